Background: an optimization exercise with open tools, aiming at small area, a short achievable clock period and few clock cycles. Do not read the settings as production practice.
At most, simulation tests tie the RTL to the original design; equivalence was not proved.
Runs are listed by start time; runs that overlapped did not see each other's results, and the first one shown may already differ from the original design.
Some runs may be left out. An edit can pass the tests and still lose a function that they never use.
Function not checked in runs 3 to 8, 13 to 15, 21, 23 to 27, 30, 32 and 36: the RTL went through the layout flow alone.

`flow/run.sh`:
```
#!/bin/bash
# synth_recipe.tcl (not shown) runs the flow's synth.tcl, then flattens the netlist and writes it again
# the make line also repeats each setting of config.mk as NAME=value (left out here)
make -C /OpenROAD-flow-scripts/flow DESIGN_CONFIG=/design/flow/config.mk WORK_HOME=/design/flow/orfs CLKGATE_MAP_FILE= SYNTH_SCRIPT=/design/flow/synth_recipe.tcl finish
```
`flow/config.mk`:
```
export PLATFORM = sky130hd
export DESIGN_NAME = kcpsmx
export DESIGN_NICKNAME = kcpsmx
export VERILOG_FILES = /design/flow/design.v
export SDC_FILE = /design/flow/constraint.sdc
export NUM_CORES = 4
export LEC_CHECK = 0
export CAP_MARGIN = 20
export CORE_MARGIN = 2
export CORE_UTILIZATION = 40
export SLEW_MARGIN = 20
```
`flow/constraint.sdc`:
```
create_clock -name core_clock -period 6.0 [get_ports {clk}]
set_input_delay 1.2000 -clock core_clock [delete_from_list [all_inputs] [get_ports {clk}]]
set_output_delay 1.2000 -clock core_clock [all_outputs]
set_load 0.01 [all_outputs]
```
`flow/design.v`:
```
package kcpsmx3_inc;
localparam OPERAND_WIDTH    = 8;                     
localparam CODE_WIDTH       = 18;
localparam CODE_DEPTH       = 10;                    
localparam CODE_SIZE        = (1 << CODE_DEPTH);     
localparam PORT_WIDTH       = OPERAND_WIDTH;         
localparam PORT_DEPTH       = OPERAND_WIDTH;         
localparam PORT_SIZE        = (1 << PORT_DEPTH);     
localparam STACK_WIDTH      = CODE_DEPTH;            
localparam STACK_DEPTH      = 5;                     
localparam STACK_SIZE       = (1 << STACK_DEPTH);    
localparam REGISTER_WIDTH   = OPERAND_WIDTH;         
localparam REGISTER_DEPTH   = 4;                     
localparam REGISTER_SIZE    = (1 << REGISTER_DEPTH); 
localparam SCRATCH_WIDTH    = OPERAND_WIDTH;         
localparam SCRATCH_DEPTH    = 6;                     
localparam SCRATCH_SIZE     = (1 << SCRATCH_DEPTH);  
localparam OPERATION_WIDTH  = 5;
localparam RESET_VECTOR     = 0;                     
localparam INTERRUPT_VECTOR = (CODE_SIZE - 1);        
typedef enum logic [1:0] {
    Z           = 2'b00,  
    NZ          = 2'b01,  
    C           = 2'b10,  
    NC          = 2'b11   
} cond_flag_t;
typedef enum logic [1:0] {
    SA          = 2'b00,  
    RL_SRX      = 2'b01,  
    RR_SLX      = 2'b10,  
    SC          = 2'b11  
} shift_op_t;
typedef enum logic [4:0] {
    LOAD        = 5'h00,
    INPUT       = 5'h02,
    FETCH       = 5'h03,
    AND         = 5'h05,
    OR          = 5'h06,
    XOR         = 5'h07,
    TEST        = 5'h09,
    COMPARE     = 5'h0a,
    ADD         = 5'h0c,
    ADDCY       = 5'h0d,
    SUB         = 5'h0e,
    SUBCY       = 5'h0f,
    RS          = 5'h10,
    RETURN      = 5'h15,
    OUTPUT      = 5'h16,
    STORE       = 5'h17,
    CALL        = 5'h18,
    JUMP        = 5'h1a,
    RETURNI     = 5'h1c,
    INTERRUPT   = 5'h1e
} opcode_t;
typedef struct packed {
    logic [11:8] x_addr;                 
    logic [7:4] y_addr;                  
    logic [3:0] padding;                 
} reg_reg_instr_t;
typedef struct packed {
    logic [11:8] x_addr;                 
    logic [7:0] constant;                
} reg_const_instr_t;
typedef struct packed {
    logic [11:8] x_addr;                 
    logic [7:6] padding;                 
    logic [5:0] scratch_addr;            
} scratch_instr_t;
typedef struct packed {
    logic [11:8] x_addr;                 
    logic [7:0] port_addr;               
} port_instr_t;
typedef struct packed {
    logic [11:8] x_addr;                 
    logic [7:4] padding;                 
    logic [3:3] dir;                     
    shift_op_t  op;                      
    logic [0:0] constant;                
} shift_instr_t;
typedef struct packed {
    cond_flag_t flags;                   
    logic [9:0] code_addr;               
} jump_instr_t;
typedef struct packed {
    logic [11:1] padding;
    logic [0:0] en;
} int_instr_t;
typedef struct packed {
    opcode_t    operation;           
    logic       op_cond_sel;         
    union packed {                   
        reg_reg_instr_t reg_reg;
        reg_const_instr_t reg_const;
        scratch_instr_t scratch;
        port_instr_t port;
        shift_instr_t shift;
        jump_instr_t jump;
        int_instr_t interrupt;
    } instr_type;
} instr_t;
endpackage
import kcpsmx3_inc::*;
module kcpsmx_idu(
	instruction_bits,
	operation,
	shift_operation, shift_direction, shift_constant,
	operand_selection,
	x_address, y_address,
	implied_value, port_address,
	scratch_address,
	code_address,
	conditional, condition_flags,
	interrupt_enable
);
input  [CODE_WIDTH-1:0] instruction_bits;                    
output logic [4:0] operation;                                
output logic [1:0] shift_operation;                          
output logic shift_direction;                                
output logic shift_constant;                                 
output logic operand_selection;                              
output logic [REGISTER_DEPTH-1:0] x_address, y_address;      
output logic [OPERAND_WIDTH-1:0] implied_value;              
output logic [PORT_DEPTH-1:0] port_address;                  
output logic [SCRATCH_DEPTH-1:0] scratch_address;            
output logic [CODE_DEPTH-1:0] code_address;                  
output logic conditional;                                    
output logic [1:0] condition_flags;                          
output logic interrupt_enable;                               
assign operation = instruction_bits[17:13];
assign x_address = instruction_bits[11:8];
assign y_address = instruction_bits[7:4];
assign operand_selection = instruction_bits[12];
assign interrupt_enable = instruction_bits[0];
assign scratch_address = instruction_bits[5:0];
assign shift_direction = instruction_bits[3];
assign shift_operation = instruction_bits[2:1];
assign shift_constant = instruction_bits[0];
assign conditional = instruction_bits[12];
assign condition_flags = instruction_bits[11:10];
assign implied_value = instruction_bits[7:0];
assign port_address = instruction_bits[7:0];
assign code_address = instruction_bits[9:0];
endmodule
import kcpsmx3_inc::*;
module kcpsmx_register(
    input clk, reset, w_write_enable,
    input  [REGISTER_DEPTH-1:0] w_address, x_address, y_address,
    input  [REGISTER_WIDTH-1:0] w_data_in,
    output [REGISTER_WIDTH-1:0] x_data_out, y_data_out
);
logic [REGISTER_WIDTH-1:0] dpr[0:REGISTER_SIZE-1];
assign x_data_out = dpr[x_address];
assign y_data_out = dpr[y_address];
always_ff @(negedge clk)
    if (w_write_enable) dpr[w_address] <= w_data_in;
endmodule
import kcpsmx3_inc::*;
module kcpsmx_alu(
    operation,
    shift_operation, shift_direction, shift_constant,
    result, operand_a, operand_b, carry_in,
    zero_out, carry_out
);
input [4:0]                     operation;				 
input [1:0]                     shift_operation;		 
input                           shift_direction;		 
input                           shift_constant;			 
output logic [OPERAND_WIDTH-1:0] result;				 
input [OPERAND_WIDTH-1:0]       operand_a, operand_b;	 
input                            carry_in;				 
output logic                     zero_out;				 
output logic                     carry_out;				 
wire [OPERAND_WIDTH-1:0] addsub_b =
    (operation == SUB
    || operation == SUBCY
    || operation == COMPARE
    ) ? (~operand_b) :
    operand_b;
wire addsub_carry =
    (operation == ADDCY) ? carry_in :
    (operation == SUB
    || operation == COMPARE
    ) ? 1 :                                          
    (operation == SUBCY) ? ~carry_in : 0;   
wire [OPERAND_WIDTH:0] addsub_result = operand_a + addsub_b + addsub_carry;
logic shift_bit;
always_comb
begin: shift_bit_mux
    case (shift_operation)
        RR_SLX: shift_bit = operand_a[0];
        RL_SRX: shift_bit = operand_a[7];
        SA:     shift_bit = carry_in;
        default:shift_bit = shift_constant;
    endcase
end
always_comb
begin: on_alu
    carry_out = 0;
    case (operation)
        ADD,
        ADDCY:
            {carry_out, result} = addsub_result;
        COMPARE,
        SUB,
        SUBCY:
            {carry_out, result} = {~addsub_result[8], addsub_result[7:0]};
        AND:
            result = operand_a & operand_b;
        OR:
            result = operand_a | operand_b;
        TEST:
            begin
                result = operand_a & operand_b; carry_out = ^result;
            end
        XOR:
            result = operand_a ^ operand_b;
        RS:
            if (shift_direction)                                 
                {result, carry_out} = {shift_bit, operand_a};
            else                                                 
                {carry_out, result} = {operand_a, shift_bit};
        default:
            result = operand_b;
    endcase
    zero_out = ~|result;
end
endmodule
import kcpsmx3_inc::*;
module kcpsmx_scratch(
	address, write_enable, data_in, data_out,
	reset, clk
);
input logic 	clk, reset, write_enable;
input logic  [SCRATCH_DEPTH-1:0] address;
input logic  [SCRATCH_WIDTH-1:0] data_in;
output logic [SCRATCH_WIDTH-1:0] data_out;
logic [SCRATCH_WIDTH-1:0] spr[0:SCRATCH_SIZE-1];
assign data_out = spr[address];
always_ff @ (posedge clk)
begin
    if (write_enable)
        spr[address] <= data_in;
end
endmodule
import kcpsmx3_inc::*;
module kcpsmx_stack(
	address, write_enable, data_in, data_out,
	reset, clk
);
input logic  clk, reset, write_enable;
input logic  [STACK_DEPTH-1:0] address;
input logic  [STACK_WIDTH-1:0] data_in;
output logic [STACK_WIDTH-1:0] data_out;
logic [STACK_WIDTH-1:0] spr[0: STACK_SIZE-1];
assign data_out = spr[address];
always_ff @(posedge clk)
begin
     if (write_enable) 
        spr[address] <= data_in;
end
endmodule
import kcpsmx3_inc::*;
module kcpsmx(
    output logic [PORT_DEPTH-1:0]   port_id,         
    output logic                    write_strobe,    
    output logic [PORT_WIDTH-1:0]   out_port,        
    output logic                    read_strobe,     
    input        [PORT_WIDTH-1:0]   in_port,         
    input                           interrupt,       
    output logic                    interrupt_ack,   
    input                           reset,           
    input                           clk,             
    output logic [CODE_DEPTH-1:0]   address,         
    input        [CODE_WIDTH-1:0]   instruction      
);
logic [CODE_DEPTH-1:0]      program_counter;
logic [CODE_DEPTH-1:0]      ifid_pcplus2;            
logic [STACK_DEPTH-1:0]     stack_pointer;           
logic                       stack_write_enable;
logic [CODE_DEPTH-1:0]      idex_pcplus2;            
logic [REGISTER_WIDTH-1:0]  idex_reg_x_out,          
                            idex_reg_y_out;          
logic [REGISTER_DEPTH-1:0]  idex_dst;                
logic                       register_write_enable;   
logic [1:0]                 idex_reg_source;         
logic                       scratch_write_enable;
logic [4:0]                 idex_operation;
logic [1:0]                 idex_shift_operation;
logic                       idex_shift_direction;
logic                       idex_shift_constant;
logic [REGISTER_DEPTH-1:0]  idex_x_address;
logic [REGISTER_DEPTH-1:0]  idex_y_address;
logic                       idex_operand_selection;
logic [REGISTER_WIDTH-1:0]  exwb_alu_result;
logic [PORT_WIDTH-1:0]      exwb_in_port;
logic [REGISTER_WIDTH-1:0]  exwb_scratch_out;
logic [REGISTER_DEPTH-1:0]  exwb_dst;
logic [1:0]                 exwb_reg_source;         
logic                       exwb_register_write;     
logic                       zero;                    
logic                       carry;                   
logic                       zero_carry_write_enable; 
logic interrupt_enable;                              
logic interrupt_latch;                               
wire zero_saved = 1'b0;                              
wire carry_saved = 1'b0;                             
logic [1:0] reset_latch;                             
wire internal_reset;                                 
wire conditional_match;                              
wire enable_PC, enable_IF, enable_EX, enable_WB;     
logic [CODE_WIDTH-1:0]           instruction_reg;         
wire [4:0]                  idu_operation;
wire [1:0]                  idu_shift_operation;
wire                        idu_shift_direction;
wire                        idu_shift_constant;
wire                        idu_operand_selection;
wire [REGISTER_DEPTH-1:0]   idu_x_address, idu_y_address;
wire [OPERAND_WIDTH-1:0]    idu_implied_value;
wire [PORT_DEPTH-1:0]       idu_port_address;
wire [SCRATCH_DEPTH-1:0]    idu_scratch_address;
wire [CODE_DEPTH-1:0]       idu_code_address;
wire                        idu_conditional;
wire [1:0]                 idu_condition_flags;
wire                        idu_interrupt_enable;
wire [OPERAND_WIDTH-1:0] alu_operand_a_in, alu_operand_b_in, alu_result;
wire alu_zero_out, alu_carry_out;
wire [STACK_WIDTH-1:0] stack_data_out;
wire [SCRATCH_DEPTH-1:0] scratch_address;
wire [SCRATCH_WIDTH-1:0] scratch_data_in, scratch_data_out;
wire [REGISTER_WIDTH-1:0] register_w_data_in, register_x_data_out, register_y_data_out;
assign address = program_counter;
always_ff @(posedge clk)
    if (internal_reset) instruction_reg <= 18'h02000;
    else if (enable_IF) instruction_reg <= instruction;
kcpsmx_idu idu(
    .instruction_bits(instruction_reg),
    .operation(idu_operation),
    .shift_operation(idu_shift_operation),
    .shift_direction(idu_shift_direction),
    .shift_constant(idu_shift_constant),
    .operand_selection(idu_operand_selection),
    .x_address(idu_x_address),
    .y_address(idu_y_address),
    .implied_value(idu_implied_value),
    .port_address(idu_port_address),
    .scratch_address(idu_scratch_address),
    .code_address(idu_code_address),
    .conditional(idu_conditional),
    .condition_flags(idu_condition_flags),
    .interrupt_enable(idu_interrupt_enable)
);
assign register_w_data_in =
    exwb_reg_source[1] ? exwb_scratch_out :
    exwb_reg_source[0] ? exwb_in_port : exwb_alu_result;
kcpsmx_register register(
    .w_address(exwb_dst),
    .w_write_enable(exwb_register_write),
    .w_data_in(register_w_data_in),
    .x_address(idu_x_address),
    .x_data_out(register_x_data_out),
    .y_address(idu_y_address),
    .y_data_out(register_y_data_out),
    .reset(reset),
    .clk(clk)
);
wire forward_alu_a_in = ((exwb_register_write == 1) && (exwb_dst == idex_x_address));
wire forward_alu_b_in = ((exwb_register_write == 1) && (exwb_dst == idex_y_address) && (idex_operand_selection == 1));
assign alu_operand_a_in = forward_alu_a_in ? register_w_data_in : idex_reg_x_out;
assign alu_operand_b_in = forward_alu_b_in ? register_w_data_in : idex_reg_y_out;
kcpsmx_alu alu(
    .operation(idex_operation),
    .shift_operation(idex_shift_operation),
    .shift_direction(idex_shift_direction),
    .shift_constant(idex_shift_constant),
    .result(alu_result),
    .operand_a(alu_operand_a_in),
    .operand_b(alu_operand_b_in),
    .carry_in(carry),
    .zero_out(alu_zero_out),
    .carry_out(alu_carry_out)
);
kcpsmx_stack stack(
    .address(stack_pointer),
    .write_enable(stack_write_enable),
    .data_in(idex_pcplus2),
    .data_out(stack_data_out),
    .reset(reset),
    .clk(clk)
);
assign scratch_address = alu_operand_b_in[SCRATCH_DEPTH-1:0];
assign scratch_data_in = alu_operand_a_in;
kcpsmx_scratch scratch(
    .address(scratch_address),
    .write_enable(scratch_write_enable),
    .data_in(scratch_data_in),
    .data_out(scratch_data_out),
    .reset(reset),
    .clk(clk)
);
assign conditional_match =
    (!idu_conditional
    || (idu_condition_flags == C && carry)
    || (idu_condition_flags == NC && ~carry)
    || (idu_condition_flags == Z && zero)
    || (idu_condition_flags == NZ && ~zero)
    ) ? 1 : 0;
assign port_id = (read_strobe || write_strobe) ? alu_operand_b_in : 0;
assign out_port = write_strobe ? alu_operand_a_in : 0;
always_ff @(posedge clk) begin: on_reset
    if (reset) reset_latch <= 'b11;
    else begin
        reset_latch[1] <= reset_latch[0];
        reset_latch[0] <= 0;
    end
end
assign internal_reset = reset_latch[1];
logic [0:3] enable_stage;
always_ff @(posedge clk) begin
    if (internal_reset) enable_stage <= 4'b1111;  
    else enable_stage <= {enable_stage[3],enable_stage[0:2]};  
end
assign {enable_PC, enable_IF, enable_EX, enable_WB} = enable_stage;
always_ff @(posedge clk) begin
    if (internal_reset) begin: on_internal_reset
        program_counter         <= RESET_VECTOR;
        stack_pointer           <= -1;  
        idex_operation          <= LOAD;
        idex_reg_x_out          <= 0;
        idex_reg_y_out          <= 0;
        idex_dst                <= 0;
        zero                    <= 0;
        carry                   <= 0;
        interrupt_ack           <= 0;
        interrupt_enable        <= 0;
        interrupt_latch         <= 0;
        write_strobe            <= 0;
        read_strobe             <= 0;
        register_write_enable   <= 0;
        exwb_register_write     <= 0;
        scratch_write_enable    <= 0;
        stack_write_enable      <= 0;
        zero_carry_write_enable <= 0;
    end
    else begin: on_run
        read_strobe             <= 0;
        write_strobe            <= 0;
        register_write_enable   <= 0;
        exwb_register_write     <= 0;
        scratch_write_enable    <= 0;
        stack_write_enable      <= 0;
        interrupt_ack           <= 0;
        zero_carry_write_enable <= 0;
        if (enable_PC) begin
            if (((idu_operation == JUMP) || (idu_operation == CALL)) && conditional_match)
                program_counter <= idu_code_address;
            else if (((idu_operation == RETURN) || (idu_operation == RETURNI)) && conditional_match)
                program_counter <= stack_data_out;
            else
                program_counter <= program_counter + 1;
        end
        if (enable_IF) begin  
            ifid_pcplus2 <= program_counter + 2;  
        end
        if (enable_EX) begin  
            idex_reg_x_out  <= register_x_data_out;
            idex_reg_y_out  <= (idu_operand_selection == 0) ? idu_implied_value : register_y_data_out;
            idex_pcplus2    <= ifid_pcplus2;
            idex_dst        <= idu_x_address;
            idex_reg_source <= {(idu_operation == FETCH),(idu_operation == INPUT)};
            idex_operation       <= idu_operation;
            idex_shift_operation <= idu_shift_operation;
            idex_shift_direction <= idu_shift_direction;
            idex_shift_constant  <= idu_shift_constant;
            execute(idu_operation);
                idex_x_address         <= idu_x_address;
                idex_y_address         <= idu_y_address;
                idex_operand_selection <= idu_operand_selection;
        end
        if (enable_WB) begin  
            exwb_alu_result     <= alu_result;
            exwb_scratch_out    <= scratch_data_out;
            exwb_dst            <= idex_dst;
            exwb_register_write <= register_write_enable;
            exwb_reg_source     <= idex_reg_source;
            exwb_in_port        <= in_port;
            if (zero_carry_write_enable) begin
                zero            <= alu_zero_out;
                carry           <= alu_carry_out;
            end
        end
    end  
end  
task execute;
input [4:0] operation;
begin
    case (operation)
        LOAD: register_write_enable <= 1;
        AND,
        OR,
        XOR,
        ADD,
        ADDCY,
        SUB,
        SUBCY,
        RS: begin
                register_write_enable   <= 1;  
                zero_carry_write_enable <= 1;  
            end
        CALL:
            if (conditional_match) begin
                stack_write_enable <= 1;
                stack_pointer      <= stack_pointer + 1;
            end
        RETURN:
            if (conditional_match) stack_pointer <= stack_pointer - 1;  
        RETURNI: begin
                stack_pointer    <= stack_pointer - 1;  
                zero             <= zero_saved;
                carry            <= carry_saved;
                interrupt_enable <= idu_interrupt_enable;
            end
        INTERRUPT: interrupt_enable <= idu_interrupt_enable;
        INPUT: begin
                read_strobe <= 1;
                register_write_enable <= 1;
            end
        OUTPUT: begin
                write_strobe <= 1;
            end
        COMPARE:
            zero_carry_write_enable <= 1;
        TEST:
            zero_carry_write_enable <= 1;
        FETCH:
            register_write_enable <= 1;  
        STORE:
            scratch_write_enable <= 1;   
        default: ;
    endcase
end
endtask
endmodule
```
==> out/results.ini, run 1 <==
[worst_setup_path]
rr_worst_depth = 16
crit_type = flip-flop to flip-flop
r2r_slack_ps = 520
worst_ep_required_time_ps = 6620
cp.arrival_ps = 6100
r2r_start = exwb_reg_source[0]
startpoint_type = flip-flop
regToRegEndpoint = zero
cp-end-kind = flip-flop
critPathMaxFanout = 23

[layout]
nFillCells = 9281
num_antenna_cells = 0
largest_reg_flops = 512
stdcell_area_mm2 = 0.0512
area_growth_syn_to_layout_pct = 15.5
nets = 2839
fin_cells = 4358
drive_gt1_share_pct = 16.8

[sta]
final.min_clock_period_ps = 5480
setup_viol = 0
rsz0062_at_grt = no
tightestPinTransition_ps = 1170
timing.fmax_mhz = 182
finClkSkew_ps = 49.2
slew-limit-headroom_pct = 21.3
fin_crit_sh_pct = 91.4
hold_slack_ps = 402
hold_viol_final = 0
slew_viol_final = 0
fin_tns_setup_ps = 0

[yosys]
synth_top_family_by_area = multiplexers
synth-adder-area-share_pct = 0.926
synth-main-ff-cell = edfxtp_1
synth-edff-count = 1025
netlist_instances = 2553
synthSimpleGateAreaFrac_pct = 4.74
synth_xor_area_share_pct = 0.948
ys_types = 68
syn_avg_cell_area_um2 = 17.4
netlist_area_mm2 = 0.0443
synth_mux_area_share_pct = 10.8
synth-compound-area-share_pct = 8.01
yosysTopAreaCellShare_pct = 69.4
seq_area_frac_synth_pct = 72.9
yosys-top-cells-area = edfxtp_1 (69%), mux4_2 (9.0%), dfxtp_1 (3.5%)
yosys_warnings = 5
synthArstFlopShare_pct = 0
synth_fp_nets = 2613
ys_seq_elements = 1103
synth_top_area_cell = edfxtp_1

[clock_network]
cts-buffers-inserted = 110
clk_latency_ps = 730
holdBufCountCts = 0
cts_setup_buffers = 0
cts_tree = built
cts_resized = 0
htreeDepth = 3
ctsLongestPathBuffers = 3
cts_root_buf = clkbuf_16
cts.reportedPaths.clkPinSlew_ps = 70
numClockSinks = 1103

[routing]
drt_wl_total_um = 112000
ant_nets = 0
vias = 25100
drc = 0
drt-initial-drc-count = 2736
wl_per_cell_um = 25.7
via_per_inst = 5.76
dr.pass1.iters = 6

[place]
dp_hpwl_um = 68700
dp.cells = 4018
placed_cell_area_mm2 = 0.0468
port-buffer-count = 55
place.gp.congestion = 0.889

[grt]
antenna_found_initial = 0
grt_pass1_vias = 25200
grt-ovfl-total = 0
grt_max_degree = 69
use_met3_pct = 3.35
grt_pass1_wl_um = 166000
track_usage_pct = 19.7
grt-busiest-layer = met2
met1_usage_pct = 26.9
grtUsageMet2_pct = 32.0

[hold_path]
holdPathEnd = idex_pcplus2[0]
hp-start = ifid_pcplus2[0]
holdPathStages = 0
hp-class = flip-flop to flip-flop

[floorplan]
coreArea_mm2 = 0.110
die-area_mm2 = 0.114
start_util_pct = 40.2
die_x_um = 337
die_h_um = 337
ios = 58
core.rowCount = 122

[flow_run]
cap_violations = 0

[status]
outcome = complete, no violations

## layer usage
metal	up-vias	wire length (µm)
met1	12900	47000
li1	10900	-
met5	-	0
met4	0	3220
met2	1076	53700
met3	210	8140
## cell families after synthesis
| group | count (synthesis) |
|---|---|
| AO/OA/AOI/OAI | 476 |
| XOR/XNOR | 48 |
| adder cells (fa/ha/maj) | 31 |
| buffers and inverters | 181 |
| flip-flops | 1103 |
| multiplexers | 255 |
| other | 1 |
| AND/OR/NAND/NOR | 458 |
## cell usage after synthesis, types with 35 or more instances
master    count
mux4_2      177
a221oi_1     60
nand2_1      92
nand3_1      35
dfxtp_1      78
a31oi_1      61
mux2i_1      65
a22oi_1     131
nor2_1      208
clkbuf_1    104
a22o_1       55
edfxtp_1   1025
a21oi_1      39
## worst max-delay path by stage
| stage | endpoint | cells after the start | slack, ps | from |
|---|---|---|---|---|
| 4_1_cts | zero | 16 | 550 | exwb_reg_source[0] |
| 5_1_grt | carry | 17 | 250 | exwb_reg_source[0] |
| 3_5_place_dp | zero | 16 | 580 | exwb_reg_source[0] |
| 3_3_place_gp | zero | 16 | 710 | exwb_reg_source[0] |
| 6_report | zero | 16 | 520 | exwb_reg_source[0] |
| 2_1_floorplan | register.dpr[0][3] | 3 | 1070 | exwb_reg_source[1] |
## through the flow
| stage | worst slack, ps | utilization, % |
|---|---|---|
| finish | 516 | 46.4 |
| global route | 254 | 46.4 |
| detailed placement | 580 | 42.4 |
| global placement | 710 | 42.4 |
| CTS | 552 | 46.2 |
| floorplan | 1070 | - |
## critical path: stages (launching register included)
cell and delay [ps]:
edfxtp_1 650, mux2i_1 300, o21a_1 270, clkinv_1 600
nand2_1 370, nand2_1 150, inv_1 230, xnor2_1 150
fa_1 460, fa_1 510, xor2_1 180, a22oi_1 130
o21ai_0 110, a221o_1 310, nor4b_2 260, or4b_1 520
o31ai_2 190
## final cells by class
type	instances	area (µm²)	share of cell area, %
clock buffer	127	2890	5.64
clock inverter	204	1310	2.55
inverter	31	116	0.227
multi-input combinational	1269	11400	22.2
sequential	1103	32400	63.2
tap	1488	1860	3.64
timing repair buffer	136	1320	2.58
## cell usage in the layout, fill, tap and decap left out, drive strengths merged, types with 23 or more instances in the layout
master and instances:
nor2 208, xnor2 31, buf 81, mux4 177, nand2 92, o21ai 33, a211oi 29, a21oi 39
edfxtp 1025, a221oi 60, clkdlybuf4s50 55, ha 28, a22oi 131, dfxtp 78, clkbuf 127, a22o 55
nand3 36, clkinv 58, nor4 23, mux2i 70, a31oi 61, inv 163
Testbench counts, summed over its fixed seeds: cycles 295,275.
Power of run 1 is not shown: the default activity estimate is doubtful for this run.
==> run 2, diff against run 1 <==
--- a/flow/config.mk
+++ b/flow/config.mk
@@ -5,7 +5,9 @@
 export SDC_FILE = /design/flow/constraint.sdc
 export NUM_CORES = 4
 export LEC_CHECK = 0
+export ABC_CLOCK_PERIOD_IN_PS = 3000
 export CAP_MARGIN = 20
 export CORE_MARGIN = 2
-export CORE_UTILIZATION = 40
+export CORE_UTILIZATION = 50
+export SETUP_SLACK_MARGIN = 2.5
 export SLEW_MARGIN = 20
==> run 2 against run 1 <==
Against the previous run:
- via count rose by 8.3%
- critical path type unchanged
- still clean on timing, DRC and antenna
- synthesized cell count unchanged
- count of clock-buffer cells in the layout is 11 higher
==> out/results.ini, run 2 <==
[sta]
rsz0062_at_grt = yes
fin_tns_setup_ps = 0
slew-limit-headroom_pct = 27.0
slew_viol_final = 0
hold_viol_final = 0
finClkSkew_ps = 24.9
hold_slack_ps = 418
tightestPinTransition_ps = 1090
setup_viol = 0

[yosys]
synthArstFlopShare_pct = 0
ys_seq_elements = 1103
synth_fp_nets = 2613
yosysTopAreaCellShare_pct = 69.4
synth_mux_area_share_pct = 10.8
synth-main-ff-cell = edfxtp_1
synth_most_common_cell = edfxtp_1
yosys-top-cells-area = edfxtp_1 (69%), mux4_2 (9.0%), dfxtp_1 (3.5%)
synthSimpleGateAreaFrac_pct = 4.74
syn_avg_cell_area_um2 = 17.4
netlist_instances = 2553
synth-edff-count = 1025
yosys_warnings = 5
synth-adder-area-share_pct = 0.926
seq_area_frac_synth_pct = 72.9
synth_xor_area_share_pct = 0.948
synth_commonest_cells = edfxtp_1 (1,025), nor2_1 (208), mux4_2 (177), a22oi_1 (131), clkbuf_1 (104)
synth-compound-area-share_pct = 8.01
synth_top_family_by_area = multiplexers
synth_top_area_cell = edfxtp_1
ys_types = 68
netlist_area_mm2 = 0.0443

[worst_setup_path]
r2r_slack_ps = 1140
critPathSlowestCell = mux4_2
cp-end-kind = flip-flop
worstPathCellList = mux4_2, mux4_2, mux2i_1, a211oi_1
cp.arrival_ps = 5410
cp-startpoint = register.dpr[4][1]
cp_common_cell = mux4_2
r2r_start = register.dpr[4][1]
worst_ep_required_time_ps = 6550
crit_type = flip-flop to flip-flop
startpoint_type = flip-flop
crit_end = idex_reg_y_out[1]
max_stage_delay_ps = 530
rr_worst_depth = 4
regToRegEndpoint = idex_reg_y_out[1]
critPathMaxFanout = 2

[grt]
grt_pass1_wl_um = 175000
grt_pass1_vias = 25900
track_usage_pct = 26.3
grt-ovfl-total = 0
antenna_found_initial = 0
grt_max_degree = 69

[floorplan]
die_h_um = 302
start_util_pct = 50.3
die-area_mm2 = 0.0911
ios = 58
coreArea_mm2 = 0.0881
core.rowCount = 109
die_x_um = 302

[hold_path]
holdPathStages = 0
hp-class = flip-flop to flip-flop

[layout]
layout_common_cells = edfxtp_1 (1,025), mux4_2 (177), inv_1 (144)
utilization_pct = 63.4
area_growth_syn_to_layout_pct = 25.9
largest_reg_flops = 512
nets = 3063
num_antenna_cells = 0
layout_commonest_cell = edfxtp_1
fin_cells = 4258
drive_gt1_share_pct = 33.4

[routing]
drt_wl_total_um = 124000
drt-initial-drc-count = 3439
ant_nets = 0
vias = 27200
via_per_inst = 6.38
wl_per_cell_um = 29.2
dr.pass1.iters = 8
drc = 0

[clock_network]
clk_latency_ps = 720
cts_tree = built
ctsLongestPathBuffers = 3
numClockSinks = 1103
cts.reportedPaths.clkPinSlew_ps = 60
cts-buffers-inserted = 113
cts_root_buf = clkbuf_16
htreeDepth = 3

[flow_run]
cap_violations = 0

[status]
outcome = complete, no violations

[place]
place.gp.congestion = 0.918
port-buffer-count = 55
dp_hpwl_um = 68900
dp.cells = 3676

## run 2: critical path: cells and delay by family (launching register included)
family	cells	cell delay [ps]
DFF	1	390
muxes	3	1210
AOI/OAI and AO/OA	1	90
## run 2: how the worst min path moves through the flow
stage | startpoint | slack [ps] | to
CTS | idex_reg_source[1] | 420 | exwb_reg_source[1]
global placement | ifid_pcplus2[8] | 410 | idex_pcplus2[8]
finish | idex_reg_source[1] | 420 | exwb_reg_source[1]
global route | idex_reg_source[1] | 430 | exwb_reg_source[1]
detailed placement | idex_reg_source[1] | 400 | exwb_reg_source[1]
floorplan | reset_latch[0] | 390 | reset_latch[1]
## run 2: cell type report
cell class | count | area [µm²]
Fill cell | 6097 | 32300
Timing Repair inverter | 5 | 61.3
Timing Repair Buffer | 348 | 3780
Multi-Input combinational cell | 1273 | 13900
Sequential cell | 1103 | 32400
Tap cell | 1165 | 1460
Clock buffer | 138 | 3000
Clock inverter | 195 | 1040
Inverter | 31 | 231
## run 2: routing by layer
metal	up-vias	track usage (%)	wire [µm]
li1	11400	-	-
met1	14100	39.5	51200
met2	1444	39.3	57200
met3	264	4.73	11300
met4	0	8.90	4350
met5	-	0	0
## run 2: kinds of logic (layout without fill, tap and decap cells)
group	count (synthesis)	after routing
fa+ha+maj	31	31
mux	255	256
compound gates	476	477
buf+inv	181	717
simple gates	458	460
xor+xnor	48	48
other cells	1	1
flops	1103	1103
## run 2: metrics by stage
step	setup slack, ps	area [µm²]
6_report	1140	55800
3_5_place_dp	946	46600
5_1_grt	1100	55800
2_1_floorplan	1400	44700
3_3_place_gp	1020	46500
4_1_cts	1190	53900
## run 2: timing repair
item / in CTS / in global routing
setup endpoints to repair: 822 / 680
pin swaps: 75 / 84
setup buffers: 144 / 77
cloned: 9 / 8
resized for setup: 442 / 217
hold buffers: 0 / 0
Power of run 2 is not shown: the default activity estimate is doubtful for this run.
==> run 3, diff against run 2 <==
==> flow/design.v (replaced) <==
package kcpsmx3_inc;
localparam OPERAND_WIDTH    = 8;                     
localparam CODE_WIDTH       = 18;
localparam CODE_DEPTH       = 10;                    
localparam CODE_SIZE        = (1 << CODE_DEPTH);     
localparam PORT_WIDTH       = OPERAND_WIDTH;         
localparam PORT_DEPTH       = OPERAND_WIDTH;         
localparam PORT_SIZE        = (1 << PORT_DEPTH);     
localparam STACK_WIDTH      = CODE_DEPTH;            
localparam STACK_DEPTH      = 5;                     
localparam STACK_SIZE       = (1 << STACK_DEPTH);    
localparam REGISTER_WIDTH   = OPERAND_WIDTH;         
localparam REGISTER_DEPTH   = 4;                     
localparam REGISTER_SIZE    = (1 << REGISTER_DEPTH); 
localparam SCRATCH_WIDTH    = OPERAND_WIDTH;         
localparam SCRATCH_DEPTH    = 6;                     
localparam SCRATCH_SIZE     = (1 << SCRATCH_DEPTH);  
localparam OPERATION_WIDTH  = 5;
localparam RESET_VECTOR     = 0;                     
localparam INTERRUPT_VECTOR = (CODE_SIZE - 1);        
typedef enum logic [1:0] {
    Z           = 2'b00,  
    NZ          = 2'b01,  
    C           = 2'b10,  
    NC          = 2'b11   
} cond_flag_t;
typedef enum logic [1:0] {
    SA          = 2'b00,  
    RL_SRX      = 2'b01,  
    RR_SLX      = 2'b10,  
    SC          = 2'b11  
} shift_op_t;
typedef enum logic [4:0] {
    LOAD        = 5'h00,
    INPUT       = 5'h02,
    FETCH       = 5'h03,
    AND         = 5'h05,
    OR          = 5'h06,
    XOR         = 5'h07,
    TEST        = 5'h09,
    COMPARE     = 5'h0a,
    ADD         = 5'h0c,
    ADDCY       = 5'h0d,
    SUB         = 5'h0e,
    SUBCY       = 5'h0f,
    RS          = 5'h10,
    RETURN      = 5'h15,
    OUTPUT      = 5'h16,
    STORE       = 5'h17,
    CALL        = 5'h18,
    JUMP        = 5'h1a,
    RETURNI     = 5'h1c,
    INTERRUPT   = 5'h1e
} opcode_t;
typedef struct packed {
    logic [11:8] x_addr;                 
    logic [7:4] y_addr;                  
    logic [3:0] padding;                 
} reg_reg_instr_t;
typedef struct packed {
    logic [11:8] x_addr;                 
    logic [7:0] constant;                
} reg_const_instr_t;
typedef struct packed {
    logic [11:8] x_addr;                 
    logic [7:6] padding;                 
    logic [5:0] scratch_addr;            
} scratch_instr_t;
typedef struct packed {
    logic [11:8] x_addr;                 
    logic [7:0] port_addr;               
} port_instr_t;
typedef struct packed {
    logic [11:8] x_addr;                 
    logic [7:4] padding;                 
    logic [3:3] dir;                     
    shift_op_t  op;                      
    logic [0:0] constant;                
} shift_instr_t;
typedef struct packed {
    cond_flag_t flags;                   
    logic [9:0] code_addr;               
} jump_instr_t;
typedef struct packed {
    logic [11:1] padding;
    logic [0:0] en;
} int_instr_t;
typedef struct packed {
    opcode_t    operation;           
    logic       op_cond_sel;         
    union packed {                   
        reg_reg_instr_t reg_reg;
        reg_const_instr_t reg_const;
        scratch_instr_t scratch;
        port_instr_t port;
        shift_instr_t shift;
        jump_instr_t jump;
        int_instr_t interrupt;
    } instr_type;
} instr_t;
endpackage
import kcpsmx3_inc::*;
module kcpsmx(
    output logic [PORT_DEPTH-1:0]   port_id,         
    output logic                    write_strobe,    
    output logic [PORT_WIDTH-1:0]   out_port,        
    output logic                    read_strobe,     
    input        [PORT_WIDTH-1:0]   in_port,         
    input                           interrupt,       
    output logic                    interrupt_ack,   
    input                           reset,           
    input                           clk,             
    output logic [CODE_DEPTH-1:0]   address,         
    input        [CODE_WIDTH-1:0]   instruction      
);
assign interrupt_ack = 1'b0;
logic [9:0]  pc;
logic [17:0] ir;
logic [7:0]  rf  [0:15];         
logic [7:0]  spr [0:63];         
logic [9:0]  stk [0:31];         
logic [4:0]  sp;                 
logic [9:0]  tos;                
logic        carry, zero;
logic [7:0]  e_a, e_b;
logic        e_fa, e_fb;         
logic [3:0]  e_dst;
logic        e_regwrite, e_flagwrite;
logic        e_input, e_output, e_store, e_reti, e_push;
logic        e_sub;
logic [1:0]  e_cin;              
logic        e_sel_add, e_sel_and, e_sel_or, e_sel_xor, e_sel_sh, e_sel_b, e_sel_scr;
logic        e_test;
logic        e_sdir;
logic [1:0]  e_sop;
logic        e_sconst;
logic [9:0]  e_pushdata;
logic [7:0]  res;
logic [3:0]  w_dst;
logic        w_regwrite, w_input, w_flagwrite, w_zclr;
assign address = pc;
wire [4:0] op = ir[17:13];
wire d_load    = (op == LOAD);
wire d_input   = (op == INPUT);
wire d_fetch   = (op == FETCH);
wire d_and     = (op == AND);
wire d_or      = (op == OR);
wire d_xor     = (op == XOR);
wire d_test    = (op == TEST);
wire d_cmp     = (op == COMPARE);
wire d_add     = (op == ADD);
wire d_addcy   = (op == ADDCY);
wire d_sub     = (op == SUB);
wire d_subcy   = (op == SUBCY);
wire d_rs      = (op == RS);
wire d_ret     = (op == RETURN);
wire d_output  = (op == OUTPUT);
wire d_store   = (op == STORE);
wire d_call    = (op == CALL);
wire d_jump    = (op == JUMP);
wire d_reti    = (op == RETURNI);
wire d_arith     = d_add | d_addcy | d_sub | d_subcy | d_cmp;
wire d_regwrite  = d_load | d_input | d_fetch | d_and | d_or | d_xor |
                   d_add | d_addcy | d_sub | d_subcy | d_rs;
wire d_flagwrite = d_and | d_or | d_xor | d_test | d_arith | d_rs;
wire d_usex      = d_and | d_or | d_xor | d_test | d_arith | d_rs | d_output | d_store;
wire d_usey      = ir[12] & (d_load | d_input | d_fetch | d_and | d_or | d_xor | d_test |
                             d_arith | d_output | d_store);
wire [7:0] wb_data = w_input ? in_port : res;
wire z_eff = w_flagwrite ? ~|res : (w_zclr ? 1'b0 : zero);
wire cond_ok = ~ir[12] | (ir[11] ? (carry ^ ir[10]) : (z_eff ^ ir[10]));
wire d_jmp  = (d_jump | d_call) & cond_ok;
wire d_retk = (d_ret & cond_ok) | d_reti;
wire d_push = d_call & cond_ok;
wire stall = e_input & ((d_usex & (ir[11:8] == e_dst)) | (d_usey & (ir[7:4] == e_dst)));
wire [9:0] pc_inc = pc + 10'd1;
wire [3:0] xa = ir[11:8];
wire [3:0] ya = ir[7:4];
wire [7:0] xv = (w_regwrite && w_dst == xa) ? wb_data : rf[xa];
wire [7:0] yv = (w_regwrite && w_dst == ya) ? wb_data : rf[ya];
always_ff @(posedge clk) begin
    if (reset) begin
        pc <= 10'd0;
        ir <= 18'h02000;         
        sp <= 5'd31;
    end else if (!stall) begin
        ir <= instruction;
        if (d_jmp)       pc <= ir[9:0];
        else if (d_retk) pc <= tos;
        else             pc <= pc_inc;
        if (d_push)      sp <= sp + 5'd1;
        else if (d_retk) sp <= sp - 5'd1;
    end
end
always_ff @(posedge clk) begin
    e_a   <= xv;
    e_b   <= ir[12] ? yv : ir[7:0];
    e_dst <= xa;
    e_fa  <= e_regwrite & (e_dst == xa);
    e_fb  <= ir[12] & e_regwrite & (e_dst == ya);
    e_sub <= d_sub | d_subcy | d_cmp;
    e_cin <= d_addcy ? 2'd2 : d_subcy ? 2'd3 : (d_sub | d_cmp) ? 2'd1 : 2'd0;
    e_sel_add <= d_arith;
    e_sel_and <= d_and | d_test;
    e_sel_or  <= d_or;
    e_sel_xor <= d_xor;
    e_sel_sh  <= d_rs;
    e_sel_b   <= d_load;
    e_sel_scr <= d_fetch;
    e_test    <= d_test;
    e_sdir    <= ir[3];
    e_sop     <= ir[2:1];
    e_sconst  <= ir[0];
    e_pushdata <= pc_inc;        
    if (reset || stall) begin
        e_regwrite  <= 1'b0;
        e_flagwrite <= 1'b0;
        e_input     <= 1'b0;
        e_output    <= 1'b0;
        e_store     <= 1'b0;
        e_reti      <= 1'b0;
        e_push      <= 1'b0;
    end else begin
        e_regwrite  <= d_regwrite;
        e_flagwrite <= d_flagwrite;
        e_input     <= d_input;
        e_output    <= d_output;
        e_store     <= d_store;
        e_reti      <= d_reti;
        e_push      <= d_push;
    end
end
wire [7:0] a = e_fa ? res : e_a;
wire [7:0] b = e_fb ? res : e_b;
wire [7:0] bx  = b ^ {8{e_sub}};
wire       cin = e_cin[1] ? (carry ^ e_cin[0]) : e_cin[0];
wire [8:0] sum = {1'b0, a} + {1'b0, bx} + {8'd0, cin};
wire sbit = (e_sop == 2'b10) ? a[0] :
            (e_sop == 2'b01) ? a[7] :
            (e_sop == 2'b00) ? carry : e_sconst;
wire [7:0] shres = e_sdir ? {sbit, a[7:1]} : {a[6:0], sbit};
wire       shout = e_sdir ? a[0] : a[7];
wire [7:0] andv = a & b;
wire [7:0] scr  = spr[b[5:0]];
wire [7:0] result = ({8{e_sel_add}} & sum[7:0]) |
                    ({8{e_sel_and}} & andv)     |
                    ({8{e_sel_or }} & (a | b))  |
                    ({8{e_sel_xor}} & (a ^ b))  |
                    ({8{e_sel_sh }} & shres)    |
                    ({8{e_sel_b  }} & b)        |
                    ({8{e_sel_scr}} & scr);
wire c_new = (e_sel_add & (sum[8] ^ e_sub)) |
             (e_test    & (^andv))           |
             (e_sel_sh  & shout);
always_ff @(posedge clk) begin
    if (e_store) spr[b[5:0]] <= a;
    if (e_push)  stk[sp] <= e_pushdata;
    tos <= e_push ? e_pushdata : stk[sp];
end
always_ff @(posedge clk) begin
    res      <= result;
    w_dst    <= e_dst;
    port_id  <= b;
    out_port <= a;
    if (reset) begin
        carry        <= 1'b0;
        w_regwrite   <= 1'b0;
        w_input      <= 1'b0;
        w_flagwrite  <= 1'b0;
        w_zclr       <= 1'b0;
        read_strobe  <= 1'b0;
        write_strobe <= 1'b0;
    end else begin
        if (e_flagwrite)                carry <= c_new;
        else if (e_reti && !w_flagwrite) carry <= 1'b0;
        w_regwrite   <= e_regwrite;
        w_input      <= e_input;
        w_flagwrite  <= e_flagwrite;
        w_zclr       <= e_reti & ~w_flagwrite;
        read_strobe  <= e_input;
        write_strobe <= e_output;
    end
end
always_ff @(posedge clk) begin
    if (w_regwrite) rf[w_dst] <= wb_data;
end
always_ff @(posedge clk) begin
    if (reset) zero <= 1'b0;
    else       zero <= z_eff;
end
endmodule
==> flow/config.mk (replaced) <==
export PLATFORM = sky130hd
export DESIGN_NAME = kcpsmx
export DESIGN_NICKNAME = kcpsmx
export VERILOG_FILES = /design/flow/design.v
export SDC_FILE = /design/flow/constraint.sdc
export NUM_CORES = 4
export LEC_CHECK = 0
export ABC_CLOCK_PERIOD_IN_PS = 2000
export CAP_MARGIN = 20
export CORE_MARGIN = 2
export CORE_UTILIZATION = 40
export SETUP_SLACK_MARGIN = 4.0
export SLEW_MARGIN = 20
==> run 3 against run 2 <==
Against the previous run:
- synthesized cell count up 10%
- critical path depth up 11
- first-iteration DRC count increased by 33%
- non-clock buffer count grew 182
- flip-flop and latch count fell by 20
- core utilization down 9.7 points
==> out/results.ini, run 3 <==
[yosys]
netlist_instances = 2817
synth-main-ff-cell = edfxtp_1
synth_commonest_cells = edfxtp_1 (960), nand2_1 (312), nor2_1 (183), mux4_2 (173), dfxtp_1 (123)
seq_area_frac_synth_pct = 70.8
yosys-top-cells-area = edfxtp_1 (65%), mux4_2 (8.8%), dfxtp_1 (5.6%)
netlist_area_mm2 = 0.0442
synth_fp_nets = 2876
synth-edff-count = 960
synth_top_area_cell = edfxtp_1
ys_seq_elements = 1083
syn_avg_cell_area_um2 = 15.7
yosys_warnings = 1
yosysTopAreaCellShare_pct = 65.2
synth_most_common_cell = edfxtp_1
ys_types = 81
synthArstFlopShare_pct = 0

[clock_network]
numClockSinks = 1083
cts.reportedPaths.clkPinSlew_ps = 60
clk_latency_ps = 730
ctsLongestPathBuffers = 3
htreeDepth = 3
cts_root_buf = clkbuf_16
cts-buffers-inserted = 108
cts_tree = built

[sta]
timing.fmax_mhz = 284
slew_viol_final = 0
tightestPinTransition_ps = 1050
slew-limit-headroom_pct = 29.8
rsz0062_at_grt = yes
finClkSkew_ps = 47.9
fin_crit_sh_pct = 58.6
setup_viol = 0
hold_viol_final = 0
final.min_clock_period_ps = 3520
fin_tns_setup_ps = 0

[place]
dp_hpwl_um = 70200
port-buffer-count = 55
place.gp.congestion = 0.894
placed_cell_area_mm2 = 0.0464

[status]
outcome = complete, no violations

[worst_setup_path]
worst_ep_required_time_ps = 6580
cp.arrival_ps = 4100
critPathMaxFanout = 7
cp-end-kind = flip-flop
crit_type = flip-flop to flip-flop
startpoint_type = flip-flop

[grt]
antenna_found_initial = 9
grt-ovfl-total = 0
track_usage_pct = 24.4
grt_pass1_vias = 28500
grt_pass1_wl_um = 201000
grt_max_degree = 53

[routing]
dr.pass1.iters = 9
via_per_inst = 6.18
wl_per_cell_um = 30.6
vias = 30000
ant_nets = 0
drc = 0
drt-initial-drc-count = 4572
drt_wl_total_um = 148000

[floorplan]
die_x_um = 336
die-area_mm2 = 0.113
coreArea_mm2 = 0.109
core.rowCount = 121
die_h_um = 336
start_util_pct = 40.5
ios = 58

[layout]
layout_commonest_cell = edfxtp_1
nFillCells = 8187
largest_reg_flops = 512
stdcell_area_mm2 = 0.0585
area_growth_syn_to_layout_pct = 32.5
multi_input_area_mm2 = 0.0140
nets = 3350
seqCellArea_mm2 = 0.0314
drive_gt1_share_pct = 37.2
layout_common_cells = edfxtp_1 (960), nand2_1 (288), buf_4 (179)

[flow_run]
cap_violations = 0

[hold_path]
hp-class = flip-flop to flip-flop

==> run 3: changes by cell type in the layout (fill, tap and decap cells not counted), sizes merged, moves of 43 or more <==
cell,delta
a21oi,+43
a221oi,-48
a22o,-54
a22oi,-114
buf,+182
dfxtp,+45
edfxtp,-65
inv,-131
nand2,+223
nand3,+44
o22ai,+65
==> run 3: critical path: stages, from the launching register on <==
cell,delay [ps]
dfxtp_4,460
buf_12,170
mux4_2,540
nor3_4,240
a2111oi_4,80
a21oi_2,180
inv_2,80
ha_4,210
nor2b_4,120
o21ai_2,180
a21oi_2,90
or4_1,450
o311ai_2,110
xnor2_1,120
a221oi_2,240
o211ai_1,110
==> run 3: path summary, 6_finish.rpt <==
| check | cells after the start | start | slack (ps) | endpoint |
|---|---|---|---|---|
| max reg2reg | 15 | e_dst[0] | 2480 | res[7] |
| max | 15 | e_dst[0] | 2480 | res[7] |
| min | 0 | ir[11] | 420 | e_dst[3] |
| min reg2reg | 0 | ir[11] | 420 | e_dst[3] |
==> run 3: kinds of logic (layout without fill, tap and decap cells) <==
family	count (synthesis)	in the layout	share of synthesized area, %
muxes	256	256	10.9
buffers and inverters	217	776	2.18
adders and majority gates	30	30	0.900
AOI/OAI and AO/OA	422	422	6.41
DFF	1083	1083	70.8
xor gates and xnor gates	49	49	0.971
other	1	3	0.00848
and+or+nand+nor	759	760	7.79
==> run 3: area by class of cell <==
class / count / share of cell area, %
timing repair buffer: 530 / 12.6
multi-input combinational: 1518 / 23.9
antenna: 2 / 0.00855
inverter: 41 / 0.509
clock inverter: 51 / 0.921
tap: 1476 / 3.15
timing repair inverter: 9 / 0.135
clock buffer: 145 / 5.06
sequential: 1083 / 53.7
==> run 3: stage by stage <==
step / worst slack [ps] / hold slack [ps] / utilization [%] / std cells
final: 2480 / 423 / 53.6 / 4855
after global routing: 2410 / 436 / 53.6 / 4854
after CTS: 2500 / 415 / 51.7 / 4745
after detailed placement: 1470 / 415 / 42.5 / 4224
after global placement: 1430 / 403 / 42.4 / 4223
after floorplan: 286 / 326 / - / 2817
==> run 3: layer usage <==
layer	up-vias	global-route usage (%)	routed length [µm]	part of all wire, %
met3	636	5.62	17900	12
li1	12000	-	-	-
met5	-	0	153	0.10
met2	2173	38.6	67500	45
met4	12	11.7	9630	6.5
met1	15100	32.0	53200	36
==> run 3: repair_timing <==
| item | 4_1_cts | 5_1_grt |
|---|---|---|
| hold endpoints to repair | 0 | 0 |
| hold buffers | 0 | 0 |
| gates cloned | 56 | 17 |
| setup buffers | 269 | 90 |
| setup endpoints to repair | 1443 | 1254 |
| resized for setup | 777 | 198 |
| pin swaps | 122 | 90 |
Power of run 3 is not shown: the default activity estimate is doubtful for this run.
==> run 4, diff against run 3 <==
==> flow/config.mk (replaced) <==
export PLATFORM = sky130hd
export DESIGN_NAME = kcpsmx
export DESIGN_NICKNAME = kcpsmx
export VERILOG_FILES = /design/flow/design.v
export SDC_FILE = /design/flow/constraint.sdc
export NUM_CORES = 4
export LEC_CHECK = 0
export ABC_CLOCK_PERIOD_IN_PS = 2500
export CAP_MARGIN = 20
export CORE_MARGIN = 2
export CORE_UTILIZATION = 40
export SETUP_SLACK_MARGIN = 3.5
export SLEW_MARGIN = 20
==> run 4 against run 3 <==
Against the previous run:
- clock skew is 5.9 ps lower
- setup slack better by 54 ps
- via count is 6.5% lower
- cell area shrank 5.5%
- non-clock buffer count is 148 lower
- global-route usage shrank 2.0 points
- register-to-register slack gained 50 ps
- wire length is 10% lower
- first-iteration DRC count fell by 18%
- highest routed layer unchanged
==> out/results.ini, run 4 <==
[layout]
nets = 3199
stdcell_area_mm2 = 0.0553
layout_common_cells = edfxtp_1 (960), nand2_1 (305), buf_4 (179)
largest_reg_flops = 512
area_growth_syn_to_layout_pct = 25.2
seqCellArea_mm2 = 0.0314
nFillCells = 8631
layout_commonest_cell = edfxtp_1
utilization_pct = 50.7
multi_input_area_mm2 = 0.0134
drive_gt1_share_pct = 31.5

[place]
port-buffer-count = 55
placed_cell_area_mm2 = 0.0464
place.gp.congestion = 0.894
dp_hpwl_um = 70200

[yosys]
synth_commonest_cells = edfxtp_1 (960), nand2_1 (312), nor2_1 (183), mux4_2 (173), dfxtp_1 (123)
synth_top_area_cell = edfxtp_1
syn_avg_cell_area_um2 = 15.7
ys_types = 81
synth_most_common_cell = edfxtp_1
seq_area_frac_synth_pct = 70.8
synthArstFlopShare_pct = 0
synth_xor_area_share_pct = 0.971
synth_fp_nets = 2876
synth_mux_area_share_pct = 10.9
netlist_area_mm2 = 0.0442
yosys-top-cells-area = edfxtp_1 (65%), mux4_2 (8.8%), dfxtp_1 (5.6%)
yosysTopAreaCellShare_pct = 65.2
synth-compound-area-share_pct = 6.41
netlist_instances = 2817
synth-main-ff-cell = edfxtp_1
synthSimpleGateAreaFrac_pct = 7.79
ys_seq_elements = 1083
synth-edff-count = 960
synth_top_family_by_area = multiplexers
synth-adder-area-share_pct = 0.900
yosys_warnings = 1

[hold_path]
hp-start = ir[11]
hp-class = flip-flop to flip-flop
holdPathStages = 0
holdPathEnd = e_dst[3]

[clock_network]
cts_tree = built
clk_latency_ps = 720
numClockSinks = 1083
cts-buffers-inserted = 108
cts_root_buf = clkbuf_16
ctsLongestPathBuffers = 3
htreeDepth = 3
cts.reportedPaths.clkPinSlew_ps = 60

[sta]
rsz0062_at_grt = yes
finClkSkew_ps = 42.0
setup_viol = 0
slew_viol_final = 0
final.min_clock_period_ps = 3460
timing.fmax_mhz = 289
hold_viol_final = 0
fin_tns_setup_ps = 0
fin_crit_sh_pct = 57.7
tightestPinTransition_ps = 1150
slew-limit-headroom_pct = 22.3

[routing]
drt_wl_total_um = 133000
wl_per_cell_um = 28.4
vias = 28000
drc = 0
drt-initial-drc-count = 3727
ant_nets = 0
via_per_inst = 5.96
dr.pass1.iters = 6

[floorplan]
coreArea_mm2 = 0.109
core.rowCount = 121
die_h_um = 336
ios = 58
die-area_mm2 = 0.113
die_x_um = 336
start_util_pct = 40.5

[grt]
grt_max_degree = 89
antenna_found_initial = 4
grt-ovfl-total = 0
grt_pass1_wl_um = 186000
grt_pass1_vias = 27200
track_usage_pct = 22.4

[worst_setup_path]
cp-end-kind = flip-flop
worstPathCellList = buf_12, mux4_2, a22oi_2, nand3_2, a21boi_4, fa_2, fa_2, nor2b_2, o21ai_2, a21boi_2, o21ai_2, a21oi_2, xor2_1, a221oi_2, nor3_1
r2r_slack_ps = 2540
rr_worst_depth = 15
crit_type = flip-flop to flip-flop
critPathMaxFanout = 6
regToRegEndpoint = carry
cp.arrival_ps = 4040
cp-startpoint = e_dst[0]
r2r_start = e_dst[0]
critPathSlowestCell = mux4_2
worst_ep_required_time_ps = 6570
max_stage_delay_ps = 500
startpoint_type = flip-flop

[flow_run]
cap_violations = 0

[status]
outcome = complete, no violations

## run 4: cell counts after synthesis
No cell type changed its count.
## run 4: cell families (layout without fill, tap and decap cells)
logic type	Yosys count	after routing
simple gates	759	759
other cells	1	3
buf+inv	217	626
compound gates	422	422
mux	256	256
fa+ha+maj	30	30
flops	1083	1083
xor+xnor	49	49
## run 4: final cells by class
type / count / share of cell area [%]
clock buffer: 145 / 5.35
timing repair inverter: 7 / 0.122
sequential: 1083 / 56.7
multi-input combinational: 1517 / 24.3
tap: 1476 / 3.34
clock inverter: 51 / 0.974
timing repair buffer: 382 / 8.66
antenna: 2 / 0.00904
inverter: 41 / 0.506
## run 4: worst max path at each step
stage	depth (start not counted)	endpoint	slack, ps
6_report	15	carry	2540
5_1_grt	16	carry	2450
3_5_place_dp	13	carry	1470
3_3_place_gp	13	carry	1430
2_1_floorplan	11	res[7]	290
4_1_cts	14	res[7]	2490
## run 4: routing by layer
layer,up-vias,global-route usage (%),wire length [µm]
met5,-,0,27
met4,4,10.2,6680
met3,401,4.15,12800
met2,1619,35.6,62200
met1,14300,30.1,51700
li1,11700,-,-
## run 4: metrics by stage
stage	hold slack, ps	setup slack [ps]	instances
5_1_grt	425	2450	4702
6_report	411	2540	4704
3_3_place_gp	403	1430	4223
4_1_cts	415	2490	4595
2_1_floorplan	326	286	2817
3_5_place_dp	415	1470	4224
## run 4: what timing repair did
action / in CTS / in global routing
endpoints found under the setup margin: 1117 / 852
resized for setup: 474 / 143
hold buffers: 0 / 0
pin swaps: 71 / 62
buffers inserted: 153 / 88
cloned: 22 / 17
## run 4: worst max-delay path: cells and delay by family, from the launching register on
kind                       cells  cell delay, ps
and+or+nand+nor                3             290
DFF                            1             460
muxes                          1             500
adders and majority gates      2             510
buffers and inverters          1             150
AOI/OAI and AO/OA              7            1260
xor gates and xnor gates       1             160
Power of run 4 is not shown: the default activity estimate is doubtful for this run.
==> run 5, diff against run 4 <==
--- a/flow/design.v
+++ b/flow/design.v
@@ -116,9 +116,9 @@
 assign interrupt_ack = 1'b0;
 logic [9:0]  pc;
 logic [17:0] ir;
-logic [7:0]  rf  [0:15];         
-logic [7:0]  spr [0:63];         
-logic [9:0]  stk [0:31];         
+logic [15:0][7:0] rf;            
+logic [63:0][7:0] spr;           
+logic [31:0][9:0] stk;           
 logic [4:0]  sp;                 
 logic [9:0]  tos;                
 logic        carry, zero;
@@ -253,8 +253,10 @@
              (e_test    & (^andv))           |
              (e_sel_sh  & shout);
 always_ff @(posedge clk) begin
-    if (e_store) spr[b[5:0]] <= a;
-    if (e_push)  stk[sp] <= e_pushdata;
+    for (int k = 0; k < 64; k++)
+        if (e_store && b[5:0] == k) spr[k] <= a;
+    for (int k = 0; k < 32; k++)
+        if (e_push && sp == k) stk[k] <= e_pushdata;
     tos <= e_push ? e_pushdata : stk[sp];
 end
 always_ff @(posedge clk) begin
@@ -282,7 +284,8 @@
     end
 end
 always_ff @(posedge clk) begin
-    if (w_regwrite) rf[w_dst] <= wb_data;
+    for (int k = 0; k < 16; k++)
+        if (w_regwrite && w_dst == k) rf[k] <= wb_data;
 end
 always_ff @(posedge clk) begin
     if (reset) zero <= 1'b0;
==> flow/config.mk (replaced) <==
export PLATFORM = sky130hd
export DESIGN_NAME = kcpsmx
export DESIGN_NICKNAME = kcpsmx
export VERILOG_FILES = /design/flow/design.v
export SDC_FILE = /design/flow/constraint.sdc
export NUM_CORES = 4
export LEC_CHECK = 0
export ABC_CLOCK_PERIOD_IN_PS = 2200
export CAP_MARGIN = 20
export CORE_MARGIN = 2
export CORE_UTILIZATION = 60
export SETUP_SLACK_MARGIN = 3.8
export SLEW_MARGIN = 20
export TNS_END_PERCENT = 20
==> run 5 against run 4 <==
Against the previous run:
- maximum frequency grew 17%
- count of clock-buffer cells in the layout grew 5
- critical path depth shrank 5
- cell area shrank 2.9%
- register-to-register slack gained 490 ps
- final cell count shrank 15%
- hold slack lost 25 ps
- flip-flop and latch count grew 9
- wire length shrank 11%
- clock skew shrank 24 ps
- first-iteration DRC count shrank 19%
==> out/results.ini, run 5 <==
[routing]
wl_per_cell_um = 29.6
drt-initial-drc-count = 3034
drt_wl_total_um = 118000
drc = 0
ant_nets = 0
via_per_inst = 6.59
vias = 26300
dr.pass1.iters = 8

[floorplan]
ios = 58
die_h_um = 277
die-area_mm2 = 0.0766
coreArea_mm2 = 0.0733
core.rowCount = 99
start_util_pct = 60.9
die_x_um = 277

[yosys]
synth_fp_nets = 2758
seq_area_frac_synth_pct = 70.5
synthArstFlopShare_pct = 0
synth_most_common_cell = edfxtp_1
synth_top_area_cell = edfxtp_1
yosysTopAreaCellShare_pct = 64.6
synth_commonest_cells = edfxtp_1 (960), nand2_1 (291), mux4_2 (239), dfxtp_1 (132), nor2_1 (132)
yosys-top-cells-area = edfxtp_1 (65%), mux4_2 (12%), dfxtp_1 (5.9%)
yosys_warnings = 1
synth-edff-count = 960
netlist_area_mm2 = 0.0446
netlist_instances = 2696
ys_seq_elements = 1092
synth-main-ff-cell = edfxtp_1
ys_types = 76
syn_avg_cell_area_um2 = 16.6

[hold_path]
hp-start = e_dst[1]
holdPathEnd = w_dst[1]
holdPathStages = 0
hp-class = flip-flop to flip-flop

[worst_setup_path]
r2r_start = res[1]
cp.arrival_ps = 3540
crit_family = compound AO/OA/AOI/OAI gates
critPathBufInv = 2
rr_worst_depth = 10
worstPathCellList = mux2i_4, clkinvlp_4, buf_6, fa_2, a21o_1, a21oi_2, o21bai_2, a2111oi_4, or4b_2, a311oi_1
regToRegEndpoint = carry
worst_ep_required_time_ps = 6570
crit_type = flip-flop to flip-flop
startpoint_type = flip-flop
r2r_slack_ps = 3030
critPathSlowestCell = or4b_2
max_stage_delay_ps = 640
critPathMaxFanout = 48
cp-end-kind = flip-flop

[sta]
final.min_clock_period_ps = 2970
timing.fmax_mhz = 336
hold_viol_final = 0
rsz0062_at_grt = yes
finClkSkew_ps = 18.3
fin_crit_sh_pct = 49.5
finalWorstSetupSlack_ps = 3030
tightestPinTransition_ps = 1120
slew_viol_final = 0
fin_tns_setup_ps = 0
slew-limit-headroom_pct = 25.3
hold_slack_ps = 386
setup_viol = 0

[status]
outcome = complete, no violations

[clock_network]
holdBufCountCts = 0
numClockSinks = 1092
cts_tree = built
htreeDepth = 3
ctsLongestPathBuffers = 3
cts-buffers-inserted = 109
cts.reportedPaths.clkPinSlew_ps = 60
clk_latency_ps = 670
cts_root_buf = clkbuf_16

[layout]
layout_common_cells = edfxtp_1 (960), nand2_1 (286), mux4_2 (239)
seqCellArea_mm2 = 0.0316
nets = 3001
multi_input_area_mm2 = 0.0137
nFillCells = 4454
layout_commonest_cell = edfxtp_1
drive_gt1_share_pct = 31.6
area_growth_syn_to_layout_pct = 20.4
largest_reg_flops = 512
num_antenna_cells = 0
stdcell_area_mm2 = 0.0537

[place]
dp_hpwl_um = 65700
port-buffer-count = 55
placed_cell_area_mm2 = 0.0465
place.gp.congestion = 0.851
dp_slack_ps = 1870

[grt]
antenna_found_initial = 4
grt_pass1_wl_um = 170000
grt-ovfl-total = 0
grt_max_degree = 70
track_usage_pct = 30.3
grt_pass1_vias = 25800

[flow_run]
cap_violations = 0

## run 5: cell count changes in the layout (fill, tap and decap cells not counted), moves of 31 or more
| cell | before | now |
|---|---|---|
| mux4_2 | 173 | 239 |
| o22ai_1 | 70 | 7 |
| nor2_4 | 63 | 17 |
| nand3_1 | 63 | 107 |
| o221ai_1 | 34 | 1 |
| nor3_4 | 0 | 32 |
| buf_12 | 71 | 40 |
## run 5: what timing repair did
action,CTS,global route
buffers inserted,85,68
endpoints found under the hold margin,0,0
pin swaps,47,28
cloned,17,6
endpoints found under the setup margin,961,930
gates resized for setup,238,262
## run 5: metal layers
layer | vias to the layer above | share of wire [%] | routed length, µm | global-route usage [%]
met5 | - | 0.011 | 13 | 0
met4 | 2 | 4.3 | 5080 | 12.2
met3 | 263 | 8.5 | 10100 | 5.10
met2 | 1368 | 49 | 57400 | 48.7
met1 | 13600 | 39 | 45600 | 42.1
li1 | 11100 | - | - | -
## run 5: kinds of logic (layout without fill, tap and decap cells)
family | after synthesis | count (layout) | synth area share (%)
AOI/OAI and AO/OA | 286 | 286 | 4.37
buffers and inverters | 213 | 550 | 2.17
other | 1 | 1 | 0.00840
DFF | 1092 | 1092 | 70.5
xor gates and xnor gates | 51 | 51 | 1.02
adders and majority gates | 33 | 33 | 0.959
muxes | 320 | 322 | 14.0
and+or+nand+nor | 700 | 700 | 6.97
## run 5: area by class of cell
class	instances	area share, %
Multi-Input combinational cell	1393	25.5
Sequential cell	1092	58.8
Inverter	42	0.377
Timing Repair Buffer	295	6.27
Clock buffer	150	5.72
Timing Repair inverter	6	0.133
Clock inverter	57	1.01
Tap cell	959	2.23
## run 5: worst reg2reg max path: stages, from the launching register on
cell and delay (ps):
dfxtp_2 480, mux2i_4 130, clkinvlp_4 170, buf_6 380, fa_2 340, a21o_1 130
a21oi_2 70, o21bai_2 180, a2111oi_4 110, or4b_2 640, a311oi_1 260
## run 5: how the worst max path moves through the flow
| stage | from | endpoint | slack, ps | cells after the start |
|---|---|---|---|---|
| 2_1_floorplan | e_fb | carry | 2800 | 13 |
| 3_3_place_gp | e_fb | spr[462] | 1870 | 4 |
| 3_5_place_dp | e_fb | spr[110] | 1870 | 4 |
| 4_1_cts | sp[0] | tos[4] | 2930 | 5 |
| 5_1_grt | e_fb | carry | 2950 | 11 |
| 6_report | res[1] | carry | 3030 | 10 |
## run 5: metrics by stage
step | std cells | util (%)
after floorplan | 2696 | -
after global placement | 3608 | 63.2
after detailed placement | 3610 | 63.4
after CTS | 3919 | 71.4
after global routing | 3994 | 73.3
final | 3994 | 73.3
Power of run 5 is not shown: the default activity estimate is doubtful for this run.
==> run 6, diff against run 5 <==
--- a/flow/config.mk
+++ b/flow/config.mk
@@ -9,6 +9,5 @@
 export CAP_MARGIN = 20
 export CORE_MARGIN = 2
 export CORE_UTILIZATION = 60
-export SETUP_SLACK_MARGIN = 3.8
+export SETUP_SLACK_MARGIN = 3.0
 export SLEW_MARGIN = 20
-export TNS_END_PERCENT = 20
==> run 6 against run 5 <==
Against the previous run:
- setup slack worse by 85 ps
- maximum frequency shrank 2.8%
- synthesized cell count unchanged
- area after synthesis unchanged
- cell area is 4.9% lower
- non-clock buffer count decreased by 123
- hold slack improved by 3.9 ps
- flip-flop and latch count stayed put
- final cell count fell by 3.3%
- clock skew up 2.0 ps
- critical endpoint unchanged
==> out/results.ini, run 6 <==
[clock_network]
clk_latency_ps = 680
cts.reportedPaths.clkPinSlew_ps = 60
ctsLongestPathBuffers = 3
cts-buffers-inserted = 107
numClockSinks = 1092
cts_root_buf = clkbuf_16
htreeDepth = 3
cts_tree = built
holdBufCountCts = 0

[layout]
layout_commonest_cell = edfxtp_1
num_antenna_cells = 0
layout_common_cells = edfxtp_1 (960), nand2_1 (289), mux4_2 (239)
nFillCells = 4791
drive_gt1_share_pct = 24.1
nets = 2873
largest_reg_flops = 512
area_growth_syn_to_layout_pct = 14.6

[floorplan]
core.rowCount = 99
die_h_um = 277
coreArea_mm2 = 0.0733
start_util_pct = 60.9
ios = 58
die-area_mm2 = 0.0766
die_x_um = 277

[place]
place.gp.congestion = 0.849
dp_hpwl_um = 65200
port-buffer-count = 55

[hold_path]
hp-class = flip-flop to flip-flop
holdPathStages = 0
hp-start = e_dst[1]
holdPathEnd = w_dst[1]

[worst_setup_path]
r2r_start = e_fb
startpoint_type = flip-flop
cp-end-kind = flip-flop
cp.arrival_ps = 3640
rr_worst_depth = 10
r2r_slack_ps = 2940
worst_ep_required_time_ps = 6580
critPathMaxFanout = 23
regToRegEndpoint = carry
crit_type = flip-flop to flip-flop

[yosys]
netlist_instances = 2696
yosys-top-cells-area = edfxtp_1 (65%), mux4_2 (12%), dfxtp_1 (5.9%)
seq_area_frac_synth_pct = 70.5
synthArstFlopShare_pct = 0
synth_commonest_cells = edfxtp_1 (960), nand2_1 (291), mux4_2 (239), dfxtp_1 (132), nor2_1 (132)
synth_fp_nets = 2758
synth_most_common_cell = edfxtp_1
synth-edff-count = 960
syn_avg_cell_area_um2 = 16.6
yosys_warnings = 1
yosysTopAreaCellShare_pct = 64.6
synth_top_area_cell = edfxtp_1
ys_types = 76
synth-main-ff-cell = edfxtp_1
ys_seq_elements = 1092
netlist_area_mm2 = 0.0446

[grt]
grt_pass1_vias = 25000
track_usage_pct = 29.2
grt_max_degree = 69
grt-ovfl-total = 0
grt_pass1_wl_um = 164000
antenna_found_initial = 0

[routing]
drt_wl_total_um = 112000
drt-initial-drc-count = 2706
wl_per_cell_um = 28.9
drc = 0
ant_nets = 0
dr.pass1.iters = 6
via_per_inst = 6.51
vias = 25200

[sta]
slew-limit-headroom_pct = 24.0
tightestPinTransition_ps = 1140
fin_crit_sh_pct = 51.0
setup_viol = 0
fin_tns_setup_ps = 0
timing.fmax_mhz = 327
finClkSkew_ps = 20.3
rsz0062_at_grt = yes
final.min_clock_period_ps = 3060
slew_viol_final = 0
hold_viol_final = 0

[flow_run]
cap_violations = 0

[status]
outcome = complete, no violations

run 6: critical path: stages (launching register included):
cell       delay [ps]
dfxtp_4           420
buf_4             190
mux2i_4           350
buf_12            250
xnor2_1            90
ha_1              370
a21oi_2            90
o21bai_2          200
a2111oi_4         100
or4b_2            640
a311oi_1          250
run 6: worst max path at each step:
stage          from  endpoint  slack [ps]  depth (start not counted)
2_1_floorplan  e_fb     carry        2800                         13
3_3_place_gp   e_fb  spr[240]        2030                          4
3_5_place_dp   e_fb   spr[16]        1950                          7
4_1_cts        e_fb     carry        2900                         11
5_1_grt        e_fb     carry        2810                         12
6_report       e_fb     carry        2940                         10
run 6: area by class of cell:
type                            count  area, µm²  share of cell area [%]
Clock buffer                      140       2990                    5.84
Clock inverter                     63        587                    1.15
Inverter                           42        210                   0.411
Multi-Input combinational cell   1393      12800                    25.1
Sequential cell                  1092      31500                    61.7
Tap cell                          959       1200                    2.35
Timing Repair Buffer              172       1740                    3.40
Timing Repair inverter              3       25.0                  0.0490
run 6: metal layers:
| layer | GRT usage, % | vias to the layer above | part of all wire [%] |
|---|---|---|---|
| met5 | 0 | - | 0 |
| met4 | 9.46 | 0 | 3.1 |
| met3 | 5.33 | 198 | 8.2 |
| met2 | 47.7 | 1169 | 49 |
| met1 | 40.3 | 12900 | 39 |
| li1 | - | 10800 | - |
run 6: cell families after synthesis:
family	count (synthesis)	synth area share [%]
flip-flops	1092	70.5
AND/OR/NAND/NOR	700	6.97
multiplexers	320	14.0
AO/OA/AOI/OAI	286	4.37
buffers and inverters	213	2.17
XOR/XNOR	51	1.02
adder cells (fa/ha/maj)	33	0.959
other	1	0.00840
run 6: stage by stage:
step / setup slack (ps) / instance area, µm² / instances / hold slack, ps / util (%)
3_5_place_dp: 1950 / 46400 / 3616 / 381 / 63.3
5_1_grt: 2810 / 51100 / 3864 / 402 / 69.7
4_1_cts: 2900 / 50800 / 3852 / 390 / 69.2
3_3_place_gp: 2030 / 46300 / 3616 / 381 / 63.1
2_1_floorplan: 2800 / 44700 / 2696 / 329 / -
6_report: 2940 / 51100 / 3864 / 390 / 69.7
run 6: timing repair:
item                       4_1_cts  5_1_grt
setup endpoints to repair      650      162
cloned                           7        3
hold endpoints to repair         0        0
gates resized for setup         91       50
buffers inserted                26        8
pin swaps                        4        4
Power of run 6 is not shown: the default activity estimate is doubtful for this run.
==> run 7, diff against run 6 <==
--- a/flow/design.v
+++ b/flow/design.v
@@ -123,6 +123,7 @@
 logic [9:0]  tos;                
 logic        carry, zero;
 logic [7:0]  e_a, e_b;
+logic [5:0]  e_saddr;            
 logic        e_fa, e_fb;         
 logic [3:0]  e_dst;
 logic        e_regwrite, e_flagwrite;
@@ -172,7 +173,10 @@
 wire d_jmp  = (d_jump | d_call) & cond_ok;
 wire d_retk = (d_ret & cond_ok) | d_reti;
 wire d_push = d_call & cond_ok;
-wire stall = e_input & ((d_usex & (ir[11:8] == e_dst)) | (d_usey & (ir[7:4] == e_dst)));
+wire d_memport = d_input | d_output | d_fetch | d_store;
+wire stall = (e_input & ((d_usex & (ir[11:8] == e_dst)) | (d_usey & (ir[7:4] == e_dst)))) |
+             (e_regwrite & ((d_memport & ir[12] & (ir[7:4] == e_dst)) |
+                            (d_store & (ir[11:8] == e_dst))));
 wire [9:0] pc_inc = pc + 10'd1;
 wire [3:0] xa = ir[11:8];
 wire [3:0] ya = ir[7:4];
@@ -195,6 +199,7 @@
 always_ff @(posedge clk) begin
     e_a   <= xv;
     e_b   <= ir[12] ? yv : ir[7:0];
+    e_saddr <= ir[12] ? yv[5:0] : ir[5:0];
     e_dst <= xa;
     e_fa  <= e_regwrite & (e_dst == xa);
     e_fb  <= ir[12] & e_regwrite & (e_dst == ya);
@@ -241,7 +246,7 @@
 wire [7:0] shres = e_sdir ? {sbit, a[7:1]} : {a[6:0], sbit};
 wire       shout = e_sdir ? a[0] : a[7];
 wire [7:0] andv = a & b;
-wire [7:0] scr  = spr[b[5:0]];
+wire [7:0] scr  = spr[e_saddr];
 wire [7:0] result = ({8{e_sel_add}} & sum[7:0]) |
                     ({8{e_sel_and}} & andv)     |
                     ({8{e_sel_or }} & (a | b))  |
@@ -254,7 +259,7 @@
              (e_sel_sh  & shout);
 always_ff @(posedge clk) begin
     for (int k = 0; k < 64; k++)
-        if (e_store && b[5:0] == k) spr[k] <= a;
+        if (e_store && e_saddr == k) spr[k] <= e_a;
     for (int k = 0; k < 32; k++)
         if (e_push && sp == k) stk[k] <= e_pushdata;
     tos <= e_push ? e_pushdata : stk[sp];
@@ -262,7 +267,7 @@
 always_ff @(posedge clk) begin
     res      <= result;
     w_dst    <= e_dst;
-    port_id  <= b;
+    port_id  <= e_b;
     out_port <= a;
     if (reset) begin
         carry        <= 1'b0;
--- a/flow/config.mk
+++ b/flow/config.mk
@@ -9,5 +9,6 @@
 export CAP_MARGIN = 20
 export CORE_MARGIN = 2
 export CORE_UTILIZATION = 60
-export SETUP_SLACK_MARGIN = 3.0
+export SETUP_SLACK_MARGIN = 3.5
 export SLEW_MARGIN = 20
+export TNS_END_PERCENT = 30
==> run 7 against run 6 <==
Against the previous run:
- critical path depth grew 3
- maximum frequency grew 3.1%
- register-to-register slack gained 90 ps
- first-iteration DRC count is essentially flat
- via count shrank 9.8%
- critical path type unchanged
==> out/results.ini, run 7 <==
[clock_network]
cts_root_buf = clkbuf_16
ctsLongestPathBuffers = 3
holdBufCountCts = 0
numClockSinks = 1092
clk_latency_ps = 680
cts_tree = built
cts.reportedPaths.clkPinSlew_ps = 60
cts-buffers-inserted = 108
htreeDepth = 3

[hold_path]
hp-class = flip-flop to flip-flop

[place]
dp.cells = 3222
port-buffer-count = 55
dp_hpwl_um = 61300
place.gp.congestion = 0.878
dp_slack_ps = 2500

[grt]
grt_pass1_vias = 22700
grt_max_degree = 68
antenna_found_initial = 1
track_usage_pct = 27.9
grt-ovfl-total = 0
grt_pass1_wl_um = 152000

[sta]
fin_crit_sh_pct = 49.4
hold_viol_final = 0
finClkSkew_ps = 25.5
setup_viol = 0
tightestPinTransition_ps = 1130
fin_tns_setup_ps = 0
slew-limit-headroom_pct = 24.2
final.min_clock_period_ps = 2960
slew_viol_final = 0
timing.fmax_mhz = 337
rsz0062_at_grt = yes
finalWorstSetupSlack_ps = 3040

[routing]
drt_wl_total_um = 104000
wl_per_cell_um = 29.7
dr.pass1.iters = 24
drt-initial-drc-count = 2704
via_per_inst = 6.49
ant_nets = 0
drc = 0
vias = 22700

[worst_setup_path]
cp.arrival_ps = 3490
startpoint_type = flip-flop
critPathMaxFanout = 3
worst_ep_required_time_ps = 6530
cp-end-kind = flip-flop
crit_type = flip-flop to flip-flop

[yosys]
yosys-top-cells-area = edfxtp_1 (65%), mux4_2 (17%), dfxtp_1 (6.0%)
yosysTopAreaCellShare_pct = 65.1
synth-edff-count = 960
synth_top_area_cell = edfxtp_1
yosys_warnings = 1
synth-main-ff-cell = edfxtp_1
netlist_area_mm2 = 0.0443
netlist_instances = 2308
synthArstFlopShare_pct = 0
synth_most_common_cell = edfxtp_1
synth_commonest_cells = edfxtp_1 (960), mux4_2 (329), nor2_1 (166), dfxtp_1 (132), mux2i_1 (87)
seq_area_frac_synth_pct = 71.0
synth_fp_nets = 2370
ys_seq_elements = 1092
ys_types = 69
syn_avg_cell_area_um2 = 19.2

[layout]
largest_reg_flops = 512
nets = 2505
layout_commonest_cell = edfxtp_1
area_growth_syn_to_layout_pct = 14.8
fin_cells = 3495
drive_gt1_share_pct = 29.3
utilization_pct = 69.6
layout_common_cells = edfxtp_1 (960), mux4_2 (329), nor2_1 (132)

[floorplan]
ios = 58
die-area_mm2 = 0.0760
coreArea_mm2 = 0.0731
die_x_um = 276
start_util_pct = 60.6
die_h_um = 276
core.rowCount = 99

[status]
outcome = complete, no violations

[flow_run]
cap_violations = 0

[run 7: changes by cell type after synthesis, moves of 23 or more]
cell      change
nand3_1      -82
mux4_2       +90
mux2i_1      +25
nor2_1       +34
clkbuf_1     -23
a21oi_1      -39
nor3_1       -68
nand2_1     -210
[run 7: kinds of logic (layout without fill, tap and decap cells)]
family	count (synthesis)	count (layout)	synth area share (%)
AOI/OAI and AO/OA	153	153	2.25
xor gates and xnor gates	50	50	0.988
adders and majority gates	33	33	0.966
buffers and inverters	163	390	1.62
DFF	1092	1092	71.0
muxes	435	435	19.2
other	1	2	0.00846
and+or+nand+nor	381	381	3.95
[run 7: what timing repair did]
item	in CTS	in global routing
resized for setup	133	55
endpoints found under the setup margin	922	799
endpoints found under the hold margin	0	0
buffers inserted	48	11
pin swaps	21	11
cloned	11	0
[run 7: critical path, cell delays in order (launching register included)]
cell      delay [ps]
dfxtp_4          350
buf_12           120
mux2i_4          180
inv_2             90
fa_2             430
fa_2             380
a21o_1           200
buf_4            150
buf_6            110
buf_6            110
a21oi_4          130
xnor2_2          100
a211oi_2         320
nand4_1          160
[run 7: per-stage QoR]
stage	hold WS [ps]	instance area, µm²
final	353	50900
after global routing	361	50900
after CTS	355	50600
after detailed placement	344	45800
after global placement	349	45800
after floorplan	326	44400
[run 7: worst paths after layout]
kind                             start    endpoint  slack (ps)  cells after the start
worst max-delay path            e_a[0]      res[4]        3040                     13
worst min-delay path            e_b[7]  port_id[7]         350                      0
worst max register to register  e_a[0]      res[4]        3040                     13
worst min register to register  e_b[7]  port_id[7]         350                      0
[run 7: area by class of cell]
cell class,instances,area (µm²)
flip-flops and latches,1092,31600
fillers,4656,22200
multi-input cells,1053,12500
clock buffers,131,2830
repair buffers,160,2050
well taps,959,1200
clock inverters,71,629
inverters,28,105
diodes,1,2.50
[run 7: metal layers]
metal / vias up / wire length (µm) / GRT usage [%]
met3: 174 / 8220 / 4.80
met4: 2 / 2750 / 7.51
met5: - / 12 / 0
met2: 944 / 48600 / 42.7
met1: 11900 / 44100 / 42.5
li1: 9648 / - / -
Power of run 7 is not shown: the default activity estimate is doubtful for this run.
==> run 8, diff against run 7 <==
--- a/flow/config.mk
+++ b/flow/config.mk
@@ -9,6 +9,5 @@
 export CAP_MARGIN = 20
 export CORE_MARGIN = 2
 export CORE_UTILIZATION = 60
-export SETUP_SLACK_MARGIN = 3.5
+export SETUP_SLACK_MARGIN = 3.8
 export SLEW_MARGIN = 20
-export TNS_END_PERCENT = 30
==> run 8 against run 7 <==
Against the previous run:
- non-clock buffer count grew 85
- clock skew grew 2.6 ps
- die area is the same
- first-iteration DRC count grew 6.5%
- count of clock-buffer cells in the layout grew 21
- global-route usage grew 0.69 points
- core utilization grew 3.4 points
- wire length grew 4.2%
- cell area grew 4.8%
- largest cell class unchanged
- still clean on timing, DRC and antenna
- maximum frequency shrank 0.88%
==> out/results.ini, run 8 <==
[status]
outcome = complete, no violations

[yosys]
synth_fp_nets = 2370
netlist_area_mm2 = 0.0443
synthArstFlopShare_pct = 0
synth_top_area_cell = edfxtp_1
synth_most_common_cell = edfxtp_1
netlist_instances = 2308
yosys-top-cells-area = edfxtp_1 (65%), mux4_2 (17%), dfxtp_1 (6.0%)
synth-main-ff-cell = edfxtp_1
synth_commonest_cells = edfxtp_1 (960), mux4_2 (329), nor2_1 (166), dfxtp_1 (132), mux2i_1 (87)
yosysTopAreaCellShare_pct = 65.1
ys_seq_elements = 1092
seq_area_frac_synth_pct = 71.0
syn_avg_cell_area_um2 = 19.2
ys_types = 69
synth-edff-count = 960
yosys_warnings = 1

[clock_network]
clk_latency_ps = 680
htreeDepth = 3
cts-buffers-inserted = 110
holdBufCountCts = 0
cts_root_buf = clkbuf_16
ctsLongestPathBuffers = 3
numClockSinks = 1092
cts.reportedPaths.clkPinSlew_ps = 60
cts_tree = built

[worst_setup_path]
rr_worst_depth = 12
r2r_start = e_fb
worst_ep_required_time_ps = 6520
max_stage_delay_ps = 390
critPathMaxFanout = 2
startpoint_type = flip-flop
cp-end-kind = flip-flop
r2r_slack_ps = 3010
critPathSlowestCell = fa_2
cp-startpoint = e_fb
crit_type = flip-flop to flip-flop
cp.arrival_ps = 3510
regToRegEndpoint = res[4]
worstPathCellList = mux2i_4, xnor2_2, fa_2, fa_2, a21o_1, buf_4, buf_4, buf_6, a21oi_4, xnor2_2, a211oi_2, nand4_1

[sta]
timing.fmax_mhz = 334
slew_viol_final = 0
fin_crit_sh_pct = 49.8
tightestPinTransition_ps = 1180
setup_viol = 0
finClkSkew_ps = 28.1
rsz0062_at_grt = yes
finalWorstSetupSlack_ps = 3010
hold_viol_final = 0
fin_tns_setup_ps = 0
slew-limit-headroom_pct = 21.4
final.min_clock_period_ps = 2990

[layout]
num_antenna_cells = 0
layout_common_cells = edfxtp_1 (960), mux4_2 (329), clkbuf_16 (116)
largest_reg_flops = 512
fin_cells = 3584
layout_commonest_cell = edfxtp_1
drive_gt1_share_pct = 38.4
area_growth_syn_to_layout_pct = 20.4
nets = 2592

[place]
dp.cells = 3223
dp_slack_ps = 2520
place.gp.congestion = 0.833
port-buffer-count = 55
dp_hpwl_um = 61000

[floorplan]
coreArea_mm2 = 0.0731
ios = 58
start_util_pct = 60.6
die_x_um = 276
die_h_um = 276
die-area_mm2 = 0.0760
core.rowCount = 99

[routing]
drc = 0
dr.pass1.iters = 23
vias = 23400
via_per_inst = 6.54
ant_nets = 0
drt-initial-drc-count = 2881
wl_per_cell_um = 30.1
drt_wl_total_um = 108000

[grt]
grt-ovfl-total = 0
antenna_found_initial = 1
grt_pass1_wl_um = 156000
grt_pass1_vias = 23100
grt_max_degree = 68
track_usage_pct = 28.6

[hold_path]
holdPathStages = 0
holdPathEnd = port_id[7]
hp-class = flip-flop to flip-flop
hp-start = e_b[7]

[flow_run]
cap_violations = 0

## run 8: cell families (layout without fill, tap and decap cells)
kind of cell             Yosys count  after routing  share of synthesized area (%)
other                              1              1                        0.00846
buffers and inverters            163            480                           1.62
adder cells (fa/ha/maj)           33             33                          0.966
multiplexers                     435            435                           19.2
AND/OR/NAND/NOR                  381            381                           3.95
XOR/XNOR                          50             50                          0.988
AO/OA/AOI/OAI                    153            153                           2.25
flip-flops                      1092           1092                           71.0
## run 8: repair_timing
| item | CTS | global route |
|---|---|---|
| resized for setup | 465 | 96 |
| hold endpoints to repair | 0 | 0 |
| cloned | 14 | 4 |
| pin swaps | 31 | 34 |
| endpoints found under the setup margin | 950 | 719 |
| buffers inserted | 87 | 49 |
## run 8: layout make-up
type	instances	area, µm²
clock buffer	152	3040
clock inverter	55	637
fill	4300	19800
inverter	28	109
multi-input combinational	1053	13500
sequential	1092	31600
tap	959	1200
timing repair buffer	245	3260
## run 8: worst max-delay path, delay by kind of cell, from the launching register on
kind | cells | cell delay [ps]
XOR/XNOR | 2 | 190
AO/OA/AOI/OAI | 3 | 690
adder cells (fa/ha/maj) | 2 | 770
multiplexers | 1 | 260
buffers and inverters | 3 | 370
AND/OR/NAND/NOR | 1 | 170
flip-flops | 1 | 370
## run 8: worst max-delay path by stage
| stage | endpoint | slack (ps) | cells after the start |
|---|---|---|---|
| global route | carry | 3010 | 11 |
| global placement | carry | 2490 | 11 |
| CTS | carry | 3170 | 11 |
| finish | res[4] | 3010 | 12 |
| detailed placement | carry | 2520 | 11 |
| floorplan | carry | 3000 | 15 |
## run 8: layer usage
| layer | GRT usage [%] | part of all wire [%] | up-vias |
|---|---|---|---|
| met1 | 44.3 | 43 | 12400 |
| met4 | 6.18 | 2.2 | 0 |
| li1 | - | - | 9833 |
| met2 | 43.9 | 47 | 1082 |
| met5 | 0 | 0 | - |
| met3 | 4.66 | 8.1 | 173 |
## run 8: through the flow
| stage | area (µm²) | utilization (%) | hold slack [ps] |
|---|---|---|---|
| 5_1_grt | 53300 | 73.0 | 374 |
| 6_report | 53300 | 73.0 | 371 |
| 3_3_place_gp | 45900 | 62.8 | 351 |
| 3_5_place_dp | 45900 | 62.8 | 352 |
| 4_1_cts | 52200 | 71.4 | 369 |
| 2_1_floorplan | 44500 | - | 326 |
Power of run 8 is not shown: the default activity estimate is doubtful for this run.
==> run 9, diff against run 8 <==
--- a/flow/design.v
+++ b/flow/design.v
@@ -122,8 +122,9 @@
 logic [4:0]  sp;                 
 logic [9:0]  tos;                
 logic        carry, zero;
-logic [7:0]  e_a, e_b;
+logic [7:0]  e_a, e_bx;          
 logic [5:0]  e_saddr;            
+logic [7:0]  e_sd;               
 logic        e_fa, e_fb;         
 logic [3:0]  e_dst;
 logic        e_regwrite, e_flagwrite;
@@ -198,8 +199,9 @@
 end
 always_ff @(posedge clk) begin
     e_a   <= xv;
-    e_b   <= ir[12] ? yv : ir[7:0];
+    e_bx  <= (ir[12] ? yv : ir[7:0]) ^ {8{d_sub | d_subcy | d_cmp}};
     e_saddr <= ir[12] ? yv[5:0] : ir[5:0];
+    if (d_store) e_sd <= xv;
     e_dst <= xa;
     e_fa  <= e_regwrite & (e_dst == xa);
     e_fb  <= ir[12] & e_regwrite & (e_dst == ya);
@@ -235,11 +237,12 @@
         e_push      <= d_push;
     end
 end
-wire [7:0] a = e_fa ? res : e_a;
-wire [7:0] b = e_fb ? res : e_b;
-wire [7:0] bx  = b ^ {8{e_sub}};
+wire [7:0] a  = e_fa ? res : e_a;
+wire [7:0] bx = e_fb ? (res ^ {8{e_sub}}) : e_bx;
+wire [7:0] b  = bx;              
 wire       cin = e_cin[1] ? (carry ^ e_cin[0]) : e_cin[0];
-wire [8:0] sum = {1'b0, a} + {1'b0, bx} + {8'd0, cin};
+wire [9:0] sum2 = {1'b0, a, 1'b1} + {1'b0, bx, cin};
+wire [8:0] sum  = sum2[9:1];
 wire sbit = (e_sop == 2'b10) ? a[0] :
             (e_sop == 2'b01) ? a[7] :
             (e_sop == 2'b00) ? carry : e_sconst;
@@ -259,7 +262,7 @@
              (e_sel_sh  & shout);
 always_ff @(posedge clk) begin
     for (int k = 0; k < 64; k++)
-        if (e_store && e_saddr == k) spr[k] <= e_a;
+        if (e_store && e_saddr == k) spr[k] <= e_sd;
     for (int k = 0; k < 32; k++)
         if (e_push && sp == k) stk[k] <= e_pushdata;
     tos <= e_push ? e_pushdata : stk[sp];
@@ -267,7 +270,7 @@
 always_ff @(posedge clk) begin
     res      <= result;
     w_dst    <= e_dst;
-    port_id  <= e_b;
+    port_id  <= e_bx;
     out_port <= a;
     if (reset) begin
         carry        <= 1'b0;
--- a/flow/config.mk
+++ b/flow/config.mk
@@ -9,5 +9,6 @@
 export CAP_MARGIN = 20
 export CORE_MARGIN = 2
 export CORE_UTILIZATION = 60
-export SETUP_SLACK_MARGIN = 3.8
+export SETUP_SLACK_MARGIN = 3.5
 export SLEW_MARGIN = 20
+export TNS_END_PERCENT = 30
==> run 9 against run 8 <==
Against the previous run:
- via count shrank 2.0%
- still clean on timing, DRC and antenna
- core utilization fell by 4.3 points
- setup slack improved by 240 ps
- synthesized cell count is 2.2% higher
- wire length decreased by 5.6%
- flip-flop and latch count increased by 14
- area after synthesis is 1.1% higher
- first-iteration DRC count fell by 18%
==> out/results.ini, run 9 <==
[grt]
grt_pass1_wl_um = 153000
grt-ovfl-total = 0
grt_max_degree = 65
antenna_found_initial = 1
grt_pass1_vias = 23000
track_usage_pct = 27.1

[floorplan]
start_util_pct = 60.3
ios = 58
die_h_um = 277
core.rowCount = 100
die-area_mm2 = 0.0768
die_x_um = 277
coreArea_mm2 = 0.0742

[yosys]
yosys_warnings = 1
syn_avg_cell_area_um2 = 19.0
netlist_area_mm2 = 0.0448
synth_fp_nets = 2412
yosysTopAreaCellShare_pct = 64.9
synth_top_area_cell = edfxtp_1
synth-edff-count = 968
ys_types = 70
ys_seq_elements = 1106
synth_most_common_cell = edfxtp_1
seq_area_frac_synth_pct = 71.1
yosys-top-cells-area = edfxtp_1 (65%), mux4_2 (17%), dfxtp_1 (6.2%)
synth-main-ff-cell = edfxtp_1
netlist_instances = 2358
synthArstFlopShare_pct = 0
synth_commonest_cells = edfxtp_1 (968), mux4_2 (328), nor2_1 (180), dfxtp_1 (138), clkbuf_1 (82)

[clock_network]
cts_root_buf = clkbuf_16
htreeDepth = 3
clk_latency_ps = 690
cts-buffers-inserted = 110
cts_tree = built
ctsLongestPathBuffers = 3
holdBufCountCts = 0
numClockSinks = 1106
cts.reportedPaths.clkPinSlew_ps = 70

[routing]
drt-initial-drc-count = 2355
ant_nets = 0
drt_wl_total_um = 102000
drc = 0
vias = 23000
wl_per_cell_um = 29.0
dr.pass1.iters = 5
via_per_inst = 6.52

[sta]
setup_viol = 0
fin_tns_setup_ps = 0
tightestPinTransition_ps = 1120
slew-limit-headroom_pct = 25.2
final.min_clock_period_ps = 2750
fin_crit_sh_pct = 45.8
hold_viol_final = 0
rsz0062_at_grt = yes
finClkSkew_ps = 27.1
slew_viol_final = 0
timing.fmax_mhz = 364

[layout]
area_growth_syn_to_layout_pct = 13.8
layout_common_cells = edfxtp_1 (968), mux4_2 (328), clkbuf_16 (110)
num_antenna_cells = 0
largest_reg_flops = 512
layout_commonest_cell = edfxtp_1
fin_cells = 3524
nets = 2515
drive_gt1_share_pct = 29.2
utilization_pct = 68.7

[hold_path]
hp-class = flip-flop to flip-flop

[worst_setup_path]
crit_type = flip-flop to flip-flop
cp.arrival_ps = 3040
cp-end-kind = flip-flop
startpoint_type = flip-flop
worst_ep_required_time_ps = 6290
critPathMaxFanout = 23

[flow_run]
cap_violations = 0

[place]
port-buffer-count = 55
place.gp.congestion = 0.877
dp_hpwl_um = 61600
dp.cells = 3271

[status]
outcome = complete, no violations

[run 9: cell types whose count changed after synthesis, sizes merged, moves of 9 or more]
cell	before	now
a22oi	9	25
a31oi	9	0
clkbuf	73	82
inv	28	37
mux2i	88	73
nor2	166	180
nor3	12	27
xnor2	28	38
[run 9: cells by family (layout without fill, tap and decap cells)]
group	count (synthesis)	count (layout)	share of synthesized area [%]
AO/OA/AOI/OAI	165	165	2.54
XOR/XNOR	55	55	1.08
multiplexers	418	418	18.6
adder cells (fa/ha/maj)	25	25	0.715
flip-flops	1106	1106	71.1
AND/OR/NAND/NOR	410	410	4.35
other	1	1	0.00838
buffers and inverters	178	375	1.65
[run 9: final cells by class]
type | instances | area (µm²)
inverters | 38 | 143
fillers | 4752 | 23300
flip-flops and latches | 1106 | 31900
repair buffers | 131 | 1410
multi-input cells | 1074 | 12700
well taps | 969 | 1210
clock inverters | 78 | 787
clock buffers | 128 | 2820
[run 9: routing by layer]
metal	vias up	track usage, %	routed length (µm)
li1	9771	-	-
met1	12100	42.0	44800
met2	952	40.9	47700
met3	185	4.56	7190
met4	0	6.80	2320
met5	-	0	0
[run 9: path summary, 6_finish.rpt]
| kind | start | to | slack, ps | cells after the start |
|---|---|---|---|---|
| hold / removal | e_bx[1] | port_id[1] | 360 | 0 |
| setup reg to reg | e_saddr[0] | spr[129] | 3250 | 5 |
| hold reg to reg | e_bx[1] | port_id[1] | 360 | 0 |
| setup / recovery | e_saddr[0] | spr[129] | 3250 | 5 |
[run 9: what timing repair did]
item | in CTS | in global routing
gates resized for setup | 127 | 58
endpoints found under the hold margin | 0 | 0
pin swaps | 11 | 2
setup endpoints to repair | 934 | 878
cloned | 3 | 0
setup buffers | 31 | 12
[run 9: worst max-delay path, stage by stage, from the launching register on]
cell and delay, ps:
dfxtp_4 400, buf_4 160, bufbuf_16 310, nor2_1 310, nand2_1 370, nor2_1 800
[run 9: per-stage QoR]
step	hold slack [ps]	cell area [µm²]	worst slack, ps
final	359	50900	3250
after global routing	368	50900	3160
after CTS	359	50600	3240
after detailed placement	348	46200	2440
after global placement	345	46200	2520
after floorplan	326	44800	3510
Testbench counts for the RTL of run 9, summed over its fixed seeds: cycles 296,784.
Power of run 9 is not shown: the default activity estimate is doubtful for this run.
==> run 10, diff against run 9 <==
--- a/flow/config.mk
+++ b/flow/config.mk
@@ -9,6 +9,7 @@
 export CAP_MARGIN = 20
 export CORE_MARGIN = 2
 export CORE_UTILIZATION = 60
+export CTS_BUF_LIST = sky130_fd_sc_hd__clkbuf_8
 export SETUP_SLACK_MARGIN = 3.5
 export SLEW_MARGIN = 20
 export TNS_END_PERCENT = 30
==> run 10 against run 9 <==
Against the previous run:
- wire length rose by 0.97%
- first-iteration DRC count up 1.3%
- non-clock buffer count down 4
- synthesized cell count stayed put
- sequential share of layout area up 0.35 points
- highest routed layer unchanged
- critical path depth decreased by 2
- hold slack better by 0.78 ps
- clock skew up 36 ps
- maximum frequency up 3.8%
- flip-flop and latch count unchanged
==> out/results.ini, run 10 <==
[place]
dp_hpwl_um = 61600
port-buffer-count = 55
dp_slack_ps = 2440
placed_cell_area_mm2 = 0.0462
place.gp.congestion = 0.877

[worst_setup_path]
worst_ep_required_time_ps = 6420
rr_worst_depth = 3
crit_end = spr[138]
r2r_slack_ps = 3350
startpoint_type = flip-flop
r2r_start = e_saddr[5]
regToRegEndpoint = spr[138]
cp.arrival_ps = 3070
critPathMaxFanout = 24
cp-startpoint = e_saddr[5]
crit_type = flip-flop to flip-flop
cp-end-kind = flip-flop

[clock_network]
cts.reportedPaths.clkPinSlew_ps = 60
ctsLongestPathBuffers = 3
cts_tree = built
htreeDepth = 4
cts-buffers-inserted = 174
numClockSinks = 1106
clk_latency_ps = 840
cts_root_buf = clkbuf_8
holdBufCountCts = 0

[sta]
slew_viol_final = 0
finClkSkew_ps = 63.4
tightestPinTransition_ps = 1170
hold_viol_final = 0
fin_crit_sh_pct = 44.2
slew-limit-headroom_pct = 21.3
setup_viol = 0
timing.fmax_mhz = 377
finalWorstSetupSlack_ps = 3350
fin_tns_setup_ps = 0
final.min_clock_period_ps = 2650
rsz0062_at_grt = yes
hold_slack_ps = 360

[yosys]
netlist_instances = 2358
synth_xor_area_share_pct = 1.08
yosys_warnings = 1
synthSimpleGateAreaFrac_pct = 4.35
synth_top_family_by_area = multiplexers
synth-main-ff-cell = edfxtp_1
synth-compound-area-share_pct = 2.54
netlist_area_mm2 = 0.0448
yosys-top-cells-area = edfxtp_1 (65%), mux4_2 (17%), dfxtp_1 (6.2%)
synth-adder-area-share_pct = 0.715
synth_most_common_cell = edfxtp_1
seq_area_frac_synth_pct = 71.1
synthArstFlopShare_pct = 0
ys_seq_elements = 1106
synth_top_area_cell = edfxtp_1
yosysTopAreaCellShare_pct = 64.9
syn_avg_cell_area_um2 = 19.0
ys_types = 70
synth-edff-count = 968
synth_mux_area_share_pct = 18.6
synth_fp_nets = 2412
synth_commonest_cells = edfxtp_1 (968), mux4_2 (328), nor2_1 (180), dfxtp_1 (138), clkbuf_1 (82)

[floorplan]
die-area_mm2 = 0.0768
coreArea_mm2 = 0.0742
start_util_pct = 60.3
die_h_um = 277
die_x_um = 277
ios = 58
core.rowCount = 100

[layout]
stdcell_area_mm2 = 0.0507
layout_commonest_cell = edfxtp_1
area_growth_syn_to_layout_pct = 13.2
largest_reg_flops = 512
layout_common_cells = edfxtp_1 (968), mux4_2 (328), clkbuf_8 (181)
nets = 2575
nFillCells = 4826
drive_gt1_share_pct = 31.2

[grt]
grt-ovfl-total = 0
grt_pass1_vias = 23500
grt_pass1_wl_um = 154000
antenna_found_initial = 1
grt_max_degree = 65
track_usage_pct = 27.5

[routing]
dr.pass1.iters = 5
via_per_inst = 6.40
vias = 23300
wl_per_cell_um = 28.3
ant_nets = 0
drc = 0
drt-initial-drc-count = 2385
drt_wl_total_um = 103000

[flow_run]
cap_violations = 0

[status]
outcome = complete, no violations

[hold_path]
hp-class = flip-flop to flip-flop
hp-start = e_bx[1]

run 10: kinds of logic (layout without fill, tap and decap cells):
kind of cell | Yosys count | after routing
compound gates | 165 | 165
xor+xnor | 55 | 55
fa+ha+maj | 25 | 25
buf+inv | 178 | 489
flops | 1106 | 1106
mux | 418 | 418
other cells | 1 | 2
simple gates | 410 | 410
run 10: what timing repair did:
| action | in CTS | in global routing |
|---|---|---|
| pin swaps | 9 | 1 |
| setup endpoints to repair | 943 | 896 |
| gates cloned | 4 | 0 |
| setup buffers | 36 | 3 |
| gates resized for setup | 192 | 59 |
run 10: through the flow:
step	utilization [%]	instances
2_1_floorplan	-	2358
6_report	68.3	3639
4_1_cts	68.0	3635
3_5_place_dp	62.3	3271
5_1_grt	68.3	3639
3_3_place_gp	62.3	3271
run 10: routing by layer:
metal	up-vias	part of all wire, %	track usage [%]
met5	-	0	0
met2	1019	47	40.9
met3	144	7.8	5.31
met4	0	2.0	8.42
li1	9935	-	-
met1	12200	43	42.1
run 10: layout make-up:
cell class                 instances  area [µm²]  share of cell area (%)
clock buffer                     181        2490                    4.91
timing repair buffer             127        1400                    2.75
multi-input combinational       1074       12700                    25.1
inverter                          38         143                   0.281
sequential                      1106       31900                    63.0
clock inverter                   143         815                    1.61
tap                              969        1210                    2.39
antenna                            1        2.50                 0.00494
run 10: critical path, cell delays in order (launching register included):
cell and delay (ps):
dfxtp_1 310, buf_4 240, nand3b_1 870, nor2_2 840
run 10: worst min path at each step:
stage,endpoint,slack (ps),depth (start not counted)
after global placement,port_id[6],350,0
after floorplan,e_dst[0],330,0
after detailed placement,port_id[7],350,0
final,port_id[1],360,0
after CTS,port_id[7],360,0
after global routing,port_id[7],370,0
Power of run 10 is not shown: the default activity estimate is doubtful for this run.
==> run 11, diff against run 10 <==
==> flow/flow/run.sh (new file) <==
#!/bin/bash
cp standard.sh out/standard.sh.copy 2>/dev/null
cp synth_recipe.tcl out/synth_recipe.tcl.copy 2>/dev/null
bash standard.sh > standard.log 2>&1
==> flow/standard.sh (new file) <==
#!/bin/bash
# synth_recipe.tcl (not shown) runs the flow's synth.tcl, then flattens the netlist and writes it again
# the make line also repeats each setting of config.mk as NAME=value (left out here)
make -C /OpenROAD-flow-scripts/flow DESIGN_CONFIG=/design/flow/config.mk WORK_HOME=/design/flow/orfs CLKGATE_MAP_FILE= SYNTH_SCRIPT=/design/flow/synth_recipe.tcl "${@:-finish}"
removed: flow/run.sh
==> run 11 against run 10 <==
Against the previous run:
- flip-flop and latch count unchanged
- non-clock buffer count unchanged
- clock skew stayed put
- area after synthesis stayed put
- maximum frequency unchanged
- hold slack stayed put
- synthesized cell count unchanged
- wire length stayed put
- via count unchanged
- setup slack unchanged
- largest cell class unchanged
==> out/results.ini, run 11 <==
[status]
outcome = complete, no violations

[yosys]
netlist_area_mm2 = 0.0448
yosys-top-cells-area = edfxtp_1 (65%), mux4_2 (17%), dfxtp_1 (6.2%)
ys_seq_elements = 1106
ys_types = 70
synth_most_common_cell = edfxtp_1
synth-main-ff-cell = edfxtp_1
syn_avg_cell_area_um2 = 19.0
synth_top_area_cell = edfxtp_1
yosysTopAreaCellShare_pct = 64.9
seq_area_frac_synth_pct = 71.1
synth_fp_nets = 2412
synthArstFlopShare_pct = 0
synth_commonest_cells = edfxtp_1 (968), mux4_2 (328), nor2_1 (180), dfxtp_1 (138), clkbuf_1 (82)
netlist_instances = 2358
yosys_warnings = 1
synth-edff-count = 968

[worst_setup_path]
cp.arrival_ps = 3070
crit_type = flip-flop to flip-flop
critPathSlowestCell = nand3b_1
cp-end-kind = flip-flop
startpoint_type = flip-flop
crit_family = simple AND/OR/NAND/NOR gates
worstPathCellList = buf_4, nand3b_1, nor2_2
critPathBufInv = 1
max_stage_delay_ps = 870
worst_ep_required_time_ps = 6420
critPathMaxFanout = 24

[hold_path]
hp-class = flip-flop to flip-flop

[sta]
timing.fmax_mhz = 377
final.min_clock_period_ps = 2650
tightestPinTransition_ps = 1170
setup_viol = 0
rsz0062_at_grt = yes
slew_viol_final = 0
fin_crit_sh_pct = 44.2
hold_viol_final = 0
finClkSkew_ps = 63.4
fin_tns_setup_ps = 0
slew-limit-headroom_pct = 21.3

[routing]
dr.pass1.iters = 5
drc = 0
drt_wl_total_um = 103000
via_per_inst = 6.40
ant_nets = 0
vias = 23300
wl_per_cell_um = 28.3
drt-initial-drc-count = 2385

[grt]
antenna_found_initial = 1
grt_max_degree = 65
track_usage_pct = 27.5
grt-ovfl-total = 0
grt_pass1_vias = 23500
grt_pass1_wl_um = 154000

[floorplan]
die_x_um = 277
core.rowCount = 100
die-area_mm2 = 0.0768
coreArea_mm2 = 0.0742
die_h_um = 277
start_util_pct = 60.3
ios = 58

[flow_run]
cap_violations = 0

[layout]
nFillCells = 4826
multi_input_area_mm2 = 0.0127
drive_gt1_share_pct = 31.2
stdcell_area_mm2 = 0.0507
nets = 2575
layout_common_cells = edfxtp_1 (968), mux4_2 (328), clkbuf_8 (181)
utilization_pct = 68.3
largest_reg_flops = 512
layout_commonest_cell = edfxtp_1
seqCellArea_mm2 = 0.0319
area_growth_syn_to_layout_pct = 13.2

[place]
port-buffer-count = 55
place.gp.congestion = 0.877
placed_cell_area_mm2 = 0.0462
dp_hpwl_um = 61600

[clock_network]
cts.reportedPaths.clkPinSlew_ps = 60
clk_latency_ps = 840
htreeDepth = 4
holdBufCountCts = 0
ctsLongestPathBuffers = 3
numClockSinks = 1106
cts_root_buf = clkbuf_8
cts-buffers-inserted = 174
cts_tree = built

run 11: cell counts after synthesis:
Identical to the previous run, type by type.
run 11: logic make-up after synthesis:
kind of cell / Yosys count / synth area share, %
other: 1 / 0.00838
DFF: 1106 / 71.1
xor gates and xnor gates: 55 / 1.08
and+or+nand+nor: 410 / 4.35
adders and majority gates: 25 / 0.715
buffers and inverters: 178 / 1.65
AOI/OAI and AO/OA: 165 / 2.54
muxes: 418 / 18.6
run 11: path summary, 6_finish.rpt:
path	startpoint	to	slack, ps	cells past startpoint
max	e_saddr[5]	spr[138]	3350	3
min	e_bx[1]	port_id[1]	360	0
max reg2reg	e_saddr[5]	spr[138]	3350	3
min reg2reg	e_bx[1]	port_id[1]	360	0
run 11: worst register-to-register path, cell delays in order (launching register included):
cell      delay (ps)
dfxtp_1          310
buf_4            240
nand3b_1         880
nor2_2           840
run 11: routing by layer:
metal | vias to the layer above | GRT usage [%] | routed length [µm]
met5 | - | 0 | 0
met4 | 0 | 8.42 | 2050
met3 | 144 | 5.31 | 8070
met2 | 1019 | 40.9 | 48400
met1 | 12200 | 42.1 | 44400
li1 | 9935 | - | -
run 11: layout make-up:
type,instances,area share (%)
Antenna cell,1,0.00494
Tap cell,969,2.39
Clock buffer,181,4.91
Clock inverter,143,1.61
Timing Repair Buffer,127,2.75
Sequential cell,1106,63.0
Inverter,38,0.281
Multi-Input combinational cell,1074,25.1
run 11: metrics by stage:
step / std cells / hold slack [ps] / setup slack, ps
5_1_grt: 3639 / 367 / 3240
2_1_floorplan: 2358 / 326 / 3510
6_report: 3639 / 360 / 3350
4_1_cts: 3635 / 356 / 3290
3_5_place_dp: 3271 / 348 / 2440
3_3_place_gp: 3271 / 345 / 2520
run 11: timing repair:
item,in CTS,in global routing
endpoints found under the setup margin,943,896
gates cloned,4,0
pin swaps,9,1
gates resized for setup,192,59
setup buffers,36,3
Power of run 11 is not shown: the default activity estimate is doubtful for this run.
==> run 12, diff against run 11 <==
==> flow/run.sh (new file) <==
#!/bin/bash
# synth_recipe.tcl (not shown) runs the flow's synth.tcl, then flattens the netlist and writes it again
# the make line also repeats each setting of config.mk as NAME=value (left out here)
make -C /OpenROAD-flow-scripts/flow DESIGN_CONFIG=/design/flow/config.mk WORK_HOME=/design/flow/orfs CLKGATE_MAP_FILE= SYNTH_SCRIPT=/design/flow/synth_recipe.tcl finish
--- a/flow/config.mk
+++ b/flow/config.mk
@@ -8,7 +8,7 @@
 export ABC_CLOCK_PERIOD_IN_PS = 2200
 export CAP_MARGIN = 20
 export CORE_MARGIN = 2
-export CORE_UTILIZATION = 60
+export CORE_UTILIZATION = 75
 export CTS_BUF_LIST = sky130_fd_sc_hd__clkbuf_8
 export SETUP_SLACK_MARGIN = 3.5
 export SLEW_MARGIN = 20
removed: flow/flow/run.sh
removed: flow/standard.sh
==> run 12 against run 11 <==
Against the previous run:
- register-to-register slack about the same
- sequential share of layout area increased by 0.77 points
- setup slack improved by 2.3 ps
- first-iteration DRC count increased by 51%
- largest cell class unchanged
- critical path type unchanged
- core utilization increased by 17 points
==> out/results.ini, run 12 <==
[status]
outcome = complete, no violations

[layout]
area_growth_syn_to_layout_pct = 11.9
seqCellArea_mm2 = 0.0319
largest_reg_flops = 512
layout_commonest_cell = edfxtp_1
multi_input_area_mm2 = 0.0127
nets = 2558
nFillCells = 2464
layout_common_cells = edfxtp_1 (968), mux4_2 (328), clkbuf_8 (175)
fin_cells = 3406
drive_gt1_share_pct = 30.4

[yosys]
netlist_area_mm2 = 0.0448
yosysTopAreaCellShare_pct = 64.9
synthArstFlopShare_pct = 0
synth_commonest_cells = edfxtp_1 (968), mux4_2 (328), nor2_1 (180), dfxtp_1 (138), clkbuf_1 (82)
synth_fp_nets = 2412
synth-edff-count = 968
netlist_instances = 2358
synth-main-ff-cell = edfxtp_1
syn_avg_cell_area_um2 = 19.0
ys_types = 70
synth_most_common_cell = edfxtp_1
yosys-top-cells-area = edfxtp_1 (65%), mux4_2 (17%), dfxtp_1 (6.2%)
ys_seq_elements = 1106
seq_area_frac_synth_pct = 71.1
yosys_warnings = 1
synth_top_area_cell = edfxtp_1

[clock_network]
numClockSinks = 1106
cts_tree = built
clk_latency_ps = 830
htreeDepth = 4
cts_root_buf = clkbuf_8
ctsLongestPathBuffers = 3
cts-buffers-inserted = 163
cts.reportedPaths.clkPinSlew_ps = 60

[place]
dp.cells = 3077
port-buffer-count = 55
place.gp.congestion = 0.918
dp_hpwl_um = 62500

[worst_setup_path]
worstPathCellList = buf_16, nor2b_1, nand2_1, nor2_1
crit_type = flip-flop to flip-flop
r2r_slack_ps = 3350
startpoint_type = flip-flop
cp-end-kind = flip-flop
worst_ep_required_time_ps = 6440
r2r_start = e_saddr[1]
cp.arrival_ps = 3080
rr_worst_depth = 4
regToRegEndpoint = spr[114]
critPathMaxFanout = 68
max_stage_delay_ps = 680
critPathSlowestCell = nor2_1

[hold_path]
hp-start = e_bx[4]
hp-class = flip-flop to flip-flop
holdPathEnd = port_id[4]
holdPathStages = 0

[floorplan]
die_h_um = 248
core.rowCount = 89
start_util_pct = 75.9
coreArea_mm2 = 0.0590
die-area_mm2 = 0.0617
ios = 58
die_x_um = 248

[routing]
via_per_inst = 7.18
vias = 24500
ant_nets = 0
wl_per_cell_um = 31.9
drt_wl_total_um = 109000
drc = 0
drt-initial-drc-count = 3600
dr.pass1.iters = 5

[sta]
tightestPinTransition_ps = 1180
finClkSkew_ps = 53.0
fin_tns_setup_ps = 0
setup_viol = 0
hold_viol_final = 0
final.min_clock_period_ps = 2650
rsz0062_at_grt = yes
slew_viol_final = 0
timing.fmax_mhz = 378
slew-limit-headroom_pct = 21.1
fin_crit_sh_pct = 44.1

[grt]
grt-ovfl-total = 0
grt_pass1_wl_um = 159000
antenna_found_initial = 4
track_usage_pct = 36.5
grt_max_degree = 69
grt_pass1_vias = 24400

[flow_run]
cap_violations = 0

## run 12: cell counts after synthesis
Identical to the previous run, type by type.
## run 12: cells by family after synthesis
family / after synthesis / share of synthesized area (%)
DFF: 1106 / 71.1
muxes: 418 / 18.6
and+or+nand+nor: 410 / 4.35
buffers and inverters: 178 / 1.65
AOI/OAI and AO/OA: 165 / 2.54
xor gates and xnor gates: 55 / 1.08
adders and majority gates: 25 / 0.715
other: 1 / 0.00838
## run 12: area by class of cell
type	instances	area share (%)
Clock inverter	118	1.25
Clock buffer	175	4.81
Sequential cell	1106	63.7
Tap cell	773	1.93
Timing Repair Buffer	121	2.66
Inverter	38	0.292
Multi-Input combinational cell	1074	25.3
Antenna cell	1	0.00500
## run 12: worst max-delay path by stage
| stage | from | end | slack [ps] |
|---|---|---|---|
| 5_1_grt | e_saddr[3] | spr[251] | 3240 |
| 2_1_floorplan | e_sub | carry | 3510 |
| 4_1_cts | e_saddr[2] | spr[161] | 3270 |
| 6_report | e_saddr[1] | spr[114] | 3350 |
| 3_3_place_gp | e_saddr[0] | res[4] | 2660 |
| 3_5_place_dp | e_saddr[0] | res[4] | 2700 |
## run 12: per-layer routing
metal	share of wire, %	track usage [%]	vias to the layer above
met5	0.031	0	-
met4	3.3	12.6	6
met3	12	9.30	297
met2	48	55.7	1893
met1	36	52.9	12400
li1	-	-	9870
## run 12: repair_timing
| action | 4_1_cts | 5_1_grt |
|---|---|---|
| setup buffers | 28 | 4 |
| pin swaps | 9 | 2 |
| cloned | 3 | 0 |
| resized for setup | 201 | 76 |
| hold endpoints to repair | 0 | 0 |
| hold buffers | 0 | 0 |
| endpoints found under the setup margin | 908 | 869 |
## run 12: per-stage QoR
step                      hold WS [ps]  setup slack (ps)  area [µm²]  utilization [%]
after floorplan                    326              3510       44800                -
after global placement             346              2660       46000             77.9
after detailed placement           345              2700       46000             77.9
after CTS                          359              3270       49800             84.3
after global routing               368              3240       50100             84.9
final                              361              3350       50100             84.9
## run 12: worst max-delay path, delay by kind of cell, from the launching register on
family,cells,cell delay [ps]
buffers and inverters,1,320
and+or+nand+nor,3,1430
DFF,1,410
Power of run 12 is not shown: the default activity estimate is doubtful for this run.
==> run 13, diff against run 12 <==
--- a/flow/design.v
+++ b/flow/design.v
@@ -116,6 +116,8 @@
 assign interrupt_ack = 1'b0;
 logic [9:0]  pc;
 logic [17:0] ir;
+logic        stall;              
+logic        byx, byy;           
 logic [15:0][7:0] rf;            
 logic [63:0][7:0] spr;           
 logic [31:0][9:0] stk;           
@@ -125,10 +127,11 @@
 logic [7:0]  e_a, e_bx;          
 logic [5:0]  e_saddr;            
 logic [7:0]  e_sd;               
+logic [7:0]  e_whi, e_wlo;       
 logic        e_fa, e_fb;         
 logic [3:0]  e_dst;
 logic        e_regwrite, e_flagwrite;
-logic        e_input, e_output, e_store, e_reti, e_push;
+logic        e_input, e_output, e_reti, e_push;
 logic        e_sub;
 logic [1:0]  e_cin;              
 logic        e_sel_add, e_sel_and, e_sel_or, e_sel_xor, e_sel_sh, e_sel_b, e_sel_scr;
@@ -139,7 +142,20 @@
 logic [9:0]  e_pushdata;
 logic [7:0]  res;
 logic [3:0]  w_dst;
-logic        w_regwrite, w_input, w_flagwrite, w_zclr;
+logic        w_regwrite, w_input, w_flagwrite;
+function automatic logic [4:0] uses(input logic [17:0] i);
+    logic [4:0] o;
+    logic alu, mem;
+    o   = i[17:13];
+    alu = (o == AND) | (o == OR) | (o == XOR) | (o == TEST) | (o == COMPARE) |
+          (o == ADD) | (o == ADDCY) | (o == SUB) | (o == SUBCY);
+    mem = (o == INPUT) | (o == OUTPUT) | (o == FETCH) | (o == STORE);
+    uses = {alu | (o == RS) | (o == OUTPUT) | (o == STORE),
+            i[12] & (alu | mem | (o == LOAD)),
+            i[12] & mem,
+            (o == STORE),
+            1'b0};
+endfunction
 assign address = pc;
 wire [4:0] op = ir[17:13];
 wire d_load    = (op == LOAD);
@@ -165,43 +181,52 @@
 wire d_regwrite  = d_load | d_input | d_fetch | d_and | d_or | d_xor |
                    d_add | d_addcy | d_sub | d_subcy | d_rs;
 wire d_flagwrite = d_and | d_or | d_xor | d_test | d_arith | d_rs;
-wire d_usex      = d_and | d_or | d_xor | d_test | d_arith | d_rs | d_output | d_store;
-wire d_usey      = ir[12] & (d_load | d_input | d_fetch | d_and | d_or | d_xor | d_test |
-                             d_arith | d_output | d_store);
-wire [7:0] wb_data = w_input ? in_port : res;
-wire z_eff = w_flagwrite ? ~|res : (w_zclr ? 1'b0 : zero);
-wire cond_ok = ~ir[12] | (ir[11] ? (carry ^ ir[10]) : (z_eff ^ ir[10]));
+wire cond_ok = ~ir[12] | (ir[11] ? (carry ^ ir[10]) : (zero ^ ir[10]));
 wire d_jmp  = (d_jump | d_call) & cond_ok;
 wire d_retk = (d_ret & cond_ok) | d_reti;
 wire d_push = d_call & cond_ok;
-wire d_memport = d_input | d_output | d_fetch | d_store;
-wire stall = (e_input & ((d_usex & (ir[11:8] == e_dst)) | (d_usey & (ir[7:4] == e_dst)))) |
-             (e_regwrite & ((d_memport & ir[12] & (ir[7:4] == e_dst)) |
-                            (d_store & (ir[11:8] == e_dst))));
 wire [9:0] pc_inc = pc + 10'd1;
+wire [7:0] wb_data = w_input ? in_port : res;
 wire [3:0] xa = ir[11:8];
 wire [3:0] ya = ir[7:4];
-wire [7:0] xv = (w_regwrite && w_dst == xa) ? wb_data : rf[xa];
-wire [7:0] yv = (w_regwrite && w_dst == ya) ? wb_data : rf[ya];
+wire [7:0] xv = byx ? wb_data : rf[xa];
+wire [7:0] yv = byy ? wb_data : rf[ya];
+wire [5:0] d_saddr = ir[12] ? yv[5:0] : ir[5:0];
+wire [17:0] nxt = stall ? ir : instruction;
+wire [4:0]  nxt_use = uses(instruction);
+wire stall_nxt = ~stall & (
+    (d_input & ((nxt_use[4] & (instruction[11:8] == xa)) |
+                (nxt_use[3] & (instruction[7:4]  == xa)))) |
+    (d_regwrite & ((nxt_use[2] & (instruction[7:4]  == xa)) |
+                   (nxt_use[1] & (instruction[11:8] == xa)))));
 always_ff @(posedge clk) begin
     if (reset) begin
-        pc <= 10'd0;
-        ir <= 18'h02000;         
-        sp <= 5'd31;
-    end else if (!stall) begin
-        ir <= instruction;
-        if (d_jmp)       pc <= ir[9:0];
-        else if (d_retk) pc <= tos;
-        else             pc <= pc_inc;
-        if (d_push)      sp <= sp + 5'd1;
-        else if (d_retk) sp <= sp - 5'd1;
+        pc    <= 10'd0;
+        ir    <= 18'h02000;      
+        sp    <= 5'd31;
+        stall <= 1'b0;
+        byx   <= 1'b0;
+        byy   <= 1'b0;
+    end else begin
+        stall <= stall_nxt;
+        byx   <= e_regwrite & (e_dst == nxt[11:8]);
+        byy   <= e_regwrite & (e_dst == nxt[7:4]);
+        if (!stall) begin
+            ir <= instruction;
+            if (d_jmp)       pc <= ir[9:0];
+            else if (d_retk) pc <= tos;
+            else             pc <= pc_inc;
+            if (d_push)      sp <= sp + 5'd1;
+            else if (d_retk) sp <= sp - 5'd1;
+        end
     end
 end
 always_ff @(posedge clk) begin
     e_a   <= xv;
     e_bx  <= (ir[12] ? yv : ir[7:0]) ^ {8{d_sub | d_subcy | d_cmp}};
-    e_saddr <= ir[12] ? yv[5:0] : ir[5:0];
+    e_saddr <= d_saddr;
     if (d_store) e_sd <= xv;
+    for (int k = 0; k < 8; k++) e_wlo[k] <= (d_saddr[2:0] == k);
     e_dst <= xa;
     e_fa  <= e_regwrite & (e_dst == xa);
     e_fb  <= ir[12] & e_regwrite & (e_dst == ya);
@@ -224,17 +249,17 @@
         e_flagwrite <= 1'b0;
         e_input     <= 1'b0;
         e_output    <= 1'b0;
-        e_store     <= 1'b0;
         e_reti      <= 1'b0;
         e_push      <= 1'b0;
+        e_whi       <= 8'd0;
     end else begin
         e_regwrite  <= d_regwrite;
         e_flagwrite <= d_flagwrite;
         e_input     <= d_input;
         e_output    <= d_output;
-        e_store     <= d_store;
         e_reti      <= d_reti;
         e_push      <= d_push;
+        for (int k = 0; k < 8; k++) e_whi[k] <= d_store & (d_saddr[5:3] == k);
     end
 end
 wire [7:0] a  = e_fa ? res : e_a;
@@ -249,20 +274,29 @@
 wire [7:0] shres = e_sdir ? {sbit, a[7:1]} : {a[6:0], sbit};
 wire       shout = e_sdir ? a[0] : a[7];
 wire [7:0] andv = a & b;
+wire [7:0] orv  = a | b;
+wire [7:0] xorv = a ^ b;
 wire [7:0] scr  = spr[e_saddr];
 wire [7:0] result = ({8{e_sel_add}} & sum[7:0]) |
                     ({8{e_sel_and}} & andv)     |
-                    ({8{e_sel_or }} & (a | b))  |
-                    ({8{e_sel_xor}} & (a ^ b))  |
+                    ({8{e_sel_or }} & orv)      |
+                    ({8{e_sel_xor}} & xorv)     |
                     ({8{e_sel_sh }} & shres)    |
                     ({8{e_sel_b  }} & b)        |
                     ({8{e_sel_scr}} & scr);
 wire c_new = (e_sel_add & (sum[8] ^ e_sub)) |
              (e_test    & (^andv))           |
              (e_sel_sh  & shout);
+wire [7:0] zk    = {orv[6:0], cin};
+wire       z_add = &(xorv ~^ zk);
+wire z_new = (e_sel_add & z_add)       |
+             (e_sel_and & ~|andv)      |
+             (e_sel_or  & ~|orv)       |
+             (e_sel_xor & ~|xorv)      |
+             (e_sel_sh  & ~|shres);
 always_ff @(posedge clk) begin
     for (int k = 0; k < 64; k++)
-        if (e_store && e_saddr == k) spr[k] <= e_sd;
+        if (e_whi[k / 8] && e_wlo[k % 8]) spr[k] <= e_sd;
     for (int k = 0; k < 32; k++)
         if (e_push && sp == k) stk[k] <= e_pushdata;
     tos <= e_push ? e_pushdata : stk[sp];
@@ -274,19 +308,23 @@
     out_port <= a;
     if (reset) begin
         carry        <= 1'b0;
+        zero         <= 1'b0;
         w_regwrite   <= 1'b0;
         w_input      <= 1'b0;
         w_flagwrite  <= 1'b0;
-        w_zclr       <= 1'b0;
         read_strobe  <= 1'b0;
         write_strobe <= 1'b0;
     end else begin
-        if (e_flagwrite)                carry <= c_new;
-        else if (e_reti && !w_flagwrite) carry <= 1'b0;
+        if (e_flagwrite) begin
+            carry <= c_new;
+            zero  <= z_new;
+        end else if (e_reti && !w_flagwrite) begin
+            carry <= 1'b0;
+            zero  <= 1'b0;
+        end
         w_regwrite   <= e_regwrite;
         w_input      <= e_input;
         w_flagwrite  <= e_flagwrite;
-        w_zclr       <= e_reti & ~w_flagwrite;
         read_strobe  <= e_input;
         write_strobe <= e_output;
     end
@@ -295,8 +333,4 @@
     for (int k = 0; k < 16; k++)
         if (w_regwrite && w_dst == k) rf[k] <= wb_data;
 end
-always_ff @(posedge clk) begin
-    if (reset) zero <= 1'b0;
-    else       zero <= z_eff;
-end
 endmodule
--- a/flow/config.mk
+++ b/flow/config.mk
@@ -8,7 +8,7 @@
 export ABC_CLOCK_PERIOD_IN_PS = 2200
 export CAP_MARGIN = 20
 export CORE_MARGIN = 2
-export CORE_UTILIZATION = 75
+export CORE_UTILIZATION = 60
 export CTS_BUF_LIST = sky130_fd_sc_hd__clkbuf_8
 export SETUP_SLACK_MARGIN = 3.5
 export SLEW_MARGIN = 20
==> run 13 against run 12 <==
Against the previous run:
- still clean on timing, DRC and antenna
- maximum frequency is 0.47% higher
- via count is 2.1% lower
- setup slack better by 12 ps
- global-route usage is 7.7 points lower
- hold slack worse by 35 ps
- final cell count is 11% higher
- area after synthesis is 1.8% higher
- wire length is 1.5% higher
- flip-flop and latch count is 17 higher
- count of clock-buffer cells in the layout is 12 higher
- non-clock buffer count is 42 higher
- largest cell class unchanged
- highest routed layer unchanged
==> out/results.ini, run 13 <==
[sta]
tightestPinTransition_ps = 1170
rsz0062_at_grt = yes
fin_tns_setup_ps = 0
final.min_clock_period_ps = 2640
setup_viol = 0
finClkSkew_ps = 58.0
hold_viol_final = 0
timing.fmax_mhz = 379
slew_viol_final = 0
fin_crit_sh_pct = 43.9
finalWorstSetupSlack_ps = 3360
slew-limit-headroom_pct = 21.8

[routing]
drt-initial-drc-count = 2293
ant_nets = 0
via_per_inst = 6.35
dr.pass1.iters = 7
drt_wl_total_um = 110000
vias = 24000
drc = 0
wl_per_cell_um = 29.2

[layout]
layout_common_cells = edfxtp_1 (968), mux4_2 (315), clkbuf_8 (187)
fin_cells = 3772
largest_reg_flops = 512
area_growth_syn_to_layout_pct = 13.5
nets = 2705
layout_commonest_cell = edfxtp_1
drive_gt1_share_pct = 29.4

[status]
outcome = complete, no violations

[worst_setup_path]
worst_ep_required_time_ps = 4800
cp-startpoint = write_strobe
critPathSlowestCell = dfxtp_2
critPathMaxFanout = 1
critPathBufInv = 1
startpoint_type = flip-flop
max_stage_delay_ps = 390
r2r_slack_ps = 3440
crit_type = flip-flop to output port
crit_family = flip-flops
cp.arrival_ps = 1440
worstPathCellList = clkdlybuf4s15_2
r2r_start = sp[1]
cp-end-kind = output port

[place]
dp.cells = 3375
dp_slack_ps = 2310
port-buffer-count = 55
dp_hpwl_um = 66400
place.gp.congestion = 0.872

[clock_network]
numClockSinks = 1123
cts_tree = built
cts_root_buf = clkbuf_8
cts.reportedPaths.clkPinSlew_ps = 70
cts-buffers-inserted = 176
htreeDepth = 4
ctsLongestPathBuffers = 3
holdBufCountCts = 0
clk_latency_ps = 830

[floorplan]
ios = 58
start_util_pct = 60.3
coreArea_mm2 = 0.0756
die_x_um = 280
die-area_mm2 = 0.0782
die_h_um = 280
core.rowCount = 101

[yosys]
yosys-top-cells-area = edfxtp_1 (64%), mux4_2 (16%), dfxtp_1 (6.8%)
ys_seq_elements = 1123
synth-edff-count = 968
netlist_area_mm2 = 0.0456
synth-main-ff-cell = edfxtp_1
ys_types = 68
synth_fp_nets = 2501
synthArstFlopShare_pct = 0
yosysTopAreaCellShare_pct = 63.8
synth_most_common_cell = edfxtp_1
syn_avg_cell_area_um2 = 18.7
seq_area_frac_synth_pct = 70.6
synth_top_area_cell = edfxtp_1
synth_commonest_cells = edfxtp_1 (968), mux4_2 (315), dfxtp_1 (155), nor2_1 (131), nand2_1 (81)
yosys_warnings = 1
netlist_instances = 2442

[flow_run]
cap_violations = 0

[grt]
met1_usage_pct = 39.0
grt_pass1_wl_um = 161000
use_met3_pct = 5.22
grt-ovfl-total = 0
antenna_found_initial = 2
grt-busiest-layer = met2
grt_pass1_vias = 24600
grtUsageMet2_pct = 47.5
track_usage_pct = 28.8
grt_max_degree = 65

[hold_path]
hp-class = flip-flop to flip-flop
hp-start = e_bx[5]

==> run 13: cell count changes after synthesis, moves of 10 or more <==
cell | before | now
and2_1 | 8 | 68
a31oi_1 | 0 | 10
a22oi_1 | 25 | 13
o21ai_0 | 26 | 39
mux4_2 | 328 | 315
buf_4 | 5 | 20
dfxtp_1 | 138 | 155
clkbuf_1 | 82 | 60
xor2_1 | 17 | 33
nor2_1 | 180 | 131
a211o_1 | 1 | 11
inv_1 | 37 | 50
==> run 13: cell type report <==
cell class                      count  area (µm²)
Inverter                           52         195
Multi-Input combinational cell   1130       13000
Clock inverter                    138         696
Clock buffer                      187        2570
Antenna cell                        1        2.50
Fill cell                        4981       23800
Timing Repair Buffer              163        1770
Sequential cell                  1123       32300
Tap cell                          978        1220
==> run 13: cell families after synthesis <==
group           synth area share [%]
fa+ha+maj                      0.857
mux                             17.8
compound gates                  2.77
other cells                  0.00823
buf+inv                         1.96
flops                           70.6
xor+xnor                        1.33
simple gates                    4.67
==> run 13: per-stage QoR <==
step / instance area [µm²] / hold WS (ps) / utilization, %
detailed placement: 47000 / 346 / 62.2
finish: 51700 / 325 / 68.5
global route: 51700 / 351 / 68.5
floorplan: 45600 / 326 / -
global placement: 47000 / 349 / 62.2
CTS: 51200 / 332 / 67.8
==> run 13: timing repair <==
item,4_1_cts,5_1_grt
cloned,2,1
setup endpoints to repair,418,355
pin swaps,4,6
setup buffers,44,22
gates resized for setup,166,70
==> run 13: path summary, 6_finish.rpt <==
check / cells after the start / end
worst max register to register: 5 / stk[254]
worst min register to register: 0 / port_id[5]
worst min-delay path: 0 / port_id[5]
worst max-delay path: 1 / write_strobe
==> run 13: metal layers <==
layer,wire (µm),share of wire [%]
met4,3610,3.3
met5,13,0.012
met3,7550,6.9
met2,55800,51
met1,43200,39
Power of run 13 is not shown: the default activity estimate is doubtful for this run.
==> run 14, diff against run 13 <==
--- a/flow/config.mk
+++ b/flow/config.mk
@@ -8,7 +8,7 @@
 export ABC_CLOCK_PERIOD_IN_PS = 2200
 export CAP_MARGIN = 20
 export CORE_MARGIN = 2
-export CORE_UTILIZATION = 60
+export CORE_UTILIZATION = 75
 export CTS_BUF_LIST = sky130_fd_sc_hd__clkbuf_8
 export SETUP_SLACK_MARGIN = 3.5
 export SLEW_MARGIN = 20
==> run 14 against run 13 <==
Against the previous run:
- still clean
- global-route usage rose by 7.7 points
- via count rose by 4.7%
- core utilization rose by 17 points
- area after synthesis did not move
- critical endpoint is now port_id[7]
==> out/results.ini, run 14 <==
[floorplan]
ios = 58
coreArea_mm2 = 0.0602
start_util_pct = 75.6
die_h_um = 251
die_x_um = 251
core.rowCount = 90
die-area_mm2 = 0.0628

[worst_setup_path]
cp.arrival_ps = 1410
r2r_start = e_saddr[1]
cp-startpoint = port_id[7]
critPathSlowestCell = dfxtp_1
max_stage_delay_ps = 330
crit_family = flip-flops
crit_end = port_id[7]
crit_type = flip-flop to output port
rr_worst_depth = 7
cp-end-kind = output port
regToRegEndpoint = res[4]
critPathMaxFanout = 1
path_depth = 1
r2r_slack_ps = 3420
worstPathCellList = dlygate4sd2_1
startpoint_type = flip-flop
critPathBufInv = 1
worst_ep_required_time_ps = 4800

[grt]
grt_max_degree = 65
track_usage_pct = 36.4
antenna_found_initial = 0
grt_pass1_wl_um = 163000
grt-ovfl-total = 0
grt_pass1_vias = 25200

[hold_path]
hp-class = flip-flop to flip-flop

[layout]
nets = 2684
largest_reg_flops = 512
area_growth_syn_to_layout_pct = 12.5
nFillCells = 2484
layout_commonest_cell = edfxtp_1
drive_gt1_share_pct = 29.3
layout_common_cells = edfxtp_1 (968), mux4_2 (315), clkbuf_8 (184)

[sta]
setup_viol = 0
fin_crit_sh_pct = 43.5
slew-limit-headroom_pct = 23.6
hold_viol_final = 0
fin_tns_setup_ps = 0
tightestPinTransition_ps = 1140
slew_viol_final = 0
timing.fmax_mhz = 383
final.min_clock_period_ps = 2610
rsz0062_at_grt = yes
finClkSkew_ps = 42.9

[place]
place.gp.congestion = 0.902
port-buffer-count = 55
dp_hpwl_um = 65700

[yosys]
yosys_warnings = 1
synth-edff-count = 968
yosysTopAreaCellShare_pct = 63.8
seq_area_frac_synth_pct = 70.6
ys_seq_elements = 1123
synth_top_area_cell = edfxtp_1
netlist_area_mm2 = 0.0456
syn_avg_cell_area_um2 = 18.7
synthArstFlopShare_pct = 0
synth_most_common_cell = edfxtp_1
synth_commonest_cells = edfxtp_1 (968), mux4_2 (315), dfxtp_1 (155), nor2_1 (131), nand2_1 (81)
ys_types = 68
synth-main-ff-cell = edfxtp_1
yosys-top-cells-area = edfxtp_1 (64%), mux4_2 (16%), dfxtp_1 (6.8%)
synth_fp_nets = 2501
netlist_instances = 2442

[routing]
drc = 0
vias = 25100
drt_wl_total_um = 112000
wl_per_cell_um = 31.8
dr.pass1.iters = 6
ant_nets = 0
drt-initial-drc-count = 3391
via_per_inst = 7.09

[clock_network]
clk_latency_ps = 820
ctsLongestPathBuffers = 3
cts.reportedPaths.clkPinSlew_ps = 60
numClockSinks = 1123
cts_root_buf = clkbuf_8
holdBufCountCts = 0
cts-buffers-inserted = 169
cts_tree = built
htreeDepth = 4

[flow_run]
cap_violations = 0

[status]
outcome = complete, no violations

run 14: layout make-up:
cell class,count,area [µm²],share of cell area (%)
Clock inverter,118,656,1.28
Tap cell,782,978,1.91
Multi-Input combinational cell,1130,12900,25.2
Sequential cell,1123,32300,63.0
Antenna cell,2,5.00,0.00976
Timing Repair Buffer,149,1710,3.34
Inverter,52,195,0.381
Clock buffer,184,2530,4.94
run 14: how the worst min path moves through the flow:
stage | from | to | slack [ps] | depth (start not counted)
after floorplan | ir[9] | e_dst[1] | 330 | 0
after detailed placement | e_bx[3] | port_id[3] | 340 | 0
final | e_bx[3] | port_id[3] | 350 | 0
after global placement | e_bx[3] | port_id[3] | 350 | 0
after global routing | e_bx[3] | port_id[3] | 360 | 0
after CTS | e_bx[3] | port_id[3] | 350 | 0
run 14: kinds of logic after synthesis:
| kind of cell | after synthesis | share of synthesized area [%] |
|---|---|---|
| XOR/XNOR | 69 | 1.33 |
| AO/OA/AOI/OAI | 184 | 2.77 |
| AND/OR/NAND/NOR | 431 | 4.67 |
| adder cells (fa/ha/maj) | 30 | 0.857 |
| multiplexers | 415 | 17.8 |
| buffers and inverters | 189 | 1.96 |
| flip-flops | 1123 | 70.6 |
| other | 1 | 0.00823 |
run 14: routing by layer:
| layer | vias to the layer above | track usage, % | routed length [µm] |
|---|---|---|---|
| met5 | - | 0 | 0 |
| met4 | 0 | 16.8 | 5220 |
| met3 | 302 | 7.13 | 10700 |
| met2 | 1791 | 59.0 | 56800 |
| met1 | 12800 | 49.0 | 39800 |
| li1 | 10200 | - | - |
run 14: stage by stage:
step | hold WS, ps | util (%) | setup slack (ps) | std cells | area, µm²
detailed placement | 338 | 77.5 | 2420 | 3171 | 46700
CTS | 350 | 84.4 | 3260 | 3516 | 50900
floorplan | 326 | - | 3530 | 2442 | 45600
global route | 360 | 85.1 | 3340 | 3538 | 51300
finish | 351 | 85.1 | 3390 | 3540 | 51300
global placement | 346 | 77.5 | 2410 | 3171 | 46700
run 14: what timing repair did:
item,CTS,global route
pin swaps,6,2
gates resized for setup,157,92
endpoints found under the setup margin,422,349
gates cloned,5,0
buffers inserted,38,22
Power of run 14 is not shown: the default activity estimate is doubtful for this run.
==> run 15, diff against run 14 <==
--- a/flow/design.v
+++ b/flow/design.v
@@ -118,6 +118,7 @@
 logic [17:0] ir;
 logic        stall;              
 logic        byx, byy;           
+logic [15:0] selx, sely;         
 logic [15:0][7:0] rf;            
 logic [63:0][7:0] spr;           
 logic [31:0][9:0] stk;           
@@ -125,9 +126,9 @@
 logic [9:0]  tos;                
 logic        carry, zero;
 logic [7:0]  e_a, e_bx;          
-logic [5:0]  e_saddr;            
 logic [7:0]  e_sd;               
 logic [7:0]  e_whi, e_wlo;       
+logic [7:0]  e_rhi;              
 logic        e_fa, e_fb;         
 logic [3:0]  e_dst;
 logic        e_regwrite, e_flagwrite;
@@ -189,8 +190,17 @@
 wire [7:0] wb_data = w_input ? in_port : res;
 wire [3:0] xa = ir[11:8];
 wire [3:0] ya = ir[7:4];
-wire [7:0] xv = byx ? wb_data : rf[xa];
-wire [7:0] yv = byy ? wb_data : rf[ya];
+logic [7:0] xr, yr;
+always_comb begin
+    xr = 8'd0;
+    yr = 8'd0;
+    for (int k = 0; k < 16; k++) begin
+        xr = xr | (rf[k] & {8{selx[k]}});
+        yr = yr | (rf[k] & {8{sely[k]}});
+    end
+end
+wire [7:0] xv = byx ? wb_data : xr;
+wire [7:0] yv = byy ? wb_data : yr;
 wire [5:0] d_saddr = ir[12] ? yv[5:0] : ir[5:0];
 wire [17:0] nxt = stall ? ir : instruction;
 wire [4:0]  nxt_use = uses(instruction);
@@ -207,12 +217,18 @@
         stall <= 1'b0;
         byx   <= 1'b0;
         byy   <= 1'b0;
+        selx  <= 16'd0;
+        sely  <= 16'd0;
     end else begin
         stall <= stall_nxt;
         byx   <= e_regwrite & (e_dst == nxt[11:8]);
         byy   <= e_regwrite & (e_dst == nxt[7:4]);
         if (!stall) begin
             ir <= instruction;
+            for (int k = 0; k < 16; k++) begin
+                selx[k] <= (instruction[11:8] == k);
+                sely[k] <= (instruction[7:4] == k);
+            end
             if (d_jmp)       pc <= ir[9:0];
             else if (d_retk) pc <= tos;
             else             pc <= pc_inc;
@@ -224,9 +240,11 @@
 always_ff @(posedge clk) begin
     e_a   <= xv;
     e_bx  <= (ir[12] ? yv : ir[7:0]) ^ {8{d_sub | d_subcy | d_cmp}};
-    e_saddr <= d_saddr;
     if (d_store) e_sd <= xv;
-    for (int k = 0; k < 8; k++) e_wlo[k] <= (d_saddr[2:0] == k);
+    for (int k = 0; k < 8; k++) begin
+        e_wlo[k] <= (d_saddr[2:0] == k);
+        e_rhi[k] <= (d_saddr[5:3] == k);
+    end
     e_dst <= xa;
     e_fa  <= e_regwrite & (e_dst == xa);
     e_fb  <= ir[12] & e_regwrite & (e_dst == ya);
@@ -276,7 +294,16 @@
 wire [7:0] andv = a & b;
 wire [7:0] orv  = a | b;
 wire [7:0] xorv = a ^ b;
-wire [7:0] scr  = spr[e_saddr];
+logic [7:0] scr;
+always_comb begin
+    logic [7:0] grp;
+    scr = 8'd0;
+    for (int g = 0; g < 8; g++) begin
+        grp = 8'd0;
+        for (int j = 0; j < 8; j++) grp = grp | (spr[8 * g + j] & {8{e_wlo[j]}});
+        scr = scr | (grp & {8{e_rhi[g]}});
+    end
+end
 wire [7:0] result = ({8{e_sel_add}} & sum[7:0]) |
                     ({8{e_sel_and}} & andv)     |
                     ({8{e_sel_or }} & orv)      |
==> run 15 against run 14 <==
Against the previous run:
- flip-flop and latch count up 34
- count of clock-buffer cells in the layout is 4 higher
- core utilization fell by 0.82 points
- maximum frequency decreased by 1.3%
- cell area down 2.8%
- via count up 12%
==> out/results.ini, run 15 <==
[status]
outcome = complete, no violations

[sta]
slew-limit-headroom_pct = 15.6
timing.fmax_mhz = 378
final.min_clock_period_ps = 2640
finClkSkew_ps = 45.8
fin_tns_setup_ps = 0
rsz0062_at_grt = yes
tightestPinTransition_ps = 1260
setup_viol = 0
fin_crit_sh_pct = 44.1
hold_viol_final = 0
slew_viol_final = 0

[routing]
wl_per_cell_um = 30.3
drt_wl_total_um = 117000
drc = 0
dr.pass1.iters = 18
ant_nets = 0
drt-initial-drc-count = 3772
vias = 28200
via_per_inst = 7.32

[yosys]
ys_types = 79
yosysTopAreaCellShare_pct = 64.8
synth-edff-count = 968
synth_mux_area_share_pct = 5.24
syn_avg_cell_area_um2 = 15.8
ys_seq_elements = 1157
synthSimpleGateAreaFrac_pct = 6.36
synth_top_family_by_area = compound AO/OA/AOI/OAI gates
netlist_instances = 2838
synth_most_common_cell = edfxtp_1
netlist_area_mm2 = 0.0449
synth_top_area_cell = edfxtp_1
synth_commonest_cells = edfxtp_1 (968), a22oi_1 (376), dfxtp_1 (189), clkbuf_1 (139), nand2_1 (104)
synth-main-ff-cell = edfxtp_1
synthArstFlopShare_pct = 0
yosys_warnings = 1
seq_area_frac_synth_pct = 73.2
synth_xor_area_share_pct = 1.33
synth-compound-area-share_pct = 10.6
synth-adder-area-share_pct = 0.870
synth_fp_nets = 2897
yosys-top-cells-area = edfxtp_1 (65%), dfxtp_1 (8.4%), a22oi_1 (6.3%)

[worst_setup_path]
cp.arrival_ps = 3320
cp-end-kind = flip-flop
r2r_slack_ps = 3360
regToRegEndpoint = e_bx[7]
startpoint_type = flip-flop
critPathSlowestCell = a2111oi_0
critPathBufInv = 0
rr_worst_depth = 6
crit_type = flip-flop to flip-flop
max_stage_delay_ps = 910
crit_family = compound AO/OA/AOI/OAI gates
r2r_start = sely[15]
worst_ep_required_time_ps = 6680
critPathMaxFanout = 9
worstPathCellList = a22o_1, a221oi_1, nand4_1, a2111oi_0, o22ai_1, xor2_1

[floorplan]
ios = 58
start_util_pct = 75.9
coreArea_mm2 = 0.0591
core.rowCount = 89
die_x_um = 249
die-area_mm2 = 0.0618
die_h_um = 249

[place]
place.gp.congestion = 0.935
port-buffer-count = 55
dp_hpwl_um = 69000

[layout]
nets = 2990
drive_gt1_share_pct = 16.1
area_growth_syn_to_layout_pct = 11.1
nFillCells = 2710
largest_reg_flops = 512
layout_commonest_cell = edfxtp_1
layout_common_cells = edfxtp_1 (968), a22oi_1 (372), clkbuf_8 (188)

[grt]
grt_pass1_vias = 27500
use_met3_pct = 8.60
grt_max_degree = 68
track_usage_pct = 37.8
grtUsageMet2_pct = 59.1
grt-ovfl-total = 0
grt-busiest-layer = met2
grt_pass1_wl_um = 172000
antenna_found_initial = 7
met1_usage_pct = 51.0

[clock_network]
htreeDepth = 4
cts_tree = built
cts_root_buf = clkbuf_8
cts.reportedPaths.clkPinSlew_ps = 70
holdBufCountCts = 0
ctsLongestPathBuffers = 3
cts-buffers-inserted = 171
numClockSinks = 1157
clk_latency_ps = 840

[flow_run]
cap_violations = 0

[hold_path]
holdPathEnd = port_id[2]
hp-class = flip-flop to flip-flop
hp-start = e_bx[2]
holdPathStages = 0

## run 15: cell types whose count changed in the layout (fill, tap and decap cells not counted), sizes merged, moves of 16 or more
| cell | change |
|---|---|
| mux4 | -230 |
| buf | -34 |
| dfxtp | +34 |
| nand2 | +23 |
| nor2 | -31 |
| nor3 | +16 |
| nand3 | +17 |
| mux2i | -43 |
| nand4 | +80 |
| o22ai | +68 |
| a22oi | +363 |
## run 15: kinds of logic after synthesis
family                   count (synthesis)
AO/OA/AOI/OAI                          647
flip-flops                            1157
other                                    1
adder cells (fa/ha/maj)                 30
AND/OR/NAND/NOR                        550
multiplexers                           127
buffers and inverters                  258
XOR/XNOR                                68
## run 15: worst max path at each step
| stage | startpoint | endpoint | slack (ps) | cells after the start |
|---|---|---|---|---|
| floorplan | e_fa | res[6] | 3500 | 12 |
| global placement | sp[0] | tos[5] | 2800 | 5 |
| detailed placement | sp[0] | tos[9] | 2820 | 5 |
| CTS | w_input | read_strobe | 3320 | 1 |
| global route | sp[1] | stk[204] | 3240 | 5 |
| finish | sely[15] | e_bx[7] | 3360 | 6 |
## run 15: area by class of cell
cell class / instances / area [µm²] / area share, %
Sequential cell: 1157 / 33000 / 66.1
Multi-Input combinational cell: 1423 / 11300 / 22.6
Clock buffer: 188 / 2590 / 5.19
Timing Repair Buffer: 115 / 1090 / 2.19
Tap cell: 773 / 967 / 1.94
Clock inverter: 127 / 706 / 1.42
Inverter: 63 / 236 / 0.475
Antenna cell: 6 / 15.0 / 0.0301
## run 15: per-layer routing
layer	part of all wire, %	vias to the layer above	wire length [µm]
li1	-	11600	-
met1	35	13700	40400
met2	48	2381	55600
met3	12	473	14300
met4	5.6	2	6560
met5	0.011	-	13
## run 15: what timing repair did
item / CTS / global route
endpoints found under the setup margin: 348 / 272
cloned: 0 / 0
pin swaps: 2 / 8
gates resized for setup: 137 / 42
setup buffers: 22 / 9
## run 15: metrics by stage
stage               util (%)  hold WS [ps]  instance area [µm²]  std cells  setup slack, ps
finish                  84.3           351                49800       3852             3360
global route            84.3           356                49800       3850             3240
CTS                     83.8           351                49500       3837             3320
detailed placement      77.5           336                45800       3500             2820
global placement        77.5           345                45800       3500             2800
floorplan                  -           329                44900       2838             3500
Power of run 15 is not shown: the default activity estimate is doubtful for this run.
==> run 16, diff against run 15 <==
--- a/flow/design.v
+++ b/flow/design.v
@@ -141,6 +141,8 @@
 logic [1:0]  e_sop;
 logic        e_sconst;
 logic [9:0]  e_pushdata;
+logic [3:0]  e_phi;              
+logic [7:0]  e_plo;
 logic [7:0]  res;
 logic [3:0]  w_dst;
 logic        w_regwrite, w_input, w_flagwrite;
@@ -187,6 +189,7 @@
 wire d_retk = (d_ret & cond_ok) | d_reti;
 wire d_push = d_call & cond_ok;
 wire [9:0] pc_inc = pc + 10'd1;
+wire [4:0] sp_inc = sp + 5'd1;
 wire [7:0] wb_data = w_input ? in_port : res;
 wire [3:0] xa = ir[11:8];
 wire [3:0] ya = ir[7:4];
@@ -232,7 +235,7 @@
             if (d_jmp)       pc <= ir[9:0];
             else if (d_retk) pc <= tos;
             else             pc <= pc_inc;
-            if (d_push)      sp <= sp + 5'd1;
+            if (d_push)      sp <= sp_inc;
             else if (d_retk) sp <= sp - 5'd1;
         end
     end
@@ -262,6 +265,7 @@
     e_sop     <= ir[2:1];
     e_sconst  <= ir[0];
     e_pushdata <= pc_inc;        
+    for (int k = 0; k < 8; k++) e_plo[k] <= (sp_inc[2:0] == k);
     if (reset || stall) begin
         e_regwrite  <= 1'b0;
         e_flagwrite <= 1'b0;
@@ -269,6 +273,7 @@
         e_output    <= 1'b0;
         e_reti      <= 1'b0;
         e_push      <= 1'b0;
+        e_phi       <= 4'd0;
         e_whi       <= 8'd0;
     end else begin
         e_regwrite  <= d_regwrite;
@@ -277,6 +282,7 @@
         e_output    <= d_output;
         e_reti      <= d_reti;
         e_push      <= d_push;
+        for (int k = 0; k < 4; k++) e_phi[k] <= d_push & (sp_inc[4:3] == k);
         for (int k = 0; k < 8; k++) e_whi[k] <= d_store & (d_saddr[5:3] == k);
     end
 end
@@ -325,7 +331,7 @@
     for (int k = 0; k < 64; k++)
         if (e_whi[k / 8] && e_wlo[k % 8]) spr[k] <= e_sd;
     for (int k = 0; k < 32; k++)
-        if (e_push && sp == k) stk[k] <= e_pushdata;
+        if (e_phi[k / 8] && e_plo[k % 8]) stk[k] <= e_pushdata;
     tos <= e_push ? e_pushdata : stk[sp];
 end
 always_ff @(posedge clk) begin
==> flow/config.mk (replaced) <==
export PLATFORM = sky130hd
export DESIGN_NAME = kcpsmx
export DESIGN_NICKNAME = kcpsmx
export VERILOG_FILES = /design/flow/design.v
export SDC_FILE = /design/flow/constraint.sdc
export NUM_CORES = 4
export LEC_CHECK = 0
export CAP_MARGIN = 20
export CORE_MARGIN = 2
export CORE_UTILIZATION = 75
export CTS_BUF_LIST = sky130_fd_sc_hd__clkbuf_16
export CTS_CLUSTER_DIAMETER = 60
export CTS_CLUSTER_SIZE = 30
export SETUP_SLACK_MARGIN = 3.5
export SLEW_MARGIN = 20
export TNS_END_PERCENT = 30
==> run 16 against run 15 <==
Against the previous run:
- still clean
- via count is 4.6% lower
- register-to-register slack worse by 30 ps
- core utilization fell by 2.3 points
- count of clock-buffer cells in the layout down 129
- setup slack lost 43 ps
- critical path depth shrank 5
- clock skew shrank 16 ps
- cell area down 2.5%
- first-iteration DRC count is 8.3% higher
- critical path type is now flip-flop to output port
- largest cell class unchanged
==> out/results.ini, run 16 <==
[place]
dp.cells = 3516
dp_hpwl_um = 68900
port-buffer-count = 55
place.gp.congestion = 0.925
placed_cell_area_mm2 = 0.0462

[sta]
tightestPinTransition_ps = 1290
setup_viol = 0
fin_crit_sh_pct = 44.8
slew_viol_final = 0
timing.fmax_mhz = 372
slew-limit-headroom_pct = 13.9
rsz0062_at_grt = yes
fin_tns_setup_ps = 0
final.min_clock_period_ps = 2690
finClkSkew_ps = 30.1
hold_viol_final = 0

[floorplan]
start_util_pct = 76.2
core.rowCount = 89
die_x_um = 249
ios = 58
die-area_mm2 = 0.0621
coreArea_mm2 = 0.0592
die_h_um = 249

[flow_run]
cap_violations = 0

[worst_setup_path]
r2r_start = sely[4]
path_depth = 1
rr_worst_depth = 6
critPathSlowestCell = clkdlybuf4s50_1
cp.arrival_ps = 1490
regToRegEndpoint = e_whi[5]
r2r_slack_ps = 3330
critPathBufInv = 1
max_stage_delay_ps = 530
startpoint_type = flip-flop
cp-startpoint = write_strobe
critPathMaxFanout = 1
cp-end-kind = output port
worst_ep_required_time_ps = 4800
crit_end = write_strobe
crit_type = flip-flop to output port
crit_family = buffers and inverters
worstPathCellList = clkdlybuf4s50_1

[yosys]
synth_commonest_cells = edfxtp_1 (968), a22oi_1 (409), dfxtp_1 (201), clkbuf_1 (155), nand2_1 (109)
synth-edff-count = 968
yosys-top-cells-area = edfxtp_1 (64%), dfxtp_1 (8.9%), a22oi_1 (6.8%)
netlist_instances = 2845
synthArstFlopShare_pct = 0
netlist_area_mm2 = 0.0451
synth_fp_nets = 2903
syn_avg_cell_area_um2 = 15.9
synth_top_area_cell = edfxtp_1
seq_area_frac_synth_pct = 73.3
synth-main-ff-cell = edfxtp_1
synth_most_common_cell = edfxtp_1
yosysTopAreaCellShare_pct = 64.4
yosys_warnings = 1
ys_types = 71
ys_seq_elements = 1169

[routing]
drt-initial-drc-count = 4086
drc = 0
vias = 26900
ant_nets = 0
wl_per_cell_um = 31.6
via_per_inst = 7.41
drt_wl_total_um = 115000
dr.pass1.iters = 7

[grt]
grt_max_degree = 79
antenna_found_initial = 5
grt_pass1_vias = 26100
grt-ovfl-total = 0
track_usage_pct = 36.9
grt_pass1_wl_um = 169000

[layout]
num_antenna_cells = 0
stdcell_area_mm2 = 0.0486
nets = 2875
fin_cells = 3633
largest_reg_flops = 512
layout_common_cells = edfxtp_1 (968), a22oi_1 (403), dfxtp_1 (161)
area_growth_syn_to_layout_pct = 7.66
layout_commonest_cell = edfxtp_1
drive_gt1_share_pct = 11.3
utilization_pct = 82.0

[hold_path]
hp-class = flip-flop to flip-flop

[clock_network]
cts_tree = built
htreeDepth = 2
clk_latency_ps = 670
cts-buffers-inserted = 53
cts_root_buf = clkbuf_16
numClockSinks = 1169
ctsLongestPathBuffers = 3
cts.reportedPaths.clkPinSlew_ps = 90

[status]
outcome = complete, no violations

==> run 16: changes by cell type after synthesis, moves of 9 or more <==
| cell | change |
|---|---|
| nand3_1 | -25 |
| dfxtp_1 | +12 |
| mux2i_1 | +9 |
| nor4_1 | -12 |
| o22ai_1 | -41 |
| buf_1 | -9 |
| and2_1 | +36 |
| clkbuf_1 | +16 |
| nor3_1 | -18 |
| a22oi_1 | +33 |
| a21oi_1 | +36 |
| inv_1 | -9 |
| a22o_1 | +11 |
| nor2_1 | -14 |
==> run 16: worst register-to-register path: stages (launching register included) <==
cell and delay, ps:
dfxtp_1 820, a22oi_1 210, and4_1 230, nand4_1 160
a22o_1 510, nand3_1 270, nor2_1 350
==> run 16: layer usage <==
| layer | share of wire (%) | global-route usage (%) | wire length, µm | vias up |
|---|---|---|---|---|
| met3 | 12 | 6.66 | 13400 | 330 |
| met2 | 48 | 58.9 | 54800 | 1986 |
| met4 | 4.5 | 14.4 | 5120 | 6 |
| met5 | 0.033 | 0 | 38 | - |
| li1 | - | - | - | 11200 |
| met1 | 36 | 51.7 | 41300 | 13300 |
==> run 16: metrics by stage <==
stage | hold slack, ps | worst slack [ps]
after CTS | 356 | 3240
final | 358 | 3310
after global routing | 372 | 3270
after global placement | 344 | 2790
after floorplan | 329 | 3500
after detailed placement | 342 | 2710
==> run 16: timing repair <==
action                                  in CTS  in global routing
buffers inserted                            16                  2
endpoints found under the setup margin      66                 54
resized for setup                           81                 32
pin swaps                                    1                  2
cloned                                       1                  0
hold buffers                                 0                  0
==> run 16: area by class of cell <==
type                       count  area, µm²
sequential                  1169      33200
multi-input combinational   1433      11300
fill                        2938      10700
clock buffer                  59       1480
timing repair buffer         108       1120
tap                          773        967
clock inverter                39        370
inverter                      52        195
==> run 16: cells by family after synthesis <==
kind of cell    share of synthesized area, %
flops                                   73.3
compound gates                          10.7
simple gates                            6.26
buf+inv                                 2.12
mux                                     5.32
xor+xnor                                1.42
fa+ha+maj                              0.837
other cells                          0.00831
==> run 16: worst min path at each step <==
stage	from	to	slack (ps)	cells past startpoint
finish	e_bx[0]	port_id[0]	360	0
global route	e_bx[0]	port_id[0]	370	0
CTS	e_bx[0]	port_id[0]	360	0
detailed placement	e_bx[0]	port_id[0]	340	0
global placement	e_bx[0]	port_id[0]	340	0
floorplan	ir[9]	e_dst[1]	330	0
Testbench counts for the RTL of run 16, summed over its fixed seeds: cycles 296,784.
Power of run 16 is not shown: the default activity estimate is doubtful for this run.
==> run 17, diff against run 16 <==
==> flow/config.mk (replaced) <==
export PLATFORM = sky130hd
export DESIGN_NAME = kcpsmx
export DESIGN_NICKNAME = kcpsmx
export VERILOG_FILES = /design/flow/design.v
export SDC_FILE = /design/flow/constraint.sdc
export NUM_CORES = 4
export LEC_CHECK = 0
export ABC_CLOCK_PERIOD_IN_PS = 2200
export CAP_MARGIN = 20
export CORE_MARGIN = 2
export CORE_UTILIZATION = 75
export CTS_BUF_LIST = sky130_fd_sc_hd__clkbuf_8
export SETUP_SLACK_MARGIN = 3.5
export SLEW_MARGIN = 20
export TNS_END_PERCENT = 30
==> run 17 against run 16 <==
Against the previous run:
- still clean on timing, DRC and antenna
- first-iteration DRC count increased by 7.1%
- wire length increased by 2.0%
- critical path type unchanged
- count of clock-buffer cells in the layout increased by 123
- register-to-register slack improved by 150 ps
- via count increased by 4.2%
==> out/results.ini, run 17 <==
[routing]
vias = 28000
wl_per_cell_um = 30.3
via_per_inst = 7.26
drt_wl_total_um = 117000
ant_nets = 0
dr.pass1.iters = 8
drc = 0
drt-initial-drc-count = 4377

[floorplan]
die-area_mm2 = 0.0621
die_h_um = 249
start_util_pct = 76.2
core.rowCount = 89
ios = 58
die_x_um = 249
coreArea_mm2 = 0.0592

[worst_setup_path]
regToRegEndpoint = e_whi[5]
cp-startpoint = port_id[1]
worstPathCellList = clkdlybuf4s15_2
r2r_slack_ps = 3480
startpoint_type = flip-flop
r2r_start = sely[8]
crit_type = flip-flop to output port
worst_ep_required_time_ps = 4800
critPathMaxFanout = 1
crit_family = flip-flops
critPathBufInv = 1
critPathSlowestCell = dfxtp_1
max_stage_delay_ps = 320
rr_worst_depth = 6
cp.arrival_ps = 1350
cp-end-kind = output port

[yosys]
netlist_instances = 2845
netlist_area_mm2 = 0.0451
synth_top_area_cell = edfxtp_1
synthArstFlopShare_pct = 0
yosys_warnings = 1
ys_seq_elements = 1169
synth_fp_nets = 2903
synth_commonest_cells = edfxtp_1 (968), a22oi_1 (409), dfxtp_1 (201), clkbuf_1 (155), nand2_1 (109)
yosysTopAreaCellShare_pct = 64.4
seq_area_frac_synth_pct = 73.3
ys_types = 71
synth_most_common_cell = edfxtp_1
synth-main-ff-cell = edfxtp_1
yosys-top-cells-area = edfxtp_1 (64%), dfxtp_1 (8.9%), a22oi_1 (6.8%)
syn_avg_cell_area_um2 = 15.9
synth-edff-count = 968

[hold_path]
hp-start = e_bx[0]
holdPathEnd = port_id[0]
holdPathStages = 0
hp-class = flip-flop to flip-flop

[layout]
multi_input_area_mm2 = 0.0114
largest_reg_flops = 512
area_growth_syn_to_layout_pct = 11.0
nFillCells = 2715
nets = 3013
seqCellArea_mm2 = 0.0332
drive_gt1_share_pct = 16.5
layout_common_cells = edfxtp_1 (968), a22oi_1 (404), clkbuf_8 (182)
layout_commonest_cell = edfxtp_1

[clock_network]
cts_root_buf = clkbuf_8
cts_tree = built
numClockSinks = 1169
htreeDepth = 4
cts.reportedPaths.clkPinSlew_ps = 60
ctsLongestPathBuffers = 3
cts-buffers-inserted = 171
clk_latency_ps = 830
holdBufCountCts = 0

[grt]
grt-ovfl-total = 0
grt_pass1_vias = 27300
grt_max_degree = 79
grt_pass1_wl_um = 171000
track_usage_pct = 37.4
antenna_found_initial = 6
grt-busiest-layer = met2
met1_usage_pct = 51.2
use_met3_pct = 8.36
grtUsageMet2_pct = 58.3

[place]
dp_hpwl_um = 68900
port-buffer-count = 55
place.gp.congestion = 0.925

[sta]
hold_viol_final = 0
setup_viol = 0
final.min_clock_period_ps = 2550
fin_tns_setup_ps = 0
slew_viol_final = 0
timing.fmax_mhz = 393
tightestPinTransition_ps = 1240
rsz0062_at_grt = yes
slew-limit-headroom_pct = 17.0
finClkSkew_ps = 25.9
fin_crit_sh_pct = 42.4

[status]
outcome = complete, no violations

[flow_run]
cap_violations = 0

==> run 17: how the worst max path moves through the flow <==
stage,endpoint,cells after the start,slack [ps]
finish,port_id[1],1,3450
global route,port_id[4],1,3400
CTS,port_id[3],1,3400
detailed placement,tos[8],6,2710
global placement,tos[8],6,2790
floorplan,carry,10,3500
==> run 17: routing by layer <==
metal,vias up,share of wire [%]
met2,2212,47
met3,410,12
li1,11600,-
met1,13800,35
met4,6,5.0
met5,-,0.030
==> run 17: cell type report <==
class / count / area share [%]
diodes: 3 / 0.0150
multi-input cells: 1433 / 22.8
flip-flops and latches: 1169 / 66.3
well taps: 773 / 1.93
repair buffers: 128 / 2.49
inverters: 52 / 0.390
clock buffers: 182 / 5.00
clock inverters: 122 / 1.15
==> run 17: worst reg2reg max path, cell delays in order, from the launching register on <==
cell and delay, ps:
dfxtp_1 790, a22oi_1 140, and4_1 240, nand4_1 180, a22o_2 360, nand3_1 220
nor2_1 450
==> run 17: metrics by stage <==
stage | worst slack, ps | instance area [µm²] | cells | hold slack [ps] | utilization, %
floorplan | 3500 | 45200 | 2845 | 329 | -
global placement | 2790 | 46200 | 3516 | 344 | 78.0
detailed placement | 2710 | 46200 | 3516 | 342 | 78.0
CTS | 3400 | 49700 | 3842 | 347 | 83.9
global route | 3400 | 50100 | 3860 | 356 | 84.6
finish | 3450 | 50100 | 3862 | 349 | 84.6
==> run 17: cell families (layout without fill, tap and decap cells) <==
kind of cell,count (synthesis),after routing,synth area share [%]
adders and majority gates,29,29,0.837
buffers and inverters,243,484,2.12
other,1,4,0.00831
muxes,133,133,5.32
and+or+nand+nor,528,528,6.26
xor gates and xnor gates,73,73,1.42
AOI/OAI and AO/OA,669,669,10.7
DFF,1169,1169,73.3
==> run 17: timing repair <==
item | in CTS | in global routing
resized for setup | 170 | 59
setup endpoints to repair | 64 | 49
pin swaps | 2 | 11
cloned | 1 | 1
setup buffers | 21 | 16
Power of run 17 is not shown: the default activity estimate is doubtful for this run.
==> run 18, diff against run 17 <==
==> flow/flow/run.sh (new file) <==
#!/bin/bash
# Standard layout, with the port buffers made from buf_4 cells instead of the
# default choice (a delay cell).
export BUFFER_PORTS_ARGS="-buffer_cell sky130_fd_sc_hd__buf_4"
bash standard.sh > standard.log 2>&1
==> flow/standard.sh (new file) <==
#!/bin/bash
# synth_recipe.tcl (not shown) runs the flow's synth.tcl, then flattens the netlist and writes it again
# the make line also repeats each setting of config.mk as NAME=value (left out here)
make -C /OpenROAD-flow-scripts/flow DESIGN_CONFIG=/design/flow/config.mk WORK_HOME=/design/flow/orfs CLKGATE_MAP_FILE= SYNTH_SCRIPT=/design/flow/synth_recipe.tcl "${@:-finish}"
removed: flow/run.sh
==> run 18 against run 17 <==
Against the previous run:
- core utilization shrank 0.070 points
- area after synthesis is the same
- hold slack better by 7.9 ps
- via count rose by 0.79%
- cell area about the same
- largest cell class unchanged
- highest routed layer unchanged
==> out/results.ini, run 18 <==
[clock_network]
cts-buffers-inserted = 171
ctsLongestPathBuffers = 3
cts_root_buf = clkbuf_8
holdBufCountCts = 0
cts_tree = built
clk_latency_ps = 840
numClockSinks = 1169
htreeDepth = 4
cts.reportedPaths.clkPinSlew_ps = 60

[sta]
fin_tns_setup_ps = 0
tightestPinTransition_ps = 1230
slew-limit-headroom_pct = 17.6
timing.fmax_mhz = 381
rsz0062_at_grt = yes
setup_viol = 0
hold_slack_ps = 357
fin_crit_sh_pct = 43.8
slew_viol_final = 0
hold_viol_final = 0
final.min_clock_period_ps = 2630
finClkSkew_ps = 37.9

[grt]
grt_max_degree = 79
grt-ovfl-total = 0
grt_pass1_wl_um = 173000
track_usage_pct = 38.0
grt_pass1_vias = 27400
antenna_found_initial = 5

[worst_setup_path]
path_depth = 1
cp-end-kind = output port
worst_ep_required_time_ps = 4800
r2r_start = res[2]
worstPathCellList = buf_4
regToRegEndpoint = carry
max_stage_delay_ps = 440
rr_worst_depth = 9
crit_family = flip-flops
startpoint_type = flip-flop
critPathMaxFanout = 5
critPathBufInv = 1
cp.arrival_ps = 1430
r2r_slack_ps = 3450
critPathSlowestCell = dfxtp_1
crit_type = flip-flop to output port

[yosys]
synth_top_area_cell = edfxtp_1
ys_types = 71
syn_avg_cell_area_um2 = 15.9
yosysTopAreaCellShare_pct = 64.4
synth_most_common_cell = edfxtp_1
synth_fp_nets = 2903
netlist_area_mm2 = 0.0451
netlist_instances = 2845
ys_seq_elements = 1169
synth-edff-count = 968
yosys-top-cells-area = edfxtp_1 (64%), dfxtp_1 (8.9%), a22oi_1 (6.8%)
synth_commonest_cells = edfxtp_1 (968), a22oi_1 (409), dfxtp_1 (201), clkbuf_1 (155), nand2_1 (109)
yosys_warnings = 1
synthArstFlopShare_pct = 0
synth-main-ff-cell = edfxtp_1
seq_area_frac_synth_pct = 73.3

[floorplan]
ios = 58
coreArea_mm2 = 0.0592
start_util_pct = 76.2
die-area_mm2 = 0.0621
die_x_um = 249
die_h_um = 249
core.rowCount = 89

[place]
dp.cells = 3514
port-buffer-count = 55
place.gp.congestion = 0.938
dp_hpwl_um = 69200

[routing]
drt-initial-drc-count = 3823
ant_nets = 0
drc = 0
vias = 28300
dr.pass1.iters = 8
via_per_inst = 7.29
wl_per_cell_um = 30.7
drt_wl_total_um = 119000

[layout]
largest_reg_flops = 512
drive_gt1_share_pct = 17.1
layout_common_cells = edfxtp_1 (968), a22oi_1 (404), clkbuf_8 (183)
fin_cells = 3873
layout_commonest_cell = edfxtp_1
nets = 3009
nFillCells = 2623
area_growth_syn_to_layout_pct = 10.9

[hold_path]
hp-start = e_bx[3]
hp-class = flip-flop to flip-flop
holdPathStages = 0
holdPathEnd = port_id[3]

[flow_run]
cap_violations = 0

[status]
outcome = complete, no violations

## run 18: changes by cell type in the layout (fill, tap and decap cells not counted), sizes merged
cell / change
buf: +34
inv: +27
clkdlybuf4s50: -26
clkinv: -15
clkdlybuf4s15: -10
bufinv: +6
clkinvlp: -3
bufbuf: -1
diode: -1
## run 18: how the worst max path moves through the flow
stage	startpoint	endpoint
3_5_place_dp	e_fa	carry
6_report	pc[4]	address[4]
5_1_grt	res[2]	carry
4_1_cts	pc[1]	address[1]
3_3_place_gp	e_fa	carry
2_1_floorplan	e_fa	carry
## run 18: logic make-up (layout without fill, tap and decap cells)
kind of cell,count (synthesis),in the layout,share of synthesized area [%]
AOI/OAI and AO/OA,669,669,10.7
xor gates and xnor gates,73,73,1.42
adders and majority gates,29,29,0.837
buffers and inverters,243,496,2.12
DFF,1169,1169,73.3
muxes,133,133,5.32
other,1,3,0.00831
and+or+nand+nor,528,528,6.26
## run 18: final cells by class
class	instances	area (µm²)	area share, %
clock buffer	183	2520	5.03
sequential	1169	33200	66.3
clock inverter	137	833	1.66
multi-input combinational	1433	11300	22.5
inverter	52	195	0.390
antenna	2	5.00	0.0100
timing repair buffer	124	1080	2.16
tap	773	967	1.93
## run 18: through the flow
stage	util [%]	setup slack [ps]	cell area (µm²)
global placement	77.7	2580	46100
CTS	83.8	3270	49700
global route	84.5	3350	50100
detailed placement	77.7	2610	46100
floorplan	-	3500	45200
finish	84.5	3370	50100
## run 18: routing by layer
metal	wire length, µm	GRT usage [%]	part of all wire, %
met5	74	0.541	0.062
met4	6440	19.0	5.4
met3	13800	8.27	12
met2	56600	59.5	48
met1	42000	51.4	35
## run 18: what timing repair did
action / CTS / global route
endpoints found under the setup margin: 53 / 54
resized for setup: 33 / 58
gates cloned: 0 / 0
pin swaps: 4 / 7
buffers inserted: 9 / 27
Power of run 18 is not shown: the default activity estimate is doubtful for this run.
==> run 19, diff against run 18 <==
==> flow/run.sh (new file) <==
#!/bin/bash
# synth_recipe.tcl (not shown) runs the flow's synth.tcl, then flattens the netlist and writes it again
# the make line also repeats each setting of config.mk as NAME=value (left out here)
make -C /OpenROAD-flow-scripts/flow DESIGN_CONFIG=/design/flow/config.mk WORK_HOME=/design/flow/orfs CLKGATE_MAP_FILE= SYNTH_SCRIPT=/design/flow/synth_recipe.tcl finish
==> flow/config.mk (replaced) <==
export PLATFORM = sky130hd
export DESIGN_NAME = kcpsmx
export DESIGN_NICKNAME = kcpsmx
export VERILOG_FILES = /design/flow/design.v
export SDC_FILE = /design/flow/constraint.sdc
export NUM_CORES = 4
export LEC_CHECK = 0
export CAP_MARGIN = 20
export CORE_MARGIN = 2
export CORE_UTILIZATION = 75
export CTS_BUF_LIST = sky130_fd_sc_hd__clkbuf_16
export CTS_CLUSTER_DIAMETER = 50
export CTS_CLUSTER_SIZE = 20
export SETUP_SLACK_MARGIN = 3.5
export SLEW_MARGIN = 20
export TNS_END_PERCENT = 30
removed: flow/flow/run.sh
removed: flow/standard.sh
==> run 19 against run 18 <==
Against the previous run:
- clock skew fell by 18 ps
- critical path depth rose by 5
- hold slack about the same
- wire length decreased by 1.1%
- global-route usage about the same
- flip-flop and latch count is the same
- non-clock buffer count down 28
- synthesized cell count did not move
- critical endpoint is now e_whi[5]
- final cell count down 5.0%
- still clean
- register-to-register slack got worse by 260 ps
- via count decreased by 2.7%
- first-iteration DRC count grew 12%
==> out/results.ini, run 19 <==
[worst_setup_path]
crit_end = e_whi[5]
critPathMaxFanout = 11
regToRegEndpoint = e_whi[5]
startpoint_type = flip-flop
cp.arrival_ps = 3300
crit_type = flip-flop to flip-flop
r2r_slack_ps = 3190
rr_worst_depth = 6
r2r_start = sely[4]
worst_ep_required_time_ps = 6490
cp-end-kind = flip-flop
cp-startpoint = sely[4]

[hold_path]
hp-class = flip-flop to flip-flop

[layout]
drive_gt1_share_pct = 12.0
nets = 2895
largest_reg_flops = 512
layout_commonest_cell = edfxtp_1
nFillCells = 2765
area_growth_syn_to_layout_pct = 9.49
utilization_pct = 83.4
layout_common_cells = edfxtp_1 (968), a22oi_1 (406), dfxtp_1 (165)

[yosys]
synth-edff-count = 968
synth_xor_area_share_pct = 1.42
synth-compound-area-share_pct = 10.7
ys_types = 71
synth_fp_nets = 2903
yosys-top-cells-area = edfxtp_1 (64%), dfxtp_1 (8.9%), a22oi_1 (6.8%)
synth-adder-area-share_pct = 0.837
synth_top_area_cell = edfxtp_1
synthSimpleGateAreaFrac_pct = 6.26
synth_top_family_by_area = compound AO/OA/AOI/OAI gates
ys_seq_elements = 1169
yosys_warnings = 1
seq_area_frac_synth_pct = 73.3
netlist_area_mm2 = 0.0451
synth-main-ff-cell = edfxtp_1
synth_most_common_cell = edfxtp_1
yosysTopAreaCellShare_pct = 64.4
netlist_instances = 2845
synth_commonest_cells = edfxtp_1 (968), a22oi_1 (409), dfxtp_1 (201), clkbuf_1 (155), nand2_1 (109)
syn_avg_cell_area_um2 = 15.9
synthArstFlopShare_pct = 0
synth_mux_area_share_pct = 5.32

[sta]
hold_viol_final = 0
finClkSkew_ps = 19.9
rsz0062_at_grt = yes
hold_slack_ps = 357
timing.fmax_mhz = 356
final.min_clock_period_ps = 2810
tightestPinTransition_ps = 1290
setup_viol = 0
slew-limit-headroom_pct = 13.9
finalWorstSetupSlack_ps = 3190
slew_viol_final = 0
fin_crit_sh_pct = 46.8
fin_tns_setup_ps = 0

[routing]
vias = 27500
dr.pass1.iters = 13
drt_wl_total_um = 118000
drt-initial-drc-count = 4271
via_per_inst = 7.47
ant_nets = 0
drc = 0
wl_per_cell_um = 32.0

[clock_network]
holdBufCountCts = 0
cts.reportedPaths.clkPinSlew_ps = 80
cts_tree = built
clk_latency_ps = 650
cts-buffers-inserted = 85
ctsLongestPathBuffers = 3
numClockSinks = 1169
cts_root_buf = clkbuf_16
htreeDepth = 3

[floorplan]
die-area_mm2 = 0.0621
die_h_um = 249
start_util_pct = 76.2
coreArea_mm2 = 0.0592
ios = 58
core.rowCount = 89
die_x_um = 249

[grt]
grt-ovfl-total = 0
antenna_found_initial = 4
track_usage_pct = 37.9
grt_max_degree = 79
grt_pass1_wl_um = 174000
grt_pass1_vias = 26900

[place]
dp_slack_ps = 2710
place.gp.congestion = 0.925
port-buffer-count = 55
dp_hpwl_um = 68900

[flow_run]
cap_violations = 0

[status]
outcome = complete, no violations

==> run 19: cell counts after synthesis <==
Identical to the previous run, type by type.
==> run 19: area by class of cell <==
type	instances	area (µm²)	area share (%)
clock buffer	90	2250	4.56
sequential	1169	33200	67.1
multi-input combinational	1433	11200	22.7
timing repair buffer	96	972	1.97
inverter	52	195	0.395
clock inverter	66	639	1.29
tap	773	967	1.96
antenna	1	2.50	0.00506
==> run 19: logic make-up (layout without fill, tap and decap cells) <==
logic type	after synthesis	count (layout)
xor gates and xnor gates	73	73
adders and majority gates	29	29
AOI/OAI and AO/OA	669	669
other	1	2
and+or+nand+nor	528	528
buffers and inverters	243	304
DFF	1169	1169
muxes	133	133
==> run 19: metal layers <==
layer	vias to the layer above	track usage, %	part of all wire, %
met3	401	6.60	12
li1	11300	-	-
met5	-	0	0.030
met4	6	16.3	5.0
met2	2233	60.8	48
met1	13500	52.5	35
==> run 19: how the worst min path moves through the flow <==
stage | start | endpoint | slack, ps | cells after the start
2_1_floorplan | ir[9] | e_dst[1] | 330 | 0
3_3_place_gp | e_bx[0] | port_id[0] | 340 | 0
3_5_place_dp | e_bx[0] | port_id[0] | 340 | 0
4_1_cts | e_bx[0] | port_id[0] | 360 | 0
5_1_grt | e_bx[0] | port_id[0] | 370 | 0
6_report | e_bx[0] | port_id[0] | 360 | 0
==> run 19: through the flow <==
stage | cell area, µm² | cells
finish | 49400 | 3680
global route | 49400 | 3679
CTS | 49300 | 3679
detailed placement | 46200 | 3516
global placement | 46200 | 3516
floorplan | 45200 | 2845
==> run 19: worst max-delay path: stages (launching register included) <==
cell     delay, ps
dfxtp_1        800
a22oi_1        200
and4_1         220
nand4_1        160
a22o_1         550
nand3_1        260
nor2_1         440
==> run 19: timing repair <==
item / 4_1_cts / 5_1_grt
endpoints found under the setup margin: 66 / 50
resized for setup: 55 / 32
setup buffers: 7 / 0
pin swaps: 0 / 0
Power of run 19 is not shown: the default activity estimate is doubtful for this run.
==> run 20, diff against run 19 <==
--- a/flow/config.mk
+++ b/flow/config.mk
@@ -8,9 +8,7 @@
 export CAP_MARGIN = 20
 export CORE_MARGIN = 2
 export CORE_UTILIZATION = 75
-export CTS_BUF_LIST = sky130_fd_sc_hd__clkbuf_16
-export CTS_CLUSTER_DIAMETER = 50
-export CTS_CLUSTER_SIZE = 20
+export CTS_BUF_LIST = sky130_fd_sc_hd__clkbuf_8 sky130_fd_sc_hd__clkbuf_16
 export SETUP_SLACK_MARGIN = 3.5
 export SLEW_MARGIN = 20
 export TNS_END_PERCENT = 30
==> run 20 against run 19 <==
Against the previous run:
- critical path type unchanged
- via count up 2.7%
- critical endpoint unchanged
- setup slack better by 49 ps
- critical path depth unchanged
- synthesized cell count unchanged
- wire length up 5.5%
==> out/results.ini, run 20 <==
[floorplan]
die_x_um = 249
start_util_pct = 76.2
coreArea_mm2 = 0.0592
core.rowCount = 89
ios = 58
die-area_mm2 = 0.0621
die_h_um = 249

[status]
outcome = complete, no violations

[worst_setup_path]
critPathMaxFanout = 11
regToRegEndpoint = e_whi[5]
r2r_start = sely[4]
cp-end-kind = flip-flop
rr_worst_depth = 6
worst_ep_required_time_ps = 6560
crit_type = flip-flop to flip-flop
cp.arrival_ps = 3320
r2r_slack_ps = 3240
startpoint_type = flip-flop

[grt]
grt_max_degree = 79
antenna_found_initial = 5
grt_pass1_wl_um = 183000
track_usage_pct = 40.1
grt_pass1_vias = 27900
grt-ovfl-total = 0

[clock_network]
cts.reportedPaths.clkPinSlew_ps = 70
cts-buffers-inserted = 106
cts_tree = built
holdBufCountCts = 0
numClockSinks = 1169
htreeDepth = 3
clk_latency_ps = 710
ctsLongestPathBuffers = 3
cts_root_buf = clkbuf_16

[yosys]
synth_top_area_cell = edfxtp_1
synth_commonest_cells = edfxtp_1 (968), a22oi_1 (409), dfxtp_1 (201), clkbuf_1 (155), nand2_1 (109)
synthArstFlopShare_pct = 0
seq_area_frac_synth_pct = 73.3
synth-main-ff-cell = edfxtp_1
yosys-top-cells-area = edfxtp_1 (64%), dfxtp_1 (8.9%), a22oi_1 (6.8%)
yosysTopAreaCellShare_pct = 64.4
netlist_instances = 2845
synth_fp_nets = 2903
ys_types = 71
synth-edff-count = 968
netlist_area_mm2 = 0.0451
syn_avg_cell_area_um2 = 15.9
ys_seq_elements = 1169
synth_most_common_cell = edfxtp_1
yosys_warnings = 1

[sta]
tightestPinTransition_ps = 1240
setup_viol = 0
hold_viol_final = 0
slew-limit-headroom_pct = 17.2
slew_viol_final = 0
rsz0062_at_grt = yes
final.min_clock_period_ps = 2760
timing.fmax_mhz = 362
hold_slack_ps = 354
finClkSkew_ps = 49.1
fin_tns_setup_ps = 0
fin_crit_sh_pct = 46.0

[hold_path]
holdPathStages = 0
holdPathEnd = port_id[0]
hp-class = flip-flop to flip-flop
hp-start = e_bx[0]

[flow_run]
cap_violations = 0

[layout]
layout_common_cells = edfxtp_1 (968), a22oi_1 (405), dfxtp_1 (164)
fin_cells = 3736
drive_gt1_share_pct = 13.4
largest_reg_flops = 512
nets = 2926
layout_commonest_cell = edfxtp_1
area_growth_syn_to_layout_pct = 11.3

[routing]
wl_per_cell_um = 33.2
via_per_inst = 7.55
dr.pass1.iters = 7
drt-initial-drc-count = 4442
vias = 28200
ant_nets = 0
drt_wl_total_um = 124000
drc = 0

[place]
port-buffer-count = 55
dp.cells = 3516
dp_hpwl_um = 68900
place.gp.congestion = 0.925

## run 20: routing by layer
layer,track usage (%),routed length (µm),vias to the layer above
li1,-,-,11400
met1,52.8,41400,13800
met2,64.5,59100,2497
met3,8.83,16000,543
met4,19.8,7550,6
met5,0,35,-
## run 20: kinds of logic (layout without fill, tap and decap cells)
family,Yosys count,count (layout),share of synthesized area [%]
adder cells (fa/ha/maj),29,29,0.837
AO/OA/AOI/OAI,669,669,10.7
multiplexers,133,133,5.32
flip-flops,1169,1169,73.3
AND/OR/NAND/NOR,528,528,6.26
other,1,3,0.00831
buffers and inverters,243,359,2.12
XOR/XNOR,73,73,1.42
## run 20: how the worst max path moves through the flow
stage / startpoint / end / cells past startpoint
5_1_grt: out_port[4] / out_port[4] / 1
3_5_place_dp: sp[0] / tos[8] / 6
4_1_cts: out_port[6] / out_port[6] / 1
3_3_place_gp: sp[0] / tos[8] / 6
2_1_floorplan: e_fa / carry / 10
6_report: sely[4] / e_whi[5] / 6
## run 20: critical path, cell delays in order, from the launching register on
cell     delay (ps)
dfxtp_1         840
a22oi_1         200
and4_1          230
nand4_1         170
a22o_1          540
nand3_1         290
nor2_1          370
## run 20: final cells by class
class,count,area [µm²]
Antenna cell,2,5.00
Tap cell,773,967
Clock buffer,116,2810
Clock inverter,85,751
Inverter,52,195
Multi-Input combinational cell,1433,11300
Timing Repair Buffer,106,1060
Sequential cell,1169,33200
Fill cell,2564,9020
## run 20: through the flow
step | area (µm²) | setup slack [ps] | utilization (%)
floorplan | 45200 | 3500 | -
global placement | 46200 | 2790 | 78.0
detailed placement | 46200 | 2710 | 78.0
CTS | 50200 | 3240 | 84.7
global route | 50200 | 3270 | 84.8
finish | 50200 | 3240 | 84.8
## run 20: repair_timing
| item | 4_1_cts | 5_1_grt |
|---|---|---|
| resized for setup | 75 | 22 |
| setup endpoints to repair | 66 | 55 |
| pin swaps | 1 | 0 |
| buffers inserted | 17 | 0 |
Power of run 20 is not shown: the default activity estimate is doubtful for this run.
==> run 21, diff against run 20 <==
--- a/flow/design.v
+++ b/flow/design.v
@@ -130,12 +130,14 @@
 logic [7:0]  e_whi, e_wlo;       
 logic [7:0]  e_rhi;              
 logic        e_fa, e_fb;         
+logic        e_far, e_faf;       
+logic        e_fetch;
 logic [3:0]  e_dst;
 logic        e_regwrite, e_flagwrite;
 logic        e_input, e_output, e_reti, e_push;
 logic        e_sub;
 logic [1:0]  e_cin;              
-logic        e_sel_add, e_sel_and, e_sel_or, e_sel_xor, e_sel_sh, e_sel_b, e_sel_scr;
+logic        e_sel_add, e_sel_and, e_sel_or, e_sel_xor, e_sel_sh, e_sel_b;
 logic        e_test;
 logic        e_sdir;
 logic [1:0]  e_sop;
@@ -145,7 +147,8 @@
 logic [7:0]  e_plo;
 logic [7:0]  res;
 logic [3:0]  w_dst;
-logic        w_regwrite, w_input, w_flagwrite;
+logic        w_regwrite, w_input, w_flagwrite, w_fetch;
+logic [7:0]  fres;               
 function automatic logic [4:0] uses(input logic [17:0] i);
     logic [4:0] o;
     logic alu, mem;
@@ -190,7 +193,7 @@
 wire d_push = d_call & cond_ok;
 wire [9:0] pc_inc = pc + 10'd1;
 wire [4:0] sp_inc = sp + 5'd1;
-wire [7:0] wb_data = w_input ? in_port : res;
+wire [7:0] wb_data = w_input ? in_port : (w_fetch ? fres : res);
 wire [3:0] xa = ir[11:8];
 wire [3:0] ya = ir[7:4];
 logic [7:0] xr, yr;
@@ -211,7 +214,8 @@
     (d_input & ((nxt_use[4] & (instruction[11:8] == xa)) |
                 (nxt_use[3] & (instruction[7:4]  == xa)))) |
     (d_regwrite & ((nxt_use[2] & (instruction[7:4]  == xa)) |
-                   (nxt_use[1] & (instruction[11:8] == xa)))));
+                   (nxt_use[1] & (instruction[11:8] == xa)))) |
+    (d_fetch & nxt_use[3] & (instruction[7:4] == xa)));
 always_ff @(posedge clk) begin
     if (reset) begin
         pc    <= 10'd0;
@@ -250,6 +254,8 @@
     end
     e_dst <= xa;
     e_fa  <= e_regwrite & (e_dst == xa);
+    e_far <= e_regwrite & ~e_fetch & (e_dst == xa);
+    e_faf <= e_regwrite &  e_fetch & (e_dst == xa);
     e_fb  <= ir[12] & e_regwrite & (e_dst == ya);
     e_sub <= d_sub | d_subcy | d_cmp;
     e_cin <= d_addcy ? 2'd2 : d_subcy ? 2'd3 : (d_sub | d_cmp) ? 2'd1 : 2'd0;
@@ -259,7 +265,7 @@
     e_sel_xor <= d_xor;
     e_sel_sh  <= d_rs;
     e_sel_b   <= d_load;
-    e_sel_scr <= d_fetch;
+    e_fetch   <= d_fetch;
     e_test    <= d_test;
     e_sdir    <= ir[3];
     e_sop     <= ir[2:1];
@@ -286,7 +292,7 @@
         for (int k = 0; k < 8; k++) e_whi[k] <= d_store & (d_saddr[5:3] == k);
     end
 end
-wire [7:0] a  = e_fa ? res : e_a;
+wire [7:0] a  = ({8{e_far}} & res) | ({8{e_faf}} & fres) | ({8{~e_fa}} & e_a);
 wire [7:0] bx = e_fb ? (res ^ {8{e_sub}}) : e_bx;
 wire [7:0] b  = bx;              
 wire       cin = e_cin[1] ? (carry ^ e_cin[0]) : e_cin[0];
@@ -315,8 +321,7 @@
                     ({8{e_sel_or }} & orv)      |
                     ({8{e_sel_xor}} & xorv)     |
                     ({8{e_sel_sh }} & shres)    |
-                    ({8{e_sel_b  }} & b)        |
-                    ({8{e_sel_scr}} & scr);
+                    ({8{e_sel_b  }} & b);
 wire c_new = (e_sel_add & (sum[8] ^ e_sub)) |
              (e_test    & (^andv))           |
              (e_sel_sh  & shout);
@@ -336,6 +341,7 @@
 end
 always_ff @(posedge clk) begin
     res      <= result;
+    fres     <= scr;
     w_dst    <= e_dst;
     port_id  <= e_bx;
     out_port <= a;
@@ -344,6 +350,7 @@
         zero         <= 1'b0;
         w_regwrite   <= 1'b0;
         w_input      <= 1'b0;
+        w_fetch      <= 1'b0;
         w_flagwrite  <= 1'b0;
         read_strobe  <= 1'b0;
         write_strobe <= 1'b0;
@@ -357,6 +364,7 @@
         end
         w_regwrite   <= e_regwrite;
         w_input      <= e_input;
+        w_fetch      <= e_fetch;
         w_flagwrite  <= e_flagwrite;
         read_strobe  <= e_input;
         write_strobe <= e_output;
==> flow/config.mk (replaced) <==
export PLATFORM = sky130hd
export DESIGN_NAME = kcpsmx
export DESIGN_NICKNAME = kcpsmx
export VERILOG_FILES = /design/flow/design.v
export SDC_FILE = /design/flow/constraint.sdc
export NUM_CORES = 4
export LEC_CHECK = 0
export ABC_CLOCK_PERIOD_IN_PS = 2200
export CAP_MARGIN = 20
export CORE_MARGIN = 2
export CORE_UTILIZATION = 75
export CTS_BUF_LIST = sky130_fd_sc_hd__clkbuf_8
export SETUP_SLACK_MARGIN = 3.5
export SLEW_MARGIN = 20
export TNS_END_PERCENT = 30
==> run 21 against run 20 <==
Against the previous run:
- first-iteration DRC count decreased by 7.0%
- wire length down 7.7%
- final cell count is 2.9% higher
- setup slack better by 190 ps
- core utilization decreased by 0.55 points
- hold slack better by 18 ps
==> out/results.ini, run 21 <==
[clock_network]
cts.reportedPaths.clkPinSlew_ps = 60
cts_tree = built
cts-buffers-inserted = 173
ctsLongestPathBuffers = 3
clk_latency_ps = 820
cts_root_buf = clkbuf_8
htreeDepth = 4
numClockSinks = 1180

[worst_setup_path]
startpoint_type = flip-flop
critPathMaxFanout = 1
max_stage_delay_ps = 300
worst_ep_required_time_ps = 4800
worstPathCellList = dlygate4sd2_1
cp-end-kind = output port
regToRegEndpoint = e_whi[3]
r2r_slack_ps = 3450
rr_worst_depth = 6
critPathSlowestCell = dfxtp_1
crit_type = flip-flop to output port
crit_family = flip-flops
critPathBufInv = 1
r2r_start = sely[9]
cp.arrival_ps = 1370

[yosys]
synth-main-ff-cell = edfxtp_1
synthArstFlopShare_pct = 0
yosys_warnings = 1
yosys-top-cells-area = edfxtp_1 (64%), dfxtp_1 (9.3%), mux4_2 (4.9%)
seq_area_frac_synth_pct = 73.0
synth_commonest_cells = edfxtp_1 (968), a22oi_1 (291), dfxtp_1 (212), clkbuf_1 (133), nand2_1 (114)
syn_avg_cell_area_um2 = 16.3
synth-edff-count = 968
synth_top_area_cell = edfxtp_1
netlist_instances = 2804
netlist_area_mm2 = 0.0456
yosysTopAreaCellShare_pct = 63.7
synth_fp_nets = 2862
ys_types = 72
ys_seq_elements = 1180
synth_most_common_cell = edfxtp_1

[grt]
grt-ovfl-total = 0
grt_pass1_wl_um = 168000
track_usage_pct = 36.7
grt_max_degree = 73
antenna_found_initial = 2
grt_pass1_vias = 26900

[routing]
dr.pass1.iters = 7
drc = 0
wl_per_cell_um = 29.8
ant_nets = 0
vias = 27500
drt-initial-drc-count = 4129
drt_wl_total_um = 115000
via_per_inst = 7.15

[floorplan]
core.rowCount = 90
die-area_mm2 = 0.0628
coreArea_mm2 = 0.0602
die_x_um = 251
ios = 58
die_h_um = 251
start_util_pct = 75.7

[sta]
hold_viol_final = 0
fin_tns_setup_ps = 0
finalWorstSetupSlack_ps = 3430
slew-limit-headroom_pct = 21.2
final.min_clock_period_ps = 2570
setup_viol = 0
slew_viol_final = 0
fin_crit_sh_pct = 42.9
finClkSkew_ps = 24.9
rsz0062_at_grt = yes
hold_slack_ps = 372
tightestPinTransition_ps = 1180
timing.fmax_mhz = 389

[status]
outcome = complete, no violations

[hold_path]
hp-class = flip-flop to flip-flop
holdPathEnd = port_id[7]
holdPathStages = 0
hp-start = e_bx[7]

[layout]
nets = 2973
area_growth_syn_to_layout_pct = 11.3
nFillCells = 2734
drive_gt1_share_pct = 18.0
layout_commonest_cell = edfxtp_1
layout_common_cells = edfxtp_1 (968), a22oi_1 (291), clkbuf_8 (190)
largest_reg_flops = 512

[flow_run]
cap_violations = 0

[place]
port-buffer-count = 55
dp_slack_ps = 2370
place.gp.congestion = 0.995
dp_hpwl_um = 67100

==> run 21: cell families after synthesis <==
| group | synth area share (%) |
|---|---|
| AO/OA/AOI/OAI | 9.77 |
| XOR/XNOR | 1.48 |
| adder cells (fa/ha/maj) | 0.829 |
| buffers and inverters | 2.09 |
| flip-flops | 73.0 |
| multiplexers | 6.47 |
| other | 0.00822 |
| AND/OR/NAND/NOR | 6.32 |
==> run 21: per-layer routing <==
layer / GRT usage [%] / wire length (µm) / vias to the layer above
met5: 0 / 0 / -
met4: 12.9 / 3890 / 0
met3: 9.21 / 15100 / 294
met2: 54.7 / 52800 / 2174
met1: 54.2 / 42800 / 13500
li1: - / - / 11500
==> run 21: how the worst max path moves through the flow <==
stage	start	end	cells past startpoint
detailed placement	in_port[3]	e_whi[3]	7
global placement	in_port[3]	e_whi[3]	7
global route	res[7]	zero	10
floorplan	e_sub	res[6]	12
finish	port_id[2]	port_id[2]	1
CTS	port_id[6]	port_id[6]	1
==> run 21: area by class of cell <==
class | count | area, µm² | share of cell area (%)
multi-input combinational | 1395 | 11700 | 23.0
sequential | 1180 | 33400 | 65.8
timing repair buffer | 123 | 1100 | 2.16
antenna | 2 | 5.00 | 0.00986
tap | 782 | 978 | 1.93
inverter | 42 | 158 | 0.311
clock buffer | 190 | 2620 | 5.15
clock inverter | 129 | 823 | 1.62
==> run 21: per-stage QoR <==
stage,instances,instance area [µm²],utilization (%)
2_1_floorplan,2804,45600,-
3_3_place_gp,3482,46600,77.3
3_5_place_dp,3483,46600,77.3
4_1_cts,3833,50500,83.8
5_1_grt,3842,50700,84.2
6_report,3843,50700,84.2
==> run 21: timing repair <==
| action | CTS | global route |
|---|---|---|
| buffers inserted | 31 | 8 |
| hold buffers | 0 | 0 |
| pin swaps | 8 | 17 |
| resized for setup | 143 | 61 |
| endpoints found under the setup margin | 74 | 68 |
Power of run 21 is not shown: the default activity estimate is doubtful for this run.
==> run 22, diff against run 21 <==
==> flow/design.v: back to that of run 16 <==
--- a/flow/config.mk
+++ b/flow/config.mk
@@ -12,4 +12,3 @@
 export CTS_BUF_LIST = sky130_fd_sc_hd__clkbuf_8
 export SETUP_SLACK_MARGIN = 3.5
 export SLEW_MARGIN = 20
-export TNS_END_PERCENT = 30
==> run 22 against run 21 <==
Against the previous run:
- count of clock-buffer cells in the layout fell by 8
- via count grew 2.2%
- critical path depth up 5
- largest cell class unchanged
- area after synthesis fell by 1.1%
- cell area is 1.3% lower
- critical endpoint is now res[3]
- clock skew is 3.1 ps higher
- still clean
- hold slack worse by 32 ps
- highest routed layer is now met5
- core utilization rose by 0.28 points
- final cell count is 0.49% higher
==> out/results.ini, run 22 <==
[worst_setup_path]
regToRegEndpoint = res[3]
worstPathCellList = buf_6, a22oi_1, nand4_1, a22oi_2, nand4_1, a221o_1
rr_worst_depth = 6
cp-end-kind = flip-flop
cp.arrival_ps = 3210
crit_type = flip-flop to flip-flop
r2r_start = e_wlo[0]
worst_ep_required_time_ps = 6690
max_stage_delay_ps = 490
r2r_slack_ps = 3480
critPathBufInv = 1
crit_family = compound AO/OA/AOI/OAI gates
critPathMaxFanout = 33
critPathSlowestCell = dfxtp_4
startpoint_type = flip-flop
cp_common_cell = nand4_1

[yosys]
synth_mux_area_share_pct = 5.32
synth_top_area_cell = edfxtp_1
synth_commonest_cells = edfxtp_1 (968), a22oi_1 (409), dfxtp_1 (201), clkbuf_1 (155), nand2_1 (109)
yosys-top-cells-area = edfxtp_1 (64%), dfxtp_1 (8.9%), a22oi_1 (6.8%)
synthArstFlopShare_pct = 0
seq_area_frac_synth_pct = 73.3
synth_top_family_by_area = compound AO/OA/AOI/OAI gates
synth-compound-area-share_pct = 10.7
yosys_warnings = 1
synth-main-ff-cell = edfxtp_1
synth-edff-count = 968
syn_avg_cell_area_um2 = 15.9
synth_fp_nets = 2903
synth_most_common_cell = edfxtp_1
synth_xor_area_share_pct = 1.42
synth-adder-area-share_pct = 0.837
netlist_instances = 2845
ys_seq_elements = 1169
netlist_area_mm2 = 0.0451
yosysTopAreaCellShare_pct = 64.4
ys_types = 71
synthSimpleGateAreaFrac_pct = 6.26

[hold_path]
hp-class = flip-flop to flip-flop
holdPathStages = 0
holdPathEnd = port_id[0]
hp-start = e_bx[0]

[sta]
fin_crit_sh_pct = 41.9
final.min_clock_period_ps = 2520
rsz0062_at_grt = yes
setup_viol = 0
slew-limit-headroom_pct = 17.4
timing.fmax_mhz = 398
finClkSkew_ps = 28.0
hold_viol_final = 0
fin_tns_setup_ps = 0
tightestPinTransition_ps = 1230
slew_viol_final = 0

[floorplan]
ios = 58
die-area_mm2 = 0.0621
core.rowCount = 89
start_util_pct = 76.2
die_h_um = 249
coreArea_mm2 = 0.0592
die_x_um = 249

[clock_network]
numClockSinks = 1169
holdBufCountCts = 0
htreeDepth = 4
cts_root_buf = clkbuf_8
ctsLongestPathBuffers = 3
cts.reportedPaths.clkPinSlew_ps = 60
clk_latency_ps = 840
cts_tree = built
cts-buffers-inserted = 171

[routing]
drt_wl_total_um = 116000
ant_nets = 0
drc = 0
drt-initial-drc-count = 4211
via_per_inst = 7.27
wl_per_cell_um = 30.2
dr.pass1.iters = 8
vias = 28100

[grt]
met1_usage_pct = 51.0
grt_max_degree = 79
grt_pass1_vias = 27400
antenna_found_initial = 6
track_usage_pct = 37.4
grt_pass1_wl_um = 171000
grt-busiest-layer = met2
use_met3_pct = 8.46
grtUsageMet2_pct = 58.5
grt-ovfl-total = 0

[status]
outcome = complete, no violations

[place]
dp.cells = 3516
port-buffer-count = 55
place.gp.congestion = 0.925
dp_hpwl_um = 68900

[layout]
nFillCells = 2727
seqCellArea_mm2 = 0.0332
largest_reg_flops = 512
drive_gt1_share_pct = 16.9
layout_commonest_cell = edfxtp_1
fin_cells = 3862
layout_common_cells = edfxtp_1 (968), a22oi_1 (403), clkbuf_8 (182)
multi_input_area_mm2 = 0.0114
nets = 3013
area_growth_syn_to_layout_pct = 10.9

[flow_run]
cap_violations = 0

[run 22: cell count changes in the layout (fill, tap and decap cells not counted), moves of 15 or more]
cell      change
mux4_2       -15
clkinv_1     +16
a21oi_1      +39
a221oi_1     -44
nor2_1       +16
a22o_1       -40
a22oi_1     +112
dfxtp_1      -20
[run 22: cell type report]
| type | instances | share of cell area (%) |
|---|---|---|
| Antenna cell | 3 | 0.0150 |
| Clock buffer | 182 | 5.00 |
| Clock inverter | 122 | 1.15 |
| Inverter | 52 | 0.390 |
| Multi-Input combinational cell | 1433 | 22.8 |
| Sequential cell | 1169 | 66.3 |
| Tap cell | 773 | 1.93 |
| Timing Repair Buffer | 128 | 2.38 |
[run 22: logic make-up after synthesis]
logic type               Yosys count
AO/OA/AOI/OAI                    669
XOR/XNOR                          73
adder cells (fa/ha/maj)           29
buffers and inverters            243
flip-flops                      1169
multiplexers                     133
other                              1
AND/OR/NAND/NOR                  528
[run 22: how the worst max path moves through the flow]
stage / startpoint / to / depth (start not counted)
6_report: e_wlo[0] / res[3] / 6
3_5_place_dp: sp[0] / tos[8] / 6
5_1_grt: e_sub / zero / 12
2_1_floorplan: e_fa / carry / 10
3_3_place_gp: sp[0] / tos[8] / 6
4_1_cts: pc[8] / address[8] / 1
[run 22: through the flow]
stage                     area [µm²]  utilization, %  hold slack (ps)  setup WS (ps)
after floorplan                45200               -              329           3500
after global placement         46200            78.0              344           2790
after detailed placement       46200            78.0              342           2710
after CTS                      49700            83.9              347           3450
after global routing           50100            84.5              349           3420
final                          50100            84.5              340           3480
[run 22: timing repair]
action | in CTS | in global routing
resized for setup | 200 | 57
pin swaps | 2 | 13
endpoints found under the setup margin | 64 | 37
gates cloned | 1 | 0
buffers inserted | 22 | 16
[run 22: metal layers]
metal	share of wire (%)	vias up
li1	-	11600
met1	35	13800
met2	47	2255
met3	12	430
met4	5.0	6
met5	0.030	-
Testbench counts for the RTL of run 22, summed over its fixed seeds: cycles 296,784.
Power of run 22 is not shown: the default activity estimate is doubtful for this run.
==> run 23, diff against run 22 <==
--- a/flow/design.v
+++ b/flow/design.v
@@ -123,12 +123,13 @@
 logic [63:0][7:0] spr;           
 logic [31:0][9:0] stk;           
 logic [4:0]  sp;                 
-logic [9:0]  tos;                
+logic [3:0]  sp_hi;              
+logic [7:0]  sp_lo;
 logic        carry, zero;
 logic [7:0]  e_a, e_bx;          
 logic [7:0]  e_sd;               
-logic [7:0]  e_whi, e_wlo;       
-logic [7:0]  e_rhi;              
+logic [7:0]  e_shi, e_slo;       
+logic        e_store;
 logic        e_fa, e_fb;         
 logic [3:0]  e_dst;
 logic        e_regwrite, e_flagwrite;
@@ -190,6 +191,17 @@
 wire d_push = d_call & cond_ok;
 wire [9:0] pc_inc = pc + 10'd1;
 wire [4:0] sp_inc = sp + 5'd1;
+wire [4:0] sp_nxt = stall ? sp : d_push ? sp_inc : d_retk ? sp - 5'd1 : sp;
+logic [9:0] tos;
+always_comb begin
+    logic [9:0] grp;
+    tos = 10'd0;
+    for (int g = 0; g < 4; g++) begin
+        grp = 10'd0;
+        for (int j = 0; j < 8; j++) grp = grp | (stk[8 * g + j] & {10{sp_lo[j]}});
+        tos = tos | (grp & {10{sp_hi[g]}});
+    end
+end
 wire [7:0] wb_data = w_input ? in_port : res;
 wire [3:0] xa = ir[11:8];
 wire [3:0] ya = ir[7:4];
@@ -217,6 +229,8 @@
         pc    <= 10'd0;
         ir    <= 18'h02000;      
         sp    <= 5'd31;
+        sp_hi <= 4'b1000;
+        sp_lo <= 8'b1000_0000;
         stall <= 1'b0;
         byx   <= 1'b0;
         byy   <= 1'b0;
@@ -224,6 +238,9 @@
         sely  <= 16'd0;
     end else begin
         stall <= stall_nxt;
+        sp    <= sp_nxt;
+        for (int k = 0; k < 4; k++) sp_hi[k] <= (sp_nxt[4:3] == k);
+        for (int k = 0; k < 8; k++) sp_lo[k] <= (sp_nxt[2:0] == k);
         byx   <= e_regwrite & (e_dst == nxt[11:8]);
         byy   <= e_regwrite & (e_dst == nxt[7:4]);
         if (!stall) begin
@@ -235,8 +252,6 @@
             if (d_jmp)       pc <= ir[9:0];
             else if (d_retk) pc <= tos;
             else             pc <= pc_inc;
-            if (d_push)      sp <= sp_inc;
-            else if (d_retk) sp <= sp - 5'd1;
         end
     end
 end
@@ -245,8 +260,8 @@
     e_bx  <= (ir[12] ? yv : ir[7:0]) ^ {8{d_sub | d_subcy | d_cmp}};
     if (d_store) e_sd <= xv;
     for (int k = 0; k < 8; k++) begin
-        e_wlo[k] <= (d_saddr[2:0] == k);
-        e_rhi[k] <= (d_saddr[5:3] == k);
+        e_slo[k] <= (d_saddr[2:0] == k);
+        e_shi[k] <= (d_saddr[5:3] == k);
     end
     e_dst <= xa;
     e_fa  <= e_regwrite & (e_dst == xa);
@@ -274,7 +289,7 @@
         e_reti      <= 1'b0;
         e_push      <= 1'b0;
         e_phi       <= 4'd0;
-        e_whi       <= 8'd0;
+        e_store     <= 1'b0;
     end else begin
         e_regwrite  <= d_regwrite;
         e_flagwrite <= d_flagwrite;
@@ -283,7 +298,7 @@
         e_reti      <= d_reti;
         e_push      <= d_push;
         for (int k = 0; k < 4; k++) e_phi[k] <= d_push & (sp_inc[4:3] == k);
-        for (int k = 0; k < 8; k++) e_whi[k] <= d_store & (d_saddr[5:3] == k);
+        e_store     <= d_store;
     end
 end
 wire [7:0] a  = e_fa ? res : e_a;
@@ -306,8 +321,8 @@
     scr = 8'd0;
     for (int g = 0; g < 8; g++) begin
         grp = 8'd0;
-        for (int j = 0; j < 8; j++) grp = grp | (spr[8 * g + j] & {8{e_wlo[j]}});
-        scr = scr | (grp & {8{e_rhi[g]}});
+        for (int j = 0; j < 8; j++) grp = grp | (spr[8 * g + j] & {8{e_slo[j]}});
+        scr = scr | (grp & {8{e_shi[g]}});
     end
 end
 wire [7:0] result = ({8{e_sel_add}} & sum[7:0]) |
@@ -329,10 +344,9 @@
              (e_sel_sh  & ~|shres);
 always_ff @(posedge clk) begin
     for (int k = 0; k < 64; k++)
-        if (e_whi[k / 8] && e_wlo[k % 8]) spr[k] <= e_sd;
+        if (e_store && e_shi[k / 8] && e_slo[k % 8]) spr[k] <= e_sd;
     for (int k = 0; k < 32; k++)
         if (e_phi[k / 8] && e_plo[k % 8]) stk[k] <= e_pushdata;
-    tos <= e_push ? e_pushdata : stk[sp];
 end
 always_ff @(posedge clk) begin
     res      <= result;
--- a/flow/config.mk
+++ b/flow/config.mk
@@ -12,3 +12,4 @@
 export CTS_BUF_LIST = sky130_fd_sc_hd__clkbuf_8
 export SETUP_SLACK_MARGIN = 3.5
 export SLEW_MARGIN = 20
+export TNS_END_PERCENT = 30
==> run 23 against run 22 <==
Against the previous run:
- still clean on timing, DRC and antenna
- non-clock buffer count up 32
- core utilization up 0.16 points
- setup slack worse by 35 ps
- critical endpoint is now port_id[0]
- highest routed layer is now met4
==> out/results.ini, run 23 <==
[sta]
rsz0062_at_grt = yes
timing.fmax_mhz = 392
setup_viol = 0
slew_viol_final = 0
hold_viol_final = 0
finalWorstSetupSlack_ps = 3450
fin_tns_setup_ps = 0
slew-limit-headroom_pct = 16.7
finClkSkew_ps = 46.7
final.min_clock_period_ps = 2550
fin_crit_sh_pct = 42.5
tightestPinTransition_ps = 1240

[worst_setup_path]
startpoint_type = flip-flop
cp-end-kind = output port
crit_family = flip-flops
critPathSlowestCell = dfxtp_1
worst_ep_required_time_ps = 4800
crit_type = flip-flop to output port
cp.arrival_ps = 1350
critPathBufInv = 1
max_stage_delay_ps = 320
worstPathCellList = clkdlybuf4s15_1
critPathMaxFanout = 1

[routing]
ant_nets = 0
drt_wl_total_um = 119000
drt-initial-drc-count = 4486
drc = 0
vias = 29000
wl_per_cell_um = 30.2
via_per_inst = 7.35
dr.pass1.iters = 6

[yosys]
synthArstFlopShare_pct = 0
netlist_instances = 2929
synth-main-ff-cell = edfxtp_1
yosys-top-cells-area = edfxtp_1 (65%), a22oi_1 (9.3%), dfxtp_1 (8.8%)
seq_area_frac_synth_pct = 74.0
synth_top_area_cell = edfxtp_1
synth-edff-count = 968
yosysTopAreaCellShare_pct = 65.3
syn_avg_cell_area_um2 = 15.2
ys_seq_elements = 1163
netlist_area_mm2 = 0.0445
synth_fp_nets = 2987
yosys_warnings = 1
synth_commonest_cells = edfxtp_1 (968), a22oi_1 (549), dfxtp_1 (195), clkbuf_1 (163), nand4_1 (125)
ys_types = 74
synth_most_common_cell = edfxtp_1

[floorplan]
core.rowCount = 89
ios = 58
die_x_um = 248
coreArea_mm2 = 0.0589
die_h_um = 248
die-area_mm2 = 0.0613
start_util_pct = 75.6

[grt]
grt_max_degree = 89
grt_pass1_vias = 27300
use_met3_pct = 9.87
grtUsageMet2_pct = 57.9
track_usage_pct = 37.9
grt-busiest-layer = met2
grt-ovfl-total = 0
met1_usage_pct = 52.5
grt_pass1_wl_um = 168000
antenna_found_initial = 1

[place]
dp_hpwl_um = 67500
port-buffer-count = 55
dp_slack_ps = 2960
place.gp.congestion = 0.989
placed_cell_area_mm2 = 0.0456

[clock_network]
cts.reportedPaths.clkPinSlew_ps = 70
cts_tree = built
cts_root_buf = clkbuf_8
htreeDepth = 4
cts-buffers-inserted = 169
clk_latency_ps = 810
ctsLongestPathBuffers = 3
holdBufCountCts = 0
numClockSinks = 1163

[layout]
layout_common_cells = edfxtp_1 (968), a22oi_1 (541), clkbuf_8 (184)
layout_commonest_cell = edfxtp_1
area_growth_syn_to_layout_pct = 12.0
multi_input_area_mm2 = 0.0109
nets = 3107
seqCellArea_mm2 = 0.0331
drive_gt1_share_pct = 14.6
stdcell_area_mm2 = 0.0499
largest_reg_flops = 512
nFillCells = 2740

[status]
outcome = complete, no violations

[flow_run]
cap_violations = 0

[hold_path]
hp-class = flip-flop to flip-flop

==> run 23: final timing paths <==
kind,from,endpoint,slack [ps],cells past startpoint
setup / recovery,port_id[0],port_id[0],3450,1
hold / removal,e_bx[4],port_id[4],350,0
setup reg to reg,sp_lo[1],pc[9],3470,7
hold reg to reg,e_bx[4],port_id[4],350,0
==> run 23: logic make-up after synthesis <==
logic type / share of synthesized area, %
buffers and inverters: 2.34
and+or+nand+nor: 6.87
other: 0.00842
xor gates and xnor gates: 1.42
DFF: 74.0
AOI/OAI and AO/OA: 13.1
muxes: 1.36
adders and majority gates: 0.848
==> run 23: area by class of cell <==
| class | instances | area share (%) |
|---|---|---|
| timing repair buffer | 160 | 3.22 |
| antenna | 1 | 0.00502 |
| tap | 773 | 1.94 |
| inverter | 56 | 0.429 |
| multi-input combinational | 1498 | 21.8 |
| timing repair inverter | 1 | 0.0100 |
| clock inverter | 115 | 1.13 |
| sequential | 1163 | 66.4 |
| clock buffer | 184 | 5.08 |
==> run 23: metrics by stage <==
step           hold slack [ps]  util, %  cells
2_1_floorplan              329        -   2929
3_3_place_gp               345     77.3   3580
3_5_place_dp               345     77.3   3582
4_1_cts                    347     83.3   3901
5_1_grt                    354     84.7   3951
6_report                   348     84.7   3951
==> run 23: metal layers <==
metal / part of all wire [%] / vias to the layer above
met5: 0 / -
met4: 4.5 / 0
met3: 14 / 425
met2: 47 / 2428
met1: 35 / 14200
li1: - / 12000
==> run 23: what timing repair did <==
| action | in CTS | in global routing |
|---|---|---|
| pin swaps | 5 | 19 |
| cloned | 1 | 4 |
| setup buffers | 19 | 45 |
| resized for setup | 175 | 106 |
| endpoints found under the setup margin | 69 | 44 |
| hold endpoints to repair | 0 | 0 |
Power of run 23 is not shown: the default activity estimate is doubtful for this run.
==> run 24, diff against run 23 <==
==> flow/config.mk (replaced) <==
export PLATFORM = sky130hd
export DESIGN_NAME = kcpsmx
export DESIGN_NICKNAME = kcpsmx
export VERILOG_FILES = /design/flow/design.v
export SDC_FILE = /design/flow/constraint.sdc
export NUM_CORES = 4
export LEC_CHECK = 0
export CAP_MARGIN = 20
export CORE_MARGIN = 2
export CORE_UTILIZATION = 75
export CTS_BUF_LIST = sky130_fd_sc_hd__clkbuf_4
export SETUP_SLACK_MARGIN = 3.5
export SLEW_MARGIN = 20
export TNS_END_PERCENT = 30
==> run 24 against run 23 <==
Against the previous run:
- count of clock-buffer cells in the layout is 236 higher
- global-route usage rose by 0.74 points
- core utilization decreased by 0.087 points
- sequential share of layout area up 0.056 points
- wire length up 1.6%
- setup slack worse by 230 ps
- clock skew increased by 60 ps
- register-to-register slack worse by 70 ps
- synthesized cell count is the same
- critical path type unchanged
- largest cell class unchanged
==> out/results.ini, run 24 <==
[worst_setup_path]
cp.arrival_ps = 1580
crit_type = flip-flop to output port
r2r_slack_ps = 3400
max_stage_delay_ps = 370
critPathBufInv = 1
startpoint_type = flip-flop
cp-startpoint = out_port[4]
rr_worst_depth = 9
r2r_start = res[3]
critPathMaxFanout = 1
regToRegEndpoint = carry
crit_end = out_port[4]
worstPathCellList = buf_6
critPathSlowestCell = dfxtp_4
worst_ep_required_time_ps = 4800
path_depth = 1
cp-end-kind = output port
crit_family = flip-flops

[yosys]
yosys_warnings = 1
seq_area_frac_synth_pct = 74.0
syn_avg_cell_area_um2 = 15.2
synth_most_common_cell = edfxtp_1
ys_seq_elements = 1163
ys_types = 74
synthArstFlopShare_pct = 0
netlist_area_mm2 = 0.0445
yosysTopAreaCellShare_pct = 65.3
synth-edff-count = 968
synth_fp_nets = 2987
synth-main-ff-cell = edfxtp_1
netlist_instances = 2929
synth_commonest_cells = edfxtp_1 (968), a22oi_1 (549), dfxtp_1 (195), clkbuf_1 (163), nand4_1 (125)
yosys-top-cells-area = edfxtp_1 (65%), a22oi_1 (9.3%), dfxtp_1 (8.8%)
synth_top_area_cell = edfxtp_1

[floorplan]
start_util_pct = 75.6
die-area_mm2 = 0.0613
die_h_um = 248
coreArea_mm2 = 0.0589
die_x_um = 248
ios = 58
core.rowCount = 89

[routing]
ant_nets = 0
wl_per_cell_um = 29.5
drc = 0
via_per_inst = 7.23
drt-initial-drc-count = 4313
drt_wl_total_um = 121000
vias = 29700
dr.pass1.iters = 7

[flow_run]
cap_violations = 0

[sta]
timing.fmax_mhz = 360
finClkSkew_ps = 107
fin_tns_setup_ps = 0
hold_viol_final = 0
slew-limit-headroom_pct = 18.1
fin_crit_sh_pct = 46.3
final.min_clock_period_ps = 2780
finalWorstSetupSlack_ps = 3220
slew_viol_final = 0
rsz0062_at_grt = yes
tightestPinTransition_ps = 1220
setup_viol = 0

[layout]
nFillCells = 2782
layout_common_cells = edfxtp_1 (968), a22oi_1 (542), clkbuf_4 (421)
nets = 3205
drive_gt1_share_pct = 19.8
fin_cells = 4109
area_growth_syn_to_layout_pct = 11.9
utilization_pct = 84.6
layout_commonest_cell = edfxtp_1
largest_reg_flops = 512

[hold_path]
hp-class = flip-flop to flip-flop

[place]
port-buffer-count = 55
place.gp.congestion = 0.989
dp.cells = 3582
dp_hpwl_um = 67500
dp_slack_ps = 2960

[grt]
grt_pass1_vias = 28500
grt_pass1_wl_um = 172000
grt-ovfl-total = 0
track_usage_pct = 38.6
antenna_found_initial = 2
grt_max_degree = 89

[clock_network]
cts-buffers-inserted = 291
ctsLongestPathBuffers = 4
cts_root_buf = clkbuf_4
holdBufCountCts = 0
cts_tree = built
cts.reportedPaths.clkPinSlew_ps = 70
numClockSinks = 1163
htreeDepth = 5
clk_latency_ps = 1140

[status]
outcome = complete, no violations

run 24: cell counts after synthesis:
Identical to the previous run, type by type.
run 24: cell families after synthesis:
family,share of synthesized area (%)
xor+xnor,1.42
simple gates,6.87
other cells,0.00842
buf+inv,2.34
fa+ha+maj,0.848
mux,1.36
flops,74.0
compound gates,13.1
run 24: worst min path at each step:
stage / endpoint / cells after the start / from / slack [ps]
after detailed placement: port_id[4] / 0 / e_bx[4] / 340
after global placement: port_id[3] / 0 / e_bx[3] / 340
after floorplan: e_dst[0] / 0 / ir[8] / 330
after global routing: port_id[5] / 0 / e_bx[5] / 350
after CTS: port_id[5] / 0 / e_bx[5] / 340
final: port_id[5] / 0 / e_bx[5] / 340
run 24: timing repair:
action                                  CTS  global route
buffers inserted                         11            31
hold endpoints to repair                  0             0
pin swaps                                 0            13
endpoints found under the setup margin   74            79
gates resized for setup                 178            90
cloned                                    0             3
run 24: layer usage:
metal | up-vias | wire length, µm | GRT usage (%)
met5 | - | 13 | 0
met4 | 2 | 5760 | 17.5
met3 | 479 | 17100 | 10.4
met2 | 2539 | 56700 | 59.6
met1 | 14300 | 41600 | 52.5
li1 | 12400 | - | -
run 24: per-stage QoR:
step | area [µm²] | hold slack [ps]
2_1_floorplan | 44600 | 329
3_3_place_gp | 45500 | 345
5_1_grt | 49800 | 353
3_5_place_dp | 45600 | 345
6_report | 49800 | 344
4_1_cts | 49100 | 344
run 24: layout make-up:
| type | instances | area [µm²] | area share [%] |
|---|---|---|---|
| Inverter | 56 | 214 | 0.429 |
| Timing Repair Buffer | 136 | 1370 | 2.75 |
| Timing Repair inverter | 1 | 5.00 | 0.0100 |
| Clock buffer | 420 | 3150 | 6.33 |
| Sequential cell | 1163 | 33100 | 66.4 |
| Multi-Input combinational cell | 1498 | 10700 | 21.6 |
| Clock inverter | 61 | 260 | 0.522 |
| Antenna cell | 1 | 2.50 | 0.00502 |
| Tap cell | 773 | 967 | 1.94 |
Power of run 24 is not shown: the default activity estimate is doubtful for this run.
==> run 25, diff against run 24 <==
--- a/flow/config.mk
+++ b/flow/config.mk
@@ -7,8 +7,8 @@
 export LEC_CHECK = 0
 export CAP_MARGIN = 20
 export CORE_MARGIN = 2
-export CORE_UTILIZATION = 75
-export CTS_BUF_LIST = sky130_fd_sc_hd__clkbuf_4
+export CORE_UTILIZATION = 85
+export CTS_BUF_LIST = sky130_fd_sc_hd__clkbuf_8
 export SETUP_SLACK_MARGIN = 3.5
 export SLEW_MARGIN = 20
 export TNS_END_PERCENT = 30
==> run 25 against run 24 <==
Against the previous run:
- the flow now stops in global routing
- area after synthesis unchanged
- synthesized cell count unchanged
==> out/results.ini, run 25 <==
[place]
place.gp.congestion = 0.967
dp_hpwl_um = 76000
port-buffer-count = 55

[status]
stop_error = [ERROR GRT-0232] Routing congestion too high. Check the congestion heatmap in the GUI.
outcome = aborted with a tool error
haltStage = global routing

[yosys]
synth_commonest_cells = edfxtp_1 (968), a22oi_1 (549), dfxtp_1 (195), clkbuf_1 (163), nand4_1 (125)
yosys_warnings = 1
synth_fp_nets = 2987
seq_area_frac_synth_pct = 74.0
ys_seq_elements = 1163
synth-main-ff-cell = edfxtp_1
ys_types = 74
synth-edff-count = 968
netlist_area_mm2 = 0.0445
synth_most_common_cell = edfxtp_1
synthArstFlopShare_pct = 0
yosys-top-cells-area = edfxtp_1 (65%), a22oi_1 (9.3%), dfxtp_1 (8.8%)
syn_avg_cell_area_um2 = 15.2
yosysTopAreaCellShare_pct = 65.3
netlist_instances = 2929
synth_top_area_cell = edfxtp_1

[floorplan]
core.rowCount = 83
die_x_um = 233
die_h_um = 233
start_util_pct = 86.5
ios = 58

[grt]
track_usage_pct = 98.6
grt_max_degree = 74
grt-ovfl-total = 2260

[clock_network]
holdBufCountCts = 0
cts_root_buf = clkbuf_8
htreeDepth = 4
ctsLongestPathBuffers = 3
numClockSinks = 1163
cts-buffers-inserted = 166

## run 25: logic make-up after synthesis
kind of cell	after synthesis	synth area share (%)
compound gates	782	13.1
xor+xnor	72	1.42
fa+ha+maj	29	0.848
buf+inv	268	2.34
flops	1163	74.0
mux	52	1.36
other cells	1	0.00842
simple gates	562	6.87
## run 25: per-stage QoR
step	utilization [%]	instances	area, µm²	worst slack, ps
after floorplan	-	2929	44600	3480
after global placement	88.1	3482	45400	2870
after detailed placement	88.1	3482	45400	2680
after CTS	95.8	3818	49300	3410
## run 25: timing repair
action	4_1_cts
buffers inserted	38
setup endpoints to repair	78
gates resized for setup	273
pin swaps	32
endpoints found under the hold margin	0
## run 25: worst max path at each step
| stage | end | slack, ps | cells after the start |
|---|---|---|---|
| 2_1_floorplan | res[7] | 3480 | 11 |
| 3_3_place_gp | stall | 2870 | 6 |
| 3_5_place_dp | carry | 2680 | 9 |
| 4_1_cts | carry | 3410 | 10 |
## run 25: metal layers
layer  track usage (%)  GRT overflow
met1              93.3           137
met2               109          1254
met3              90.8           172
met4               104           669
met5              79.2            28
==> run 26, diff against run 25 <==
--- a/flow/config.mk
+++ b/flow/config.mk
@@ -7,7 +7,7 @@
 export LEC_CHECK = 0
 export CAP_MARGIN = 20
 export CORE_MARGIN = 2
-export CORE_UTILIZATION = 85
+export CORE_UTILIZATION = 80
 export CTS_BUF_LIST = sky130_fd_sc_hd__clkbuf_8
 export SETUP_SLACK_MARGIN = 3.5
 export SLEW_MARGIN = 20
==> run 26 against run 25 <==
Against the previous run:
- now clean on timing, DRC and antenna
- synthesized cell count stayed put
- area after synthesis stayed put
==> out/results.ini, run 26 <==
[floorplan]
die_x_um = 240
start_util_pct = 80.8
core.rowCount = 86
ios = 58
die_h_um = 240
die-area_mm2 = 0.0576
coreArea_mm2 = 0.0551

[yosys]
ys_seq_elements = 1163
synth-main-ff-cell = edfxtp_1
yosys-top-cells-area = edfxtp_1 (65%), a22oi_1 (9.3%), dfxtp_1 (8.8%)
synth_commonest_cells = edfxtp_1 (968), a22oi_1 (549), dfxtp_1 (195), clkbuf_1 (163), nand4_1 (125)
netlist_instances = 2929
seq_area_frac_synth_pct = 74.0
yosys_warnings = 1
syn_avg_cell_area_um2 = 15.2
synth_most_common_cell = edfxtp_1
synth_top_area_cell = edfxtp_1
netlist_area_mm2 = 0.0445
yosysTopAreaCellShare_pct = 65.3
synth-edff-count = 968
synth_fp_nets = 2987
ys_types = 74
synthArstFlopShare_pct = 0

[clock_network]
ctsLongestPathBuffers = 3
clk_latency_ps = 850
numClockSinks = 1163
htreeDepth = 4
cts_tree = built
cts-buffers-inserted = 167
holdBufCountCts = 0
cts.reportedPaths.clkPinSlew_ps = 70
cts_root_buf = clkbuf_8

[worst_setup_path]
r2r_slack_ps = 3180
cp-end-kind = flip-flop
cp.arrival_ps = 3520
rr_worst_depth = 8
cp-startpoint = e_slo[6]
regToRegEndpoint = res[5]
critPathMaxFanout = 11
worst_ep_required_time_ps = 6710
r2r_start = e_slo[6]
crit_type = flip-flop to flip-flop
startpoint_type = flip-flop

[place]
place.gp.congestion = 0.962
dp.cells = 3557
dp_hpwl_um = 69200
port-buffer-count = 55

[grt]
antenna_found_initial = 5
track_usage_pct = 44.5
grt_pass1_wl_um = 184000
grt_max_degree = 74
grt_pass1_vias = 29300
grt-ovfl-total = 0

[sta]
finClkSkew_ps = 49.0
timing.fmax_mhz = 355
hold_viol_final = 0
fin_crit_sh_pct = 47.0
setup_viol = 0
tightestPinTransition_ps = 1240
hold_slack_ps = 330
final.min_clock_period_ps = 2820
slew-limit-headroom_pct = 17.0
slew_viol_final = 0
fin_tns_setup_ps = 0
rsz0062_at_grt = yes

[routing]
top_layer_used = met5
wl_met3_um = 22200
drt_wl_total_um = 134000
dr.pass1.iters = 7
wl_per_cell_um = 34.3
met2_length_um = 61200
drc = 0
ant_nets = 0
drt-initial-drc-count = 6159
met1_length_um = 40900
vias = 31000
via_per_inst = 7.93

[hold_path]
holdPathEnd = port_id[2]
hp-start = e_bx[2]
holdPathStages = 0
hp-class = flip-flop to flip-flop

[layout]
largest_reg_flops = 512
seqCellArea_mm2 = 0.0331
drive_gt1_share_pct = 14.6
area_growth_syn_to_layout_pct = 11.7
multi_input_area_mm2 = 0.0109
nFillCells = 1881
layout_common_cells = edfxtp_1 (968), a22oi_1 (537), clkbuf_8 (186)
nets = 3092
fin_cells = 3915
layout_commonest_cell = edfxtp_1

[flow_run]
cap_violations = 0

[status]
outcome = complete, no violations

-- run 26: cell counts after synthesis --
Identical to the previous run, type by type.
-- run 26: area by class of cell --
cell class                      instances  share of cell area (%)
Antenna cell                            2                  0.0101
Clock buffer                          186                    5.15
Clock inverter                        114                    1.08
Inverter                               56                   0.423
Multi-Input combinational cell       1498                    21.9
Sequential cell                      1163                    66.5
Tap cell                              748                    1.88
Timing Repair Buffer                  148                    3.01
-- run 26: worst max path at each step --
stage                  to  slack, ps  cells past startpoint
4_1_cts        port_id[4]       3410                      1
6_report           res[5]       3180                      8
3_3_place_gp       res[7]       2870                     10
2_1_floorplan      res[7]       3480                     11
5_1_grt            res[5]       3200                      8
3_5_place_dp       res[7]       2820                     10
-- run 26: routing by layer --
layer,track usage (%),vias up
li1,-,12000
met5,0,-
met3,12.6,834
met1,57.4,14600
met2,69.2,3609
met4,24.8,6
-- run 26: timing repair --
item	CTS	global route
cloned	1	6
gates resized for setup	197	83
endpoints found under the setup margin	47	46
pin swaps	5	26
setup buffers	16	33
-- run 26: cells by family (layout without fill, tap and decap cells) --
| logic type | after synthesis | in the layout | synth area share, % |
|---|---|---|---|
| AOI/OAI and AO/OA | 782 | 782 | 13.1 |
| xor gates and xnor gates | 72 | 72 | 1.42 |
| adders and majority gates | 29 | 29 | 0.848 |
| buffers and inverters | 268 | 504 | 2.34 |
| DFF | 1163 | 1163 | 74.0 |
| muxes | 52 | 52 | 1.36 |
| other | 1 | 3 | 0.00842 |
| and+or+nand+nor | 562 | 562 | 6.87 |
-- run 26: worst max-delay path, stage by stage (launching register included) --
cell and delay, ps:
dfxtp_4 350, buf_12 140, buf_4 140, clkbuf_16 180
a22oi_1 190, nand4_1 300, a22oi_1 370, nand4_1 480
a221o_1 510
-- run 26: per-stage QoR --
stage / utilization [%] / setup WS [ps] / cell area [µm²]
after detailed placement: 82.6 / 2820 / 45500
after floorplan: - / 3480 / 44600
after global placement: 82.6 / 2870 / 45500
final: 90.3 / 3180 / 49700
after CTS: 88.9 / 3410 / 49000
after global routing: 90.3 / 3200 / 49700
Power of run 26 is not shown: the default activity estimate is doubtful for this run.
==> run 27, diff against run 26 <==
--- a/flow/design.v
+++ b/flow/design.v
@@ -131,22 +131,22 @@
 logic [7:0]  e_shi, e_slo;       
 logic        e_store;
 logic        e_fa, e_fb;         
+logic        e_far, e_faf;       
+logic        e_fetch;
 logic [3:0]  e_dst;
 logic        e_regwrite, e_flagwrite;
-logic        e_input, e_output, e_reti, e_push;
+logic        e_input, e_output, e_reti;
 logic        e_sub;
 logic [1:0]  e_cin;              
-logic        e_sel_add, e_sel_and, e_sel_or, e_sel_xor, e_sel_sh, e_sel_b, e_sel_scr;
+logic        e_sel_add, e_sel_and, e_sel_or, e_sel_xor, e_sel_sh, e_sel_b;
 logic        e_test;
 logic        e_sdir;
 logic [1:0]  e_sop;
 logic        e_sconst;
-logic [9:0]  e_pushdata;
-logic [3:0]  e_phi;              
-logic [7:0]  e_plo;
 logic [7:0]  res;
 logic [3:0]  w_dst;
-logic        w_regwrite, w_input, w_flagwrite;
+logic        w_regwrite, w_input, w_flagwrite, w_fetch;
+logic [7:0]  fres;               
 function automatic logic [4:0] uses(input logic [17:0] i);
     logic [4:0] o;
     logic alu, mem;
@@ -192,6 +192,12 @@
 wire [9:0] pc_inc = pc + 10'd1;
 wire [4:0] sp_inc = sp + 5'd1;
 wire [4:0] sp_nxt = stall ? sp : d_push ? sp_inc : d_retk ? sp - 5'd1 : sp;
+wire [7:0] push_lo = {sp_lo[6:0], sp_lo[7]};
+wire [3:0] push_hi = sp_lo[7] ? {sp_hi[2:0], sp_hi[3]} : sp_hi;
+always_ff @(posedge clk) begin
+    for (int k = 0; k < 32; k++)
+        if (d_push && push_hi[k / 8] && push_lo[k % 8]) stk[k] <= pc_inc;
+end
 logic [9:0] tos;
 always_comb begin
     logic [9:0] grp;
@@ -202,7 +208,7 @@
         tos = tos | (grp & {10{sp_hi[g]}});
     end
 end
-wire [7:0] wb_data = w_input ? in_port : res;
+wire [7:0] wb_data = w_input ? in_port : (w_fetch ? fres : res);
 wire [3:0] xa = ir[11:8];
 wire [3:0] ya = ir[7:4];
 logic [7:0] xr, yr;
@@ -223,7 +229,8 @@
     (d_input & ((nxt_use[4] & (instruction[11:8] == xa)) |
                 (nxt_use[3] & (instruction[7:4]  == xa)))) |
     (d_regwrite & ((nxt_use[2] & (instruction[7:4]  == xa)) |
-                   (nxt_use[1] & (instruction[11:8] == xa)))));
+                   (nxt_use[1] & (instruction[11:8] == xa)))) |
+    (d_fetch & nxt_use[3] & (instruction[7:4] == xa)));
 always_ff @(posedge clk) begin
     if (reset) begin
         pc    <= 10'd0;
@@ -265,6 +272,8 @@
     end
     e_dst <= xa;
     e_fa  <= e_regwrite & (e_dst == xa);
+    e_far <= e_regwrite & ~e_fetch & (e_dst == xa);
+    e_faf <= e_regwrite &  e_fetch & (e_dst == xa);
     e_fb  <= ir[12] & e_regwrite & (e_dst == ya);
     e_sub <= d_sub | d_subcy | d_cmp;
     e_cin <= d_addcy ? 2'd2 : d_subcy ? 2'd3 : (d_sub | d_cmp) ? 2'd1 : 2'd0;
@@ -274,21 +283,17 @@
     e_sel_xor <= d_xor;
     e_sel_sh  <= d_rs;
     e_sel_b   <= d_load;
-    e_sel_scr <= d_fetch;
+    e_fetch   <= d_fetch;
     e_test    <= d_test;
     e_sdir    <= ir[3];
     e_sop     <= ir[2:1];
     e_sconst  <= ir[0];
-    e_pushdata <= pc_inc;        
-    for (int k = 0; k < 8; k++) e_plo[k] <= (sp_inc[2:0] == k);
     if (reset || stall) begin
         e_regwrite  <= 1'b0;
         e_flagwrite <= 1'b0;
         e_input     <= 1'b0;
         e_output    <= 1'b0;
         e_reti      <= 1'b0;
-        e_push      <= 1'b0;
-        e_phi       <= 4'd0;
         e_store     <= 1'b0;
     end else begin
         e_regwrite  <= d_regwrite;
@@ -296,12 +301,10 @@
         e_input     <= d_input;
         e_output    <= d_output;
         e_reti      <= d_reti;
-        e_push      <= d_push;
-        for (int k = 0; k < 4; k++) e_phi[k] <= d_push & (sp_inc[4:3] == k);
         e_store     <= d_store;
     end
 end
-wire [7:0] a  = e_fa ? res : e_a;
+wire [7:0] a  = ({8{e_far}} & res) | ({8{e_faf}} & fres) | ({8{~e_fa}} & e_a);
 wire [7:0] bx = e_fb ? (res ^ {8{e_sub}}) : e_bx;
 wire [7:0] b  = bx;              
 wire       cin = e_cin[1] ? (carry ^ e_cin[0]) : e_cin[0];
@@ -330,8 +333,7 @@
                     ({8{e_sel_or }} & orv)      |
                     ({8{e_sel_xor}} & xorv)     |
                     ({8{e_sel_sh }} & shres)    |
-                    ({8{e_sel_b  }} & b)        |
-                    ({8{e_sel_scr}} & scr);
+                    ({8{e_sel_b  }} & b);
 wire c_new = (e_sel_add & (sum[8] ^ e_sub)) |
              (e_test    & (^andv))           |
              (e_sel_sh  & shout);
@@ -345,11 +347,10 @@
 always_ff @(posedge clk) begin
     for (int k = 0; k < 64; k++)
         if (e_store && e_shi[k / 8] && e_slo[k % 8]) spr[k] <= e_sd;
-    for (int k = 0; k < 32; k++)
-        if (e_phi[k / 8] && e_plo[k % 8]) stk[k] <= e_pushdata;
 end
 always_ff @(posedge clk) begin
     res      <= result;
+    fres     <= scr;
     w_dst    <= e_dst;
     port_id  <= e_bx;
     out_port <= a;
@@ -358,6 +359,7 @@
         zero         <= 1'b0;
         w_regwrite   <= 1'b0;
         w_input      <= 1'b0;
+        w_fetch      <= 1'b0;
         w_flagwrite  <= 1'b0;
         read_strobe  <= 1'b0;
         write_strobe <= 1'b0;
@@ -371,6 +373,7 @@
         end
         w_regwrite   <= e_regwrite;
         w_input      <= e_input;
+        w_fetch      <= e_fetch;
         w_flagwrite  <= e_flagwrite;
         read_strobe  <= e_input;
         write_strobe <= e_output;
--- a/flow/config.mk
+++ b/flow/config.mk
@@ -5,9 +5,10 @@
 export SDC_FILE = /design/flow/constraint.sdc
 export NUM_CORES = 4
 export LEC_CHECK = 0
+export ABC_CLOCK_PERIOD_IN_PS = 2200
 export CAP_MARGIN = 20
 export CORE_MARGIN = 2
-export CORE_UTILIZATION = 80
+export CORE_UTILIZATION = 75
 export CTS_BUF_LIST = sky130_fd_sc_hd__clkbuf_8
 export SETUP_SLACK_MARGIN = 3.5
 export SLEW_MARGIN = 20
==> run 27 against run 26 <==
Against the previous run:
- critical path depth shrank 1
- still clean
- synthesized cell count grew 0.41%
- setup slack gained 240 ps
- critical path type unchanged
- sequential share of layout area grew 0.071 points
- hold slack gained 48 ps
- count of clock-buffer cells in the layout shrank 5
- area after synthesis shrank 0.40%
- die area grew 6.1%
==> out/results.ini, run 27 <==
[worst_setup_path]
cp-startpoint = pc[0]
r2r_slack_ps = 3420
cp_common_cell = buf_4
critPathSlowestCell = or4_1
cp-end-kind = flip-flop
max_stage_delay_ps = 660
rr_worst_depth = 7
regToRegEndpoint = pc[9]
r2r_start = pc[0]
worst_ep_required_time_ps = 6700
crit_end = pc[9]
worstPathCellList = buf_4, clkinvlp_4, or4_1, xnor2_2, buf_4, o211ai_1, a221oi_1
critPathMaxFanout = 33
cp.arrival_ps = 3280
path_depth = 7
crit_type = flip-flop to flip-flop
startpoint_type = flip-flop
critPathBufInv = 3
crit_family = buffers and inverters

[grt]
grt_max_degree = 104
track_usage_pct = 38.6
antenna_found_initial = 5
grt_pass1_wl_um = 171000
grt_pass1_vias = 27800
grt-ovfl-total = 0

[routing]
via_per_inst = 7.28
drc = 0
dr.pass1.iters = 7
wl_per_cell_um = 30.0
drt_wl_total_um = 118000
vias = 28600
drt-initial-drc-count = 3950
ant_nets = 0

[yosys]
yosys-top-cells-area = edfxtp_1 (66%), dfxtp_1 (8.3%), a22oi_1 (8.0%)
synth-main-ff-cell = edfxtp_1
yosys_warnings = 1
seq_area_frac_synth_pct = 73.8
synth_most_common_cell = edfxtp_1
synth_commonest_cells = edfxtp_1 (968), a22oi_1 (473), clkbuf_1 (205), dfxtp_1 (184), nand4_1 (126)
netlist_instances = 2941
ys_types = 66
syn_avg_cell_area_um2 = 15.1
ys_seq_elements = 1152
synth_fp_nets = 2994
synth_top_area_cell = edfxtp_1
yosysTopAreaCellShare_pct = 65.5
synth-edff-count = 968
netlist_area_mm2 = 0.0444
synthArstFlopShare_pct = 0

[layout]
layout_common_cells = edfxtp_1 (968), a22oi_1 (472), clkbuf_8 (181)
area_growth_syn_to_layout_pct = 11.2
nets = 3069
drive_gt1_share_pct = 14.7
layout_commonest_cell = edfxtp_1
largest_reg_flops = 512
nFillCells = 2781

[clock_network]
numClockSinks = 1152
ctsLongestPathBuffers = 3
htreeDepth = 4
cts-buffers-inserted = 170
cts_tree = built
cts.reportedPaths.clkPinSlew_ps = 60
clk_latency_ps = 860
holdBufCountCts = 0
cts_root_buf = clkbuf_8

[sta]
slew-limit-headroom_pct = 17.3
hold_viol_final = 0
final.min_clock_period_ps = 2580
fin_tns_setup_ps = 0
finClkSkew_ps = 65.2
slew_viol_final = 0
timing.fmax_mhz = 388
setup_viol = 0
fin_crit_sh_pct = 43.0
tightestPinTransition_ps = 1240
rsz0062_at_grt = yes

[hold_path]
hp-class = flip-flop to flip-flop

[status]
outcome = complete, no violations

[floorplan]
die_x_um = 247
die_h_um = 247
core.rowCount = 89
start_util_pct = 75.4
die-area_mm2 = 0.0611
coreArea_mm2 = 0.0588
ios = 58

[flow_run]
cap_violations = 0

[place]
port-buffer-count = 55
dp_hpwl_um = 65800
place.gp.congestion = 0.964

[run 27: metrics by stage]
step	utilization (%)	instance area [µm²]	setup slack (ps)	cells	hold slack, ps
2_1_floorplan	-	44400	3380	2941	326
3_3_place_gp	77.3	45500	2960	3591	388
3_5_place_dp	77.3	45500	2920	3591	384
4_1_cts	83.2	48900	3410	3918	382
5_1_grt	83.9	49300	3390	3931	391
6_report	83.9	49300	3420	3931	377
[run 27: how the worst min path moves through the flow]
stage | slack [ps] | start | cells past startpoint | to
floorplan | 330 | ir[11] | 0 | e_dst[3]
global placement | 390 | e_bx[7] | 0 | port_id[7]
detailed placement | 380 | e_bx[7] | 0 | port_id[7]
CTS | 380 | e_bx[6] | 0 | port_id[6]
global route | 390 | e_bx[7] | 0 | port_id[7]
finish | 380 | e_bx[6] | 0 | port_id[6]
[run 27: layout make-up]
class                      count  area [µm²]  area share (%)
timing repair inverter         1        5.00          0.0101
clock inverter               132         768            1.56
timing repair buffer         122        1040            2.12
clock buffer                 181        2490            5.05
multi-input combinational   1521       11000            22.3
sequential                  1152       32800            66.6
inverter                      48         184           0.373
tap                          773         967            1.96
antenna                        1        2.50         0.00507
[run 27: cell families (layout without fill, tap and decap cells)]
family          after synthesis  in the layout  share of synthesized area [%]
buf+inv                     269            484                           2.31
simple gates                593            593                           7.40
fa+ha+maj                    24             24                          0.694
mux                          53             53                           1.30
other cells                   1              2                        0.00845
compound gates              776            776                           13.0
xor+xnor                     73             74                           1.44
flops                      1152           1152                           73.8
[run 27: repair_timing]
| action | in CTS | in global routing |
|---|---|---|
| pin swaps | 0 | 13 |
| setup buffers | 13 | 10 |
| gates cloned | 1 | 1 |
| gates resized for setup | 177 | 80 |
| endpoints found under the setup margin | 370 | 403 |
[run 27: layer usage]
layer	vias to the layer above	routed length, µm	share of wire (%)	track usage [%]
met1	13800	40200	34	52.0
met3	429	15900	13	8.39
li1	12000	-	-	-
met5	-	49	0.042	0
met4	8	5970	5.1	18.7
met2	2417	55800	47	60.7
Power of run 27 is not shown: the default activity estimate is doubtful for this run.
==> run 28, diff against run 27 <==
--- a/flow/design.v
+++ b/flow/design.v
@@ -143,6 +143,9 @@
 logic        e_sdir;
 logic [1:0]  e_sop;
 logic        e_sconst;
+logic [9:0]  e_pushdata;
+logic [3:0]  e_phi;              
+logic [7:0]  e_plo;
 logic [7:0]  res;
 logic [3:0]  w_dst;
 logic        w_regwrite, w_input, w_flagwrite, w_fetch;
@@ -192,12 +195,6 @@
 wire [9:0] pc_inc = pc + 10'd1;
 wire [4:0] sp_inc = sp + 5'd1;
 wire [4:0] sp_nxt = stall ? sp : d_push ? sp_inc : d_retk ? sp - 5'd1 : sp;
-wire [7:0] push_lo = {sp_lo[6:0], sp_lo[7]};
-wire [3:0] push_hi = sp_lo[7] ? {sp_hi[2:0], sp_hi[3]} : sp_hi;
-always_ff @(posedge clk) begin
-    for (int k = 0; k < 32; k++)
-        if (d_push && push_hi[k / 8] && push_lo[k % 8]) stk[k] <= pc_inc;
-end
 logic [9:0] tos;
 always_comb begin
     logic [9:0] grp;
@@ -288,12 +285,15 @@
     e_sdir    <= ir[3];
     e_sop     <= ir[2:1];
     e_sconst  <= ir[0];
+    e_pushdata <= pc_inc;        
+    for (int k = 0; k < 8; k++) e_plo[k] <= (sp_inc[2:0] == k);
     if (reset || stall) begin
         e_regwrite  <= 1'b0;
         e_flagwrite <= 1'b0;
         e_input     <= 1'b0;
         e_output    <= 1'b0;
         e_reti      <= 1'b0;
+        e_phi       <= 4'd0;
         e_store     <= 1'b0;
     end else begin
         e_regwrite  <= d_regwrite;
@@ -301,6 +301,7 @@
         e_input     <= d_input;
         e_output    <= d_output;
         e_reti      <= d_reti;
+        for (int k = 0; k < 4; k++) e_phi[k] <= d_push & (sp_inc[4:3] == k);
         e_store     <= d_store;
     end
 end
@@ -347,6 +348,8 @@
 always_ff @(posedge clk) begin
     for (int k = 0; k < 64; k++)
         if (e_store && e_shi[k / 8] && e_slo[k % 8]) spr[k] <= e_sd;
+    for (int k = 0; k < 32; k++)
+        if (e_phi[k / 8] && e_plo[k % 8]) stk[k] <= e_pushdata;
 end
 always_ff @(posedge clk) begin
     res      <= result;
==> run 28 against run 27 <==
Against the previous run:
- still clean
- highest routed layer is now met4
- die area is 1.2% higher
- critical path depth is 1 lower
- hold slack better by 20 ps
- sequential share of layout area is 0.71 points higher
- first-iteration DRC count is 1.5% higher
- largest cell class unchanged
- area after synthesis is 1.2% higher
==> out/results.ini, run 28 <==
[status]
outcome = complete, no violations

[clock_network]
ctsLongestPathBuffers = 3
cts.reportedPaths.clkPinSlew_ps = 60
cts-buffers-inserted = 172
numClockSinks = 1174
clk_latency_ps = 830
htreeDepth = 4
cts_root_buf = clkbuf_8
cts_tree = built

[yosys]
netlist_instances = 2975
synthSimpleGateAreaFrac_pct = 7.48
synthArstFlopShare_pct = 0
synth_fp_nets = 3032
netlist_area_mm2 = 0.0449
synth_most_common_cell = edfxtp_1
synth_xor_area_share_pct = 1.48
seq_area_frac_synth_pct = 73.9
synth-compound-area-share_pct = 12.9
synth_mux_area_share_pct = 1.21
yosys-top-cells-area = edfxtp_1 (65%), dfxtp_1 (9.2%), a22oi_1 (7.9%)
yosysTopAreaCellShare_pct = 64.7
ys_seq_elements = 1174
yosys_warnings = 1
synth_top_area_cell = edfxtp_1
synth-edff-count = 968
synth_top_family_by_area = compound AO/OA/AOI/OAI gates
synth-main-ff-cell = edfxtp_1
synth_commonest_cells = edfxtp_1 (968), a22oi_1 (472), dfxtp_1 (206), clkbuf_1 (195), nand4_1 (125)
syn_avg_cell_area_um2 = 15.1
ys_types = 72
synth-adder-area-share_pct = 0.797

[flow_run]
cap_violations = 0

[worst_setup_path]
worst_ep_required_time_ps = 6640
max_stage_delay_ps = 540
critPathSlowestCell = a22oi_1
cp-end-kind = flip-flop
cp.arrival_ps = 3160
crit_type = flip-flop to flip-flop
startpoint_type = flip-flop
critPathMaxFanout = 33
worstPathCellList = buf_4, buf_4, a22oi_1, nand4_1, a22oi_1, nand4_1

[routing]
drc = 0
wl_per_cell_um = 29.0
drt_wl_total_um = 115000
ant_nets = 0
vias = 28700
via_per_inst = 7.24
drt-initial-drc-count = 4011
dr.pass1.iters = 27

[sta]
finClkSkew_ps = 44.3
hold_viol_final = 0
fin_tns_setup_ps = 0
tightestPinTransition_ps = 1170
slew_viol_final = 0
final.min_clock_period_ps = 2520
slew-limit-headroom_pct = 21.6
rsz0062_at_grt = yes
fin_crit_sh_pct = 42.1
setup_viol = 0
timing.fmax_mhz = 396

[grt]
track_usage_pct = 37.2
grt_pass1_wl_um = 171000
grt-ovfl-total = 0
antenna_found_initial = 4
grt_pass1_vias = 28000
grt_max_degree = 65

[layout]
fin_cells = 3962
drive_gt1_share_pct = 12.6
layout_commonest_cell = edfxtp_1
layout_common_cells = edfxtp_1 (968), a22oi_1 (472), clkbuf_8 (180)
nets = 3102
area_growth_syn_to_layout_pct = 10.1
nFillCells = 2831
largest_reg_flops = 512

[hold_path]
hp-class = flip-flop to flip-flop

[place]
dp_hpwl_um = 66200
place.gp.congestion = 0.968
port-buffer-count = 55
dp.cells = 3629

[floorplan]
core.rowCount = 89
die_h_um = 249
die_x_um = 249
coreArea_mm2 = 0.0591
die-area_mm2 = 0.0619
start_util_pct = 76.0
ios = 58

run 28: final timing paths:
check,endpoint,cells past startpoint,from,slack [ps]
worst max-delay path,fres[1],6,e_slo[4],3480
worst min-delay path,port_id[3],0,e_bx[3],400
worst min register to register,port_id[3],0,e_bx[3],400
worst max register to register,fres[1],6,e_slo[4],3480
run 28: cell families after synthesis:
group | after synthesis
compound gates | 782
xor+xnor | 76
fa+ha+maj | 28
buf+inv | 257
flops | 1174
mux | 49
other cells | 1
simple gates | 608
run 28: metrics by stage:
step	cell area (µm²)	hold WS [ps]	setup WS (ps)	util, %
floorplan	44900	326	3550	-
global placement	45900	364	2790	77.7
CTS	49300	391	3400	83.3
global route	49400	394	3430	83.6
finish	49400	397	3480	83.6
detailed placement	45900	383	2650	77.7
run 28: repair_timing:
action / 4_1_cts / 5_1_grt
pin swaps: 2 / 4
hold buffers: 0 / 0
gates cloned: 0 / 1
buffers inserted: 11 / 3
resized for setup: 151 / 34
endpoints found under the setup margin: 63 / 42
endpoints found under the hold margin: 0 / 0
run 28: cell type report:
class	count	area (µm²)	share of cell area [%]
Tap cell	773	967	1.96
Clock buffer	180	2480	5.01
Sequential cell	1174	33300	67.3
Clock inverter	135	774	1.57
Inverter	44	165	0.334
Timing Repair Buffer	108	847	1.71
Antenna cell	3	7.51	0.0152
Multi-Input combinational cell	1545	10900	22.1
run 28: routing by layer:
metal | track usage, % | vias up | share of wire [%]
met5 | 0 | - | 0
met3 | 9.13 | 347 | 13
met2 | 58.0 | 2217 | 48
li1 | - | 12100 | -
met1 | 51.1 | 14000 | 36
met4 | 16.2 | 0 | 3.8
run 28: worst max-delay path, delay by kind of cell, from the launching register on:
family | cells | cell delay [ps]
buffers and inverters | 2 | 660
AOI/OAI and AO/OA | 2 | 770
DFF | 1 | 410
and+or+nand+nor | 2 | 460
Testbench counts for the RTL of run 28, summed over its fixed seeds: cycles 296,972.
Power of run 28 is not shown: the default activity estimate is doubtful for this run.
==> run 29, diff against run 28 <==
--- a/flow/config.mk
+++ b/flow/config.mk
@@ -5,10 +5,9 @@
 export SDC_FILE = /design/flow/constraint.sdc
 export NUM_CORES = 4
 export LEC_CHECK = 0
-export ABC_CLOCK_PERIOD_IN_PS = 2200
 export CAP_MARGIN = 20
 export CORE_MARGIN = 2
-export CORE_UTILIZATION = 75
+export CORE_UTILIZATION = 70
 export CTS_BUF_LIST = sky130_fd_sc_hd__clkbuf_8
 export SETUP_SLACK_MARGIN = 3.5
 export SLEW_MARGIN = 20
==> run 29 against run 28 <==
Against the previous run:
- still clean on timing, DRC and antenna
- sequential share of layout area is 0.48 points lower
- wire length is 0.56% higher
- hold slack worse by 37 ps
- maximum frequency is 0.90% lower
- area after synthesis stayed put
- final cell count is 2.0% higher
- flip-flop and latch count stayed put
- clock skew is 25 ps higher
- critical endpoint is now spr[308]
- highest routed layer unchanged
==> out/results.ini, run 29 <==
[place]
port-buffer-count = 55
dp_slack_ps = 2660
dp_hpwl_um = 66700
place.gp.congestion = 0.927

[yosys]
yosys_warnings = 1
netlist_instances = 2975
synth-main-ff-cell = edfxtp_1
yosysTopAreaCellShare_pct = 64.7
synth_top_area_cell = edfxtp_1
syn_avg_cell_area_um2 = 15.1
yosys-top-cells-area = edfxtp_1 (65%), dfxtp_1 (9.2%), a22oi_1 (7.9%)
synth_most_common_cell = edfxtp_1
ys_types = 72
ys_seq_elements = 1174
synth_fp_nets = 3032
synthArstFlopShare_pct = 0
synth-edff-count = 968
seq_area_frac_synth_pct = 73.9
netlist_area_mm2 = 0.0449
synth_commonest_cells = edfxtp_1 (968), a22oi_1 (472), dfxtp_1 (206), clkbuf_1 (195), nand4_1 (125)

[layout]
seqCellArea_mm2 = 0.0333
layout_common_cells = edfxtp_1 (968), a22oi_1 (472), clkbuf_8 (185)
drive_gt1_share_pct = 13.5
nets = 3109
nFillCells = 3579
multi_input_area_mm2 = 0.0110
layout_commonest_cell = edfxtp_1
area_growth_syn_to_layout_pct = 10.8
largest_reg_flops = 512

[routing]
ant_nets = 0
wl_per_cell_um = 28.6
drc = 0
dr.pass1.iters = 8
vias = 28500
drt-initial-drc-count = 3866
drt_wl_total_um = 116000
via_per_inst = 7.05

[floorplan]
ios = 58
coreArea_mm2 = 0.0632
start_util_pct = 71.1
die_h_um = 257
die-area_mm2 = 0.0662
die_x_um = 257
core.rowCount = 92

[sta]
finClkSkew_ps = 69.5
tightestPinTransition_ps = 1260
finalWorstSetupSlack_ps = 3450
fin_crit_sh_pct = 42.4
setup_viol = 0
slew-limit-headroom_pct = 15.9
rsz0062_at_grt = yes
slew_viol_final = 0
hold_viol_final = 0
fin_tns_setup_ps = 0
timing.fmax_mhz = 393
final.min_clock_period_ps = 2550

[worst_setup_path]
critPathSlowestCell = dfxtp_2
r2r_slack_ps = 3450
regToRegEndpoint = spr[308]
worstPathCellList = buf_4, and3_1
worst_ep_required_time_ps = 6440
cp-end-kind = flip-flop
max_stage_delay_ps = 990
critPathMaxFanout = 39
r2r_start = e_slo[6]
crit_end = spr[308]
cp.arrival_ps = 2980
crit_type = flip-flop to flip-flop
cp-startpoint = e_slo[6]
startpoint_type = flip-flop
rr_worst_depth = 2

[clock_network]
clk_latency_ps = 860
htreeDepth = 4
ctsLongestPathBuffers = 3
cts-buffers-inserted = 173
cts_root_buf = clkbuf_8
holdBufCountCts = 0
cts.reportedPaths.clkPinSlew_ps = 60
cts_tree = built
numClockSinks = 1174

[status]
outcome = complete, no violations

[grt]
grt_max_degree = 65
grt-ovfl-total = 0
grt_pass1_vias = 27500
antenna_found_initial = 3
grt_pass1_wl_um = 170000
track_usage_pct = 34.7

[hold_path]
hp-class = flip-flop to flip-flop

[flow_run]
cap_violations = 0

[run 29: cell counts after synthesis]
No cell type changed its count.
[run 29: worst min path at each step]
| stage | from | endpoint | slack (ps) | depth (start not counted) |
|---|---|---|---|---|
| global placement | e_bx[3] | port_id[3] | 350 | 0 |
| CTS | e_bx[3] | port_id[3] | 360 | 0 |
| floorplan | e_bx[7] | port_id[7] | 330 | 0 |
| detailed placement | e_bx[3] | port_id[3] | 360 | 0 |
| global route | e_bx[3] | port_id[3] | 370 | 0 |
| finish | e_bx[3] | port_id[3] | 360 | 0 |
[run 29: cells by family (layout without fill, tap and decap cells)]
family / Yosys count / after routing / synth area share [%]
xor+xnor: 76 / 76 / 1.48
simple gates: 608 / 608 / 7.48
mux: 49 / 49 / 1.21
other cells: 1 / 2 / 0.00835
fa+ha+maj: 28 / 28 / 0.797
flops: 1174 / 1174 / 73.9
buf+inv: 257 / 477 / 2.21
compound gates: 782 / 783 / 12.9
[run 29: per-stage QoR]
stage	hold WS, ps	util, %	area (µm²)	instances
global placement	354	72.8	46000	3702
global route	366	78.8	49800	4043
finish	361	78.8	49800	4043
floorplan	326	-	44900	2975
CTS	357	78.4	49600	4033
detailed placement	355	72.8	46000	3702
[run 29: what timing repair did]
| action | 4_1_cts | 5_1_grt |
|---|---|---|
| resized for setup | 142 | 59 |
| gates cloned | 1 | 0 |
| buffers inserted | 11 | 9 |
| setup endpoints to repair | 73 | 90 |
[run 29: layout make-up]
class                   count  area share, %
repair buffers            114           1.89
well taps                 846           2.13
flip-flops and latches   1174           66.8
clock inverters           134           1.68
diodes                      1        0.00503
multi-input cells        1545           22.0
inverters                  44          0.339
clock buffers             185           5.11
[run 29: critical path: cells and delay by family, from the launching register on]
kind	cells	cell delay [ps]
DFF	1	990
buffers and inverters	1	570
and+or+nand+nor	1	570
[run 29: layer usage]
metal	routed length (µm)	vias up	global-route usage [%]
met1	43600	14000	49.2
met4	4990	0	15.3
met2	53300	1996	52.7
met3	13800	346	7.67
li1	-	12100	-
met5	0	-	0
Power of run 29 is not shown: the default activity estimate is doubtful for this run.
==> run 30, diff against run 29 <==
--- a/flow/design.v
+++ b/flow/design.v
@@ -127,7 +127,6 @@
 logic [7:0]  sp_lo;
 logic        carry, zero;
 logic [7:0]  e_a, e_bx;          
-logic [7:0]  e_sd;               
 logic [7:0]  e_shi, e_slo;       
 logic        e_store;
 logic        e_fa, e_fb;         
@@ -262,7 +261,6 @@
 always_ff @(posedge clk) begin
     e_a   <= xv;
     e_bx  <= (ir[12] ? yv : ir[7:0]) ^ {8{d_sub | d_subcy | d_cmp}};
-    if (d_store) e_sd <= xv;
     for (int k = 0; k < 8; k++) begin
         e_slo[k] <= (d_saddr[2:0] == k);
         e_shi[k] <= (d_saddr[5:3] == k);
@@ -347,7 +345,7 @@
              (e_sel_sh  & ~|shres);
 always_ff @(posedge clk) begin
     for (int k = 0; k < 64; k++)
-        if (e_store && e_shi[k / 8] && e_slo[k % 8]) spr[k] <= e_sd;
+        if (e_store && e_shi[k / 8] && e_slo[k % 8]) spr[k] <= e_a;      
     for (int k = 0; k < 32; k++)
         if (e_phi[k / 8] && e_plo[k % 8]) stk[k] <= e_pushdata;
 end
--- a/flow/config.mk
+++ b/flow/config.mk
@@ -5,9 +5,10 @@
 export SDC_FILE = /design/flow/constraint.sdc
 export NUM_CORES = 4
 export LEC_CHECK = 0
+export ABC_CLOCK_PERIOD_IN_PS = 2200
 export CAP_MARGIN = 20
 export CORE_MARGIN = 2
-export CORE_UTILIZATION = 70
+export CORE_UTILIZATION = 75
 export CTS_BUF_LIST = sky130_fd_sc_hd__clkbuf_8
 export SETUP_SLACK_MARGIN = 3.5
 export SLEW_MARGIN = 20
==> run 30 against run 29 <==
Against the previous run:
- core utilization increased by 5.9 points
- hold slack improved by 12 ps
- largest cell class unchanged
- maximum frequency increased by 0.42%
- area after synthesis decreased by 0.83%
- critical path depth increased by 4
- flip-flop and latch count decreased by 8
- register-to-register slack about the same
- critical endpoint is now e_slo[5]
- sequential share of layout area decreased by 0.53 points
- synthesized cell count decreased by 1.1%
- highest routed layer is now met5
- clock skew decreased by 32 ps
- die area decreased by 7.3%
- count of clock-buffer cells in the layout increased by 15
==> out/results.ini, run 30 <==
[worst_setup_path]
rr_worst_depth = 6
crit_type = flip-flop to flip-flop
cp-end-kind = flip-flop
max_stage_delay_ps = 760
worst_ep_required_time_ps = 6720
critPathMaxFanout = 9
cp-startpoint = sely[0]
r2r_start = sely[0]
regToRegEndpoint = e_slo[5]
startpoint_type = flip-flop
worstPathCellList = a22o_1, a221oi_1, and4_1, o21ai_0, mux2_2, and3b_1
cp.arrival_ps = 3250
critPathSlowestCell = dfxtp_1
r2r_slack_ps = 3460

[place]
dp_hpwl_um = 67200
dp.cells = 3597
port-buffer-count = 55
place.gp.congestion = 0.956

[yosys]
synth_commonest_cells = edfxtp_1 (960), a22oi_1 (476), dfxtp_1 (206), clkbuf_1 (186), nand4_1 (124)
yosys_warnings = 1
netlist_instances = 2941
synth_top_family_by_area = compound AO/OA/AOI/OAI gates
ys_seq_elements = 1166
yosysTopAreaCellShare_pct = 64.7
synth_mux_area_share_pct = 1.19
netlist_area_mm2 = 0.0445
synth_most_common_cell = edfxtp_1
syn_avg_cell_area_um2 = 15.1
synth-adder-area-share_pct = 0.803
ys_types = 71
yosys-top-cells-area = edfxtp_1 (65%), dfxtp_1 (9.3%), a22oi_1 (8.0%)
synthArstFlopShare_pct = 0
synth-edff-count = 960
synthSimpleGateAreaFrac_pct = 7.15
synth_top_area_cell = edfxtp_1
synth-main-ff-cell = edfxtp_1
synth-compound-area-share_pct = 13.1
seq_area_frac_synth_pct = 74.0
synth_fp_nets = 2998
synth_xor_area_share_pct = 1.47

[flow_run]
cap_violations = 0

[grt]
grt_pass1_wl_um = 179000
grt_max_degree = 71
track_usage_pct = 40.5
antenna_found_initial = 2
grt-ovfl-total = 0
grt_pass1_vias = 28300

[hold_path]
hp-class = flip-flop to flip-flop
holdPathStages = 0
holdPathEnd = port_id[7]
hp-start = e_bx[7]

[routing]
vias = 29300
drc = 0
via_per_inst = 7.40
dr.pass1.iters = 6
drt_wl_total_um = 124000
drt-initial-drc-count = 4160
wl_per_cell_um = 31.3
ant_nets = 0

[sta]
fin_tns_setup_ps = 0
tightestPinTransition_ps = 1190
final.min_clock_period_ps = 2540
fin_crit_sh_pct = 42.3
slew-limit-headroom_pct = 20.4
slew_viol_final = 0
timing.fmax_mhz = 394
rsz0062_at_grt = yes
finClkSkew_ps = 37.7
setup_viol = 0
hold_viol_final = 0

[clock_network]
holdBufCountCts = 0
cts.reportedPaths.clkPinSlew_ps = 70
cts_root_buf = clkbuf_8
cts-buffers-inserted = 172
clk_latency_ps = 850
ctsLongestPathBuffers = 3
htreeDepth = 4
numClockSinks = 1166
cts_tree = built

[layout]
fin_cells = 3957
utilization_pct = 84.7
layout_commonest_cell = edfxtp_1
layout_common_cells = edfxtp_1 (960), a22oi_1 (475), clkbuf_8 (200)
multi_input_area_mm2 = 0.0109
drive_gt1_share_pct = 14.7
area_growth_syn_to_layout_pct = 12.0
largest_reg_flops = 512
nets = 3099
nFillCells = 2721
seqCellArea_mm2 = 0.0331

[floorplan]
die-area_mm2 = 0.0614
die_x_um = 248
coreArea_mm2 = 0.0589
die_h_um = 248
start_util_pct = 75.6
ios = 58
core.rowCount = 89

[status]
outcome = complete, no violations

## run 30: how the worst max path moves through the flow
| stage | to | slack, ps | depth (start not counted) |
|---|---|---|---|
| 2_1_floorplan | res[5] | 3370 | 10 |
| 3_3_place_gp | sp_lo[7] | 2730 | 6 |
| 3_5_place_dp | sp_lo[7] | 2660 | 6 |
| 4_1_cts | out_port[3] | 3430 | 1 |
| 5_1_grt | res[5] | 3390 | 11 |
| 6_report | e_slo[5] | 3460 | 6 |
## run 30: through the flow
step	setup slack (ps)	area, µm²	hold slack (ps)
floorplan	3370	44500	326
finish	3460	49900	372
detailed placement	2660	45600	360
CTS	3430	49500	368
global placement	2730	45500	371
global route	3390	49900	389
## run 30: timing repair
item,4_1_cts,5_1_grt
gates cloned,6,3
buffers inserted,20,14
pin swaps,2,11
setup endpoints to repair,90,72
resized for setup,199,47
## run 30: cells by family (layout without fill, tap and decap cells)
| group | after synthesis | in the layout |
|---|---|---|
| flip-flops | 1166 | 1166 |
| AO/OA/AOI/OAI | 785 | 786 |
| AND/OR/NAND/NOR | 582 | 582 |
| buffers and inverters | 256 | 497 |
| XOR/XNOR | 75 | 75 |
| multiplexers | 48 | 48 |
| adder cells (fa/ha/maj) | 28 | 28 |
| other | 1 | 2 |
## run 30: metal layers
layer	up-vias	global-route usage, %	routed length, µm	part of all wire (%)
li1	12100	-	-	-
met1	14200	53.7	41700	34
met2	2533	62.7	58200	47
met3	492	9.79	16800	14
met4	2	22.1	7330	5.9
met5	-	0	8	0.0065
## run 30: critical path: cells and delay by family, from the launching register on
| family | cells | cell delay [ps] |
|---|---|---|
| compound gates | 3 | 760 |
| mux | 1 | 380 |
| simple gates | 2 | 500 |
| flops | 1 | 760 |
## run 30: area by class of cell
class | count | area share (%)
diodes | 1 | 0.00502
clock buffers | 200 | 5.52
well taps | 773 | 1.94
multi-input cells | 1520 | 21.9
clock inverters | 115 | 1.20
inverters | 48 | 0.361
repair buffers | 134 | 2.76
flip-flops and latches | 1166 | 66.3
Power of run 30 is not shown: the default activity estimate is doubtful for this run.
==> run 31, diff against run 30 <==
--- a/flow/design.v
+++ b/flow/design.v
@@ -127,6 +127,7 @@
 logic [7:0]  sp_lo;
 logic        carry, zero;
 logic [7:0]  e_a, e_bx;          
+logic [7:0]  e_sd;               
 logic [7:0]  e_shi, e_slo;       
 logic        e_store;
 logic        e_fa, e_fb;         
@@ -261,6 +262,7 @@
 always_ff @(posedge clk) begin
     e_a   <= xv;
     e_bx  <= (ir[12] ? yv : ir[7:0]) ^ {8{d_sub | d_subcy | d_cmp}};
+    if (d_store) e_sd <= xv;
     for (int k = 0; k < 8; k++) begin
         e_slo[k] <= (d_saddr[2:0] == k);
         e_shi[k] <= (d_saddr[5:3] == k);
@@ -345,7 +347,7 @@
              (e_sel_sh  & ~|shres);
 always_ff @(posedge clk) begin
     for (int k = 0; k < 64; k++)
-        if (e_store && e_shi[k / 8] && e_slo[k % 8]) spr[k] <= e_a;      
+        if (e_store && e_shi[k / 8] && e_slo[k % 8]) spr[k] <= e_sd;
     for (int k = 0; k < 32; k++)
         if (e_phi[k / 8] && e_plo[k % 8]) stk[k] <= e_pushdata;
 end
==> flow/config.mk (replaced) <==
export PLATFORM = sky130hd
export DESIGN_NAME = kcpsmx
export DESIGN_NICKNAME = kcpsmx
export VERILOG_FILES = /design/flow/design.v
export SDC_FILE = /design/flow/constraint.sdc
export NUM_CORES = 4
export LEC_CHECK = 0
export CAP_MARGIN = 20
export CORE_MARGIN = 2
export CORE_UTILIZATION = 75
export CTS_BUF_LIST = sky130_fd_sc_hd__clkbuf_8
export SETUP_SLACK_MARGIN = 3.6
export SLEW_MARGIN = 20
export TNS_END_PERCENT = 30
==> run 31 against run 30 <==
Against the previous run:
- final cell count up 0.33%
- wire length down 6.2%
- clock skew down 1.2 ps
- flip-flop and latch count up 8
- sequential share of layout area up 0.79 points
- global-route usage down 3.1 points
- non-clock buffer count down 12
- register-to-register slack better by 80 ps
- count of clock-buffer cells in the layout down 21
- synthesized cell count up 1.2%
- critical path type is now flip-flop to output port
- cell area down 0.47%
==> out/results.ini, run 31 <==
[status]
outcome = complete, no violations

[yosys]
netlist_area_mm2 = 0.0449
yosysTopAreaCellShare_pct = 64.7
seq_area_frac_synth_pct = 73.9
yosys-top-cells-area = edfxtp_1 (65%), dfxtp_1 (9.2%), a22oi_1 (7.9%)
synthArstFlopShare_pct = 0
ys_seq_elements = 1174
synth-main-ff-cell = edfxtp_1
synth_most_common_cell = edfxtp_1
ys_types = 72
synth_fp_nets = 3032
netlist_instances = 2975
synth-edff-count = 968
synth_commonest_cells = edfxtp_1 (968), a22oi_1 (472), dfxtp_1 (206), clkbuf_1 (195), nand4_1 (125)
synth_top_area_cell = edfxtp_1
yosys_warnings = 1
syn_avg_cell_area_um2 = 15.1

[routing]
drc = 0
vias = 28800
ant_nets = 0
wl_per_cell_um = 29.3
drt_wl_total_um = 116000
via_per_inst = 7.26
drt-initial-drc-count = 4175
dr.pass1.iters = 28

[worst_setup_path]
startpoint_type = flip-flop
cp-end-kind = output port
critPathMaxFanout = 2
critPathSlowestCell = dfxtp_4
worst_ep_required_time_ps = 4800
worstPathCellList = buf_6
cp.arrival_ps = 1290
crit_type = flip-flop to output port
critPathBufInv = 1
max_stage_delay_ps = 360
crit_family = flip-flops

[layout]
layout_common_cells = edfxtp_1 (968), a22oi_1 (470), clkbuf_8 (179)
utilization_pct = 83.9
drive_gt1_share_pct = 13.8
nets = 3117
fin_cells = 3970
layout_commonest_cell = edfxtp_1
largest_reg_flops = 512
area_growth_syn_to_layout_pct = 10.5

[place]
dp_hpwl_um = 66600
port-buffer-count = 55
place.gp.congestion = 0.954
dp.cells = 3625

[sta]
hold_slack_ps = 393
fin_crit_sh_pct = 41.5
final.min_clock_period_ps = 2490
setup_viol = 0
tightestPinTransition_ps = 1300
slew_viol_final = 0
finClkSkew_ps = 36.4
timing.fmax_mhz = 402
rsz0062_at_grt = yes
slew-limit-headroom_pct = 12.9
fin_tns_setup_ps = 0
hold_viol_final = 0

[floorplan]
die_x_um = 249
coreArea_mm2 = 0.0591
die_h_um = 249
start_util_pct = 76.0
die-area_mm2 = 0.0619
core.rowCount = 89
ios = 58

[grt]
track_usage_pct = 37.4
grt_pass1_wl_um = 172000
antenna_found_initial = 5
grt_pass1_vias = 27800
grt-ovfl-total = 0
grt_max_degree = 94

[clock_network]
cts_root_buf = clkbuf_8
numClockSinks = 1174
clk_latency_ps = 820
ctsLongestPathBuffers = 3
cts_tree = built
holdBufCountCts = 0
htreeDepth = 4
cts-buffers-inserted = 172
cts.reportedPaths.clkPinSlew_ps = 60

[hold_path]
hp-class = flip-flop to flip-flop

[flow_run]
cap_violations = 0

[run 31: cell types whose count changed after synthesis, moves of 7 or more]
cell and change:
a21oi_1 +32, clkbuf_1 +9, edfxtp_1 +8, nand2_1 -21, nand2b_1 +7, nand3_1 -10
nor2_1 +25, nor3_1 +15, nor4_1 +16, o22ai_1 -31, xnor2_1 +7
[run 31: what timing repair did]
item	4_1_cts	5_1_grt
pin swaps	1	13
endpoints found under the setup margin	118	210
setup buffers	12	19
gates resized for setup	184	64
cloned	1	1
[run 31: final timing paths]
check | from | to | slack, ps | depth (start not counted)
hold reg to reg | e_bx[4] | port_id[4] | 390 | 0
setup reg to reg | e_sub | carry | 3540 | 11
setup / recovery | pc[0] | address[0] | 3510 | 1
hold / removal | e_bx[4] | port_id[4] | 390 | 0
[run 31: layer usage]
metal	routed length (µm)	track usage, %	vias up
met5	23	0	-
met3	15000	9.08	377
li1	-	-	12100
met4	4720	16.1	4
met2	54800	57.3	2327
met1	41900	52.2	14000
[run 31: cell type report]
| cell class | instances | area, µm² |
|---|---|---|
| clock buffer | 179 | 2460 |
| clock inverter | 129 | 612 |
| fill | 2831 | 9500 |
| multi-input combinational | 1546 | 11100 |
| inverter | 44 | 169 |
| sequential | 1174 | 33300 |
| timing repair buffer | 122 | 1040 |
| tap | 773 | 967 |
| antenna | 3 | 7.51 |
[run 31: cell families after synthesis]
family | count (synthesis) | synth area share, %
DFF | 1174 | 73.9
AOI/OAI and AO/OA | 782 | 12.9
and+or+nand+nor | 608 | 7.48
buffers and inverters | 257 | 2.21
xor gates and xnor gates | 76 | 1.48
muxes | 49 | 1.21
adders and majority gates | 28 | 0.797
other | 1 | 0.00835
[run 31: per-stage QoR]
step	setup slack, ps	instance area (µm²)
2_1_floorplan	3570	44900
3_3_place_gp	2800	45900
3_5_place_dp	2730	45900
4_1_cts	3470	49200
5_1_grt	3450	49600
6_report	3510	49600
Testbench counts for the RTL of run 31, summed over its fixed seeds: cycles 296,972.
Power of run 31 is not shown: the default activity estimate is doubtful for this run.
==> run 32, diff against run 31 <==
--- a/flow/design.v
+++ b/flow/design.v
@@ -114,6 +114,7 @@
     input        [CODE_WIDTH-1:0]   instruction      
 );
 assign interrupt_ack = 1'b0;
+logic        rst;                
 logic [9:0]  pc;
 logic [17:0] ir;
 logic        stall;              
@@ -164,6 +165,7 @@
             1'b0};
 endfunction
 assign address = pc;
+always_ff @(posedge clk) rst <= reset;
 wire [4:0] op = ir[17:13];
 wire d_load    = (op == LOAD);
 wire d_input   = (op == INPUT);
@@ -229,7 +231,7 @@
                    (nxt_use[1] & (instruction[11:8] == xa)))) |
     (d_fetch & nxt_use[3] & (instruction[7:4] == xa)));
 always_ff @(posedge clk) begin
-    if (reset) begin
+    if (rst) begin
         pc    <= 10'd0;
         ir    <= 18'h02000;      
         sp    <= 5'd31;
@@ -287,7 +289,7 @@
     e_sconst  <= ir[0];
     e_pushdata <= pc_inc;        
     for (int k = 0; k < 8; k++) e_plo[k] <= (sp_inc[2:0] == k);
-    if (reset || stall) begin
+    if (rst || stall) begin
         e_regwrite  <= 1'b0;
         e_flagwrite <= 1'b0;
         e_input     <= 1'b0;
@@ -357,7 +359,7 @@
     w_dst    <= e_dst;
     port_id  <= e_bx;
     out_port <= a;
-    if (reset) begin
+    if (rst) begin
         carry        <= 1'b0;
         zero         <= 1'b0;
         w_regwrite   <= 1'b0;
--- a/flow/config.mk
+++ b/flow/config.mk
@@ -5,10 +5,11 @@
 export SDC_FILE = /design/flow/constraint.sdc
 export NUM_CORES = 4
 export LEC_CHECK = 0
+export ABC_CLOCK_PERIOD_IN_PS = 2200
 export CAP_MARGIN = 20
 export CORE_MARGIN = 2
 export CORE_UTILIZATION = 75
 export CTS_BUF_LIST = sky130_fd_sc_hd__clkbuf_8
-export SETUP_SLACK_MARGIN = 3.6
+export SETUP_SLACK_MARGIN = 3.5
 export SLEW_MARGIN = 20
 export TNS_END_PERCENT = 30
==> run 32 against run 31 <==
Against the previous run:
- area after synthesis decreased by 0.21%
- wire length shrank 0.65%
- critical endpoint is now port_id[2]
- sequential share of layout area rose by 0.38 points
- maximum frequency is 2.2% lower
- synthesized cell count is 0.97% lower
- still clean on timing, DRC and antenna
- flip-flop and latch count increased by 1
- core utilization shrank 0.35 points
- die area down 0.20%
- count of clock-buffer cells in the layout is 12 higher
- highest routed layer unchanged
- first-iteration DRC count is 5.5% higher
- via count down 0.84%
- clock skew increased by 2.6 ps
==> out/results.ini, run 32 <==
[routing]
wl_per_cell_um = 29.3
drc = 0
dr.pass1.iters = 8
via_per_inst = 7.26
ant_nets = 0
drt-initial-drc-count = 4404
vias = 28600
drt_wl_total_um = 116000

[clock_network]
htreeDepth = 4
cts-buffers-inserted = 172
cts.reportedPaths.clkPinSlew_ps = 60
numClockSinks = 1175
cts_tree = built
ctsLongestPathBuffers = 3
cts_root_buf = clkbuf_8
clk_latency_ps = 850

[worst_setup_path]
crit_family = flip-flops
critPathSlowestCell = dfxtp_1
critPathBufInv = 1
worst_ep_required_time_ps = 4800
max_stage_delay_ps = 320
critPathMaxFanout = 1
startpoint_type = flip-flop
path_depth = 1
cp.arrival_ps = 1350
cp-end-kind = output port
crit_type = flip-flop to output port
rr_worst_depth = 9
worstPathCellList = clkdlybuf4s15_2

[yosys]
ys_seq_elements = 1175
synth_top_area_cell = edfxtp_1
synth_xor_area_share_pct = 1.43
synth-main-ff-cell = edfxtp_1
synthArstFlopShare_pct = 0
synth-edff-count = 968
yosysTopAreaCellShare_pct = 64.9
seq_area_frac_synth_pct = 74.1
synth-compound-area-share_pct = 13.1
synth_mux_area_share_pct = 1.19
synth-adder-area-share_pct = 0.798
synthSimpleGateAreaFrac_pct = 7.20
synth_fp_nets = 3003
synth_most_common_cell = edfxtp_1
yosys-top-cells-area = edfxtp_1 (65%), dfxtp_1 (9.2%), a22oi_1 (7.9%)
netlist_instances = 2946
synth_top_family_by_area = compound AO/OA/AOI/OAI gates
netlist_area_mm2 = 0.0448
synth_commonest_cells = edfxtp_1 (968), a22oi_1 (472), dfxtp_1 (207), clkbuf_1 (180), nand4_1 (124)
ys_types = 75
syn_avg_cell_area_um2 = 15.2
yosys_warnings = 1

[sta]
hold_slack_ps = 372
setup_viol = 0
timing.fmax_mhz = 393
rsz0062_at_grt = yes
fin_crit_sh_pct = 42.4
hold_viol_final = 0
finClkSkew_ps = 39.0
fin_tns_setup_ps = 0
slew_viol_final = 0
tightestPinTransition_ps = 1220
final.min_clock_period_ps = 2550
slew-limit-headroom_pct = 18.4

[layout]
layout_common_cells = edfxtp_1 (968), a22oi_1 (472), clkbuf_8 (191)
nFillCells = 2933
layout_commonest_cell = edfxtp_1
nets = 3078
utilization_pct = 83.6
area_growth_syn_to_layout_pct = 10.1
largest_reg_flops = 512
seqCellArea_mm2 = 0.0333
multi_input_area_mm2 = 0.0107
drive_gt1_share_pct = 12.2

[floorplan]
start_util_pct = 75.9
coreArea_mm2 = 0.0590
core.rowCount = 89
ios = 58
die_x_um = 248
die-area_mm2 = 0.0617
die_h_um = 248

[hold_path]
hp-class = flip-flop to flip-flop
holdPathStages = 0

[status]
outcome = complete, no violations

[grt]
grt_max_degree = 73
grt_pass1_wl_um = 171000
track_usage_pct = 37.1
grt_pass1_vias = 27900
antenna_found_initial = 4
grt-ovfl-total = 0

[place]
place.gp.congestion = 1.01
dp_hpwl_um = 67000
port-buffer-count = 55

[flow_run]
cap_violations = 0

-- run 32: cell types whose count changed after synthesis, moves of 4 or more --
cell      delta
a21oi_1     -33
buf_1        +9
buf_2        -4
clkbuf_1    -15
inv_1        +7
nand2_1     +27
nand2b_1     -7
nor2_1      -32
nor3_1       -9
nor4_1      -17
o211ai_1     -4
o22ai_1     +32
or3_1       +10
xor2_1       -5
-- run 32: worst paths after layout --
check	slack [ps]	end	from
worst min register to register	370	port_id[7]	e_bx[7]
worst max register to register	3460	res[6]	e_fb
worst min-delay path	370	port_id[7]	e_bx[7]
worst max-delay path	3450	port_id[2]	port_id[2]
-- run 32: layout make-up --
type                            count  share of cell area (%)
Sequential cell                  1175                    67.5
Antenna cell                        2                  0.0101
Clock buffer                      191                    5.33
Timing Repair inverter              1                  0.0101
Tap cell                          773                    1.96
Clock inverter                    126                    1.21
Timing Repair Buffer              103                    1.83
Inverter                           51                   0.396
Multi-Input combinational cell   1517                    21.8
-- run 32: repair_timing --
item                       4_1_cts  5_1_grt
hold buffers                     0        0
pin swaps                        0        2
setup buffers                   12        0
hold endpoints to repair         0        0
setup endpoints to repair       44       55
gates resized for setup        130       34
gates cloned                     0        1
-- run 32: per-layer routing --
layer  share of wire (%)  GRT usage (%)  up-vias
met5               0.024              0        -
met4                 4.6           17.2        4
met3                  12           7.96      380
met2                  47           57.9     2332
met1                  36           51.0    13800
li1                    -              -    12000
-- run 32: worst reg2reg max path, delay by kind of cell, from the launching register on --
family	cells	cell delay, ps
simple gates	4	580
xor+xnor	1	180
compound gates	2	640
buf+inv	1	130
flops	1	470
fa+ha+maj	1	410
-- run 32: cell families (layout without fill, tap and decap cells) --
group,Yosys count,in the layout
simple gates,586,586
mux,48,48
buf+inv,254,472
fa+ha+maj,28,28
other cells,1,3
flops,1175,1175
xor+xnor,73,73
compound gates,781,781
-- run 32: metrics by stage --
stage | std cells | instance area, µm² | setup WS [ps]
floorplan | 2946 | 44800 | 3540
global placement | 3607 | 45900 | 2800
detailed placement | 3607 | 45900 | 2680
CTS | 3936 | 49200 | 3410
global route | 3939 | 49300 | 3350
finish | 3939 | 49300 | 3450
Power of run 32 is not shown: the default activity estimate is doubtful for this run.
==> run 33, diff against run 32 <==
--- a/flow/design.v
+++ b/flow/design.v
@@ -114,7 +114,6 @@
     input        [CODE_WIDTH-1:0]   instruction      
 );
 assign interrupt_ack = 1'b0;
-logic        rst;                
 logic [9:0]  pc;
 logic [17:0] ir;
 logic        stall;              
@@ -165,7 +164,6 @@
             1'b0};
 endfunction
 assign address = pc;
-always_ff @(posedge clk) rst <= reset;
 wire [4:0] op = ir[17:13];
 wire d_load    = (op == LOAD);
 wire d_input   = (op == INPUT);
@@ -231,7 +229,7 @@
                    (nxt_use[1] & (instruction[11:8] == xa)))) |
     (d_fetch & nxt_use[3] & (instruction[7:4] == xa)));
 always_ff @(posedge clk) begin
-    if (rst) begin
+    if (reset) begin
         pc    <= 10'd0;
         ir    <= 18'h02000;      
         sp    <= 5'd31;
@@ -289,7 +287,7 @@
     e_sconst  <= ir[0];
     e_pushdata <= pc_inc;        
     for (int k = 0; k < 8; k++) e_plo[k] <= (sp_inc[2:0] == k);
-    if (rst || stall) begin
+    if (reset || stall) begin
         e_regwrite  <= 1'b0;
         e_flagwrite <= 1'b0;
         e_input     <= 1'b0;
@@ -359,7 +357,7 @@
     w_dst    <= e_dst;
     port_id  <= e_bx;
     out_port <= a;
-    if (rst) begin
+    if (reset) begin
         carry        <= 1'b0;
         zero         <= 1'b0;
         w_regwrite   <= 1'b0;
==> flow/flow/run.sh (new file) <==
#!/bin/bash
# Standard layout, with the port buffers made from buf_4 cells instead of the
# default choice (a delay cell).
export BUFFER_PORTS_ARGS="-buffer_cell sky130_fd_sc_hd__buf_4"
bash standard.sh > standard.log 2>&1
==> flow/standard.sh (new file) <==
#!/bin/bash
# synth_recipe.tcl (not shown) runs the flow's synth.tcl, then flattens the netlist and writes it again
# the make line also repeats each setting of config.mk as NAME=value (left out here)
make -C /OpenROAD-flow-scripts/flow DESIGN_CONFIG=/design/flow/config.mk WORK_HOME=/design/flow/orfs CLKGATE_MAP_FILE= SYNTH_SCRIPT=/design/flow/synth_recipe.tcl "${@:-finish}"
removed: flow/run.sh
==> run 33 against run 32 <==
Against the previous run:
- cell area grew 0.18%
- still clean on timing, DRC and antenna
- setup slack improved by 33 ps
- critical path depth unchanged
- count of clock-buffer cells in the layout increased by 5
- final cell count grew 0.46%
- area after synthesis rose by 0.21%
==> out/results.ini, run 33 <==
[place]
place.gp.congestion = 0.950
port-buffer-count = 55
dp_hpwl_um = 66000

[routing]
vias = 28400
via_per_inst = 7.19
wl_per_cell_um = 28.9
wl_met3_um = 14500
top_layer_used = met5
drc = 0
drt_wl_total_um = 114000
met2_length_um = 53500
drt-initial-drc-count = 4034
met1_length_um = 42000
dr.pass1.iters = 27
ant_nets = 0

[sta]
hold_viol_final = 0
setup_viol = 0
timing.fmax_mhz = 398
rsz0062_at_grt = yes
slew-limit-headroom_pct = 19.0
fin_crit_sh_pct = 41.9
slew_viol_final = 0
tightestPinTransition_ps = 1210
fin_tns_setup_ps = 0
final.min_clock_period_ps = 2510
finClkSkew_ps = 32.1

[yosys]
ys_seq_elements = 1174
synth_top_area_cell = edfxtp_1
synthArstFlopShare_pct = 0
synth-main-ff-cell = edfxtp_1
synth-edff-count = 968
yosysTopAreaCellShare_pct = 64.7
synth_fp_nets = 3032
yosys-top-cells-area = edfxtp_1 (65%), dfxtp_1 (9.2%), a22oi_1 (7.9%)
syn_avg_cell_area_um2 = 15.1
synth_most_common_cell = edfxtp_1
netlist_area_mm2 = 0.0449
yosys_warnings = 1
seq_area_frac_synth_pct = 73.9
synth_commonest_cells = edfxtp_1 (968), a22oi_1 (472), dfxtp_1 (206), clkbuf_1 (195), nand4_1 (125)
netlist_instances = 2975
ys_types = 72

[clock_network]
cts.reportedPaths.clkPinSlew_ps = 60
htreeDepth = 4
holdBufCountCts = 0
cts-buffers-inserted = 174
cts_tree = built
clk_latency_ps = 830
numClockSinks = 1174
cts_root_buf = clkbuf_8
ctsLongestPathBuffers = 3

[layout]
utilization_pct = 83.6
multi_input_area_mm2 = 0.0109
area_growth_syn_to_layout_pct = 10.0
nFillCells = 2867
seqCellArea_mm2 = 0.0333
nets = 3097
layout_commonest_cell = edfxtp_1
drive_gt1_share_pct = 13.5
layout_common_cells = edfxtp_1 (968), a22oi_1 (472), clkbuf_8 (196)
largest_reg_flops = 512

[hold_path]
hp-class = flip-flop to flip-flop

[worst_setup_path]
worst_ep_required_time_ps = 4800
critPathSlowestCell = dfxtp_2
startpoint_type = flip-flop
cp.arrival_ps = 1310
crit_type = flip-flop to output port
critPathBufInv = 1
crit_family = flip-flops
max_stage_delay_ps = 370
critPathMaxFanout = 1
worstPathCellList = buf_4
cp-end-kind = output port

[flow_run]
cap_violations = 0

[floorplan]
die_h_um = 249
die-area_mm2 = 0.0619
start_util_pct = 76.0
core.rowCount = 89
coreArea_mm2 = 0.0591
die_x_um = 249
ios = 58

[grt]
grt_pass1_wl_um = 171000
antenna_found_initial = 3
track_usage_pct = 37.1
grt_max_degree = 65
grt-ovfl-total = 0
grt_pass1_vias = 28000

[status]
outcome = complete, no violations

==> run 33: metal layers <==
metal	track usage, %	vias up
met4	15.6	2
met5	0	-
li1	-	12100
met1	52.2	13800
met2	56.8	2224
met3	9.09	309
==> run 33: what timing repair did <==
item                       4_1_cts  5_1_grt
pin swaps                        2        3
buffers inserted                12        0
setup endpoints to repair       57       40
gates resized for setup         43       29
==> run 33: area by class of cell <==
cell class | instances | area share [%]
flip-flops and latches | 1174 | 67.3
multi-input cells | 1544 | 22.0
clock buffers | 196 | 5.46
well taps | 773 | 1.96
repair buffers | 102 | 1.60
clock inverters | 120 | 1.30
inverters | 44 | 0.334
diodes | 4 | 0.0203
==> run 33: final timing paths <==
| kind | from | endpoint | slack, ps | cells past startpoint |
|---|---|---|---|---|
| max | out_port[1] | out_port[1] | 3490 | 1 |
| min | e_bx[4] | port_id[4] | 410 | 0 |
| max reg2reg | e_slo[0] | fres[4] | 3510 | 5 |
| min reg2reg | e_bx[4] | port_id[4] | 410 | 0 |
==> run 33: logic make-up after synthesis <==
kind of cell / share of synthesized area, %
AOI/OAI and AO/OA: 12.9
other: 0.00835
buffers and inverters: 2.21
adders and majority gates: 0.797
xor gates and xnor gates: 1.48
muxes: 1.21
and+or+nand+nor: 7.48
DFF: 73.9
==> run 33: through the flow <==
step	cells	setup WS, ps	hold WS [ps]	area, µm²
after floorplan	2975	3550	326	44900
after global placement	3623	2790	399	45700
after detailed placement	3623	2710	403	45700
after CTS	3951	3440	397	49300
after global routing	3955	3420	400	49400
final	3957	3490	407	49400
Testbench counts for the RTL of run 33, summed over its fixed seeds: cycles 296,972.
Power of run 33 is not shown: the default activity estimate is doubtful for this run.
==> run 34, diff against run 33 <==
==> flow/run.sh (new file) <==
#!/bin/bash
# synth_recipe.tcl (not shown) runs the flow's synth.tcl, then flattens the netlist and writes it again
# the make line also repeats each setting of config.mk as NAME=value (left out here)
make -C /OpenROAD-flow-scripts/flow DESIGN_CONFIG=/design/flow/config.mk WORK_HOME=/design/flow/orfs CLKGATE_MAP_FILE= SYNTH_SCRIPT=/design/flow/synth_recipe.tcl finish
==> flow/config.mk (replaced) <==
export PLATFORM = sky130hd
export DESIGN_NAME = kcpsmx
export DESIGN_NICKNAME = kcpsmx
export VERILOG_FILES = /design/flow/design.v
export SDC_FILE = /design/flow/constraint.sdc
export NUM_CORES = 4
export LEC_CHECK = 0
export CAP_MARGIN = 20
export CORE_MARGIN = 2
export CORE_UTILIZATION = 75
export CTS_BUF_LIST = sky130_fd_sc_hd__clkbuf_8
export SETUP_SLACK_MARGIN = 3.7
export SLEW_MARGIN = 20
export TNS_END_PERCENT = 30
removed: flow/flow/run.sh
removed: flow/standard.sh
==> run 34 against run 33 <==
Against the previous run:
- first-iteration DRC count up 1.5%
- core utilization is 1.3 points higher
- synthesized cell count unchanged
- final cell count rose by 0.83%
- cell area up 1.5%
- wire length up 1.6%
- maximum frequency increased by 0.96%
- via count is 1.2% higher
- non-clock buffer count up 32
- register-to-register slack improved by 80 ps
- hold slack improved by 8.8 ps
- critical path type unchanged
- critical endpoint is now read_strobe
- largest cell class unchanged
==> out/results.ini, run 34 <==
[status]
outcome = complete, no violations

[place]
placed_cell_area_mm2 = 0.0459
place.gp.congestion = 0.941
dp_hpwl_um = 65800
port-buffer-count = 55

[yosys]
yosysTopAreaCellShare_pct = 64.7
synth-adder-area-share_pct = 0.797
ys_seq_elements = 1174
seq_area_frac_synth_pct = 73.9
yosys-top-cells-area = edfxtp_1 (65%), dfxtp_1 (9.2%), a22oi_1 (7.9%)
synth_mux_area_share_pct = 1.21
syn_avg_cell_area_um2 = 15.1
synthArstFlopShare_pct = 0
synthSimpleGateAreaFrac_pct = 7.48
ys_types = 72
synth_top_area_cell = edfxtp_1
synth_commonest_cells = edfxtp_1 (968), a22oi_1 (472), dfxtp_1 (206), clkbuf_1 (195), nand4_1 (125)
synth-compound-area-share_pct = 12.9
synth_top_family_by_area = compound AO/OA/AOI/OAI gates
synth_most_common_cell = edfxtp_1
synth_xor_area_share_pct = 1.48
synth_fp_nets = 3032
netlist_area_mm2 = 0.0449
yosys_warnings = 1
synth-edff-count = 968
netlist_instances = 2975
synth-main-ff-cell = edfxtp_1

[layout]
utilization_pct = 84.9
largest_reg_flops = 512
drive_gt1_share_pct = 15.9
nets = 3131
area_growth_syn_to_layout_pct = 11.7
layout_common_cells = edfxtp_1 (968), a22oi_1 (467), clkbuf_8 (185)
stdcell_area_mm2 = 0.0502
nFillCells = 2765
layout_commonest_cell = edfxtp_1

[clock_network]
ctsLongestPathBuffers = 3
htreeDepth = 4
cts_root_buf = clkbuf_8
clk_latency_ps = 820
cts_tree = built
cts-buffers-inserted = 174
cts.reportedPaths.clkPinSlew_ps = 60
holdBufCountCts = 0
numClockSinks = 1174

[hold_path]
holdPathStages = 0
hp-class = flip-flop to flip-flop

[worst_setup_path]
cp.arrival_ps = 1290
critPathMaxFanout = 5
max_stage_delay_ps = 360
worst_ep_required_time_ps = 4800
critPathBufInv = 1
startpoint_type = flip-flop
worstPathCellList = buf_6
crit_type = flip-flop to output port
path_depth = 1
crit_family = flip-flops
critPathSlowestCell = dfxtp_4
rr_worst_depth = 11
cp-end-kind = output port

[routing]
drt_wl_total_um = 116000
drc = 0
dr.pass1.iters = 23
wl_per_cell_um = 29.1
drt-initial-drc-count = 4095
vias = 28800
ant_nets = 0
via_per_inst = 7.21

[grt]
antenna_found_initial = 4
grt_pass1_vias = 27800
grt_pass1_wl_um = 172000
track_usage_pct = 37.5
grt-ovfl-total = 0
grt_max_degree = 65

[sta]
tightestPinTransition_ps = 1190
hold_viol_final = 0
setup_viol = 0
fin_crit_sh_pct = 41.5
slew-limit-headroom_pct = 20.3
slew_viol_final = 0
final.min_clock_period_ps = 2490
finClkSkew_ps = 36.5
timing.fmax_mhz = 402
fin_tns_setup_ps = 0
rsz0062_at_grt = yes

[floorplan]
core.rowCount = 89
start_util_pct = 76.0
die_h_um = 249
coreArea_mm2 = 0.0591
die_x_um = 249
die-area_mm2 = 0.0619
ios = 58

[flow_run]
cap_violations = 0

[run 34: cell count changes in the layout (fill, tap and decap cells not counted), moves of 8 or more]
cell             change
buf_4               -30
dfxtp_1             -28
buf_6               +27
clkdlybuf4s50_1     +26
dfxtp_2             +26
inv_1               -21
clkinv_1            +14
clkbuf_8            -11
clkinv_2            +11
ha_4                +11
ha_1                 -8
[run 34: timing repair]
action	4_1_cts	5_1_grt
pin swaps	14	17
setup buffers	31	13
cloned	1	1
resized for setup	231	75
endpoints found under the setup margin	203	390
[run 34: stage by stage]
stage	setup WS [ps]	cells	hold WS (ps)
floorplan	3580	2975	326
global placement	2800	3625	391
detailed placement	2670	3625	390
CTS	3470	3973	412
global route	3460	3989	409
finish	3510	3990	416
[run 34: layout make-up]
cell class | instances | area (µm²) | area share (%)
multi-input cells | 1545 | 11200 | 22.4
clock inverters | 131 | 739 | 1.47
repair inverters | 1 | 5.00 | 0.00997
repair buffers | 134 | 1200 | 2.39
clock buffers | 185 | 2550 | 5.07
diodes | 3 | 7.51 | 0.0150
well taps | 773 | 967 | 1.93
flip-flops and latches | 1174 | 33300 | 66.4
inverters | 44 | 173 | 0.344
[run 34: cells by family after synthesis]
| logic type | count (synthesis) |
|---|---|
| AOI/OAI and AO/OA | 782 |
| other | 1 |
| and+or+nand+nor | 608 |
| muxes | 49 |
| DFF | 1174 |
| adders and majority gates | 28 |
| xor gates and xnor gates | 76 |
| buffers and inverters | 257 |
[run 34: worst paths after layout]
| path | from | end | slack [ps] |
|---|---|---|---|
| max | w_input | read_strobe | 3510 |
| min | e_bx[4] | port_id[4] | 420 |
| max reg2reg | e_sub | res[5] | 3590 |
| min reg2reg | e_bx[4] | port_id[4] | 420 |
[run 34: routing by layer]
layer  wire, µm  global-route usage [%]  vias up
met5         23                       0        -
met4       4290                    15.0        4
met3      15400                    8.77      333
met2      54600                    57.4     2247
met1      41800                    53.1    14000
li1           -                       -    12100
Power of run 34 is not shown: the default activity estimate is doubtful for this run.
==> run 35, diff against run 34 <==
--- a/flow/config.mk
+++ b/flow/config.mk
@@ -9,6 +9,6 @@
 export CORE_MARGIN = 2
 export CORE_UTILIZATION = 75
 export CTS_BUF_LIST = sky130_fd_sc_hd__clkbuf_8
-export SETUP_SLACK_MARGIN = 3.7
+export SETUP_SLACK_MARGIN = 3.8
 export SLEW_MARGIN = 20
 export TNS_END_PERCENT = 30
==> run 35 against run 34 <==
Against the previous run:
- setup slack got worse by 20 ps
- die area did not move
- cell area fell by 0.13%
- global-route usage rose by 0.15 points
- flip-flop and latch count did not move
- clock skew rose by 14 ps
- area after synthesis did not move
- count of clock-buffer cells in the layout fell by 2
- maximum frequency fell by 0.80%
- final cell count fell by 0.23%
- register-to-register slack barely moved
- non-clock buffer count fell by 6
==> out/results.ini, run 35 <==
[status]
outcome = complete, no violations

[routing]
dr.pass1.iters = 25
vias = 28800
drt_wl_total_um = 117000
via_per_inst = 7.24
wl_per_cell_um = 29.3
drt-initial-drc-count = 4535
drc = 0
ant_nets = 0

[sta]
tightestPinTransition_ps = 1210
fin_crit_sh_pct = 41.8
rsz0062_at_grt = yes
timing.fmax_mhz = 398
hold_viol_final = 0
setup_viol = 0
slew_viol_final = 0
hold_slack_ps = 347
slew-limit-headroom_pct = 18.8
fin_tns_setup_ps = 0
finClkSkew_ps = 50.8
final.min_clock_period_ps = 2510

[yosys]
yosysTopAreaCellShare_pct = 64.7
synth_top_area_cell = edfxtp_1
synth-main-ff-cell = edfxtp_1
synth-edff-count = 968
syn_avg_cell_area_um2 = 15.1
synthArstFlopShare_pct = 0
seq_area_frac_synth_pct = 73.9
synth_most_common_cell = edfxtp_1
synth_commonest_cells = edfxtp_1 (968), a22oi_1 (472), dfxtp_1 (206), clkbuf_1 (195), nand4_1 (125)
ys_seq_elements = 1174
netlist_area_mm2 = 0.0449
netlist_instances = 2975
synth_fp_nets = 3032
yosys_warnings = 1
yosys-top-cells-area = edfxtp_1 (65%), dfxtp_1 (9.2%), a22oi_1 (7.9%)
ys_types = 72

[floorplan]
die_h_um = 249
coreArea_mm2 = 0.0591
start_util_pct = 76.0
die-area_mm2 = 0.0619
ios = 58
die_x_um = 249
core.rowCount = 89

[grt]
grt_pass1_wl_um = 172000
grt_max_degree = 73
grt_pass1_vias = 28100
track_usage_pct = 37.6
grt-ovfl-total = 0
antenna_found_initial = 3

[layout]
area_growth_syn_to_layout_pct = 11.6
fin_cells = 3981
stdcell_area_mm2 = 0.0501
layout_commonest_cell = edfxtp_1
drive_gt1_share_pct = 15.8
layout_common_cells = edfxtp_1 (968), a22oi_1 (467), clkbuf_8 (183)
nets = 3122
largest_reg_flops = 512

[worst_setup_path]
critPathSlowestCell = dfxtp_4
r2r_slack_ps = 3590
worstPathCellList = buf_6
cp.arrival_ps = 1310
cp-end-kind = output port
critPathBufInv = 1
crit_type = flip-flop to output port
worst_ep_required_time_ps = 4800
max_stage_delay_ps = 390
critPathMaxFanout = 2
startpoint_type = flip-flop
crit_family = flip-flops

[clock_network]
cts.reportedPaths.clkPinSlew_ps = 70
htreeDepth = 4
numClockSinks = 1174
cts-buffers-inserted = 170
clk_latency_ps = 840
holdBufCountCts = 0
cts_tree = built
cts_root_buf = clkbuf_8
ctsLongestPathBuffers = 3

[place]
dp.cells = 3622
dp_hpwl_um = 66600
place.gp.congestion = 0.976
placed_cell_area_mm2 = 0.0459
port-buffer-count = 55

[hold_path]
hp-class = flip-flop to flip-flop

[flow_run]
cap_violations = 0

==> run 35: cell counts after synthesis <==
Identical to the previous run, type by type.
==> run 35: per-layer routing <==
layer  vias up  part of all wire [%]  track usage (%)
li1      12100                     -                -
met1     14100                    36             52.9
met2      2290                    47             58.0
met3       305                    13             8.48
met4         0                   4.0             15.8
met5         -                     0                0
==> run 35: cells by family after synthesis <==
kind of cell | after synthesis | synth area share, %
fa+ha+maj | 28 | 0.797
xor+xnor | 76 | 1.48
buf+inv | 257 | 2.21
simple gates | 608 | 7.48
flops | 1174 | 73.9
compound gates | 782 | 12.9
other cells | 1 | 0.00835
mux | 49 | 1.21
==> run 35: through the flow <==
stage	utilization (%)	setup slack, ps
4_1_cts	84.1	3460
3_3_place_gp	77.6	2780
5_1_grt	84.7	3460
6_report	84.7	3490
3_5_place_dp	77.6	2680
2_1_floorplan	-	3710
==> run 35: final timing paths <==
check,startpoint,end,depth (start not counted)
setup / recovery,w_input,read_strobe,1
hold reg to reg,e_bx[4],port_id[4],0
setup reg to reg,e_sub,carry,10
hold / removal,e_bx[4],port_id[4],0
==> run 35: area by class of cell <==
| cell class | count | area [µm²] |
|---|---|---|
| timing repair inverter | 1 | 5.00 |
| timing repair buffer | 128 | 1130 |
| antenna | 1 | 2.50 |
| clock inverter | 131 | 689 |
| fill | 2718 | 9020 |
| tap | 773 | 967 |
| multi-input combinational | 1546 | 11300 |
| sequential | 1174 | 33300 |
| clock buffer | 183 | 2520 |
| inverter | 44 | 173 |
==> run 35: timing repair <==
action | 4_1_cts | 5_1_grt
setup endpoints to repair | 284 | 331
pin swaps | 25 | 13
buffers inserted | 38 | 3
resized for setup | 238 | 79
cloned | 3 | 0
Power of run 35 is not shown: the default activity estimate is doubtful for this run.
==> run 36, diff against run 35 <==
--- a/flow/design.v
+++ b/flow/design.v
@@ -355,13 +355,13 @@
     res      <= result;
     fres     <= scr;
     w_dst    <= e_dst;
+    w_input  <= e_input;         
     port_id  <= e_bx;
     out_port <= a;
     if (reset) begin
         carry        <= 1'b0;
         zero         <= 1'b0;
         w_regwrite   <= 1'b0;
-        w_input      <= 1'b0;
         w_fetch      <= 1'b0;
         w_flagwrite  <= 1'b0;
         read_strobe  <= 1'b0;
@@ -375,7 +375,6 @@
             zero  <= 1'b0;
         end
         w_regwrite   <= e_regwrite;
-        w_input      <= e_input;
         w_fetch      <= e_fetch;
         w_flagwrite  <= e_flagwrite;
         read_strobe  <= e_input;
--- a/flow/config.mk
+++ b/flow/config.mk
@@ -9,6 +9,6 @@
 export CORE_MARGIN = 2
 export CORE_UTILIZATION = 75
 export CTS_BUF_LIST = sky130_fd_sc_hd__clkbuf_8
-export SETUP_SLACK_MARGIN = 3.8
+export SETUP_SLACK_MARGIN = 3.7
 export SLEW_MARGIN = 20
 export TNS_END_PERCENT = 30
==> run 36 against run 35 <==
Against the previous run:
- register-to-register slack worse by 20 ps
- final cell count up 0.45%
- critical path type unchanged
- wire length up 3.6%
- core utilization about the same
- via count up 1.9%
- synthesized cell count hardly changed
- critical endpoint is now out_port[2]
- flip-flop and latch count rose by 1
- clock skew fell by 6.5 ps
==> out/results.ini, run 36 <==
[sta]
tightestPinTransition_ps = 1230
fin_crit_sh_pct = 41.6
setup_viol = 0
slew-limit-headroom_pct = 17.5
final.min_clock_period_ps = 2490
slew_viol_final = 0
finalWorstSetupSlack_ps = 3510
fin_tns_setup_ps = 0
timing.fmax_mhz = 401
hold_viol_final = 0
finClkSkew_ps = 44.3
rsz0062_at_grt = yes

[yosys]
synth_top_area_cell = edfxtp_1
synth_commonest_cells = edfxtp_1 (968), a22oi_1 (472), dfxtp_1 (207), clkbuf_1 (192), nand4_1 (125)
synth-main-ff-cell = edfxtp_1
syn_avg_cell_area_um2 = 15.1
ys_seq_elements = 1175
synth_fp_nets = 3033
synth-edff-count = 968
netlist_instances = 2976
yosys_warnings = 1
ys_types = 74
yosysTopAreaCellShare_pct = 64.7
netlist_area_mm2 = 0.0449
yosys-top-cells-area = edfxtp_1 (65%), dfxtp_1 (9.2%), a22oi_1 (7.9%)
synth_most_common_cell = edfxtp_1
synthArstFlopShare_pct = 0
seq_area_frac_synth_pct = 73.9

[layout]
layout_common_cells = edfxtp_1 (968), a22oi_1 (471), clkbuf_8 (185)
nFillCells = 2675
area_growth_syn_to_layout_pct = 11.5
seqCellArea_mm2 = 0.0333
largest_reg_flops = 512
multi_input_area_mm2 = 0.0111
nets = 3142
drive_gt1_share_pct = 15.5
fin_cells = 3999
layout_commonest_cell = edfxtp_1

[clock_network]
htreeDepth = 4
clk_latency_ps = 840
cts_tree = built
cts.reportedPaths.clkPinSlew_ps = 70
ctsLongestPathBuffers = 3
numClockSinks = 1175
cts-buffers-inserted = 172
cts_root_buf = clkbuf_8

[worst_setup_path]
path_depth = 1
max_stage_delay_ps = 370
cp.arrival_ps = 1290
critPathMaxFanout = 1
critPathSlowestCell = dfxtp_4
rr_worst_depth = 12
worst_ep_required_time_ps = 4800
critPathBufInv = 1
worstPathCellList = buf_6
crit_family = flip-flops
crit_type = flip-flop to output port
startpoint_type = flip-flop
cp-end-kind = output port

[routing]
drt_wl_total_um = 121000
via_per_inst = 7.35
drt-initial-drc-count = 4453
wl_per_cell_um = 30.2
vias = 29400
ant_nets = 0
dr.pass1.iters = 6
drc = 0

[place]
dp_slack_ps = 2580
dp.cells = 3629
dp_hpwl_um = 68000
port-buffer-count = 55
place.gp.congestion = 0.960

[status]
outcome = complete, no violations

[flow_run]
cap_violations = 0

[grt]
grt_pass1_wl_um = 176000
grt_max_degree = 65
antenna_found_initial = 4
grt_pass1_vias = 28200
track_usage_pct = 38.3
grt-ovfl-total = 0

[floorplan]
coreArea_mm2 = 0.0591
ios = 58
die-area_mm2 = 0.0619
die_h_um = 249
start_util_pct = 76.0
core.rowCount = 89
die_x_um = 249

[hold_path]
holdPathStages = 0
hp-class = flip-flop to flip-flop

run 36: per-stage QoR:
step / hold slack, ps / utilization, % / instance area (µm²)
floorplan: 324 / - / 45000
global placement: 342 / 77.7 / 46000
detailed placement: 341 / 77.7 / 46000
CTS: 348 / 84.1 / 49800
global route: 353 / 84.8 / 50100
finish: 349 / 84.8 / 50100
run 36: logic make-up after synthesis:
kind of cell             after synthesis  share of synthesized area [%]
XOR/XNOR                              76                           1.48
multiplexers                          49                           1.21
other                                  1                        0.00834
flip-flops                          1175                           73.9
AND/OR/NAND/NOR                      608                           7.49
AO/OA/AOI/OAI                        782                           12.9
adder cells (fa/ha/maj)               28                          0.796
buffers and inverters                257                           2.21
run 36: area by class of cell:
class / count / share of cell area, %
Sequential cell: 1175 / 66.5
Clock buffer: 185 / 5.08
Multi-Input combinational cell: 1546 / 22.2
Clock inverter: 128 / 1.36
Timing Repair inverter: 1 / 0.00998
Antenna cell: 2 / 0.00998
Inverter: 44 / 0.349
Tap cell: 773 / 1.93
Timing Repair Buffer: 145 / 2.55
run 36: what timing repair did:
action	in CTS	in global routing
gates cloned	0	3
hold buffers	0	0
buffers inserted	33	17
endpoints found under the hold margin	0	0
endpoints found under the setup margin	197	408
pin swaps	17	20
resized for setup	236	58
run 36: final timing paths:
kind                    start     endpoint  slack [ps]
setup / recovery  out_port[2]  out_port[2]        3510
setup reg to reg        e_sub       res[6]        3570
hold reg to reg       e_bx[4]   port_id[4]         350
hold / removal        e_bx[4]   port_id[4]         350
run 36: routing by layer:
metal / part of all wire, % / track usage [%]
met5: 0.011 / 0
met4: 3.7 / 14.0
met3: 14 / 8.73
met2: 47 / 60.0
met1: 36 / 53.8
Power of run 36 is not shown: the default activity estimate is doubtful for this run.
==> run 37, diff against run 36 <==
--- a/flow/design.v
+++ b/flow/design.v
@@ -355,13 +355,13 @@
     res      <= result;
     fres     <= scr;
     w_dst    <= e_dst;
-    w_input  <= e_input;         
     port_id  <= e_bx;
     out_port <= a;
     if (reset) begin
         carry        <= 1'b0;
         zero         <= 1'b0;
         w_regwrite   <= 1'b0;
+        w_input      <= 1'b0;
         w_fetch      <= 1'b0;
         w_flagwrite  <= 1'b0;
         read_strobe  <= 1'b0;
@@ -375,6 +375,7 @@
             zero  <= 1'b0;
         end
         w_regwrite   <= e_regwrite;
+        w_input      <= e_input;
         w_fetch      <= e_fetch;
         w_flagwrite  <= e_flagwrite;
         read_strobe  <= e_input;
--- a/flow/config.mk
+++ b/flow/config.mk
@@ -5,10 +5,10 @@
 export SDC_FILE = /design/flow/constraint.sdc
 export NUM_CORES = 4
 export LEC_CHECK = 0
-export CAP_MARGIN = 20
+export CAP_MARGIN = 0
 export CORE_MARGIN = 2
 export CORE_UTILIZATION = 75
 export CTS_BUF_LIST = sky130_fd_sc_hd__clkbuf_8
 export SETUP_SLACK_MARGIN = 3.7
-export SLEW_MARGIN = 20
+export SLEW_MARGIN = 0
 export TNS_END_PERCENT = 30
==> run 37 against run 36 <==
Against the previous run:
- register-to-register slack better by 40 ps
- maximum frequency is 0.53% lower
- area after synthesis hardly changed
- sequential share of layout area hardly changed
- wire length is 3.6% lower
- hold slack better by 41 ps
- via count is 1.6% lower
- count of clock-buffer cells in the layout is 3 higher
==> out/results.ini, run 37 <==
[yosys]
ys_types = 72
synth_fp_nets = 3032
synth_most_common_cell = edfxtp_1
netlist_instances = 2975
synth_top_area_cell = edfxtp_1
synth-edff-count = 968
synth-main-ff-cell = edfxtp_1
synthArstFlopShare_pct = 0
synth_commonest_cells = edfxtp_1 (968), a22oi_1 (472), dfxtp_1 (206), clkbuf_1 (195), nand4_1 (125)
yosys_warnings = 1
ys_seq_elements = 1174
syn_avg_cell_area_um2 = 15.1
yosys-top-cells-area = edfxtp_1 (65%), dfxtp_1 (9.2%), a22oi_1 (7.9%)
yosysTopAreaCellShare_pct = 64.7
netlist_area_mm2 = 0.0449
seq_area_frac_synth_pct = 73.9

[clock_network]
htreeDepth = 4
numClockSinks = 1174
ctsLongestPathBuffers = 3
cts-buffers-inserted = 172
cts_tree = built
cts.reportedPaths.clkPinSlew_ps = 60
cts_root_buf = clkbuf_8
clk_latency_ps = 830

[floorplan]
ios = 58
start_util_pct = 76.0
die-area_mm2 = 0.0619
die_x_um = 249
coreArea_mm2 = 0.0591
core.rowCount = 89
die_h_um = 249

[worst_setup_path]
startpoint_type = flip-flop
max_stage_delay_ps = 380
critPathSlowestCell = dfxtp_4
critPathBufInv = 1
cp.arrival_ps = 1310
cp-end-kind = output port
worst_ep_required_time_ps = 4800
critPathMaxFanout = 1
worstPathCellList = buf_6
rr_worst_depth = 2
crit_family = flip-flops
path_depth = 1
crit_type = flip-flop to output port

[sta]
rsz0062_at_grt = yes
hold_viol_final = 0
slew-limit-headroom_pct = 9.31
setup_viol = 0
slew_viol_final = 0
fin_crit_sh_pct = 41.8
finClkSkew_ps = 38.5
final.min_clock_period_ps = 2510
fin_tns_setup_ps = 0
tightestPinTransition_ps = 1360
timing.fmax_mhz = 399

[routing]
dr.pass1.iters = 26
drt_wl_total_um = 117000
vias = 28900
drc = 0
via_per_inst = 7.26
ant_nets = 0
wl_per_cell_um = 29.3
drt-initial-drc-count = 4194

[layout]
drive_gt1_share_pct = 15.8
num_antenna_cells = 0
layout_common_cells = edfxtp_1 (968), a22oi_1 (465), clkbuf_8 (188)
nFillCells = 2769
layout_commonest_cell = edfxtp_1
largest_reg_flops = 512
nets = 3131
area_growth_syn_to_layout_pct = 11.6

[grt]
grt_pass1_wl_um = 173000
grt_pass1_vias = 27900
antenna_found_initial = 3
grt-ovfl-total = 0
grt_max_degree = 65
track_usage_pct = 37.7

[hold_path]
holdPathStages = 0
hp-class = flip-flop to flip-flop

[status]
outcome = complete, no violations

[place]
port-buffer-count = 55
dp_hpwl_um = 65800
place.gp.congestion = 0.941

[flow_run]
cap_violations = 0

[run 37: logic make-up after synthesis]
logic type	share of synthesized area (%)
buf+inv	2.21
xor+xnor	1.48
fa+ha+maj	0.797
compound gates	12.9
simple gates	7.48
mux	1.21
flops	73.9
other cells	0.00835
[run 37: metrics by stage]
step                      hold slack, ps  worst slack, ps  instance area (µm²)  util (%)  cells
after floorplan                      326             3580                44900         -   2975
after global placement               391             2800                45900      77.6   3625
after detailed placement             381             2680                45900      77.6   3625
after CTS                            380             3460                49700      84.0   3970
after global routing                 385             3450                50100      84.7   3983
final                                390             3490                50100      84.7   3983
[run 37: timing repair]
action                                  CTS  global route
gates resized for setup                 232            81
setup buffers                            34            11
hold buffers                              0             0
endpoints found under the setup margin  216           390
gates cloned                              1             2
pin swaps                                19            26
[run 37: final timing paths]
check,startpoint,to,slack (ps)
setup / recovery,out_port[1],out_port[1],3490
hold / removal,e_bx[3],port_id[3],390
setup reg to reg,e_slo[3],spr[153],3610
hold reg to reg,e_bx[3],port_id[3],390
[run 37: worst reg2reg max path, delay by kind of cell (launching register included)]
family	cells	cell delay (ps)
buffers and inverters	1	690
flip-flops	1	650
AND/OR/NAND/NOR	1	680
[run 37: final cells by class]
class                   instances  area (µm²)  area share (%)
flip-flops and latches       1174       33300            66.5
clock buffers                 188        2590            5.16
repair buffers                135        1190            2.37
repair inverters                1        5.00         0.00999
multi-input cells            1546       11300            22.5
inverters                      44         175           0.350
well taps                     773         967            1.93
clock inverters               122         612            1.22
[run 37: layer usage]
metal	part of all wire, %	routed length (µm)	track usage, %
met1	36	41900	53.0
met2	47	55200	58.0
met3	13	15300	9.03
met4	3.5	4090	15.2
met5	0.023	27	0
Testbench counts for the RTL of run 37, summed over its fixed seeds: cycles 296,972.
Power of run 37 is not shown: the default activity estimate is doubtful for this run.
==> run 38, diff against run 37 <==
==> flow/config.mk (replaced) <==
export PLATFORM = sky130hd
export DESIGN_NAME = kcpsmx
export DESIGN_NICKNAME = kcpsmx
export VERILOG_FILES = /design/flow/design.v
export SDC_FILE = /design/flow/constraint.sdc
export NUM_CORES = 4
export LEC_CHECK = 0
export CAP_MARGIN = 20
export CORE_MARGIN = 2
export CORE_UTILIZATION = 75
export CTS_BUF_LIST = sky130_fd_sc_hd__clkbuf_8
export SETUP_SLACK_MARGIN = 3.7
export SLEW_MARGIN = 20
export TNS_END_PERCENT = 10
==> run 38 against run 37 <==
Against the previous run:
- cell area fell by 0.38%
- still clean on timing, DRC and antenna
- global-route usage fell by 0.45 points
- wire length fell by 0.73%
- critical path depth did not move
- largest cell class unchanged
- first-iteration DRC count fell by 0.76%
- synthesized cell count did not move
- sequential share of layout area rose by 0.25 points
- setup slack improved by 15 ps
- flip-flop and latch count did not move
- final cell count barely moved
- register-to-register slack got worse by 90 ps
- core utilization fell by 0.32 points
==> out/results.ini, run 38 <==
[status]
outcome = complete, no violations

[clock_network]
cts_root_buf = clkbuf_8
htreeDepth = 4
cts.reportedPaths.clkPinSlew_ps = 60
cts-buffers-inserted = 174
holdBufCountCts = 0
cts_tree = built
clk_latency_ps = 830
ctsLongestPathBuffers = 3
numClockSinks = 1174

[yosys]
synth-edff-count = 968
synth_xor_area_share_pct = 1.48
ys_types = 72
synth_most_common_cell = edfxtp_1
synth-compound-area-share_pct = 12.9
netlist_area_mm2 = 0.0449
synthSimpleGateAreaFrac_pct = 7.48
synth-main-ff-cell = edfxtp_1
syn_avg_cell_area_um2 = 15.1
yosysTopAreaCellShare_pct = 64.7
synth_commonest_cells = edfxtp_1 (968), a22oi_1 (472), dfxtp_1 (206), clkbuf_1 (195), nand4_1 (125)
synth_top_area_cell = edfxtp_1
synthArstFlopShare_pct = 0
synth-adder-area-share_pct = 0.797
synth_top_family_by_area = compound AO/OA/AOI/OAI gates
seq_area_frac_synth_pct = 73.9
yosys_warnings = 1
synth_fp_nets = 3032
netlist_instances = 2975
yosys-top-cells-area = edfxtp_1 (65%), dfxtp_1 (9.2%), a22oi_1 (7.9%)
ys_seq_elements = 1174
synth_mux_area_share_pct = 1.21

[worst_setup_path]
critPathSlowestCell = dfxtp_4
cp-startpoint = w_input
worstPathCellList = buf_6
r2r_slack_ps = 3520
max_stage_delay_ps = 360
cp-end-kind = output port
crit_end = read_strobe
regToRegEndpoint = carry
crit_family = flip-flops
path_depth = 1
startpoint_type = flip-flop
crit_type = flip-flop to output port
cp.arrival_ps = 1290
r2r_start = e_fa
worst_ep_required_time_ps = 4800
critPathMaxFanout = 5
critPathBufInv = 1
rr_worst_depth = 11

[routing]
drc = 0
via_per_inst = 7.24
drt-initial-drc-count = 4162
drt_wl_total_um = 116000
vias = 28800
dr.pass1.iters = 23
ant_nets = 0
wl_per_cell_um = 29.0

[grt]
grt_pass1_vias = 27700
grt-ovfl-total = 0
grt_pass1_wl_um = 171000
antenna_found_initial = 4
grtUsageMet2_pct = 57.1
track_usage_pct = 37.2
grt-busiest-layer = met2
grt_max_degree = 65
use_met3_pct = 8.55
met1_usage_pct = 52.9

[floorplan]
start_util_pct = 76.0
die_x_um = 249
die_h_um = 249
die-area_mm2 = 0.0619
coreArea_mm2 = 0.0591
core.rowCount = 89
ios = 58

[layout]
layout_common_cells = edfxtp_1 (968), a22oi_1 (471), clkbuf_8 (185)
largest_reg_flops = 512
nFillCells = 2826
drive_gt1_share_pct = 15.0
layout_commonest_cell = edfxtp_1
utilization_pct = 84.4
nets = 3123
area_growth_syn_to_layout_pct = 11.1

[sta]
fin_crit_sh_pct = 41.6
fin_tns_setup_ps = 0
finClkSkew_ps = 39.9
setup_viol = 0
hold_viol_final = 0
slew_viol_final = 0
timing.fmax_mhz = 401
rsz0062_at_grt = yes
tightestPinTransition_ps = 1200
slew-limit-headroom_pct = 19.2
final.min_clock_period_ps = 2490

[place]
place.gp.congestion = 0.941
dp_hpwl_um = 65800
port-buffer-count = 55

[flow_run]
cap_violations = 0

[hold_path]
hp-class = flip-flop to flip-flop

==> run 38: cell counts after synthesis <==
No cell type changed its count.
==> run 38: layout make-up <==
class	count	area, µm²	share of cell area, %
multi-input cells	1545	11100	22.3
clock inverters	131	739	1.48
well taps	773	967	1.94
repair inverters	1	5.00	0.0100
repair buffers	126	1060	2.13
inverters	44	173	0.346
flip-flops and latches	1174	33300	66.7
diodes	3	7.51	0.0150
clock buffers	185	2550	5.10
==> run 38: cell families after synthesis <==
logic type,after synthesis
multiplexers,49
AND/OR/NAND/NOR,608
buffers and inverters,257
XOR/XNOR,76
flip-flops,1174
AO/OA/AOI/OAI,782
adder cells (fa/ha/maj),28
other,1
==> run 38: stage by stage <==
stage | hold WS, ps | worst slack (ps) | area [µm²] | std cells
floorplan | 326 | 3580 | 44900 | 2975
global placement | 391 | 2800 | 45900 | 3625
detailed placement | 390 | 2670 | 45900 | 3625
CTS | 412 | 3470 | 49400 | 3957
global route | 409 | 3390 | 49900 | 3980
finish | 409 | 3510 | 49900 | 3982
==> run 38: how the worst min path moves through the flow <==
stage | startpoint | to | slack, ps | depth (start not counted)
after floorplan | e_bx[7] | port_id[7] | 330 | 0
after global placement | e_bx[3] | port_id[3] | 390 | 0
after detailed placement | e_bx[4] | port_id[4] | 390 | 0
after CTS | e_bx[3] | port_id[3] | 410 | 0
after global routing | e_bx[4] | port_id[4] | 410 | 0
final | e_bx[4] | port_id[4] | 410 | 0
==> run 38: what timing repair did <==
item	in CTS	in global routing
pin swaps	1	21
gates cloned	1	1
setup endpoints to repair	203	392
gates resized for setup	171	99
setup buffers	15	21
==> run 38: per-layer routing <==
metal	wire length (µm)	vias to the layer above
met5	25	-
met3	15200	352
met2	54200	2315
met4	4560	4
met1	41700	14000
li1	-	12100
Power of run 38 is not shown: the default activity estimate is doubtful for this run.
==> run 39, diff against run 38 <==
--- a/flow/config.mk
+++ b/flow/config.mk
@@ -9,6 +9,7 @@
 export CORE_MARGIN = 2
 export CORE_UTILIZATION = 75
 export CTS_BUF_LIST = sky130_fd_sc_hd__clkbuf_8
+export PLACE_DENSITY = 0.85
 export SETUP_SLACK_MARGIN = 3.7
 export SLEW_MARGIN = 20
-export TNS_END_PERCENT = 10
+export TNS_END_PERCENT = 30
==> run 39 against run 38 <==
Against the previous run:
- critical path depth unchanged
- setup slack got worse by 12 ps
- global-route usage increased by 1.3 points
- clock skew increased by 9.5 ps
- count of clock-buffer cells in the layout decreased by 2
- register-to-register slack improved by 70 ps
- critical path type unchanged
==> out/results.ini, run 39 <==
[status]
outcome = complete, no violations

[routing]
ant_nets = 0
vias = 29400
drt-initial-drc-count = 4926
via_per_inst = 7.41
dr.pass1.iters = 23
wl_per_cell_um = 30.2
drt_wl_total_um = 120000
drc = 0

[clock_network]
cts_tree = built
ctsLongestPathBuffers = 3
clk_latency_ps = 820
cts.reportedPaths.clkPinSlew_ps = 60
numClockSinks = 1174
htreeDepth = 4
holdBufCountCts = 0
cts_root_buf = clkbuf_8
cts-buffers-inserted = 170

[worst_setup_path]
crit_family = flip-flops
critPathBufInv = 1
startpoint_type = flip-flop
critPathMaxFanout = 1
critPathSlowestCell = dfxtp_4
worstPathCellList = buf_6
cp.arrival_ps = 1300
cp-end-kind = output port
max_stage_delay_ps = 360
worst_ep_required_time_ps = 4800
crit_type = flip-flop to output port

[floorplan]
coreArea_mm2 = 0.0591
die_x_um = 249
die_h_um = 249
core.rowCount = 89
ios = 58
die-area_mm2 = 0.0619
start_util_pct = 76.0

[layout]
seqCellArea_mm2 = 0.0333
area_growth_syn_to_layout_pct = 11.0
multi_input_area_mm2 = 0.0111
largest_reg_flops = 512
nets = 3118
layout_commonest_cell = edfxtp_1
drive_gt1_share_pct = 14.9
nFillCells = 2653
layout_common_cells = edfxtp_1 (968), a22oi_1 (471), clkbuf_8 (183)

[yosys]
yosys_warnings = 1
netlist_area_mm2 = 0.0449
ys_types = 72
yosysTopAreaCellShare_pct = 64.7
yosys-top-cells-area = edfxtp_1 (65%), dfxtp_1 (9.2%), a22oi_1 (7.9%)
ys_seq_elements = 1174
synth_commonest_cells = edfxtp_1 (968), a22oi_1 (472), dfxtp_1 (206), clkbuf_1 (195), nand4_1 (125)
syn_avg_cell_area_um2 = 15.1
synth_most_common_cell = edfxtp_1
synth_top_area_cell = edfxtp_1
seq_area_frac_synth_pct = 73.9
synthArstFlopShare_pct = 0
synth_fp_nets = 3032
netlist_instances = 2975
synth-main-ff-cell = edfxtp_1
synth-edff-count = 968

[sta]
finClkSkew_ps = 49.4
hold_viol_final = 0
slew-limit-headroom_pct = 18.9
setup_viol = 0
final.min_clock_period_ps = 2500
fin_crit_sh_pct = 41.7
tightestPinTransition_ps = 1210
timing.fmax_mhz = 399
fin_tns_setup_ps = 0
rsz0062_at_grt = yes
slew_viol_final = 0

[grt]
grt-ovfl-total = 0
antenna_found_initial = 1
track_usage_pct = 38.5
grt_pass1_wl_um = 177000
grt_max_degree = 65
grt_pass1_vias = 28600

[place]
port-buffer-count = 55
place.gp.congestion = 0.959
dp_hpwl_um = 67100

[hold_path]
hp-class = flip-flop to flip-flop

[flow_run]
cap_violations = 0

-- run 39: cell counts after synthesis --
Identical to the previous run, type by type.
-- run 39: cell type report --
cell class              count  share of cell area, %
diodes                      3                 0.0151
clock buffers             183                   5.05
clock inverters           121                   1.24
inverters                  44                  0.331
multi-input cells        1545                   22.3
flip-flops and latches   1174                   66.9
well taps                 773                   1.94
repair buffers            126                   2.32
-- run 39: cell families after synthesis --
family	synth area share [%]
multiplexers	1.21
flip-flops	73.9
AND/OR/NAND/NOR	7.48
buffers and inverters	2.21
AO/OA/AOI/OAI	12.9
XOR/XNOR	1.48
other	0.00835
adder cells (fa/ha/maj)	0.797
-- run 39: path summary, 6_finish.rpt --
kind               startpoint          end  slack [ps]  depth (start not counted)
setup reg to reg     e_slo[4]      fres[4]        3590                          6
setup / recovery  out_port[1]  out_port[1]        3500                          1
hold / removal        e_bx[0]   port_id[0]         350                          0
hold reg to reg       e_bx[0]   port_id[0]         350                          0
-- run 39: what timing repair did --
item | 4_1_cts | 5_1_grt
buffers inserted | 29 | 2
endpoints found under the setup margin | 217 | 290
gates cloned | 1 | 0
pin swaps | 20 | 4
hold endpoints to repair | 0 | 0
resized for setup | 251 | 41
-- run 39: layer usage --
| metal | global-route usage, % | routed length (µm) | part of all wire [%] |
|---|---|---|---|
| met1 | 52.8 | 40800 | 34 |
| met4 | 17.1 | 5780 | 4.8 |
| met2 | 60.0 | 56100 | 47 |
| met5 | 0 | 0 | 0 |
| met3 | 9.34 | 17000 | 14 |
-- run 39: metrics by stage --
step / utilization [%] / worst slack, ps / area (µm²) / std cells / hold WS [ps]
3_5_place_dp: 77.6 / 2720 / 45900 / 3627 / 346
3_3_place_gp: 77.6 / 2800 / 45900 / 3627 / 350
6_report: 84.3 / 3500 / 49900 / 3969 / 347
4_1_cts: 84.0 / 3470 / 49700 / 3961 / 348
2_1_floorplan: - / 3580 / 44900 / 2975 / 326
5_1_grt: 84.3 / 3470 / 49900 / 3967 / 355
Power of run 39 is not shown: the default activity estimate is doubtful for this run.
==> run 40, diff against run 39 <==
--- a/flow/config.mk
+++ b/flow/config.mk
@@ -9,7 +9,7 @@
 export CORE_MARGIN = 2
 export CORE_UTILIZATION = 75
 export CTS_BUF_LIST = sky130_fd_sc_hd__clkbuf_8
-export PLACE_DENSITY = 0.85
+export PLACE_DENSITY_LB_ADDON = 0.15
 export SETUP_SLACK_MARGIN = 3.7
 export SLEW_MARGIN = 20
 export TNS_END_PERCENT = 30
==> run 40 against run 39 <==
Against the previous run:
- global-route usage fell by 0.38 points
- clock skew fell by 5.0 ps
- critical path depth did not move
- flip-flop and latch count did not move
- synthesized cell count did not move
- area after synthesis did not move
- sequential share of layout area fell by 0.15 points
- critical path type unchanged
- highest routed layer is now met5
==> out/results.ini, run 40 <==
[status]
outcome = complete, no violations

[routing]
drt-initial-drc-count = 4282
dr.pass1.iters = 25
ant_nets = 0
wl_per_cell_um = 29.7
drt_wl_total_um = 118000
drc = 0
vias = 29100
via_per_inst = 7.31

[yosys]
synth_fp_nets = 3032
synth-edff-count = 968
yosys-top-cells-area = edfxtp_1 (65%), dfxtp_1 (9.2%), a22oi_1 (7.9%)
ys_seq_elements = 1174
ys_types = 72
synth_top_area_cell = edfxtp_1
seq_area_frac_synth_pct = 73.9
synthArstFlopShare_pct = 0
netlist_area_mm2 = 0.0449
yosysTopAreaCellShare_pct = 64.7
synth_commonest_cells = edfxtp_1 (968), a22oi_1 (472), dfxtp_1 (206), clkbuf_1 (195), nand4_1 (125)
yosys_warnings = 1
synth-main-ff-cell = edfxtp_1
synth_most_common_cell = edfxtp_1
syn_avg_cell_area_um2 = 15.1
netlist_instances = 2975

[clock_network]
cts.reportedPaths.clkPinSlew_ps = 70
cts_tree = built
cts_root_buf = clkbuf_8
numClockSinks = 1174
holdBufCountCts = 0
cts-buffers-inserted = 173
clk_latency_ps = 850
htreeDepth = 4
ctsLongestPathBuffers = 3

[worst_setup_path]
worstPathCellList = buf_6
r2r_start = e_sub
r2r_slack_ps = 3570
critPathBufInv = 1
crit_family = flip-flops
path_depth = 1
worst_ep_required_time_ps = 4800
cp-startpoint = pc[0]
startpoint_type = flip-flop
crit_type = flip-flop to output port
critPathSlowestCell = dfxtp_4
critPathMaxFanout = 2
rr_worst_depth = 11
regToRegEndpoint = res[5]
cp-end-kind = output port
max_stage_delay_ps = 360
cp.arrival_ps = 1330

[sta]
rsz0062_at_grt = yes
slew-limit-headroom_pct = 23.3
tightestPinTransition_ps = 1150
finalWorstSetupSlack_ps = 3470
timing.fmax_mhz = 396
fin_tns_setup_ps = 0
fin_crit_sh_pct = 42.1
slew_viol_final = 0
finClkSkew_ps = 44.4
hold_viol_final = 0
final.min_clock_period_ps = 2530
setup_viol = 0

[floorplan]
die_x_um = 249
die-area_mm2 = 0.0619
core.rowCount = 89
start_util_pct = 76.0
ios = 58
coreArea_mm2 = 0.0591
die_h_um = 249

[place]
dp_hpwl_um = 66600
port-buffer-count = 55
place.gp.congestion = 0.947
placed_cell_area_mm2 = 0.0459
dp_slack_ps = 2700

[hold_path]
hp-start = e_bx[0]
holdPathStages = 0
hp-class = flip-flop to flip-flop
holdPathEnd = port_id[0]

[grt]
antenna_found_initial = 2
grt_pass1_vias = 28100
grt_pass1_wl_um = 175000
grt-ovfl-total = 0
track_usage_pct = 38.2
grt_max_degree = 65

[layout]
nFillCells = 2768
layout_commonest_cell = edfxtp_1
area_growth_syn_to_layout_pct = 11.2
stdcell_area_mm2 = 0.0499
nets = 3129
largest_reg_flops = 512
drive_gt1_share_pct = 15.2
layout_common_cells = edfxtp_1 (968), a22oi_1 (469), clkbuf_8 (179)

[flow_run]
cap_violations = 0

[run 40: cell counts after synthesis]
No cell type changed its count.
[run 40: worst max-delay path by stage]
| stage | endpoint |
|---|---|
| finish | address[0] |
| global route | address[1] |
| CTS | address[1] |
| detailed placement | e_shi[4] |
| global placement | e_shi[3] |
| floorplan | e_shi[7] |
[run 40: stage by stage]
stage	instances	hold WS [ps]	util, %
5_1_grt	3977	383	84.4
3_5_place_dp	3626	374	77.6
4_1_cts	3961	375	83.9
3_3_place_gp	3626	373	77.6
2_1_floorplan	2975	326	-
6_report	3977	377	84.4
[run 40: what timing repair did]
item,4_1_cts,5_1_grt
gates resized for setup,251,46
pin swaps,21,18
endpoints found under the setup margin,198,271
cloned,0,2
buffers inserted,30,10
[run 40: cells by family (layout without fill, tap and decap cells)]
logic type / count (synthesis) / in the layout / share of synthesized area, %
AOI/OAI and AO/OA: 782 / 783 / 12.9
xor gates and xnor gates: 76 / 76 / 1.48
adders and majority gates: 28 / 28 / 0.797
buffers and inverters: 257 / 483 / 2.21
DFF: 1174 / 1174 / 73.9
muxes: 49 / 49 / 1.21
other: 1 / 3 / 0.00835
and+or+nand+nor: 608 / 608 / 7.48
[run 40: area by class of cell]
class	instances	area, µm²	area share (%)
clock inverters	126	641	1.28
diodes	2	5.00	0.0100
multi-input cells	1545	11200	22.5
repair inverters	1	5.00	0.0100
inverters	44	171	0.343
well taps	773	967	1.94
repair buffers	133	1150	2.31
clock buffers	179	2460	4.93
flip-flops and latches	1174	33300	66.7
[run 40: per-layer routing]
layer  vias up  part of all wire, %  track usage [%]
met2      2426                   48             59.5
met1     14100                   35             52.5
met3       356                   13             9.73
met5         -                0.011                0
met4         2                  3.7             15.3
li1      12100                    -                -
Power of run 40 is not shown: the default activity estimate is doubtful for this run.
==> run 41, diff against run 40 <==
--- a/flow/config.mk
+++ b/flow/config.mk
@@ -9,7 +9,8 @@
 export CORE_MARGIN = 2
 export CORE_UTILIZATION = 75
 export CTS_BUF_LIST = sky130_fd_sc_hd__clkbuf_8
-export PLACE_DENSITY_LB_ADDON = 0.15
+export CTS_CLUSTER_DIAMETER = 60
+export CTS_CLUSTER_SIZE = 18
 export SETUP_SLACK_MARGIN = 3.7
 export SLEW_MARGIN = 20
 export TNS_END_PERCENT = 30
==> run 41 against run 40 <==
Against the previous run:
- still clean on timing, DRC and antenna
- cell area down 3.3%
- count of clock-buffer cells in the layout shrank 102
- synthesized cell count unchanged
- hold slack improved by 48 ps
- register-to-register slack worse by 60 ps
- clock skew is 4.5 ps lower
- first-iteration DRC count is 4.8% lower
- critical path type is now flip-flop to flip-flop
==> out/results.ini, run 41 <==
[routing]
top_layer_used = met5
via_per_inst = 7.41
vias = 28200
met2_length_um = 53100
wl_met3_um = 14700
wl_per_cell_um = 29.8
drt_wl_total_um = 113000
ant_nets = 0
drt-initial-drc-count = 4077
dr.pass1.iters = 28
met1_length_um = 41200
drc = 0

[layout]
stdcell_area_mm2 = 0.0483
layout_common_cells = edfxtp_1 (968), a22oi_1 (469), dfxtp_1 (150)
nets = 3046
drive_gt1_share_pct = 12.3
largest_reg_flops = 512
area_growth_syn_to_layout_pct = 7.49
layout_commonest_cell = edfxtp_1

[clock_network]
cts.reportedPaths.clkPinSlew_ps = 110
htreeDepth = 3
cts_root_buf = clkbuf_8
clk_latency_ps = 730
numClockSinks = 1174
ctsLongestPathBuffers = 3
cts-buffers-inserted = 76
cts_tree = built

[yosys]
netlist_area_mm2 = 0.0449
synth_most_common_cell = edfxtp_1
synth-main-ff-cell = edfxtp_1
synth_top_area_cell = edfxtp_1
seq_area_frac_synth_pct = 73.9
syn_avg_cell_area_um2 = 15.1
netlist_instances = 2975
synth_fp_nets = 3032
ys_seq_elements = 1174
synth_commonest_cells = edfxtp_1 (968), a22oi_1 (472), dfxtp_1 (206), clkbuf_1 (195), nand4_1 (125)
yosys_warnings = 1
ys_types = 72
synthArstFlopShare_pct = 0
synth-edff-count = 968
yosys-top-cells-area = edfxtp_1 (65%), dfxtp_1 (9.2%), a22oi_1 (7.9%)
yosysTopAreaCellShare_pct = 64.7

[worst_setup_path]
worst_ep_required_time_ps = 6650
crit_type = flip-flop to flip-flop
cp_common_cell = buf_4
crit_family = buffers and inverters
startpoint_type = flip-flop
critPathMaxFanout = 6
cp-end-kind = flip-flop
critPathBufInv = 12
critPathSlowestCell = dfxtp_4
worstPathCellList = buf_8, xnor2_4, a21oi_2, inv_2, buf_4, buf_4, buf_4, buf_4, buf_4, buf_4, buf_4, buf_4, buf_4, buf_6, o2111ai_4
cp.arrival_ps = 3140
max_stage_delay_ps = 400

[sta]
final.min_clock_period_ps = 2490
setup_viol = 0
timing.fmax_mhz = 401
finClkSkew_ps = 39.9
fin_crit_sh_pct = 41.5
slew_viol_final = 0
finalWorstSetupSlack_ps = 3510
rsz0062_at_grt = yes
slew-limit-headroom_pct = 17.3
hold_viol_final = 0
fin_tns_setup_ps = 0
tightestPinTransition_ps = 1230
hold_slack_ps = 425

[grt]
antenna_found_initial = 2
track_usage_pct = 36.3
grt-ovfl-total = 0
grt_max_degree = 65
grt_pass1_wl_um = 167000
grt_pass1_vias = 26800

[floorplan]
die_x_um = 249
core.rowCount = 89
ios = 58
die-area_mm2 = 0.0619
coreArea_mm2 = 0.0591
die_h_um = 249
start_util_pct = 76.0

[place]
dp_hpwl_um = 65800
place.gp.congestion = 0.941
port-buffer-count = 55
dp_slack_ps = 2670
placed_cell_area_mm2 = 0.0459

[status]
outcome = complete, no violations

[flow_run]
cap_violations = 0

[hold_path]
hp-class = flip-flop to flip-flop

## run 41: cell counts after synthesis
No cell type changed its count.
## run 41: final cells by class
cell class | count | area, µm²
repair buffers | 145 | 1260
repair inverters | 1 | 5.00
clock inverters | 45 | 259
multi-input cells | 1547 | 11200
flip-flops and latches | 1174 | 33300
well taps | 773 | 967
clock buffers | 77 | 1060
inverters | 44 | 173
fillers | 3033 | 10900
diodes | 3 | 7.51
## run 41: per-stage QoR
stage,util [%],instances
2_1_floorplan,-,2975
3_3_place_gp,77.6,3625
3_5_place_dp,77.6,3625
4_1_cts,80.9,3791
5_1_grt,81.6,3808
6_report,81.6,3809
## run 41: path summary, 6_finish.rpt
path                               from          to  slack [ps]  cells past startpoint
worst max-delay path              e_sub      res[1]        3510                     15
worst min-delay path            e_bx[3]  port_id[3]         420                      0
worst max register to register    e_sub      res[1]        3510                     15
worst min register to register  e_bx[3]  port_id[3]         420                      0
## run 41: kinds of logic after synthesis
family	count (synthesis)	share of synthesized area, %
AOI/OAI and AO/OA	782	12.9
xor gates and xnor gates	76	1.48
other	1	0.00835
muxes	49	1.21
DFF	1174	73.9
and+or+nand+nor	608	7.48
adders and majority gates	28	0.797
buffers and inverters	257	2.21
## run 41: metal layers
metal / track usage, % / vias up
li1: - / 11900
met2: 56.7 / 2238
met5: 0 / -
met3: 6.97 / 332
met1: 52.2 / 13800
met4: 12.7 / 2
## run 41: worst register-to-register path, cell delays in order, from the launching register on
cell       delay (ps)
dfxtp_4           400
buf_8             160
xnor2_4           120
a21oi_2           200
inv_2              90
buf_4             140
buf_4             130
buf_4             120
buf_4             120
buf_4             130
buf_4             120
buf_4             120
buf_4             120
buf_4             130
buf_6             120
o2111ai_4         210
## run 41: repair_timing
action,4_1_cts,5_1_grt
resized for setup,235,58
setup buffers,43,11
cloned,1,3
pin swaps,15,15
setup endpoints to repair,280,376
hold buffers,0,0
Power of run 41 is not shown: the default activity estimate is doubtful for this run.
==> run 42, diff against run 41 <==
--- a/flow/config.mk
+++ b/flow/config.mk
@@ -9,8 +9,8 @@
 export CORE_MARGIN = 2
 export CORE_UTILIZATION = 75
 export CTS_BUF_LIST = sky130_fd_sc_hd__clkbuf_8
-export CTS_CLUSTER_DIAMETER = 60
-export CTS_CLUSTER_SIZE = 18
+export CTS_CLUSTER_DIAMETER = 50
+export CTS_CLUSTER_SIZE = 14
 export SETUP_SLACK_MARGIN = 3.7
 export SLEW_MARGIN = 20
 export TNS_END_PERCENT = 30
==> run 42 against run 41 <==
Against the previous run:
- still clean on timing, DRC and antenna
- hold slack got worse by 22 ps
- wire length increased by 0.59%
- synthesized cell count unchanged
- final cell count increased by 0.63%
- flip-flop and latch count unchanged
- setup slack improved by 48 ps
- critical path depth decreased by 14
- clock skew decreased by 6.1 ps
- sequential share of layout area decreased by 0.68 points
- critical path type is now flip-flop to output port
- highest routed layer unchanged
==> out/results.ini, run 42 <==
[hold_path]
hp-class = flip-flop to flip-flop

[yosys]
ys_seq_elements = 1174
netlist_instances = 2975
synth-edff-count = 968
yosysTopAreaCellShare_pct = 64.7
syn_avg_cell_area_um2 = 15.1
synth_commonest_cells = edfxtp_1 (968), a22oi_1 (472), dfxtp_1 (206), clkbuf_1 (195), nand4_1 (125)
synth_fp_nets = 3032
yosys-top-cells-area = edfxtp_1 (65%), dfxtp_1 (9.2%), a22oi_1 (7.9%)
ys_types = 72
synthArstFlopShare_pct = 0
yosys_warnings = 1
netlist_area_mm2 = 0.0449
synth_top_area_cell = edfxtp_1
synth_most_common_cell = edfxtp_1
synth-main-ff-cell = edfxtp_1
seq_area_frac_synth_pct = 73.9

[sta]
fin_crit_sh_pct = 40.7
hold_viol_final = 0
setup_viol = 0
finalWorstSetupSlack_ps = 3560
final.min_clock_period_ps = 2440
slew-limit-headroom_pct = 20.5
tightestPinTransition_ps = 1190
timing.fmax_mhz = 409
hold_slack_ps = 403
rsz0062_at_grt = yes
slew_viol_final = 0
finClkSkew_ps = 33.7
fin_tns_setup_ps = 0

[clock_network]
ctsLongestPathBuffers = 3
clk_latency_ps = 760
cts-buffers-inserted = 102
numClockSinks = 1174
cts.reportedPaths.clkPinSlew_ps = 90
htreeDepth = 3
cts_tree = built
cts_root_buf = clkbuf_8

[place]
dp_hpwl_um = 65800
dp_slack_ps = 2670
port-buffer-count = 55
place.gp.congestion = 0.941

[routing]
drc = 0
wl_per_cell_um = 29.8
via_per_inst = 7.37
vias = 28300
drt_wl_total_um = 114000
dr.pass1.iters = 24
drt-initial-drc-count = 3830
ant_nets = 0

[flow_run]
cap_violations = 0

[layout]
utilization_pct = 82.5
drive_gt1_share_pct = 13.0
area_growth_syn_to_layout_pct = 8.58
nets = 3054
layout_common_cells = edfxtp_1 (968), a22oi_1 (467), dfxtp_1 (143)
nFillCells = 2951
largest_reg_flops = 512
layout_commonest_cell = edfxtp_1

[worst_setup_path]
startpoint_type = flip-flop
critPathBufInv = 1
crit_family = flip-flops
cp.arrival_ps = 1240
critPathSlowestCell = dfxtp_4
worstPathCellList = buf_6
crit_type = flip-flop to output port
cp-end-kind = output port
worst_ep_required_time_ps = 4800
critPathMaxFanout = 1
max_stage_delay_ps = 370

[floorplan]
die-area_mm2 = 0.0619
die_h_um = 249
ios = 58
coreArea_mm2 = 0.0591
core.rowCount = 89
start_util_pct = 76.0
die_x_um = 249

[grt]
track_usage_pct = 36.6
grt_pass1_wl_um = 168000
grt_max_degree = 65
grt_pass1_vias = 27200
grt-ovfl-total = 0
antenna_found_initial = 5

[status]
outcome = complete, no violations

[run 42: cell counts after synthesis]
No cell type changed its count.
[run 42: final timing paths]
check / slack [ps] / end / cells after the start / start
min: 400 / port_id[3] / 0 / e_bx[3]
max: 3560 / out_port[1] / 1 / out_port[1]
min reg2reg: 400 / port_id[3] / 0 / e_bx[3]
max reg2reg: 3600 / carry / 11 / e_sub
[run 42: area by class of cell]
type	count	area (µm²)	area share (%)
Clock buffer	103	1420	2.91
Inverter	44	175	0.359
Timing Repair inverter	1	5.00	0.0103
Sequential cell	1174	33300	68.3
Timing Repair Buffer	128	1150	2.35
Clock inverter	62	584	1.20
Antenna cell	2	5.00	0.0103
Multi-Input combinational cell	1546	11200	22.9
Tap cell	773	967	1.98
[run 42: through the flow]
stage	area [µm²]	std cells
2_1_floorplan	44900	2975
3_3_place_gp	45900	3625
3_5_place_dp	45900	3625
4_1_cts	48400	3816
5_1_grt	48800	3832
6_report	48800	3833
[run 42: cells by family (layout without fill, tap and decap cells)]
kind of cell	after synthesis	after routing	share of synthesized area, %
flip-flops	1174	1174	73.9
AO/OA/AOI/OAI	782	783	12.9
AND/OR/NAND/NOR	608	608	7.48
buffers and inverters	257	338	2.21
XOR/XNOR	76	76	1.48
multiplexers	49	50	1.21
adder cells (fa/ha/maj)	28	28	0.797
other	1	3	0.00835
[run 42: metal layers]
layer	GRT usage, %	share of wire, %	vias to the layer above
li1	-	-	11900
met1	52.3	36	13800
met2	56.5	47	2181
met3	7.67	13	332
met4	14.1	4.0	4
met5	0.386	0.020	-
[run 42: what timing repair did]
action,in CTS,in global routing
pin swaps,7,9
setup buffers,25,13
gates cloned,1,2
setup endpoints to repair,241,408
hold buffers,0,0
resized for setup,233,55
Power of run 42 is not shown: the default activity estimate is doubtful for this run.
==> run 43, diff against run 42 <==
--- a/flow/config.mk
+++ b/flow/config.mk
@@ -9,8 +9,8 @@
 export CORE_MARGIN = 2
 export CORE_UTILIZATION = 75
 export CTS_BUF_LIST = sky130_fd_sc_hd__clkbuf_8
-export CTS_CLUSTER_DIAMETER = 50
-export CTS_CLUSTER_SIZE = 14
+export CTS_CLUSTER_DIAMETER = 45
+export CTS_CLUSTER_SIZE = 16
 export SETUP_SLACK_MARGIN = 3.7
 export SLEW_MARGIN = 20
 export TNS_END_PERCENT = 30
==> run 43 against run 42 <==
Against the previous run:
- hold slack better by 8.6 ps
- non-clock buffer count up 2
- synthesized cell count unchanged
- area after synthesis unchanged
- sequential share of layout area down 0.94 points
- flip-flop and latch count unchanged
- wire length up 0.20%
- setup slack worse by 11 ps
- critical path type unchanged
==> out/results.ini, run 43 <==
[status]
outcome = complete, no violations

[place]
dp_hpwl_um = 65800
port-buffer-count = 55
place.gp.congestion = 0.941

[clock_network]
htreeDepth = 3
cts-buffers-inserted = 110
cts_tree = built
holdBufCountCts = 0
cts.reportedPaths.clkPinSlew_ps = 90
ctsLongestPathBuffers = 3
numClockSinks = 1174
cts_root_buf = clkbuf_8
clk_latency_ps = 770

[routing]
drt-initial-drc-count = 4513
drt_wl_total_um = 114000
dr.pass1.iters = 25
via_per_inst = 7.36
vias = 28500
wl_per_cell_um = 29.5
ant_nets = 0
drc = 0
met1_length_um = 41300
top_layer_used = met5
wl_met3_um = 14700
met2_length_um = 53800

[grt]
grt_pass1_vias = 27200
grt_pass1_wl_um = 169000
antenna_found_initial = 3
grt-ovfl-total = 0
track_usage_pct = 36.7
grt_max_degree = 65

[layout]
layout_commonest_cell = edfxtp_1
largest_reg_flops = 512
layout_common_cells = edfxtp_1 (968), a22oi_1 (468), dfxtp_1 (142)
area_growth_syn_to_layout_pct = 10.1
drive_gt1_share_pct = 15.0
nFillCells = 2864
nets = 3063

[worst_setup_path]
critPathSlowestCell = dfxtp_4
crit_type = flip-flop to output port
worstPathCellList = buf_6
cp-end-kind = output port
critPathBufInv = 1
worst_ep_required_time_ps = 4800
critPathMaxFanout = 2
startpoint_type = flip-flop
crit_family = flip-flops
cp.arrival_ps = 1250
max_stage_delay_ps = 370

[yosys]
netlist_area_mm2 = 0.0449
synth-edff-count = 968
ys_seq_elements = 1174
yosysTopAreaCellShare_pct = 64.7
seq_area_frac_synth_pct = 73.9
netlist_instances = 2975
synth_fp_nets = 3032
synth-main-ff-cell = edfxtp_1
synth_top_area_cell = edfxtp_1
synthArstFlopShare_pct = 0
syn_avg_cell_area_um2 = 15.1
synth_most_common_cell = edfxtp_1
yosys_warnings = 1
yosys-top-cells-area = edfxtp_1 (65%), dfxtp_1 (9.2%), a22oi_1 (7.9%)
synth_commonest_cells = edfxtp_1 (968), a22oi_1 (472), dfxtp_1 (206), clkbuf_1 (195), nand4_1 (125)
ys_types = 72

[sta]
slew_viol_final = 0
fin_tns_setup_ps = 0
fin_crit_sh_pct = 40.9
setup_viol = 0
finClkSkew_ps = 40.9
tightestPinTransition_ps = 1170
rsz0062_at_grt = yes
slew-limit-headroom_pct = 21.8
final.min_clock_period_ps = 2450
hold_viol_final = 0
timing.fmax_mhz = 408

[floorplan]
die-area_mm2 = 0.0619
core.rowCount = 89
coreArea_mm2 = 0.0591
start_util_pct = 76.0
ios = 58
die_x_um = 249
die_h_um = 249

[flow_run]
cap_violations = 0

[hold_path]
hp-class = flip-flop to flip-flop

-- run 43: cell count changes in the layout (fill, tap and decap cells not counted), moves of 4 or more --
cell | before | now
clkbuf_8 | 103 | 111
clkinv_1 | 1 | 5
clkinv_4 | 1 | 7
clkinv_8 | 1 | 5
clkinvlp_4 | 4 | 11
ha_4 | 12 | 16
inv_1 | 67 | 42
inv_6 | 6 | 19
inv_8 | 3 | 10
xnor2_1 | 40 | 36
-- run 43: stage by stage --
step | area, µm² | util [%] | instances | hold WS, ps | setup WS, ps
final | 49400 | 83.6 | 3869 | 411 | 3550
after global routing | 49400 | 83.6 | 3868 | 412 | 3490
after detailed placement | 45900 | 77.6 | 3625 | 390 | 2670
after CTS | 49100 | 83.1 | 3859 | 414 | 3510
after global placement | 45900 | 77.6 | 3625 | 391 | 2800
after floorplan | 44900 | - | 2975 | 326 | 3580
-- run 43: worst reg2reg max path, stage by stage, from the launching register on --
cell	delay, ps
dfxtp_1	770
a22o_1	250
a221oi_1	60
and4_1	240
o21ai_0	390
mux2_2	390
and3b_1	200
-- run 43: final cells by class --
cell class	count	area, µm²	share of cell area (%)
flip-flops and latches	1174	33300	67.4
diodes	3	7.51	0.0152
repair buffers	130	1180	2.38
clock inverters	88	1010	2.04
multi-input cells	1545	11300	22.8
inverters	44	175	0.354
repair inverters	1	5.00	0.0101
clock buffers	111	1530	3.09
well taps	773	967	1.96
-- run 43: what timing repair did --
action,CTS,global route
resized for setup,251,54
pin swaps,21,19
setup endpoints to repair,225,399
gates cloned,1,1
buffers inserted,34,6
-- run 43: logic make-up (layout without fill, tap and decap cells) --
| logic type | after synthesis | in the layout | share of synthesized area [%] |
|---|---|---|---|
| flops | 1174 | 1174 | 73.9 |
| compound gates | 782 | 783 | 12.9 |
| simple gates | 608 | 608 | 7.48 |
| buf+inv | 257 | 374 | 2.21 |
| xor+xnor | 76 | 76 | 1.48 |
| mux | 49 | 49 | 1.21 |
| fa+ha+maj | 28 | 28 | 0.797 |
| other cells | 1 | 4 | 0.00835 |
-- run 43: worst paths after layout --
kind,cells past startpoint,startpoint,slack (ps),to
min reg2reg,0,e_bx[3],410,port_id[3]
min,0,e_bx[3],410,port_id[3]
max,1,w_input,3550,read_strobe
max reg2reg,6,sely[11],3570,e_slo[5]
-- run 43: routing by layer --
metal  GRT usage (%)  vias to the layer above
met5               0                        -
met4            13.8                        4
met1            52.3                    13900
li1                -                    12000
met3            7.51                      336
met2            57.4                     2264
Power of run 43 is not shown: the default activity estimate is doubtful for this run.
==> run 44, diff against run 43 <==
--- a/flow/config.mk
+++ b/flow/config.mk
@@ -9,8 +9,8 @@
 export CORE_MARGIN = 2
 export CORE_UTILIZATION = 75
 export CTS_BUF_LIST = sky130_fd_sc_hd__clkbuf_8
-export CTS_CLUSTER_DIAMETER = 45
-export CTS_CLUSTER_SIZE = 16
+export CTS_CLUSTER_DIAMETER = 60
+export CTS_CLUSTER_SIZE = 14
 export SETUP_SLACK_MARGIN = 3.7
 export SLEW_MARGIN = 20
 export TNS_END_PERCENT = 30
==> run 44 against run 43 <==
Against the previous run:
- still clean
- final cell count shrank 1.4%
- synthesized cell count is the same
- die area is the same
- register-to-register slack gained 40 ps
- via count shrank 0.86%
==> out/results.ini, run 44 <==
[yosys]
yosys-top-cells-area = edfxtp_1 (65%), dfxtp_1 (9.2%), a22oi_1 (7.9%)
synth-main-ff-cell = edfxtp_1
seq_area_frac_synth_pct = 73.9
syn_avg_cell_area_um2 = 15.1
ys_seq_elements = 1174
synthArstFlopShare_pct = 0
synth-edff-count = 968
synth_most_common_cell = edfxtp_1
synth_fp_nets = 3032
netlist_area_mm2 = 0.0449
netlist_instances = 2975
yosys_warnings = 1
ys_types = 72
yosysTopAreaCellShare_pct = 64.7
synth_commonest_cells = edfxtp_1 (968), a22oi_1 (472), dfxtp_1 (206), clkbuf_1 (195), nand4_1 (125)
synth_top_area_cell = edfxtp_1

[hold_path]
hp-class = flip-flop to flip-flop

[worst_setup_path]
cp-end-kind = output port
regToRegEndpoint = e_slo[5]
r2r_slack_ps = 3610
cp.arrival_ps = 1220
max_stage_delay_ps = 370
cp-startpoint = out_port[1]
critPathBufInv = 1
critPathMaxFanout = 1
worst_ep_required_time_ps = 4800
rr_worst_depth = 6
critPathSlowestCell = dfxtp_4
startpoint_type = flip-flop
crit_end = out_port[1]
crit_family = flip-flops
crit_type = flip-flop to output port
worstPathCellList = buf_6
r2r_start = sely[11]
path_depth = 1

[sta]
finClkSkew_ps = 39.4
final.min_clock_period_ps = 2420
slew_viol_final = 0
setup_viol = 0
slew-limit-headroom_pct = 20.4
hold_viol_final = 0
fin_crit_sh_pct = 40.3
hold_slack_ps = 429
tightestPinTransition_ps = 1190
rsz0062_at_grt = yes
timing.fmax_mhz = 414
fin_tns_setup_ps = 0

[routing]
drc = 0
ant_nets = 0
drt_wl_total_um = 114000
dr.pass1.iters = 23
drt-initial-drc-count = 4262
wl_per_cell_um = 29.8
vias = 28200
via_per_inst = 7.39

[floorplan]
coreArea_mm2 = 0.0591
die_h_um = 249
ios = 58
die_x_um = 249
start_util_pct = 76.0
die-area_mm2 = 0.0619
core.rowCount = 89

[layout]
utilization_pct = 82.0
layout_commonest_cell = edfxtp_1
area_growth_syn_to_layout_pct = 8.02
nFillCells = 3007
nets = 3050
stdcell_area_mm2 = 0.0485
drive_gt1_share_pct = 13.0
largest_reg_flops = 512
layout_common_cells = edfxtp_1 (968), a22oi_1 (468), dfxtp_1 (144)

[clock_network]
ctsLongestPathBuffers = 3
holdBufCountCts = 0
cts_tree = built
cts-buffers-inserted = 94
clk_latency_ps = 740
htreeDepth = 3
numClockSinks = 1174
cts.reportedPaths.clkPinSlew_ps = 90
cts_root_buf = clkbuf_8

[grt]
track_usage_pct = 36.5
grt_max_degree = 65
grt_pass1_wl_um = 168000
antenna_found_initial = 5
grt-ovfl-total = 0
grt_pass1_vias = 27000

[flow_run]
cap_violations = 0

[place]
dp_hpwl_um = 65800
placed_cell_area_mm2 = 0.0459
port-buffer-count = 55
place.gp.congestion = 0.941

[status]
outcome = complete, no violations

-- run 44: cell counts after synthesis --
Identical to the previous run, type by type.
-- run 44: layer usage --
metal | GRT usage [%] | share of wire, % | routed length, µm | vias up
met5 | 0 | 0.028 | 32 | -
met4 | 12.7 | 3.8 | 4380 | 6
met3 | 7.25 | 13 | 14700 | 337
met2 | 57.1 | 47 | 53700 | 2214
met1 | 52.3 | 36 | 41000 | 13800
li1 | - | - | - | 11900
-- run 44: final cells by class --
type,count,area (µm²),share of cell area [%]
multi-input combinational,1546,11300,23.3
timing repair buffer,132,1170,2.41
tap,773,967,1.99
timing repair inverter,1,5.00,0.0103
clock buffer,94,1290,2.67
sequential,1174,33300,68.7
clock inverter,50,259,0.534
inverter,44,180,0.371
antenna,2,5.00,0.0103
-- run 44: cells by family after synthesis --
group	share of synthesized area (%)
DFF	73.9
AOI/OAI and AO/OA	12.9
and+or+nand+nor	7.48
buffers and inverters	2.21
xor gates and xnor gates	1.48
muxes	1.21
adders and majority gates	0.797
other	0.00835
-- run 44: repair_timing --
item / in CTS / in global routing
pin swaps: 23 / 15
setup endpoints to repair: 241 / 390
gates resized for setup: 245 / 71
gates cloned: 1 / 2
setup buffers: 34 / 8
-- run 44: worst min-delay path by stage --
stage	endpoint	slack [ps]	start	depth (start not counted)
after floorplan	port_id[7]	330	e_bx[7]	0
after global placement	port_id[3]	390	e_bx[3]	0
after detailed placement	port_id[4]	390	e_bx[4]	0
after CTS	port_id[3]	420	e_bx[3]	0
after global routing	port_id[3]	430	e_bx[3]	0
final	port_id[3]	430	e_bx[3]	0
-- run 44: per-stage QoR --
step	cells	worst slack, ps
3_5_place_dp	3625	2670
2_1_floorplan	2975	3580
6_report	3816	3580
5_1_grt	3815	3540
4_1_cts	3804	3550
3_3_place_gp	3625	2800
Power of run 44 is not shown: the default activity estimate is doubtful for this run.
==> run 45, diff against run 44 <==
--- a/flow/config.mk
+++ b/flow/config.mk
@@ -9,8 +9,8 @@
 export CORE_MARGIN = 2
 export CORE_UTILIZATION = 75
 export CTS_BUF_LIST = sky130_fd_sc_hd__clkbuf_8
-export CTS_CLUSTER_DIAMETER = 60
-export CTS_CLUSTER_SIZE = 14
+export CTS_CLUSTER_DIAMETER = 50
+export CTS_CLUSTER_SIZE = 12
 export SETUP_SLACK_MARGIN = 3.7
 export SLEW_MARGIN = 20
 export TNS_END_PERCENT = 30
==> run 45 against run 44 <==
Against the previous run:
- core utilization increased by 0.71 points
- setup slack worse by 12 ps
- largest cell class unchanged
- count of clock-buffer cells in the layout grew 22
- cell area up 0.86%
- via count rose by 0.63%
- synthesized cell count unchanged
- critical endpoint is now address[1]
- hold slack worse by 37 ps
- final cell count rose by 0.97%
- flip-flop and latch count stayed put
- still clean on timing, DRC and antenna
- wire length grew 0.82%
==> out/results.ini, run 45 <==
[floorplan]
die_h_um = 249
coreArea_mm2 = 0.0591
start_util_pct = 76.0
ios = 58
core.rowCount = 89
die_x_um = 249
die-area_mm2 = 0.0619

[grt]
antenna_found_initial = 3
grt-ovfl-total = 0
track_usage_pct = 36.5
grt_pass1_vias = 27100
grt_pass1_wl_um = 168000
grt_max_degree = 65

[sta]
hold_viol_final = 0
slew_viol_final = 0
tightestPinTransition_ps = 1250
timing.fmax_mhz = 411
fin_crit_sh_pct = 40.5
finClkSkew_ps = 33.9
fin_tns_setup_ps = 0
slew-limit-headroom_pct = 16.0
final.min_clock_period_ps = 2430
setup_viol = 0
rsz0062_at_grt = yes

[flow_run]
cap_violations = 0

[clock_network]
htreeDepth = 3
cts_root_buf = clkbuf_8
cts_tree = built
clk_latency_ps = 760
ctsLongestPathBuffers = 3
numClockSinks = 1174
cts-buffers-inserted = 112
cts.reportedPaths.clkPinSlew_ps = 80

[worst_setup_path]
max_stage_delay_ps = 360
crit_type = flip-flop to output port
crit_family = flip-flops
critPathMaxFanout = 2
cp.arrival_ps = 1230
startpoint_type = flip-flop
cp-end-kind = output port
critPathBufInv = 1
worst_ep_required_time_ps = 4800
worstPathCellList = buf_6
critPathSlowestCell = dfxtp_4

[layout]
area_growth_syn_to_layout_pct = 8.95
layout_common_cells = edfxtp_1 (968), a22oi_1 (469), dfxtp_1 (141)
layout_commonest_cell = edfxtp_1
drive_gt1_share_pct = 13.9
largest_reg_flops = 512
stdcell_area_mm2 = 0.0489
nets = 3071
nFillCells = 2958

[routing]
dr.pass1.iters = 28
wl_per_cell_um = 29.8
drt-initial-drc-count = 3963
via_per_inst = 7.37
vias = 28400
ant_nets = 0
drt_wl_total_um = 115000
drc = 0

[yosys]
synth-edff-count = 968
synthArstFlopShare_pct = 0
synth-main-ff-cell = edfxtp_1
ys_types = 72
syn_avg_cell_area_um2 = 15.1
yosys_warnings = 1
seq_area_frac_synth_pct = 73.9
yosys-top-cells-area = edfxtp_1 (65%), dfxtp_1 (9.2%), a22oi_1 (7.9%)
synth_most_common_cell = edfxtp_1
netlist_area_mm2 = 0.0449
synth_fp_nets = 3032
synth_commonest_cells = edfxtp_1 (968), a22oi_1 (472), dfxtp_1 (206), clkbuf_1 (195), nand4_1 (125)
netlist_instances = 2975
ys_seq_elements = 1174
yosysTopAreaCellShare_pct = 64.7
synth_top_area_cell = edfxtp_1

[place]
placed_cell_area_mm2 = 0.0459
dp_hpwl_um = 65800
port-buffer-count = 55
place.gp.congestion = 0.941

[status]
outcome = complete, no violations

[hold_path]
hp-class = flip-flop to flip-flop

## run 45: cell counts after synthesis
No cell type changed its count.
## run 45: final timing paths
path                  from    endpoint  slack [ps]  depth (start not counted)
hold / removal     e_bx[3]  port_id[3]         390                          0
setup reg to reg  e_slo[3]     fres[2]        3640                          5
setup / recovery     pc[1]  address[1]        3570                          1
hold reg to reg    e_bx[3]  port_id[3]         390                          0
## run 45: cell type report
cell class / count / area (µm²) / area share, %
Tap cell: 773 / 967 / 1.98
Multi-Input combinational cell: 1547 / 11300 / 23.1
Clock inverter: 62 / 364 / 0.744
Clock buffer: 116 / 1600 / 3.26
Timing Repair inverter: 1 / 5.00 / 0.0102
Timing Repair Buffer: 134 / 1180 / 2.40
Sequential cell: 1174 / 33300 / 68.1
Inverter: 44 / 180 / 0.368
Antenna cell: 2 / 5.00 / 0.0102
## run 45: cells by family after synthesis
| group | synth area share (%) |
|---|---|
| xor gates and xnor gates | 1.48 |
| and+or+nand+nor | 7.48 |
| AOI/OAI and AO/OA | 12.9 |
| other | 0.00835 |
| DFF | 73.9 |
| buffers and inverters | 2.21 |
| adders and majority gates | 0.797 |
| muxes | 1.21 |
## run 45: layer usage
metal	vias to the layer above	global-route usage, %	wire length [µm]
met4	2	14.5	4760
met2	2215	56.4	53400
met3	373	6.97	15300
li1	12000	-	-
met5	-	0.309	13
met1	13800	52.5	41300
## run 45: what timing repair did
item                                    CTS  global route
pin swaps                                12            28
endpoints found under the setup margin  257           375
hold buffers                              0             0
gates resized for setup                 226            97
setup buffers                            22            20
gates cloned                              1             3
## run 45: metrics by stage
| step | setup slack (ps) | hold slack, ps | util [%] | std cells |
|---|---|---|---|---|
| final | 3570 | 392 | 82.8 | 3853 |
| after global routing | 3540 | 402 | 82.7 | 3852 |
| after CTS | 3540 | 397 | 81.7 | 3826 |
| after detailed placement | 2670 | 390 | 77.6 | 3625 |
| after global placement | 2800 | 391 | 77.6 | 3625 |
| after floorplan | 3580 | 326 | - | 2975 |
Power of run 45 is not shown: the default activity estimate is doubtful for this run.
==> run 46, diff against run 45 <==
--- a/flow/config.mk
+++ b/flow/config.mk
@@ -10,7 +10,7 @@
 export CORE_UTILIZATION = 75
 export CTS_BUF_LIST = sky130_fd_sc_hd__clkbuf_8
 export CTS_CLUSTER_DIAMETER = 50
-export CTS_CLUSTER_SIZE = 12
+export CTS_CLUSTER_SIZE = 10
 export SETUP_SLACK_MARGIN = 3.7
 export SLEW_MARGIN = 20
 export TNS_END_PERCENT = 30
==> run 46 against run 45 <==
Against the previous run:
- still clean on timing, DRC and antenna
- first-iteration DRC count is 1.3% higher
- via count up 0.87%
- count of clock-buffer cells in the layout is 26 higher
- die area is the same
- wire length rose by 0.68%
- clock skew hardly changed
- setup slack worse by 58 ps
- critical path type unchanged
==> out/results.ini, run 46 <==
[routing]
drc = 0
drt_wl_total_um = 116000
via_per_inst = 7.36
vias = 28600
drt-initial-drc-count = 4014
ant_nets = 0
wl_per_cell_um = 29.7
dr.pass1.iters = 26

[clock_network]
clk_latency_ps = 830
htreeDepth = 4
numClockSinks = 1174
ctsLongestPathBuffers = 3
cts.reportedPaths.clkPinSlew_ps = 70
cts-buffers-inserted = 136
cts_tree = built
holdBufCountCts = 0
cts_root_buf = clkbuf_8

[grt]
grt_pass1_wl_um = 170000
grt-ovfl-total = 0
track_usage_pct = 37.3
antenna_found_initial = 1
grt_max_degree = 65
grt_pass1_vias = 27600

[layout]
seqCellArea_mm2 = 0.0333
multi_input_area_mm2 = 0.0112
largest_reg_flops = 512
area_growth_syn_to_layout_pct = 9.71
nFillCells = 2889
drive_gt1_share_pct = 14.6
layout_commonest_cell = edfxtp_1
layout_common_cells = edfxtp_1 (968), a22oi_1 (469), clkbuf_8 (142)
nets = 3106
utilization_pct = 83.3
stdcell_area_mm2 = 0.0493

[sta]
tightestPinTransition_ps = 1200
timing.fmax_mhz = 402
slew-limit-headroom_pct = 19.7
setup_viol = 0
rsz0062_at_grt = yes
hold_viol_final = 0
finClkSkew_ps = 34.0
fin_crit_sh_pct = 41.5
fin_tns_setup_ps = 0
slew_viol_final = 0
final.min_clock_period_ps = 2490

[floorplan]
core.rowCount = 89
ios = 58
die_h_um = 249
coreArea_mm2 = 0.0591
start_util_pct = 76.0
die-area_mm2 = 0.0619
die_x_um = 249

[yosys]
synth-edff-count = 968
synthArstFlopShare_pct = 0
ys_seq_elements = 1174
synth-main-ff-cell = edfxtp_1
yosys-top-cells-area = edfxtp_1 (65%), dfxtp_1 (9.2%), a22oi_1 (7.9%)
synth_top_area_cell = edfxtp_1
synth_fp_nets = 3032
yosys_warnings = 1
yosysTopAreaCellShare_pct = 64.7
synth_commonest_cells = edfxtp_1 (968), a22oi_1 (472), dfxtp_1 (206), clkbuf_1 (195), nand4_1 (125)
seq_area_frac_synth_pct = 73.9
netlist_area_mm2 = 0.0449
netlist_instances = 2975
synth_most_common_cell = edfxtp_1
ys_types = 72
syn_avg_cell_area_um2 = 15.1

[worst_setup_path]
r2r_slack_ps = 3560
worst_ep_required_time_ps = 4800
max_stage_delay_ps = 360
cp.arrival_ps = 1290
rr_worst_depth = 11
regToRegEndpoint = carry
critPathMaxFanout = 2
r2r_start = e_sub
startpoint_type = flip-flop
critPathBufInv = 1
worstPathCellList = buf_6
crit_family = flip-flops
cp-end-kind = output port
critPathSlowestCell = dfxtp_4
crit_type = flip-flop to output port

[place]
place.gp.congestion = 0.941
placed_cell_area_mm2 = 0.0459
port-buffer-count = 55
dp_hpwl_um = 65800

[hold_path]
hp-start = e_bx[2]
holdPathStages = 0
holdPathEnd = port_id[2]
hp-class = flip-flop to flip-flop

[flow_run]
cap_violations = 0

[status]
outcome = complete, no violations

## run 46: cell families after synthesis
family          after synthesis  synth area share, %
flops                      1174                 73.9
compound gates              782                 12.9
simple gates                608                 7.48
buf+inv                     257                 2.21
xor+xnor                     76                 1.48
mux                          49                 1.21
fa+ha+maj                    28                0.797
other cells                   1              0.00835
## run 46: final cells by class
type / count / share of cell area (%)
sequential: 1174 / 67.6
multi-input combinational: 1546 / 22.8
clock buffer: 142 / 3.97
timing repair buffer: 146 / 2.65
tap: 773 / 1.96
clock inverter: 61 / 0.622
inverter: 44 / 0.350
antenna: 4 / 0.0203
timing repair inverter: 1 / 0.0102
## run 46: routing by layer
| layer | wire length (µm) | GRT usage [%] |
|---|---|---|
| met1 | 41500 | 53.0 |
| met2 | 54100 | 57.1 |
| met3 | 15400 | 8.41 |
| met4 | 4530 | 15.3 |
| met5 | 0 | 0 |
## run 46: metrics by stage
step	setup WS (ps)	instances	hold WS [ps]
3_3_place_gp	2800	3625	391
5_1_grt	3480	3889	400
3_5_place_dp	2670	3625	390
2_1_floorplan	3580	2975	326
4_1_cts	3460	3874	407
6_report	3510	3891	405
## run 46: worst max path at each step
stage / slack [ps] / startpoint / end / depth (start not counted)
global route: 3480 / w_input / read_strobe / 1
global placement: 2800 / in_port[3] / e_shi[6] / 7
CTS: 3460 / w_input / read_strobe / 1
finish: 3510 / w_input / read_strobe / 1
detailed placement: 2670 / ir[11] / sp_hi[1] / 6
floorplan: 3580 / in_port[4] / e_shi[7] / 6
## run 46: what timing repair did
| item | CTS | global route |
|---|---|---|
| cloned | 1 | 2 |
| resized for setup | 246 | 61 |
| endpoints found under the setup margin | 209 | 413 |
| pin swaps | 23 | 13 |
| buffers inserted | 45 | 10 |
Power of run 46 is not shown: the default activity estimate is doubtful for this run.
==> run 47, diff against run 46 <==
--- a/flow/config.mk
+++ b/flow/config.mk
@@ -9,8 +9,8 @@
 export CORE_MARGIN = 2
 export CORE_UTILIZATION = 75
 export CTS_BUF_LIST = sky130_fd_sc_hd__clkbuf_8
-export CTS_CLUSTER_DIAMETER = 50
-export CTS_CLUSTER_SIZE = 10
+export CTS_CLUSTER_DIAMETER = 40
+export CTS_CLUSTER_SIZE = 12
 export SETUP_SLACK_MARGIN = 3.7
 export SLEW_MARGIN = 20
 export TNS_END_PERCENT = 30
==> run 47 against run 46 <==
Against the previous run:
- register-to-register slack improved by 60 ps
- area after synthesis unchanged
- critical path depth unchanged
- non-clock buffer count decreased by 18
- global-route usage decreased by 0.059 points
- final cell count unchanged
- hold slack improved by 1.7 ps
- highest routed layer is now met5
==> out/results.ini, run 47 <==
[sta]
timing.fmax_mhz = 403
finClkSkew_ps = 31.7
rsz0062_at_grt = yes
slew-limit-headroom_pct = 17.3
fin_crit_sh_pct = 41.4
tightestPinTransition_ps = 1230
setup_viol = 0
final.min_clock_period_ps = 2480
fin_tns_setup_ps = 0
hold_viol_final = 0
slew_viol_final = 0

[clock_network]
cts-buffers-inserted = 135
htreeDepth = 4
cts.reportedPaths.clkPinSlew_ps = 80
ctsLongestPathBuffers = 3
clk_latency_ps = 810
cts_tree = built
cts_root_buf = clkbuf_8
numClockSinks = 1174

[hold_path]
hp-class = flip-flop to flip-flop

[grt]
antenna_found_initial = 3
grt_max_degree = 65
track_usage_pct = 37.2
grt_pass1_wl_um = 170000
grt_pass1_vias = 27400
grt-ovfl-total = 0

[worst_setup_path]
crit_end = out_port[1]
worst_ep_required_time_ps = 4800
critPathMaxFanout = 1
path_depth = 1
crit_type = flip-flop to output port
cp.arrival_ps = 1280
max_stage_delay_ps = 360
critPathBufInv = 1
cp-startpoint = out_port[1]
regToRegEndpoint = zero
startpoint_type = flip-flop
r2r_slack_ps = 3620
crit_family = flip-flops
r2r_start = e_sub
critPathSlowestCell = dfxtp_4
worstPathCellList = buf_6
rr_worst_depth = 11
cp-end-kind = output port

[yosys]
ys_seq_elements = 1174
netlist_area_mm2 = 0.0449
synth_top_area_cell = edfxtp_1
syn_avg_cell_area_um2 = 15.1
synth-edff-count = 968
yosys_warnings = 1
synth_commonest_cells = edfxtp_1 (968), a22oi_1 (472), dfxtp_1 (206), clkbuf_1 (195), nand4_1 (125)
seq_area_frac_synth_pct = 73.9
synth_most_common_cell = edfxtp_1
yosys-top-cells-area = edfxtp_1 (65%), dfxtp_1 (9.2%), a22oi_1 (7.9%)
synthArstFlopShare_pct = 0
synth_fp_nets = 3032
synth-main-ff-cell = edfxtp_1
netlist_instances = 2975
ys_types = 72
yosysTopAreaCellShare_pct = 64.7

[place]
dp_hpwl_um = 65800
place.gp.congestion = 0.941
port-buffer-count = 55

[layout]
largest_reg_flops = 512
nets = 3087
layout_commonest_cell = edfxtp_1
drive_gt1_share_pct = 15.2
layout_common_cells = edfxtp_1 (968), a22oi_1 (470), clkbuf_8 (141)
area_growth_syn_to_layout_pct = 10.1

[routing]
drt-initial-drc-count = 3962
via_per_inst = 7.34
ant_nets = 0
wl_per_cell_um = 29.6
drt_wl_total_um = 115000
drc = 0
vias = 28600
dr.pass1.iters = 28

[floorplan]
die-area_mm2 = 0.0619
core.rowCount = 89
coreArea_mm2 = 0.0591
ios = 58
start_util_pct = 76.0
die_x_um = 249
die_h_um = 249

[status]
outcome = complete, no violations

[flow_run]
cap_violations = 0

-- run 47: changes by cell type in the layout (fill, tap and decap cells not counted), moves of 8 or more --
cell | previous run | this run
clkinv_1 | 1 | 11
inv_6 | 3 | 15
buf_4 | 76 | 65
inv_1 | 79 | 53
clkinv_2 | 0 | 8
bufinv_16 | 0 | 8
-- run 47: through the flow --
step	cell area (µm²)	util, %	hold slack [ps]	std cells	setup slack (ps)
after global placement	45900	77.6	391	3625	2800
after CTS	49200	83.2	392	3882	3480
after detailed placement	45900	77.6	390	3625	2670
after floorplan	44900	-	326	2975	3580
after global routing	49500	83.6	392	3891	3500
final	49500	83.6	406	3891	3520
-- run 47: what timing repair did --
action | in CTS | in global routing
resized for setup | 244 | 54
pin swaps | 14 | 20
cloned | 1 | 2
setup buffers | 32 | 6
endpoints found under the hold margin | 0 | 0
setup endpoints to repair | 236 | 405
hold buffers | 0 | 0
-- run 47: logic make-up after synthesis --
logic type               after synthesis  synth area share [%]
AND/OR/NAND/NOR                      608                  7.48
flip-flops                          1174                  73.9
XOR/XNOR                              76                  1.48
other                                  1               0.00835
buffers and inverters                257                  2.21
AO/OA/AOI/OAI                        782                  12.9
adder cells (fa/ha/maj)               28                 0.797
multiplexers                          49                  1.21
-- run 47: worst reg2reg max path, delay by kind of cell (launching register included) --
kind / cells / cell delay [ps]
compound gates: 5 / 1040
flops: 1 / 400
fa+ha+maj: 2 / 370
buf+inv: 2 / 230
xor+xnor: 1 / 140
simple gates: 1 / 90
-- run 47: metal layers --
layer	GRT usage, %	part of all wire (%)	vias to the layer above
met5	0	0.020	-
met4	14.4	3.7	4
met2	57.6	47	2287
met1	52.9	36	14000
li1	-	-	12000
met3	8.16	13	309
-- run 47: worst min path at each step --
stage,startpoint,endpoint,slack [ps],cells past startpoint
finish,e_bx[4],port_id[4],410,0
global route,e_bx[3],port_id[3],390,0
CTS,e_bx[3],port_id[3],390,0
detailed placement,e_bx[4],port_id[4],390,0
global placement,e_bx[3],port_id[3],390,0
floorplan,e_bx[7],port_id[7],330,0
-- run 47: final cells by class --
type                    count  area [µm²]
multi-input cells        1546       11200
fillers                  2871        9670
diodes                      1        2.50
inverters                  44         175
repair inverters            1        5.00
flip-flops and latches   1174       33300
clock inverters            83         706
repair buffers            128        1140
well taps                 773         967
clock buffers             141        1940
Power of run 47 is not shown: the default activity estimate is doubtful for this run.

[re-timing with driven ports]
In the flow no input, the clock included, has a driving cell. The finished layouts below were timed again as built, in two steps. Step 1 (the two cells are an assumption about what drives the block):
set clk [get_ports {clk}]
set_driving_cell -lib_cell sky130_fd_sc_hd__clkbuf_16 $clk
set_driving_cell -lib_cell sky130_fd_sc_hd__buf_2 [delete_from_list [all_inputs] $clk]
Step 2 moves the port delays by t, midway between the first and last clock arrival at a register: inputs arrive t later, outputs are due t later. That takes back most of the time a late clock gives input paths. a / b / c = no drivers / after step 1 / after step 2; a / b = the first two.
run	t (ns)	setup slack, ns	worst setup path after step 2
run 3	0.780	2.482 / 2.482 / 2.482	register to register
run 4	0.774	2.536 / 2.536 / 2.536	register to register
run 5	0.732	3.028 / 3.028 / 3.028	register to register
run 6	0.741	2.943 / 2.943 / 2.943	register to register
run 7	0.734	3.036 / 3.036 / 3.036	register to register
run 8	0.730	3.010 / 3.010 / 3.010	register to register
run 9	0.737	3.250 / 3.224 / 2.937	input to register
run 10	0.869	3.350 / 3.350 / 2.923	input to register
run 11	0.869	3.350 / 3.350 / 2.923	input to register
run 12	0.859	3.352 / 3.352 / 2.884	input to register
run 13	0.867	3.364 / 3.297 / 2.612	input to register
run 14	0.865	3.390 / 3.328 / 2.668	input to register
run 15	0.881	3.355 / 3.299 / 2.668	input to register
run 16	0.717	3.313 / 3.250 / 2.673	input to register
run 17	0.875	3.454 / 3.390 / 2.708	input to register
run 18	0.881	3.372 / 3.310 / 2.738	input to register
run 19	0.704	3.189 / 3.189 / 2.527	input to register
run 20	0.750	3.238 / 3.226 / 2.600	input to register
run 21	0.866	3.429 / 3.365 / 2.733	input to register
run 22	0.883	3.485 / 3.424 / 2.812	input to register
run 23	0.852	3.450 / 3.385 / 3.030	input to register
run 24	1.138	3.223 / 3.168 / 2.889	input to register
run 26	0.881	3.182 / 3.182 / 2.769	input to register
run 27	0.889	3.420 / 3.395 / 2.917	input to register
run 28	0.868	3.477 / 3.420 / 2.733	input to register
run 29	0.889	3.454 / 3.437 / 2.946	input to register
run 30	0.899	3.464 / 3.400 / 2.758	input to register
run 31	0.869	3.510 / 3.445 / 2.973	input to register
run 32	0.893	3.454 / 3.390 / 2.969	input to register
run 33	0.873	3.487 / 3.429 / 2.806	input to register
run 34	0.869	3.510 / 3.450 / 2.947	input to register
run 35	0.873	3.490 / 3.426 / 3.034	input to register
run 36	0.879	3.505 / 3.439 / 2.937	input to register
run 37	0.875	3.492 / 3.435 / 2.941	input to register
run 38	0.876	3.507 / 3.443 / 2.952	input to register
run 39	0.865	3.495 / 3.431 / 2.948	input to register
run 40	0.885	3.472 / 3.414 / 2.952	input to register
run 41	0.765	3.509 / 3.509 / 3.013	input to register
run 42	0.804	3.557 / 3.493 / 2.954	input to register
run 43	0.806	3.546 / 3.487 / 2.920	input to register
run 44	0.786	3.582 / 3.517 / 2.986	input to register
run 45	0.806	3.569 / 3.507 / 2.915	input to register
run 46	0.871	3.511 / 3.451 / 2.951	input to register
run 47	0.861	3.519 / 3.455 / 2.916	input to register
After both steps setup and hold are still met in every run listed. The setup slack of run 13, which loses most, moves by -0.067 ns with the drivers and by -0.752 ns with both steps.
